This is an optimization exercise on Yosys and OpenROAD, whose aim is small area, not a production implementation.
At most, simulation tests tie the RTL to the original design; equivalence was not proved.
The runs stand in the order in which they began. Some may have run side by side, so a run need not build on the results above it, and the first need not be the original design.
Not every run is shown, and edits may drop behaviour that the tests do not exercise.
No functional check of the RTL was part of runs 2 to 5, 16 to 20, 22 to 24, 26 and 36 to 38.

**design.v**
```verilog
`timescale 1ns / 1ps
module calc(clk, rst, validIn, dataIn, dataOut);
input clk, rst, validIn;
input  [15:0] dataIn;
output reg [15:0] dataOut;
reg [1:0] state, stateNext;
reg [15:0] num1, num1Next, dataOutNext;
reg [2:0] operator, operatorNext;
always @(posedge clk) begin
    if (rst) begin
        state    <= 0;
        num1     <= 0;
        operator <= 0;
        dataOut  <= 0;
    end else begin
       state         <=  stateNext;
       num1          <=  num1Next;
       operator      <=  operatorNext;
       dataOut       <=  dataOutNext;
    end
end
always @(*) begin
    stateNext    = state;
    num1Next     = num1;
    operatorNext = operator;
    dataOutNext  = dataOut;
    case(state)
        0: begin
            if(validIn) begin
               stateNext   = 1;
               num1Next    = dataIn;
               dataOutNext = dataIn;
            end
        end
        1: begin
            if(validIn) begin
               stateNext = 0;
               case(dataIn)
                 2: dataOutNext = num1 * num1;
                 3: dataOutNext = num1 + 1;        
                 default: begin
                    dataOutNext = dataIn;
                    if(dataIn <2) begin
                       stateNext  = 2;
                       operatorNext = dataIn;
                    end else
                      stateNext  = 1;
                end
               endcase  
            end
        end
        2: begin
            if(validIn) begin
               stateNext = 0;
               case(operator)
                    0: dataOutNext = num1 * dataIn;
                    1: dataOutNext = num1 + dataIn;
               endcase
            end
        end
    endcase
end
endmodule
```
**run.sh**
```bash
#!/bin/bash
# synth_recipe.tcl (not shown) runs the flow's synth.tcl, then flattens the netlist and writes it again
# the make line also repeats each setting of config.mk as NAME=value (left out here)
make -C /OpenROAD-flow-scripts/flow DESIGN_CONFIG=/design/flow/config.mk WORK_HOME=/design/flow/orfs CLKGATE_MAP_FILE= SYNTH_SCRIPT=/design/flow/synth_recipe.tcl finish
```
**config.mk**
```make
export PLATFORM = sky130hd
export DESIGN_NAME = calc
export DESIGN_NICKNAME = calc
export VERILOG_FILES = /design/flow/design.v
export SDC_FILE = /design/flow/constraint.sdc
export NUM_CORES = 4
export LEC_CHECK = 0
export CAP_MARGIN = 20
export CORE_MARGIN = 2
export CORE_UTILIZATION = 40
export SLEW_MARGIN = 20
```
**constraint.sdc**
```tcl
create_clock -name core_clock -period 8.0 [get_ports {clk}]
set_input_delay 1.6000 -clock core_clock [delete_from_list [all_inputs] [get_ports {clk}]]
set_output_delay 1.6000 -clock core_clock [all_outputs]
set_load 0.01 [all_outputs]
```
==> run notes, run 1 <==
PostCTS Resize Cnt=0; synthesized flop and latch total=37; P&R area growth vs syn=8.61%; via count=8388; CP endpoint kind=flip-flop; Port Buffer Count=34; first-pass GRT wire length=~46000 um; mapped cell area=10200 um2; CP Launch Type=primary input; CTS tree=done; slew margin rel.=around a fifth; Fin. Hold Viols=0; drt pass-1 iters=5; die area=~27000 um2; HPWL Detailed=between 20000 and 25000 um; Pins Over Slew Limit=0; initial antenna violation count=0; Avg Vias per Cell=5.27; Mapped Avg Cell Area=8.08 um2; classification of the worst-slack hold path=reg2reg; Total GRT Usage=21.8%; routed wire length=28300 um; DRC=0; fmax=138 MHz; grt total ovfl=0; RSZ-0062 raised after global routing=no; Tightest Pin Transition=1190 ps; setup TNS=0 ps; Worst EP arrival=7370 ps; CP Max Fanout=14; layout cells sized above 1=3.96%; most common cell after layout, fill and taps aside=inv_1; clock latency on the worst-skew pair=280 ps; IO Pins=35; Nets=about 1500; chip width=163 um; root buffer cell=clkbuf_16; total number of yosys warnings=1; reg2reg start=num1[2]; Finished Core Util=44.1%; fin crit share=90.3%; CTS sink cnt=37; fillers=2526; Hold Crit Start=dataOut[3]; r2r setup slk=around 1400 ps; sequential fraction of the synthesis area=7.29%; wire length per cell=17.7 um; EDFF count, synth=0; post-synthesis cell type count=57; Placer Congestion=0.924; Antenna diodes=0; Async S/R FF share, synth=0%; Final setup viols=0; crit path from=dataIn[2]; Starting Density=a little over 40%; initial drt markers=about 500; most frequent cells in the layout=229 x inv_1, 182 x nand2_1, 148 x fa_1, 117 x ha_1, 82 x and2_1; vias in the first global route=8681; cell row count=58; Final Critical Period=7220 ps; TritonCTS buffer count=5; ANT nets after route=0; Post CTS Setup Buffer Count=0; hold-fix buffers at CTS=0; status=finished clean; H-tree depth=2; cell count after synthesis=1258; Crit Path Category=in2reg; Final Skew=approximately 3.7 ps; Post-Syn Nets=1542; largest net degree at the start of global routing=40; max_cap viols=0; Die Span Y=163 um; Req. time, crit path=8150 ps; clk slew on worst S/H paths=60 ps; clock buffer depth=2; Primary FF master, synth=dfxtp_1; core box area=25000 um2
state kept, by name (all words and copies together), names as in the netlist:
register and cells:
state 2, dataOut 16, operator 3, num1 16
per-stage QoR:
step                std cells  setup WS, ps  hold slack (ps)  instance area [um2]
floorplan                1258          1480              472                10200
global placement         1584           586              449                10900
detailed placement       1584           490              447                10900
CTS                      1592           754              455                11000
global route             1592           468              467                11000
finish                   1592           778              449                11000
per-layer routing:
layer	routed length, um	global-route usage [%]	vias up
li1	-	-	3973
met1	12700	28.9	4121
met2	13000	36.2	222
met3	1400	2.74	72
met4	1080	8.57	0
met5	0	0	-
synth_stat cells (3+ instances only):
cell type,number,share of area (%)
inv_1,229,8.5
nand2_1,182,6.7
fa_1,148,29
ha_1,117,14
and2_1,82,5.0
xnor2_1,62,5.3
a21oi_1,54,2.7
clkbuf_1,48,1.8
o21ai_0,41,2.0
dfxtp_1,37,7.3
nor2_1,34,1.3
xor2_1,19,1.6
nor3_1,18,0.89
a211oi_1,15,1.1
a21o_1,11,0.81
buf_2,10,0.49
nand2b_1,10,0.62
nor2b_1,10,0.62
nand3_1,9,0.44
nor4_1,8,0.49
o211ai_1,8,0.59
buf_1,7,0.26
nor3b_1,7,0.52
o21a_1,7,0.52
a31oi_1,6,0.37
nand4_1,6,0.37
or3_1,6,0.37
and3_1,5,0.31
o31ai_1,5,0.37
a22oi_1,4,0.30
mux2i_1,4,0.39
or2_2,4,0.25
a221oi_1,3,0.26
a311oi_1,3,0.26
a31o_2,3,0.26
o21bai_1,3,0.22
o22ai_1,3,0.18
o31a_1,3,0.26
cell type report:
| cell class | count | area (um2) | area share [%] |
|---|---|---|---|
| clock buffers | 7 | 143 | 1.29 |
| clock inverters | 1 | 30.0 | 0.272 |
| inverters | 229 | 860 | 7.79 |
| multi-input cells | 926 | 8300 | 75.2 |
| flip-flops and latches | 37 | 741 | 6.71 |
| well taps | 330 | 413 | 3.74 |
| repair buffers | 62 | 551 | 4.99 |
logic make-up after synthesis:
family | count (synthesis) | synth area share [%]
fa+ha+maj | 265 | 43.6
mux | 6 | 0.616
xor+xnor | 82 | 7.20
buf+inv | 295 | 11.0
flops | 37 | 7.29
simple gates | 384 | 18.1
compound gates | 189 | 12.2
critical path: stages:
cell	delay, ps
clkdlybuf4s50_1	730
and2_1	340
fa_1	510
inv_1	60
fa_1	540
inv_1	60
fa_1	480
fa_1	540
inv_1	50
fa_1	450
fa_1	390
xnor2_1	190
xnor2_1	110
xnor2_1	210
xnor2_1	140
xnor3_1	450
a31o_2	240
a31oi_1	160
a311oi_1	110
path summary, 6_finish.rpt:
kind	to	depth (start not counted)
setup / recovery	dataOut[15]	19
hold / removal	dataOut[3]	2
setup reg to reg	dataOut[15]	21
hold reg to reg	dataOut[3]	2
Power of run 1 is not shown: the default activity estimate is doubtful for this run.
==> run 2: changes to the inputs <==
==> design.v (replaced) <==
`timescale 1ns / 1ps
module calc(clk, rst, validIn, dataIn, dataOut);
input clk, rst, validIn;
input  [15:0] dataIn;
output reg [15:0] dataOut;
reg [1:0] state;
reg [15:0] num1;
wire inA = ~state[1] & ~state[0];
wire inB = state[0];
wire inC = state[1];
wire opAdd = dataOut[0];
wire isOp  = (dataIn[15:2] == 14'd0);
wire selSq  = inB & ~dataIn[0];
wire selMul = inC & ~opAdd;
wire [15:0] mb;
assign mb[0] = (selSq & num1[0]) | (selMul & dataIn[0]) | (inC & opAdd) | (inB & dataIn[0]);
assign mb[15:1] = ({15{selSq}} & num1[15:1]) | ({15{selMul}} & dataIn[15:1]);
wire injHi = inC & opAdd;
wire injLo = inB | (inC & opAdd);
wire [15:0] prod;
    wire pp_0_0 = ~(num1[0] & mb[0]);
    wire pp_1_0 = ~(num1[1] & mb[0]);
    wire pp_2_0 = ~(num1[2] & mb[0]);
    wire pp_3_0 = ~(num1[3] & mb[0]);
    wire pp_4_0 = ~(num1[4] & mb[0]);
    wire pp_5_0 = ~(num1[5] & mb[0]);
    wire pp_6_0 = ~(num1[6] & mb[0]);
    wire pp_7_0 = ~(num1[7] & mb[0]);
    wire pp_8_0 = ~(num1[8] & mb[0]);
    wire pp_9_0 = ~(num1[9] & mb[0]);
    wire pp_10_0 = ~(num1[10] & mb[0]);
    wire pp_11_0 = ~(num1[11] & mb[0]);
    wire pp_12_0 = ~(num1[12] & mb[0]);
    wire pp_13_0 = ~(num1[13] & mb[0]);
    wire pp_14_0 = ~(num1[14] & mb[0]);
    wire pp_15_0 = ~(num1[15] & mb[0]);
    wire pp_0_1 = ~((num1[0] & mb[1]) | (dataIn[1] & injHi));
    wire pp_1_1 = ~((num1[1] & mb[1]) | (dataIn[2] & injHi));
    wire pp_2_1 = ~((num1[2] & mb[1]) | (dataIn[3] & injHi));
    wire pp_3_1 = ~((num1[3] & mb[1]) | (dataIn[4] & injHi));
    wire pp_4_1 = ~((num1[4] & mb[1]) | (dataIn[5] & injHi));
    wire pp_5_1 = ~((num1[5] & mb[1]) | (dataIn[6] & injHi));
    wire pp_6_1 = ~((num1[6] & mb[1]) | (dataIn[7] & injHi));
    wire pp_7_1 = ~((num1[7] & mb[1]) | (dataIn[8] & injHi));
    wire pp_8_1 = ~((num1[8] & mb[1]) | (dataIn[9] & injHi));
    wire pp_9_1 = ~((num1[9] & mb[1]) | (dataIn[10] & injHi));
    wire pp_10_1 = ~((num1[10] & mb[1]) | (dataIn[11] & injHi));
    wire pp_11_1 = ~((num1[11] & mb[1]) | (dataIn[12] & injHi));
    wire pp_12_1 = ~((num1[12] & mb[1]) | (dataIn[13] & injHi));
    wire pp_13_1 = ~((num1[13] & mb[1]) | (dataIn[14] & injHi));
    wire pp_14_1 = ~((num1[14] & mb[1]) | (dataIn[15] & injHi));
    wire pp_0_2 = ~(num1[0] & mb[2]);
    wire pp_1_2 = ~(num1[1] & mb[2]);
    wire pp_2_2 = ~(num1[2] & mb[2]);
    wire pp_3_2 = ~(num1[3] & mb[2]);
    wire pp_4_2 = ~(num1[4] & mb[2]);
    wire pp_5_2 = ~(num1[5] & mb[2]);
    wire pp_6_2 = ~(num1[6] & mb[2]);
    wire pp_7_2 = ~(num1[7] & mb[2]);
    wire pp_8_2 = ~(num1[8] & mb[2]);
    wire pp_9_2 = ~(num1[9] & mb[2]);
    wire pp_10_2 = ~(num1[10] & mb[2]);
    wire pp_11_2 = ~(num1[11] & mb[2]);
    wire pp_12_2 = ~(num1[12] & mb[2]);
    wire pp_13_2 = ~(num1[13] & mb[2]);
    wire pp_0_3 = ~(num1[0] & mb[3]);
    wire pp_1_3 = ~(num1[1] & mb[3]);
    wire pp_2_3 = ~(num1[2] & mb[3]);
    wire pp_3_3 = ~(num1[3] & mb[3]);
    wire pp_4_3 = ~(num1[4] & mb[3]);
    wire pp_5_3 = ~(num1[5] & mb[3]);
    wire pp_6_3 = ~(num1[6] & mb[3]);
    wire pp_7_3 = ~(num1[7] & mb[3]);
    wire pp_8_3 = ~(num1[8] & mb[3]);
    wire pp_9_3 = ~(num1[9] & mb[3]);
    wire pp_10_3 = ~(num1[10] & mb[3]);
    wire pp_11_3 = ~(num1[11] & mb[3]);
    wire pp_12_3 = ~(num1[12] & mb[3]);
    wire pp_0_4 = ~(num1[0] & mb[4]);
    wire pp_1_4 = ~(num1[1] & mb[4]);
    wire pp_2_4 = ~(num1[2] & mb[4]);
    wire pp_3_4 = ~(num1[3] & mb[4]);
    wire pp_4_4 = ~(num1[4] & mb[4]);
    wire pp_5_4 = ~(num1[5] & mb[4]);
    wire pp_6_4 = ~(num1[6] & mb[4]);
    wire pp_7_4 = ~(num1[7] & mb[4]);
    wire pp_8_4 = ~(num1[8] & mb[4]);
    wire pp_9_4 = ~(num1[9] & mb[4]);
    wire pp_10_4 = ~(num1[10] & mb[4]);
    wire pp_11_4 = ~(num1[11] & mb[4]);
    wire pp_0_5 = ~(num1[0] & mb[5]);
    wire pp_1_5 = ~(num1[1] & mb[5]);
    wire pp_2_5 = ~(num1[2] & mb[5]);
    wire pp_3_5 = ~(num1[3] & mb[5]);
    wire pp_4_5 = ~(num1[4] & mb[5]);
    wire pp_5_5 = ~(num1[5] & mb[5]);
    wire pp_6_5 = ~(num1[6] & mb[5]);
    wire pp_7_5 = ~(num1[7] & mb[5]);
    wire pp_8_5 = ~(num1[8] & mb[5]);
    wire pp_9_5 = ~(num1[9] & mb[5]);
    wire pp_10_5 = ~(num1[10] & mb[5]);
    wire pp_0_6 = ~(num1[0] & mb[6]);
    wire pp_1_6 = ~(num1[1] & mb[6]);
    wire pp_2_6 = ~(num1[2] & mb[6]);
    wire pp_3_6 = ~(num1[3] & mb[6]);
    wire pp_4_6 = ~(num1[4] & mb[6]);
    wire pp_5_6 = ~(num1[5] & mb[6]);
    wire pp_6_6 = ~(num1[6] & mb[6]);
    wire pp_7_6 = ~(num1[7] & mb[6]);
    wire pp_8_6 = ~(num1[8] & mb[6]);
    wire pp_9_6 = ~(num1[9] & mb[6]);
    wire pp_0_7 = ~(num1[0] & mb[7]);
    wire pp_1_7 = ~(num1[1] & mb[7]);
    wire pp_2_7 = ~(num1[2] & mb[7]);
    wire pp_3_7 = ~(num1[3] & mb[7]);
    wire pp_4_7 = ~(num1[4] & mb[7]);
    wire pp_5_7 = ~(num1[5] & mb[7]);
    wire pp_6_7 = ~(num1[6] & mb[7]);
    wire pp_7_7 = ~(num1[7] & mb[7]);
    wire pp_8_7 = ~(num1[8] & mb[7]);
    wire pp_0_8 = ~(num1[0] & mb[8]);
    wire pp_1_8 = ~(num1[1] & mb[8]);
    wire pp_2_8 = ~(num1[2] & mb[8]);
    wire pp_3_8 = ~(num1[3] & mb[8]);
    wire pp_4_8 = ~(num1[4] & mb[8]);
    wire pp_5_8 = ~(num1[5] & mb[8]);
    wire pp_6_8 = ~(num1[6] & mb[8]);
    wire pp_7_8 = ~(num1[7] & mb[8]);
    wire pp_0_9 = ~(num1[0] & mb[9]);
    wire pp_1_9 = ~(num1[1] & mb[9]);
    wire pp_2_9 = ~(num1[2] & mb[9]);
    wire pp_3_9 = ~(num1[3] & mb[9]);
    wire pp_4_9 = ~(num1[4] & mb[9]);
    wire pp_5_9 = ~(num1[5] & mb[9]);
    wire pp_6_9 = ~(num1[6] & mb[9]);
    wire pp_0_10 = ~(num1[0] & mb[10]);
    wire pp_1_10 = ~(num1[1] & mb[10]);
    wire pp_2_10 = ~(num1[2] & mb[10]);
    wire pp_3_10 = ~(num1[3] & mb[10]);
    wire pp_4_10 = ~(num1[4] & mb[10]);
    wire pp_5_10 = ~(num1[5] & mb[10]);
    wire pp_0_11 = ~(num1[0] & mb[11]);
    wire pp_1_11 = ~(num1[1] & mb[11]);
    wire pp_2_11 = ~(num1[2] & mb[11]);
    wire pp_3_11 = ~(num1[3] & mb[11]);
    wire pp_4_11 = ~(num1[4] & mb[11]);
    wire pp_0_12 = ~(num1[0] & mb[12]);
    wire pp_1_12 = ~(num1[1] & mb[12]);
    wire pp_2_12 = ~(num1[2] & mb[12]);
    wire pp_3_12 = ~(num1[3] & mb[12]);
    wire pp_0_13 = ~(num1[0] & mb[13]);
    wire pp_1_13 = ~(num1[1] & mb[13]);
    wire pp_2_13 = ~(num1[2] & mb[13]);
    wire pp_0_14 = ~(num1[0] & mb[14]);
    wire pp_1_14 = ~(num1[1] & mb[14]);
    wire pp_0_15 = ~(num1[0] & mb[15]);
    wire pp_inj0 = ~(dataIn[0] & injLo);
    wire s1 = ~(pp_2_0 ^ pp_1_1);
    wire c2 = pp_2_0 | pp_1_1;
    wire s3, c4;
    fa u_s3 (.a(pp_3_0), .b(pp_2_1), .c(pp_1_2), .s(s3), .co(c4));
    wire s5 = ~(pp_0_3 ^ c2);
    wire c6 = pp_0_3 | c2;
    wire s7, c8;
    fa u_s7 (.a(pp_4_0), .b(pp_3_1), .c(pp_2_2), .s(s7), .co(c8));
    wire s9, c10;
    fa u_s9 (.a(pp_1_3), .b(pp_0_4), .c(c6), .s(s9), .co(c10));
    wire s11 = ~(c4 ^ s7);
    wire c12 = c4 | s7;
    wire s13, c14;
    fa u_s13 (.a(pp_5_0), .b(pp_4_1), .c(pp_3_2), .s(s13), .co(c14));
    wire s15, c16;
    fa u_s15 (.a(pp_2_3), .b(pp_1_4), .c(pp_0_5), .s(s15), .co(c16));
    wire s17, c18;
    fa u_s17 (.a(c8), .b(s13), .c(s15), .s(s17), .co(c18));
    wire s19 = ~(c12 ^ c10);
    wire c20 = c12 | c10;
    wire s21, c22;
    fa u_s21 (.a(pp_6_0), .b(pp_5_1), .c(pp_4_2), .s(s21), .co(c22));
    wire s23, c24;
    fa u_s23 (.a(pp_3_3), .b(pp_2_4), .c(pp_1_5), .s(s23), .co(c24));
    wire s25, c26;
    fa u_s25 (.a(pp_0_6), .b(c14), .c(c16), .s(s25), .co(c26));
    wire s27, c28;
    fa u_s27 (.a(s21), .b(s23), .c(c18), .s(s27), .co(c28));
    wire s29 = ~(s25 ^ c20);
    wire c30 = s25 | c20;
    wire s31, c32;
    fa u_s31 (.a(pp_7_0), .b(pp_6_1), .c(pp_5_2), .s(s31), .co(c32));
    wire s33, c34;
    fa u_s33 (.a(pp_4_3), .b(pp_3_4), .c(pp_2_5), .s(s33), .co(c34));
    wire s35, c36;
    fa u_s35 (.a(pp_1_6), .b(pp_0_7), .c(c22), .s(s35), .co(c36));
    wire s37, c38;
    fa u_s37 (.a(c24), .b(s31), .c(s33), .s(s37), .co(c38));
    wire s39, c40;
    fa u_s39 (.a(c26), .b(s35), .c(s37), .s(s39), .co(c40));
    wire s41 = ~(c30 ^ c28);
    wire c42 = c30 | c28;
    wire s43, c44;
    fa u_s43 (.a(pp_8_0), .b(pp_7_1), .c(pp_6_2), .s(s43), .co(c44));
    wire s45, c46;
    fa u_s45 (.a(pp_5_3), .b(pp_4_4), .c(pp_3_5), .s(s45), .co(c46));
    wire s47, c48;
    fa u_s47 (.a(pp_2_6), .b(pp_1_7), .c(pp_0_8), .s(s47), .co(c48));
    wire s49, c50;
    fa u_s49 (.a(c32), .b(c34), .c(s43), .s(s49), .co(c50));
    wire s51, c52;
    fa u_s51 (.a(s45), .b(s47), .c(c36), .s(s51), .co(c52));
    wire s53, c54;
    fa u_s53 (.a(c38), .b(s49), .c(s51), .s(s53), .co(c54));
    wire s55 = ~(c40 ^ c42);
    wire c56 = c40 | c42;
    wire s57, c58;
    fa u_s57 (.a(pp_9_0), .b(pp_8_1), .c(pp_7_2), .s(s57), .co(c58));
    wire s59, c60;
    fa u_s59 (.a(pp_6_3), .b(pp_5_4), .c(pp_4_5), .s(s59), .co(c60));
    wire s61, c62;
    fa u_s61 (.a(pp_3_6), .b(pp_2_7), .c(pp_1_8), .s(s61), .co(c62));
    wire s63, c64;
    fa u_s63 (.a(pp_0_9), .b(c44), .c(c46), .s(s63), .co(c64));
    wire s65, c66;
    fa u_s65 (.a(c48), .b(s57), .c(s59), .s(s65), .co(c66));
    wire s67, c68;
    fa u_s67 (.a(s61), .b(c50), .c(s63), .s(s67), .co(c68));
    wire s69, c70;
    fa u_s69 (.a(s65), .b(c52), .c(s67), .s(s69), .co(c70));
    wire s71 = ~(c54 ^ c56);
    wire c72 = c54 | c56;
    wire s73, c74;
    fa u_s73 (.a(pp_10_0), .b(pp_9_1), .c(pp_8_2), .s(s73), .co(c74));
    wire s75, c76;
    fa u_s75 (.a(pp_7_3), .b(pp_6_4), .c(pp_5_5), .s(s75), .co(c76));
    wire s77, c78;
    fa u_s77 (.a(pp_4_6), .b(pp_3_7), .c(pp_2_8), .s(s77), .co(c78));
    wire s79, c80;
    fa u_s79 (.a(pp_1_9), .b(pp_0_10), .c(c58), .s(s79), .co(c80));
    wire s81, c82;
    fa u_s81 (.a(c60), .b(c62), .c(s73), .s(s81), .co(c82));
    wire s83, c84;
    fa u_s83 (.a(s75), .b(s77), .c(c64), .s(s83), .co(c84));
    wire s85, c86;
    fa u_s85 (.a(c66), .b(s79), .c(s81), .s(s85), .co(c86));
    wire s87, c88;
    fa u_s87 (.a(c68), .b(s83), .c(s85), .s(s87), .co(c88));
    wire s89 = ~(c70 ^ c72);
    wire c90 = c70 | c72;
    wire s91, c92;
    fa u_s91 (.a(pp_11_0), .b(pp_10_1), .c(pp_9_2), .s(s91), .co(c92));
    wire s93, c94;
    fa u_s93 (.a(pp_8_3), .b(pp_7_4), .c(pp_6_5), .s(s93), .co(c94));
    wire s95, c96;
    fa u_s95 (.a(pp_5_6), .b(pp_4_7), .c(pp_3_8), .s(s95), .co(c96));
    wire s97, c98;
    fa u_s97 (.a(pp_2_9), .b(pp_1_10), .c(pp_0_11), .s(s97), .co(c98));
    wire s99, c100;
    fa u_s99 (.a(c74), .b(c76), .c(c78), .s(s99), .co(c100));
    wire s101, c102;
    fa u_s101 (.a(s91), .b(s93), .c(s95), .s(s101), .co(c102));
    wire s103, c104;
    fa u_s103 (.a(s97), .b(c80), .c(c82), .s(s103), .co(c104));
    wire s105, c106;
    fa u_s105 (.a(s99), .b(s101), .c(c84), .s(s105), .co(c106));
    wire s107, c108;
    fa u_s107 (.a(c86), .b(s103), .c(s105), .s(s107), .co(c108));
    wire s109 = ~(c88 ^ c90);
    wire c110 = c88 | c90;
    wire s111, c112;
    fa u_s111 (.a(pp_12_0), .b(pp_11_1), .c(pp_10_2), .s(s111), .co(c112));
    wire s113, c114;
    fa u_s113 (.a(pp_9_3), .b(pp_8_4), .c(pp_7_5), .s(s113), .co(c114));
    wire s115, c116;
    fa u_s115 (.a(pp_6_6), .b(pp_5_7), .c(pp_4_8), .s(s115), .co(c116));
    wire s117, c118;
    fa u_s117 (.a(pp_3_9), .b(pp_2_10), .c(pp_1_11), .s(s117), .co(c118));
    wire s119, c120;
    fa u_s119 (.a(pp_0_12), .b(c92), .c(c94), .s(s119), .co(c120));
    wire s121, c122;
    fa u_s121 (.a(c96), .b(c98), .c(s111), .s(s121), .co(c122));
    wire s123, c124;
    fa u_s123 (.a(s113), .b(s115), .c(s117), .s(s123), .co(c124));
    wire s125, c126;
    fa u_s125 (.a(c100), .b(c102), .c(s119), .s(s125), .co(c126));
    wire s127, c128;
    fa u_s127 (.a(s121), .b(s123), .c(c104), .s(s127), .co(c128));
    wire s129, c130;
    fa u_s129 (.a(s125), .b(c106), .c(s127), .s(s129), .co(c130));
    wire s131 = ~(c108 ^ s129);
    wire c132 = c108 | s129;
    wire s133, c134;
    fa u_s133 (.a(pp_13_0), .b(pp_12_1), .c(pp_11_2), .s(s133), .co(c134));
    wire s135, c136;
    fa u_s135 (.a(pp_10_3), .b(pp_9_4), .c(pp_8_5), .s(s135), .co(c136));
    wire s137, c138;
    fa u_s137 (.a(pp_7_6), .b(pp_6_7), .c(pp_5_8), .s(s137), .co(c138));
    wire s139, c140;
    fa u_s139 (.a(pp_4_9), .b(pp_3_10), .c(pp_2_11), .s(s139), .co(c140));
    wire s141, c142;
    fa u_s141 (.a(pp_1_12), .b(pp_0_13), .c(c112), .s(s141), .co(c142));
    wire s143, c144;
    fa u_s143 (.a(c114), .b(c116), .c(c118), .s(s143), .co(c144));
    wire s145, c146;
    fa u_s145 (.a(s133), .b(s135), .c(s137), .s(s145), .co(c146));
    wire s147, c148;
    fa u_s147 (.a(s139), .b(c120), .c(c122), .s(s147), .co(c148));
    wire s149, c150;
    fa u_s149 (.a(c124), .b(s141), .c(s143), .s(s149), .co(c150));
    wire s151, c152;
    fa u_s151 (.a(s145), .b(c126), .c(s147), .s(s151), .co(c152));
    wire s153, c154;
    fa u_s153 (.a(s149), .b(c128), .c(s151), .s(s153), .co(c154));
    wire s155 = ~(c130 ^ s153);
    wire c156 = c130 | s153;
    wire s157, c158;
    fa u_s157 (.a(pp_14_0), .b(pp_13_1), .c(pp_12_2), .s(s157), .co(c158));
    wire s159, c160;
    fa u_s159 (.a(pp_11_3), .b(pp_10_4), .c(pp_9_5), .s(s159), .co(c160));
    wire s161, c162;
    fa u_s161 (.a(pp_8_6), .b(pp_7_7), .c(pp_6_8), .s(s161), .co(c162));
    wire s163, c164;
    fa u_s163 (.a(pp_5_9), .b(pp_4_10), .c(pp_3_11), .s(s163), .co(c164));
    wire s165, c166;
    fa u_s165 (.a(pp_2_12), .b(pp_1_13), .c(pp_0_14), .s(s165), .co(c166));
    wire s167, c168;
    fa u_s167 (.a(c134), .b(c136), .c(c138), .s(s167), .co(c168));
    wire s169, c170;
    fa u_s169 (.a(c140), .b(s157), .c(s159), .s(s169), .co(c170));
    wire s171, c172;
    fa u_s171 (.a(s161), .b(s163), .c(s165), .s(s171), .co(c172));
    wire s173, c174;
    fa u_s173 (.a(c142), .b(c144), .c(c146), .s(s173), .co(c174));
    wire s175, c176;
    fa u_s175 (.a(s167), .b(s169), .c(s171), .s(s175), .co(c176));
    wire s177, c178;
    fa u_s177 (.a(c148), .b(c150), .c(s173), .s(s177), .co(c178));
    wire s179, c180;
    fa u_s179 (.a(s175), .b(c152), .c(s177), .s(s179), .co(c180));
    wire s181 = ~(c154 ^ s179);
    wire c182 = c154 | s179;
    wire t183;
    xn2 u_t183 (.a(pp_15_0), .b(pp_14_1), .y(t183));
    wire s184;
    xn2 u_s184 (.a(t183), .b(pp_13_2), .y(s184));
    wire t185;
    xn2 u_t185 (.a(pp_12_3), .b(pp_11_4), .y(t185));
    wire s186;
    xn2 u_s186 (.a(t185), .b(pp_10_5), .y(s186));
    wire t187;
    xn2 u_t187 (.a(pp_9_6), .b(pp_8_7), .y(t187));
    wire s188;
    xn2 u_s188 (.a(t187), .b(pp_7_8), .y(s188));
    wire t189;
    xn2 u_t189 (.a(pp_6_9), .b(pp_5_10), .y(t189));
    wire s190;
    xn2 u_s190 (.a(t189), .b(pp_4_11), .y(s190));
    wire t191;
    xn2 u_t191 (.a(pp_3_12), .b(pp_2_13), .y(t191));
    wire s192;
    xn2 u_s192 (.a(t191), .b(pp_1_14), .y(s192));
    wire t193;
    xn2 u_t193 (.a(pp_0_15), .b(s184), .y(t193));
    wire s194;
    xn2 u_s194 (.a(t193), .b(s186), .y(s194));
    wire t195;
    xn2 u_t195 (.a(s188), .b(s190), .y(t195));
    wire s196;
    xn2 u_s196 (.a(t195), .b(s192), .y(s196));
    wire t197;
    xn2 u_t197 (.a(c158), .b(c160), .y(t197));
    wire s198;
    xn2 u_s198 (.a(t197), .b(c162), .y(s198));
    wire t199;
    xn2 u_t199 (.a(c164), .b(c166), .y(t199));
    wire s200;
    xn2 u_s200 (.a(t199), .b(s194), .y(s200));
    wire t201;
    xn2 u_t201 (.a(s196), .b(s198), .y(t201));
    wire s202;
    xn2 u_s202 (.a(t201), .b(c168), .y(s202));
    wire t203;
    xn2 u_t203 (.a(c170), .b(c172), .y(t203));
    wire s204;
    xn2 u_s204 (.a(t203), .b(s200), .y(s204));
    wire t205;
    xn2 u_t205 (.a(s202), .b(c174), .y(t205));
    wire s206;
    xn2 u_s206 (.a(t205), .b(s204), .y(s206));
    wire t207;
    xn2 u_t207 (.a(c176), .b(s206), .y(t207));
    wire s208;
    xn2 u_s208 (.a(t207), .b(c178), .y(s208));
    wire t209;
    xn2 u_t209 (.a(s208), .b(c180), .y(t209));
    wire s210;
    xn2 u_s210 (.a(t209), .b(c182), .y(s210));
    wire s211 = ~(pp_0_0 ^ pp_inj0);
    wire c212 = pp_0_0 | pp_inj0;
    wire s213, c214;
    fa u_s213 (.a(pp_1_0), .b(pp_0_1), .c(c212), .s(s213), .co(c214));
    wire s215, c216;
    fa u_s215 (.a(pp_0_2), .b(s1), .c(c214), .s(s215), .co(c216));
    wire s217, c218;
    fa u_s217 (.a(s5), .b(s3), .c(c216), .s(s217), .co(c218));
    wire s219, c220;
    fa u_s219 (.a(s11), .b(s9), .c(c218), .s(s219), .co(c220));
    wire s221, c222;
    fa u_s221 (.a(s19), .b(s17), .c(c220), .s(s221), .co(c222));
    wire s223, c224;
    fa u_s223 (.a(s29), .b(s27), .c(c222), .s(s223), .co(c224));
    wire s225, c226;
    fa u_s225 (.a(s41), .b(s39), .c(c224), .s(s225), .co(c226));
    wire s227, c228;
    fa u_s227 (.a(s55), .b(s53), .c(c226), .s(s227), .co(c228));
    wire s229, c230;
    fa u_s229 (.a(s71), .b(s69), .c(c228), .s(s229), .co(c230));
    wire s231, c232;
    fa u_s231 (.a(s87), .b(s89), .c(c230), .s(s231), .co(c232));
    wire s233, c234;
    fa u_s233 (.a(s107), .b(s109), .c(c232), .s(s233), .co(c234));
    wire s235, c236;
    fa u_s235 (.a(c110), .b(s131), .c(c234), .s(s235), .co(c236));
    wire s237, c238;
    fa u_s237 (.a(c132), .b(s155), .c(c236), .s(s237), .co(c238));
    wire s239, c240;
    fa u_s239 (.a(c156), .b(s181), .c(c238), .s(s239), .co(c240));
    wire s241;
    xn2 u_s241 (.a(s210), .b(c240), .y(s241));
    assign prod = ~{s241, s239, s237, s235, s233, s231, s229, s227, s225, s223, s221, s219, s217, s215, s213, s211};
reg [15:0] res;
reg [1:0] stn;
always @(*) begin
    res = dataIn;
    stn = 2'b00;
    if (inB) begin
        if (isOp & dataIn[1]) res = prod;
        stn = isOp ? (dataIn[1] ? 2'b00 : 2'b10) : 2'b01;
    end else if (inC) begin
        res = prod;
        stn = 2'b00;
    end else begin
        stn = 2'b01;
    end
end
always @(posedge clk) begin
    if (inA) num1 <= dataIn;
    if (rst) begin
        state   <= 2'b00;
        dataOut <= 16'd0;
    end else if (validIn) begin
        state   <= stn;
        dataOut <= res;
    end
end
endmodule
module fa(input a, input b, input c, output s, output co);
assign s = a ^ b ^ c;
assign co = (a & b) | (a & c) | (b & c);
endmodule
module xn2(input a, input b, output y);
assign y = ~(a ^ b);
endmodule
--- a/config.mk
+++ b/config.mk
@@ -9,3 +9,4 @@
 export CORE_MARGIN = 2
 export CORE_UTILIZATION = 40
 export SLEW_MARGIN = 20
+export SYNTH_HIERARCHICAL = 1
==> run 2 against run 1 <==
  * Critical path type unchanged
  * Die area is 53% lower
  * Cell area is 50% lower
  * Register-to-register slack worse by 290 ps
  * Via count is 58% lower
  * Clock skew is 7.6 ps higher
  * Wire length is 58% lower
  * First-iteration DRC count is 54% lower
  * Critical endpoint unchanged
  * Global-route usage is 1.3 points lower
  * Still clean
==> run notes, run 2 <==
post-synthesis cell type count=37 (-35%); grt total ovfl=0 (unchanged); first-pass GRT wire length=20300 um (-55%); leading area contributor after synthesis=fa_1; synthesized flop and latch total=34 (-8.1%); Die Span Y=113 um (-31%); Fin. Hold Viols=0 (unchanged); vias in the first global route=3814 (-56%); Port Buffer Count=34 (unchanged); clock buffer depth=2 (unchanged); total number of yosys warnings=7 (+6); reg2reg end=dataOut[15]; via count=3554 (-58%); final std cells w/o fill=658 (-59%); slew margin rel.=35.3% (+15 points); cell count after synthesis=482 (-62%); DRC=0 (unchanged); fillers=1077 (-57%); clock latency on the worst-skew pair=290 ps (about the same); root buffer cell=clkbuf_16; largest registers=dataOut: 16 flops, num1: 16 flops, state: 2 flops; most frequent cells in the layout=123 x nand2_1, 79 x fa_1, 35 x inv_1, 32 x clkdlybuf4s50_1, 29 x xnor2_1; EDFF count, synth=16 (+16); CP endpoint kind=flip-flop; TritonCTS buffer count=5 (unchanged); Async S/R FF share, synth=0% (unchanged); IO Pins=35 (unchanged); worst setup slack after placement=-746 ps (-1240 ps); ANT nets after route=0 (unchanged); largest cells by area after synthesis=fa_1 39%, edfxtp_1 10%, nand2_1 9.8%; fmax=129 MHz (-7.1%); core box area=11500 um2 (-54%); Pins Over Slew Limit=0 (unchanged); Primary FF master, synth=dfxtp_1; HPWL Detailed=9420 um (-57%); P&R area growth vs syn=17.0%; Final setup viols=0 (unchanged); CTS tree=done; H-tree depth=2 (unchanged); status=finished clean; sequential fraction of the synthesis area=17.8% (+11 points); Req. time, crit path=8180 ps (+30 ps); routed wire length=12000 um (-58%); wire length per cell=18.2 um (+2.5%); post-layout instance area=5520 um2 (-50%); Worst EP arrival=7960 ps (+590 ps); initial antenna violation count=0 (unchanged); Starting Density=41.1% (+0.51 points); die area=12700 um2 (-53%); Tightest Pin Transition=969 ps (-220 ps); mapped cell area=4710 um2 (-54%); Total GRT Usage=20.5% (-1.3 points); Reg2Reg Depth=22 (+4.8%); largest net degree at the start of global routing=20 (-50%); hold-fix buffers at CTS=0 (unchanged); max_cap viols=0 (unchanged); Crit Path Category=in2reg; Mapped Avg Cell Area=9.78 um2 (+21%); classification of the worst-slack hold path=reg2reg; drt pass-1 iters=4 (-1); Synth top area share=39.1% (+9.9 points); Antenna diodes=0 (unchanged); clk slew on worst S/H paths=60 ps (about the same); CTS sink cnt=34 (-8.1%); CP Launch Type=primary input; layout cells sized above 1=11.3% (+7.3 points); dpl cell area=5290 um2 (-51%); Placer Congestion=0.837 (-9.4%); reg2reg start=state[1]; placed cells=650 (-59%); most common cell after layout, fill and taps aside=nand2_1; Avg Vias per Cell=5.40 (+2.5%); final setup margin=227 ps (-551 ps); Nets=639 (-59%); fin crit share=97.2% (+6.9 points); Synth top cells by count=123 x nand2_1, 92 x fa_1, 35 x inv_1, 29 x xnor2_1, 25 x clkbuf_1; most frequent cell after synthesis=nand2_1; r2r setup slk=1140 ps (-290 ps); crit path from=dataIn[0]; RSZ-0062 raised after global routing=no; chip width=113 um (-31%); Final Skew=11.3 ps (+7.61 ps); Post-Syn Nets=607 (-61%); critical path endpoint=dataOut[15]; CP Max Fanout=6 (-8); cell row count=39 (-33%); initial drt markers=230 (-54%); Final Critical Period=7770 ps (+551 ps)
## run 2: area by class of cell
class	count	area [um2]	area share (%)
Clock buffer	5	125	2.27
Multi-Input combinational cell	377	3620	65.7
Timing Repair Buffer	61	546	9.89
Tap cell	143	179	3.24
Inverter	35	131	2.38
Clock inverter	3	68.8	1.25
Sequential cell	34	841	15.2
## run 2: repair_timing
action,in CTS,in global routing
setup endpoints to repair,3,2
gates resized for setup,8,5
setup buffers,0,0
pin swaps,2,2
## run 2: routing by layer
layer  routed length [um]  vias to the layer above  global-route usage, %
li1                     -                     1622                      -
met1                 5420                     1792                   29.0
met2                 5630                      124                   33.1
met3                  713                       16                   3.19
met4                  198                        0                   5.28
met5                    0                        -                      0
## run 2: worst min-delay path by stage
| stage | startpoint | endpoint | slack [ps] | cells past startpoint |
|---|---|---|---|---|
| after floorplan | dataOut[0] | dataOut[0] | 460 | 2 |
| after global routing | dataOut[1] | dataOut[1] | 490 | 1 |
| after detailed placement | dataOut[1] | dataOut[1] | 460 | 1 |
| after global placement | dataOut[1] | dataOut[1] | 460 | 1 |
| after CTS | dataOut[1] | dataOut[1] | 470 | 1 |
| final | dataOut[1] | dataOut[1] | 470 | 1 |
## run 2: critical path: stages
cell and delay [ps]:
clkdlybuf4s15_1 250, nor2b_1 90, a22o_4 260, a22o_1 230, ha_1 280, inv_1 50, fa_2 360, fa_2 410
fa_2 360, fa_2 350, fa_2 350, fa_2 350, fa_2 350, fa_2 340, fa_1 380, fa_2 350
fa_2 350, fa_2 350, fa_2 340, xnor2_1 130, o21bai_1 160, a211oi_1 250
## run 2: cell families (layout without fill, tap and decap cells)
logic type | count (synthesis) | in the layout | synth area share [%]
mux | 1 | 1 | 0.239
simple gates | 158 | 158 | 14.7
flops | 34 | 34 | 17.8
buf+inv | 71 | 104 | 6.32
compound gates | 83 | 83 | 12.7
fa+ha+maj | 106 | 106 | 42.8
xor+xnor | 29 | 29 | 5.39
## run 2: per-stage QoR
stage	TNS, ps	hold slack, ps	util (%)
final	0	474	48.1
after detailed placement	-1730	459	46.1
after floorplan	0	465	-
after CTS	0	469	47.9
after global routing	0	494	48.1
after global placement	-1450	457	46.1
## run 2: Yosys stat by module (local to each module, per instance)
module,cells,times used,area (um2),flops+latches
calc,361,1,2620,34
fa,1,92,20.0,0
xn2,1,29,8.76,0
Power of run 2 is not shown: the default activity estimate is doubtful for this run.
==> run 3: changes to the inputs <==
--- a/design.v
+++ b/design.v
@@ -409,8 +409,8 @@
     fa u_s223 (.a(s29), .b(s27), .c(c222), .s(s223), .co(c224));
     wire s225, c226;
     fa u_s225 (.a(s41), .b(s39), .c(c224), .s(s225), .co(c226));
-    wire s227, c228;
-    fa u_s227 (.a(s55), .b(s53), .c(c226), .s(s227), .co(c228));
+    wire s227 = ~(s55 ^ s53);
+    wire c228 = s55 | s53;
     wire s229, c230;
     fa u_s229 (.a(s71), .b(s69), .c(c228), .s(s229), .co(c230));
     wire s231, c232;
@@ -425,7 +425,31 @@
     fa u_s239 (.a(c156), .b(s181), .c(c238), .s(s239), .co(c240));
     wire s241;
     xn2 u_s241 (.a(s210), .b(c240), .y(s241));
-    assign prod = ~{s241, s239, s237, s235, s233, s231, s229, s227, s225, s223, s221, s219, s217, s215, s213, s211};
+    wire s242 = s55 ^ s53;
+    wire c243 = s55 & s53;
+    wire s244, c245;
+    fa u_s244 (.a(s71), .b(s69), .c(c243), .s(s244), .co(c245));
+    wire s246, c247;
+    fa u_s246 (.a(s87), .b(s89), .c(c245), .s(s246), .co(c247));
+    wire s248, c249;
+    fa u_s248 (.a(s107), .b(s109), .c(c247), .s(s248), .co(c249));
+    wire s250, c251;
+    fa u_s250 (.a(c110), .b(s131), .c(c249), .s(s250), .co(c251));
+    wire s252, c253;
+    fa u_s252 (.a(c132), .b(s155), .c(c251), .s(s252), .co(c253));
+    wire s254, c255;
+    fa u_s254 (.a(c156), .b(s181), .c(c253), .s(s254), .co(c255));
+    wire s256;
+    xn2 u_s256 (.a(s210), .b(c255), .y(s256));
+    wire m257 = c226 ? s227 : s242;
+    wire m258 = c226 ? s229 : s244;
+    wire m259 = c226 ? s231 : s246;
+    wire m260 = c226 ? s233 : s248;
+    wire m261 = c226 ? s235 : s250;
+    wire m262 = c226 ? s237 : s252;
+    wire m263 = c226 ? s239 : s254;
+    wire m264 = c226 ? s241 : s256;
+    assign prod = ~{m264, m263, m262, m261, m260, m259, m258, m257, s225, s223, s221, s219, s217, s215, s213, s211};
 reg [15:0] res;
 reg [1:0] stn;
 always @(*) begin
==> run 3 against run 2 <==
  * Still clean on timing, DRC and antenna
  * Non-clock buffer count fell by 5
  * Global-route usage increased by 0.35 points
  * Register-to-register slack improved by 280 ps
  * Synthesized cell count increased by 5.0%
  * First-iteration DRC count up 24%
==> run notes, run 3 <==
Post-Syn Nets=638 (+5.1%); vias in the first global route=3970 (+4.1%); Final Critical Period=7640 ps (-132 ps); drt pass-1 iters=5 (+1); routed wire length=12800 um (+7.1%); die area=13200 um2 (+4.2%); Hold Crit Start=dataOut[9]; total number of yosys warnings=7 (unchanged); status=finished clean; CP Max Fanout=8 (+2); fmax=131 MHz (+1.7%); clk slew on worst S/H paths=50 ps (about the same); setup TNS=0 ps (unchanged); DRC=0 (unchanged); Nets=665 (+4.1%); root buffer cell=clkbuf_16; grt total ovfl=0 (unchanged); Synth top area share=39.5% (+0.39 points); CP Launch Type=primary input; Antenna diodes=0 (unchanged); reg2reg start=num1[0]; Avg Vias per Cell=5.50 (+1.8%); max_cap viols=0 (unchanged); PostCTS Resize Cnt=0 (-8); IO Pins=35 (unchanged); Pins Over Slew Limit=0 (unchanged); largest cells by area after synthesis=fa_1 39%, nand2_1 10%, edfxtp_1 9.8%; Worst EP arrival=7820 ps (-140 ps); CTS tree=done; CTS sink cnt=34 (unchanged); core box area=12000 um2 (+4.7%); Final Skew=3.27 ps (-8.02 ps); Mapped Avg Cell Area=9.72 um2 (-0.57%); initial antenna violation count=0 (unchanged); Synth top cells by count=134 x nand2_1, 97 x fa_1, 37 x inv_1, 31 x xnor2_1, 25 x clkbuf_1; Total GRT Usage=20.8% (+0.35 points); FF+latch area=841 um2 (unchanged); fillers=1144 (+6.2%); Starting Density=41.0% (-0.14 points); crit path from=dataIn[0]; most frequent cell after synthesis=nand2_1; CP endpoint kind=flip-flop; H-tree depth=2 (unchanged); Async S/R FF share, synth=0% (unchanged); hold-fix buffers at CTS=0 (unchanged); post-synthesis cell type count=36 (-2.7%); wire length per cell=18.8 um (+3.5%); cell row count=40 (+2.6%); sequential fraction of the synthesis area=17.1% (-0.75 points); chip width=115 um (+2.1%); layout cells sized above 1=6.55% (-4.7 points); Die Span Y=115 um (+2.1%); most common cell after layout, fill and taps aside=nand2_1; first-pass GRT wire length=20900 um (+3.0%); clock buffer depth=2 (unchanged); EDFF count, synth=16 (unchanged); Final setup viols=0 (unchanged); cell count after synthesis=506 (+5.0%); Port Buffer Count=34 (unchanged); initial drt markers=285 (+24%); slew margin rel.=29.7% (-5.6 points); Crit Path Category=in2reg; Fin. Hold Viols=0 (unchanged); largest registers=dataOut: 16 flops, num1: 16 flops, state: 2 flops; Primary FF master, synth=dfxtp_1; mapped cell area=4920 um2 (+4.4%); Multi-input gate area=3780 um2 (+4.3%); largest net degree at the start of global routing=31 (+55%); via count=3743 (+5.3%); fin crit share=95.5% (-1.7 points); synthesized flop and latch total=34 (unchanged); most frequent cells in the layout=134 x nand2_1, 97 x fa_1, 37 x inv_1, 34 x clkdlybuf4s50_1, 31 x xnor2_1; P&R area growth vs syn=13.8%; Placer Congestion=0.861 (+3.0%); RSZ-0062 raised after global routing=no; Tightest Pin Transition=1050 ps (+83.7 ps); leading area contributor after synthesis=fa_1; TritonCTS buffer count=5 (unchanged); classification of the worst-slack hold path=reg2reg; HPWL Detailed=10100 um (+6.9%); ANT nets after route=0 (unchanged); clock latency on the worst-skew pair=280 ps (about the same); Req. time, crit path=8180 ps (about the same); Post CTS Setup Buffer Count=0 (unchanged)
run 3: cell types whose count changed after synthesis, moves of 9 or more:
cell,before,now
o21bai_1,14,0
a211oi_1,14,1
a21oi_1,16,3
nand2_1,123,134
o21ai_1,0,10
a311oi_1,0,9
run 3: kinds of logic (layout without fill, tap and decap cells):
logic type	after synthesis	in the layout	share of synthesized area [%]
AOI/OAI and AO/OA	63	63	9.59
and+or+nand+nor	184	184	16.8
buffers and inverters	74	102	6.08
xor gates and xnor gates	31	31	5.52
DFF	34	34	17.1
muxes	7	7	1.42
adders and majority gates	113	113	43.5
run 3: layout make-up:
| cell class | count | share of cell area (%) |
|---|---|---|
| Sequential cell | 34 | 15.0 |
| Timing Repair Buffer | 56 | 9.03 |
| Clock buffer | 7 | 2.55 |
| Tap cell | 147 | 3.28 |
| Clock inverter | 1 | 0.0894 |
| Inverter | 38 | 2.55 |
| Multi-Input combinational cell | 398 | 67.5 |
run 3: per-module statistics from Yosys, one instance, submodules excluded:
module	flip-flops and latches	copies in the design	cells	area [um2]
calc	34	1	379	2720
fa	0	97	1	20.0
xn2	0	30	1	8.76
run 3: metrics by stage:
| stage | util, % | hold slack, ps | worst slack, ps | cells | cell area, um2 |
|---|---|---|---|---|---|
| floorplan | - | 491 | 714 | 506 | 4920 |
| global placement | 45.4 | 480 | 231 | 673 | 5450 |
| detailed placement | 45.4 | 482 | 114 | 673 | 5450 |
| CTS | 46.6 | 489 | 401 | 681 | 5600 |
| global route | 46.6 | 517 | 90.9 | 681 | 5600 |
| finish | 46.6 | 483 | 359 | 681 | 5600 |
run 3: routing by layer:
layer  global-route usage (%)  share of wire [%]
met4                     5.78                1.6
met5                        0                  0
met2                     34.0                 48
met1                     28.6                 43
met3                     3.95                7.3
run 3: path summary, 6_finish.rpt:
kind                               endpoint  slack (ps)  cells past startpoint
worst max-delay path            dataOut[15]         360                     22
worst min-delay path             dataOut[9]         480                      2
worst max register to register  dataOut[15]        1420                     20
worst min register to register   dataOut[9]         480                      2
run 3: critical path: stages:
cell,delay (ps)
clkdlybuf4s50_1,420
nor2b_1,170
buf_4,180
a22o_1,330
nand2_1,120
fa_1,410
fa_1,400
fa_1,520
fa_1,440
inv_1,80
ha_1,140
inv_1,50
fa_1,370
fa_1,380
fa_1,390
fa_1,390
fa_1,390
fa_1,390
xnor2_1,130
mux2i_1,160
o21ai_1,90
a311oi_1,280
Power of run 3 is not shown: the default activity estimate is doubtful for this run.
==> run 4: changes to the inputs <==
--- a/design.v
+++ b/design.v
@@ -155,17 +155,20 @@
     wire pp_1_14 = ~(num1[1] & mb[14]);
     wire pp_0_15 = ~(num1[0] & mb[15]);
     wire pp_inj0 = ~(dataIn[0] & injLo);
-    wire s1 = ~(pp_2_0 ^ pp_1_1);
+    wire s1;
+    xn2 u_s1 (.a(pp_2_0), .b(pp_1_1), .y(s1));
     wire c2 = pp_2_0 | pp_1_1;
     wire s3, c4;
     fa u_s3 (.a(pp_3_0), .b(pp_2_1), .c(pp_1_2), .s(s3), .co(c4));
-    wire s5 = ~(pp_0_3 ^ c2);
+    wire s5;
+    xn2 u_s5 (.a(pp_0_3), .b(c2), .y(s5));
     wire c6 = pp_0_3 | c2;
     wire s7, c8;
     fa u_s7 (.a(pp_4_0), .b(pp_3_1), .c(pp_2_2), .s(s7), .co(c8));
     wire s9, c10;
     fa u_s9 (.a(pp_1_3), .b(pp_0_4), .c(c6), .s(s9), .co(c10));
-    wire s11 = ~(c4 ^ s7);
+    wire s11;
+    xn2 u_s11 (.a(c4), .b(s7), .y(s11));
     wire c12 = c4 | s7;
     wire s13, c14;
     fa u_s13 (.a(pp_5_0), .b(pp_4_1), .c(pp_3_2), .s(s13), .co(c14));
@@ -173,7 +176,8 @@
     fa u_s15 (.a(pp_2_3), .b(pp_1_4), .c(pp_0_5), .s(s15), .co(c16));
     wire s17, c18;
     fa u_s17 (.a(c8), .b(s13), .c(s15), .s(s17), .co(c18));
-    wire s19 = ~(c12 ^ c10);
+    wire s19;
+    xn2 u_s19 (.a(c12), .b(c10), .y(s19));
     wire c20 = c12 | c10;
     wire s21, c22;
     fa u_s21 (.a(pp_6_0), .b(pp_5_1), .c(pp_4_2), .s(s21), .co(c22));
@@ -183,7 +187,8 @@
     fa u_s25 (.a(pp_0_6), .b(c14), .c(c16), .s(s25), .co(c26));
     wire s27, c28;
     fa u_s27 (.a(s21), .b(s23), .c(c18), .s(s27), .co(c28));
-    wire s29 = ~(s25 ^ c20);
+    wire s29;
+    xn2 u_s29 (.a(s25), .b(c20), .y(s29));
     wire c30 = s25 | c20;
     wire s31, c32;
     fa u_s31 (.a(pp_7_0), .b(pp_6_1), .c(pp_5_2), .s(s31), .co(c32));
@@ -195,7 +200,8 @@
     fa u_s37 (.a(c24), .b(s31), .c(s33), .s(s37), .co(c38));
     wire s39, c40;
     fa u_s39 (.a(c26), .b(s35), .c(s37), .s(s39), .co(c40));
-    wire s41 = ~(c30 ^ c28);
+    wire s41;
+    xn2 u_s41 (.a(c30), .b(c28), .y(s41));
     wire c42 = c30 | c28;
     wire s43, c44;
     fa u_s43 (.a(pp_8_0), .b(pp_7_1), .c(pp_6_2), .s(s43), .co(c44));
@@ -209,7 +215,8 @@
     fa u_s51 (.a(s45), .b(s47), .c(c36), .s(s51), .co(c52));
     wire s53, c54;
     fa u_s53 (.a(c38), .b(s49), .c(s51), .s(s53), .co(c54));
-    wire s55 = ~(c40 ^ c42);
+    wire s55;
+    xn2 u_s55 (.a(c40), .b(c42), .y(s55));
     wire c56 = c40 | c42;
     wire s57, c58;
     fa u_s57 (.a(pp_9_0), .b(pp_8_1), .c(pp_7_2), .s(s57), .co(c58));
@@ -225,7 +232,8 @@
     fa u_s67 (.a(s61), .b(c50), .c(s63), .s(s67), .co(c68));
     wire s69, c70;
     fa u_s69 (.a(s65), .b(c52), .c(s67), .s(s69), .co(c70));
-    wire s71 = ~(c54 ^ c56);
+    wire s71;
+    xn2 u_s71 (.a(c54), .b(c56), .y(s71));
     wire c72 = c54 | c56;
     wire s73, c74;
     fa u_s73 (.a(pp_10_0), .b(pp_9_1), .c(pp_8_2), .s(s73), .co(c74));
@@ -243,7 +251,8 @@
     fa u_s85 (.a(c66), .b(s79), .c(s81), .s(s85), .co(c86));
     wire s87, c88;
     fa u_s87 (.a(c68), .b(s83), .c(s85), .s(s87), .co(c88));
-    wire s89 = ~(c70 ^ c72);
+    wire s89;
+    xn2 u_s89 (.a(c70), .b(c72), .y(s89));
     wire c90 = c70 | c72;
     wire s91, c92;
     fa u_s91 (.a(pp_11_0), .b(pp_10_1), .c(pp_9_2), .s(s91), .co(c92));
@@ -263,7 +272,8 @@
     fa u_s105 (.a(s99), .b(s101), .c(c84), .s(s105), .co(c106));
     wire s107, c108;
     fa u_s107 (.a(c86), .b(s103), .c(s105), .s(s107), .co(c108));
-    wire s109 = ~(c88 ^ c90);
+    wire s109;
+    xn2 u_s109 (.a(c88), .b(c90), .y(s109));
     wire c110 = c88 | c90;
     wire s111, c112;
     fa u_s111 (.a(pp_12_0), .b(pp_11_1), .c(pp_10_2), .s(s111), .co(c112));
@@ -285,7 +295,8 @@
     fa u_s127 (.a(s121), .b(s123), .c(c104), .s(s127), .co(c128));
     wire s129, c130;
     fa u_s129 (.a(s125), .b(c106), .c(s127), .s(s129), .co(c130));
-    wire s131 = ~(c108 ^ s129);
+    wire s131;
+    xn2 u_s131 (.a(c108), .b(s129), .y(s131));
     wire c132 = c108 | s129;
     wire s133, c134;
     fa u_s133 (.a(pp_13_0), .b(pp_12_1), .c(pp_11_2), .s(s133), .co(c134));
@@ -309,7 +320,8 @@
     fa u_s151 (.a(s145), .b(c126), .c(s147), .s(s151), .co(c152));
     wire s153, c154;
     fa u_s153 (.a(s149), .b(c128), .c(s151), .s(s153), .co(c154));
-    wire s155 = ~(c130 ^ s153);
+    wire s155;
+    xn2 u_s155 (.a(c130), .b(s153), .y(s155));
     wire c156 = c130 | s153;
     wire s157, c158;
     fa u_s157 (.a(pp_14_0), .b(pp_13_1), .c(pp_12_2), .s(s157), .co(c158));
@@ -335,7 +347,8 @@
     fa u_s177 (.a(c148), .b(c150), .c(s173), .s(s177), .co(c178));
     wire s179, c180;
     fa u_s179 (.a(s175), .b(c152), .c(s177), .s(s179), .co(c180));
-    wire s181 = ~(c154 ^ s179);
+    wire s181;
+    xn2 u_s181 (.a(c154), .b(s179), .y(s181));
     wire c182 = c154 | s179;
     wire t183;
     xn2 u_t183 (.a(pp_15_0), .b(pp_14_1), .y(t183));
@@ -393,7 +406,8 @@
     xn2 u_t209 (.a(s208), .b(c180), .y(t209));
     wire s210;
     xn2 u_s210 (.a(t209), .b(c182), .y(s210));
-    wire s211 = ~(pp_0_0 ^ pp_inj0);
+    wire s211;
+    xn2 u_s211 (.a(pp_0_0), .b(pp_inj0), .y(s211));
     wire c212 = pp_0_0 | pp_inj0;
     wire s213, c214;
     fa u_s213 (.a(pp_1_0), .b(pp_0_1), .c(c212), .s(s213), .co(c214));
@@ -409,8 +423,8 @@
     fa u_s223 (.a(s29), .b(s27), .c(c222), .s(s223), .co(c224));
     wire s225, c226;
     fa u_s225 (.a(s41), .b(s39), .c(c224), .s(s225), .co(c226));
-    wire s227 = ~(s55 ^ s53);
-    wire c228 = s55 | s53;
+    wire s227, c228;
+    fa u_s227 (.a(s55), .b(s53), .c(c226), .s(s227), .co(c228));
     wire s229, c230;
     fa u_s229 (.a(s71), .b(s69), .c(c228), .s(s229), .co(c230));
     wire s231, c232;
@@ -425,31 +439,7 @@
     fa u_s239 (.a(c156), .b(s181), .c(c238), .s(s239), .co(c240));
     wire s241;
     xn2 u_s241 (.a(s210), .b(c240), .y(s241));
-    wire s242 = s55 ^ s53;
-    wire c243 = s55 & s53;
-    wire s244, c245;
-    fa u_s244 (.a(s71), .b(s69), .c(c243), .s(s244), .co(c245));
-    wire s246, c247;
-    fa u_s246 (.a(s87), .b(s89), .c(c245), .s(s246), .co(c247));
-    wire s248, c249;
-    fa u_s248 (.a(s107), .b(s109), .c(c247), .s(s248), .co(c249));
-    wire s250, c251;
-    fa u_s250 (.a(c110), .b(s131), .c(c249), .s(s250), .co(c251));
-    wire s252, c253;
-    fa u_s252 (.a(c132), .b(s155), .c(c251), .s(s252), .co(c253));
-    wire s254, c255;
-    fa u_s254 (.a(c156), .b(s181), .c(c253), .s(s254), .co(c255));
-    wire s256;
-    xn2 u_s256 (.a(s210), .b(c255), .y(s256));
-    wire m257 = c226 ? s227 : s242;
-    wire m258 = c226 ? s229 : s244;
-    wire m259 = c226 ? s231 : s246;
-    wire m260 = c226 ? s233 : s248;
-    wire m261 = c226 ? s235 : s250;
-    wire m262 = c226 ? s237 : s252;
-    wire m263 = c226 ? s239 : s254;
-    wire m264 = c226 ? s241 : s256;
-    assign prod = ~{m264, m263, m262, m261, m260, m259, m258, m257, s225, s223, s221, s219, s217, s215, s213, s211};
+    assign prod = ~{s241, s239, s237, s235, s233, s231, s229, s227, s225, s223, s221, s219, s217, s215, s213, s211};
 reg [15:0] res;
 reg [1:0] stn;
 always @(*) begin
--- a/config.mk
+++ b/config.mk
@@ -8,5 +8,6 @@
 export CAP_MARGIN = 20
 export CORE_MARGIN = 2
 export CORE_UTILIZATION = 40
+export CTS_BUF_LIST = sky130_fd_sc_hd__clkbuf_4
 export SLEW_MARGIN = 20
 export SYNTH_HIERARCHICAL = 1
==> run 4 against run 3 <==
  * Sequential share of layout area grew 0.78 points
  * Cell area shrank 4.9%
  * Clock skew grew 17 ps
  * Global-route usage grew 0.57 points
  * Final cell count shrank 5.0%
  * Area after synthesis shrank 7.5%
  * Critical path depth is the same
  * Non-clock buffer count grew 13
  * Largest cell class unchanged
==> run notes, run 4 <==
status=finished clean; clk slew on worst S/H paths=120 ps (+70 ps); most frequent cell after synthesis=nand2_1; Final Skew=20.6 ps (+17.3 ps); Crit Path Category=in2reg; total number of yosys warnings=7 (unchanged); Synth top area share=40.5% (+1.0 points); CP Max Fanout=5 (-3); Tightest Pin Transition=1010 ps (-46.0 ps); post-synthesis cell type count=36 (unchanged); Pins Over Slew Limit=0 (unchanged); Hold Path Cell Cnt=2 (unchanged); grt total ovfl=0 (unchanged); fin crit share=96.9% (+1.3 points); wire length per cell=19.6 um (+4.2%); fillers=1059 (-7.4%); clock latency on the worst-skew pair=340 ps (+60 ps); CTS sink cnt=34 (unchanged); WHS Endpoint=dataOut[1]; Mapped Avg Cell Area=9.79 um2 (+0.65%); cell count after synthesis=465 (-8.1%); most common cell after layout, fill and taps aside=nand2_1; CP endpoint kind=flip-flop; Antenna diodes=0 (unchanged); largest cells by area after synthesis=fa_1 40%, edfxtp_1 11%, nand2_1 10%; Nets=617 (-7.2%); Primary FF master, synth=dfxtp_1; reg2reg start=state[1]; Reg2Reg Depth=21 (+5.0%); Post CTS Setup Buffer Count=0 (unchanged); largest registers=dataOut: 16 flops, num1: 16 flops, state: 2 flops; clock buffer depth=2 (unchanged); Worst EP arrival=8010 ps (+190 ps); max_cap viols=0 (unchanged); PostCTS Resize Cnt=7 (+7); TritonCTS buffer count=5 (unchanged); worst setup slack after placement=-775 ps (-888 ps); Post-Syn Nets=576 (-9.7%); EDFF count, synth=16 (unchanged); reg2reg end=dataOut[15]; HPWL Detailed=10000 um (-0.45%); first-pass GRT wire length=20700 um (-0.89%); hold-fix buffers at CTS=0 (unchanged); core box area=11000 um2 (-8.6%); via count=3631 (-3.0%); DRC=0 (unchanged); CP Launch Type=primary input; most frequent cells in the layout=125 x nand2_1, 82 x fa_1, 43 x xnor2_1, 35 x buf_4, 32 x clkdlybuf4s50_1; initial antenna violation count=0 (unchanged); Req. time, crit path=8260 ps (+80 ps); fmax=129 MHz (-1.4%); Synth top cells by count=125 x nand2_1, 92 x fa_1, 43 x xnor2_1, 31 x clkbuf_1, 21 x nor2_1; initial drt markers=267 (-6.3%); root buffer cell=clkbuf_4; Avg Vias per Cell=5.61 (+2.1%); classification of the worst-slack hold path=reg2reg; Final Critical Period=7750 ps (+108 ps); leading area contributor after synthesis=fa_1; vias in the first global route=3862 (-2.7%); cell row count=38 (-5.0%); Starting Density=41.4% (+0.47 points); mapped cell area=4550 um2 (-7.5%); synthesized flop and latch total=34 (unchanged); die area=12200 um2 (-7.2%); Fin. Hold Viols=0 (unchanged); largest net degree at the start of global routing=31 (unchanged); crit path from=dataIn[0]; Async S/R FF share, synth=0% (unchanged); Total GRT Usage=21.4% (+0.57 points); slew margin rel.=32.9% (+3.2 points); ANT nets after route=0 (unchanged); routed wire length=12700 um (-0.98%); Port Buffer Count=34 (unchanged); sequential fraction of the synthesis area=18.5% (+1.4 points); Die Span Y=111 um (-3.7%); RSZ-0062 raised after global routing=no; chip width=111 um (-3.7%); H-tree depth=2 (unchanged); final setup margin=251 ps (-108 ps); IO Pins=35 (unchanged); Hold Crit Start=dataOut[1]; CTS tree=done; layout cells sized above 1=13.8% (+7.3 points); Final setup viols=0 (unchanged); drt pass-1 iters=5 (unchanged); Placer Congestion=0.809 (-6.1%); r2r setup slk=930 ps (-490 ps); P&R area growth vs syn=17.0%
==> run 4: cell count changes in the layout (fill, tap and decap cells not counted), moves of 13 or more <==
cell     before  now
inv_1        37    1
ha_1         16    0
fa_1         97   82
a211o_1       0   14
a21oi_1       3   17
a31oi_1       0   14
buf_4        22   35
==> run 4: per-layer routing <==
| layer | share of wire [%] | GRT usage (%) | vias up |
|---|---|---|---|
| met5 | 0 | 0 | - |
| li1 | - | - | 1629 |
| met1 | 42 | 29.0 | 1850 |
| met3 | 6.9 | 3.34 | 10 |
| met4 | 1.7 | 5.42 | 0 |
| met2 | 49 | 36.2 | 142 |
==> run 4: stage by stage <==
step | instance area, um2 | utilization [%] | instances | hold slack [ps] | TNS (ps)
5_1_grt | 5320 | 48.5 | 647 | 521 | 0
2_1_floorplan | 4590 | - | 465 | 504 | 0
4_1_cts | 5310 | 48.4 | 647 | 507 | 0
3_3_place_gp | 5220 | 47.5 | 639 | 469 | -1500
6_report | 5320 | 48.5 | 647 | 500 | 0
3_5_place_dp | 5220 | 47.5 | 639 | 479 | -1840
==> run 4: cells by family (layout without fill, tap and decap cells) <==
| logic type | after synthesis | after routing | synth area share (%) |
|---|---|---|---|
| xor+xnor | 43 | 43 | 8.28 |
| simple gates | 177 | 177 | 16.8 |
| fa+ha+maj | 92 | 92 | 40.5 |
| flops | 34 | 34 | 18.5 |
| buf+inv | 37 | 79 | 3.16 |
| compound gates | 82 | 82 | 12.8 |
==> run 4: how the worst max path moves through the flow <==
stage | to | depth (start not counted) | slack, ps
5_1_grt | dataOut[15] | 22 | 40
4_1_cts | dataOut[15] | 22 | 30
2_1_floorplan | dataOut[15] | 21 | 30
6_report | dataOut[15] | 22 | 250
3_3_place_gp | dataOut[15] | 22 | -660
3_5_place_dp | dataOut[15] | 22 | -770
==> run 4: cell type report <==
| cell class | instances | area [um2] | area share, % |
|---|---|---|---|
| clock inverters | 2 | 33.8 | 0.635 |
| clock buffers | 6 | 45.0 | 0.846 |
| inverters | 2 | 7.51 | 0.141 |
| repair buffers | 69 | 603 | 11.3 |
| multi-input cells | 394 | 3620 | 68.0 |
| flip-flops and latches | 34 | 841 | 15.8 |
| well taps | 140 | 175 | 3.29 |
==> run 4: per-module statistics from Yosys, one instance, submodules excluded <==
| module | cells inside | times used | flops+latches |
|---|---|---|---|
| fa | 1 | 92 | 0 |
| xn2 | 1 | 43 | 0 |
| calc | 330 | 1 | 34 |
==> run 4: worst max-delay path: stages <==
cell	delay, ps
clkdlybuf4s15_2	220
o21ai_0	90
nand2_1	110
nand2_1	80
or2_2	300
fa_1	390
fa_2	370
fa_2	360
fa_2	350
fa_2	350
fa_2	350
fa_1	390
fa_2	350
fa_2	340
fa_1	390
fa_2	350
fa_2	350
fa_2	350
fa_1	380
xnor2_1	140
a211o_1	260
a31oi_1	130
Power of run 4 is not shown: the default activity estimate is doubtful for this run.
==> run 5: changes to the inputs <==
--- a/config.mk
+++ b/config.mk
@@ -8,6 +8,5 @@
 export CAP_MARGIN = 20
 export CORE_MARGIN = 2
 export CORE_UTILIZATION = 40
-export CTS_BUF_LIST = sky130_fd_sc_hd__clkbuf_4
 export SLEW_MARGIN = 20
 export SYNTH_HIERARCHICAL = 1
==> run 5 against run 4 <==
  * Clock skew down 9.9 ps
  * Final cell count up 0.15%
  * Sequential share of layout area down 0.29 points
  * Fmax down 0.54%
  * Global-route usage about the same
  * Worst setup slack worse by 42 ps
  * Highest routed layer unchanged
  * Critical endpoint unchanged
==> run notes, run 5 <==
largest registers=dataOut: 16 flops, num1: 16 flops, state: 2 flops; grt total ovfl=0 (unchanged); status=finished clean; initial drt markers=236 (-12%); hold-fix buffers at CTS=0 (unchanged); Die Span Y=111 um (unchanged); HPWL Detailed=10000 um (unchanged); post-layout instance area=5420 um2 (+1.9%); layout cells sized above 1=14.0% (+0.17 points); CP Max Fanout=14 (+9); setup TNS=0 ps (unchanged); dpl cell area=5220 um2 (unchanged); root buffer cell=clkbuf_16; clock latency on the worst-skew pair=280 ps (-60 ps); most frequent cell after synthesis=nand2_1; routed wire length=12700 um (+0.17%); most common cell after layout, fill and taps aside=nand2_1; Synth top area share=40.5% (unchanged); leading area contributor after synthesis=fa_1; clock buffer depth=2 (unchanged); classification of the worst-slack hold path=reg2reg; IO Pins=35 (unchanged); Synth top cells by count=125 x nand2_1, 92 x fa_1, 43 x xnor2_1, 31 x clkbuf_1, 21 x nor2_1; Post-Syn Nets=576 (unchanged); cell row count=38 (unchanged); CP Launch Type=primary input; ANT nets after route=0 (unchanged); H-tree depth=2 (unchanged); FF+latch area=841 um2 (unchanged); drt pass-1 iters=5 (unchanged); Worst EP arrival=7990 ps (-20 ps); Final setup viols=0 (unchanged); mapped cell area=4550 um2 (unchanged); clk slew on worst S/H paths=60 ps (-60 ps); sequential fraction of the synthesis area=18.5% (unchanged); Antenna diodes=0 (unchanged); P&R area growth vs syn=19.2%; Placer Congestion=0.809 (unchanged); first-pass GRT wire length=20700 um (unchanged); Pins Over Slew Limit=0 (unchanged); wire length per cell=19.6 um (about the same); largest cells by area after synthesis=fa_1 40%, edfxtp_1 11%, nand2_1 10%; total number of yosys warnings=7 (unchanged); Tightest Pin Transition=1020 ps (+11.0 ps); most frequent cells in the layout=125 x nand2_1, 81 x fa_1, 43 x xnor2_1, 36 x buf_4, 32 x clkdlybuf4s50_1; Final Skew=10.7 ps (-9.87 ps); fmax=128 MHz (-0.54%); fillers=1046 (-1.2%); fin crit share=97.4% (+0.53 points); CTS sink cnt=34 (unchanged); Avg Vias per Cell=5.60 (-0.21%); Total GRT Usage=21.4% (+0.033 points); core box area=11000 um2 (unchanged); EDFF count, synth=16 (unchanged); Mapped Avg Cell Area=9.79 um2 (unchanged); via count=3629 (-0.055%); Primary FF master, synth=dfxtp_1; Fin. Hold Viols=0 (unchanged); Final Critical Period=7790 ps (+42.1 ps); RSZ-0062 raised after global routing=no; largest net degree at the start of global routing=31 (unchanged); Nets=618 (+0.16%); Multi-input gate area=3620 um2 (about the same); post-synthesis cell type count=36 (unchanged); CP endpoint kind=flip-flop; DRC=0 (unchanged); slew margin rel.=32.2% (-0.73 points); chip width=111 um (unchanged); r2r setup slk=1010 ps (+80 ps); synthesized flop and latch total=34 (unchanged); Crit Path Category=in2reg; cell count after synthesis=465 (unchanged); Port Buffer Count=34 (unchanged); Starting Density=41.4% (unchanged); Async S/R FF share, synth=0% (unchanged); max_cap viols=0 (unchanged); vias in the first global route=3879 (+0.44%); Req. time, crit path=8200 ps (-60 ps); initial antenna violation count=0 (unchanged); die area=12200 um2 (unchanged); CTS tree=done; TritonCTS buffer count=5 (unchanged)
-- run 5: modules after synthesis (local to each module, per instance) --
module	area, um2	cells	flip-flops and latches
calc	2330	330	34
fa	20.0	1	0
xn2	8.76	1	0
-- run 5: area by class of cell --
class | count | share of cell area [%]
Clock buffer | 8 | 3.09
Inverter | 2 | 0.138
Multi-Input combinational cell | 394 | 66.8
Sequential cell | 34 | 15.5
Tap cell | 140 | 3.23
Timing Repair Buffer | 70 | 11.3
-- run 5: logic make-up after synthesis --
| group | share of synthesized area [%] |
|---|---|
| and+or+nand+nor | 16.8 |
| adders and majority gates | 40.5 |
| AOI/OAI and AO/OA | 12.8 |
| DFF | 18.5 |
| buffers and inverters | 3.16 |
| xor gates and xnor gates | 8.28 |
-- run 5: repair_timing --
action	in CTS	in global routing
resized for setup	8	6
pin swaps	0	1
endpoints found under the setup margin	3	2
buffers inserted	0	1
-- run 5: worst max-delay path, cell delays in order --
cell and delay [ps]:
clkdlybuf4s15_2 210, o21ai_0 160, nand2_1 90, buf_4 140
buf_4 120, buf_4 180, nand2_1 110, xnor2_1 110
fa_2 390, fa_2 360, fa_2 350, fa_2 350
fa_2 350, fa_1 390, fa_2 350, fa_2 340
fa_1 390, fa_2 350, fa_2 350, fa_2 350
fa_1 380, xnor2_1 150, a211o_1 260, a31oi_1 130
-- run 5: path summary, 6_finish.rpt --
check	depth (start not counted)	endpoint	from
hold reg to reg	2	dataOut[1]	dataOut[1]
setup / recovery	24	dataOut[15]	dataIn[0]
hold / removal	2	dataOut[1]	dataOut[1]
setup reg to reg	21	dataOut[15]	state[1]
-- run 5: through the flow --
stage          std cells  worst slack [ps]  util (%)  hold WS [ps]
2_1_floorplan        465              31.0         -           504
3_3_place_gp         639              -658      47.5           469
3_5_place_dp         639              -775      47.5           479
4_1_cts              647              8.41      49.2           497
5_1_grt              648              2.31      49.4           512
6_report             648               209      49.4           490
-- run 5: layer usage --
layer / up-vias / global-route usage [%] / wire (um)
met4: 0 / 5.75 / 235
li1: 1630 / - / -
met2: 130 / 36.4 / 6240
met3: 12 / 3.23 / 731
met1: 1857 / 28.8 / 5500
met5: - / 0 / 0
Power of run 5 is not shown: the default activity estimate is doubtful for this run.
==> run 6: changes to the inputs <==
--- a/design.v
+++ b/design.v
@@ -2,9 +2,11 @@
 module calc(clk, rst, validIn, dataIn, dataOut);
 input clk, rst, validIn;
 input  [15:0] dataIn;
-output reg [15:0] dataOut;
+output [15:0] dataOut;
 reg [1:0] state;
 reg [15:0] num1;
+reg [15:0] dataOutN;
+assign dataOut = ~dataOutN;
 wire inA = ~state[1] & ~state[0];
 wire inB = state[0];
 wire inC = state[1];
@@ -440,30 +442,19 @@
     wire s241;
     xn2 u_s241 (.a(s210), .b(c240), .y(s241));
     assign prod = ~{s241, s239, s237, s235, s233, s231, s229, s227, s225, s223, s221, s219, s217, s215, s213, s211};
-reg [15:0] res;
-reg [1:0] stn;
-always @(*) begin
-    res = dataIn;
-    stn = 2'b00;
-    if (inB) begin
-        if (isOp & dataIn[1]) res = prod;
-        stn = isOp ? (dataIn[1] ? 2'b00 : 2'b10) : 2'b01;
-    end else if (inC) begin
-        res = prod;
-        stn = 2'b00;
-    end else begin
-        stn = 2'b01;
-    end
-end
+wire selRes = inC | (inB & isOp & dataIn[1]);
+wire [1:0] stn = inB ? (isOp ? (dataIn[1] ? 2'b00 : 2'b10) : 2'b01) : (inC ? 2'b00 : 2'b01);
+wire ld   = validIn & ~rst;
+wire sRes = ld & selRes;
+wire sIn  = ld & ~selRes;
+wire sOld = ~validIn & ~rst;
 always @(posedge clk) begin
     if (inA) num1 <= dataIn;
-    if (rst) begin
-        state   <= 2'b00;
-        dataOut <= 16'd0;
-    end else if (validIn) begin
-        state   <= stn;
-        dataOut <= res;
-    end
+    if (rst)
+        state <= 2'b00;
+    else if (validIn)
+        state <= stn;
+    dataOutN <= ~(({16{sRes}} & prod) | ({16{sIn}} & dataIn) | ({16{sOld}} & dataOut));
 end
 endmodule
 module fa(input a, input b, input c, output s, output co);
==> flow/run.sh (new file) <==
#!/bin/bash
# Layout flow: the standard layout (standard.sh), with the port buffers
# that global placement inserts on every input and output port made from the
# smallest buffer cell instead of the cell the resizer picks by default.
# The resizer still upsizes any of them that needs more drive.
export BUFFER_PORTS_ARGS="-buffer_cell sky130_fd_sc_hd__buf_1"
bash standard.sh finish > standard.log 2>&1
==> standard.sh (new file) <==
#!/bin/bash
# synth_recipe.tcl (not shown) runs the flow's synth.tcl, then flattens the netlist and writes it again
# the make line also repeats each setting of config.mk as NAME=value (left out here)
make -C /OpenROAD-flow-scripts/flow DESIGN_CONFIG=/design/flow/config.mk WORK_HOME=/design/flow/orfs CLKGATE_MAP_FILE= SYNTH_SCRIPT=/design/flow/synth_recipe.tcl "${@:-finish}"
--- a/config.mk
+++ b/config.mk
@@ -8,5 +8,6 @@
 export CAP_MARGIN = 20
 export CORE_MARGIN = 2
 export CORE_UTILIZATION = 40
+export CTS_BUF_LIST = sky130_fd_sc_hd__clkbuf_8
 export SLEW_MARGIN = 20
 export SYNTH_HIERARCHICAL = 1
removed: run.sh
==> run 6 against run 5 <==
  * Still clean on timing, DRC and antenna
  * Sequential share of layout area up 1.1 points
  * First-iteration DRC count up 19%
  * Worst setup slack improved by 33 ps
  * Non-clock buffer count decreased by 8
  * Wire length is 3.0% lower
  * Hold slack gained 2.7 ps
  * Cell area down 6.6%
  * Count of clock-buffer cells in the layout decreased by 3
  * Fmax rose by 0.43%
  * Largest cell class unchanged
==> run notes, run 6 <==
status=finished clean; fillers=1041 (-0.48%); synthesized flop and latch total=34 (unchanged); largest registers=dataOutN: 16 flops, num1: 16 flops, state: 2 flops; largest family of logic cells by synthesized area=adder cells; Post-Synth XOR/XNOR Area=8.38% (+0.10 points); met3 wire length=1000 um (+37%); ANT nets after route=0 (unchanged); Final Critical Period=7760 ps (-33.3 ps); worst setup slack after placement=-331 ps (+444 ps); EDFF count, synth=16 (unchanged); CP Max Fanout=5 (-9); Req. time, crit path=8140 ps (-60 ps); Nets=608 (-1.6%); clock buffer depth=2 (unchanged); cell count after synthesis=461 (-0.86%); leading area contributor after synthesis=fa_1; Synth top area share=41.0% (+0.50 points); layout cells sized above 1=11.2% (-2.7 points); highest metal used=met4; Post-Syn Nets=572 (-0.69%); buffers plus inverters on the worst setup path=1 (-3); core box area=10900 um2 (-0.87%); reg2reg start=state[1]; grt total ovfl=0 (unchanged); Hold Path Cell Cnt=2 (unchanged); max_cap viols=0 (unchanged); fmax=129 MHz (+0.43%); HPWL Detailed=9670 um (-3.5%); drt pass-1 iters=5 (unchanged); Post-Synth Adder-Cell Area=41.0% (+0.50 points); most common cell after layout, fill and taps aside=nand2_1; Final setup viols=0 (unchanged); Avg Vias per Cell=5.60 (about the same); slowest CP cell=fa_1; CTS sink cnt=34 (unchanged); Antenna diodes=0 (unchanged); wire length per cell=19.3 um (-1.5%); P&R area growth vs syn=12.6%; Fin. Hold Viols=0 (unchanged); Most Frequent Cell on Critical Path=fa_1; first-pass GRT wire length=20000 um (-3.4%); fin crit share=97.0% (-0.42 points); Tightest Pin Transition=897 ps (-120 ps); Reg2Reg Depth=19 (-9.5%); most frequent cell after synthesis=nand2_1; Worst EP arrival=7900 ps (-90 ps); final setup margin=243 ps (+33.3 ps); hold-fix buffers at CTS=0 (unchanged); area fraction in and, or, nand and nor cells after synthesis=17.5% (+0.62 points); root buffer cell=clkbuf_8; Total GRT Usage=22.2% (+0.74 points); met2 WL=5720 um (-8.4%); Synth top cells by count=124 x nand2_1, 92 x fa_1, 43 x xnor2_1, 30 x clkbuf_1, 20 x inv_1; dpl cell area=4920 um2 (-5.8%); post-synthesis mux area share=0% (unchanged); DRC=0 (unchanged); total number of yosys warnings=7 (unchanged); routed wire length=12300 um (-3.0%); via count=3571 (-1.6%); WHS Endpoint=dataOutN[4]; Mapped Avg Cell Area=9.75 um2 (-0.35%); CP Launch Type=primary input; chip width=110 um (-0.58%); Synth Area in Compound Gates=9.94% (-2.8 points); cell family with most CP delay=adder cells; Starting Density=41.3% (-0.14 points); Die Span Y=110 um (-0.58%); Pins Over Slew Limit=0 (unchanged); vias in the first global route=3723 (-4.0%); post-layout instance area=5060 um2 (-6.6%); initial drt markers=280 (+19%); sequential fraction of the synthesis area=18.7% (+0.23 points); worst-path cell chain=buf_2 -> nor2b_4 -> a22o_4 -> a22oi_1 -> fa_2 -> fa_1 -> fa_2 -> fa_1 -> fa_1 -> fa_2 -> fa_1 -> fa_1 -> fa_2 -> fa_2 -> fa_1 -> fa_1 -> fa_1 -> fa_1 -> xnor2_1 -> nor3_1 -> a311oi_1; post-synthesis cell type count=33 (-8.3%); most frequent cells in the layout=123 x nand2_1, 87 x fa_1, 43 x xnor2_1, 33 x buf_1, 28 x buf_4; largest net degree at the start of global routing=32 (+3.2%); WL met1=5260 um (-4.3%); setup TNS=0 ps (unchanged); H-tree depth=2 (unchanged); clk slew on worst S/H paths=80 ps (+20 ps); initial antenna violation count=0 (unchanged); slew margin rel.=40.0% (+7.8 points); Primary FF master, synth=dfxtp_1; die area=12100 um2 (-1.2%); classification of the worst-slack hold path=reg2reg; Final Skew=10.9 ps (+0.188 ps); cell row count=38 (unchanged); Hold Crit Start=dataOutN[4]; largest cells by area after synthesis=fa_1 41%, edfxtp_1 11%, nand2_1 10%; TritonCTS buffer count=5 (unchanged); mapped cell area=4500 um2 (-1.2%); RSZ-0062 raised after global routing=no; reg2reg end=dataOutN[15]; CP peak stage delay=410 ps (+20 ps); Placer Congestion=0.861 (+6.4%); CTS tree=done; CP endpoint kind=flip-flop; Finished Core Util=46.5% (-2.9 points); clock latency on the worst-skew pair=290 ps (about the same); Crit Path Category=in2reg; Port Buffer Count=34 (unchanged); r2r setup slk=730 ps (-280 ps); Async S/R FF share, synth=0% (unchanged); IO Pins=35 (unchanged)
==> run 6: layout make-up <==
class                           instances  area [um2]  share of cell area [%]
Clock buffer                            5        68.8                    1.36
Clock inverter                          3        63.8                    1.26
Inverter                               20        75.1                    1.48
Multi-Input combinational cell        374        3500                    69.1
Sequential cell                        34         841                    16.6
Tap cell                              140         175                    3.46
Timing Repair Buffer                   62         339                    6.70
==> run 6: how the worst max path moves through the flow <==
| stage | start | to | cells past startpoint |
|---|---|---|---|
| final | dataIn[0] | dataOutN[15] | 21 |
| after global routing | dataIn[0] | dataOutN[15] | 21 |
| after CTS | dataIn[0] | dataOutN[15] | 21 |
| after detailed placement | dataIn[0] | dataOutN[15] | 21 |
| after global placement | dataIn[0] | dataOutN[15] | 21 |
| after floorplan | dataIn[0] | dataOutN[15] | 21 |
==> run 6: what timing repair did <==
action                                  in CTS  in global routing
endpoints found under the setup margin       1                  2
pin swaps                                    0                  2
gates resized for setup                      1                  4
buffers inserted                             0                  0
==> run 6: modules after synthesis (local to each module, per instance) <==
module	area (um2)	times used	cells	flops+latches
fa	20.0	92	1	0
xn2	8.76	43	1	0
calc	2280	1	326	34
==> run 6: worst min-delay path, cell delays in order (launching register included) <==
cell	delay [ps]
dfxtp_1	320
nor2_1	90
a311oi_1	40
==> run 6: cells by family after synthesis <==
kind of cell,after synthesis
xor gates and xnor gates,43
AOI/OAI and AO/OA,57
buffers and inverters,53
DFF,34
adders and majority gates,92
and+or+nand+nor,182
==> run 6: per-layer routing <==
| layer | up-vias | global-route usage (%) |
|---|---|---|
| met3 | 21 | 5.00 |
| li1 | 1579 | - |
| met2 | 166 | 34.8 |
| met1 | 1805 | 30.4 |
| met4 | 0 | 7.41 |
| met5 | - | 0 |
==> run 6: stage by stage <==
stage                     std cells  hold WS [ps]
final                           638           492
after global routing            638           514
after CTS                       638           497
after detailed placement        630           479
after global placement          630           462
after floorplan                 461           436
Power of run 6 is not shown: the default activity estimate is doubtful for this run.
==> run 7: changes to the inputs <==
==> run.sh (new file) <==
#!/bin/bash
# synth_recipe.tcl (not shown) runs the flow's synth.tcl, then flattens the netlist and writes it again
# the make line also repeats each setting of config.mk as NAME=value (left out here)
make -C /OpenROAD-flow-scripts/flow DESIGN_CONFIG=/design/flow/config.mk WORK_HOME=/design/flow/orfs CLKGATE_MAP_FILE= SYNTH_SCRIPT=/design/flow/synth_recipe.tcl finish
removed: flow/run.sh
removed: standard.sh
==> run 7 against run 6 <==
  * Critical path type unchanged
  * Count of clock-buffer cells in the layout did not move
  * Cell area rose by 5.7%
  * Sequential share of layout area fell by 0.90 points
  * Final cell count rose by 1.4%
==> run notes, run 7 <==
status=finished clean; root buffer cell=clkbuf_8; P&R area growth vs syn=19.1%; H-tree depth=2 (unchanged); r2r setup slk=960 ps (+230 ps); synthesized flop and latch total=34 (unchanged); TritonCTS buffer count=5 (unchanged); WL met1=5170 um (-1.7%); Synth top area share=41.0% (unchanged); HPWL Detailed=9600 um (-0.76%); largest registers=dataOutN: 16 flops, num1: 16 flops, state: 2 flops; largest net degree at the start of global routing=32 (unchanged); final std cells w/o fill=647 (+1.4%); routed wire length=12400 um (+0.44%); sequential fraction of the synthesis area=18.7% (unchanged); Req. time, crit path=8140 ps (about the same); Reg2Reg Depth=21 (+2); most frequent cells in the layout=123 x nand2_1, 86 x fa_1, 43 x xnor2_1, 36 x buf_4, 32 x clkdlybuf4s50_1; CP Max Fanout=4 (-1); mapped cell area=4500 um2 (unchanged); reg2reg start=state[1]; classification of the worst-slack hold path=reg2reg; Primary FF master, synth=dfxtp_1; Async S/R FF share, synth=0% (unchanged); slew margin rel.=36.5% (-3.5 points); ANT nets after route=0 (unchanged); Pins Over Slew Limit=0 (unchanged); Final Skew=8.01 ps (-2.87 ps); DRC=0 (unchanged); Placer Congestion=0.854 (-0.79%); Port Buffer Count=34 (unchanged); clk slew on worst S/H paths=80 ps (about the same); Starting Density=41.3% (unchanged); total number of yosys warnings=7 (unchanged); Post-Syn Nets=572 (unchanged); EDFF count, synth=16 (unchanged); die area=12100 um2 (unchanged); Synth top cells by count=124 x nand2_1, 92 x fa_1, 43 x xnor2_1, 30 x clkbuf_1, 20 x inv_1; Final Critical Period=7730 ps (-25.0 ps); initial drt markers=255 (-8.9%); highest metal used=met4; RSZ-0062 raised after global routing=no; max_cap viols=0 (unchanged); first-pass GRT wire length=20100 um (+0.45%); Avg Vias per Cell=5.47 (-2.3%); cell row count=38 (unchanged); Mapped Avg Cell Area=9.75 um2 (unchanged); reg2reg end=dataOutN[15]; via count=3538 (-0.92%); Nets=617 (+1.5%); leading area contributor after synthesis=fa_1; fin crit share=96.7% (-0.31 points); fmax=129 MHz (+0.32%); Worst EP arrival=7870 ps (-30 ps); Hold WS=483 ps (-9.85 ps); largest cells by area after synthesis=fa_1 41%, edfxtp_1 11%, nand2_1 10%; clock buffer depth=2 (unchanged); vias in the first global route=3758 (+0.94%); grt total ovfl=0 (unchanged); Fin. Hold Viols=0 (unchanged); crit path from=dataIn[2]; CP endpoint kind=flip-flop; Final setup viols=0 (unchanged); CTS tree=done; wire length per cell=19.1 um (-0.96%); chip width=110 um (unchanged); critical path endpoint=dataOutN[15]; met3 wire length=935 um (-6.9%); Total GRT Usage=22.4% (+0.26 points); cell count after synthesis=461 (unchanged); initial antenna violation count=0 (unchanged); Crit Path Category=in2reg; CTS sink cnt=34 (unchanged); post-synthesis cell type count=33 (unchanged); core box area=10900 um2 (unchanged); Antenna diodes=0 (unchanged); layout cells sized above 1=13.4% (+2.2 points); Tightest Pin Transition=949 ps (+51.9 ps); IO Pins=35 (unchanged); clock latency on the worst-skew pair=300 ps (about the same); fillers=1064 (+2.2%); met2 WL=5970 um (+4.3%); most frequent cell after synthesis=nand2_1; CP Launch Type=primary input; most common cell after layout, fill and taps aside=nand2_1; drt pass-1 iters=5 (unchanged); Die Span Y=110 um (unchanged); placed cells=638 (+1.3%)
[run 7: layer usage]
metal / track usage, % / vias to the layer above
met4: 5.70 / 0
met3: 3.94 / 27
met1: 30.5 / 1769
met2: 37.3 / 147
met5: 0 / -
li1: - / 1595
[run 7: Yosys stat by module, one instance, submodules excluded]
module  copies in the design  cells  flip-flops and latches  cell area, um2
calc                       1    326                      34            2280
fa                        92      1                       0            20.0
xn2                       43      1                       0            8.76
[run 7: worst max-delay path, stage by stage]
cell             delay [ps]
clkdlybuf4s50_1         510
a22o_1                  240
nand2_1                 100
fa_1                    480
fa_2                    400
fa_1                    400
fa_2                    360
fa_2                    350
fa_1                    400
fa_2                    360
fa_2                    350
fa_1                    390
fa_1                    380
fa_1                    380
fa_1                    400
fa_1                    390
xnor2_1                 140
nor3_1                  190
a311oi_1                 60
[run 7: layout make-up]
cell class / instances / area, um2 / share of cell area (%)
Clock buffer: 5 / 68.8 / 1.29
Clock inverter: 3 / 68.8 / 1.29
Inverter: 20 / 75.1 / 1.40
Multi-Input combinational cell: 374 / 3510 / 65.5
Sequential cell: 34 / 841 / 15.7
Tap cell: 140 / 175 / 3.27
Timing Repair Buffer: 71 / 616 / 11.5
[run 7: worst min path at each step]
stage | start | end | slack (ps) | cells after the start
2_1_floorplan | dataOutN[1] | dataOutN[1] | 440 | 2
3_3_place_gp | dataOutN[1] | dataOutN[1] | 460 | 2
3_5_place_dp | dataOutN[1] | dataOutN[1] | 470 | 2
4_1_cts | dataOutN[1] | dataOutN[1] | 490 | 2
5_1_grt | dataOutN[5] | dataOutN[5] | 500 | 2
6_report | dataOutN[1] | dataOutN[1] | 480 | 2
[run 7: kinds of logic (layout without fill, tap and decap cells)]
logic type	Yosys count	after routing	share of synthesized area [%]
and+or+nand+nor	182	182	17.5
buffers and inverters	53	99	4.56
adders and majority gates	92	92	41.0
AOI/OAI and AO/OA	57	57	9.94
DFF	34	34	18.7
xor gates and xnor gates	43	43	8.38
[run 7: metrics by stage]
step | TNS, ps | setup slack, ps | utilization [%] | area (um2)
5_1_grt | 0 | 9.67 | 49.2 | 5350
3_5_place_dp | -1520 | -653 | 47.7 | 5190
2_1_floorplan | 0 | 38.5 | - | 4540
6_report | 0 | 268 | 49.2 | 5350
4_1_cts | 0 | 15.9 | 49.0 | 5330
3_3_place_gp | -1450 | -643 | 47.6 | 5180
[run 7: timing repair]
action	CTS	global route
pin swaps	0	3
hold buffers	0	0
gates resized for setup	4	7
setup endpoints to repair	2	2
buffers inserted	0	1
Power of run 7 is not shown: the default activity estimate is doubtful for this run.
==> run 8: changes to the inputs <==
==> flow/run.sh (new file) <==
#!/bin/bash
# Layout flow: the standard layout (standard.sh) with two changes:
# - the port buffers that global placement puts on every input and output
#   port are made from the smallest buffer cell (the resizer still upsizes
#   any that needs more drive);
# - clock tree synthesis adds no dummy loads (they only balance the leaf
#   buffers' loads and take area).
# Every tool's output goes to standard.log here, and ORFS's own logs.
export BUFFER_PORTS_ARGS="-buffer_cell sky130_fd_sc_hd__buf_1"
export CTS_ARGS="-sink_clustering_enable -repair_clock_nets -buf_list sky130_fd_sc_hd__clkbuf_8 -dont_use_dummy_load"
bash standard.sh finish > standard.log 2>&1
==> standard.sh (new file) <==
#!/bin/bash
# synth_recipe.tcl (not shown) runs the flow's synth.tcl, then flattens the netlist and writes it again
# the make line also repeats each setting of config.mk as NAME=value (left out here)
make -C /OpenROAD-flow-scripts/flow DESIGN_CONFIG=/design/flow/config.mk WORK_HOME=/design/flow/orfs CLKGATE_MAP_FILE= SYNTH_SCRIPT=/design/flow/synth_recipe.tcl "${@:-finish}"
--- a/config.mk
+++ b/config.mk
@@ -5,9 +5,9 @@
 export SDC_FILE = /design/flow/constraint.sdc
 export NUM_CORES = 4
 export LEC_CHECK = 0
-export CAP_MARGIN = 20
+export CAP_MARGIN = 0
 export CORE_MARGIN = 2
 export CORE_UTILIZATION = 40
 export CTS_BUF_LIST = sky130_fd_sc_hd__clkbuf_8
-export SLEW_MARGIN = 20
+export SLEW_MARGIN = 0
 export SYNTH_HIERARCHICAL = 1
removed: run.sh
==> run 8 against run 7 <==
  * Final cell count down 1.9%
  * Cell area down 6.8%
  * Register-to-register slack worse by 200 ps
  * Via count up 0.42%
  * Fmax down 0.40%
  * Utilization down 3.3 points
  * Count of clock-buffer cells in the layout unchanged
  * Sequential cell count unchanged
  * First-iteration DRC count up 5.1%
  * Die area unchanged
  * Highest routed layer unchanged
  * Wire length down 1.2%
  * Worst setup slack worse by 31 ps
==> run notes, run 8 <==
largest net degree at the start of global routing=32 (unchanged); Worst EP arrival=7870 ps (about the same); dpl cell area=4910 um2 (-5.5%); CP Max Fanout=5 (+1); classification of the worst-slack hold path=reg2reg; synthesized flop and latch total=34 (unchanged); cell count after synthesis=461 (unchanged); initial drt markers=268 (+5.1%); Post CTS Setup Buffer Count=0 (unchanged); Final Skew=12.3 ps (+4.31 ps); reg2reg end=dataOutN[15]; Hold Crit Start=dataOutN[1]; slew margin rel.=16.4% (-20 points); DRC=0 (unchanged); vias in the first global route=3705 (-1.4%); clock latency on the worst-skew pair=290 ps (about the same); via count=3553 (+0.42%); most frequent cells in the layout=123 x nand2_1, 86 x fa_1, 43 x xnor2_1, 33 x buf_1, 28 x buf_4; CTS tree=done; Port Buffer Count=34 (unchanged); leading area contributor after synthesis=fa_1; largest registers=dataOutN: 16 flops, num1: 16 flops, state: 2 flops; root buffer cell=clkbuf_8; Final setup viols=0 (unchanged); chip width=110 um (unchanged); Hold Path Cell Cnt=2 (unchanged); max_cap viols=0 (unchanged); Synth top area share=41.0% (unchanged); Post-Syn Nets=572 (unchanged); first-pass GRT wire length=19800 um (-1.4%); Final Critical Period=7760 ps (+31.0 ps); Placer Congestion=0.861 (+0.80%); die area=12100 um2 (unchanged); core box area=10900 um2 (unchanged); Total GRT Usage=22.0% (-0.45 points); drt pass-1 iters=5 (unchanged); Nets=608 (-1.5%); ANT nets after route=0 (unchanged); grt total ovfl=0 (unchanged); EDFF count, synth=16 (unchanged); cell row count=38 (unchanged); final std cells w/o fill=635 (-1.9%); reg2reg start=state[1]; H-tree depth=2 (unchanged); Primary FF master, synth=dfxtp_1; fin crit share=97.0% (+0.39 points); WHS Endpoint=dataOutN[1]; post-synthesis cell type count=33 (unchanged); most common cell after layout, fill and taps aside=nand2_1; Async S/R FF share, synth=0% (unchanged); r2r setup slk=760 ps (-200 ps); Avg Vias per Cell=5.60 (+2.3%); sequential fraction of the synthesis area=18.7% (unchanged); Crit Path Category=in2reg; RSZ-0062 raised after global routing=no; placed cells=630 (-1.3%); Mapped Avg Cell Area=9.75 um2 (unchanged); Pins Over Slew Limit=0 (unchanged); status=finished clean; post-layout instance area=4990 um2 (-6.8%); initial antenna violation count=0 (unchanged); Fin. Hold Viols=0 (unchanged); fmax=129 MHz (-0.40%); CTS sink cnt=34 (unchanged); routed wire length=12200 um (-1.2%); Antenna diodes=0 (unchanged); Req. time, crit path=8110 ps (-30 ps); Synth top cells by count=124 x nand2_1, 92 x fa_1, 43 x xnor2_1, 30 x clkbuf_1, 20 x inv_1; fillers=1061 (-0.28%); IO Pins=35 (unchanged); most frequent cell after synthesis=nand2_1; Tightest Pin Transition=1250 ps (+304 ps); clock buffer depth=2 (unchanged); HPWL Detailed=9650 um (+0.56%); Die Span Y=110 um (unchanged); Hold WS=481 ps (-1.41 ps); CP Launch Type=primary input; Starting Density=41.3% (unchanged); mapped cell area=4500 um2 (unchanged); layout cells sized above 1=11.1% (-2.3 points); Reg2Reg Depth=19 (-9.5%); clk slew on worst S/H paths=80 ps (about the same); CP endpoint kind=flip-flop; wire length per cell=19.3 um (+0.66%); P&R area growth vs syn=11.0%; largest cells by area after synthesis=fa_1 41%, edfxtp_1 11%, nand2_1 10%; TritonCTS buffer count=5 (unchanged); total number of yosys warnings=7 (unchanged)
## run 8: final cells by class
class / instances / area, um2 / share of cell area [%]
multi-input combinational: 374 / 3490 / 70.0
sequential: 34 / 841 / 16.9
timing repair buffer: 62 / 339 / 6.80
tap: 140 / 175 / 3.51
inverter: 20 / 75.1 / 1.50
clock buffer: 5 / 68.8 / 1.38
## run 8: worst max-delay path: stages
cell and delay [ps]:
buf_2 130, nor2b_4 120, a22o_4 160, a22oi_1 100, fa_2 420, fa_1 400
fa_2 370, fa_2 360, fa_1 400, fa_2 360, fa_1 390, fa_1 410
fa_2 360, fa_2 350, fa_1 380, fa_1 390, fa_1 390, fa_1 380
xnor2_1 140, nor3_1 210, a311oi_1 70
## run 8: layer usage
metal	vias up	GRT usage [%]	routed length, um
met1	1804	30.5	5350
met5	-	0	0
li1	1574	-	-
met2	152	35.5	5660
met3	23	3.53	916
met4	0	6.78	302
## run 8: worst max-delay path by stage
stage	from	endpoint	slack (ps)	depth (start not counted)
6_report	dataIn[0]	dataOutN[15]	240	21
5_1_grt	dataIn[0]	dataOutN[15]	7	21
4_1_cts	dataIn[0]	dataOutN[15]	10	21
3_5_place_dp	dataIn[0]	dataOutN[15]	-340	21
3_3_place_gp	dataIn[0]	dataOutN[15]	-290	21
2_1_floorplan	dataIn[0]	dataOutN[15]	40	21
## run 8: per-module statistics from Yosys, one instance, submodules excluded
module / cells / flops+latches
calc: 326 / 34
fa: 1 / 0
xn2: 1 / 0
## run 8: cell families after synthesis
group / share of synthesized area (%)
compound gates: 9.94
flops: 18.7
xor+xnor: 8.38
buf+inv: 4.56
simple gates: 17.5
fa+ha+maj: 41.0
## run 8: what timing repair did
action	CTS	global route
gates resized for setup	1	5
hold buffers	0	0
pin swaps	0	3
endpoints found under the setup margin	1	2
## run 8: per-stage QoR
step	worst slack (ps)	setup TNS (ps)	util, %
floorplan	38.5	0	-
global placement	-292	-495	45.1
detailed placement	-345	-602	45.1
CTS	10.3	0	45.7
global route	7.48	0	45.8
finish	237	0	45.8
Power of run 8 is not shown: the default activity estimate is doubtful for this run.
==> run 9: changes to the inputs <==
--- a/design.v
+++ b/design.v
@@ -5,8 +5,7 @@
 output [15:0] dataOut;
 reg [1:0] state;
 reg [15:0] num1;
-reg [15:0] dataOutN;
-assign dataOut = ~dataOutN;
+reg [15:0] dataOut;
 wire inA = ~state[1] & ~state[0];
 wire inB = state[0];
 wire inC = state[1];
@@ -19,7 +18,7 @@
 assign mb[15:1] = ({15{selSq}} & num1[15:1]) | ({15{selMul}} & dataIn[15:1]);
 wire injHi = inC & opAdd;
 wire injLo = inB | (inC & opAdd);
-wire [15:0] prod;
+wire [15:0] prodN;
     wire pp_0_0 = ~(num1[0] & mb[0]);
     wire pp_1_0 = ~(num1[1] & mb[0]);
     wire pp_2_0 = ~(num1[2] & mb[0]);
@@ -441,20 +440,26 @@
     fa u_s239 (.a(c156), .b(s181), .c(c238), .s(s239), .co(c240));
     wire s241;
     xn2 u_s241 (.a(s210), .b(c240), .y(s241));
-    assign prod = ~{s241, s239, s237, s235, s233, s231, s229, s227, s225, s223, s221, s219, s217, s215, s213, s211};
+    assign prodN = {s241, s239, s237, s235, s233, s231, s229, s227, s225, s223, s221, s219, s217, s215, s213, s211};
 wire selRes = inC | (inB & isOp & dataIn[1]);
 wire [1:0] stn = inB ? (isOp ? (dataIn[1] ? 2'b00 : 2'b10) : 2'b01) : (inC ? 2'b00 : 2'b01);
-wire ld   = validIn & ~rst;
-wire sRes = ld & selRes;
-wire sIn  = ld & ~selRes;
-wire sOld = ~validIn & ~rst;
+wire ld    = validIn & ~rst;
+wire sResN = ~(ld & selRes);
+wire sIn   = ld & ~selRes;
+wire sOld  = ~validIn & ~rst;
+wire [15:0] dNext;
+genvar gi;
+generate for (gi = 0; gi < 16; gi = gi + 1) begin : g_out
+    omux u_omux (.pn(prodN[gi]), .x(dataIn[gi]), .q(dataOut[gi]),
+                 .s1n(sResN), .s2(sIn), .s3(sOld), .d(dNext[gi]));
+end endgenerate
 always @(posedge clk) begin
     if (inA) num1 <= dataIn;
     if (rst)
         state <= 2'b00;
     else if (validIn)
         state <= stn;
-    dataOutN <= ~(({16{sRes}} & prod) | ({16{sIn}} & dataIn) | ({16{sOld}} & dataOut));
+    dataOut <= dNext;
 end
 endmodule
 module fa(input a, input b, input c, output s, output co);
@@ -464,3 +469,6 @@
 module xn2(input a, input b, output y);
 assign y = ~(a ^ b);
 endmodule
+module omux(input pn, input x, input q, input s1n, input s2, input s3, output d);
+assign d = ~((s1n | pn) & ~((x & s2) | (q & s3)));
+endmodule
--- a/config.mk
+++ b/config.mk
@@ -7,7 +7,7 @@
 export LEC_CHECK = 0
 export CAP_MARGIN = 0
 export CORE_MARGIN = 2
-export CORE_UTILIZATION = 40
+export CORE_UTILIZATION = 65
 export CTS_BUF_LIST = sky130_fd_sc_hd__clkbuf_8
 export SLEW_MARGIN = 0
 export SYNTH_HIERARCHICAL = 1
==> run 9 against run 8 <==
  * Count of clock-buffer cells in the layout unchanged
  * First-iteration DRC count increased by 7.8%
  * Utilization increased by 28 points
  * Wire length decreased by 6.0%
  * Critical endpoint is now dataOut[15]
  * Critical path depth unchanged
  * Global-route usage increased by 12 points
  * Clock skew increased by 5.1 ps
  * Hold slack improved by 21 ps
  * Fmax decreased by 0.20%
  * Cell area decreased by 4.6%
  * Synthesized cell count decreased by 8.0%
  * Sequential share of layout area increased by 0.81 points
==> run notes, run 9 <==
most common cell after layout, fill and taps aside=nand2_1; layout cells sized above 1=10.6% (-0.51 points); HPWL Detailed=8870 um (-8.1%); Starting Density=67.7% (+26 points); Async S/R FF share, synth=0% (unchanged); final std cells w/o fill=539 (-15%); total number of yosys warnings=7 (unchanged); Mapped Avg Cell Area=10.2 um2 (+5.1%); chip width=85.8 um (-22%); largest net degree at the start of global routing=18 (-44%); via count=3485 (-1.9%); cell row count=29 (-24%); clock buffer depth=2 (unchanged); post-synthesis cell type count=37 (+12%); worst setup slack after placement=-166 ps (+178 ps); largest cells by area after synthesis=fa_1 42%, edfxtp_1 11%, nand2_1 10%; IO Pins=35 (unchanged); worst-path cell chain=clkbuf_2 -> nor2b_2 -> a22o_1 -> buf_4 -> buf_4 -> a22oi_1 -> fa_1 -> xnor2_1 -> fa_1 -> fa_1 -> fa_1 -> fa_1 -> fa_1 -> fa_1 -> fa_1 -> fa_1 -> fa_1 -> fa_1 -> fa_1 -> xnor2_1 -> o21ai_1; classification of the worst-slack hold path=reg2reg; fin crit share=97.2% (+0.20 points); Most Frequent Cell on Critical Path=fa_1; Worst EP arrival=7950 ps (+80 ps); Final Critical Period=7780 ps (+15.9 ps); mapped cell area=4350 um2 (-3.3%); highest metal used=met4; fillers=489 (-54%); routed wire length=11500 um (-6.0%); largest registers=dataOut: 16 flops, num1: 16 flops, state: 2 flops; Die Span Y=85.8 um (-22%); Port Buffer Count=34 (unchanged); max_cap viols=0 (unchanged); Final Skew=17.5 ps (+5.14 ps); slowest CP cell=fa_1; setup TNS=0 ps (unchanged); Post-Syn Nets=535 (-6.5%); initial antenna violation count=0 (unchanged); reg2reg end=dataOut[15]; TritonCTS buffer count=5 (unchanged); clock latency on the worst-skew pair=300 ps (about the same); Hold Crit Start=dataOut[2]; drt pass-1 iters=18 (+13); CTS tree=done; RSZ-0062 raised after global routing=no; Nets=575 (-5.4%); most frequent cell after synthesis=nand2_1; CTS sink cnt=34 (unchanged); sequential fraction of the synthesis area=19.3% (+0.65 points); CP endpoint kind=flip-flop; Placer Congestion=0.885 (+2.8%); CP Max Fanout=8 (+3); final setup margin=221 ps (-15.9 ps); reg2reg start=dataOut[0]; r2r setup slk=930 ps (+170 ps); wire length per cell=21.3 um (+11%); Fin. Hold Viols=0 (unchanged); Req. time, crit path=8170 ps (+60 ps); slew margin rel.=49.8% (+33 points); DRC=0 (unchanged); most frequent cells in the layout=121 x nand2_1, 90 x fa_1, 43 x xnor2_1, 33 x buf_1, 29 x a22oi_1; Synth top cells by count=121 x nand2_1, 92 x fa_1, 43 x xnor2_1, 30 x a22oi_1, 22 x clkbuf_1; leading area contributor after synthesis=fa_1; cell count after synthesis=424 (-8.0%); clk slew on worst S/H paths=80 ps (about the same); core box area=6420 um2 (-41%); ANT nets after route=0 (unchanged); synthesized flop and latch total=34 (unchanged); Antenna diodes=0 (unchanged); Avg Vias per Cell=6.47 (+16%); H-tree depth=2 (unchanged); Hold Path Cell Cnt=2 (unchanged); met2 WL=5800 um (+2.5%); Pins Over Slew Limit=0 (unchanged); placed cells=534 (-15%); Final setup viols=0 (unchanged); initial drt markers=289 (+7.8%); Primary FF master, synth=dfxtp_1; Synth top area share=42.4% (+1.4 points); die area=7360 um2 (-39%); Reg2Reg Depth=21 (+2); Tightest Pin Transition=753 ps (-501 ps); WHS Endpoint=dataOut[2]; first-pass GRT wire length=18600 um (-6.0%); status=finished clean; grt total ovfl=0 (unchanged); fmax=129 MHz (-0.20%); CP Launch Type=primary input; vias in the first global route=3575 (-3.5%); CP peak stage delay=510 ps (+90 ps); met3 wire length=965 um (+5.3%); P&R area growth vs syn=9.59%; WL met1=4400 um (-18%); EDFF count, synth=16 (unchanged); Crit Path Category=in2reg; Total GRT Usage=34.0% (+12 points); root buffer cell=clkbuf_8
## run 9: changes by cell type in the layout (fill, tap and decap cells not counted), moves of 2 or more
cell / change
o21ai_0: -3
buf_4: -2
inv_1: -16
a22oi_1: +15
fa_2: -4
nand2_1: -2
a21oi_1: -2
a311oi_1: -14
nor3_1: -11
nor2_1: -14
o21ai_1: +16
fa_1: +4
nand4_1: -2
o21a_1: +2
## run 9: how the worst max path moves through the flow
stage | cells past startpoint | end | slack [ps] | start
after floorplan | 21 | dataOut[15] | 20 | dataIn[0]
after global placement | 20 | dataOut[15] | -50 | dataIn[0]
after detailed placement | 21 | dataOut[15] | -170 | dataIn[0]
after CTS | 21 | dataOut[15] | 130 | dataIn[0]
after global routing | 20 | dataOut[15] | 40 | dataIn[0]
final | 21 | dataOut[15] | 220 | dataIn[0]
## run 9: cells by family (layout without fill, tap and decap cells)
family	after synthesis	after routing	share of synthesized area (%)
buf+inv	32	70	2.91
xor+xnor	43	43	8.67
compound gates	73	73	11.9
fa+ha+maj	92	92	42.4
flops	34	34	19.3
simple gates	150	150	14.7
## run 9: cell type report
cell class	instances	area, um2	area share (%)
tap	77	96.3	2.02
sequential	34	841	17.7
multi-input combinational	358	3410	71.5
inverter	4	15.0	0.315
timing repair buffer	61	335	7.04
clock buffer	5	68.8	1.45
## run 9: worst max-delay path, delay by kind of cell
kind            cells  cell delay (ps)
simple gates        1               60
compound gates      3              500
buf+inv             3              460
fa+ha+maj          12             4960
xor+xnor            2              340
## run 9: timing repair
action	CTS	global route
endpoints found under the setup margin	0	2
resized for setup	0	6
hold buffers	0	0
buffers inserted	0	0
## run 9: per-module statistics from Yosys (local to each module, per instance)
module	flops+latches	cells inside
calc	34	257
fa	0	1
xn2	0	1
omux	0	2
## run 9: through the flow
| step | instance area (um2) | hold slack, ps | utilization (%) |
|---|---|---|---|
| finish | 4760 | 502 | 74.1 |
| global route | 4760 | 534 | 74.1 |
| CTS | 4740 | 510 | 73.8 |
| detailed placement | 4670 | 494 | 72.7 |
| global placement | 4670 | 479 | 72.7 |
| floorplan | 4360 | 533 | - |
## run 9: per-layer routing
layer | track usage, % | vias up
met5 | 0 | -
met4 | 12.7 | 0
met3 | 6.26 | 29
met2 | 55.3 | 206
met1 | 46.2 | 1758
li1 | - | 1492
Power of run 9 is not shown: the default activity estimate is doubtful for this run.
==> run 10: changes to the inputs <==
--- a/config.mk
+++ b/config.mk
@@ -7,7 +7,8 @@
 export LEC_CHECK = 0
 export CAP_MARGIN = 0
 export CORE_MARGIN = 2
-export CORE_UTILIZATION = 65
+export CORE_UTILIZATION = 40
 export CTS_BUF_LIST = sky130_fd_sc_hd__clkbuf_8
+export GPL_TIMING_DRIVEN = 0
 export SLEW_MARGIN = 0
 export SYNTH_HIERARCHICAL = 1
==> run 10 against run 9 <==
  * Count of clock-buffer cells in the layout stayed put
  * Sequential cell count unchanged
  * Global-route usage decreased by 13 points
  * Critical path type unchanged
  * Final cell count grew 12%
  * Largest cell class unchanged
  * Via count decreased by 3.0%
  * Cell area increased by 1.3%
  * Hold slack gained 3.4 ps
  * Non-clock buffer count rose by 1
  * Critical path depth is 1 higher
  * First-iteration DRC count shrank 17%
==> run notes, run 10 <==
Fin. Hold Viols=0 (unchanged); most common cell after layout, fill and taps aside=nand2_1; Total GRT Usage=21.4% (-13 points); Antenna diodes=0 (unchanged); most frequent cell after synthesis=nand2_1; total number of yosys warnings=7 (unchanged); Hold Path Cell Cnt=2 (unchanged); Hold Crit Start=dataOut[1]; clock latency on the worst-skew pair=290 ps (about the same); via count=3380 (-3.0%); initial antenna violation count=0 (unchanged); post-synthesis cell type count=37 (unchanged); ANT nets after route=0 (unchanged); FF+latch area=841 um2 (unchanged); largest cells by area after synthesis=fa_1 42%, edfxtp_1 11%, nand2_1 10%; Final setup viols=0 (unchanged); fillers=1044 (+110%); crit path from=dataIn[0]; Reg2Reg Depth=20 (-4.8%); Synth top area share=42.4% (unchanged); initial drt markers=240 (-17%); cell count after synthesis=424 (unchanged); max_cap viols=0 (unchanged); chip width=108 um (+26%); clk slew on worst S/H paths=90 ps (about the same); H-tree depth=2 (unchanged); Nets=576 (+0.17%); DRC=0 (unchanged); Pins Over Slew Limit=0 (unchanged); die area=11700 um2 (+59%); classification of the worst-slack hold path=reg2reg; wire length per cell=19.6 um (-8.2%); Most Frequent Cell on Critical Path=fa_2; HPWL Detailed=9340 um (+5.3%); Final Critical Period=7840 ps (+64.2 ps); CP peak stage delay=440 ps (-70 ps); setup TNS=0 ps (unchanged); core box area=10700 um2 (+67%); Synth top cells by count=121 x nand2_1, 92 x fa_1, 43 x xnor2_1, 30 x a22oi_1, 22 x clkbuf_1; reg2reg end=dataOut[15]; reg2reg start=state[1]; largest registers=dataOut: 16 flops, num1: 16 flops, state: 2 flops; sequential fraction of the synthesis area=19.3% (unchanged); leading area contributor after synthesis=fa_1; Port Buffer Count=34 (unchanged); worst-path cell chain=buf_2 -> o21a_1 -> nand2b_1 -> buf_6 -> clkbuf_8 -> nand2_1 -> fa_2 -> fa_1 -> fa_2 -> fa_2 -> fa_1 -> fa_1 -> fa_2 -> fa_2 -> fa_2 -> fa_2 -> fa_1 -> fa_1 -> fa_2 -> fa_2 -> xnor2_4 -> o21ai_1; CTS sink cnt=34 (unchanged); Async S/R FF share, synth=0% (unchanged); first-pass GRT wire length=19000 um (+2.1%); Post-Syn Nets=535 (unchanged); r2r setup slk=790 ps (-140 ps); buffers plus inverters on the worst setup path=3 (unchanged); EDFF count, synth=16 (unchanged); Mapped Avg Cell Area=10.2 um2 (unchanged); WP depth=22 (+4.8%); slowest CP cell=fa_2; fmax=127 MHz (-0.82%); slew margin rel.=18.9% (-31 points); synthesized flop and latch total=34 (unchanged); Tightest Pin Transition=1210 ps (+459 ps); worst setup slack after placement=-891 ps (-725 ps); GR Util met2=36.2% (-19 points); hold-fix buffers at CTS=0 (unchanged); Final Skew=22.1 ps (+4.63 ps); cell row count=38 (+31%); drt pass-1 iters=8 (-10); Multi-input gate area=3440 um2 (+1.1%); root buffer cell=clkbuf_8; Worst EP arrival=8000 ps (+50 ps); Die Span Y=108 um (+26%); fin crit share=98.0% (+0.80 points); clock buffer depth=2 (unchanged); Starting Density=40.6% (-27 points); grt total ovfl=0 (unchanged); most frequent cells in the layout=121 x nand2_1, 83 x fa_1, 42 x xnor2_1, 35 x buf_1, 30 x a22oi_1; GRT met3 Usage=3.07% (-3.2 points); Avg Vias per Cell=5.61 (-13%); busiest grt layer=met2; Req. time, crit path=8160 ps (about the same); status=finished clean; Primary FF master, synth=dfxtp_1; routed wire length=11800 um (+2.7%); P&R area growth vs syn=11.0%; met1 Use GR=29.5% (-17 points); CP endpoint kind=flip-flop; CTS tree=done; largest net degree at the start of global routing=17 (-1); vias in the first global route=3537 (-1.1%); CP Launch Type=primary input; Placer Congestion=0.847 (-4.3%); mapped cell area=4350 um2 (unchanged); final setup margin=156 ps (-64.2 ps); critical path endpoint=dataOut[15]; layout cells sized above 1=9.07% (-1.5 points); TritonCTS buffer count=5 (unchanged); CP Max Fanout=10 (+2); IO Pins=35 (unchanged); cell family with most CP delay=adder cells; Crit Path Category=in2reg
-- run 10: layer usage --
layer / share of wire (%) / routed length [um] / up-vias
li1: - / - / 1491
met1: 42 / 4920 / 1742
met2: 50 / 5920 / 131
met3: 6.1 / 722 / 16
met4: 2.0 / 241 / 0
met5: 0 / 0 / -
-- run 10: through the flow --
| stage | std cells | hold slack [ps] | utilization, % | area (um2) |
|---|---|---|---|---|
| floorplan | 424 | 533 | - | 4360 |
| global placement | 598 | 480 | 43.6 | 4670 |
| detailed placement | 599 | 498 | 43.8 | 4690 |
| CTS | 603 | 514 | 45.0 | 4810 |
| global route | 603 | 535 | 45.1 | 4820 |
| finish | 603 | 506 | 45.1 | 4820 |
-- run 10: worst min path at each step --
stage / endpoint / slack (ps)
2_1_floorplan: state[0] / 530
3_3_place_gp: dataOut[6] / 480
3_5_place_dp: dataOut[7] / 500
4_1_cts: dataOut[3] / 510
5_1_grt: dataOut[7] / 530
6_report: dataOut[1] / 510
-- run 10: area by class of cell --
class	count	area share, %
Buffer	27	2.93
Clock buffer	5	1.43
Inverter	4	0.311
Multi-Input combinational cell	358	71.4
Sequential cell	34	17.4
Tap cell	140	3.63
Timing Repair Buffer	35	2.85
-- run 10: cell families (layout without fill, tap and decap cells) --
family,count (synthesis),in the layout,synth area share (%)
xor+xnor,43,43,8.67
simple gates,150,150,14.7
compound gates,73,73,11.9
fa+ha+maj,92,92,42.4
buf+inv,32,71,2.91
flops,34,34,19.3
-- run 10: worst register-to-register path: stages, from the launching register on --
cell	delay [ps]
dfxtp_1	450
and2_1	160
clkbuf_1	250
clkbuf_1	480
a22oi_1	220
fa_2	400
fa_1	400
fa_2	360
fa_2	360
fa_1	390
fa_1	410
fa_2	360
fa_2	350
fa_2	350
fa_2	350
fa_1	380
fa_1	390
fa_2	350
fa_2	390
xnor2_4	180
o21ai_1	90
-- run 10: modules after synthesis (local to each module, per instance) --
module,cells inside,copies in the design,flops+latches,cell area [um2]
xn2,1,43,0,8.76
omux,2,16,0,12.5
calc,257,1,34,1930
fa,1,92,0,20.0
-- run 10: timing repair --
action / CTS / global route
pin swaps: 3 / 2
buffers inserted: 0 / 0
gates cloned: 0 / 0
setup endpoints to repair: 2 / 2
gates resized for setup: 16 / 7
Power of run 10 is not shown: the default activity estimate is doubtful for this run.
==> run 11: changes to the inputs <==
--- a/config.mk
+++ b/config.mk
@@ -9,6 +9,5 @@
 export CORE_MARGIN = 2
 export CORE_UTILIZATION = 40
 export CTS_BUF_LIST = sky130_fd_sc_hd__clkbuf_8
-export GPL_TIMING_DRIVEN = 0
 export SLEW_MARGIN = 0
 export SYNTH_HIERARCHICAL = 1
==> run 11 against run 10 <==
  * Worst setup slack improved by 110 ps
  * First-iteration DRC count increased by 28%
  * Highest routed layer unchanged
  * Final cell count decreased by 0.33%
  * Critical path type unchanged
  * Utilization decreased by 0.13 points
  * Critical path depth decreased by 2
  * Non-clock buffer count decreased by 2
==> run notes, run 11 <==
status=finished clean; CTS tree=done; IO Pins=35 (unchanged); Total GRT Usage=21.8% (+0.40 points); clk slew on worst S/H paths=60 ps (-30 ps); Pins Over Slew Limit=0 (unchanged); grt total ovfl=0 (unchanged); layout cells sized above 1=9.33% (+0.26 points); Die Span Y=108 um (unchanged); slowest CP cell=fa_1; Final setup viols=0 (unchanged); DRC=0 (unchanged); Placer Congestion=0.840 (-0.84%); fmax=129 MHz (+1.4%); fin crit share=96.7% (-1.3 points); clock buffer depth=2 (unchanged); synthesized flop and latch total=34 (unchanged); CP Max Fanout=6 (-4); Starting Density=40.6% (unchanged); post-synthesis cell type count=37 (unchanged); worst setup slack after placement=-75.5 ps (+815 ps); total number of yosys warnings=7 (unchanged); Nets=574 (-0.35%); CTS sink cnt=34 (unchanged); cell family with most CP delay=adder cells; clock latency on the worst-skew pair=300 ps (about the same); core box area=10700 um2 (unchanged); CP Launch Type=primary input; classification of the worst-slack hold path=reg2reg; ANT nets after route=0 (unchanged); P&R area growth vs syn=10.7%; slew margin rel.=47.7% (+29 points); Fin. Hold Viols=0 (unchanged); RSZ-0062 raised after global routing=no; hold-fix buffers at CTS=0 (unchanged); drt pass-1 iters=5 (-3); Req. time, crit path=8140 ps (-20 ps); Async S/R FF share, synth=0% (unchanged); largest net degree at the start of global routing=18 (+1); max_cap viols=0 (unchanged); Worst EP arrival=7880 ps (-120 ps); worst-path cell chain=buf_1 -> nor2b_1 -> a22o_1 -> buf_4 -> a22oi_1 -> fa_1 -> fa_1 -> fa_1 -> fa_1 -> fa_1 -> fa_1 -> fa_1 -> fa_1 -> fa_1 -> fa_1 -> fa_1 -> fa_1 -> fa_1 -> xnor2_1 -> o21ai_1; Tightest Pin Transition=785 ps (-426 ps); wire length per cell=19.5 um (-0.48%); Finished Core Util=45.0% (-0.13 points); initial antenna violation count=0 (unchanged); vias in the first global route=3617 (+2.3%); root buffer cell=clkbuf_8; Synth top area share=42.4% (unchanged); routed wire length=11700 um (-0.81%); Port Buffer Count=34 (unchanged); first-pass GRT wire length=19300 um (+1.4%); cell count after synthesis=424 (unchanged); Avg Vias per Cell=5.58 (-0.47%); Mapped Avg Cell Area=10.2 um2 (unchanged); mapped cell area=4350 um2 (unchanged); HPWL Detailed=9160 um (-2.0%); Post CTS Setup Buffer Count=0 (unchanged); chip width=108 um (unchanged); most common cell after layout, fill and taps aside=nand2_1; leading area contributor after synthesis=fa_1; setup TNS=0 ps (unchanged); Antenna diodes=0 (unchanged); EDFF count, synth=16 (unchanged); initial drt markers=308 (+28%); Crit Path Category=in2reg; Final Skew=25.9 ps (+3.80 ps); sequential fraction of the synthesis area=19.3% (unchanged); largest cells by area after synthesis=fa_1 42%, edfxtp_1 11%, nand2_1 10%; most frequent cells in the layout=121 x nand2_1, 91 x fa_1, 43 x xnor2_1, 34 x buf_1, 30 x a22oi_1; largest registers=dataOut: 16 flops, num1: 16 flops, state: 2 flops; H-tree depth=2 (unchanged); PostCTS Resize Cnt=0 (-16); most frequent cell after synthesis=nand2_1; Synth top cells by count=121 x nand2_1, 92 x fa_1, 43 x xnor2_1, 30 x a22oi_1, 22 x clkbuf_1; die area=11700 um2 (unchanged); CP endpoint kind=flip-flop; buffers plus inverters on the worst setup path=2 (-1); cell row count=38 (unchanged); TritonCTS buffer count=5 (unchanged); Primary FF master, synth=dfxtp_1; Post-Syn Nets=535 (unchanged); final setup margin=262 ps (+106 ps); Most Frequent Cell on Critical Path=fa_1; via count=3353 (-0.80%); Final Critical Period=7740 ps (-106 ps); CP peak stage delay=480 ps (+40 ps)
## run 11: cell counts after synthesis
Identical to the previous run, type by type.
## run 11: cell type report
type	instances	area (um2)
fill	1045	5890
multi-input combinational	358	3390
sequential	34	841
timing repair buffer	60	323
inverter	4	15.0
tap	140	175
clock buffer	5	68.8
## run 11: modules after synthesis, one instance, submodules excluded
module	cell area, um2	times used
omux	12.5	16
xn2	8.76	43
calc	1930	1
fa	20.0	92
## run 11: logic make-up after synthesis
group / share of synthesized area (%)
simple gates: 14.7
fa+ha+maj: 42.4
compound gates: 11.9
xor+xnor: 8.67
flops: 19.3
buf+inv: 2.91
## run 11: routing by layer
layer  share of wire, %  GRT usage (%)  vias up
li1                   -              -     1481
met1                 43           29.9     1703
met2                 49           35.9      143
met3                5.7           3.50       26
met4                2.5           6.41        0
met5                  0              0        -
## run 11: worst register-to-register path: cells and delay by family, from the launching register on
family,cells,cell delay [ps]
xor+xnor,1,160
simple gates,2,470
buf+inv,1,230
fa+ha+maj,14,5420
flops,1,450
compound gates,2,210
## run 11: path summary, 6_finish.rpt
kind | from | end | slack, ps | depth (start not counted)
setup / recovery | dataIn[0] | dataOut[15] | 260 | 20
hold reg to reg | dataOut[4] | dataOut[4] | 500 | 2
setup reg to reg | state[1] | dataOut[15] | 900 | 20
hold / removal | dataOut[4] | dataOut[4] | 500 | 2
## run 11: per-stage QoR
stage,area [um2],hold WS [ps],cells
floorplan,4360,533,424
global placement,4740,483,596
detailed placement,4740,491,596
CTS,4810,504,601
global route,4810,532,601
finish,4810,495,601
Power of run 11 is not shown: the default activity estimate is doubtful for this run.
==> run 12: changes to the inputs <==
==> flow/run.sh (replaced) <==
#!/bin/bash
# Layout flow: the standard layout (standard.sh) with these changes:
# - the port buffers that global placement puts on every input and output
#   port are made from the smallest buffer cell (the resizer still upsizes
#   any that needs more drive);
# - clock tree synthesis adds no dummy loads (they only balance the leaf
#   buffers' loads and take area);
# - the resizer may not use the large plain buffers (buf_4 and up) when it
#   splits high-fanout nets, so it uses the smaller ones.
# Every tool's output goes to standard.log here, and ORFS's own logs.
export BUFFER_PORTS_ARGS="-buffer_cell sky130_fd_sc_hd__buf_1"
export CTS_ARGS="-sink_clustering_enable -repair_clock_nets -buf_list sky130_fd_sc_hd__clkbuf_8 -dont_use_dummy_load"
export DONT_USE_CELLS="sky130_fd_sc_hd__buf_4 sky130_fd_sc_hd__buf_6 sky130_fd_sc_hd__buf_8 sky130_fd_sc_hd__buf_12 sky130_fd_sc_hd__buf_16"
bash standard.sh finish > standard.log 2>&1
==> run 12 against run 11 <==
  * Still clean on timing, DRC and antenna
  * Cell area unchanged
  * Area after synthesis unchanged
  * Synthesized cell count unchanged
  * Via count unchanged
  * Final cell count unchanged
  * Register-to-register slack about the same
  * Clock skew unchanged
  * Worst setup slack unchanged
  * Fmax unchanged
==> run notes, run 12 <==
status=finished clean; Placer Congestion=0.840 (unchanged); EDFF count, synth=16 (unchanged); reg2reg end=dataOut[15]; Mapped Avg Cell Area=10.2 um2 (unchanged); Most Frequent Cell on Critical Path=fa_1; clock latency on the worst-skew pair=300 ps (about the same); synthesized flop and latch total=34 (unchanged); initial drt markers=308 (unchanged); Final Skew=25.9 ps (unchanged); post-layout instance area=4810 um2 (unchanged); Reg2Reg Depth=20 (unchanged); chip width=108 um (unchanged); highest metal used=met4; met3 wire length=669 um (unchanged); Final setup viols=0 (unchanged); Worst EP arrival=7880 ps (about the same); Req. time, crit path=8140 ps (about the same); dpl cell area=4740 um2 (unchanged); fin crit share=96.7% (unchanged); Antenna diodes=0 (unchanged); sequential fraction of the synthesis area=19.3% (unchanged); post-synthesis cell type count=37 (unchanged); Synth top cells by count=121 x nand2_1, 92 x fa_1, 43 x xnor2_1, 30 x a22oi_1, 22 x clkbuf_1; Avg Vias per Cell=5.58 (unchanged); Primary FF master, synth=dfxtp_1; TritonCTS buffer count=5 (unchanged); worst-path cell chain=buf_1 -> nor2b_1 -> a22o_1 -> buf_4 -> a22oi_1 -> fa_1 -> fa_1 -> fa_1 -> fa_1 -> fa_1 -> fa_1 -> fa_1 -> fa_1 -> fa_1 -> fa_1 -> fa_1 -> fa_1 -> fa_1 -> xnor2_1 -> o21ai_1; via count=3353 (unchanged); CP Max Fanout=6 (unchanged); H-tree depth=2 (unchanged); mapped cell area=4350 um2 (unchanged); Pins Over Slew Limit=0 (unchanged); CTS tree=done; cell family with most CP delay=adder cells; largest registers=dataOut: 16 flops, num1: 16 flops, state: 2 flops; RSZ-0062 raised after global routing=no; Async S/R FF share, synth=0% (unchanged); classification of the worst-slack hold path=reg2reg; Synth top area share=42.4% (unchanged); first-pass GRT wire length=19300 um (unchanged); drt pass-1 iters=5 (unchanged); initial antenna violation count=0 (unchanged); Total GRT Usage=21.8% (unchanged); clk slew on worst S/H paths=60 ps (about the same); r2r setup slk=900 ps (about the same); CP peak stage delay=480 ps (about the same); Post-Syn Nets=535 (unchanged); CP endpoint kind=flip-flop; most common cell after layout, fill and taps aside=nand2_1; clock buffer depth=2 (unchanged); wire length per cell=19.5 um (unchanged); routed wire length=11700 um (unchanged); largest cells by area after synthesis=fa_1 42%, edfxtp_1 11%, nand2_1 10%; layout cells sized above 1=9.33% (unchanged); met2 WL=5690 um (unchanged); HPWL Detailed=9160 um (unchanged); hold-fix buffers at CTS=0 (unchanged); final std cells w/o fill=601 (unchanged); P&R area growth vs syn=10.7% (unchanged); Starting Density=40.6% (unchanged); most frequent cells in the layout=121 x nand2_1, 91 x fa_1, 43 x xnor2_1, 34 x buf_1, 30 x a22oi_1; Nets=574 (unchanged); max_cap viols=0 (unchanged); Die Span Y=108 um (unchanged); die area=11700 um2 (unchanged); cell count after synthesis=424 (unchanged); core box area=10700 um2 (unchanged); vias in the first global route=3617 (unchanged); reg2reg start=state[1]; Tightest Pin Transition=785 ps (unchanged); Post CTS Setup Buffer Count=0 (unchanged); WL met1=5050 um (unchanged); Final Critical Period=7740 ps (unchanged); most frequent cell after synthesis=nand2_1; fmax=129 MHz (unchanged); buffers plus inverters on the worst setup path=2 (unchanged); DRC=0 (unchanged); cell row count=38 (unchanged); largest net degree at the start of global routing=18 (unchanged); Hold Path Cell Cnt=2 (unchanged); leading area contributor after synthesis=fa_1; CP Launch Type=primary input; grt total ovfl=0 (unchanged); ANT nets after route=0 (unchanged); IO Pins=35 (unchanged); Fin. Hold Viols=0 (unchanged); WHS Endpoint=dataOut[4]; slowest CP cell=fa_1; total number of yosys warnings=7 (unchanged); root buffer cell=clkbuf_8; CTS sink cnt=34 (unchanged); placed cells=596 (unchanged); slew margin rel.=47.7% (unchanged); Port Buffer Count=34 (unchanged); crit path from=dataIn[0]; Hold Crit Start=dataOut[4]; Crit Path Category=in2reg; PostCTS Resize Cnt=0 (unchanged)
run 12: through the flow:
step                hold slack (ps)  TNS, ps  setup slack (ps)  util (%)
floorplan                       533        0              20.1         -
detailed placement              491    -75.5             -75.5      44.3
global route                    532        0              19.3      45.0
CTS                             504        0               225      45.0
finish                          495        0               262      45.0
global placement                483        0              3.75      44.3
run 12: per-layer routing:
layer | vias to the layer above | GRT usage (%)
li1 | 1481 | -
met1 | 1703 | 29.9
met2 | 143 | 35.9
met3 | 26 | 3.50
met4 | 0 | 6.41
met5 | - | 0
run 12: cell families after synthesis:
logic type	after synthesis	share of synthesized area, %
AOI/OAI and AO/OA	73	11.9
xor gates and xnor gates	43	8.67
adders and majority gates	92	42.4
buffers and inverters	32	2.91
DFF	34	19.3
and+or+nand+nor	150	14.7
run 12: layout make-up:
type	instances	area [um2]
Clock buffer	5	68.8
Tap cell	140	175
Multi-Input combinational cell	358	3390
Sequential cell	34	841
Inverter	4	15.0
Fill cell	1045	5890
Timing Repair Buffer	60	323
run 12: Yosys stat by module, one instance, submodules excluded:
module | cells inside | cell area [um2]
calc | 257 | 1930
fa | 1 | 20.0
omux | 2 | 12.5
xn2 | 1 | 8.76
run 12: worst max-delay path by stage:
stage / end / slack (ps) / depth (start not counted)
2_1_floorplan: dataOut[15] / 20 / 21
3_3_place_gp: dataOut[15] / 4 / 20
3_5_place_dp: dataOut[15] / -80 / 20
4_1_cts: dataOut[15] / 230 / 20
5_1_grt: dataOut[15] / 20 / 20
6_report: dataOut[15] / 260 / 20
run 12: worst min-delay path: cells and delay by family (launching register included):
family	cells	cell delay, ps
flip-flops	1	320
AO/OA/AOI/OAI	2	140
Power of run 12 is not shown: the default activity estimate is doubtful for this run.
==> run 13: changes to the inputs <==
==> flow/run.sh (replaced) <==
#!/bin/bash
# Layout flow: the standard layout (standard.sh) with these changes:
# - the port buffers that global placement puts on every input and output
#   port are made from the smallest buffer cell (the resizer still upsizes
#   any that needs more drive);
# - clock tree synthesis adds no dummy loads (they only balance the leaf
#   buffers' loads and take area);
# - the resizer may not use the large plain buffers (buf_4 and up) when it
#   splits high-fanout nets, so it uses the smaller ones. DONT_USE_CELLS is
#   the platform's list with those buffers added.
# Every tool's output goes to standard.log here, and ORFS's own logs.
export BUFFER_PORTS_ARGS="-buffer_cell sky130_fd_sc_hd__buf_1"
export CTS_ARGS="-sink_clustering_enable -repair_clock_nets -buf_list sky130_fd_sc_hd__clkbuf_8 -dont_use_dummy_load"
DU="sky130_fd_sc_hd__probe_p_8 sky130_fd_sc_hd__probec_p_8 sky130_fd_sc_hd__lpflow_bleeder_1 sky130_fd_sc_hd__lpflow_clkbufkapwr_1 sky130_fd_sc_hd__lpflow_clkbufkapwr_16 sky130_fd_sc_hd__lpflow_clkbufkapwr_2 sky130_fd_sc_hd__lpflow_clkbufkapwr_4 sky130_fd_sc_hd__lpflow_clkbufkapwr_8 sky130_fd_sc_hd__lpflow_clkinvkapwr_1 sky130_fd_sc_hd__lpflow_clkinvkapwr_16 sky130_fd_sc_hd__lpflow_clkinvkapwr_2 sky130_fd_sc_hd__lpflow_clkinvkapwr_4 sky130_fd_sc_hd__lpflow_clkinvkapwr_8 sky130_fd_sc_hd__lpflow_decapkapwr_12 sky130_fd_sc_hd__lpflow_decapkapwr_3 sky130_fd_sc_hd__lpflow_decapkapwr_4 sky130_fd_sc_hd__lpflow_decapkapwr_6 sky130_fd_sc_hd__lpflow_decapkapwr_8 sky130_fd_sc_hd__lpflow_inputiso0n_1 sky130_fd_sc_hd__lpflow_inputiso0p_1 sky130_fd_sc_hd__lpflow_inputiso1n_1 sky130_fd_sc_hd__lpflow_inputiso1p_1 sky130_fd_sc_hd__lpflow_inputisolatch_1 sky130_fd_sc_hd__lpflow_isobufsrc_1 sky130_fd_sc_hd__lpflow_isobufsrc_16 sky130_fd_sc_hd__lpflow_isobufsrc_2 sky130_fd_sc_hd__lpflow_isobufsrc_4 sky130_fd_sc_hd__lpflow_isobufsrc_8 sky130_fd_sc_hd__lpflow_isobufsrckapwr_16 sky130_fd_sc_hd__lpflow_lsbuf_lh_hl_isowell_tap_1 sky130_fd_sc_hd__lpflow_lsbuf_lh_hl_isowell_tap_2 sky130_fd_sc_hd__lpflow_lsbuf_lh_hl_isowell_tap_4 sky130_fd_sc_hd__lpflow_lsbuf_lh_isowell_4 sky130_fd_sc_hd__lpflow_lsbuf_lh_isowell_tap_1 sky130_fd_sc_hd__lpflow_lsbuf_lh_isowell_tap_2 sky130_fd_sc_hd__lpflow_lsbuf_lh_isowell_tap_4  sky130_fd_sc_hd__buf_4 sky130_fd_sc_hd__buf_6 sky130_fd_sc_hd__buf_8 sky130_fd_sc_hd__buf_12 sky130_fd_sc_hd__buf_16"
bash standard.sh "DONT_USE_CELLS=$DU" finish > standard.log 2>&1
==> run 13 against run 12 <==
  * The run now fails in 1_2_yosys
==> run notes, run 13 <==
Err=ERROR: TCL interpreter returned an error: The step that buffers pass-through wires placed cells that are on DONT_USE_CELLS: 1 sky130_fd_sc_hd__buf_4 (a module's cells ...; status=aborted with a tool error; total number of yosys warnings=1 (-6); Fail Step=1_2_yosys
==> run 14: changes to the inputs <==
==> flow/run.sh (replaced) <==
#!/bin/bash
# Layout flow: the standard layout (standard.sh) with these changes:
# - the port buffers that global placement puts on every input and output
#   port are made from the smallest buffer cell (the resizer still upsizes
#   any that needs more drive);
# - clock tree synthesis uses clkbuf_4 below a clkbuf_8 root and adds no
#   dummy loads (they only balance the leaf buffers' loads and take area).
# Every tool's output goes to standard.log here, and ORFS's own logs.
export BUFFER_PORTS_ARGS="-buffer_cell sky130_fd_sc_hd__buf_1"
export CTS_ARGS="-sink_clustering_enable -repair_clock_nets -buf_list sky130_fd_sc_hd__clkbuf_4 -root_buf sky130_fd_sc_hd__clkbuf_8 -dont_use_dummy_load"
bash standard.sh finish > standard.log 2>&1
--- a/config.mk
+++ b/config.mk
@@ -8,6 +8,6 @@
 export CAP_MARGIN = 0
 export CORE_MARGIN = 2
 export CORE_UTILIZATION = 40
-export CTS_BUF_LIST = sky130_fd_sc_hd__clkbuf_8
+export CTS_BUF_LIST = sky130_fd_sc_hd__clkbuf_4
 export SLEW_MARGIN = 0
 export SYNTH_HIERARCHICAL = 1
==> run 14 against run 13 <==
  * The run now finishes clean
==> run notes, run 14 <==
ANT nets after route=0; synthesized flop and latch total=34; fin crit share=96.7%; CTS tree=done; sequential fraction of the synthesis area=19.3%; layout cells sized above 1=9.33%; fmax=129 MHz; Final setup viols=0; Starting Density=40.6%; clk slew on worst S/H paths=60 ps; max_cap viols=0; Final Critical Period=7740 ps; IO Pins=35; Primary FF master, synth=dfxtp_1; routed wire length=~12000 um; slew margin rel.=47.7%; initial drt markers=308; Mapped Avg Cell Area=10.2 um2; final setup margin=262 ps; Total GRT Usage=21.8%; Multi-input gate area=3390 um2; Async S/R FF share, synth=0%; leading area contributor after synthesis=fa_1; largest registers=dataOut: 16 flops, num1: 16 flops, state: 2 flops; CP Max Fanout=6; initial antenna violation count=0; Post CTS Setup Buffer Count=0; Crit Path Category=in2reg; Fin. Hold Viols=0; grt total ovfl=0; largest net degree at the start of global routing=18; worst setup slack after placement=-75.5 ps; Synth top area share=42.4%; chip width=108 um; Tightest Pin Transition=a little under 800 ps; vias in the first global route=between 3000 and 4000; Post-Syn Nets=about 540; total number of yosys warnings=7 (+6); final std cells w/o fill=between 600 and 700; wire length per cell=19.5 um; post-synthesis cell type count=37; clock buffer depth=2; CTS sink cnt=34; Final Skew=25.9 ps; Worst EP arrival=7880 ps; Placer Congestion=about 0.84; Antenna diodes=0; core box area=10700 um2; Hold WS=495 ps; EDFF count, synth=16; P&R area growth vs syn=10.7%; classification of the worst-slack hold path=reg2reg; Port Buffer Count=34; H-tree depth=2; TritonCTS buffer count=5; cell count after synthesis=424; placed cells=596; Avg Vias per Cell=5.58; Pins Over Slew Limit=0; DRC=0; mapped cell area=around 4300 um2; Synth top cells by count=121 x nand2_1, 92 x fa_1, 43 x xnor2_1, 30 x a22oi_1, 22 x clkbuf_1; cell row count=38; root buffer cell=clkbuf_8; clock latency on the worst-skew pair=300 ps; die area=11700 um2; PostCTS Resize Cnt=0; fillers=1045; HPWL Detailed=roughly 9000 um; drt pass-1 iters=5; via count=3353; CP endpoint kind=flip-flop; RSZ-0062 raised after global routing=no; Nets=574; most frequent cell after synthesis=nand2_1; Die Span Y=about 110 um; hold-fix buffers at CTS=0; most common cell after layout, fill and taps aside=nand2_1; most frequent cells in the layout=121 x nand2_1, 91 x fa_1, 43 x xnor2_1, 34 x buf_1, 30 x a22oi_1; FF+latch area=roughly 840 um2; first-pass GRT wire length=slightly below 20000 um; largest cells by area after synthesis=fa_1 42%, edfxtp_1 11%, nand2_1 10%; CP Launch Type=primary input; Req. time, crit path=8140 ps; status=finished clean; r2r setup slk=about 900 ps
[run 14: logic make-up (layout without fill, tap and decap cells)]
kind of cell	after synthesis	count (layout)	synth area share (%)
adder cells (fa/ha/maj)	92	92	42.4
AO/OA/AOI/OAI	73	73	11.9
AND/OR/NAND/NOR	150	150	14.7
XOR/XNOR	43	43	8.67
flip-flops	34	34	19.3
buffers and inverters	32	69	2.91
[run 14: worst paths after layout]
path | startpoint | depth (start not counted) | to
max | dataIn[0] | 20 | dataOut[15]
min | dataOut[4] | 2 | dataOut[4]
max reg2reg | state[1] | 20 | dataOut[15]
min reg2reg | dataOut[4] | 2 | dataOut[4]
[run 14: metal layers]
metal  up-vias  GRT usage [%]  part of all wire [%]
met1      1703           29.9                    43
met4         0           6.41                   2.5
met5         -              0                     0
met3        26           3.50                   5.7
met2       143           35.9                    49
li1       1481              -                     -
[run 14: cell type report]
type,count,area share [%]
timing repair buffer,60,6.71
sequential,34,17.5
clock buffer,5,1.43
multi-input combinational,358,70.4
inverter,4,0.312
tap,140,3.64
[run 14: critical path, cell delays in order]
cell and delay (ps):
buf_1 180, nor2b_1 90, a22o_1 230, buf_4 150, a22oi_1 190, fa_1 480
fa_1 430, fa_1 390, fa_1 400, fa_1 400, fa_1 390, fa_1 390
fa_1 380, fa_1 380, fa_1 380, fa_1 380, fa_1 400, fa_1 390
xnor2_1 160, o21ai_1 80
[run 14: per-module statistics from Yosys (local to each module, per instance)]
| module | cells | times used | area (um2) | flops+latches |
|---|---|---|---|---|
| xn2 | 1 | 43 | 8.76 | 0 |
| calc | 257 | 1 | 1930 | 34 |
| fa | 1 | 92 | 20.0 | 0 |
| omux | 2 | 16 | 12.5 | 0 |
[run 14: per-stage QoR]
step                      setup TNS, ps  util (%)  cell area (um2)
after global placement                0      44.3             4740
final                                 0      45.0             4810
after CTS                             0      45.0             4810
after floorplan                       0         -             4360
after detailed placement          -75.5      44.3             4740
after global routing                  0      45.0             4810
Power of run 14 is not shown: the default activity estimate is doubtful for this run.
==> run 15: changes to the inputs <==
==> flow/run.sh (replaced) <==
#!/bin/bash
# Layout flow: the standard layout (standard.sh) with these changes:
# - the port buffers that global placement puts on every input and output
#   port are made from the smallest buffer cell (the resizer still upsizes
#   any that needs more drive);
# - clock tree synthesis adds no dummy loads (they only balance the leaf
#   buffers' loads and take area);
# - the resizer may not use the large plain buffers (buf_4 and up) when it
#   splits high-fanout nets, so it uses the smaller ones. DONT_USE_CELLS is
#   the platform's list with those buffers added, after synthesis (which
#   runs unchanged).
# Every tool's output goes to standard.log here, and ORFS's own logs.
export BUFFER_PORTS_ARGS="-buffer_cell sky130_fd_sc_hd__buf_1"
export CTS_ARGS="-sink_clustering_enable -repair_clock_nets -buf_list sky130_fd_sc_hd__clkbuf_8 -dont_use_dummy_load"
DU="sky130_fd_sc_hd__probe_p_8 sky130_fd_sc_hd__probec_p_8 sky130_fd_sc_hd__lpflow_bleeder_1 sky130_fd_sc_hd__lpflow_clkbufkapwr_1 sky130_fd_sc_hd__lpflow_clkbufkapwr_16 sky130_fd_sc_hd__lpflow_clkbufkapwr_2 sky130_fd_sc_hd__lpflow_clkbufkapwr_4 sky130_fd_sc_hd__lpflow_clkbufkapwr_8 sky130_fd_sc_hd__lpflow_clkinvkapwr_1 sky130_fd_sc_hd__lpflow_clkinvkapwr_16 sky130_fd_sc_hd__lpflow_clkinvkapwr_2 sky130_fd_sc_hd__lpflow_clkinvkapwr_4 sky130_fd_sc_hd__lpflow_clkinvkapwr_8 sky130_fd_sc_hd__lpflow_decapkapwr_12 sky130_fd_sc_hd__lpflow_decapkapwr_3 sky130_fd_sc_hd__lpflow_decapkapwr_4 sky130_fd_sc_hd__lpflow_decapkapwr_6 sky130_fd_sc_hd__lpflow_decapkapwr_8 sky130_fd_sc_hd__lpflow_inputiso0n_1 sky130_fd_sc_hd__lpflow_inputiso0p_1 sky130_fd_sc_hd__lpflow_inputiso1n_1 sky130_fd_sc_hd__lpflow_inputiso1p_1 sky130_fd_sc_hd__lpflow_inputisolatch_1 sky130_fd_sc_hd__lpflow_isobufsrc_1 sky130_fd_sc_hd__lpflow_isobufsrc_16 sky130_fd_sc_hd__lpflow_isobufsrc_2 sky130_fd_sc_hd__lpflow_isobufsrc_4 sky130_fd_sc_hd__lpflow_isobufsrc_8 sky130_fd_sc_hd__lpflow_isobufsrckapwr_16 sky130_fd_sc_hd__lpflow_lsbuf_lh_hl_isowell_tap_1 sky130_fd_sc_hd__lpflow_lsbuf_lh_hl_isowell_tap_2 sky130_fd_sc_hd__lpflow_lsbuf_lh_hl_isowell_tap_4 sky130_fd_sc_hd__lpflow_lsbuf_lh_isowell_4 sky130_fd_sc_hd__lpflow_lsbuf_lh_isowell_tap_1 sky130_fd_sc_hd__lpflow_lsbuf_lh_isowell_tap_2 sky130_fd_sc_hd__lpflow_lsbuf_lh_isowell_tap_4  sky130_fd_sc_hd__buf_4 sky130_fd_sc_hd__buf_6 sky130_fd_sc_hd__buf_8 sky130_fd_sc_hd__buf_12 sky130_fd_sc_hd__buf_16"
bash standard.sh synth > standard_synth.log 2>&1
bash standard.sh "DONT_USE_CELLS=$DU" finish > standard.log 2>&1
--- a/config.mk
+++ b/config.mk
@@ -8,6 +8,6 @@
 export CAP_MARGIN = 0
 export CORE_MARGIN = 2
 export CORE_UTILIZATION = 40
-export CTS_BUF_LIST = sky130_fd_sc_hd__clkbuf_4
+export CTS_BUF_LIST = sky130_fd_sc_hd__clkbuf_8
 export SLEW_MARGIN = 0
 export SYNTH_HIERARCHICAL = 1
==> run 15 against run 14 <==
  * Cell area grew 4.0%
  * Synthesized cell count is the same
  * Wire length shrank 0.93%
  * Die area is the same
  * Critical path depth is the same
==> run notes, run 15 <==
layout cells sized above 1=5.49% (-3.8 points); Mapped Avg Cell Area=10.2 um2 (unchanged); sequential fraction of the synthesis area=19.3% (unchanged); CP Max Fanout=5 (-1); Tightest Pin Transition=816 ps (+30.5 ps); leading area contributor after synthesis=fa_1; Starting Density=40.6% (unchanged); Worst EP arrival=7920 ps (+40 ps); mapped cell area=4350 um2 (unchanged); fmax=129 MHz (-0.44%); vias in the first global route=3603 (-0.39%); max_cap viols=0 (unchanged); core box area=10700 um2 (unchanged); Final setup viols=0 (unchanged); Avg Vias per Cell=5.66 (+1.5%); most frequent cells in the layout=121 x nand2_1, 91 x fa_1, 43 x xnor2_1, 33 x buf_1, 30 x a22oi_1; clock latency on the worst-skew pair=300 ps (about the same); Finished Core Util=46.7% (+1.8 points); clk slew on worst S/H paths=70 ps (about the same); Hold WS=503 ps (+7.75 ps); H-tree depth=2 (unchanged); Nets=587 (+2.3%); Final Skew=29.5 ps (+3.60 ps); initial antenna violation count=0 (unchanged); Final Critical Period=7770 ps (+34.6 ps); largest cells by area after synthesis=fa_1 42%, edfxtp_1 11%, nand2_1 10%; chip width=108 um (unchanged); Req. time, crit path=8150 ps (about the same); HPWL Detailed=9180 um (+0.18%); Total GRT Usage=21.5% (-0.33 points); post-synthesis cell type count=37 (unchanged); EDFF count, synth=16 (unchanged); cell row count=38 (unchanged); Placer Congestion=0.864 (+2.8%); Synth top area share=42.4% (unchanged); fillers=1035 (-0.96%); P&R area growth vs syn=15.1%; largest registers=dataOut: 16 flops, num1: 16 flops, state: 2 flops; CP endpoint kind=flip-flop; Pins Over Slew Limit=0 (unchanged); first-pass GRT wire length=18900 um (-1.8%); Hold Crit Start=dataOut[6]; via count=3478 (+3.7%); ANT nets after route=0 (unchanged); CTS tree=done; RSZ-0062 raised after global routing=no; Antenna diodes=0 (unchanged); Port Buffer Count=34 (unchanged); grt total ovfl=0 (unchanged); fin crit share=97.2% (+0.43 points); reg2reg end=dataOut[15]; Crit Path Category=in2reg; reg2reg start=num1[1]; root buffer cell=clkbuf_8; cell count after synthesis=424 (unchanged); WHS Endpoint=dataOut[6]; Die Span Y=108 um (unchanged); IO Pins=35 (unchanged); classification of the worst-slack hold path=reg2reg; Reg2Reg Depth=19 (-5.0%); synthesized flop and latch total=34 (unchanged); r2r setup slk=860 ps (-40 ps); wire length per cell=18.9 um (-3.0%); total number of yosys warnings=7 (unchanged); status=finished clean; Hold Path Cell Cnt=2 (unchanged); largest net degree at the start of global routing=17 (-1); DRC=0 (unchanged); CP Launch Type=primary input; slew margin rel.=45.6% (-2.0 points); most frequent cell after synthesis=nand2_1; drt pass-1 iters=4 (-1); initial drt markers=245 (-20%); setup TNS=0 ps (unchanged); Primary FF master, synth=dfxtp_1; Async S/R FF share, synth=0% (unchanged); Synth top cells by count=121 x nand2_1, 92 x fa_1, 43 x xnor2_1, 30 x a22oi_1, 22 x clkbuf_1; TritonCTS buffer count=5 (unchanged); Fin. Hold Viols=0 (unchanged); clock buffer depth=2 (unchanged); most common cell after layout, fill and taps aside=nand2_1; routed wire length=11600 um (-0.93%); CTS sink cnt=34 (unchanged); Post-Syn Nets=535 (unchanged); die area=11700 um2 (unchanged)
==> run 15: changes by cell type in the layout (fill, tap and decap cells not counted) <==
cell	before	now
buf_1	34	33
buf_4	26	0
bufbuf_8	0	3
clkbuf_2	0	2
clkdlybuf4s15_1	0	3
clkdlybuf4s15_2	0	1
clkdlybuf4s18_2	0	2
dlygate4sd1_1	0	29
nand2b_1	2	1
nand2b_4	0	1
o21ai_0	2	1
o21ai_1	16	17
==> run 15: cell families (layout without fill, tap and decap cells) <==
group | after synthesis | count (layout) | share of synthesized area, %
xor gates and xnor gates | 43 | 43 | 8.67
AOI/OAI and AO/OA | 73 | 73 | 11.9
DFF | 34 | 34 | 19.3
adders and majority gates | 92 | 92 | 42.4
and+or+nand+nor | 150 | 150 | 14.7
buffers and inverters | 32 | 82 | 2.91
==> run 15: critical path, cell delays in order <==
cell      delay [ps]
clkbuf_2         110
nor2b_1          150
a22o_1           200
a22oi_1          100
fa_2             390
fa_1             410
fa_1             400
fa_1             400
fa_1             400
fa_1             400
fa_1             400
fa_1             390
fa_1             390
fa_1             400
fa_1             390
fa_1             390
fa_1             390
fa_1             390
xnor2_1          160
o21ai_1           80
==> run 15: metal layers <==
layer | part of all wire, % | GRT usage, % | vias to the layer above
met1 | 40 | 29.0 | 1776
li1 | - | - | 1506
met4 | 3.5 | 8.61 | 0
met3 | 7.9 | 2.89 | 22
met5 | 0 | 0 | -
met2 | 48 | 35.1 | 174
==> run 15: per-stage QoR <==
step           setup slack, ps  instance area [um2]  instances
3_5_place_dp              -186                 4910        607
2_1_floorplan             20.1                 4360        424
3_3_place_gp             -64.7                 4910        607
5_1_grt                   16.3                 5000        614
6_report                   227                 5000        614
4_1_cts                    127                 4980        612
==> run 15: repair_timing <==
item	in CTS	in global routing
hold buffers	0	0
resized for setup	0	4
buffers inserted	0	2
setup endpoints to repair	0	1
==> run 15: how the worst max path moves through the flow <==
stage | startpoint | endpoint | slack, ps | cells after the start
finish | dataIn[0] | dataOut[15] | 230 | 20
global route | dataIn[0] | dataOut[15] | 20 | 20
CTS | dataIn[0] | dataOut[15] | 130 | 21
detailed placement | dataIn[0] | dataOut[15] | -190 | 21
global placement | dataIn[0] | dataOut[15] | -60 | 20
floorplan | dataIn[0] | dataOut[15] | 20 | 21
==> run 15: layout make-up <==
class                      instances  area, um2  area share (%)
inverter                           4       15.0           0.300
timing repair buffer              73        505            10.1
multi-input combinational        358       3390            67.9
sequential                        34        841            16.8
tap                              140        175            3.50
clock buffer                       5       68.8            1.38
==> run 15: modules after synthesis, one instance, submodules excluded <==
| module | flops+latches | cells inside |
|---|---|---|
| omux | 0 | 2 |
| fa | 0 | 1 |
| xn2 | 0 | 1 |
| calc | 34 | 257 |
Power of run 15 is not shown: the default activity estimate is doubtful for this run.
==> run 16: changes to the inputs <==
--- a/design.v
+++ b/design.v
@@ -432,15 +432,28 @@
     fa u_s231 (.a(s87), .b(s89), .c(c230), .s(s231), .co(c232));
     wire s233, c234;
     fa u_s233 (.a(s107), .b(s109), .c(c232), .s(s233), .co(c234));
-    wire s235, c236;
-    fa u_s235 (.a(c110), .b(s131), .c(c234), .s(s235), .co(c236));
+    wire s235;
+    xn2 u_s235 (.a(c110), .b(s131), .y(s235));
+    wire c236 = c110 | s131;
     wire s237, c238;
     fa u_s237 (.a(c132), .b(s155), .c(c236), .s(s237), .co(c238));
     wire s239, c240;
     fa u_s239 (.a(c156), .b(s181), .c(c238), .s(s239), .co(c240));
     wire s241;
     xn2 u_s241 (.a(s210), .b(c240), .y(s241));
-    assign prodN = {s241, s239, s237, s235, s233, s231, s229, s227, s225, s223, s221, s219, s217, s215, s213, s211};
+    wire s242 = c110 ^ s131;
+    wire c243 = c110 & s131;
+    wire s244, c245;
+    fa u_s244 (.a(c132), .b(s155), .c(c243), .s(s244), .co(c245));
+    wire s246, c247;
+    fa u_s246 (.a(c156), .b(s181), .c(c245), .s(s246), .co(c247));
+    wire s248;
+    xn2 u_s248 (.a(s210), .b(c247), .y(s248));
+    wire m249 = c234 ? s235 : s242;
+    wire m250 = c234 ? s237 : s244;
+    wire m251 = c234 ? s239 : s246;
+    wire m252 = c234 ? s241 : s248;
+    assign prodN = {m252, m251, m250, m249, s233, s231, s229, s227, s225, s223, s221, s219, s217, s215, s213, s211};
 wire selRes = inC | (inB & isOp & dataIn[1]);
 wire [1:0] stn = inB ? (isOp ? (dataIn[1] ? 2'b00 : 2'b10) : 2'b01) : (inC ? 2'b00 : 2'b01);
 wire ld    = validIn & ~rst;
==> flow/run.sh (replaced) <==
#!/bin/bash
# Layout flow: the standard layout (standard.sh) with two changes:
# - the port buffers that global placement puts on every input and output
#   port are made from the smallest buffer cell (the resizer still upsizes
#   any that needs more drive);
# - clock tree synthesis adds no dummy loads (they only balance the leaf
#   buffers' loads and take area).
# Every tool's output goes to standard.log here, and ORFS's own logs.
export BUFFER_PORTS_ARGS="-buffer_cell sky130_fd_sc_hd__buf_1"
export CTS_ARGS="-sink_clustering_enable -repair_clock_nets -buf_list sky130_fd_sc_hd__clkbuf_8 -dont_use_dummy_load"
bash standard.sh finish > standard.log 2>&1
==> run 16 against run 15 <==
  * Via count shrank 2.2%
  * Cell area shrank 3.7%
  * Count of clock-buffer cells in the layout is the same
  * First-iteration DRC count grew 36%
  * Non-clock buffer count shrank 28
  * Hold slack lost 4.8 ps
  * Worst setup slack gained 850 ps
  * Wire length grew 0.77%
  * Sequential share of layout area grew 0.64 points
  * Die area grew 2.7%
  * Fmax grew 12%
==> run notes, run 16 <==
status=finished clean; core box area=10900 um2 (+1.8%); sequential fraction of the synthesis area=18.8% (-0.53 points); DRC=0 (unchanged); final std cells w/o fill=598 (-2.6%); post-synthesis cell type count=39 (+5.4%); largest registers=dataOut: 16 flops, num1: 16 flops, state: 2 flops; CP endpoint kind=flip-flop; clock latency on the worst-skew pair=300 ps (about the same); Starting Density=41.0% (+0.41 points); clk slew on worst S/H paths=90 ps (+20 ps); Primary FF master, synth=dfxtp_1; Final setup viols=0 (unchanged); initial antenna violation count=0 (unchanged); CP Max Fanout=8 (+3); EDFF count, synth=16 (unchanged); placed cells=593 (-2.3%); die area=12000 um2 (+2.7%); Most Frequent Cell on Critical Path=fa_1; Placer Congestion=0.835 (-3.3%); worst-path cell chain=buf_1 -> a22o_1 -> a22oi_1 -> fa_1 -> fa_1 -> fa_1 -> fa_1 -> fa_1 -> fa_1 -> fa_1 -> fa_1 -> fa_1 -> fa_1 -> fa_1 -> mux2_2 -> o21ai_1; Hold WS=498 ps (-4.81 ps); CTS sink cnt=34 (unchanged); Finished Core Util=44.2% (-2.5 points); most common cell after layout, fill and taps aside=nand2_1; root buffer cell=clkbuf_8; CP peak stage delay=500 ps (+90 ps); Final Critical Period=6930 ps (-847 ps); chip width=110 um (+1.3%); Worst EP arrival=7160 ps (-760 ps); mapped cell area=4470 um2 (+2.8%); cell count after synthesis=436 (+2.8%); most frequent cell after synthesis=nand2_1; slew margin rel.=18.2% (-27 points); HPWL Detailed=8950 um (-2.5%); Port Buffer Count=34 (unchanged); CP Launch Type=primary input; Final Skew=27.6 ps (-1.92 ps); Synth top area share=41.7% (-0.70 points); Avg Vias per Cell=5.69 (+0.40%); Total GRT Usage=21.1% (-0.39 points); max_cap viols=0 (unchanged); drt pass-1 iters=5 (+1); via count=3401 (-2.2%); Pins Over Slew Limit=0 (unchanged); IO Pins=35 (unchanged); largest cells by area after synthesis=fa_1 42%, edfxtp_1 11%, nand2_1 10%; slowest CP cell=fa_1; Crit Path Category=in2reg; Antenna diodes=0 (unchanged); synthesized flop and latch total=34 (unchanged); routed wire length=11700 um (+0.77%); PostCTS Resize Cnt=0 (unchanged); setup TNS=0 ps (unchanged); RSZ-0062 raised after global routing=no; first-pass GRT wire length=19100 um (+0.73%); total number of yosys warnings=7 (unchanged); most frequent cells in the layout=121 x nand2_1, 93 x fa_1, 45 x xnor2_1, 34 x buf_1, 30 x a22oi_1; Async S/R FF share, synth=0% (unchanged); leading area contributor after synthesis=fa_1; Die Span Y=110 um (+1.3%); Post-Syn Nets=550 (+2.8%); fin crit share=86.6% (-11 points); Fin. Hold Viols=0 (unchanged); ANT nets after route=0 (unchanged); Req. time, crit path=8230 ps (+80 ps); CTS tree=done; fmax=144 MHz (+12%); hold-fix buffers at CTS=0 (unchanged); grt total ovfl=0 (unchanged); Post CTS Setup Buffer Count=0 (unchanged); clock buffer depth=2 (unchanged); Nets=574 (-2.2%); cell row count=38 (unchanged); Tightest Pin Transition=1220 ps (+407 ps); classification of the worst-slack hold path=reg2reg; TritonCTS buffer count=5 (unchanged); Synth top cells by count=121 x nand2_1, 93 x fa_1, 45 x xnor2_1, 30 x a22oi_1, 22 x clkbuf_1; largest net degree at the start of global routing=18 (+1); initial drt markers=332 (+36%); vias in the first global route=3595 (-0.22%); wire length per cell=19.6 um (+3.5%); H-tree depth=2 (unchanged); P&R area growth vs syn=7.82%; layout cells sized above 1=6.77% (+1.3 points); Mapped Avg Cell Area=10.2 um2 (about the same)
run 16: cells by family (layout without fill, tap and decap cells):
logic type	count (synthesis)	in the layout	share of synthesized area, %
adder cells (fa/ha/maj)	95	95	42.2
multiplexers	4	4	1.01
flip-flops	34	34	18.8
AND/OR/NAND/NOR	151	151	14.5
buffers and inverters	34	56	3.00
AO/OA/AOI/OAI	73	73	11.6
XOR/XNOR	45	45	8.82
run 16: per-module statistics from Yosys, one instance, submodules excluded:
module / copies in the design / cells inside
fa: 93 / 1
calc: 1 / 266
omux: 16 / 2
xn2: 45 / 1
run 16: layer usage:
metal  GRT usage (%)  wire, um
met1            29.2      4960
met2            35.1      5760
met3            2.90       777
met4            4.97       195
met5               0         0
run 16: final timing paths:
| check | start | end | slack [ps] | cells after the start |
|---|---|---|---|---|
| worst max register to register | state[1] | dataOut[15] | 1630 | 16 |
| worst min-delay path | dataOut[6] | dataOut[6] | 500 | 2 |
| worst max-delay path | dataIn[1] | dataOut[15] | 1070 | 16 |
| worst min register to register | dataOut[6] | dataOut[6] | 500 | 2 |
run 16: through the flow:
stage | area [um2] | setup WS, ps
6_report | 4820 | 1070
5_1_grt | 4820 | 866
4_1_cts | 4820 | 1060
3_5_place_dp | 4750 | 735
3_3_place_gp | 4750 | 834
2_1_floorplan | 4470 | 738
run 16: cell type report:
type                            instances  area [um2]
Multi-Input combinational cell        368        3500
Inverter                                6        22.5
Clock buffer                            5        68.8
Fill cell                            1049        6070
Tap cell                              140         175
Sequential cell                        34         841
Timing Repair Buffer                   45         210
run 16: critical path: cells and delay by family:
family,cells,cell delay [ps]
muxes,1,320
buffers and inverters,1,310
adders and majority gates,11,4450
AOI/OAI and AO/OA,3,460
Power of run 16 is not shown: the default activity estimate is doubtful for this run.
==> run 17: changes to the inputs <==
--- a/config.mk
+++ b/config.mk
@@ -9,5 +9,6 @@
 export CORE_MARGIN = 2
 export CORE_UTILIZATION = 40
 export CTS_BUF_LIST = sky130_fd_sc_hd__clkbuf_8
+export GPL_TIMING_DRIVEN = 0
 export SLEW_MARGIN = 0
 export SYNTH_HIERARCHICAL = 1
==> run 17 against run 16 <==
  * Area after synthesis did not move
  * Largest cell class unchanged
  * Fmax fell by 11%
  * Synthesized cell count did not move
  * Count of clock-buffer cells in the layout did not move
  * Utilization rose by 0.43 points
  * Still clean on timing, DRC and antenna
  * Final cell count rose by 3.0%
  * Hold slack got worse by 4.9 ps
  * Clock skew fell by 8.9 ps
==> run notes, run 17 <==
classification of the worst-slack hold path=reg2reg; largest net degree at the start of global routing=17 (-1); most common cell after layout, fill and taps aside=nand2_1; most frequent cell after synthesis=nand2_1; mapped cell area=4470 um2 (unchanged); Mapped Avg Cell Area=10.2 um2 (unchanged); Synth top area share=41.7% (unchanged); largest registers=dataOut: 16 flops, num1: 16 flops, state: 2 flops; reg2reg start=num1[0]; reg2reg end=dataOut[12]; Worst EP arrival=8010 ps (+850 ps); drt pass-1 iters=4 (-1); Post CTS Setup Buffer Count=0 (unchanged); clock buffer depth=2 (unchanged); chip width=110 um (unchanged); P&R area growth vs syn=8.85%; slowest CP cell=fa_1; ANT nets after route=0 (unchanged); sequential fraction of the synthesis area=18.8% (unchanged); vias in the first global route=3555 (-1.1%); Hold Path Cell Cnt=2 (unchanged); first-pass GRT wire length=18500 um (-3.1%); Port Buffer Count=34 (unchanged); CP Launch Type=primary input; leading area contributor after synthesis=fa_1; CP endpoint kind=flip-flop; CP Max Fanout=10 (+2); clock latency on the worst-skew pair=290 ps (about the same); Final Critical Period=7790 ps (+865 ps); TritonCTS buffer count=5 (unchanged); IO Pins=35 (unchanged); cell count after synthesis=436 (unchanged); Nets=592 (+3.1%); H-tree depth=2 (unchanged); slew margin rel.=21.5% (+3.3 points); Hold Crit Start=dataOut[5]; r2r setup slk=1170 ps (-460 ps); fin crit share=97.4% (+11 points); buffers plus inverters on the worst setup path=3 (+2); Primary FF master, synth=dfxtp_1; Final setup viols=0 (unchanged); CTS sink cnt=34 (unchanged); Starting Density=41.0% (unchanged); synthesized flop and latch total=34 (unchanged); Reg2Reg Depth=19 (+3); final std cells w/o fill=616 (+3.0%); Async S/R FF share, synth=0% (unchanged); routed wire length=11400 um (-2.4%); CP peak stage delay=480 ps (-20 ps); largest cells by area after synthesis=fa_1 42%, edfxtp_1 11%, nand2_1 10%; cell row count=38 (unchanged); cell family with most CP delay=adder cells; DRC=0 (unchanged); clk slew on worst S/H paths=80 ps (about the same); grt total ovfl=0 (unchanged); hold-fix buffers at CTS=0 (unchanged); core box area=10900 um2 (unchanged); Post-Syn Nets=550 (unchanged); CTS tree=done; Fin. Hold Viols=0 (unchanged); Final Skew=18.7 ps (-8.91 ps); Tightest Pin Transition=1170 ps (-50.0 ps); PostCTS Resize Cnt=0 (unchanged); EDFF count, synth=16 (unchanged); Crit Path Category=in2reg; RSZ-0062 raised after global routing=no; most frequent cells in the layout=121 x nand2_1, 93 x fa_1, 45 x xnor2_1, 37 x buf_1, 30 x a22oi_1; max_cap viols=0 (unchanged); Synth top cells by count=121 x nand2_1, 93 x fa_1, 45 x xnor2_1, 30 x a22oi_1, 22 x clkbuf_1; layout cells sized above 1=5.67% (-1.1 points); via count=3393 (-0.24%); Placer Congestion=0.880 (+5.3%); Avg Vias per Cell=5.51 (-3.2%); Most Frequent Cell on Critical Path=fa_1; final setup margin=209 ps (-865 ps); Die Span Y=110 um (unchanged); worst setup slack after placement=-147 ps (-881 ps); initial drt markers=247 (-26%); post-synthesis cell type count=39 (unchanged); WHS Endpoint=dataOut[5]; Req. time, crit path=8220 ps (about the same); placed cells=611 (+3.0%); Total GRT Usage=20.3% (-0.77 points); Pins Over Slew Limit=0 (unchanged); initial antenna violation count=0 (unchanged); wire length per cell=18.5 um (-5.2%); HPWL Detailed=9170 um (+2.5%); status=finished clean; fillers=1064 (+1.4%); Antenna diodes=0 (unchanged); root buffer cell=clkbuf_8; worst-path cell chain=buf_1 -> o21a_1 -> nand2b_1 -> clkbuf_1 -> clkbuf_1 -> nand2_1 -> fa_1 -> fa_1 -> fa_1 -> fa_1 -> fa_1 -> fa_1 -> fa_1 -> fa_1 -> fa_1 -> fa_1 -> fa_1 -> mux2_2 -> o21ai_1; die area=12000 um2 (unchanged); total number of yosys warnings=7 (unchanged); fmax=128 MHz (-11%)
-- run 17: kinds of logic (layout without fill, tap and decap cells) --
family          Yosys count  count (layout)  share of synthesized area [%]
simple gates            151             151                           14.5
fa+ha+maj                95              95                           42.2
compound gates           73              73                           11.6
xor+xnor                 45              45                           8.82
flops                    34              34                           18.8
buf+inv                  34              74                           3.00
mux                       4               4                           1.01
-- run 17: layer usage --
metal	wire (um)	part of all wire (%)	GRT usage (%)	vias to the layer above
met1	5020	44	29.3	1731
met2	5590	49	33.2	116
met3	637	5.6	1.96	14
li1	-	-	-	1532
met5	0	0	0	-
met4	170	1.5	4.79	0
-- run 17: worst reg2reg max path: stages (launching register included) --
cell      delay, ps
edfxtp_1        330
clkbuf_1        290
o21ai_0         120
nand2b_1         80
clkbuf_1        310
clkbuf_1        450
nand2_1         170
fa_1            480
fa_1            400
fa_1            400
fa_1            400
fa_1            410
fa_1            400
fa_1            390
fa_1            390
fa_1            390
fa_1            400
fa_1            460
mux2_2          350
o21ai_1         140
-- run 17: worst max path at each step --
stage | cells past startpoint | start | slack [ps] | endpoint
final | 19 | dataIn[0] | 210 | dataOut[12]
after global routing | 19 | dataIn[0] | 20 | dataOut[13]
after CTS | 19 | dataIn[0] | 160 | dataOut[12]
after detailed placement | 19 | dataIn[0] | -150 | dataOut[12]
after global placement | 19 | dataIn[0] | -30 | dataOut[15]
after floorplan | 18 | dataIn[0] | 740 | dataOut[12]
-- run 17: area by class of cell --
type | count | area [um2] | area share [%]
repair buffers | 35 | 135 | 2.78
inverters | 6 | 22.5 | 0.463
multi-input cells | 368 | 3510 | 72.1
clock buffers | 5 | 68.8 | 1.42
flip-flops and latches | 34 | 841 | 17.3
well taps | 140 | 175 | 3.60
plain buffers | 28 | 113 | 2.32
-- run 17: Yosys stat by module, one instance, submodules excluded --
| module | cells inside | copies in the design |
|---|---|---|
| calc | 266 | 1 |
| fa | 1 | 93 |
| omux | 2 | 16 |
| xn2 | 1 | 45 |
-- run 17: per-stage QoR --
step | hold slack [ps] | setup TNS (ps) | instance area, um2 | utilization (%)
floorplan | 533 | 0 | 4470 | -
global placement | 481 | -131 | 4770 | 43.8
detailed placement | 487 | -550 | 4790 | 44.0
CTS | 502 | 0 | 4860 | 44.6
global route | 534 | 0 | 4860 | 44.7
finish | 493 | 0 | 4860 | 44.7
Power of run 17 is not shown: the default activity estimate is doubtful for this run.
==> run 18: changes to the inputs <==
--- a/design.v
+++ b/design.v
@@ -432,28 +432,25 @@
     fa u_s231 (.a(s87), .b(s89), .c(c230), .s(s231), .co(c232));
     wire s233, c234;
     fa u_s233 (.a(s107), .b(s109), .c(c232), .s(s233), .co(c234));
-    wire s235;
-    xn2 u_s235 (.a(c110), .b(s131), .y(s235));
-    wire c236 = c110 | s131;
-    wire s237, c238;
-    fa u_s237 (.a(c132), .b(s155), .c(c236), .s(s237), .co(c238));
+    wire s235, c236;
+    fa u_s235 (.a(c110), .b(s131), .c(c234), .s(s235), .co(c236));
+    wire s237;
+    xn2 u_s237 (.a(c132), .b(s155), .y(s237));
+    wire c238 = c132 | s155;
     wire s239, c240;
     fa u_s239 (.a(c156), .b(s181), .c(c238), .s(s239), .co(c240));
     wire s241;
     xn2 u_s241 (.a(s210), .b(c240), .y(s241));
-    wire s242 = c110 ^ s131;
-    wire c243 = c110 & s131;
+    wire s242 = c132 ^ s155;
+    wire c243 = c132 & s155;
     wire s244, c245;
-    fa u_s244 (.a(c132), .b(s155), .c(c243), .s(s244), .co(c245));
-    wire s246, c247;
-    fa u_s246 (.a(c156), .b(s181), .c(c245), .s(s246), .co(c247));
-    wire s248;
-    xn2 u_s248 (.a(s210), .b(c247), .y(s248));
-    wire m249 = c234 ? s235 : s242;
-    wire m250 = c234 ? s237 : s244;
-    wire m251 = c234 ? s239 : s246;
-    wire m252 = c234 ? s241 : s248;
-    assign prodN = {m252, m251, m250, m249, s233, s231, s229, s227, s225, s223, s221, s219, s217, s215, s213, s211};
+    fa u_s244 (.a(c156), .b(s181), .c(c243), .s(s244), .co(c245));
+    wire s246;
+    xn2 u_s246 (.a(s210), .b(c245), .y(s246));
+    wire m247 = c236 ? s237 : s242;
+    wire m248 = c236 ? s239 : s244;
+    wire m249 = c236 ? s241 : s246;
+    assign prodN = {m249, m248, m247, s235, s233, s231, s229, s227, s225, s223, s221, s219, s217, s215, s213, s211};
 wire selRes = inC | (inB & isOp & dataIn[1]);
 wire [1:0] stn = inB ? (isOp ? (dataIn[1] ? 2'b00 : 2'b10) : 2'b01) : (inC ? 2'b00 : 2'b01);
 wire ld    = validIn & ~rst;
--- a/config.mk
+++ b/config.mk
@@ -9,6 +9,5 @@
 export CORE_MARGIN = 2
 export CORE_UTILIZATION = 40
 export CTS_BUF_LIST = sky130_fd_sc_hd__clkbuf_8
-export GPL_TIMING_DRIVEN = 0
 export SLEW_MARGIN = 0
 export SYNTH_HIERARCHICAL = 1
==> run 18 against run 17 <==
  * Critical endpoint is now dataOut[14]
  * Critical path type unchanged
  * Via count grew 0.35%
  * Still clean
  * Non-clock buffer count fell by 16
  * Wire length grew 4.0%
  * Final cell count fell by 2.9%
  * Sequential cell count is the same
  * Clock skew grew 0.89 ps
  * Register-to-register slack improved by 110 ps
  * Fmax rose by 6.6%
==> run notes, run 18 <==
status=finished clean; grt total ovfl=0 (unchanged); Final Skew=19.5 ps (+0.890 ps); root buffer cell=clkbuf_8; Pins Over Slew Limit=0 (unchanged); CP peak stage delay=470 ps (about the same); hold-fix buffers at CTS=0 (unchanged); clock latency on the worst-skew pair=290 ps (about the same); routed wire length=11900 um (+4.0%); mapped cell area=4430 um2 (-0.76%); ANT nets after route=0 (unchanged); cell row count=38 (unchanged); most frequent cells in the layout=121 x nand2_1, 92 x fa_1, 45 x xnor2_1, 34 x buf_1, 30 x a22oi_1; r2r setup slk=1280 ps (+110 ps); most frequent cell after synthesis=nand2_1; HPWL Detailed=8990 um (-1.9%); Synth top area share=41.5% (-0.13 points); PostCTS Resize Cnt=0 (unchanged); fillers=1072 (+0.75%); fmax=137 MHz (+6.6%); clk slew on worst S/H paths=70 ps (about the same); clock buffer depth=2 (unchanged); IO Pins=35 (unchanged); wire length per cell=19.9 um (+7.1%); Worst EP arrival=7540 ps (-470 ps); leading area contributor after synthesis=fa_1; CP endpoint kind=flip-flop; cell family with most CP delay=adder cells; largest registers=dataOut: 16 flops, num1: 16 flops, state: 2 flops; die area=11900 um2 (-0.73%); first-pass GRT wire length=19300 um (+4.3%); Antenna diodes=0 (unchanged); chip width=109 um (-0.36%); Primary FF master, synth=dfxtp_1; Final setup viols=0 (unchanged); Synth top cells by count=121 x nand2_1, 92 x fa_1, 45 x xnor2_1, 30 x a22oi_1, 22 x clkbuf_1; setup TNS=0 ps (unchanged); Most Frequent Cell on Critical Path=fa_1; initial antenna violation count=0 (unchanged); FF+latch area=841 um2 (unchanged); Req. time, crit path=8220 ps (about the same); RSZ-0062 raised after global routing=no; Post-Syn Nets=547 (-0.55%); slew margin rel.=19.7% (-1.9 points); H-tree depth=2 (unchanged); buffers plus inverters on the worst setup path=2 (-1); Avg Vias per Cell=5.69 (+3.4%); initial drt markers=370 (+50%); post-synthesis cell type count=39 (unchanged); Multi-input gate area=3460 um2 (-1.3%); total number of yosys warnings=7 (unchanged); Tightest Pin Transition=1200 ps (+28.2 ps); cell count after synthesis=434 (-0.46%); Total GRT Usage=21.7% (+1.4 points); Fin. Hold Viols=0 (unchanged); Nets=573 (-3.2%); vias in the first global route=3443 (-3.2%); classification of the worst-slack hold path=reg2reg; sequential fraction of the synthesis area=19.0% (+0.14 points); worst-path cell chain=buf_1 -> nor2b_1 -> buf_4 -> a22o_1 -> nand2_1 -> fa_1 -> fa_1 -> fa_1 -> fa_1 -> fa_1 -> fa_1 -> fa_1 -> fa_1 -> fa_1 -> fa_1 -> fa_1 -> mux2_2 -> o21ai_1; core box area=10800 um2 (-0.44%); most common cell after layout, fill and taps aside=nand2_1; via count=3405 (+0.35%); Crit Path Category=in2reg; drt pass-1 iters=5 (+1); Starting Density=40.9% (-0.13 points); CP Max Fanout=15 (+5); P&R area growth vs syn=8.21%; CTS tree=done; Hold WS=498 ps (+5.28 ps); max_cap viols=0 (unchanged); Post CTS Setup Buffer Count=0 (unchanged); Async S/R FF share, synth=0% (unchanged); CTS sink cnt=34 (unchanged); TritonCTS buffer count=5 (unchanged); CP Launch Type=primary input; largest cells by area after synthesis=fa_1 42%, edfxtp_1 11%, nand2_1 10%; layout cells sized above 1=6.99% (+1.3 points); slowest CP cell=fa_1; DRC=0 (unchanged); Die Span Y=109 um (-0.36%); fin crit share=91.4% (-6.0 points); Port Buffer Count=34 (unchanged); Placer Congestion=0.847 (-3.7%); Mapped Avg Cell Area=10.2 um2 (-0.30%); synthesized flop and latch total=34 (unchanged); EDFF count, synth=16 (unchanged); largest net degree at the start of global routing=18 (+1); Final Critical Period=7310 ps (-480 ps)
## run 18: cell types whose count changed after synthesis, sizes merged
cell,change
fa,-1
inv,+1
mux2,-1
nor4,-1
## run 18: cells by family after synthesis
group | Yosys count | synth area share (%)
flip-flops | 34 | 19.0
adder cells (fa/ha/maj) | 94 | 42.1
AO/OA/AOI/OAI | 73 | 11.7
multiplexers | 3 | 0.762
XOR/XNOR | 45 | 8.89
buffers and inverters | 35 | 3.10
AND/OR/NAND/NOR | 150 | 14.5
## run 18: area by class of cell
cell class                      count  share of cell area, %
Inverter                            7                  0.548
Sequential cell                    34                   17.5
Multi-Input combinational cell    365                   72.1
Clock buffer                        5                   1.43
Tap cell                          140                   3.65
Timing Repair Buffer               47                   4.69
## run 18: tightest hold or removal path, delay by kind of cell (launching register included)
kind | cells | cell delay [ps]
flops | 1 | 320
compound gates | 2 | 140
## run 18: final timing paths
path	depth (start not counted)	startpoint	to
worst max-delay path	18	dataIn[0]	dataOut[14]
worst min-delay path	2	dataOut[7]	dataOut[7]
worst min register to register	2	dataOut[7]	dataOut[7]
worst max register to register	17	dataOut[0]	dataOut[14]
## run 18: Yosys stat by module, one instance, submodules excluded
| module | cells | flip-flops and latches |
|---|---|---|
| calc | 265 | 34 |
| fa | 1 | 0 |
| xn2 | 1 | 0 |
| omux | 2 | 0 |
## run 18: routing by layer
metal  global-route usage (%)  wire length [um]  vias to the layer above
li1                         -                 -                     1491
met1                     30.0              5030                     1763
met2                     36.6              5830                      138
met3                     2.39               793                       13
met4                     5.52               214                        0
met5                        0                 0                        -
## run 18: stage by stage
stage               instance area (um2)  cells  util [%]  worst slack (ps)
finish                             4800    598      44.3               689
global route                       4800    598      44.3               482
CTS                                4800    598      44.3               693
detailed placement                 4730    593      43.6               386
global placement                   4730    593      43.6               475
floorplan                          4430    434         -               377
Power of run 18 is not shown: the default activity estimate is doubtful for this run.
==> run 19: changes to the inputs <==
--- a/design.v
+++ b/design.v
@@ -434,23 +434,20 @@
     fa u_s233 (.a(s107), .b(s109), .c(c232), .s(s233), .co(c234));
     wire s235, c236;
     fa u_s235 (.a(c110), .b(s131), .c(c234), .s(s235), .co(c236));
-    wire s237;
-    xn2 u_s237 (.a(c132), .b(s155), .y(s237));
-    wire c238 = c132 | s155;
-    wire s239, c240;
-    fa u_s239 (.a(c156), .b(s181), .c(c238), .s(s239), .co(c240));
+    wire s237, c238;
+    fa u_s237 (.a(c132), .b(s155), .c(c236), .s(s237), .co(c238));
+    wire s239;
+    xn2 u_s239 (.a(c156), .b(s181), .y(s239));
+    wire c240 = c156 | s181;
     wire s241;
     xn2 u_s241 (.a(s210), .b(c240), .y(s241));
-    wire s242 = c132 ^ s155;
-    wire c243 = c132 & s155;
-    wire s244, c245;
-    fa u_s244 (.a(c156), .b(s181), .c(c243), .s(s244), .co(c245));
-    wire s246;
-    xn2 u_s246 (.a(s210), .b(c245), .y(s246));
-    wire m247 = c236 ? s237 : s242;
-    wire m248 = c236 ? s239 : s244;
-    wire m249 = c236 ? s241 : s246;
-    assign prodN = {m249, m248, m247, s235, s233, s231, s229, s227, s225, s223, s221, s219, s217, s215, s213, s211};
+    wire s242 = c156 ^ s181;
+    wire c243 = c156 & s181;
+    wire s244;
+    xn2 u_s244 (.a(s210), .b(c243), .y(s244));
+    wire m245 = c238 ? s239 : s242;
+    wire m246 = c238 ? s241 : s244;
+    assign prodN = {m246, m245, s237, s235, s233, s231, s229, s227, s225, s223, s221, s219, s217, s215, s213, s211};
 wire selRes = inC | (inB & isOp & dataIn[1]);
 wire [1:0] stn = inB ? (isOp ? (dataIn[1] ? 2'b00 : 2'b10) : 2'b01) : (inC ? 2'b00 : 2'b01);
 wire ld    = validIn & ~rst;
==> run 19 against run 18 <==
  * Hold slack improved by 4.3 ps
  * Register-to-register slack got worse by 230 ps
  * Non-clock buffer count rose by 4
  * First-iteration DRC count fell by 24%
  * Global-route usage barely moved
  * Via count fell by 2.6%
  * Fmax fell by 5.5%
  * Area after synthesis fell by 0.71%
  * Critical path type unchanged
  * Highest routed layer unchanged
==> run notes, run 19 <==
status=finished clean; CTS sink cnt=34 (unchanged); H-tree depth=2 (unchanged); synthesized flop and latch total=34 (unchanged); Post CTS Setup Buffer Count=0 (unchanged); chip width=109 um (-0.34%); max_cap viols=0 (unchanged); PostCTS Resize Cnt=0 (unchanged); Post-Syn Nets=544 (-0.55%); fmax=129 MHz (-5.5%); Tightest Pin Transition=1200 ps (-1.12 ps); Final setup viols=0 (unchanged); clock buffer depth=2 (unchanged); Antenna diodes=0 (unchanged); Synth top area share=41.4% (-0.16 points); Post-Synth XOR/XNOR Area=8.95% (+0.063 points); CP peak stage delay=460 ps (about the same); clk slew on worst S/H paths=80 ps (about the same); Req. time, crit path=8220 ps (about the same); Placer Congestion=0.907 (+7.2%); layout cells sized above 1=7.61% (+0.62 points); Crit Path Category=in2reg; CP endpoint kind=flip-flop; mapped cell area=4400 um2 (-0.71%); Starting Density=40.8% (-0.11 points); classification of the worst-slack hold path=reg2reg; routed wire length=11600 um (-1.9%); core box area=10800 um2 (-0.44%); cell row count=38 (unchanged); Die Span Y=109 um (-0.34%); final std cells w/o fill=600 (+0.33%); Worst EP arrival=7960 ps (+420 ps); HPWL Detailed=9180 um (+2.1%); slowest CP cell=fa_1; post-synthesis cell type count=39 (unchanged); Post-Synth Adder-Cell Area=42.0% (-0.16 points); CTS tree=done; RSZ-0062 raised after global routing=no; Primary FF master, synth=dfxtp_1; worst-path cell chain=buf_1 -> o21a_1 -> nand2b_1 -> nand2_1 -> fa_1 -> fa_1 -> fa_1 -> fa_1 -> fa_1 -> fa_1 -> fa_1 -> fa_1 -> fa_1 -> fa_1 -> fa_1 -> fa_1 -> fa_1 -> mux2_2 -> o21ai_1; wire length per cell=19.4 um (-2.2%); largest family of logic cells by synthesized area=adder cells; Nets=574 (+0.17%); total number of yosys warnings=7 (unchanged); Mapped Avg Cell Area=10.2 um2 (-0.25%); die area=11900 um2 (-0.69%); IO Pins=35 (unchanged); via count=3317 (-2.6%); first-pass GRT wire length=19200 um (about the same); Most Frequent Cell on Critical Path=fa_1; dpl cell area=4730 um2 (about the same); Final Critical Period=7740 ps (+429 ps); Pins Over Slew Limit=0 (unchanged); Final Skew=17.5 ps (-2.05 ps); post-layout instance area=4800 um2 (about the same); Synth top cells by count=121 x nand2_1, 91 x fa_1, 45 x xnor2_1, 30 x a22oi_1, 22 x clkbuf_1; CP Max Fanout=6 (-9); Synth Area in Compound Gates=11.8% (+0.083 points); fin crit share=96.8% (+5.4 points); TritonCTS buffer count=5 (unchanged); hold-fix buffers at CTS=0 (unchanged); grt total ovfl=0 (unchanged); most frequent cell after synthesis=nand2_1; placed cells=595 (+0.34%); DRC=0 (unchanged); most common cell after layout, fill and taps aside=nand2_1; largest net degree at the start of global routing=18 (unchanged); most frequent cells in the layout=121 x nand2_1, 91 x fa_1, 45 x xnor2_1, 34 x buf_1, 30 x a22oi_1; CP Launch Type=primary input; Fin. Hold Viols=0 (unchanged); cell count after synthesis=432 (-0.46%); clock latency on the worst-skew pair=290 ps (about the same); slew margin rel.=19.7% (+0.075 points); Port Buffer Count=34 (unchanged); initial drt markers=281 (-24%); sequential fraction of the synthesis area=19.1% (+0.13 points); drt pass-1 iters=4 (-1); Avg Vias per Cell=5.53 (-2.9%); initial antenna violation count=0 (unchanged); largest cells by area after synthesis=fa_1 41%, edfxtp_1 11%, nand2_1 10%; Total GRT Usage=21.7% (-0.044 points); root buffer cell=clkbuf_8; Async S/R FF share, synth=0% (unchanged); vias in the first global route=3607 (+4.8%); P&R area growth vs syn=8.95%; EDFF count, synth=16 (unchanged); post-synthesis mux area share=0.512% (-0.25 points); ANT nets after route=0 (unchanged); area fraction in and, or, nand and nor cells after synthesis=14.6% (+0.10 points); leading area contributor after synthesis=fa_1; largest registers=dataOut: 16 flops, num1: 16 flops, state: 2 flops
## run 19: changes by cell type after synthesis
cell,before,now
fa_1,92,91
mux2_2,3,2
## run 19: metal layers
| metal | part of all wire, % | global-route usage [%] |
|---|---|---|
| met5 | 0 | 0 |
| met4 | 2.8 | 7.42 |
| met3 | 6.2 | 2.99 |
| met2 | 49 | 35.1 |
| met1 | 42 | 29.9 |
## run 19: final cells by class
class	instances	area (um2)
multi-input combinational	363	3430
timing repair buffer	51	255
fill	1027	6000
clock buffer	5	68.8
inverter	7	26.3
sequential	34	841
tap	140	175
## run 19: per-module statistics from Yosys, one instance, submodules excluded
module	flops+latches	cell area, um2	cells inside	copies in the design
fa	0	20.0	1	91
omux	0	12.5	2	16
xn2	0	8.76	1	45
calc	34	1990	264	1
## run 19: cell families after synthesis
| group | Yosys count |
|---|---|
| flops | 34 |
| simple gates | 150 |
| buf+inv | 35 |
| compound gates | 73 |
| mux | 2 |
| xor+xnor | 45 |
| fa+ha+maj | 93 |
## run 19: worst max-delay path, delay by kind of cell
| family | cells | cell delay, ps |
|---|---|---|
| buffers and inverters | 1 | 200 |
| adder cells (fa/ha/maj) | 13 | 5290 |
| multiplexers | 1 | 300 |
| AND/OR/NAND/NOR | 2 | 230 |
| AO/OA/AOI/OAI | 2 | 350 |
## run 19: path summary, 6_finish.rpt
path,from,depth (start not counted),to,slack [ps]
worst max-delay path,dataIn[0],19,dataOut[14],260
worst min-delay path,dataOut[2],2,dataOut[2],500
worst max register to register,state[1],18,dataOut[14],1050
worst min register to register,dataOut[2],2,dataOut[2],500
## run 19: stage by stage
| step | hold WS (ps) | setup slack [ps] | setup TNS (ps) | utilization (%) |
|---|---|---|---|---|
| global route | 532 | 95.7 | 0 | 44.4 |
| global placement | 480 | 127 | 0 | 43.8 |
| detailed placement | 492 | -69.0 | -101 | 43.8 |
| CTS | 507 | 244 | 0 | 44.4 |
| finish | 503 | 260 | 0 | 44.4 |
| floorplan | 533 | 27.5 | 0 | - |
Power of run 19 is not shown: the default activity estimate is doubtful for this run.
==> run 20: changes to the inputs <==
--- a/design.v
+++ b/design.v
@@ -11,150 +11,291 @@
 wire inC = state[1];
 wire opAdd = dataOut[0];
 wire isOp  = (dataIn[15:2] == 14'd0);
-wire selSq  = inB & ~dataIn[0];
-wire selMul = inC & ~opAdd;
+wire isInc  = isOp & dataIn[1] & dataIn[0];
+wire selN   = (inB & ~(validIn & isInc)) | (inC & ~validIn);
+wire selX   = inA | (inC & validIn & ~opAdd);
+wire selOne = validIn & ((inC & opAdd) | (inB & isInc));
 wire [15:0] mb;
-assign mb[0] = (selSq & num1[0]) | (selMul & dataIn[0]) | (inC & opAdd) | (inB & dataIn[0]);
-assign mb[15:1] = ({15{selSq}} & num1[15:1]) | ({15{selMul}} & dataIn[15:1]);
+assign mb[0] = (selN & num1[0]) | (selX & dataIn[0]) | selOne;
+genvar gj;
+generate for (gj = 1; gj < 16; gj = gj + 1) begin : g_mb
+    ao22 u_mb (.a(selN), .b(num1[gj]), .c(selX), .d(dataIn[gj]), .y(mb[gj]));
+end endgenerate
 wire injHi = inC & opAdd;
 wire injLo = inB | (inC & opAdd);
 wire [15:0] prodN;
-    wire pp_0_0 = ~(num1[0] & mb[0]);
-    wire pp_1_0 = ~(num1[1] & mb[0]);
-    wire pp_2_0 = ~(num1[2] & mb[0]);
-    wire pp_3_0 = ~(num1[3] & mb[0]);
-    wire pp_4_0 = ~(num1[4] & mb[0]);
-    wire pp_5_0 = ~(num1[5] & mb[0]);
-    wire pp_6_0 = ~(num1[6] & mb[0]);
-    wire pp_7_0 = ~(num1[7] & mb[0]);
-    wire pp_8_0 = ~(num1[8] & mb[0]);
-    wire pp_9_0 = ~(num1[9] & mb[0]);
-    wire pp_10_0 = ~(num1[10] & mb[0]);
-    wire pp_11_0 = ~(num1[11] & mb[0]);
-    wire pp_12_0 = ~(num1[12] & mb[0]);
-    wire pp_13_0 = ~(num1[13] & mb[0]);
-    wire pp_14_0 = ~(num1[14] & mb[0]);
-    wire pp_15_0 = ~(num1[15] & mb[0]);
-    wire pp_0_1 = ~((num1[0] & mb[1]) | (dataIn[1] & injHi));
-    wire pp_1_1 = ~((num1[1] & mb[1]) | (dataIn[2] & injHi));
-    wire pp_2_1 = ~((num1[2] & mb[1]) | (dataIn[3] & injHi));
-    wire pp_3_1 = ~((num1[3] & mb[1]) | (dataIn[4] & injHi));
-    wire pp_4_1 = ~((num1[4] & mb[1]) | (dataIn[5] & injHi));
-    wire pp_5_1 = ~((num1[5] & mb[1]) | (dataIn[6] & injHi));
-    wire pp_6_1 = ~((num1[6] & mb[1]) | (dataIn[7] & injHi));
-    wire pp_7_1 = ~((num1[7] & mb[1]) | (dataIn[8] & injHi));
-    wire pp_8_1 = ~((num1[8] & mb[1]) | (dataIn[9] & injHi));
-    wire pp_9_1 = ~((num1[9] & mb[1]) | (dataIn[10] & injHi));
-    wire pp_10_1 = ~((num1[10] & mb[1]) | (dataIn[11] & injHi));
-    wire pp_11_1 = ~((num1[11] & mb[1]) | (dataIn[12] & injHi));
-    wire pp_12_1 = ~((num1[12] & mb[1]) | (dataIn[13] & injHi));
-    wire pp_13_1 = ~((num1[13] & mb[1]) | (dataIn[14] & injHi));
-    wire pp_14_1 = ~((num1[14] & mb[1]) | (dataIn[15] & injHi));
-    wire pp_0_2 = ~(num1[0] & mb[2]);
-    wire pp_1_2 = ~(num1[1] & mb[2]);
-    wire pp_2_2 = ~(num1[2] & mb[2]);
-    wire pp_3_2 = ~(num1[3] & mb[2]);
-    wire pp_4_2 = ~(num1[4] & mb[2]);
-    wire pp_5_2 = ~(num1[5] & mb[2]);
-    wire pp_6_2 = ~(num1[6] & mb[2]);
-    wire pp_7_2 = ~(num1[7] & mb[2]);
-    wire pp_8_2 = ~(num1[8] & mb[2]);
-    wire pp_9_2 = ~(num1[9] & mb[2]);
-    wire pp_10_2 = ~(num1[10] & mb[2]);
-    wire pp_11_2 = ~(num1[11] & mb[2]);
-    wire pp_12_2 = ~(num1[12] & mb[2]);
-    wire pp_13_2 = ~(num1[13] & mb[2]);
-    wire pp_0_3 = ~(num1[0] & mb[3]);
-    wire pp_1_3 = ~(num1[1] & mb[3]);
-    wire pp_2_3 = ~(num1[2] & mb[3]);
-    wire pp_3_3 = ~(num1[3] & mb[3]);
-    wire pp_4_3 = ~(num1[4] & mb[3]);
-    wire pp_5_3 = ~(num1[5] & mb[3]);
-    wire pp_6_3 = ~(num1[6] & mb[3]);
-    wire pp_7_3 = ~(num1[7] & mb[3]);
-    wire pp_8_3 = ~(num1[8] & mb[3]);
-    wire pp_9_3 = ~(num1[9] & mb[3]);
-    wire pp_10_3 = ~(num1[10] & mb[3]);
-    wire pp_11_3 = ~(num1[11] & mb[3]);
-    wire pp_12_3 = ~(num1[12] & mb[3]);
-    wire pp_0_4 = ~(num1[0] & mb[4]);
-    wire pp_1_4 = ~(num1[1] & mb[4]);
-    wire pp_2_4 = ~(num1[2] & mb[4]);
-    wire pp_3_4 = ~(num1[3] & mb[4]);
-    wire pp_4_4 = ~(num1[4] & mb[4]);
-    wire pp_5_4 = ~(num1[5] & mb[4]);
-    wire pp_6_4 = ~(num1[6] & mb[4]);
-    wire pp_7_4 = ~(num1[7] & mb[4]);
-    wire pp_8_4 = ~(num1[8] & mb[4]);
-    wire pp_9_4 = ~(num1[9] & mb[4]);
-    wire pp_10_4 = ~(num1[10] & mb[4]);
-    wire pp_11_4 = ~(num1[11] & mb[4]);
-    wire pp_0_5 = ~(num1[0] & mb[5]);
-    wire pp_1_5 = ~(num1[1] & mb[5]);
-    wire pp_2_5 = ~(num1[2] & mb[5]);
-    wire pp_3_5 = ~(num1[3] & mb[5]);
-    wire pp_4_5 = ~(num1[4] & mb[5]);
-    wire pp_5_5 = ~(num1[5] & mb[5]);
-    wire pp_6_5 = ~(num1[6] & mb[5]);
-    wire pp_7_5 = ~(num1[7] & mb[5]);
-    wire pp_8_5 = ~(num1[8] & mb[5]);
-    wire pp_9_5 = ~(num1[9] & mb[5]);
-    wire pp_10_5 = ~(num1[10] & mb[5]);
-    wire pp_0_6 = ~(num1[0] & mb[6]);
-    wire pp_1_6 = ~(num1[1] & mb[6]);
-    wire pp_2_6 = ~(num1[2] & mb[6]);
-    wire pp_3_6 = ~(num1[3] & mb[6]);
-    wire pp_4_6 = ~(num1[4] & mb[6]);
-    wire pp_5_6 = ~(num1[5] & mb[6]);
-    wire pp_6_6 = ~(num1[6] & mb[6]);
-    wire pp_7_6 = ~(num1[7] & mb[6]);
-    wire pp_8_6 = ~(num1[8] & mb[6]);
-    wire pp_9_6 = ~(num1[9] & mb[6]);
-    wire pp_0_7 = ~(num1[0] & mb[7]);
-    wire pp_1_7 = ~(num1[1] & mb[7]);
-    wire pp_2_7 = ~(num1[2] & mb[7]);
-    wire pp_3_7 = ~(num1[3] & mb[7]);
-    wire pp_4_7 = ~(num1[4] & mb[7]);
-    wire pp_5_7 = ~(num1[5] & mb[7]);
-    wire pp_6_7 = ~(num1[6] & mb[7]);
-    wire pp_7_7 = ~(num1[7] & mb[7]);
-    wire pp_8_7 = ~(num1[8] & mb[7]);
-    wire pp_0_8 = ~(num1[0] & mb[8]);
-    wire pp_1_8 = ~(num1[1] & mb[8]);
-    wire pp_2_8 = ~(num1[2] & mb[8]);
-    wire pp_3_8 = ~(num1[3] & mb[8]);
-    wire pp_4_8 = ~(num1[4] & mb[8]);
-    wire pp_5_8 = ~(num1[5] & mb[8]);
-    wire pp_6_8 = ~(num1[6] & mb[8]);
-    wire pp_7_8 = ~(num1[7] & mb[8]);
-    wire pp_0_9 = ~(num1[0] & mb[9]);
-    wire pp_1_9 = ~(num1[1] & mb[9]);
-    wire pp_2_9 = ~(num1[2] & mb[9]);
-    wire pp_3_9 = ~(num1[3] & mb[9]);
-    wire pp_4_9 = ~(num1[4] & mb[9]);
-    wire pp_5_9 = ~(num1[5] & mb[9]);
-    wire pp_6_9 = ~(num1[6] & mb[9]);
-    wire pp_0_10 = ~(num1[0] & mb[10]);
-    wire pp_1_10 = ~(num1[1] & mb[10]);
-    wire pp_2_10 = ~(num1[2] & mb[10]);
-    wire pp_3_10 = ~(num1[3] & mb[10]);
-    wire pp_4_10 = ~(num1[4] & mb[10]);
-    wire pp_5_10 = ~(num1[5] & mb[10]);
-    wire pp_0_11 = ~(num1[0] & mb[11]);
-    wire pp_1_11 = ~(num1[1] & mb[11]);
-    wire pp_2_11 = ~(num1[2] & mb[11]);
-    wire pp_3_11 = ~(num1[3] & mb[11]);
-    wire pp_4_11 = ~(num1[4] & mb[11]);
-    wire pp_0_12 = ~(num1[0] & mb[12]);
-    wire pp_1_12 = ~(num1[1] & mb[12]);
-    wire pp_2_12 = ~(num1[2] & mb[12]);
-    wire pp_3_12 = ~(num1[3] & mb[12]);
-    wire pp_0_13 = ~(num1[0] & mb[13]);
-    wire pp_1_13 = ~(num1[1] & mb[13]);
-    wire pp_2_13 = ~(num1[2] & mb[13]);
-    wire pp_0_14 = ~(num1[0] & mb[14]);
-    wire pp_1_14 = ~(num1[1] & mb[14]);
-    wire pp_0_15 = ~(num1[0] & mb[15]);
+    wire pp_0_0;
+    nd2 u_pp_0_0 (.a(num1[0]), .b(mb[0]), .y(pp_0_0));
+    wire pp_1_0;
+    nd2 u_pp_1_0 (.a(num1[1]), .b(mb[0]), .y(pp_1_0));
+    wire pp_2_0;
+    nd2 u_pp_2_0 (.a(num1[2]), .b(mb[0]), .y(pp_2_0));
+    wire pp_3_0;
+    nd2 u_pp_3_0 (.a(num1[3]), .b(mb[0]), .y(pp_3_0));
+    wire pp_4_0;
+    nd2 u_pp_4_0 (.a(num1[4]), .b(mb[0]), .y(pp_4_0));
+    wire pp_5_0;
+    nd2 u_pp_5_0 (.a(num1[5]), .b(mb[0]), .y(pp_5_0));
+    wire pp_6_0;
+    nd2 u_pp_6_0 (.a(num1[6]), .b(mb[0]), .y(pp_6_0));
+    wire pp_7_0;
+    nd2 u_pp_7_0 (.a(num1[7]), .b(mb[0]), .y(pp_7_0));
+    wire pp_8_0;
+    nd2 u_pp_8_0 (.a(num1[8]), .b(mb[0]), .y(pp_8_0));
+    wire pp_9_0;
+    nd2 u_pp_9_0 (.a(num1[9]), .b(mb[0]), .y(pp_9_0));
+    wire pp_10_0;
+    nd2 u_pp_10_0 (.a(num1[10]), .b(mb[0]), .y(pp_10_0));
+    wire pp_11_0;
+    nd2 u_pp_11_0 (.a(num1[11]), .b(mb[0]), .y(pp_11_0));
+    wire pp_12_0;
+    nd2 u_pp_12_0 (.a(num1[12]), .b(mb[0]), .y(pp_12_0));
+    wire pp_13_0;
+    nd2 u_pp_13_0 (.a(num1[13]), .b(mb[0]), .y(pp_13_0));
+    wire pp_14_0;
+    nd2 u_pp_14_0 (.a(num1[14]), .b(mb[0]), .y(pp_14_0));
+    wire pp_15_0;
+    nd2 u_pp_15_0 (.a(num1[15]), .b(mb[0]), .y(pp_15_0));
+    wire pp_0_1;
+    ao22n u_pp_0_1 (.a(num1[0]), .b(mb[1]), .c(dataIn[1]), .d(injHi), .y(pp_0_1));
+    wire pp_1_1;
+    ao22n u_pp_1_1 (.a(num1[1]), .b(mb[1]), .c(dataIn[2]), .d(injHi), .y(pp_1_1));
+    wire pp_2_1;
+    ao22n u_pp_2_1 (.a(num1[2]), .b(mb[1]), .c(dataIn[3]), .d(injHi), .y(pp_2_1));
+    wire pp_3_1;
+    ao22n u_pp_3_1 (.a(num1[3]), .b(mb[1]), .c(dataIn[4]), .d(injHi), .y(pp_3_1));
+    wire pp_4_1;
+    ao22n u_pp_4_1 (.a(num1[4]), .b(mb[1]), .c(dataIn[5]), .d(injHi), .y(pp_4_1));
+    wire pp_5_1;
+    ao22n u_pp_5_1 (.a(num1[5]), .b(mb[1]), .c(dataIn[6]), .d(injHi), .y(pp_5_1));
+    wire pp_6_1;
+    ao22n u_pp_6_1 (.a(num1[6]), .b(mb[1]), .c(dataIn[7]), .d(injHi), .y(pp_6_1));
+    wire pp_7_1;
+    ao22n u_pp_7_1 (.a(num1[7]), .b(mb[1]), .c(dataIn[8]), .d(injHi), .y(pp_7_1));
+    wire pp_8_1;
+    ao22n u_pp_8_1 (.a(num1[8]), .b(mb[1]), .c(dataIn[9]), .d(injHi), .y(pp_8_1));
+    wire pp_9_1;
+    ao22n u_pp_9_1 (.a(num1[9]), .b(mb[1]), .c(dataIn[10]), .d(injHi), .y(pp_9_1));
+    wire pp_10_1;
+    ao22n u_pp_10_1 (.a(num1[10]), .b(mb[1]), .c(dataIn[11]), .d(injHi), .y(pp_10_1));
+    wire pp_11_1;
+    ao22n u_pp_11_1 (.a(num1[11]), .b(mb[1]), .c(dataIn[12]), .d(injHi), .y(pp_11_1));
+    wire pp_12_1;
+    ao22n u_pp_12_1 (.a(num1[12]), .b(mb[1]), .c(dataIn[13]), .d(injHi), .y(pp_12_1));
+    wire pp_13_1;
+    ao22n u_pp_13_1 (.a(num1[13]), .b(mb[1]), .c(dataIn[14]), .d(injHi), .y(pp_13_1));
+    wire pp_14_1;
+    ao22n u_pp_14_1 (.a(num1[14]), .b(mb[1]), .c(dataIn[15]), .d(injHi), .y(pp_14_1));
+    wire pp_0_2;
+    nd2 u_pp_0_2 (.a(num1[0]), .b(mb[2]), .y(pp_0_2));
+    wire pp_1_2;
+    nd2 u_pp_1_2 (.a(num1[1]), .b(mb[2]), .y(pp_1_2));
+    wire pp_2_2;
+    nd2 u_pp_2_2 (.a(num1[2]), .b(mb[2]), .y(pp_2_2));
+    wire pp_3_2;
+    nd2 u_pp_3_2 (.a(num1[3]), .b(mb[2]), .y(pp_3_2));
+    wire pp_4_2;
+    nd2 u_pp_4_2 (.a(num1[4]), .b(mb[2]), .y(pp_4_2));
+    wire pp_5_2;
+    nd2 u_pp_5_2 (.a(num1[5]), .b(mb[2]), .y(pp_5_2));
+    wire pp_6_2;
+    nd2 u_pp_6_2 (.a(num1[6]), .b(mb[2]), .y(pp_6_2));
+    wire pp_7_2;
+    nd2 u_pp_7_2 (.a(num1[7]), .b(mb[2]), .y(pp_7_2));
+    wire pp_8_2;
+    nd2 u_pp_8_2 (.a(num1[8]), .b(mb[2]), .y(pp_8_2));
+    wire pp_9_2;
+    nd2 u_pp_9_2 (.a(num1[9]), .b(mb[2]), .y(pp_9_2));
+    wire pp_10_2;
+    nd2 u_pp_10_2 (.a(num1[10]), .b(mb[2]), .y(pp_10_2));
+    wire pp_11_2;
+    nd2 u_pp_11_2 (.a(num1[11]), .b(mb[2]), .y(pp_11_2));
+    wire pp_12_2;
+    nd2 u_pp_12_2 (.a(num1[12]), .b(mb[2]), .y(pp_12_2));
+    wire pp_13_2;
+    nd2 u_pp_13_2 (.a(num1[13]), .b(mb[2]), .y(pp_13_2));
+    wire pp_0_3;
+    nd2 u_pp_0_3 (.a(num1[0]), .b(mb[3]), .y(pp_0_3));
+    wire pp_1_3;
+    nd2 u_pp_1_3 (.a(num1[1]), .b(mb[3]), .y(pp_1_3));
+    wire pp_2_3;
+    nd2 u_pp_2_3 (.a(num1[2]), .b(mb[3]), .y(pp_2_3));
+    wire pp_3_3;
+    nd2 u_pp_3_3 (.a(num1[3]), .b(mb[3]), .y(pp_3_3));
+    wire pp_4_3;
+    nd2 u_pp_4_3 (.a(num1[4]), .b(mb[3]), .y(pp_4_3));
+    wire pp_5_3;
+    nd2 u_pp_5_3 (.a(num1[5]), .b(mb[3]), .y(pp_5_3));
+    wire pp_6_3;
+    nd2 u_pp_6_3 (.a(num1[6]), .b(mb[3]), .y(pp_6_3));
+    wire pp_7_3;
+    nd2 u_pp_7_3 (.a(num1[7]), .b(mb[3]), .y(pp_7_3));
+    wire pp_8_3;
+    nd2 u_pp_8_3 (.a(num1[8]), .b(mb[3]), .y(pp_8_3));
+    wire pp_9_3;
+    nd2 u_pp_9_3 (.a(num1[9]), .b(mb[3]), .y(pp_9_3));
+    wire pp_10_3;
+    nd2 u_pp_10_3 (.a(num1[10]), .b(mb[3]), .y(pp_10_3));
+    wire pp_11_3;
+    nd2 u_pp_11_3 (.a(num1[11]), .b(mb[3]), .y(pp_11_3));
+    wire pp_12_3;
+    nd2 u_pp_12_3 (.a(num1[12]), .b(mb[3]), .y(pp_12_3));
+    wire pp_0_4;
+    nd2 u_pp_0_4 (.a(num1[0]), .b(mb[4]), .y(pp_0_4));
+    wire pp_1_4;
+    nd2 u_pp_1_4 (.a(num1[1]), .b(mb[4]), .y(pp_1_4));
+    wire pp_2_4;
+    nd2 u_pp_2_4 (.a(num1[2]), .b(mb[4]), .y(pp_2_4));
+    wire pp_3_4;
+    nd2 u_pp_3_4 (.a(num1[3]), .b(mb[4]), .y(pp_3_4));
+    wire pp_4_4;
+    nd2 u_pp_4_4 (.a(num1[4]), .b(mb[4]), .y(pp_4_4));
+    wire pp_5_4;
+    nd2 u_pp_5_4 (.a(num1[5]), .b(mb[4]), .y(pp_5_4));
+    wire pp_6_4;
+    nd2 u_pp_6_4 (.a(num1[6]), .b(mb[4]), .y(pp_6_4));
+    wire pp_7_4;
+    nd2 u_pp_7_4 (.a(num1[7]), .b(mb[4]), .y(pp_7_4));
+    wire pp_8_4;
+    nd2 u_pp_8_4 (.a(num1[8]), .b(mb[4]), .y(pp_8_4));
+    wire pp_9_4;
+    nd2 u_pp_9_4 (.a(num1[9]), .b(mb[4]), .y(pp_9_4));
+    wire pp_10_4;
+    nd2 u_pp_10_4 (.a(num1[10]), .b(mb[4]), .y(pp_10_4));
+    wire pp_11_4;
+    nd2 u_pp_11_4 (.a(num1[11]), .b(mb[4]), .y(pp_11_4));
+    wire pp_0_5;
+    nd2 u_pp_0_5 (.a(num1[0]), .b(mb[5]), .y(pp_0_5));
+    wire pp_1_5;
+    nd2 u_pp_1_5 (.a(num1[1]), .b(mb[5]), .y(pp_1_5));
+    wire pp_2_5;
+    nd2 u_pp_2_5 (.a(num1[2]), .b(mb[5]), .y(pp_2_5));
+    wire pp_3_5;
+    nd2 u_pp_3_5 (.a(num1[3]), .b(mb[5]), .y(pp_3_5));
+    wire pp_4_5;
+    nd2 u_pp_4_5 (.a(num1[4]), .b(mb[5]), .y(pp_4_5));
+    wire pp_5_5;
+    nd2 u_pp_5_5 (.a(num1[5]), .b(mb[5]), .y(pp_5_5));
+    wire pp_6_5;
+    nd2 u_pp_6_5 (.a(num1[6]), .b(mb[5]), .y(pp_6_5));
+    wire pp_7_5;
+    nd2 u_pp_7_5 (.a(num1[7]), .b(mb[5]), .y(pp_7_5));
+    wire pp_8_5;
+    nd2 u_pp_8_5 (.a(num1[8]), .b(mb[5]), .y(pp_8_5));
+    wire pp_9_5;
+    nd2 u_pp_9_5 (.a(num1[9]), .b(mb[5]), .y(pp_9_5));
+    wire pp_10_5;
+    nd2 u_pp_10_5 (.a(num1[10]), .b(mb[5]), .y(pp_10_5));
+    wire pp_0_6;
+    nd2 u_pp_0_6 (.a(num1[0]), .b(mb[6]), .y(pp_0_6));
+    wire pp_1_6;
+    nd2 u_pp_1_6 (.a(num1[1]), .b(mb[6]), .y(pp_1_6));
+    wire pp_2_6;
+    nd2 u_pp_2_6 (.a(num1[2]), .b(mb[6]), .y(pp_2_6));
+    wire pp_3_6;
+    nd2 u_pp_3_6 (.a(num1[3]), .b(mb[6]), .y(pp_3_6));
+    wire pp_4_6;
+    nd2 u_pp_4_6 (.a(num1[4]), .b(mb[6]), .y(pp_4_6));
+    wire pp_5_6;
+    nd2 u_pp_5_6 (.a(num1[5]), .b(mb[6]), .y(pp_5_6));
+    wire pp_6_6;
+    nd2 u_pp_6_6 (.a(num1[6]), .b(mb[6]), .y(pp_6_6));
+    wire pp_7_6;
+    nd2 u_pp_7_6 (.a(num1[7]), .b(mb[6]), .y(pp_7_6));
+    wire pp_8_6;
+    nd2 u_pp_8_6 (.a(num1[8]), .b(mb[6]), .y(pp_8_6));
+    wire pp_9_6;
+    nd2 u_pp_9_6 (.a(num1[9]), .b(mb[6]), .y(pp_9_6));
+    wire pp_0_7;
+    nd2 u_pp_0_7 (.a(num1[0]), .b(mb[7]), .y(pp_0_7));
+    wire pp_1_7;
+    nd2 u_pp_1_7 (.a(num1[1]), .b(mb[7]), .y(pp_1_7));
+    wire pp_2_7;
+    nd2 u_pp_2_7 (.a(num1[2]), .b(mb[7]), .y(pp_2_7));
+    wire pp_3_7;
+    nd2 u_pp_3_7 (.a(num1[3]), .b(mb[7]), .y(pp_3_7));
+    wire pp_4_7;
+    nd2 u_pp_4_7 (.a(num1[4]), .b(mb[7]), .y(pp_4_7));
+    wire pp_5_7;
+    nd2 u_pp_5_7 (.a(num1[5]), .b(mb[7]), .y(pp_5_7));
+    wire pp_6_7;
+    nd2 u_pp_6_7 (.a(num1[6]), .b(mb[7]), .y(pp_6_7));
+    wire pp_7_7;
+    nd2 u_pp_7_7 (.a(num1[7]), .b(mb[7]), .y(pp_7_7));
+    wire pp_8_7;
+    nd2 u_pp_8_7 (.a(num1[8]), .b(mb[7]), .y(pp_8_7));
+    wire pp_0_8;
+    nd2 u_pp_0_8 (.a(num1[0]), .b(mb[8]), .y(pp_0_8));
+    wire pp_1_8;
+    nd2 u_pp_1_8 (.a(num1[1]), .b(mb[8]), .y(pp_1_8));
+    wire pp_2_8;
+    nd2 u_pp_2_8 (.a(num1[2]), .b(mb[8]), .y(pp_2_8));
+    wire pp_3_8;
+    nd2 u_pp_3_8 (.a(num1[3]), .b(mb[8]), .y(pp_3_8));
+    wire pp_4_8;
+    nd2 u_pp_4_8 (.a(num1[4]), .b(mb[8]), .y(pp_4_8));
+    wire pp_5_8;
+    nd2 u_pp_5_8 (.a(num1[5]), .b(mb[8]), .y(pp_5_8));
+    wire pp_6_8;
+    nd2 u_pp_6_8 (.a(num1[6]), .b(mb[8]), .y(pp_6_8));
+    wire pp_7_8;
+    nd2 u_pp_7_8 (.a(num1[7]), .b(mb[8]), .y(pp_7_8));
+    wire pp_0_9;
+    nd2 u_pp_0_9 (.a(num1[0]), .b(mb[9]), .y(pp_0_9));
+    wire pp_1_9;
+    nd2 u_pp_1_9 (.a(num1[1]), .b(mb[9]), .y(pp_1_9));
+    wire pp_2_9;
+    nd2 u_pp_2_9 (.a(num1[2]), .b(mb[9]), .y(pp_2_9));
+    wire pp_3_9;
+    nd2 u_pp_3_9 (.a(num1[3]), .b(mb[9]), .y(pp_3_9));
+    wire pp_4_9;
+    nd2 u_pp_4_9 (.a(num1[4]), .b(mb[9]), .y(pp_4_9));
+    wire pp_5_9;
+    nd2 u_pp_5_9 (.a(num1[5]), .b(mb[9]), .y(pp_5_9));
+    wire pp_6_9;
+    nd2 u_pp_6_9 (.a(num1[6]), .b(mb[9]), .y(pp_6_9));
+    wire pp_0_10;
+    nd2 u_pp_0_10 (.a(num1[0]), .b(mb[10]), .y(pp_0_10));
+    wire pp_1_10;
+    nd2 u_pp_1_10 (.a(num1[1]), .b(mb[10]), .y(pp_1_10));
+    wire pp_2_10;
+    nd2 u_pp_2_10 (.a(num1[2]), .b(mb[10]), .y(pp_2_10));
+    wire pp_3_10;
+    nd2 u_pp_3_10 (.a(num1[3]), .b(mb[10]), .y(pp_3_10));
+    wire pp_4_10;
+    nd2 u_pp_4_10 (.a(num1[4]), .b(mb[10]), .y(pp_4_10));
+    wire pp_5_10;
+    nd2 u_pp_5_10 (.a(num1[5]), .b(mb[10]), .y(pp_5_10));
+    wire pp_0_11;
+    nd2 u_pp_0_11 (.a(num1[0]), .b(mb[11]), .y(pp_0_11));
+    wire pp_1_11;
+    nd2 u_pp_1_11 (.a(num1[1]), .b(mb[11]), .y(pp_1_11));
+    wire pp_2_11;
+    nd2 u_pp_2_11 (.a(num1[2]), .b(mb[11]), .y(pp_2_11));
+    wire pp_3_11;
+    nd2 u_pp_3_11 (.a(num1[3]), .b(mb[11]), .y(pp_3_11));
+    wire pp_4_11;
+    nd2 u_pp_4_11 (.a(num1[4]), .b(mb[11]), .y(pp_4_11));
+    wire pp_0_12;
+    nd2 u_pp_0_12 (.a(num1[0]), .b(mb[12]), .y(pp_0_12));
+    wire pp_1_12;
+    nd2 u_pp_1_12 (.a(num1[1]), .b(mb[12]), .y(pp_1_12));
+    wire pp_2_12;
+    nd2 u_pp_2_12 (.a(num1[2]), .b(mb[12]), .y(pp_2_12));
+    wire pp_3_12;
+    nd2 u_pp_3_12 (.a(num1[3]), .b(mb[12]), .y(pp_3_12));
+    wire pp_0_13;
+    nd2 u_pp_0_13 (.a(num1[0]), .b(mb[13]), .y(pp_0_13));
+    wire pp_1_13;
+    nd2 u_pp_1_13 (.a(num1[1]), .b(mb[13]), .y(pp_1_13));
+    wire pp_2_13;
+    nd2 u_pp_2_13 (.a(num1[2]), .b(mb[13]), .y(pp_2_13));
+    wire pp_0_14;
+    nd2 u_pp_0_14 (.a(num1[0]), .b(mb[14]), .y(pp_0_14));
+    wire pp_1_14;
+    nd2 u_pp_1_14 (.a(num1[1]), .b(mb[14]), .y(pp_1_14));
+    wire pp_0_15;
+    nd2 u_pp_0_15 (.a(num1[0]), .b(mb[15]), .y(pp_0_15));
     wire pp_inj0 = ~(dataIn[0] & injLo);
     wire s1;
     xn2 u_s1 (.a(pp_2_0), .b(pp_1_1), .y(s1));
@@ -432,22 +573,28 @@
     fa u_s231 (.a(s87), .b(s89), .c(c230), .s(s231), .co(c232));
     wire s233, c234;
     fa u_s233 (.a(s107), .b(s109), .c(c232), .s(s233), .co(c234));
-    wire s235, c236;
-    fa u_s235 (.a(c110), .b(s131), .c(c234), .s(s235), .co(c236));
+    wire s235;
+    xn2 u_s235 (.a(c110), .b(s131), .y(s235));
+    wire c236 = c110 | s131;
     wire s237, c238;
     fa u_s237 (.a(c132), .b(s155), .c(c236), .s(s237), .co(c238));
-    wire s239;
-    xn2 u_s239 (.a(c156), .b(s181), .y(s239));
-    wire c240 = c156 | s181;
+    wire s239, c240;
+    fa u_s239 (.a(c156), .b(s181), .c(c238), .s(s239), .co(c240));
     wire s241;
     xn2 u_s241 (.a(s210), .b(c240), .y(s241));
-    wire s242 = c156 ^ s181;
-    wire c243 = c156 & s181;
-    wire s244;
-    xn2 u_s244 (.a(s210), .b(c243), .y(s244));
-    wire m245 = c238 ? s239 : s242;
-    wire m246 = c238 ? s241 : s244;
-    assign prodN = {m246, m245, s237, s235, s233, s231, s229, s227, s225, s223, s221, s219, s217, s215, s213, s211};
+    wire s242 = c110 ^ s131;
+    wire c243 = c110 & s131;
+    wire s244, c245;
+    fa u_s244 (.a(c132), .b(s155), .c(c243), .s(s244), .co(c245));
+    wire s246, c247;
+    fa u_s246 (.a(c156), .b(s181), .c(c245), .s(s246), .co(c247));
+    wire s248;
+    xn2 u_s248 (.a(s210), .b(c247), .y(s248));
+    wire m249 = c234 ? s235 : s242;
+    wire m250 = c234 ? s237 : s244;
+    wire m251 = c234 ? s239 : s246;
+    wire m252 = c234 ? s241 : s248;
+    assign prodN = {m252, m251, m250, m249, s233, s231, s229, s227, s225, s223, s221, s219, s217, s215, s213, s211};
 wire selRes = inC | (inB & isOp & dataIn[1]);
 wire [1:0] stn = inB ? (isOp ? (dataIn[1] ? 2'b00 : 2'b10) : 2'b01) : (inC ? 2'b00 : 2'b01);
 wire ld    = validIn & ~rst;
@@ -461,7 +608,7 @@
                  .s1n(sResN), .s2(sIn), .s3(sOld), .d(dNext[gi]));
 end endgenerate
 always @(posedge clk) begin
-    if (inA) num1 <= dataIn;
+    num1 <= mb;
     if (rst)
         state <= 2'b00;
     else if (validIn)
@@ -479,3 +626,12 @@
 module omux(input pn, input x, input q, input s1n, input s2, input s3, output d);
 assign d = ~((s1n | pn) & ~((x & s2) | (q & s3)));
 endmodule
+module nd2(input a, input b, output y);
+assign y = ~(a & b);
+endmodule
+module ao22n(input a, input b, input c, input d, output y);
+assign y = ~((a & b) | (c & d));
+endmodule
+module ao22(input a, input b, input c, input d, output y);
+assign y = (a & b) | (c & d);
+endmodule
==> run 20 against run 19 <==
  * Cell area rose by 2.2%
  * Hold slack barely moved
  * Register-to-register slack improved by 250 ps
  * Fmax rose by 0.39%
  * Die area fell by 2.2%
  * Worst setup slack improved by 30 ps
  * Non-clock buffer count rose by 16
  * First-iteration DRC count fell by 39%
  * Area after synthesis fell by 2.3%
==> run notes, run 20 <==
layout cells sized above 1=14.7% (+7.1 points); H-tree depth=2 (unchanged); initial drt markers=171 (-39%); most frequent cells in the layout=124 x nand2_1, 93 x fa_1, 45 x xnor2_1, 34 x dfxtp_1, 34 x buf_1; Async S/R FF share, synth=0% (unchanged); Antenna diodes=0 (unchanged); largest net degree at the start of global routing=17 (-1); CP peak stage delay=460 ps (about the same); CTS tree=done; HPWL Detailed=9350 um (+1.9%); highest metal used=met4; CTS sink cnt=34 (unchanged); met2 WL=6020 um (+6.2%); final setup margin=290 ps (+30.4 ps); Worst EP arrival=7910 ps (-50 ps); worst setup slack after placement=6.77 ps (+75.7 ps); final std cells w/o fill=618 (+3.0%); Avg Vias per Cell=5.52 (-0.22%); Post-Syn Nets=528 (-2.9%); setup TNS=0 ps (unchanged); core box area=10400 um2 (-3.9%); status=finished clean; Hold WS=502 ps (-0.309 ps); reg2reg end=dataOut[14]; ANT nets after route=0 (unchanged); Nets=598 (+4.2%); slew margin rel.=20.5% (+0.75 points); routed wire length=12000 um (+3.0%); reg2reg start=state[1]; cell row count=37 (-2.6%); PostCTS Resize Cnt=0 (unchanged); Synth top area share=43.3% (+1.9 points); chip width=108 um (-1.1%); clock buffer depth=2 (unchanged); Total GRT Usage=22.3% (+0.68 points); synthesized flop and latch total=34 (unchanged); Starting Density=41.5% (+0.70 points); wire length per cell=19.4 um (about the same); Fin. Hold Viols=0 (unchanged); Placer Congestion=0.871 (-4.1%); classification of the worst-slack hold path=reg2reg; most frequent cell after synthesis=nand2_1; cell count after synthesis=414 (-4.2%); CP Max Fanout=16 (+10); total number of yosys warnings=7 (unchanged); Hold Crit Start=dataOut[5]; Crit Path Category=in2reg; mapped cell area=4300 um2 (-2.3%); Req. time, crit path=8200 ps (-20 ps); DRC=0 (unchanged); CP endpoint kind=flip-flop; worst-path cell chain=buf_1 -> nor4_1 -> buf_4 -> and4_1 -> and2_1 -> a221o_1 -> buf_4 -> nand2_1 -> fa_1 -> fa_1 -> fa_1 -> fa_1 -> fa_1 -> fa_1 -> fa_1 -> fa_1 -> fa_1 -> fa_1 -> fa_1 -> mux2_2 -> o21ai_1; slowest CP cell=fa_1; WHS Endpoint=dataOut[5]; hold-fix buffers at CTS=0 (unchanged); fin crit share=96.4% (-0.38 points); initial antenna violation count=0 (unchanged); fillers=1014 (-1.3%); CP Launch Type=primary input; Primary FF master, synth=dfxtp_1; Post CTS Setup Buffer Count=0 (unchanged); grt total ovfl=0 (unchanged); Final Critical Period=7710 ps (-30.4 ps); placed cells=613 (+3.0%); Synth top cells by count=124 x nand2_1, 93 x fa_1, 45 x xnor2_1, 34 x dfxtp_1; Most Frequent Cell on Critical Path=fa_1; clock latency on the worst-skew pair=290 ps (about the same); Pins Over Slew Limit=0 (unchanged); Post-Synth XOR/XNOR Area=9.16% (+0.21 points); Die Span Y=108 um (-1.1%); Tightest Pin Transition=1190 ps (-11.3 ps); Synth Area in Compound Gates=13.7% (+1.9 points); post-synthesis cell type count=35 (-10%); WL met1=5040 um (+2.5%); first-pass GRT wire length=19500 um (+1.3%); Final Skew=20.1 ps (+2.55 ps); via count=3409 (+2.8%); largest family of logic cells by synthesized area=adder cells; Port Buffer Count=34 (unchanged); post-synthesis mux area share=1.05% (+0.54 points); Reg2Reg Depth=20 (+2); Final setup viols=0 (unchanged); max_cap viols=0 (unchanged); met3 wire length=635 um (-13%); root buffer cell=clkbuf_8; most common cell after layout, fill and taps aside=nand2_1; leading area contributor after synthesis=fa_1; die area=11600 um2 (-2.2%); largest registers=dataOut: 16 flops, num1: 16 flops, state: 2 flops; EDFF count, synth=0 (-16); TritonCTS buffer count=5 (unchanged); crit path from=dataIn[6]; Mapped Avg Cell Area=10.4 um2 (+2.0%); RSZ-0062 raised after global routing=no; P&R area growth vs syn=14.0%; area fraction in and, or, nand and nor cells after synthesis=15.6% (+1.1 points); Hold Path Cell Cnt=2 (unchanged); IO Pins=35 (unchanged); sequential fraction of the synthesis area=15.8% (-3.3 points); fmax=130 MHz (+0.39%); r2r setup slk=1300 ps (+250 ps); Post-Synth Adder-Cell Area=43.9% (+1.9 points); largest cells by area after synthesis=fa_1 43%, dfxtp_1 16%, nand2_1 11%; clk slew on worst S/H paths=80 ps (about the same); drt pass-1 iters=4 (unchanged); vias in the first global route=3746 (+3.9%)
==> run 20: Yosys stat by module (local to each module, per instance) <==
| module | cell area (um2) | flops+latches |
|---|---|---|
| calc | 1070 | 34 |
| xn2 | 8.76 | 0 |
| ao22n | 12.5 | 0 |
| omux | 12.5 | 0 |
| ao22 | 8.76 | 0 |
| fa | 20.0 | 0 |
| nd2 | 3.75 | 0 |
==> run 20: area by class of cell <==
| class | count | area, um2 | area share (%) |
|---|---|---|---|
| Multi-Input combinational cell | 372 | 3590 | 73.3 |
| Sequential cell | 34 | 681 | 13.9 |
| Timing Repair Buffer | 67 | 375 | 7.66 |
| Tap cell | 136 | 170 | 3.47 |
| Clock buffer | 5 | 68.8 | 1.40 |
| Inverter | 4 | 15.0 | 0.306 |
==> run 20: how the worst max path moves through the flow <==
stage                              to  slack [ps]  depth (start not counted)
after floorplan           dataOut[12]         110                         18
after global placement    dataOut[14]          90                         21
after detailed placement  dataOut[14]           7                         21
after CTS                 dataOut[14]         270                         21
after global routing      dataOut[13]          10                         22
final                     dataOut[14]         290                         21
==> run 20: metrics by stage <==
step           instance area, um2  util (%)
2_1_floorplan                4300         -
3_3_place_gp                 4830      46.6
5_1_grt                      4900      47.3
3_5_place_dp                 4830      46.6
4_1_cts                      4900      47.3
6_report                     4900      47.3
==> run 20: critical path: cells and delay by family <==
family                     cells  cell delay (ps)
AOI/OAI and AO/OA              2              290
adders and majority gates     11             4430
and+or+nand+nor                4              760
buffers and inverters          3              500
muxes                          1              300
==> run 20: kinds of logic after synthesis <==
group,Yosys count
AND/OR/NAND/NOR,156
multiplexers,4
AO/OA/AOI/OAI,72
adder cells (fa/ha/maj),95
XOR/XNOR,45
buffers and inverters,8
flip-flops,34
==> run 20: metal layers <==
layer,vias up,track usage [%]
li1,1533,-
met1,1758,28.8
met2,100,38.7
met3,18,3.09
met4,0,7.23
met5,-,0
Power of run 20 is not shown: the default activity estimate is doubtful for this run.
==> run 21: changes to the inputs <==
--- a/design.v
+++ b/design.v
@@ -573,28 +573,25 @@
     fa u_s231 (.a(s87), .b(s89), .c(c230), .s(s231), .co(c232));
     wire s233, c234;
     fa u_s233 (.a(s107), .b(s109), .c(c232), .s(s233), .co(c234));
-    wire s235;
-    xn2 u_s235 (.a(c110), .b(s131), .y(s235));
-    wire c236 = c110 | s131;
-    wire s237, c238;
-    fa u_s237 (.a(c132), .b(s155), .c(c236), .s(s237), .co(c238));
+    wire s235, c236;
+    fa u_s235 (.a(c110), .b(s131), .c(c234), .s(s235), .co(c236));
+    wire s237;
+    xn2 u_s237 (.a(c132), .b(s155), .y(s237));
+    wire c238 = c132 | s155;
     wire s239, c240;
     fa u_s239 (.a(c156), .b(s181), .c(c238), .s(s239), .co(c240));
     wire s241;
     xn2 u_s241 (.a(s210), .b(c240), .y(s241));
-    wire s242 = c110 ^ s131;
-    wire c243 = c110 & s131;
+    wire s242 = c132 ^ s155;
+    wire c243 = c132 & s155;
     wire s244, c245;
-    fa u_s244 (.a(c132), .b(s155), .c(c243), .s(s244), .co(c245));
-    wire s246, c247;
-    fa u_s246 (.a(c156), .b(s181), .c(c245), .s(s246), .co(c247));
-    wire s248;
-    xn2 u_s248 (.a(s210), .b(c247), .y(s248));
-    wire m249 = c234 ? s235 : s242;
-    wire m250 = c234 ? s237 : s244;
-    wire m251 = c234 ? s239 : s246;
-    wire m252 = c234 ? s241 : s248;
-    assign prodN = {m252, m251, m250, m249, s233, s231, s229, s227, s225, s223, s221, s219, s217, s215, s213, s211};
+    fa u_s244 (.a(c156), .b(s181), .c(c243), .s(s244), .co(c245));
+    wire s246;
+    xn2 u_s246 (.a(s210), .b(c245), .y(s246));
+    wire m247 = c236 ? s237 : s242;
+    wire m248 = c236 ? s239 : s244;
+    wire m249 = c236 ? s241 : s246;
+    assign prodN = {m249, m248, m247, s235, s233, s231, s229, s227, s225, s223, s221, s219, s217, s215, s213, s211};
 wire selRes = inC | (inB & isOp & dataIn[1]);
 wire [1:0] stn = inB ? (isOp ? (dataIn[1] ? 2'b00 : 2'b10) : 2'b01) : (inC ? 2'b00 : 2'b01);
 wire ld    = validIn & ~rst;
==> run 21 against run 20 <==
  * Synthesized cell count fell by 0.48%
  * Area after synthesis shrank 0.73%
  * Cell area increased by 0.61%
  * Wire length is 5.1% lower
  * First-iteration DRC count grew 18%
==> run notes, run 21 <==
status=finished clean; CP endpoint kind=flip-flop; Synth top cells by count=124 x nand2_1, 92 x fa_1, 45 x xnor2_1, 34 x dfxtp_1; cell row count=37 (unchanged); drt pass-1 iters=4 (unchanged); RSZ-0062 raised after global routing=no; Final Critical Period=7760 ps (+45.3 ps); max_cap viols=0 (unchanged); Antenna diodes=0 (unchanged); HPWL Detailed=8860 um (-5.3%); die area=11500 um2 (-0.69%); Nets=599 (+0.17%); grt total ovfl=0 (unchanged); IO Pins=35 (unchanged); Final Skew=25.8 ps (+5.74 ps); fillers=993 (-2.1%); layout cells sized above 1=17.4% (+2.6 points); H-tree depth=2 (unchanged); Hold WS=504 ps (+1.63 ps); EDFF count, synth=0 (unchanged); Pins Over Slew Limit=0 (unchanged); vias in the first global route=3680 (-1.8%); most frequent cells in the layout=124 x nand2_1, 86 x fa_1, 45 x xnor2_1, 37 x buf_4; most common cell after layout, fill and taps aside=nand2_1; CP Launch Type=primary input; via count=3348 (-1.8%); initial antenna violation count=0 (unchanged); largest net degree at the start of global routing=17 (unchanged); Worst EP arrival=7960 ps (+50 ps); cell count after synthesis=412 (-0.48%); classification of the worst-slack hold path=reg2reg; Avg Vias per Cell=5.40 (-2.1%); P&R area growth vs syn=15.5%; setup TNS=0 ps (unchanged); CTS tree=done; CTS sink cnt=34 (unchanged); synthesized flop and latch total=34 (unchanged); total number of yosys warnings=7 (unchanged); Reg2Reg Depth=21 (+5.0%); wire length per cell=18.3 um (-5.4%); ANT nets after route=0 (unchanged); DRC=0 (unchanged); Port Buffer Count=34 (unchanged); chip width=107 um (-0.35%); Multi-input gate area=3590 um2 (-0.10%); r2r setup slk=1270 ps (-30 ps); Tightest Pin Transition=1220 ps (+30.9 ps); largest registers=dataOut: 16 flops, num1: 16 flops, state: 2 flops; clock latency on the worst-skew pair=300 ps (about the same); sequential fraction of the synthesis area=15.9% (+0.12 points); crit path from=dataIn[10]; initial drt markers=201 (+18%); Total GRT Usage=21.7% (-0.66 points); first-pass GRT wire length=18900 um (-2.9%); reg2reg start=state[1]; core box area=10300 um2 (-0.45%); Die Span Y=107 um (-0.35%); Crit Path Category=in2reg; largest cells by area after synthesis=fa_1 43%, dfxtp_1 16%, nand2_1 11%; FF+latch area=681 um2 (unchanged); fin crit share=96.9% (+0.57 points); CP Max Fanout=4 (-12); Mapped Avg Cell Area=10.4 um2 (-0.25%); leading area contributor after synthesis=fa_1; Final setup viols=0 (unchanged); mapped cell area=4270 um2 (-0.73%); Starting Density=41.4% (-0.12 points); Primary FF master, synth=dfxtp_1; Post-Syn Nets=525 (-0.57%); clock buffer depth=2 (unchanged); critical path endpoint=dataOut[15]; post-synthesis cell type count=35 (unchanged); clk slew on worst S/H paths=70 ps (about the same); slew margin rel.=18.4% (-2.1 points); reg2reg end=dataOut[15]; fmax=129 MHz (-0.58%); Synth top area share=43.1% (-0.15 points); TritonCTS buffer count=5 (unchanged); Placer Congestion=0.833 (-4.4%); Req. time, crit path=8210 ps (about the same); Async S/R FF share, synth=0% (unchanged); Fin. Hold Viols=0 (unchanged); Hold Path Cell Cnt=2 (unchanged); root buffer cell=clkbuf_8; most frequent cell after synthesis=nand2_1; routed wire length=11400 um (-5.1%)
run 21: repair_timing:
action,4_1_cts,5_1_grt
hold buffers,0,0
setup buffers,0,0
gates cloned,0,0
pin swaps,1,2
resized for setup,1,7
setup endpoints to repair,3,4
run 21: cell families (layout without fill, tap and decap cells):
logic type	Yosys count	after routing	synth area share (%)
xor gates and xnor gates	45	45	9.23
adders and majority gates	94	94	43.7
DFF	34	34	15.9
muxes	3	3	0.791
buffers and inverters	9	81	0.879
AOI/OAI and AO/OA	72	72	13.8
and+or+nand+nor	155	155	15.6
run 21: per-stage QoR:
| step | std cells | utilization [%] | cell area [um2] | worst slack, ps |
|---|---|---|---|---|
| after floorplan | 412 | - | 4280 | 37.6 |
| after global placement | 615 | 46.9 | 4840 | -192 |
| after detailed placement | 615 | 46.9 | 4840 | -305 |
| after CTS | 620 | 47.6 | 4920 | 25.0 |
| after global routing | 620 | 47.8 | 4930 | 3.99 |
| final | 620 | 47.8 | 4930 | 245 |
run 21: how the worst min path moves through the flow:
| stage | start | endpoint | slack, ps |
|---|---|---|---|
| floorplan | num1[15] | num1[15] | 470 |
| global placement | dataOut[5] | dataOut[5] | 480 |
| detailed placement | dataOut[4] | dataOut[4] | 490 |
| CTS | dataOut[13] | dataOut[13] | 510 |
| global route | dataOut[5] | dataOut[5] | 540 |
| finish | dataOut[5] | dataOut[5] | 500 |
run 21: area by class of cell:
| class | instances | share of cell area (%) |
|---|---|---|
| Timing Repair Buffer | 71 | 8.22 |
| Multi-Input combinational cell | 369 | 72.8 |
| Clock buffer | 5 | 1.39 |
| Tap cell | 136 | 3.45 |
| Sequential cell | 34 | 13.8 |
| Inverter | 5 | 0.380 |
run 21: worst max-delay path, stage by stage:
cell and delay [ps]:
buf_1 90, nor4_1 280, buf_4 160, and4_4 230, and2_1 120, a221o_2 150, nand2_1 60, or2_2 310
fa_1 390, fa_2 350, fa_1 390, fa_2 360, fa_2 350, fa_2 350, fa_1 390, fa_1 390
fa_1 390, fa_1 390, fa_2 360, fa_2 440, mux2_2 290, o21ai_1 120
run 21: per-layer routing:
metal / up-vias / GRT usage [%] / wire (um)
li1: 1532 / - / -
met1: 1703 / 29.2 / 5010
met2: 92 / 35.3 / 5560
met3: 21 / 3.03 / 523
met4: 0 / 8.91 / 280
met5: - / 0 / 0
run 21: Yosys stat by module, one instance, submodules excluded:
module / copies in the design / cells inside
calc: 1 / 92
ao22: 15 / 1
fa: 92 / 1
xn2: 45 / 1
ao22n: 15 / 1
omux: 16 / 2
nd2: 121 / 1
Power of run 21 is not shown: the default activity estimate is doubtful for this run.
==> run 22: changes to the inputs <==
--- a/design.v
+++ b/design.v
@@ -573,25 +573,28 @@
     fa u_s231 (.a(s87), .b(s89), .c(c230), .s(s231), .co(c232));
     wire s233, c234;
     fa u_s233 (.a(s107), .b(s109), .c(c232), .s(s233), .co(c234));
-    wire s235, c236;
-    fa u_s235 (.a(c110), .b(s131), .c(c234), .s(s235), .co(c236));
-    wire s237;
-    xn2 u_s237 (.a(c132), .b(s155), .y(s237));
-    wire c238 = c132 | s155;
+    wire s235;
+    xn2 u_s235 (.a(c110), .b(s131), .y(s235));
+    wire c236 = c110 | s131;
+    wire s237, c238;
+    fa u_s237 (.a(c132), .b(s155), .c(c236), .s(s237), .co(c238));
     wire s239, c240;
     fa u_s239 (.a(c156), .b(s181), .c(c238), .s(s239), .co(c240));
     wire s241;
     xn2 u_s241 (.a(s210), .b(c240), .y(s241));
-    wire s242 = c132 ^ s155;
-    wire c243 = c132 & s155;
+    wire s242 = c110 ^ s131;
+    wire c243 = c110 & s131;
     wire s244, c245;
-    fa u_s244 (.a(c156), .b(s181), .c(c243), .s(s244), .co(c245));
-    wire s246;
-    xn2 u_s246 (.a(s210), .b(c245), .y(s246));
-    wire m247 = c236 ? s237 : s242;
-    wire m248 = c236 ? s239 : s244;
-    wire m249 = c236 ? s241 : s246;
-    assign prodN = {m249, m248, m247, s235, s233, s231, s229, s227, s225, s223, s221, s219, s217, s215, s213, s211};
+    fa u_s244 (.a(c132), .b(s155), .c(c243), .s(s244), .co(c245));
+    wire s246, c247;
+    fa u_s246 (.a(c156), .b(s181), .c(c245), .s(s246), .co(c247));
+    wire s248;
+    xn2 u_s248 (.a(s210), .b(c247), .y(s248));
+    wire m249 = c234 ? s235 : s242;
+    wire m250 = c234 ? s237 : s244;
+    wire m251 = c234 ? s239 : s246;
+    wire m252 = c234 ? s241 : s248;
+    assign prodN = {m252, m251, m250, m249, s233, s231, s229, s227, s225, s223, s221, s219, s217, s215, s213, s211};
 wire selRes = inC | (inB & isOp & dataIn[1]);
 wire [1:0] stn = inB ? (isOp ? (dataIn[1] ? 2'b00 : 2'b10) : 2'b01) : (inC ? 2'b00 : 2'b01);
 wire ld    = validIn & ~rst;
--- a/config.mk
+++ b/config.mk
@@ -9,5 +9,6 @@
 export CORE_MARGIN = 2
 export CORE_UTILIZATION = 40
 export CTS_BUF_LIST = sky130_fd_sc_hd__clkbuf_8
+export GPL_TIMING_DRIVEN = 0
 export SLEW_MARGIN = 0
 export SYNTH_HIERARCHICAL = 1
==> run 22 against run 21 <==
  * Sequential cell count is the same
  * Clock skew is 6.3 ps higher
  * Area after synthesis grew 0.73%
  * Final cell count decreased by 4.5%
  * Non-clock buffer count fell by 30
  * Count of clock-buffer cells in the layout stayed put
  * Register-to-register slack got worse by 610 ps
  * Die area up 0.70%
  * Worst setup slack improved by 0.83 ps
  * Fmax about the same
  * Utilization fell by 2.0 points
  * Wire length shrank 1.0%
==> run notes, run 22 <==
vias in the first global route=3602 (-2.1%); largest net degree at the start of global routing=18 (+1); routed wire length=11300 um (-1.0%); FF+latch area=681 um2 (unchanged); Finished Core Util=45.8% (-2.0 points); Synth top cells by count=124 x nand2_1, 93 x fa_1, 45 x xnor2_1, 34 x dfxtp_1; cell count after synthesis=414 (+0.49%); Hold Path Cell Cnt=2 (unchanged); die area=11600 um2 (+0.70%); classification of the worst-slack hold path=reg2reg; fmax=129 MHz (about the same); Req. time, crit path=8200 ps (about the same); Pins Over Slew Limit=0 (unchanged); clk slew on worst S/H paths=60 ps (about the same); Post-Syn Nets=528 (+0.57%); slew margin rel.=21.3% (+2.9 points); root buffer cell=clkbuf_8; Synth top area share=43.3% (+0.15 points); Tightest Pin Transition=1180 ps (-43.4 ps); CP Launch Type=primary input; most common cell after layout, fill and taps aside=nand2_1; grt total ovfl=0 (unchanged); initial antenna violation count=0 (unchanged); post-synthesis cell type count=35 (unchanged); Primary FF master, synth=dfxtp_1; synthesized flop and latch total=34 (unchanged); largest registers=dataOut: 16 flops, num1: 16 flops, state: 2 flops; Final Critical Period=7750 ps (-0.826 ps); Crit Path Category=in2reg; Fin. Hold Viols=0 (unchanged); total number of yosys warnings=7 (unchanged); crit path from=dataIn[6]; Total GRT Usage=20.9% (-0.80 points); Port Buffer Count=33 (-2.9%); sequential fraction of the synthesis area=15.8% (-0.12 points); CTS tree=done; largest cells by area after synthesis=fa_1 43%, dfxtp_1 16%, nand2_1 11%; Final Skew=32.1 ps (+6.27 ps); Starting Density=41.5% (+0.12 points); RSZ-0062 raised after global routing=no; fillers=1019 (+2.6%); TritonCTS buffer count=5 (unchanged); area fraction in and, or, nand and nor cells after synthesis=15.6% (-0.027 points); via count=3363 (+0.45%); Avg Vias per Cell=5.68 (+5.2%); largest family of logic cells by synthesized area=adder cells; ANT nets after route=0 (unchanged); CP endpoint kind=flip-flop; layout cells sized above 1=11.6% (-5.7 points); most frequent cell after synthesis=nand2_1; most frequent cells in the layout=124 x nand2_1, 92 x fa_1, 45 x xnor2_1, 34 x dfxtp_1, 33 x buf_1; Reg2Reg Depth=19 (-9.5%); IO Pins=35 (unchanged); Post-Synth Adder-Cell Area=43.9% (+0.15 points); worst setup slack after placement=-787 ps (-482 ps); drt pass-1 iters=4 (unchanged); Die Span Y=108 um (+0.35%); cell row count=37 (unchanged); Post-Synth XOR/XNOR Area=9.16% (-0.067 points); Hold Crit Start=dataOut[7]; reg2reg start=state[1]; wire length per cell=19.0 um (+3.6%); HPWL Detailed=8330 um (-5.9%); Async S/R FF share, synth=0% (unchanged); post-synthesis mux area share=1.05% (+0.26 points); Nets=572 (-4.5%); mapped cell area=4300 um2 (+0.73%); CP Max Fanout=6 (+2); chip width=108 um (+0.35%); clock latency on the worst-skew pair=310 ps (about the same); core box area=10400 um2 (+0.45%); first-pass GRT wire length=18400 um (-3.0%); fin crit share=96.9% (about the same); CTS sink cnt=34 (unchanged); max_cap viols=0 (unchanged); Final setup viols=0 (unchanged); final setup margin=245 ps (+0.826 ps); H-tree depth=2 (unchanged); Mapped Avg Cell Area=10.4 um2 (+0.25%); Synth Area in Compound Gates=13.7% (-0.10 points); P&R area growth vs syn=10.4%; DRC=0 (unchanged); EDFF count, synth=0 (unchanged); initial drt markers=207 (+3.0%); Multi-input gate area=3640 um2 (+1.3%); status=finished clean; Antenna diodes=0 (unchanged); clock buffer depth=2 (unchanged); Placer Congestion=0.822 (-1.3%); Worst EP arrival=7960 ps (about the same); leading area contributor after synthesis=fa_1
==> run 22: cell count changes in the layout (fill, tap and decap cells not counted), sizes merged <==
cell / before / now
buf: 71 / 39
mux2: 3 / 4
fa: 92 / 93
inv: 5 / 4
clkbuf: 5 / 7
nor2: 6 / 7
==> run 22: cells by family after synthesis <==
| group | Yosys count |
|---|---|
| simple gates | 156 |
| buf+inv | 8 |
| compound gates | 72 |
| xor+xnor | 45 |
| fa+ha+maj | 95 |
| flops | 34 |
| mux | 4 |
==> run 22: worst max-delay path, stage by stage <==
cell and delay (ps):
buf_1 150, nor4_2 310, and4_4 300, and2_1 140, a221o_2 170, nand2_1 70
or2_2 340, fa_1 400, fa_1 410, fa_1 400, fa_1 390, fa_1 400
fa_1 400, fa_1 400, fa_1 390, fa_1 390, fa_1 440, fa_2 410
mux2_2 310, o21ai_1 140
==> run 22: area by class of cell <==
class | instances | area share, %
Multi-Input combinational cell | 372 | 76.5
Sequential cell | 34 | 14.3
Tap cell | 136 | 3.58
Timing Repair Buffer | 38 | 3.48
Clock buffer | 5 | 1.45
Buffer | 3 | 0.316
Inverter | 4 | 0.316
==> run 22: per-module statistics from Yosys, one instance, submodules excluded, a selection <==
module,area [um2],flops+latches,cells,copies in the design
calc,1070,34,93,1
fa,20.0,0,1,93
omux,12.5,0,2,16
ao22n,12.5,0,1,15
ao22,8.76,0,1,15
nd2,3.75,0,1,121
==> run 22: final timing paths <==
path,endpoint,slack [ps]
setup / recovery,dataOut[14],250
hold / removal,dataOut[7],500
setup reg to reg,dataOut[14],660
hold reg to reg,dataOut[7],500
==> run 22: repair_timing <==
action | CTS | global route
pin swaps | 1 | 0
setup endpoints to repair | 5 | 5
buffers inserted | 4 | 0
hold buffers | 0 | 0
gates resized for setup | 7 | 5
==> run 22: through the flow <==
| stage | hold WS (ps) | TNS (ps) | area [um2] | cells |
|---|---|---|---|---|
| 6_report | 497 | 0 | 4750 | 592 |
| 5_1_grt | 535 | 0 | 4750 | 592 |
| 3_3_place_gp | 479 | -3480 | 4600 | 583 |
| 4_1_cts | 503 | 0 | 4740 | 593 |
| 3_5_place_dp | 487 | -3610 | 4610 | 584 |
| 2_1_floorplan | 473 | 0 | 4300 | 414 |
==> run 22: layer usage <==
metal / share of wire, % / track usage, % / vias to the layer above
li1: - / - / 1478
met1: 43 / 27.1 / 1752
met2: 49 / 36.2 / 105
met3: 5.4 / 2.97 / 28
met4: 2.4 / 6.23 / 0
met5: 0 / 0 / -
Power of run 22 is not shown: the default activity estimate is doubtful for this run.
==> run 23: changes to the inputs <==
==> flow/run.sh (replaced) <==
#!/bin/bash
# Layout flow: the standard layout (standard.sh) with two changes:
# - the port buffers that global placement puts on every input and output
#   port are made from a small buffer cell (buf_2) (the resizer still upsizes
#   any that needs more drive);
# - clock tree synthesis adds no dummy loads (they only balance the leaf
#   buffers' loads and take area).
# Every tool's output goes to standard.log here, and ORFS's own logs.
export BUFFER_PORTS_ARGS="-buffer_cell sky130_fd_sc_hd__buf_2"
export CTS_ARGS="-sink_clustering_enable -repair_clock_nets -buf_list sky130_fd_sc_hd__clkbuf_8 -dont_use_dummy_load"
bash standard.sh finish > standard.log 2>&1
--- a/config.mk
+++ b/config.mk
@@ -9,6 +9,5 @@
 export CORE_MARGIN = 2
 export CORE_UTILIZATION = 40
 export CTS_BUF_LIST = sky130_fd_sc_hd__clkbuf_8
-export GPL_TIMING_DRIVEN = 0
 export SLEW_MARGIN = 0
 export SYNTH_HIERARCHICAL = 1
==> run 23 against run 22 <==
  * Area after synthesis stayed put
  * Clock skew is 27 ps lower
  * Synthesized cell count unchanged
  * Non-clock buffer count is 21 higher
  * Wire length rose by 4.1%
  * Worst setup slack better by 86 ps
  * Utilization grew 1.7 points
  * Critical path depth rose by 1
  * Sequential share of layout area fell by 0.50 points
  * Largest cell class unchanged
  * Die area unchanged
  * Still clean
  * Cell area rose by 3.6%
==> run notes, run 23 <==
Pins Over Slew Limit=0 (unchanged); Total GRT Usage=22.1% (+1.3 points); drt pass-1 iters=4 (unchanged); IO Pins=35 (unchanged); clock latency on the worst-skew pair=290 ps (-20 ps); Tightest Pin Transition=1240 ps (+63.9 ps); largest net degree at the start of global routing=18 (unchanged); ANT nets after route=0 (unchanged); Fin. Hold Viols=0 (unchanged); cell row count=37 (unchanged); Mapped Avg Cell Area=10.4 um2 (unchanged); RSZ-0062 raised after global routing=no; HPWL Detailed=9170 um (+10%); fmax=130 MHz (+1.1%); Post-Syn Nets=528 (unchanged); most frequent cells in the layout=124 x nand2_1, 92 x fa_1, 45 x xnor2_1, 34 x dfxtp_1, 34 x buf_2; largest cells by area after synthesis=fa_1 43%, dfxtp_1 16%, nand2_1 11%; fin crit share=95.9% (-1.1 points); leading area contributor after synthesis=fa_1; final setup margin=331 ps (+85.6 ps); vias in the first global route=3728 (+3.5%); P&R area growth vs syn=14.5%; Async S/R FF share, synth=0% (unchanged); chip width=108 um (unchanged); most frequent cell after synthesis=nand2_1; cell count after synthesis=414 (unchanged); first-pass GRT wire length=19400 um (+5.6%); clk slew on worst S/H paths=70 ps (about the same); initial antenna violation count=0 (unchanged); Avg Vias per Cell=5.54 (-2.4%); status=finished clean; Port Buffer Count=34 (+3.0%); clock buffer depth=2 (unchanged); classification of the worst-slack hold path=reg2reg; root buffer cell=clkbuf_8; CP Max Fanout=5 (-1); die area=11600 um2 (unchanged); Placer Congestion=0.860 (+4.6%); grt total ovfl=0 (unchanged); EDFF count, synth=0 (unchanged); DRC=0 (unchanged); setup TNS=0 ps (unchanged); routed wire length=11700 um (+4.1%); Synth top cells by count=124 x nand2_1, 93 x fa_1, 45 x xnor2_1, 34 x dfxtp_1; layout cells sized above 1=21.6% (+10 points); total number of yosys warnings=7 (unchanged); Worst EP arrival=7890 ps (-70 ps); Antenna diodes=0 (unchanged); max_cap viols=0 (unchanged); final std cells w/o fill=613 (+3.5%); TritonCTS buffer count=5 (unchanged); worst setup slack after placement=-103 ps (+684 ps); CTS tree=done; Nets=593 (+3.7%); CTS sink cnt=34 (unchanged); initial drt markers=214 (+3.4%); placed cells=608 (+4.1%); Primary FF master, synth=dfxtp_1; Synth top area share=43.3% (unchanged); Crit Path Category=in2reg; fillers=1006 (-1.3%); H-tree depth=2 (unchanged); synthesized flop and latch total=34 (unchanged); most common cell after layout, fill and taps aside=nand2_1; Final Skew=5.32 ps (-26.7 ps); Starting Density=41.5% (unchanged); largest registers=dataOut: 16 flops, num1: 16 flops, state: 2 flops; sequential fraction of the synthesis area=15.8% (unchanged); post-synthesis cell type count=35 (unchanged); wire length per cell=19.1 um (+0.55%); Die Span Y=108 um (unchanged); CP Launch Type=primary input; Final setup viols=0 (unchanged); Final Critical Period=7670 ps (-85.6 ps); Req. time, crit path=8220 ps (+20 ps); Finished Core Util=47.5% (+1.7 points); via count=3399 (+1.1%); slew margin rel.=17.0% (-4.3 points); core box area=10400 um2 (unchanged); mapped cell area=4300 um2 (unchanged); CP endpoint kind=flip-flop
-- run 23: final timing paths --
kind                                  from          end  slack (ps)  cells after the start
worst min-delay path            dataOut[6]   dataOut[6]         500                      2
worst max register to register    state[1]  dataOut[14]        1430                     20
worst max-delay path            dataIn[13]  dataOut[14]         330                     21
worst min register to register  dataOut[6]   dataOut[6]         500                      2
-- run 23: worst max-delay path: stages --
cell and delay [ps]:
buf_2 140, nor4_2 380, and4_1 310, buf_4 140, nand3_1 70, a21o_1 190
a22o_2 310, a22oi_2 230, xnor2_1 130, fa_1 420, fa_1 410, fa_1 390
fa_1 400, fa_1 390, fa_1 390, fa_1 380, fa_1 390, fa_1 390
fa_2 390, mux2_2 290, o21ai_1 130
-- run 23: per-module statistics from Yosys (local to each module, per instance) --
module / area, um2 / flops+latches / copies in the design
omux: 12.5 / 0 / 16
ao22n: 12.5 / 0 / 15
ao22: 8.76 / 0 / 15
xn2: 8.76 / 0 / 45
nd2: 3.75 / 0 / 121
calc: 1070 / 34 / 1
fa: 20.0 / 0 / 93
-- run 23: final cells by class --
type / count / area [um2] / share of cell area, %
Multi-Input combinational cell: 372 / 3610 / 73.3
Sequential cell: 34 / 681 / 13.8
Timing Repair Buffer: 62 / 380 / 7.73
Tap cell: 136 / 170 / 3.46
Clock buffer: 5 / 68.8 / 1.40
Inverter: 4 / 15.0 / 0.305
-- run 23: through the flow --
stage | hold WS, ps | cell area, um2
2_1_floorplan | 473 | 4300
3_3_place_gp | 478 | 4840
3_5_place_dp | 485 | 4840
4_1_cts | 503 | 4910
5_1_grt | 525 | 4920
6_report | 498 | 4920
-- run 23: timing repair --
action / CTS / global route
resized for setup: 0 / 3
buffers inserted: 0 / 0
setup endpoints to repair: 0 / 4
endpoints found under the hold margin: 0 / 0
hold buffers: 0 / 0
-- run 23: cells by family (layout without fill, tap and decap cells) --
logic type | Yosys count | count (layout) | share of synthesized area [%]
fa+ha+maj | 95 | 95 | 43.9
flops | 34 | 34 | 15.8
compound gates | 72 | 72 | 13.7
buf+inv | 8 | 71 | 0.785
simple gates | 156 | 156 | 15.6
mux | 4 | 4 | 1.05
xor+xnor | 45 | 45 | 9.16
-- run 23: metal layers --
metal	wire length [um]	GRT usage [%]
met1	4880	29.0
met2	5880	37.6
met3	684	2.60
met4	277	8.06
met5	0	0
Power of run 23 is not shown: the default activity estimate is doubtful for this run.
==> run 24: changes to the inputs <==
--- a/design.v
+++ b/design.v
@@ -573,28 +573,15 @@
     fa u_s231 (.a(s87), .b(s89), .c(c230), .s(s231), .co(c232));
     wire s233, c234;
     fa u_s233 (.a(s107), .b(s109), .c(c232), .s(s233), .co(c234));
-    wire s235;
-    xn2 u_s235 (.a(c110), .b(s131), .y(s235));
-    wire c236 = c110 | s131;
+    wire s235, c236;
+    fa u_s235 (.a(c110), .b(s131), .c(c234), .s(s235), .co(c236));
     wire s237, c238;
     fa u_s237 (.a(c132), .b(s155), .c(c236), .s(s237), .co(c238));
     wire s239, c240;
     fa u_s239 (.a(c156), .b(s181), .c(c238), .s(s239), .co(c240));
     wire s241;
     xn2 u_s241 (.a(s210), .b(c240), .y(s241));
-    wire s242 = c110 ^ s131;
-    wire c243 = c110 & s131;
-    wire s244, c245;
-    fa u_s244 (.a(c132), .b(s155), .c(c243), .s(s244), .co(c245));
-    wire s246, c247;
-    fa u_s246 (.a(c156), .b(s181), .c(c245), .s(s246), .co(c247));
-    wire s248;
-    xn2 u_s248 (.a(s210), .b(c247), .y(s248));
-    wire m249 = c234 ? s235 : s242;
-    wire m250 = c234 ? s237 : s244;
-    wire m251 = c234 ? s239 : s246;
-    wire m252 = c234 ? s241 : s248;
-    assign prodN = {m252, m251, m250, m249, s233, s231, s229, s227, s225, s223, s221, s219, s217, s215, s213, s211};
+    assign prodN = {s241, s239, s237, s235, s233, s231, s229, s227, s225, s223, s221, s219, s217, s215, s213, s211};
 wire selRes = inC | (inB & isOp & dataIn[1]);
 wire [1:0] stn = inB ? (isOp ? (dataIn[1] ? 2'b00 : 2'b10) : 2'b01) : (inC ? 2'b00 : 2'b01);
 wire ld    = validIn & ~rst;
==> flow/run.sh (replaced) <==
#!/bin/bash
# Layout flow: the standard layout (standard.sh) with two changes:
# - the port buffers that global placement puts on every input and output
#   port are made from the smallest buffer cell (the resizer still upsizes
#   any that needs more drive);
# - clock tree synthesis adds no dummy loads (they only balance the leaf
#   buffers' loads and take area).
# Every tool's output goes to standard.log here, and ORFS's own logs.
export BUFFER_PORTS_ARGS="-buffer_cell sky130_fd_sc_hd__buf_1"
export CTS_ARGS="-sink_clustering_enable -repair_clock_nets -buf_list sky130_fd_sc_hd__clkbuf_8 -dont_use_dummy_load"
bash standard.sh finish > standard.log 2>&1
--- a/config.mk
+++ b/config.mk
@@ -9,5 +9,6 @@
 export CORE_MARGIN = 2
 export CORE_UTILIZATION = 40
 export CTS_BUF_LIST = sky130_fd_sc_hd__clkbuf_8
+export GPL_TIMING_DRIVEN = 0
 export SLEW_MARGIN = 0
 export SYNTH_HIERARCHICAL = 1
==> run 24 against run 23 <==
  * Now fails the layout checks on setup timing
  * First-iteration DRC count decreased by 11%
  * Die area decreased by 2.7%
  * Sequential cell count is the same
  * Sequential share of layout area grew 0.14 points
  * Cell area down 0.99%
  * Highest routed layer unchanged
==> run notes, run 24 <==
status=complete, but fails checks; SO Viols=setup timing; Primary FF master, synth=dfxtp_1; clock latency on the worst-skew pair=290 ps (about the same); most frequent cell after synthesis=nand2_1; P&R area growth vs syn=16.5%; Synth top cells by count=124 x nand2_1, 92 x fa_1, 43 x xnor2_1, 34 x dfxtp_1; CTS sink cnt=34 (unchanged); Starting Density=40.9% (-0.60 points); clk slew on worst S/H paths=70 ps (about the same); largest registers=dataOut: 16 flops, num1: 16 flops, state: 2 flops; CP Launch Type=primary input; cell row count=37 (unchanged); post-synthesis cell type count=33 (-5.7%); IO Pins=35 (unchanged); H-tree depth=2 (unchanged); DRC=0 (unchanged); synthesized flop and latch total=34 (unchanged); leading area contributor after synthesis=fa_1; wire length per cell=19.4 um (+1.6%); Worst EP arrival=8190 ps (+300 ps); drt pass-1 iters=5 (+1); classification of the worst-slack hold path=reg2reg; Final Skew=8.18 ps (+2.85 ps); max_cap viols=0 (unchanged); CP Max Fanout=7 (+2); clock buffer depth=2 (unchanged); layout cells sized above 1=18.8% (-2.8 points); Crit Path Category=in2reg; CTS tree=done; Pins Over Slew Limit=0 (unchanged); mapped cell area=4180 um2 (-2.8%); Total GRT Usage=21.7% (-0.38 points); Req. time, crit path=8170 ps (-50 ps); fillers=978 (-2.8%); core box area=10200 um2 (-1.3%); Tightest Pin Transition=1170 ps (-66.0 ps); TritonCTS buffer count=5 (unchanged); Final setup viols=2 (+2); Async S/R FF share, synth=0% (unchanged); chip width=106 um (-1.3%); slowest CP cell=fa_2; RSZ-0062 raised after global routing=yes; root buffer cell=clkbuf_8; die area=11300 um2 (-2.7%); initial drt markers=191 (-11%); most frequent cells in the layout=123 x nand2_1, 78 x fa_1, 41 x xnor2_1, 34 x dfxtp_1, 24 x buf_1; sequential fraction of the synthesis area=16.3% (+0.45 points); hold-fix buffers at CTS=0 (unchanged); fin crit share=100% (+4.4 points); Die Span Y=106 um (-1.3%); slew margin rel.=21.5% (+4.4 points); EDFF count, synth=0 (unchanged); via count=3268 (-3.9%); placed cells=572 (-5.9%); first-pass GRT wire length=18600 um (-3.9%); FF+latch area=681 um2 (unchanged); Placer Congestion=0.886 (+3.1%); Final Critical Period=8020 ps (+354 ps); largest cells by area after synthesis=fa_1 44%, dfxtp_1 16%, nand2_1 11%; Synth top area share=44.0% (+0.75 points); Post-Syn Nets=513 (-2.8%); HPWL Detailed=8490 um (-7.3%); vias in the first global route=3586 (-3.8%); Antenna diodes=0 (unchanged); routed wire length=11400 um (-2.3%); fmax=125 MHz (-4.4%); Multi-input gate area=3640 um2 (+0.90%); initial antenna violation count=0 (unchanged); final std cells w/o fill=589 (-3.9%); Nets=566 (-4.6%); final setup margin=-22.5 ps (-354 ps); CP endpoint kind=flip-flop; total number of yosys warnings=7 (unchanged); grt total ovfl=0 (unchanged); Most Frequent Cell on Critical Path=fa_2; largest net degree at the start of global routing=18 (unchanged); Avg Vias per Cell=5.55 (about the same); most common cell after layout, fill and taps aside=nand2_1; CP peak stage delay=570 ps (+150 ps); worst-path cell chain=buf_1 -> nor4_4 -> and4_1 -> clkbuf_8 -> nand3_4 -> a21o_4 -> a22o_4 -> buf_4 -> a22oi_2 -> fa_2 -> fa_2 -> fa_2 -> fa_2 -> fa_2 -> fa_2 -> fa_2 -> fa_2 -> fa_2 -> fa_2 -> fa_2 -> fa_2 -> fa_2 -> fa_2 -> o21ai_2; Fin. Hold Viols=0 (unchanged); Port Buffer Count=33 (-2.9%); ANT nets after route=0 (unchanged); Mapped Avg Cell Area=10.4 um2 (+0.14%); cell count after synthesis=402 (-2.9%)
[run 24: what timing repair did]
item	4_1_cts	5_1_grt
gates resized for setup	38	2
endpoints found under the hold margin	0	0
pin swaps	5	1
setup endpoints to repair	3	2
cloned	0	0
setup buffers	11	1
[run 24: worst max-delay path, delay by kind of cell]
family	cells	cell delay [ps]
fa+ha+maj	14	5220
buf+inv	3	560
compound gates	4	490
simple gates	3	320
[run 24: cell type report]
class | count | area share [%]
multi-input cells | 362 | 74.7
flip-flops and latches | 34 | 14.0
repair buffers | 46 | 5.70
well taps | 136 | 3.49
clock buffers | 5 | 1.41
plain buffers | 4 | 0.590
inverters | 2 | 0.154
[run 24: routing by layer]
layer	GRT usage, %	part of all wire (%)	routed length [um]
met5	0	0	0
met4	5.45	1.4	165
met3	2.70	5.3	610
met2	37.7	50	5770
met1	29.0	43	4900
[run 24: cells by family (layout without fill, tap and decap cells)]
kind of cell / Yosys count / in the layout / share of synthesized area, %
AND/OR/NAND/NOR: 155 / 155 / 16.0
adder cells (fa/ha/maj): 92 / 92 / 44.0
AO/OA/AOI/OAI: 72 / 72 / 14.1
XOR/XNOR: 43 / 43 / 9.00
flip-flops: 34 / 34 / 16.3
buffers and inverters: 6 / 57 / 0.628
[run 24: through the flow]
step                TNS, ps  worst slack, ps  instance area [um2]  hold WS (ps)  util (%)
floorplan             -9.92            -9.92                 4240           473         -
global placement      -1800             -757                 4540           483      44.3
detailed placement    -2010             -823                 4550           494      44.5
CTS                   -5.60            -5.60                 4860           511      47.5
global route           -449             -228                 4870           532      47.6
finish                -31.2            -22.5                 4870           505      47.6
[run 24: per-module statistics from Yosys (local to each module, per instance)]
module  cell area, um2  cells
calc               991     84
nd2               3.75      1
ao22              8.76      1
fa                20.0      1
omux              12.5      2
ao22n             12.5      1
xn2               8.76      1
[run 24: final timing paths]
path                from           to  slack [ps]  depth (start not counted)
min reg2reg  dataOut[10]  dataOut[10]         500                          2
max           dataIn[10]  dataOut[14]         -20                         24
min          dataOut[10]  dataOut[10]         500                          2
max reg2reg     state[1]  dataOut[14]         360                         21
Power of run 24 is not shown: the default activity estimate is doubtful for this run.
==> run 25: changes to the inputs <==
--- a/design.v
+++ b/design.v
@@ -575,13 +575,23 @@
     fa u_s233 (.a(s107), .b(s109), .c(c232), .s(s233), .co(c234));
     wire s235, c236;
     fa u_s235 (.a(c110), .b(s131), .c(c234), .s(s235), .co(c236));
-    wire s237, c238;
-    fa u_s237 (.a(c132), .b(s155), .c(c236), .s(s237), .co(c238));
+    wire s237;
+    xn2 u_s237 (.a(c132), .b(s155), .y(s237));
+    wire c238 = c132 | s155;
     wire s239, c240;
     fa u_s239 (.a(c156), .b(s181), .c(c238), .s(s239), .co(c240));
     wire s241;
     xn2 u_s241 (.a(s210), .b(c240), .y(s241));
-    assign prodN = {s241, s239, s237, s235, s233, s231, s229, s227, s225, s223, s221, s219, s217, s215, s213, s211};
+    wire s242 = c132 ^ s155;
+    wire c243 = c132 & s155;
+    wire s244, c245;
+    fa u_s244 (.a(c156), .b(s181), .c(c243), .s(s244), .co(c245));
+    wire s246;
+    xn2 u_s246 (.a(s210), .b(c245), .y(s246));
+    wire m247 = c236 ? s237 : s242;
+    wire m248 = c236 ? s239 : s244;
+    wire m249 = c236 ? s241 : s246;
+    assign prodN = {m249, m248, m247, s235, s233, s231, s229, s227, s225, s223, s221, s219, s217, s215, s213, s211};
 wire selRes = inC | (inB & isOp & dataIn[1]);
 wire [1:0] stn = inB ? (isOp ? (dataIn[1] ? 2'b00 : 2'b10) : 2'b01) : (inC ? 2'b00 : 2'b01);
 wire ld    = validIn & ~rst;
==> run 25 against run 24 <==
  * The run now finishes clean
  * Sequential cell count unchanged
  * Largest cell class unchanged
  * Worst setup slack better by 280 ps
  * Critical path type unchanged
  * Synthesized cell count up 2.5%
  * Non-clock buffer count down 8
  * Sequential share of layout area up 0.39 points
==> run notes, run 25 <==
Pins Over Slew Limit=0 (unchanged); Most Frequent Cell on Critical Path=fa_2; worst-path cell chain=buf_2 -> nor4_2 -> and4_1 -> clkbuf_2 -> and2_1 -> a221o_2 -> nand2_1 -> or2_2 -> fa_1 -> fa_1 -> fa_2 -> fa_2 -> fa_2 -> fa_2 -> fa_2 -> fa_2 -> fa_1 -> fa_2 -> fa_2 -> fa_2 -> mux2_2 -> o21ai_1; clock latency on the worst-skew pair=300 ps (about the same); buffers plus inverters on the worst setup path=2 (-1); drt pass-1 iters=5 (unchanged); Nets=570 (+0.71%); Worst EP arrival=7940 ps (-250 ps); Synth top cells by count=124 x nand2_1, 92 x fa_1, 45 x xnor2_1, 34 x dfxtp_1; Post-Syn Nets=525 (+2.3%); CP peak stage delay=400 ps (-170 ps); Tightest Pin Transition=1200 ps (+25.6 ps); chip width=107 um (+1.0%); Post-Synth XOR/XNOR Area=9.23% (+0.23 points); core box area=10300 um2 (+0.91%); mapped cell area=4270 um2 (+2.1%); largest registers=dataOut: 16 flops, num1: 16 flops, state: 2 flops; Die Span Y=107 um (+1.0%); sequential fraction of the synthesis area=15.9% (-0.33 points); CTS sink cnt=34 (unchanged); CP Launch Type=primary input; grt total ovfl=0 (unchanged); clock buffer depth=2 (unchanged); total number of yosys warnings=7 (unchanged); initial drt markers=273 (+43%); CTS tree=done; reg2reg end=dataOut[15]; largest cells by area after synthesis=fa_1 43%, dfxtp_1 16%, nand2_1 11%; Mapped Avg Cell Area=10.4 um2 (-0.38%); Post-Synth Adder-Cell Area=43.7% (-0.32 points); Hold Crit Start=dataOut[7]; via count=3327 (+1.8%); Hold Path Cell Cnt=2 (unchanged); H-tree depth=2 (unchanged); die area=11500 um2 (+2.0%); EDFF count, synth=0 (unchanged); DRC=0 (unchanged); r2r setup slk=760 ps (+400 ps); wire length per cell=19.0 um (-2.3%); slowest CP cell=fa_1; clk slew on worst S/H paths=60 ps (about the same); routed wire length=11200 um (-2.0%); Total GRT Usage=21.0% (-0.70 points); most common cell after layout, fill and taps aside=nand2_1; layout cells sized above 1=13.4% (-5.4 points); max_cap viols=0 (unchanged); Final Skew=25.2 ps (+17.0 ps); Final Critical Period=7740 ps (-285 ps); Reg2Reg Depth=20 (-4.8%); area fraction in and, or, nand and nor cells after synthesis=15.6% (-0.33 points); ANT nets after route=0 (unchanged); Placer Congestion=0.879 (-0.82%); cell family with most CP delay=adder cells; Synth Area in Compound Gates=13.8% (-0.29 points); classification of the worst-slack hold path=reg2reg; RSZ-0062 raised after global routing=no; Primary FF master, synth=dfxtp_1; status=finished clean; CP Max Fanout=6 (-1); fillers=975 (-0.31%); Crit Path Category=in2reg; largest net degree at the start of global routing=18 (unchanged); TritonCTS buffer count=5 (unchanged); post-synthesis cell type count=35 (+6.1%); Synth top area share=43.1% (-0.90 points); IO Pins=35 (unchanged); Starting Density=41.4% (+0.48 points); Antenna diodes=0 (unchanged); Port Buffer Count=33 (unchanged); WHS Endpoint=dataOut[7]; Fin. Hold Viols=0 (unchanged); largest family of logic cells by synthesized area=adder cells; first-pass GRT wire length=18400 um (-1.4%); Hold WS=500 ps (-4.71 ps); fin crit share=96.7% (-3.6 points); slew margin rel.=19.8% (-1.7 points); most frequent cells in the layout=124 x nand2_1, 83 x fa_1, 45 x xnor2_1, 34 x dfxtp_1, 31 x buf_1; leading area contributor after synthesis=fa_1; cell row count=37 (unchanged); synthesized flop and latch total=34 (unchanged); initial antenna violation count=0 (unchanged); Req. time, crit path=8200 ps (+30 ps); Final setup viols=0 (-2); reg2reg start=state[1]; root buffer cell=clkbuf_8; hold-fix buffers at CTS=0 (unchanged); Avg Vias per Cell=5.63 (+1.5%); post-synthesis mux area share=0.791% (+0.79 points); most frequent cell after synthesis=nand2_1; CP endpoint kind=flip-flop; cell count after synthesis=412 (+2.5%); Async S/R FF share, synth=0% (unchanged); P&R area growth vs syn=11.1%; vias in the first global route=3500 (-2.4%); HPWL Detailed=8470 um (-0.33%); fmax=129 MHz (+3.7%)
## run 25: worst max path at each step
| stage | startpoint | to | slack (ps) | cells past startpoint |
|---|---|---|---|---|
| 4_1_cts | dataIn[10] | dataOut[15] | 40 | 22 |
| 5_1_grt | dataIn[14] | dataOut[14] | 10 | 22 |
| 6_report | dataIn[10] | dataOut[15] | 260 | 22 |
| 2_1_floorplan | dataIn[3] | dataOut[13] | 40 | 21 |
| 3_5_place_dp | dataIn[9] | dataOut[15] | -920 | 22 |
| 3_3_place_gp | dataIn[9] | dataOut[15] | -870 | 22 |
## run 25: final cells by class
class                           count  area, um2  area share [%]
Inverter                            5       18.8           0.396
Buffer                              4       20.0           0.422
Timing Repair Buffer               38        168            3.53
Clock buffer                        5       68.8            1.45
Sequential cell                    34        681            14.3
Multi-Input combinational cell    369       3620            76.3
Tap cell                          136        170            3.59
## run 25: worst reg2reg max path: cells and delay by family (launching register included)
kind	cells	cell delay (ps)
simple gates	4	1370
flops	1	450
fa+ha+maj	12	4390
mux	1	300
compound gates	3	640
## run 25: stage by stage
stage | setup TNS [ps] | util [%] | instances | setup WS, ps | instance area (um2)
3_5_place_dp | -3870 | 44.5 | 582 | -917 | 4590
5_1_grt | 0 | 45.9 | 591 | 10.9 | 4740
2_1_floorplan | 0 | - | 412 | 37.6 | 4280
4_1_cts | 0 | 45.9 | 591 | 39.7 | 4740
3_3_place_gp | -3650 | 44.3 | 581 | -869 | 4580
6_report | 0 | 45.9 | 591 | 262 | 4740
## run 25: what timing repair did
action | CTS | global route
gates resized for setup | 13 | 3
setup buffers | 4 | 0
pin swaps | 3 | 3
setup endpoints to repair | 5 | 4
## run 25: kinds of logic after synthesis
kind of cell | Yosys count
mux | 3
compound gates | 72
buf+inv | 9
flops | 34
simple gates | 155
fa+ha+maj | 94
xor+xnor | 45
## run 25: metal layers
metal / up-vias / GRT usage (%) / part of all wire (%)
li1: 1471 / - / -
met1: 1715 / 28.9 / 43
met2: 130 / 35.8 / 49
met3: 11 / 2.66 / 6.4
met4: 0 / 4.45 / 1.3
met5: - / 0 / 0
## run 25: modules after synthesis (local to each module, per instance)
module,cells inside,area (um2),copies in the design,flops+latches
nd2,1,3.75,121,0
ao22,1,8.76,15,0
xn2,1,8.76,45,0
fa,1,20.0,92,0
omux,2,12.5,16,0
ao22n,1,12.5,15,0
calc,92,1060,1,34
Power of run 25 is not shown: the default activity estimate is doubtful for this run.
==> run 26: changes to the inputs <==
--- a/design.v
+++ b/design.v
@@ -575,23 +575,20 @@
     fa u_s233 (.a(s107), .b(s109), .c(c232), .s(s233), .co(c234));
     wire s235, c236;
     fa u_s235 (.a(c110), .b(s131), .c(c234), .s(s235), .co(c236));
-    wire s237;
-    xn2 u_s237 (.a(c132), .b(s155), .y(s237));
-    wire c238 = c132 | s155;
-    wire s239, c240;
-    fa u_s239 (.a(c156), .b(s181), .c(c238), .s(s239), .co(c240));
+    wire s237, c238;
+    fa u_s237 (.a(c132), .b(s155), .c(c236), .s(s237), .co(c238));
+    wire s239;
+    xn2 u_s239 (.a(c156), .b(s181), .y(s239));
+    wire c240 = c156 | s181;
     wire s241;
     xn2 u_s241 (.a(s210), .b(c240), .y(s241));
-    wire s242 = c132 ^ s155;
-    wire c243 = c132 & s155;
-    wire s244, c245;
-    fa u_s244 (.a(c156), .b(s181), .c(c243), .s(s244), .co(c245));
-    wire s246;
-    xn2 u_s246 (.a(s210), .b(c245), .y(s246));
-    wire m247 = c236 ? s237 : s242;
-    wire m248 = c236 ? s239 : s244;
-    wire m249 = c236 ? s241 : s246;
-    assign prodN = {m249, m248, m247, s235, s233, s231, s229, s227, s225, s223, s221, s219, s217, s215, s213, s211};
+    wire s242 = c156 ^ s181;
+    wire c243 = c156 & s181;
+    wire s244;
+    xn2 u_s244 (.a(s210), .b(c243), .y(s244));
+    wire m245 = c238 ? s239 : s242;
+    wire m246 = c238 ? s241 : s244;
+    assign prodN = {m246, m245, s237, s235, s233, s231, s229, s227, s225, s223, s221, s219, s217, s215, s213, s211};
 wire selRes = inC | (inB & isOp & dataIn[1]);
 wire [1:0] stn = inB ? (isOp ? (dataIn[1] ? 2'b00 : 2'b10) : 2'b01) : (inC ? 2'b00 : 2'b01);
 wire ld    = validIn & ~rst;
==> run 26 against run 25 <==
  * Cell area rose by 3.0%
  * Area after synthesis fell by 0.73%
  * Non-clock buffer count rose by 6
  * Clock skew fell by 8.6 ps
  * Hold slack got worse by 0.86 ps
  * Still clean on timing, DRC and antenna
  * Critical path type unchanged
  * Global-route usage fell by 0.055 points
  * Sequential share of layout area fell by 0.41 points
==> run notes, run 26 <==
status=finished clean; CTS tree=done; post-layout instance area=4880 um2 (+3.0%); cell family with most CP delay=adder cells; Most Frequent Cell on Critical Path=fa_2; wire length per cell=18.7 um (-1.4%); classification of the worst-slack hold path=reg2reg; Starting Density=41.1% (-0.30 points); Final setup viols=0 (unchanged); initial antenna violation count=0 (unchanged); worst-path cell chain=buf_4 -> nor4_4 -> and4_1 -> clkbuf_8 -> nand3_2 -> a21o_4 -> a22o_4 -> a22oi_2 -> xnor2_2 -> fa_2 -> fa_2 -> fa_2 -> fa_2 -> fa_2 -> fa_2 -> fa_2 -> fa_2 -> fa_2 -> fa_2 -> fa_2 -> fa_2 -> mux2_4 -> o21ai_1; chip width=107 um (-0.35%); P&R area growth vs syn=15.2%; root buffer cell=clkbuf_8; largest registers=dataOut: 16 flops, num1: 16 flops, state: 2 flops; vias in the first global route=3470 (-0.86%); most frequent cells in the layout=123 x nand2_1, 78 x fa_1, 43 x xnor2_1, 34 x dfxtp_1, 25 x buf_1; layout cells sized above 1=17.9% (+4.5 points); CP Launch Type=primary input; Tightest Pin Transition=1250 ps (+54.2 ps); slowest CP cell=fa_2; clk slew on worst S/H paths=80 ps (+20 ps); post-synthesis cell type count=35 (unchanged); first-pass GRT wire length=18300 um (-0.41%); met1 Use GR=29.1% (+0.10 points); largest cells by area after synthesis=fa_1 43%, dfxtp_1 16%, nand2_1 11%; Pins Over Slew Limit=0 (unchanged); Synth top area share=43.0% (-0.15 points); CP Max Fanout=6 (unchanged); CP endpoint kind=flip-flop; GRT met3 Usage=3.22% (+0.56 points); Die Span Y=107 um (-0.35%); total number of yosys warnings=7 (unchanged); Primary FF master, synth=dfxtp_1; Port Buffer Count=33 (unchanged); worst setup slack after placement=-823 ps (+93.9 ps); DRC=0 (unchanged); CTS sink cnt=34 (unchanged); sequential fraction of the synthesis area=16.1% (+0.12 points); mapped cell area=4240 um2 (-0.73%); max_cap viols=0 (unchanged); H-tree depth=2 (unchanged); die area=11400 um2 (-0.71%); hold-fix buffers at CTS=0 (unchanged); Post-Syn Nets=522 (-0.57%); HPWL Detailed=8350 um (-1.3%); busiest grt layer=met2; final setup margin=182 ps (-80.7 ps); buffers plus inverters on the worst setup path=2 (unchanged); largest net degree at the start of global routing=18 (unchanged); clock buffer depth=2 (unchanged); Fin. Hold Viols=0 (unchanged); Placer Congestion=0.845 (-3.9%); Req. time, crit path=8220 ps (+20 ps); Synth top cells by count=124 x nand2_1, 91 x fa_1, 45 x xnor2_1, 34 x dfxtp_1; fmax=128 MHz (-1.0%); core box area=10300 um2 (unchanged); IO Pins=35 (unchanged); grt total ovfl=0 (unchanged); CP peak stage delay=380 ps (-20 ps); Worst EP arrival=8040 ps (+100 ps); Finished Core Util=47.3% (+1.4 points); TritonCTS buffer count=5 (unchanged); drt pass-1 iters=4 (-1); leading area contributor after synthesis=fa_1; Nets=573 (+0.53%); routed wire length=11100 um (-0.74%); cell count after synthesis=410 (-0.49%); EDFF count, synth=0 (unchanged); most common cell after layout, fill and taps aside=nand2_1; cell row count=37 (unchanged); Antenna diodes=0 (unchanged); fin crit share=97.7% (+1.0 points); clock latency on the worst-skew pair=290 ps (about the same); Mapped Avg Cell Area=10.3 um2 (-0.25%); initial drt markers=239 (-12%); GR Util met2=34.8% (-1.0 points); most frequent cell after synthesis=nand2_1; Total GRT Usage=21.0% (-0.055 points); Final Skew=16.6 ps (-8.63 ps); setup TNS=0 ps (unchanged); via count=3310 (-0.51%); synthesized flop and latch total=34 (unchanged); Crit Path Category=in2reg; Final Critical Period=7820 ps (+80.8 ps); Async S/R FF share, synth=0% (unchanged); Avg Vias per Cell=5.56 (-1.2%); ANT nets after route=0 (unchanged); slew margin rel.=16.1% (-3.6 points); dpl cell area=4590 um2 (about the same)
==> run 26: kinds of logic after synthesis <==
family	after synthesis	synth area share (%)
multiplexers	2	0.531
adder cells (fa/ha/maj)	93	43.6
XOR/XNOR	45	9.30
flip-flops	34	16.1
AND/OR/NAND/NOR	155	15.8
AO/OA/AOI/OAI	72	13.9
buffers and inverters	9	0.886
==> run 26: worst reg2reg max path, stage by stage (launching register included) <==
cell	delay [ps]
dfxtp_1	470
and2_1	770
o21ai_0	340
nor2_1	190
a221o_4	200
nand2_2	60
or2_4	280
fa_2	340
fa_2	350
fa_2	350
fa_2	350
fa_2	350
fa_2	360
fa_2	350
fa_2	340
fa_2	350
fa_2	350
fa_2	350
fa_2	380
fa_2	370
mux2_4	300
o21ai_1	120
==> run 26: metal layers <==
layer,part of all wire (%),up-vias
met2,51,116
met1,41,1698
met5,0,-
met3,6.3,17
li1,-,1479
met4,1.9,0
==> run 26: final timing paths <==
check                  start     endpoint  slack, ps  depth (start not counted)
hold / removal    dataOut[2]   dataOut[2]        500                          2
setup / recovery  dataIn[10]  dataOut[14]        180                         23
setup reg to reg    state[1]  dataOut[14]        640                         21
hold reg to reg   dataOut[2]   dataOut[2]        500                          2
==> run 26: final cells by class <==
| cell class | instances | area (um2) |
|---|---|---|
| fill | 980 | 5440 |
| multi-input combinational | 367 | 3670 |
| sequential | 34 | 681 |
| timing repair buffer | 44 | 249 |
| tap | 136 | 170 |
| clock buffer | 5 | 68.8 |
| buffer | 4 | 28.8 |
| inverter | 5 | 18.8 |
==> run 26: through the flow <==
| step | hold WS (ps) | cells |
|---|---|---|
| 2_1_floorplan | 473 | 410 |
| 3_3_place_gp | 480 | 579 |
| 3_5_place_dp | 491 | 580 |
| 4_1_cts | 507 | 592 |
| 5_1_grt | 531 | 595 |
| 6_report | 499 | 595 |
==> run 26: modules after synthesis (local to each module, per instance), excerpt <==
module	times used	area (um2)	cells inside	flip-flops and latches
omux	16	12.5	2	0
ao22	15	8.76	1	0
ao22n	15	12.5	1	0
calc	1	1050	91	34
xn2	45	8.76	1	0
fa	91	20.0	1	0
==> run 26: what timing repair did <==
item / in CTS / in global routing
resized for setup: 13 / 34
pin swaps: 5 / 5
endpoints found under the setup margin: 4 / 3
gates cloned: 0 / 0
buffers inserted: 7 / 3
Power of run 26 is not shown: the default activity estimate is doubtful for this run.
==> run 27: changes to the inputs <==
--- a/design.v
+++ b/design.v
@@ -575,20 +575,23 @@
     fa u_s233 (.a(s107), .b(s109), .c(c232), .s(s233), .co(c234));
     wire s235, c236;
     fa u_s235 (.a(c110), .b(s131), .c(c234), .s(s235), .co(c236));
-    wire s237, c238;
-    fa u_s237 (.a(c132), .b(s155), .c(c236), .s(s237), .co(c238));
-    wire s239;
-    xn2 u_s239 (.a(c156), .b(s181), .y(s239));
-    wire c240 = c156 | s181;
+    wire s237;
+    xn2 u_s237 (.a(c132), .b(s155), .y(s237));
+    wire c238 = c132 | s155;
+    wire s239, c240;
+    fa u_s239 (.a(c156), .b(s181), .c(c238), .s(s239), .co(c240));
     wire s241;
     xn2 u_s241 (.a(s210), .b(c240), .y(s241));
-    wire s242 = c156 ^ s181;
-    wire c243 = c156 & s181;
-    wire s244;
-    xn2 u_s244 (.a(s210), .b(c243), .y(s244));
-    wire m245 = c238 ? s239 : s242;
-    wire m246 = c238 ? s241 : s244;
-    assign prodN = {m246, m245, s237, s235, s233, s231, s229, s227, s225, s223, s221, s219, s217, s215, s213, s211};
+    wire s242 = c132 ^ s155;
+    wire c243 = c132 & s155;
+    wire s244, c245;
+    fa u_s244 (.a(c156), .b(s181), .c(c243), .s(s244), .co(c245));
+    wire s246;
+    xn2 u_s246 (.a(s210), .b(c245), .y(s246));
+    wire m247 = c236 ? s237 : s242;
+    wire m248 = c236 ? s239 : s244;
+    wire m249 = c236 ? s241 : s246;
+    assign prodN = {m249, m248, m247, s235, s233, s231, s229, s227, s225, s223, s221, s219, s217, s215, s213, s211};
 wire selRes = inC | (inB & isOp & dataIn[1]);
 wire [1:0] stn = inB ? (isOp ? (dataIn[1] ? 2'b00 : 2'b10) : 2'b01) : (inC ? 2'b00 : 2'b01);
 wire ld    = validIn & ~rst;
--- a/flow/run.sh
+++ b/flow/run.sh
@@ -7,5 +7,5 @@
 #   buffers' loads and take area).
 # Every tool's output goes to standard.log here, and ORFS's own logs.
 export BUFFER_PORTS_ARGS="-buffer_cell sky130_fd_sc_hd__buf_1"
-export CTS_ARGS="-sink_clustering_enable -repair_clock_nets -buf_list sky130_fd_sc_hd__clkbuf_8 -dont_use_dummy_load"
+export CTS_ARGS="-sink_clustering_enable -repair_clock_nets -buf_list sky130_fd_sc_hd__clkbuf_16 -dont_use_dummy_load"
 bash standard.sh finish > standard.log 2>&1
--- a/config.mk
+++ b/config.mk
@@ -8,7 +8,7 @@
 export CAP_MARGIN = 0
 export CORE_MARGIN = 2
 export CORE_UTILIZATION = 40
-export CTS_BUF_LIST = sky130_fd_sc_hd__clkbuf_8
+export CTS_BUF_LIST = sky130_fd_sc_hd__clkbuf_16
 export GPL_TIMING_DRIVEN = 0
 export SLEW_MARGIN = 0
 export SYNTH_HIERARCHICAL = 1
==> run 27 against run 26 <==
  * Still clean on timing, DRC and antenna
  * Sequential share of layout area is 0.24 points higher
  * Die area grew 0.71%
  * Area after synthesis rose by 0.74%
  * Clock skew fell by 1.5 ps
  * Global-route usage grew 0.15 points
  * Worst setup slack better by 90 ps
  * Cell area down 1.7%
  * Register-to-register slack better by 150 ps
  * Non-clock buffer count is 6 lower
  * Final cell count shrank 0.67%
==> run notes, run 27 <==
Starting Density=41.4% (+0.30 points); buffers plus inverters on the worst setup path=2 (unchanged); Final setup viols=0 (unchanged); final std cells w/o fill=591 (-0.67%); die area=11500 um2 (+0.71%); classification of the worst-slack hold path=reg2reg; largest registers=dataOut: 16 flops, num1: 16 flops, state: 2 flops; vias in the first global route=3492 (+0.63%); Req. time, crit path=8200 ps (-20 ps); fillers=969 (-1.1%); CP Launch Type=primary input; Total GRT Usage=21.1% (+0.15 points); first-pass GRT wire length=18400 um (+0.45%); H-tree depth=2 (unchanged); fin crit share=96.6% (-1.1 points); DRC=0 (unchanged); status=finished clean; Primary FF master, synth=dfxtp_1; Post-Syn Nets=525 (+0.57%); Nets=570 (-0.52%); cell row count=37 (unchanged); TritonCTS buffer count=5 (unchanged); grt total ovfl=0 (unchanged); ANT nets after route=0 (unchanged); Synth top area share=43.1% (+0.15 points); root buffer cell=clkbuf_16; Most Frequent Cell on Critical Path=fa_2; max_cap viols=0 (unchanged); initial antenna violation count=0 (unchanged); via count=3331 (+0.63%); Die Span Y=107 um (+0.36%); drt pass-1 iters=5 (+1); IO Pins=35 (unchanged); slew margin rel.=19.9% (+3.7 points); EDFF count, synth=0 (unchanged); CP peak stage delay=400 ps (+20 ps); clock buffer depth=2 (unchanged); Finished Core Util=46.5% (-0.81 points); Tightest Pin Transition=1200 ps (-55.8 ps); chip width=107 um (+0.36%); post-synthesis cell type count=35 (unchanged); most common cell after layout, fill and taps aside=nand2_1; Async S/R FF share, synth=0% (unchanged); cell count after synthesis=412 (+0.49%); largest net degree at the start of global routing=18 (unchanged); cell family with most CP delay=adder cells; largest cells by area after synthesis=fa_1 43%, dfxtp_1 16%, nand2_1 11%; synthesized flop and latch total=34 (unchanged); HPWL Detailed=8470 um (+1.4%); placed cells=582 (+0.34%); Placer Congestion=0.879 (+4.0%); leading area contributor after synthesis=fa_1; layout cells sized above 1=13.4% (-4.5 points); Avg Vias per Cell=5.64 (+1.3%); Fin. Hold Viols=0 (unchanged); most frequent cells in the layout=124 x nand2_1, 83 x fa_1, 45 x xnor2_1, 34 x dfxtp_1, 31 x buf_1; Mapped Avg Cell Area=10.4 um2 (+0.25%); Antenna diodes=0 (unchanged); Port Buffer Count=33 (unchanged); wire length per cell=19.0 um (+1.5%); sequential fraction of the synthesis area=15.9% (-0.12 points); fmax=129 MHz (+1.2%); clk slew on worst S/H paths=50 ps (-30 ps); CTS tree=done; CP endpoint kind=flip-flop; most frequent cell after synthesis=nand2_1; RSZ-0062 raised after global routing=no; routed wire length=11200 um (+0.85%); Hold WS=497 ps (-2.04 ps); Final Skew=15.0 ps (-1.54 ps); CP Max Fanout=6 (unchanged); Synth top cells by count=124 x nand2_1, 92 x fa_1, 45 x xnor2_1, 34 x dfxtp_1; clock latency on the worst-skew pair=290 ps (about the same); Final Critical Period=7730 ps (-90.0 ps); Crit Path Category=in2reg; CTS sink cnt=34 (unchanged); worst-path cell chain=buf_1 -> nor4_2 -> and4_1 -> clkbuf_2 -> and2_1 -> a221o_2 -> nand2_1 -> or2_2 -> fa_1 -> fa_1 -> fa_2 -> fa_2 -> fa_2 -> fa_2 -> fa_2 -> fa_2 -> fa_1 -> fa_2 -> fa_2 -> fa_2 -> mux2_2 -> o21ai_1; Worst EP arrival=7930 ps (-110 ps); total number of yosys warnings=7 (unchanged); mapped cell area=4270 um2 (+0.74%); core box area=10300 um2 (unchanged); initial drt markers=305 (+28%); Pins Over Slew Limit=0 (unchanged); slowest CP cell=fa_1; P&R area growth vs syn=12.4%
-- run 27: changes by cell type in the layout (fill, tap and decap cells not counted), sizes merged --
cell    previous run  this run
buf               43        39
fa                91        92
mux2               2         3
clkbuf            10         8
-- run 27: modules after synthesis, one instance, submodules excluded, excerpt --
module  times used  cells inside
calc             1            92
xn2             45             1
omux            16             2
ao22            15             1
fa              92             1
ao22n           15             1
-- run 27: final timing paths --
check	from	to	slack, ps	cells past startpoint
min reg2reg	dataOut[7]	dataOut[7]	500	2
max	dataIn[14]	dataOut[15]	270	22
max reg2reg	state[1]	dataOut[15]	790	20
min	dataOut[7]	dataOut[7]	500	2
-- run 27: per-layer routing --
metal / GRT usage (%) / part of all wire [%] / up-vias
met4: 5.29 / 1.4 / 0
met5: 0 / 0 / -
met1: 28.9 / 44 / 1736
li1: - / - / 1476
met2: 35.8 / 50 / 109
met3: 2.66 / 4.7 / 10
-- run 27: cells by family after synthesis --
kind of cell,Yosys count,synth area share (%)
compound gates,72,13.8
xor+xnor,45,9.23
fa+ha+maj,94,43.7
buf+inv,9,0.879
flops,34,15.9
mux,3,0.791
simple gates,155,15.6
-- run 27: per-stage QoR --
stage | setup WS (ps) | cell area, um2 | TNS [ps]
6_report | 272 | 4800 | 0
5_1_grt | 5.91 | 4800 | 0
3_5_place_dp | -917 | 4590 | -3870
2_1_floorplan | 37.6 | 4280 | 0
4_1_cts | 30.8 | 4790 | 0
3_3_place_gp | -869 | 4580 | -3650
-- run 27: timing repair --
item / 4_1_cts / 5_1_grt
pin swaps: 3 / 3
resized for setup: 13 / 3
buffers inserted: 4 / 0
hold buffers: 0 / 0
endpoints found under the setup margin: 5 / 4
-- run 27: final cells by class --
type | count | area, um2 | area share, %
buffer | 4 | 20.0 | 0.417
clock buffer | 5 | 125 | 2.61
inverter | 5 | 18.8 | 0.391
multi-input combinational | 369 | 3620 | 75.4
sequential | 34 | 681 | 14.2
tap | 136 | 170 | 3.55
timing repair buffer | 38 | 168 | 3.49
-- run 27: worst reg2reg max path, delay by kind of cell, from the launching register on --
kind                       cells  cell delay, ps
muxes                          1             300
AOI/OAI and AO/OA              3             640
and+or+nand+nor                4            1360
DFF                            1             440
adders and majority gates     12            4390
Power of run 27 is not shown: the default activity estimate is doubtful for this run.
==> run 28: changes to the inputs <==
--- a/flow/run.sh
+++ b/flow/run.sh
@@ -7,5 +7,5 @@
 #   buffers' loads and take area).
 # Every tool's output goes to standard.log here, and ORFS's own logs.
 export BUFFER_PORTS_ARGS="-buffer_cell sky130_fd_sc_hd__buf_1"
-export CTS_ARGS="-sink_clustering_enable -repair_clock_nets -buf_list sky130_fd_sc_hd__clkbuf_16 -dont_use_dummy_load"
+export CTS_ARGS="-sink_clustering_enable -repair_clock_nets -buf_list sky130_fd_sc_hd__clkbuf_8 -sink_clustering_size 40 -sink_clustering_max_diameter 200 -dont_use_dummy_load"
 bash standard.sh finish > standard.log 2>&1
--- a/config.mk
+++ b/config.mk
@@ -8,7 +8,7 @@
 export CAP_MARGIN = 0
 export CORE_MARGIN = 2
 export CORE_UTILIZATION = 40
-export CTS_BUF_LIST = sky130_fd_sc_hd__clkbuf_16
+export CTS_BUF_LIST = sky130_fd_sc_hd__clkbuf_8
 export GPL_TIMING_DRIVEN = 0
 export SLEW_MARGIN = 0
 export SYNTH_HIERARCHICAL = 1
==> run 28 against run 27 <==
  * Still clean on timing, DRC and antenna
  * Fmax decreased by 0.12%
  * Utilization decreased by 0.55 points
  * Synthesized cell count unchanged
  * Critical path depth unchanged
  * Sequential share of layout area increased by 0.17 points
  * First-iteration DRC count decreased by 10%
  * Cell area decreased by 1.2%
  * Hold slack improved by 2.9 ps
  * Via count decreased by 0.12%
  * Non-clock buffer count unchanged
  * Count of clock-buffer cells in the layout unchanged
  * Register-to-register slack got worse by 30 ps
==> run notes, run 28 <==
total number of yosys warnings=7 (unchanged); post-layout instance area=4740 um2 (-1.2%); fmax=129 MHz (-0.12%); met1 Use GR=28.9% (+0.079 points); IO Pins=35 (unchanged); leading area contributor after synthesis=fa_1; r2r setup slk=760 ps (-30 ps); H-tree depth=2 (unchanged); P&R area growth vs syn=11.1%; Nets=570 (unchanged); Synth top cells by count=124 x nand2_1, 92 x fa_1, 45 x xnor2_1, 34 x dfxtp_1; synthesized flop and latch total=34 (unchanged); initial drt markers=273 (-10%); most frequent cell after synthesis=nand2_1; critical path endpoint=dataOut[15]; routed wire length=11200 um (-0.11%); crit path from=dataIn[10]; Final Skew=25.2 ps (+10.2 ps); first-pass GRT wire length=18400 um (about the same); Die Span Y=107 um (unchanged); hold-fix buffers at CTS=0 (unchanged); ANT nets after route=0 (unchanged); post-synthesis cell type count=35 (unchanged); classification of the worst-slack hold path=reg2reg; fin crit share=96.7% (+0.12 points); Async S/R FF share, synth=0% (unchanged); Synth top area share=43.1% (unchanged); status=finished clean; clock buffer depth=2 (unchanged); most frequent cells in the layout=124 x nand2_1, 83 x fa_1, 45 x xnor2_1, 34 x dfxtp_1, 31 x buf_1; Placer Congestion=0.879 (unchanged); largest cells by area after synthesis=fa_1 43%, dfxtp_1 16%, nand2_1 11%; reg2reg start=state[1]; GR Util met2=35.8% (unchanged); CTS sink cnt=34 (unchanged); fillers=975 (+0.62%); clock latency on the worst-skew pair=300 ps (about the same); clk slew on worst S/H paths=60 ps (about the same); mapped cell area=4270 um2 (unchanged); Antenna diodes=0 (unchanged); max_cap viols=0 (unchanged); largest registers=dataOut: 16 flops, num1: 16 flops, state: 2 flops; initial antenna violation count=0 (unchanged); most common cell after layout, fill and taps aside=nand2_1; CP Launch Type=primary input; Total GRT Usage=21.0% (-0.091 points); largest net degree at the start of global routing=18 (unchanged); TritonCTS buffer count=5 (unchanged); DRC=0 (unchanged); dpl cell area=4590 um2 (unchanged); Port Buffer Count=33 (unchanged); Final setup viols=0 (unchanged); layout cells sized above 1=13.4% (unchanged); CP endpoint kind=flip-flop; vias in the first global route=3500 (+0.23%); EDFF count, synth=0 (unchanged); Post-Syn Nets=525 (unchanged); CP Max Fanout=6 (unchanged); Reg2Reg Depth=20 (unchanged); sequential fraction of the synthesis area=15.9% (unchanged); Worst EP arrival=7940 ps (about the same); core box area=10300 um2 (unchanged); Final Critical Period=7740 ps (+9.26 ps); drt pass-1 iters=5 (unchanged); slew margin rel.=19.8% (-0.11 points); root buffer cell=clkbuf_8; Mapped Avg Cell Area=10.4 um2 (unchanged); Avg Vias per Cell=5.63 (-0.12%); Crit Path Category=in2reg; die area=11500 um2 (unchanged); CTS tree=done; Primary FF master, synth=dfxtp_1; HPWL Detailed=8470 um (unchanged); GRT met3 Usage=2.66% (unchanged); reg2reg end=dataOut[15]; via count=3327 (-0.12%); Tightest Pin Transition=1200 ps (+1.68 ps); busiest grt layer=met2; Starting Density=41.4% (unchanged); Pins Over Slew Limit=0 (unchanged); cell count after synthesis=412 (unchanged); grt total ovfl=0 (unchanged); Fin. Hold Viols=0 (unchanged); RSZ-0062 raised after global routing=no; Req. time, crit path=8200 ps (about the same); cell row count=37 (unchanged); chip width=107 um (unchanged); wire length per cell=19.0 um (-0.11%)
[run 28: cell counts after synthesis]
Identical to the previous run, type by type.
[run 28: kinds of logic (layout without fill, tap and decap cells)]
logic type      after synthesis  in the layout  share of synthesized area [%]
compound gates               72             72                           13.8
buf+inv                       9             52                          0.879
mux                           3              3                          0.791
flops                        34             34                           15.9
xor+xnor                     45             45                           9.23
fa+ha+maj                    94             94                           43.7
simple gates                155            155                           15.6
[run 28: per-layer routing]
| layer | vias up | routed length, um |
|---|---|---|
| li1 | 1471 | - |
| met1 | 1715 | 4800 |
| met2 | 130 | 5550 |
| met4 | 0 | 146 |
| met5 | - | 0 |
| met3 | 11 | 722 |
[run 28: final cells by class]
type	count	area [um2]	share of cell area, %
plain buffers	4	20.0	0.422
repair buffers	38	168	3.53
well taps	136	170	3.59
multi-input cells	369	3620	76.3
inverters	5	18.8	0.396
clock buffers	5	68.8	1.45
flip-flops and latches	34	681	14.3
[run 28: how the worst min path moves through the flow]
stage                       end   startpoint  cells after the start  slack [ps]
finish               dataOut[7]   dataOut[7]                      2         500
global route        dataOut[15]  dataOut[15]                      2         530
CTS                  dataOut[7]   dataOut[7]                      2         510
detailed placement   dataOut[7]   dataOut[7]                      2         490
global placement     dataOut[5]   dataOut[5]                      2         480
floorplan              num1[15]     num1[15]                      1         470
[run 28: per-module statistics from Yosys, one instance, submodules excluded]
module	cells inside	flops+latches	area [um2]	times used
calc	92	34	1060	1
ao22n	1	0	12.5	15
fa	1	0	20.0	92
xn2	1	0	8.76	45
ao22	1	0	8.76	15
omux	2	0	12.5	16
nd2	1	0	3.75	121
[run 28: critical path: stages]
cell	delay, ps
buf_2	150
nor4_2	300
and4_1	220
clkbuf_2	150
and2_1	140
a221o_2	160
nand2_1	70
or2_2	340
fa_1	390
fa_1	400
fa_2	360
fa_2	350
fa_2	350
fa_2	350
fa_2	350
fa_2	350
fa_1	380
fa_2	360
fa_2	350
fa_2	400
mux2_2	300
o21ai_1	120
[run 28: what timing repair did]
action	4_1_cts	5_1_grt
pin swaps	3	3
gates cloned	0	0
gates resized for setup	13	3
endpoints found under the setup margin	5	4
setup buffers	4	0
[run 28: per-stage QoR]
stage                     util (%)  setup slack [ps]  hold slack [ps]  std cells  setup TNS (ps)
after floorplan                  -              37.6              473        412               0
after global placement        44.3              -869              481        581           -3650
after detailed placement      44.5              -917              490        582           -3870
after CTS                     45.9              39.7              505        591               0
after global routing          45.9              10.9              532        591               0
final                         45.9               262              500        591               0
Power of run 28 is not shown: the default activity estimate is doubtful for this run.
==> run 29: changes to the inputs <==
==> run.sh (new file) <==
#!/bin/bash
# synth_recipe.tcl (not shown) runs the flow's synth.tcl, then flattens the netlist and writes it again
# the make line also repeats each setting of config.mk as NAME=value (left out here)
make -C /OpenROAD-flow-scripts/flow DESIGN_CONFIG=/design/flow/config.mk WORK_HOME=/design/flow/orfs CLKGATE_MAP_FILE= SYNTH_SCRIPT=/design/flow/synth_recipe.tcl finish
removed: flow/run.sh
removed: standard.sh
==> run 29 against run 28 <==
  * Still clean on timing, DRC and antenna
  * Via count is 1.0% lower
  * Wire length is 1.9% lower
  * Sequential share of layout area decreased by 0.75 points
  * Die area stayed put
  * Area after synthesis unchanged
  * Non-clock buffer count is 2 higher
  * Sequential cell count did not move
  * Critical path depth shrank 1
  * Cell area increased by 5.5%
  * Register-to-register slack improved by 120 ps
  * Hold slack worse by 1.7 ps
  * Critical endpoint unchanged
  * Highest routed layer unchanged
==> run notes, run 29 <==
Post-Syn Nets=525 (unchanged); HPWL Detailed=8440 um (-0.29%); Die Span Y=107 um (unchanged); most frequent cell after synthesis=nand2_1; Synth top cells by count=124 x nand2_1, 92 x fa_1, 45 x xnor2_1, 34 x dfxtp_1; CP Launch Type=primary input; Multi-input gate area=3620 um2 (+0.17%); cell count after synthesis=412 (unchanged); Antenna diodes=0 (unchanged); Pins Over Slew Limit=0 (unchanged); Avg Vias per Cell=5.53 (-1.9%); cell row count=37 (unchanged); chip width=107 um (unchanged); total number of yosys warnings=7 (unchanged); CP endpoint kind=flip-flop; most frequent cells in the layout=124 x nand2_1, 82 x fa_1, 45 x xnor2_1, 34 x dfxtp_1, 19 x clkdlybuf4s50_1; mapped cell area=4270 um2 (unchanged); P&R area growth vs syn=17.2%; Final setup viols=0 (unchanged); sequential fraction of the synthesis area=15.9% (unchanged); initial drt markers=135 (-51%); setup TNS=0 ps (unchanged); largest registers=dataOut: 16 flops, num1: 16 flops, state: 2 flops; Starting Density=41.4% (unchanged); layout cells sized above 1=14.8% (+1.4 points); Req. time, crit path=8220 ps (+20 ps); slew margin rel.=19.6% (-0.14 points); clk slew on worst S/H paths=70 ps (about the same); Synth top area share=43.1% (unchanged); drt pass-1 iters=5 (unchanged); CTS sink cnt=34 (unchanged); fillers=949 (-2.7%); via count=3293 (-1.0%); FF+latch area=681 um2 (unchanged); Worst EP arrival=8010 ps (+70 ps); Mapped Avg Cell Area=10.4 um2 (unchanged); largest cells by area after synthesis=fa_1 43%, dfxtp_1 16%, nand2_1 11%; RSZ-0062 raised after global routing=no; status=finished clean; Tightest Pin Transition=1200 ps (+2.12 ps); Fin. Hold Viols=0 (unchanged); DRC=0 (unchanged); root buffer cell=clkbuf_8; TritonCTS buffer count=5 (unchanged); Async S/R FF share, synth=0% (unchanged); Port Buffer Count=33 (unchanged); Total GRT Usage=20.3% (-0.72 points); Nets=572 (+0.35%); hold-fix buffers at CTS=0 (unchanged); synthesized flop and latch total=34 (unchanged); ANT nets after route=0 (unchanged); post-synthesis cell type count=35 (unchanged); Crit Path Category=in2reg; largest net degree at the start of global routing=18 (unchanged); first-pass GRT wire length=17800 um (-3.0%); fin crit share=97.4% (+0.64 points); core box area=10300 um2 (unchanged); leading area contributor after synthesis=fa_1; max_cap viols=0 (unchanged); clock buffer depth=2 (unchanged); H-tree depth=2 (unchanged); die area=11500 um2 (unchanged); Primary FF master, synth=dfxtp_1; CP Max Fanout=13 (+7); Placer Congestion=0.863 (-1.8%); clock latency on the worst-skew pair=290 ps (about the same); initial antenna violation count=0 (unchanged); wire length per cell=18.5 um (-2.8%); Final Skew=7.41 ps (-17.8 ps); vias in the first global route=3448 (-1.5%); CTS tree=done; IO Pins=35 (unchanged); EDFF count, synth=0 (unchanged); routed wire length=11000 um (-1.9%); Final Critical Period=7790 ps (+51.0 ps); fmax=128 MHz (-0.66%); most common cell after layout, fill and taps aside=nand2_1; grt total ovfl=0 (unchanged); classification of the worst-slack hold path=reg2reg
-- run 29: critical path, cell delays in order --
cell and delay, ps:
dlygate4sd2_1 300, nor4_1 290, and4_1 230, clkbuf_8 140, nand3_1 90, a21o_4 250
buf_12 140, a22o_1 460, nand2_1 180, fa_1 440, fa_1 410, fa_1 480
fa_2 380, fa_2 350, fa_2 340, fa_1 380, fa_2 360, fa_2 350
fa_2 410, mux2_2 300, o21ai_1 120
-- run 29: cells by family (layout without fill, tap and decap cells) --
family / after synthesis / after routing / synth area share, %
simple gates: 155 / 155 / 15.6
fa+ha+maj: 94 / 94 / 43.7
compound gates: 72 / 72 / 13.8
xor+xnor: 45 / 45 / 9.23
flops: 34 / 34 / 15.9
buf+inv: 9 / 57 / 0.879
mux: 3 / 3 / 0.791
-- run 29: modules after synthesis, one instance, submodules excluded --
module	cell area [um2]	flops+latches	times used
ao22	8.76	0	15
ao22n	12.5	0	15
calc	1060	34	1
fa	20.0	0	92
nd2	3.75	0	121
omux	12.5	0	16
xn2	8.76	0	45
-- run 29: cell type report --
class | count | share of cell area [%]
multi-input combinational | 369 | 72.4
sequential | 34 | 13.6
timing repair buffer | 40 | 7.73
tap | 136 | 3.40
clock buffer | 6 | 1.65
buffer | 4 | 0.575
inverter | 5 | 0.375
clock inverter | 2 | 0.250
-- run 29: stage by stage --
| stage | std cells | hold slack, ps | util (%) | area [um2] | setup WS, ps |
|---|---|---|---|---|---|
| after global routing | 596 | 519 | 48.5 | 5000 | 5.77 |
| after global placement | 581 | 483 | 46.3 | 4780 | -1230 |
| final | 596 | 498 | 48.5 | 5000 | 211 |
| after detailed placement | 582 | 487 | 46.5 | 4800 | -1280 |
| after CTS | 594 | 507 | 48.1 | 4970 | 16.8 |
| after floorplan | 412 | 473 | - | 4280 | 37.6 |
-- run 29: final timing paths --
| kind | startpoint | end | slack (ps) | cells after the start |
|---|---|---|---|---|
| hold reg to reg | dataOut[5] | dataOut[5] | 500 | 2 |
| setup / recovery | dataIn[2] | dataOut[15] | 210 | 21 |
| hold / removal | dataOut[5] | dataOut[5] | 500 | 2 |
| setup reg to reg | state[1] | dataOut[15] | 880 | 20 |
-- run 29: repair_timing --
item | 4_1_cts | 5_1_grt
resized for setup | 33 | 3
pin swaps | 7 | 3
buffers inserted | 4 | 2
endpoints found under the setup margin | 5 | 4
-- run 29: layer usage --
layer	wire length, um	vias up	track usage [%]
met3	751	14	3.63
met4	242	0	6.31
met5	0	-	0
li1	-	1481	-
met1	4630	1684	26.8
met2	5370	114	34.2
Power of run 29 is not shown: the default activity estimate is doubtful for this run.
==> run 30: changes to the inputs <==
==> flow/run.sh (new file) <==
#!/bin/bash
# Layout flow: the standard layout (standard.sh) with two changes:
# - the port buffers that global placement puts on every input and output
#   port are made from the smallest buffer cell (the resizer still upsizes
#   any that needs more drive);
# - clock tree synthesis adds no dummy loads (they only balance the leaf
#   buffers' loads and take area).
# Every tool's output goes to standard.log here, and ORFS's own logs.
export BUFFER_PORTS_ARGS="-buffer_cell sky130_fd_sc_hd__buf_1"
export CTS_ARGS="-sink_clustering_enable -repair_clock_nets -buf_list sky130_fd_sc_hd__clkbuf_8 -dont_use_dummy_load"
bash standard.sh finish > standard.log 2>&1
==> standard.sh (new file) <==
#!/bin/bash
# synth_recipe.tcl (not shown) runs the flow's synth.tcl, then flattens the netlist and writes it again
# the make line also repeats each setting of config.mk as NAME=value (left out here)
make -C /OpenROAD-flow-scripts/flow DESIGN_CONFIG=/design/flow/config.mk WORK_HOME=/design/flow/orfs CLKGATE_MAP_FILE= SYNTH_SCRIPT=/design/flow/synth_recipe.tcl "${@:-finish}"
--- a/config.mk
+++ b/config.mk
@@ -7,7 +7,7 @@
 export LEC_CHECK = 0
 export CAP_MARGIN = 0
 export CORE_MARGIN = 2
-export CORE_UTILIZATION = 40
+export CORE_UTILIZATION = 55
 export CTS_BUF_LIST = sky130_fd_sc_hd__clkbuf_8
 export GPL_TIMING_DRIVEN = 0
 export SLEW_MARGIN = 0
removed: run.sh
==> run 30 against run 29 <==
  * Still clean on timing, DRC and antenna
  * Utilization increased by 14 points
  * Sequential share of layout area increased by 0.81 points
  * First-iteration DRC count decreased by 2.2%
  * Fmax increased by 0.33%
  * Clock skew increased by 8.4 ps
  * Sequential cell count unchanged
==> run notes, run 30 <==
status=finished clean; clock latency on the worst-skew pair=280 ps (about the same); root buffer cell=clkbuf_8; CP Max Fanout=12 (-1); mapped cell area=4270 um2 (unchanged); Hold WS=511 ps (+12.8 ps); wire length per cell=19.6 um (+6.5%); Mapped Avg Cell Area=10.4 um2 (unchanged); Reg2Reg Depth=20 (unchanged); hold-fix buffers at CTS=0 (unchanged); reg2reg start=state[1]; Req. time, crit path=8210 ps (about the same); routed wire length=11000 um (-0.13%); Worst EP arrival=7970 ps (-40 ps); Total GRT Usage=28.2% (+7.9 points); Synth top area share=43.1% (unchanged); initial drt markers=132 (-2.2%); synthesized flop and latch total=34 (unchanged); fmax=129 MHz (+0.33%); IO Pins=35 (unchanged); cell family with most CP delay=adder cells; slew margin rel.=20.9% (+1.3 points); most frequent cell after synthesis=nand2_1; cell count after synthesis=412 (unchanged); CTS tree=done; total number of yosys warnings=7 (unchanged); grt total ovfl=0 (unchanged); DRC=0 (unchanged); P&R area growth vs syn=10.5%; largest registers=dataOut: 16 flops, num1: 16 flops, state: 2 flops; chip width=92.1 um (-14%); CTS sink cnt=34 (unchanged); Final Skew=15.8 ps (+8.40 ps); CP peak stage delay=470 ps (about the same); Die Span Y=92.1 um (-14%); fin crit share=97.0% (-0.32 points); HPWL Detailed=8210 um (-2.7%); Primary FF master, synth=dfxtp_1; fillers=681 (-28%); worst-path cell chain=buf_1 -> nor4_2 -> and4_1 -> clkbuf_4 -> nand3_1 -> a21o_4 -> buf_4 -> a22o_1 -> nand2_1 -> fa_1 -> fa_1 -> fa_1 -> fa_2 -> fa_2 -> fa_1 -> fa_1 -> fa_2 -> fa_2 -> fa_2 -> mux2_2 -> o21ai_1; TritonCTS buffer count=5 (unchanged); Starting Density=56.1% (+15 points); post-synthesis cell type count=35 (unchanged); ANT nets after route=0 (unchanged); crit path from=dataIn[13]; critical path endpoint=dataOut[13]; layout cells sized above 1=13.8% (-1.0 points); drt pass-1 iters=5 (unchanged); Final setup viols=0 (unchanged); most common cell after layout, fill and taps aside=nand2_1; sequential fraction of the synthesis area=15.9% (unchanged); Pins Over Slew Limit=0 (unchanged); most frequent cells in the layout=124 x nand2_1, 83 x fa_1, 45 x xnor2_1, 34 x dfxtp_1, 32 x buf_1; cell row count=32 (-14%); largest cells by area after synthesis=fa_1 43%, dfxtp_1 16%, nand2_1 11%; Placer Congestion=0.885 (+2.5%); reg2reg end=dataOut[13]; EDFF count, synth=0 (unchanged); max_cap viols=0 (unchanged); clock buffer depth=2 (unchanged); leading area contributor after synthesis=fa_1; buffers plus inverters on the worst setup path=3 (unchanged); H-tree depth=2 (unchanged); Crit Path Category=in2reg; Avg Vias per Cell=5.93 (+7.4%); core box area=7610 um2 (-26%); via count=3316 (+0.70%); WP depth=21 (unchanged); Async S/R FF share, synth=0% (unchanged); r2r setup slk=780 ps (-100 ps); CP Launch Type=primary input; largest net degree at the start of global routing=18 (unchanged); first-pass GRT wire length=18200 um (+2.1%); Post-Syn Nets=525 (unchanged); Antenna diodes=0 (unchanged); Tightest Pin Transition=1180 ps (-19.0 ps); vias in the first global route=3501 (+1.5%); Port Buffer Count=33 (unchanged); CP endpoint kind=flip-flop; Fin. Hold Viols=0 (unchanged); clk slew on worst S/H paths=70 ps (about the same); RSZ-0062 raised after global routing=no; slowest CP cell=fa_1; Synth top cells by count=124 x nand2_1, 92 x fa_1, 45 x xnor2_1, 34 x dfxtp_1; Nets=572 (unchanged); initial antenna violation count=0 (unchanged); Final Critical Period=7760 ps (-26.0 ps); die area=8490 um2 (-26%); classification of the worst-slack hold path=reg2reg
-- run 30: changes by cell type in the layout (fill, tap and decap cells not counted), moves of 2 or more --
cell	delta
buf_1	+32
clkbuf_8	-2
clkdlybuf4s15_2	-2
clkdlybuf4s50_1	-19
dlygate4sd2_1	-12
-- run 30: Yosys stat by module (local to each module, per instance) --
module / copies in the design / area, um2 / cells / flip-flops and latches
calc: 1 / 1060 / 92 / 34
nd2: 121 / 3.75 / 1 / 0
fa: 92 / 20.0 / 1 / 0
xn2: 45 / 8.76 / 1 / 0
ao22: 15 / 8.76 / 1 / 0
ao22n: 15 / 12.5 / 1 / 0
omux: 16 / 12.5 / 2 / 0
-- run 30: cell families after synthesis --
| family | Yosys count | share of synthesized area (%) |
|---|---|---|
| AOI/OAI and AO/OA | 72 | 13.8 |
| and+or+nand+nor | 155 | 15.6 |
| adders and majority gates | 94 | 43.7 |
| buffers and inverters | 9 | 0.879 |
| xor gates and xnor gates | 45 | 9.23 |
| muxes | 3 | 0.791 |
| DFF | 34 | 15.9 |
-- run 30: layout make-up --
class	instances	area (um2)	area share, %
buffer	4	22.5	0.477
inverter	5	18.8	0.398
tap	102	128	2.70
multi-input combinational	369	3620	76.7
clock buffer	5	68.8	1.46
sequential	34	681	14.4
timing repair buffer	40	181	3.84
-- run 30: through the flow --
stage	cell area (um2)	util, %	TNS, ps	setup WS, ps	instances
final	4720	62.1	0	237	559
after global routing	4720	62.1	0	2.28	559
after CTS	4710	61.9	0	31.2	559
after detailed placement	4550	59.8	-3930	-926	548
after global placement	4530	59.6	-3530	-854	547
after floorplan	4280	-	0	37.6	412
-- run 30: how the worst min path moves through the flow --
stage | slack, ps | startpoint | to | depth (start not counted)
detailed placement | 490 | num1[15] | num1[15] | 1
floorplan | 470 | num1[15] | num1[15] | 1
finish | 510 | dataOut[1] | dataOut[1] | 2
global placement | 480 | dataOut[4] | dataOut[4] | 2
global route | 540 | dataOut[14] | dataOut[14] | 2
CTS | 510 | dataOut[10] | dataOut[10] | 2
-- run 30: worst reg2reg max path: stages (launching register included) --
cell     delay (ps)
dfxtp_1         480
and2_1          780
o21ai_0         340
nor2_1          160
a221o_2         180
nand2_1          90
or2_4           300
fa_1            390
fa_2            360
fa_2            350
fa_2            360
fa_2            360
fa_2            360
fa_2            350
fa_1            380
fa_1            390
fa_2            370
fa_2            350
fa_2            410
mux2_2          310
o21ai_1         120
-- run 30: routing by layer --
metal  vias to the layer above  track usage [%]  share of wire, %
li1                       1476                -                 -
met1                      1716             38.6                42
met2                       114             47.2                49
met3                        10             3.20               6.4
met4                         0             9.08               2.8
met5                         -                0                 0
-- run 30: what timing repair did --
action	in CTS	in global routing
setup buffers	6	0
gates resized for setup	13	5
pin swaps	6	2
setup endpoints to repair	5	4
Power of run 30 is not shown: the default activity estimate is doubtful for this run.
==> run 31: changes to the inputs <==
--- a/flow/run.sh
+++ b/flow/run.sh
@@ -7,5 +7,5 @@
 #   buffers' loads and take area).
 # Every tool's output goes to standard.log here, and ORFS's own logs.
 export BUFFER_PORTS_ARGS="-buffer_cell sky130_fd_sc_hd__buf_1"
-export CTS_ARGS="-sink_clustering_enable -repair_clock_nets -buf_list sky130_fd_sc_hd__clkbuf_8 -dont_use_dummy_load"
+export CTS_ARGS="-sink_clustering_enable -repair_clock_nets -buf_list sky130_fd_sc_hd__clkbuf_4 -dont_use_dummy_load"
 bash standard.sh finish > standard.log 2>&1
--- a/config.mk
+++ b/config.mk
@@ -8,7 +8,7 @@
 export CAP_MARGIN = 0
 export CORE_MARGIN = 2
 export CORE_UTILIZATION = 55
-export CTS_BUF_LIST = sky130_fd_sc_hd__clkbuf_8
+export CTS_BUF_LIST = sky130_fd_sc_hd__clkbuf_4
 export GPL_TIMING_DRIVEN = 0
 export SLEW_MARGIN = 0
 export SYNTH_HIERARCHICAL = 1
==> run 31 against run 30 <==
  * Critical path depth grew 1
  * Wire length grew 0.44%
  * Synthesized cell count is the same
  * Final cell count is the same
  * Via count shrank 0.21%
  * Hold slack gained 7.5 ps
  * Critical path type unchanged
==> run notes, run 31 <==
core box area=7610 um2 (unchanged); initial drt markers=169 (+28%); DRC=0 (unchanged); routed wire length=11000 um (+0.44%); Req. time, crit path=8280 ps (+70 ps); Fin. Hold Viols=0 (unchanged); Starting Density=56.1% (unchanged); cell count after synthesis=412 (unchanged); Post-Syn Nets=525 (unchanged); die area=8490 um2 (unchanged); Die Span Y=92.1 um (unchanged); CP endpoint kind=flip-flop; CTS tree=done; CP Launch Type=primary input; Most Frequent Cell on Critical Path=fa_2; CP Max Fanout=6 (-6); reg2reg end=dataOut[14]; max_cap viols=0 (unchanged); cell row count=32 (unchanged); clock latency on the worst-skew pair=350 ps (+70 ps); Placer Congestion=0.885 (unchanged); grt total ovfl=0 (unchanged); WHS Endpoint=dataOut[1]; Pins Over Slew Limit=0 (unchanged); Hold Crit Start=dataOut[1]; root buffer cell=clkbuf_4; most common cell after layout, fill and taps aside=nand2_1; Reg2Reg Depth=20 (unchanged); fin crit share=97.3% (+0.28 points); RSZ-0062 raised after global routing=no; Total GRT Usage=28.3% (+0.076 points); hold-fix buffers at CTS=0 (unchanged); H-tree depth=2 (unchanged); Mapped Avg Cell Area=10.4 um2 (unchanged); leading area contributor after synthesis=fa_1; layout cells sized above 1=13.3% (-0.44 points); clk slew on worst S/H paths=130 ps (+60 ps); CP peak stage delay=410 ps (-60 ps); Antenna diodes=0 (unchanged); chip width=92.1 um (unchanged); Worst EP arrival=8070 ps (+100 ps); synthesized flop and latch total=34 (unchanged); clock buffer depth=2 (unchanged); reg2reg start=state[1]; Crit Path Category=in2reg; placed cells=548 (unchanged); CTS sink cnt=34 (unchanged); Primary FF master, synth=dfxtp_1; Tightest Pin Transition=1130 ps (-50.6 ps); Hold WS=519 ps (+7.49 ps); most frequent cell after synthesis=nand2_1; Nets=572 (unchanged); largest registers=dataOut: 16 flops, num1: 16 flops, state: 2 flops; Async S/R FF share, synth=0% (unchanged); total number of yosys warnings=7 (unchanged); Final Critical Period=7790 ps (+22.7 ps); status=finished clean; HPWL Detailed=8210 um (unchanged); P&R area growth vs syn=9.67%; classification of the worst-slack hold path=reg2reg; initial antenna violation count=0 (unchanged); EDFF count, synth=0 (unchanged); Synth top area share=43.1% (unchanged); Synth top cells by count=124 x nand2_1, 92 x fa_1, 45 x xnor2_1, 34 x dfxtp_1; most frequent cells in the layout=124 x nand2_1, 84 x fa_1, 45 x xnor2_1, 34 x dfxtp_1, 32 x buf_1; r2r setup slk=720 ps (-60 ps); worst-path cell chain=buf_1 -> nor4_2 -> and4_1 -> clkbuf_4 -> and2_1 -> a221o_2 -> nand2_1 -> or2_2 -> fa_1 -> fa_1 -> fa_2 -> fa_2 -> fa_2 -> fa_2 -> fa_2 -> fa_1 -> fa_1 -> fa_2 -> fa_2 -> fa_2 -> mux2_2 -> o21ai_1; drt pass-1 iters=4 (-1); wire length per cell=19.7 um (+0.44%); Port Buffer Count=33 (unchanged); slowest CP cell=fa_1; final setup margin=215 ps (-22.7 ps); vias in the first global route=3477 (-0.69%); mapped cell area=4270 um2 (unchanged); slew margin rel.=24.3% (+3.4 points); largest cells by area after synthesis=fa_1 43%, dfxtp_1 16%, nand2_1 11%; Hold Path Cell Cnt=2 (unchanged); Final setup viols=0 (unchanged); IO Pins=35 (unchanged); via count=3309 (-0.21%); Final Skew=34.9 ps (+19.1 ps); worst setup slack after placement=-926 ps (unchanged); post-synthesis cell type count=35 (unchanged); largest net degree at the start of global routing=18 (unchanged); Avg Vias per Cell=5.92 (-0.21%); final std cells w/o fill=559 (unchanged); sequential fraction of the synthesis area=15.9% (unchanged); TritonCTS buffer count=5 (unchanged); fmax=128 MHz (-0.29%); first-pass GRT wire length=18200 um (+0.26%); ANT nets after route=0 (unchanged)
## run 31: cell types whose count changed in the layout (fill, tap and decap cells not counted)
cell      previous run  this run
fa_1                83        84
fa_2                 9         8
or2_2                7         8
clkbuf_4             1         6
or2_4                1         0
a22o_2               2         1
clkbuf_8             5         0
a22o_1              12        13
## run 31: critical path, delay by kind of cell
kind                     cells  cell delay (ps)
adder cells (fa/ha/maj)     12             4470
AND/OR/NAND/NOR              5             1120
buffers and inverters        2              310
multiplexers                 1              300
AO/OA/AOI/OAI                2              290
## run 31: cell families (layout without fill, tap and decap cells)
| logic type | after synthesis | in the layout | synth area share (%) |
|---|---|---|---|
| and+or+nand+nor | 155 | 155 | 15.6 |
| adders and majority gates | 94 | 94 | 43.7 |
| AOI/OAI and AO/OA | 72 | 72 | 13.8 |
| xor gates and xnor gates | 45 | 45 | 9.23 |
| DFF | 34 | 34 | 15.9 |
| buffers and inverters | 9 | 54 | 0.879 |
| muxes | 3 | 3 | 0.791 |
## run 31: through the flow
stage	instance area, um2	utilization (%)	TNS [ps]
6_report	4680	61.6	0
5_1_grt	4680	61.6	0
4_1_cts	4670	61.4	0
3_5_place_dp	4550	59.8	-3930
3_3_place_gp	4530	59.6	-3530
2_1_floorplan	4280	-	0
## run 31: cell type report
type | instances | area (um2)
Sequential cell | 34 | 681
Multi-Input combinational cell | 369 | 3610
Inverter | 5 | 18.8
Timing Repair Buffer | 40 | 181
Buffer | 4 | 22.5
Tap cell | 102 | 128
Fill cell | 687 | 2920
Clock buffer | 5 | 37.5
## run 31: modules after synthesis, one instance, submodules excluded
module,cells,flip-flops and latches,times used,area (um2)
ao22n,1,0,15,12.5
ao22,1,0,15,8.76
calc,92,34,1,1060
fa,1,0,92,20.0
nd2,1,0,121,3.75
omux,2,0,16,12.5
xn2,1,0,45,8.76
## run 31: worst max path at each step
stage                     from     endpoint  slack (ps)  cells after the start
finish              dataIn[13]  dataOut[14]         210                     22
global route        dataIn[13]  dataOut[13]          10                     22
CTS                 dataIn[14]  dataOut[14]           7                     22
detailed placement   dataIn[9]  dataOut[14]        -930                     22
global placement     dataIn[9]  dataOut[15]        -850                     22
floorplan            dataIn[3]  dataOut[13]          40                     21
## run 31: repair_timing
item,CTS,global route
pin swaps,6,2
endpoints found under the setup margin,5,4
resized for setup,11,4
setup buffers,6,0
## run 31: per-layer routing
metal  GRT usage [%]  wire, um  vias to the layer above
met3            2.88       506                       16
met2            48.5      5520                      105
li1                -         -                     1481
met1            38.5      4710                     1707
met4            7.71       291                        0
met5               0         0                        -
Power of run 31 is not shown: the default activity estimate is doubtful for this run.
==> run 32: changes to the inputs <==
==> flow/run.sh (replaced) <==
#!/bin/bash
# Layout flow: the standard layout (standard.sh) with these changes:
# - the port buffers that global placement puts on every input and output
#   port are made from the smallest buffer cell (the resizer still upsizes
#   any that needs more drive);
# - clock tree synthesis adds no dummy loads (they only balance the leaf
#   buffers' loads and take area);
# - after global routing, ORFS's power recovery (repair_timing
#   -recover_power) downsizes gates on paths that have slack to spare.
# Every tool's output goes to standard.log here, and ORFS's own logs.
export BUFFER_PORTS_ARGS="-buffer_cell sky130_fd_sc_hd__buf_1"
export CTS_ARGS="-sink_clustering_enable -repair_clock_nets -buf_list sky130_fd_sc_hd__clkbuf_8 -dont_use_dummy_load"
export RECOVER_POWER=100
bash standard.sh finish > standard.log 2>&1
--- a/config.mk
+++ b/config.mk
@@ -7,8 +7,7 @@
 export LEC_CHECK = 0
 export CAP_MARGIN = 0
 export CORE_MARGIN = 2
-export CORE_UTILIZATION = 55
-export CTS_BUF_LIST = sky130_fd_sc_hd__clkbuf_4
-export GPL_TIMING_DRIVEN = 0
+export CORE_UTILIZATION = 40
+export CTS_BUF_LIST = sky130_fd_sc_hd__clkbuf_8
 export SLEW_MARGIN = 0
 export SYNTH_HIERARCHICAL = 1
==> run 32 against run 31 <==
  * The layout now fails its checks (capacitance limit, slew limit)
  * Register-to-register slack improved by 550 ps
  * Non-clock buffer count increased by 27
  * Final cell count is 11% higher
  * Cell area grew 4.8%
  * Die area increased by 36%
  * Critical path depth did not move
  * Area after synthesis is the same
  * Utilization is 14 points lower
  * Critical endpoint is now dataOut[15]
==> run notes, run 32 <==
status=complete, but fails checks; SO Viols=capacitance limit, slew limit; buffers plus inverters on the worst setup path=2 (unchanged); Final setup viols=0 (unchanged); r2r setup slk=1270 ps (+550 ps); cell count after synthesis=412 (unchanged); vias in the first global route=3680 (+5.8%); Pins Over Slew Limit=17 (+17); grt total ovfl=0 (unchanged); Starting Density=41.4% (-15 points); most frequent cells in the layout=124 x nand2_1, 86 x fa_1, 45 x xnor2_1, 34 x dfxtp_1, 34 x buf_1; chip width=107 um (+17%); Final Critical Period=7760 ps (-28.2 ps); Crit Path Category=in2reg; CP endpoint kind=flip-flop; Antenna diodes=0 (unchanged); sequential fraction of the synthesis area=15.9% (unchanged); layout cells sized above 1=15.9% (+2.6 points); P&R area growth vs syn=14.9%; via count=3358 (+1.5%); Synth top area share=43.1% (unchanged); CP Max Fanout=4 (-2); largest cells by area after synthesis=fa_1 43%, dfxtp_1 16%, nand2_1 11%; Total GRT Usage=21.7% (-6.6 points); mapped cell area=4270 um2 (unchanged); Async S/R FF share, synth=0% (unchanged); cell family with most CP delay=adder cells; Die Span Y=107 um (+17%); initial antenna violation count=0 (unchanged); CP Launch Type=primary input; leading area contributor after synthesis=fa_1; Mapped Avg Cell Area=10.4 um2 (unchanged); largest registers=dataOut: 16 flops, num1: 16 flops, state: 2 flops; Fin. Hold Viols=0 (unchanged); Port Buffer Count=34 (+3.0%); slew margin rel.=-37.7% (-62 points); post-synthesis cell type count=35 (unchanged); ANT nets after route=0 (unchanged); final setup margin=243 ps (+28.2 ps); HPWL Detailed=8860 um (+7.9%); clk slew on worst S/H paths=70 ps (-60 ps); Placer Congestion=0.833 (-6.0%); slowest CP cell=fa_2; core box area=10300 um2 (+36%); TritonCTS buffer count=5 (unchanged); routed wire length=11400 um (+3.5%); max_cap viols=1 (+1); Hold WS=504 ps (-14.8 ps); root buffer cell=clkbuf_8; Final Skew=26.2 ps (-8.72 ps); H-tree depth=2 (unchanged); Post-Syn Nets=525 (unchanged); drt pass-1 iters=4 (unchanged); Synth top cells by count=124 x nand2_1, 92 x fa_1, 45 x xnor2_1, 34 x dfxtp_1; Worst EP arrival=7960 ps (-110 ps); wire length per cell=18.4 um (-6.7%); synthesized flop and latch total=34 (unchanged); DRC=0 (unchanged); clock latency on the worst-skew pair=300 ps (-50 ps); most frequent cell after synthesis=nand2_1; classification of the worst-slack hold path=reg2reg; CP peak stage delay=440 ps (+30 ps); CTS sink cnt=34 (unchanged); die area=11500 um2 (+36%); Avg Vias per Cell=5.42 (-8.5%); worst-path cell chain=buf_1 -> nor4_1 -> buf_4 -> and4_4 -> and2_1 -> a221o_2 -> nand2_1 -> or2_2 -> fa_1 -> fa_2 -> fa_1 -> fa_2 -> fa_2 -> fa_2 -> fa_1 -> fa_1 -> fa_1 -> fa_1 -> fa_2 -> fa_2 -> mux2_2 -> o21ai_1; fin crit share=97.0% (-0.35 points); placed cells=615 (+12%); final std cells w/o fill=620 (+11%); Post CTS Setup Buffer Count=0 (-6); worst setup slack after placement=-305 ps (+620 ps); fmax=129 MHz (+0.36%); cell row count=37 (+16%); total number of yosys warnings=7 (unchanged); Primary FF master, synth=dfxtp_1; IO Pins=35 (unchanged); hold-fix buffers at CTS=0 (unchanged); clock buffer depth=2 (unchanged); most common cell after layout, fill and taps aside=nand2_1; first-pass GRT wire length=18900 um (+3.7%); CTS tree=done; initial drt markers=183 (+8.3%); Nets=599 (+4.7%); Tightest Pin Transition=2060 ps (+929 ps); largest net degree at the start of global routing=17 (-1); EDFF count, synth=0 (unchanged); RSZ-0062 raised after global routing=no; Req. time, crit path=8210 ps (-70 ps)
-- run 32: cells by family (layout without fill, tap and decap cells) --
logic type,Yosys count,count (layout),synth area share [%]
AOI/OAI and AO/OA,72,72,13.8
xor gates and xnor gates,45,45,9.23
adders and majority gates,94,94,43.7
muxes,3,3,0.791
buffers and inverters,9,81,0.879
DFF,34,34,15.9
and+or+nand+nor,155,155,15.6
-- run 32: worst paths after layout --
path | start | end | depth (start not counted)
max | dataIn[10] | dataOut[15] | 22
min | dataOut[5] | dataOut[5] | 2
max reg2reg | state[1] | dataOut[15] | 21
min reg2reg | dataOut[5] | dataOut[5] | 2
-- run 32: metal layers --
metal / track usage (%) / wire length (um) / share of wire, % / vias up
met4: 8.91 / 281 / 2.5 / 0
li1: - / - / - / 1534
met3: 3.03 / 441 / 3.9 / 19
met5: 0 / 0 / 0 / -
met1: 29.2 / 5120 / 45 / 1711
met2: 35.3 / 5580 / 49 / 94
-- run 32: worst reg2reg max path, cell delays in order (launching register included) --
cell     delay, ps
dfxtp_1        450
and2_1         160
buf_4          270
o21ai_0        150
nor2_1         110
a221o_2        160
nand2_1         60
or2_2          310
fa_1           390
fa_2           350
fa_1           390
fa_2           360
fa_2           350
fa_2           350
fa_1           390
fa_1           390
fa_1           390
fa_1           390
fa_2           360
fa_2           440
mux2_2         290
o21ai_1        120
-- run 32: layout make-up --
cell class,instances,area [um2]
Timing Repair Buffer,71,383
Fill cell,1002,5420
Tap cell,136,170
Multi-Input combinational cell,369,3580
Clock buffer,5,68.8
Inverter,5,18.8
Sequential cell,34,681
-- run 32: per-module statistics from Yosys (local to each module, per instance) --
module  flops+latches  cells inside  copies in the design
ao22                0             1                    15
ao22n               0             1                    15
calc               34            92                     1
fa                  0             1                    92
nd2                 0             1                   121
omux                0             2                    16
xn2                 0             1                    45
-- run 32: per-stage QoR --
stage,TNS [ps],cell area (um2),util (%)
6_report,0,4910,47.5
3_5_place_dp,-1090,4840,46.9
2_1_floorplan,0,4280,-
5_1_grt,0,4910,47.5
4_1_cts,0,4920,47.6
3_3_place_gp,-651,4840,46.9
-- run 32: timing repair --
action                                  CTS  global route
pin swaps                                 1             2
endpoints found under the hold margin     0             0
endpoints found under the setup margin    3             4
resized for setup                         1             7
Power of run 32 is not shown: the default activity estimate is doubtful for this run.
==> run 33: changes to the inputs <==
--- a/config.mk
+++ b/config.mk
@@ -9,5 +9,6 @@
 export CORE_MARGIN = 2
 export CORE_UTILIZATION = 40
 export CTS_BUF_LIST = sky130_fd_sc_hd__clkbuf_8
+export GPL_TIMING_DRIVEN = 0
 export SLEW_MARGIN = 0
 export SYNTH_HIERARCHICAL = 1
==> run 33 against run 32 <==
  * Now clean on timing, DRC and antenna
  * Sequential share of layout area up 0.52 points
  * Count of clock-buffer cells in the layout unchanged
  * Register-to-register slack worse by 500 ps
  * Cell area down 3.6%
  * Die area unchanged
  * Fmax up 0.38%
  * Global-route usage down 0.63 points
==> run notes, run 33 <==
Nets=570 (-4.8%); Worst EP arrival=7930 ps (-30 ps); Starting Density=41.4% (unchanged); drt pass-1 iters=5 (+1); clock buffer depth=2 (unchanged); root buffer cell=clkbuf_8; Hold Path Cell Cnt=2 (unchanged); IO Pins=35 (unchanged); CP endpoint kind=flip-flop; post-synthesis cell type count=35 (unchanged); CP Max Fanout=6 (+2); largest cells by area after synthesis=fa_1 43%, dfxtp_1 16%, nand2_1 11%; grt total ovfl=0 (unchanged); vias in the first global route=3500 (-4.9%); layout cells sized above 1=12.7% (-3.2 points); first-pass GRT wire length=18400 um (-2.9%); Tightest Pin Transition=1190 ps (-872 ps); max_cap viols=0 (-1); most frequent cells in the layout=124 x nand2_1, 83 x fa_1, 45 x xnor2_1, 34 x dfxtp_1, 31 x buf_1; CP peak stage delay=410 ps (-30 ps); RSZ-0062 raised after global routing=no; DRC=0 (unchanged); Req. time, crit path=8200 ps (about the same); CTS sink cnt=34 (unchanged); Reg2Reg Depth=20 (-4.8%); largest registers=dataOut: 16 flops, num1: 16 flops, state: 2 flops; core box area=10300 um2 (unchanged); synthesized flop and latch total=34 (unchanged); Placer Congestion=0.879 (+5.6%); worst setup slack after placement=-917 ps (-612 ps); total number of yosys warnings=7 (unchanged); clock latency on the worst-skew pair=300 ps (about the same); Synth top area share=43.1% (unchanged); Primary FF master, synth=dfxtp_1; leading area contributor after synthesis=fa_1; TritonCTS buffer count=5 (unchanged); H-tree depth=2 (unchanged); cell family with most CP delay=adder cells; Crit Path Category=in2reg; r2r setup slk=770 ps (-500 ps); P&R area growth vs syn=10.8%; routed wire length=11200 um (-1.8%); Pins Over Slew Limit=0 (-17); setup TNS=0 ps (unchanged); Most Frequent Cell on Critical Path=fa_2; mapped cell area=4270 um2 (unchanged); Final Critical Period=7730 ps (-29.3 ps); ANT nets after route=0 (unchanged); post-layout instance area=4730 um2 (-3.6%); wire length per cell=19.0 um (+3.0%); EDFF count, synth=0 (unchanged); CTS tree=done; worst-path cell chain=buf_2 -> nor4_2 -> and4_1 -> clkbuf_2 -> and2_1 -> a221o_2 -> nand2_1 -> or2_2 -> fa_1 -> fa_1 -> fa_2 -> fa_2 -> fa_2 -> fa_2 -> fa_2 -> fa_2 -> fa_1 -> fa_2 -> fa_2 -> fa_2 -> mux2_2 -> o21ai_1; slowest CP cell=fa_2; Synth top cells by count=124 x nand2_1, 92 x fa_1, 45 x xnor2_1, 34 x dfxtp_1; WP depth=22 (unchanged); Avg Vias per Cell=5.62 (+3.8%); Final setup viols=0 (unchanged); CP Launch Type=primary input; cell row count=37 (unchanged); Async S/R FF share, synth=0% (unchanged); Post-Syn Nets=525 (unchanged); Final Skew=25.0 ps (-1.18 ps); chip width=107 um (unchanged); fmax=129 MHz (+0.38%); fin crit share=96.6% (-0.37 points); classification of the worst-slack hold path=reg2reg; via count=3323 (-1.0%); Die Span Y=107 um (unchanged); HPWL Detailed=8470 um (-4.4%); sequential fraction of the synthesis area=15.9% (unchanged); most common cell after layout, fill and taps aside=nand2_1; cell count after synthesis=412 (unchanged); die area=11500 um2 (unchanged); hold-fix buffers at CTS=0 (unchanged); Total GRT Usage=21.0% (-0.63 points); Fin. Hold Viols=0 (unchanged); Antenna diodes=0 (unchanged); initial antenna violation count=0 (unchanged); Port Buffer Count=33 (-2.9%); dpl cell area=4590 um2 (-5.2%); buffers plus inverters on the worst setup path=2 (unchanged); largest net degree at the start of global routing=18 (+1); most frequent cell after synthesis=nand2_1; slew margin rel.=20.4% (+58 points); clk slew on worst S/H paths=60 ps (about the same); status=finished clean; final setup margin=272 ps (+29.3 ps); Mapped Avg Cell Area=10.4 um2 (unchanged); initial drt markers=274 (+50%)
==> run 33: changes by cell type in the layout (fill, tap and decap cells not counted), moves of 3 or more <==
| cell | change |
|---|---|
| clkbuf_1 | -3 |
| fa_1 | -3 |
| o21ai_0 | -4 |
| buf_4 | -28 |
| buf_1 | -3 |
| fa_2 | +3 |
| o21ai_1 | +4 |
==> run 33: layer usage <==
layer / track usage, % / share of wire, %
met4: 4.45 / 1.2
met1: 28.9 / 44
met5: 0 / 0
met2: 35.8 / 49
met3: 2.66 / 5.4
==> run 33: worst paths after layout <==
kind / from / to
max: dataIn[10] / dataOut[15]
min: dataOut[7] / dataOut[7]
max reg2reg: state[1] / dataOut[15]
min reg2reg: dataOut[7] / dataOut[7]
==> run 33: Yosys stat by module (local to each module, per instance), a selection <==
module / area, um2 / cells inside / times used / flip-flops and latches
nd2: 3.75 / 1 / 121 / 0
fa: 20.0 / 1 / 92 / 0
omux: 12.5 / 2 / 16 / 0
calc: 1060 / 92 / 1 / 34
xn2: 8.76 / 1 / 45 / 0
ao22n: 12.5 / 1 / 15 / 0
==> run 33: logic make-up after synthesis <==
group / synth area share, %
flops: 15.9
xor+xnor: 9.23
buf+inv: 0.879
compound gates: 13.8
simple gates: 15.6
fa+ha+maj: 43.7
mux: 0.791
==> run 33: final cells by class <==
cell class,count,area (um2)
Clock buffer,5,68.8
Timing Repair Buffer,38,164
Buffer,4,20.0
Tap cell,136,170
Fill cell,977,5590
Sequential cell,34,681
Inverter,5,18.8
Multi-Input combinational cell,369,3610
==> run 33: worst min-delay path, stage by stage, from the launching register on <==
cell     delay [ps]
dfxtp_1         320
a22oi_1          80
o21ai_1          70
==> run 33: per-stage QoR <==
| step | hold WS [ps] | utilization [%] | std cells |
|---|---|---|---|
| after global placement | 481 | 44.3 | 581 |
| after CTS | 505 | 45.9 | 591 |
| after global routing | 532 | 45.8 | 591 |
| final | 500 | 45.8 | 591 |
| after detailed placement | 490 | 44.5 | 582 |
| after floorplan | 473 | - | 412 |
==> run 33: what timing repair did <==
action | in CTS | in global routing
endpoints found under the hold margin | 0 | 0
pin swaps | 3 | 3
buffers inserted | 4 | 0
resized for setup | 13 | 3
gates cloned | 0 | 0
endpoints found under the setup margin | 5 | 4
Power of run 33 is not shown: the default activity estimate is doubtful for this run.
==> run 34: changes to the inputs <==
--- a/design.v
+++ b/design.v
@@ -57,35 +57,35 @@
     wire pp_15_0;
     nd2 u_pp_15_0 (.a(num1[15]), .b(mb[0]), .y(pp_15_0));
     wire pp_0_1;
-    ao22n u_pp_0_1 (.a(num1[0]), .b(mb[1]), .c(dataIn[1]), .d(injHi), .y(pp_0_1));
+    assign pp_0_1 = ~((num1[0] & mb[1]) | (dataIn[1] & injHi));
     wire pp_1_1;
-    ao22n u_pp_1_1 (.a(num1[1]), .b(mb[1]), .c(dataIn[2]), .d(injHi), .y(pp_1_1));
+    assign pp_1_1 = ~((num1[1] & mb[1]) | (dataIn[2] & injHi));
     wire pp_2_1;
-    ao22n u_pp_2_1 (.a(num1[2]), .b(mb[1]), .c(dataIn[3]), .d(injHi), .y(pp_2_1));
+    assign pp_2_1 = ~((num1[2] & mb[1]) | (dataIn[3] & injHi));
     wire pp_3_1;
-    ao22n u_pp_3_1 (.a(num1[3]), .b(mb[1]), .c(dataIn[4]), .d(injHi), .y(pp_3_1));
+    assign pp_3_1 = ~((num1[3] & mb[1]) | (dataIn[4] & injHi));
     wire pp_4_1;
-    ao22n u_pp_4_1 (.a(num1[4]), .b(mb[1]), .c(dataIn[5]), .d(injHi), .y(pp_4_1));
+    assign pp_4_1 = ~((num1[4] & mb[1]) | (dataIn[5] & injHi));
     wire pp_5_1;
-    ao22n u_pp_5_1 (.a(num1[5]), .b(mb[1]), .c(dataIn[6]), .d(injHi), .y(pp_5_1));
+    assign pp_5_1 = ~((num1[5] & mb[1]) | (dataIn[6] & injHi));
     wire pp_6_1;
-    ao22n u_pp_6_1 (.a(num1[6]), .b(mb[1]), .c(dataIn[7]), .d(injHi), .y(pp_6_1));
+    assign pp_6_1 = ~((num1[6] & mb[1]) | (dataIn[7] & injHi));
     wire pp_7_1;
-    ao22n u_pp_7_1 (.a(num1[7]), .b(mb[1]), .c(dataIn[8]), .d(injHi), .y(pp_7_1));
+    assign pp_7_1 = ~((num1[7] & mb[1]) | (dataIn[8] & injHi));
     wire pp_8_1;
-    ao22n u_pp_8_1 (.a(num1[8]), .b(mb[1]), .c(dataIn[9]), .d(injHi), .y(pp_8_1));
+    assign pp_8_1 = ~((num1[8] & mb[1]) | (dataIn[9] & injHi));
     wire pp_9_1;
-    ao22n u_pp_9_1 (.a(num1[9]), .b(mb[1]), .c(dataIn[10]), .d(injHi), .y(pp_9_1));
+    assign pp_9_1 = ~((num1[9] & mb[1]) | (dataIn[10] & injHi));
     wire pp_10_1;
-    ao22n u_pp_10_1 (.a(num1[10]), .b(mb[1]), .c(dataIn[11]), .d(injHi), .y(pp_10_1));
+    assign pp_10_1 = ~((num1[10] & mb[1]) | (dataIn[11] & injHi));
     wire pp_11_1;
-    ao22n u_pp_11_1 (.a(num1[11]), .b(mb[1]), .c(dataIn[12]), .d(injHi), .y(pp_11_1));
+    assign pp_11_1 = ~((num1[11] & mb[1]) | (dataIn[12] & injHi));
     wire pp_12_1;
-    ao22n u_pp_12_1 (.a(num1[12]), .b(mb[1]), .c(dataIn[13]), .d(injHi), .y(pp_12_1));
+    assign pp_12_1 = ~((num1[12] & mb[1]) | (dataIn[13] & injHi));
     wire pp_13_1;
-    ao22n u_pp_13_1 (.a(num1[13]), .b(mb[1]), .c(dataIn[14]), .d(injHi), .y(pp_13_1));
+    assign pp_13_1 = ~((num1[13] & mb[1]) | (dataIn[14] & injHi));
     wire pp_14_1;
-    ao22n u_pp_14_1 (.a(num1[14]), .b(mb[1]), .c(dataIn[15]), .d(injHi), .y(pp_14_1));
+    assign pp_14_1 = ~((num1[14] & mb[1]) | (dataIn[15] & injHi));
     wire pp_0_2;
     nd2 u_pp_0_2 (.a(num1[0]), .b(mb[2]), .y(pp_0_2));
     wire pp_1_2;
==> flow/run.sh (replaced) <==
#!/bin/bash
# Layout flow: the standard layout (standard.sh) with two changes:
# - the port buffers that global placement puts on every input and output
#   port are made from the smallest buffer cell (the resizer still upsizes
#   any that needs more drive);
# - clock tree synthesis adds no dummy loads (they only balance the leaf
#   buffers' loads and take area).
# Every tool's output goes to standard.log here, and ORFS's own logs.
export BUFFER_PORTS_ARGS="-buffer_cell sky130_fd_sc_hd__buf_1"
export CTS_ARGS="-sink_clustering_enable -repair_clock_nets -buf_list sky130_fd_sc_hd__clkbuf_8 -dont_use_dummy_load"
bash standard.sh finish > standard.log 2>&1
==> run 34 against run 33 <==
  * Global-route usage increased by 0.24 points
  * Sequential cell count unchanged
  * Wire length is essentially flat
  * Non-clock buffer count increased by 2
  * Still clean on timing, DRC and antenna
  * First-iteration DRC count decreased by 7.7%
  * Critical path depth stayed put
  * Final cell count increased by 0.34%
  * Via count fell by 0.66%
==> run notes, run 34 <==
largest net degree at the start of global routing=18 (unchanged); Nets=572 (+0.35%); vias in the first global route=3491 (-0.26%); Worst EP arrival=8010 ps (+80 ps); GR Util met2=35.8% (about the same); FF+latch area=681 um2 (unchanged); Tightest Pin Transition=1210 ps (+18.9 ps); Post-Syn Nets=528 (+0.57%); Multi-input gate area=3560 um2 (-1.3%); most frequent cells in the layout=124 x nand2_1, 83 x fa_1, 45 x xnor2_1, 34 x dfxtp_1, 33 x buf_1; Req. time, crit path=8200 ps (about the same); status=finished clean; first-pass GRT wire length=18300 um (-0.18%); chip width=107 um (-0.72%); Crit Path Category=in2reg; Final setup viols=0 (unchanged); fillers=1015 (+3.9%); cell count after synthesis=415 (+0.73%); synthesized flop and latch total=34 (unchanged); met1 Use GR=29.4% (+0.47 points); Async S/R FF share, synth=0% (unchanged); ANT nets after route=0 (unchanged); CP Launch Type=primary input; Antenna diodes=0 (unchanged); GRT met3 Usage=2.45% (-0.21 points); die area=11400 um2 (-1.4%); hold-fix buffers at CTS=0 (unchanged); sequential fraction of the synthesis area=16.2% (+0.24 points); Avg Vias per Cell=5.57 (-1.0%); largest registers=dataOut: 16 flops, num1: 16 flops, state: 2 flops; Placer Congestion=0.868 (-1.3%); Final Skew=21.1 ps (-3.87 ps); cell row count=37 (unchanged); clk slew on worst S/H paths=60 ps (about the same); total number of yosys warnings=7 (unchanged); HPWL Detailed=8520 um (+0.59%); initial antenna violation count=0 (unchanged); CP Max Fanout=10 (+4); classification of the worst-slack hold path=reg2reg; root buffer cell=clkbuf_8; Die Span Y=107 um (-0.72%); busiest grt layer=met2; grt total ovfl=0 (unchanged); leading area contributor after synthesis=fa_1; fin crit share=97.6% (+1.0 points); setup TNS=0 ps (unchanged); CTS tree=done; TritonCTS buffer count=5 (unchanged); routed wire length=11200 um (about the same); via count=3301 (-0.66%); Synth top cells by count=124 x nand2_1, 92 x fa_1, 45 x xnor2_1, 34 x dfxtp_1, 31 x a22oi_1; DRC=0 (unchanged); wire length per cell=18.9 um (-0.39%); drt pass-1 iters=4 (-1); Primary FF master, synth=dfxtp_1; IO Pins=35 (unchanged); P&R area growth vs syn=11.7%; H-tree depth=2 (unchanged); post-synthesis cell type count=34 (-2.9%); max_cap viols=0 (unchanged); CTS sink cnt=34 (unchanged); fmax=128 MHz (-1.1%); RSZ-0062 raised after global routing=no; clock buffer depth=2 (unchanged); Fin. Hold Viols=0 (unchanged); most frequent cell after synthesis=nand2_1; layout cells sized above 1=10.3% (-2.5 points); largest cells by area after synthesis=fa_1 44%, dfxtp_1 16%, nand2_1 11%; mapped cell area=4210 um2 (-1.5%); Starting Density=40.9% (-0.43 points); clock latency on the worst-skew pair=290 ps (about the same); Pins Over Slew Limit=0 (unchanged); Port Buffer Count=33 (unchanged); EDFF count, synth=0 (unchanged); most common cell after layout, fill and taps aside=nand2_1; Synth top area share=43.8% (+0.65 points); initial drt markers=253 (-7.7%); CP endpoint kind=flip-flop; slew margin rel.=19.2% (-1.3 points); Final Critical Period=7810 ps (+82.4 ps); Mapped Avg Cell Area=10.1 um2 (-2.2%); Total GRT Usage=21.3% (+0.24 points); core box area=10300 um2 (-0.45%)
==> run 34: logic make-up (layout without fill, tap and decap cells) <==
group | Yosys count | in the layout | share of synthesized area [%]
xor gates and xnor gates | 45 | 45 | 9.37
muxes | 3 | 3 | 0.803
buffers and inverters | 12 | 54 | 1.16
DFF | 34 | 34 | 16.2
and+or+nand+nor | 155 | 155 | 15.9
adders and majority gates | 94 | 94 | 44.4
AOI/OAI and AO/OA | 72 | 72 | 12.2
==> run 34: Yosys stat by module, one instance, submodules excluded <==
module  cell area [um2]  copies in the design  cells inside  flops+latches
fa                 20.0                    92             1              0
nd2                3.75                   121             1              0
xn2                8.76                    45             1              0
ao22               8.76                    15             1              0
calc               1180                     1           110             34
omux               12.5                    16             2              0
==> run 34: cell type report <==
cell class | count | share of cell area, %
plain buffers | 7 | 0.932
flip-flops and latches | 34 | 14.5
repair buffers | 37 | 3.35
clock buffers | 5 | 1.46
multi-input cells | 369 | 75.8
well taps | 136 | 3.62
inverters | 5 | 0.399
==> run 34: metrics by stage <==
| stage | hold slack [ps] | util [%] | worst slack (ps) | cell area (um2) | instances |
|---|---|---|---|---|---|
| 5_1_grt | 532 | 45.7 | 19.1 | 4700 | 593 |
| 3_3_place_gp | 481 | 44.0 | -741 | 4520 | 584 |
| 6_report | 504 | 45.7 | 190 | 4700 | 593 |
| 2_1_floorplan | 473 | - | 38.5 | 4230 | 415 |
| 3_5_place_dp | 492 | 44.1 | -774 | 4540 | 585 |
| 4_1_cts | 513 | 45.6 | 40.0 | 4690 | 593 |
==> run 34: per-layer routing <==
layer | wire length (um) | up-vias
li1 | - | 1478
met1 | 4800 | 1699
met2 | 5500 | 111
met3 | 720 | 13
met4 | 182 | 0
met5 | 0 | -
==> run 34: repair_timing <==
action / 4_1_cts / 5_1_grt
gates resized for setup: 14 / 7
setup endpoints to repair: 4 / 4
setup buffers: 3 / 0
pin swaps: 6 / 4
==> run 34: path summary, 6_finish.rpt <==
kind / startpoint / endpoint / slack (ps) / cells past startpoint
worst min register to register: dataOut[12] / dataOut[12] / 500 / 2
worst max-delay path: dataIn[2] / dataOut[14] / 190 / 22
worst min-delay path: dataOut[12] / dataOut[12] / 500 / 2
worst max register to register: state[1] / dataOut[14] / 1200 / 21
==> run 34: worst max-delay path, cell delays in order <==
cell and delay [ps]:
buf_1 160, nor4_1 290, and4_1 230, buf_4 140, nand3_1 90, a21o_4 240
a22o_4 290, clkbuf_8 170, a22oi_2 210, fa_1 470, fa_2 390, fa_2 350
fa_2 350, fa_2 350, fa_2 350, fa_1 380, fa_1 390, fa_2 370
fa_2 350, fa_2 410, mux2_2 290, o21ai_1 130
Power of run 34 is not shown: the default activity estimate is doubtful for this run.
==> run 35: changes to the inputs <==
==> flow/run.sh (replaced) <==
#!/bin/bash
# Layout flow: the standard layout (standard.sh) with these changes:
# - the port buffers that global placement puts on every input and output
#   port are made from the smallest buffer cell (the resizer still upsizes
#   any that needs more drive);
# - clock tree synthesis adds no dummy loads (they only balance the leaf
#   buffers' loads and take area);
# - after global routing, ORFS's power recovery (repair_timing
#   -recover_power) downsizes gates on paths that have slack to spare.
# Every tool's output goes to standard.log here, and ORFS's own logs.
export BUFFER_PORTS_ARGS="-buffer_cell sky130_fd_sc_hd__buf_1"
export CTS_ARGS="-sink_clustering_enable -repair_clock_nets -buf_list sky130_fd_sc_hd__clkbuf_8 -dont_use_dummy_load"
export RECOVER_POWER=100
bash standard.sh finish > standard.log 2>&1
==> run 35 against run 34 <==
  * Non-clock buffer count unchanged
  * Clock skew increased by 0.72 ps
  * Hold slack got worse by 0.56 ps
  * Worst setup slack improved by 37 ps
  * Synthesized cell count unchanged
==> run notes, run 35 <==
Hold Crit Start=dataOut[12]; largest family of logic cells by synthesized area=adder cells; CTS tree=done; via count=3314 (+0.39%); classification of the worst-slack hold path=reg2reg; IO Pins=35 (unchanged); CP peak stage delay=460 ps (about the same); mapped cell area=4210 um2 (unchanged); most frequent cells in the layout=124 x nand2_1, 83 x fa_1, 45 x xnor2_1, 34 x dfxtp_1, 33 x buf_1; cell row count=37 (unchanged); Starting Density=40.9% (unchanged); first-pass GRT wire length=18300 um (unchanged); initial antenna violation count=0 (unchanged); largest cells by area after synthesis=fa_1 44%, dfxtp_1 16%, nand2_1 11%; slew margin rel.=17.3% (-1.9 points); Synth top cells by count=124 x nand2_1, 92 x fa_1, 45 x xnor2_1, 34 x dfxtp_1, 31 x a22oi_1; fmax=129 MHz (+0.48%); Post-Synth XOR/XNOR Area=9.37% (unchanged); Nets=572 (unchanged); Tightest Pin Transition=1240 ps (+27.8 ps); wire length per cell=18.9 um (unchanged); chip width=107 um (unchanged); WHS Endpoint=dataOut[12]; total number of yosys warnings=7 (unchanged); Antenna diodes=0 (unchanged); slowest CP cell=fa_1; die area=11400 um2 (unchanged); RSZ-0062 raised after global routing=no; Hold Path Cell Cnt=2 (unchanged); HPWL Detailed=8520 um (unchanged); Async S/R FF share, synth=0% (unchanged); buffers plus inverters on the worst setup path=3 (unchanged); TritonCTS buffer count=5 (unchanged); Synth top area share=43.8% (unchanged); CP Max Fanout=10 (unchanged); post-synthesis cell type count=34 (unchanged); CP endpoint kind=flip-flop; Total GRT Usage=21.3% (unchanged); DRC=0 (unchanged); clk slew on worst S/H paths=60 ps (about the same); Die Span Y=107 um (unchanged); Reg2Reg Depth=21 (unchanged); Post-Synth Adder-Cell Area=44.4% (unchanged); Crit Path Category=in2reg; vias in the first global route=3491 (unchanged); most common cell after layout, fill and taps aside=nand2_1; Post-Syn Nets=528 (unchanged); Fin. Hold Viols=0 (unchanged); drt pass-1 iters=4 (unchanged); CTS sink cnt=34 (unchanged); Req. time, crit path=8200 ps (about the same); clock buffer depth=2 (unchanged); Mapped Avg Cell Area=10.1 um2 (unchanged); final setup margin=227 ps (+36.9 ps); CP Launch Type=primary input; largest registers=dataOut: 16 flops, num1: 16 flops, state: 2 flops; worst-path cell chain=buf_1 -> nor4_2 -> and4_1 -> buf_4 -> nand3_1 -> a21o_4 -> a22o_4 -> clkbuf_8 -> a22oi_2 -> fa_1 -> fa_2 -> fa_2 -> fa_2 -> fa_2 -> fa_2 -> fa_1 -> fa_1 -> fa_2 -> fa_2 -> fa_2 -> mux2_2 -> o21ai_1; Final setup viols=0 (unchanged); largest net degree at the start of global routing=18 (unchanged); sequential fraction of the synthesis area=16.2% (unchanged); max_cap viols=0 (unchanged); H-tree depth=2 (unchanged); Synth Area in Compound Gates=12.2% (unchanged); root buffer cell=clkbuf_8; leading area contributor after synthesis=fa_1; reg2reg end=dataOut[14]; synthesized flop and latch total=34 (unchanged); grt total ovfl=0 (unchanged); Final Critical Period=7770 ps (-36.9 ps); Placer Congestion=0.868 (unchanged); initial drt markers=274 (+8.3%); status=finished clean; clock latency on the worst-skew pair=290 ps (about the same); Port Buffer Count=33 (unchanged); most frequent cell after synthesis=nand2_1; Most Frequent Cell on Critical Path=fa_2; r2r setup slk=1190 ps (about the same); fin crit share=97.2% (-0.46 points); worst setup slack after placement=-774 ps (unchanged); ANT nets after route=0 (unchanged); EDFF count, synth=0 (unchanged); cell count after synthesis=415 (unchanged); Worst EP arrival=7970 ps (-40 ps); layout cells sized above 1=10.1% (-0.22 points); post-synthesis mux area share=0.803% (unchanged); Final Skew=21.8 ps (+0.717 ps); core box area=10300 um2 (unchanged); routed wire length=11200 um (unchanged); Primary FF master, synth=dfxtp_1; cell family with most CP delay=adder cells; Avg Vias per Cell=5.59 (+0.39%); area fraction in and, or, nand and nor cells after synthesis=15.9% (unchanged); reg2reg start=state[1]; P&R area growth vs syn=11.7% (about the same); Pins Over Slew Limit=0 (unchanged)
## run 35: cell counts after synthesis
No cell type changed its count.
## run 35: modules after synthesis (local to each module, per instance)
module	times used	cells inside	area [um2]	flops+latches
xn2	45	1	8.76	0
fa	92	1	20.0	0
omux	16	2	12.5	0
calc	1	110	1180	34
nd2	121	1	3.75	0
ao22	15	1	8.76	0
## run 35: worst reg2reg max path: stages, from the launching register on
cell	delay (ps)
dfxtp_1	500
and2_1	180
clkbuf_1	280
o21ai_0	210
nor2_1	140
a221o_2	180
nand2_1	80
or2_2	340
fa_2	350
fa_1	390
fa_2	360
fa_2	350
fa_2	350
fa_2	350
fa_2	350
fa_1	380
fa_1	390
fa_2	370
fa_2	350
fa_2	410
mux2_2	290
o21ai_1	130
## run 35: how the worst max path moves through the flow
stage	cells past startpoint	from	slack, ps	endpoint
2_1_floorplan	21	dataIn[3]	40	dataOut[13]
3_3_place_gp	22	dataIn[13]	-740	dataOut[15]
3_5_place_dp	23	dataIn[8]	-770	dataOut[14]
4_1_cts	22	dataIn[14]	40	dataOut[14]
5_1_grt	22	dataIn[13]	20	dataOut[14]
6_report	22	dataIn[13]	230	dataOut[14]
## run 35: per-stage QoR
| stage | util [%] | cell area, um2 | std cells | hold WS, ps | TNS [ps] |
|---|---|---|---|---|---|
| after global placement | 44.0 | 4520 | 584 | 481 | -3010 |
| after floorplan | - | 4230 | 415 | 473 | 0 |
| after CTS | 45.6 | 4690 | 593 | 513 | 0 |
| after detailed placement | 44.1 | 4540 | 585 | 492 | -3130 |
| after global routing | 45.7 | 4700 | 593 | 533 | 0 |
| final | 45.7 | 4700 | 593 | 504 | 0 |
## run 35: timing repair
item	4_1_cts	5_1_grt
setup buffers	3	0
gates resized for setup	14	7
pin swaps	6	4
hold buffers	0	0
setup endpoints to repair	4	4
## run 35: metal layers
metal  track usage (%)  part of all wire [%]  up-vias
met5                 0                     0        -
met4              5.66                   1.6        0
met3              2.45                   4.8       13
met2              35.8                    50      102
met1              29.4                    44     1722
li1                  -                     -     1477
## run 35: layout make-up
class / count / area, um2
well taps: 136 / 170
flip-flops and latches: 34 / 681
multi-input cells: 369 / 3560
inverters: 5 / 18.8
clock buffers: 5 / 68.8
plain buffers: 7 / 43.8
fillers: 1015 / 5580
repair buffers: 37 / 154
## run 35: kinds of logic after synthesis
logic type                 Yosys count
and+or+nand+nor                    155
adders and majority gates           94
AOI/OAI and AO/OA                   72
xor gates and xnor gates            45
DFF                                 34
buffers and inverters               12
muxes                                3
Power of run 35 is not shown: the default activity estimate is doubtful for this run.
==> run 36: changes to the inputs <==
--- a/design.v
+++ b/design.v
@@ -573,25 +573,28 @@
     fa u_s231 (.a(s87), .b(s89), .c(c230), .s(s231), .co(c232));
     wire s233, c234;
     fa u_s233 (.a(s107), .b(s109), .c(c232), .s(s233), .co(c234));
-    wire s235, c236;
-    fa u_s235 (.a(c110), .b(s131), .c(c234), .s(s235), .co(c236));
-    wire s237;
-    xn2 u_s237 (.a(c132), .b(s155), .y(s237));
-    wire c238 = c132 | s155;
+    wire s235;
+    xn2 u_s235 (.a(c110), .b(s131), .y(s235));
+    wire c236 = c110 | s131;
+    wire s237, c238;
+    fa u_s237 (.a(c132), .b(s155), .c(c236), .s(s237), .co(c238));
     wire s239, c240;
     fa u_s239 (.a(c156), .b(s181), .c(c238), .s(s239), .co(c240));
     wire s241;
     xn2 u_s241 (.a(s210), .b(c240), .y(s241));
-    wire s242 = c132 ^ s155;
-    wire c243 = c132 & s155;
+    wire s242 = c110 ^ s131;
+    wire c243 = c110 & s131;
     wire s244, c245;
-    fa u_s244 (.a(c156), .b(s181), .c(c243), .s(s244), .co(c245));
-    wire s246;
-    xn2 u_s246 (.a(s210), .b(c245), .y(s246));
-    wire m247 = c236 ? s237 : s242;
-    wire m248 = c236 ? s239 : s244;
-    wire m249 = c236 ? s241 : s246;
-    assign prodN = {m249, m248, m247, s235, s233, s231, s229, s227, s225, s223, s221, s219, s217, s215, s213, s211};
+    fa u_s244 (.a(c132), .b(s155), .c(c243), .s(s244), .co(c245));
+    wire s246, c247;
+    fa u_s246 (.a(c156), .b(s181), .c(c245), .s(s246), .co(c247));
+    wire s248;
+    xn2 u_s248 (.a(s210), .b(c247), .y(s248));
+    wire m249 = c234 ? s235 : s242;
+    wire m250 = c234 ? s237 : s244;
+    wire m251 = c234 ? s239 : s246;
+    wire m252 = c234 ? s241 : s248;
+    assign prodN = {m252, m251, m250, m249, s233, s231, s229, s227, s225, s223, s221, s219, s217, s215, s213, s211};
 wire selRes = inC | (inB & isOp & dataIn[1]);
 wire [1:0] stn = inB ? (isOp ? (dataIn[1] ? 2'b00 : 2'b10) : 2'b01) : (inC ? 2'b00 : 2'b01);
 wire ld    = validIn & ~rst;
==> run 36 against run 35 <==
  * Still clean
  * Global-route usage shrank 0.56 points
  * Final cell count grew 0.67%
  * Worst setup slack lost 6.0 ps
  * Sequential share of layout area is essentially flat
  * Critical path depth shrank 2
  * Largest cell class unchanged
==> run notes, run 36 <==
slew margin rel.=16.0% (-1.3 points); Final Critical Period=7780 ps (+6.01 ps); most frequent cell after synthesis=nand2_1; Synth Area in Compound Gates=12.1% (-0.090 points); largest cells by area after synthesis=fa_1 44%, dfxtp_1 16%, nand2_1 11%; CP Max Fanout=5 (-5); fin crit share=97.2% (about the same); final setup margin=221 ps (-6.01 ps); most frequent cells in the layout=124 x nand2_1, 91 x fa_1, 45 x xnor2_1, 34 x dfxtp_1, 33 x buf_1; worst setup slack after placement=-956 ps (-182 ps); CP endpoint kind=flip-flop; core box area=10300 um2 (+0.45%); chip width=107 um (+0.36%); classification of the worst-slack hold path=reg2reg; CP peak stage delay=440 ps (-20 ps); routed wire length=11000 um (-1.8%); Req. time, crit path=8210 ps (about the same); Nets=577 (+0.87%); post-layout instance area=4710 um2 (+0.27%); worst-path cell chain=buf_1 -> nor4_2 -> and4_4 -> and2_0 -> a221o_2 -> nand2_1 -> or2_2 -> fa_1 -> fa_1 -> fa_1 -> fa_1 -> fa_1 -> fa_1 -> fa_1 -> fa_1 -> fa_1 -> fa_2 -> fa_2 -> mux2_2 -> o21ai_1; DRC=0 (unchanged); final std cells w/o fill=597 (+0.67%); IO Pins=35 (unchanged); Worst EP arrival=7990 ps (+20 ps); synthesized flop and latch total=34 (unchanged); reg2reg start=state[1]; EDFF count, synth=0 (unchanged); CTS sink cnt=34 (unchanged); Synth top cells by count=124 x nand2_1, 93 x fa_1, 45 x xnor2_1, 34 x dfxtp_1, 31 x a22oi_1; largest family of logic cells by synthesized area=adder cells; wire length per cell=18.4 um (-2.5%); Final setup viols=0 (unchanged); leading area contributor after synthesis=fa_1; initial antenna violation count=0 (unchanged); cell row count=37 (unchanged); Post-Syn Nets=531 (+0.57%); RSZ-0062 raised after global routing=no; clock latency on the worst-skew pair=300 ps (about the same); P&R area growth vs syn=11.1%; Antenna diodes=0 (unchanged); area fraction in and, or, nand and nor cells after synthesis=15.9% (-0.029 points); vias in the first global route=3604 (+3.2%); slowest CP cell=fa_2; ANT nets after route=0 (unchanged); r2r setup slk=1100 ps (-90 ps); post-synthesis mux area share=1.06% (+0.26 points); Final Skew=28.1 ps (+6.22 ps); via count=3333 (+0.57%); critical path endpoint=dataOut[15]; Starting Density=41.0% (+0.12 points); dpl cell area=4550 um2 (+0.41%); most common cell after layout, fill and taps aside=nand2_1; layout cells sized above 1=8.68% (-1.4 points); post-synthesis cell type count=34 (unchanged); Primary FF master, synth=dfxtp_1; fmax=129 MHz (about the same); clk slew on worst S/H paths=60 ps (about the same); fillers=964 (-5.0%); Most Frequent Cell on Critical Path=fa_1; initial drt markers=207 (-24%); largest net degree at the start of global routing=18 (unchanged); sequential fraction of the synthesis area=16.1% (-0.12 points); Mapped Avg Cell Area=10.2 um2 (+0.26%); cell count after synthesis=417 (+0.48%); Tightest Pin Transition=1260 ps (+19.8 ps); Total GRT Usage=20.7% (-0.56 points); grt total ovfl=0 (unchanged); Post-Synth Adder-Cell Area=44.5% (+0.14 points); placed cells=587 (+0.34%); Fin. Hold Viols=0 (unchanged); die area=11400 um2 (+0.71%); Hold Crit Start=dataOut[10]; total number of yosys warnings=7 (unchanged); first-pass GRT wire length=18200 um (-0.57%); Async S/R FF share, synth=0% (unchanged); max_cap viols=0 (unchanged); largest registers=dataOut: 16 flops, num1: 16 flops, state: 2 flops; hold-fix buffers at CTS=0 (unchanged); Crit Path Category=in2reg; H-tree depth=2 (unchanged); Placer Congestion=0.839 (-3.3%); reg2reg end=dataOut[15]; Synth top area share=43.9% (+0.15 points); root buffer cell=clkbuf_8; mapped cell area=4240 um2 (+0.74%); CP Launch Type=primary input; Pins Over Slew Limit=0 (unchanged); crit path from=dataIn[14]; HPWL Detailed=8320 um (-2.3%); status=finished clean; clock buffer depth=2 (unchanged); Post-Synth XOR/XNOR Area=9.30% (-0.069 points); drt pass-1 iters=4 (unchanged); Avg Vias per Cell=5.58 (-0.10%); Reg2Reg Depth=20 (-4.8%); CTS tree=done; Die Span Y=107 um (+0.36%); Port Buffer Count=33 (unchanged); TritonCTS buffer count=5 (unchanged)
==> run 36: final cells by class <==
class,count,area [um2],share of cell area [%]
timing repair buffer,40,173,3.67
clock buffer,5,68.8,1.46
tap,136,170,3.61
multi-input combinational,372,3570,75.9
buffer,6,30.0,0.638
sequential,34,681,14.5
inverter,4,15.0,0.319
==> run 36: per-module statistics from Yosys, one instance, submodules excluded <==
module  area, um2  flops+latches
omux         12.5              0
calc         1200             34
fa           20.0              0
xn2          8.76              0
nd2          3.75              0
ao22         8.76              0
==> run 36: per-layer routing <==
layer	up-vias	routed length (um)	track usage (%)
met4	0	230	6.77
met3	22	679	3.71
li1	1489	-	-
met5	-	0	0
met2	122	5340	35.1
met1	1700	4750	27.0
==> run 36: kinds of logic (layout without fill, tap and decap cells) <==
| group | after synthesis | count (layout) |
|---|---|---|
| simple gates | 156 | 156 |
| fa+ha+maj | 95 | 95 |
| compound gates | 72 | 72 |
| xor+xnor | 45 | 45 |
| flops | 34 | 34 |
| buf+inv | 11 | 55 |
| mux | 4 | 4 |
==> run 36: worst min-delay path by stage <==
stage / slack [ps] / endpoint / depth (start not counted)
after CTS: 510 / dataOut[10] / 2
after detailed placement: 490 / dataOut[10] / 2
after global placement: 480 / dataOut[5] / 2
after global routing: 530 / dataOut[7] / 2
after floorplan: 470 / num1[15] / 1
final: 500 / dataOut[10] / 2
==> run 36: stage by stage <==
step           util (%)  TNS [ps]  hold slack [ps]
2_1_floorplan         -         0              473
3_3_place_gp       44.0     -4120              479
3_5_place_dp       44.1     -4490              492
4_1_cts            45.2         0              508
5_1_grt            45.6         0              527
6_report           45.6         0              496
==> run 36: critical path, delay by kind of cell <==
kind	cells	cell delay, ps
adder cells (fa/ha/maj)	11	4410
AO/OA/AOI/OAI	2	310
buffers and inverters	1	130
multiplexers	1	310
AND/OR/NAND/NOR	5	1210
==> run 36: repair_timing <==
item	in CTS	in global routing
buffers inserted	1	5
pin swaps	2	6
resized for setup	12	5
setup endpoints to repair	5	5
Power of run 36 is not shown: the default activity estimate is doubtful for this run.
==> run 37: changes to the inputs <==
--- a/design.v
+++ b/design.v
@@ -573,28 +573,22 @@
     fa u_s231 (.a(s87), .b(s89), .c(c230), .s(s231), .co(c232));
     wire s233, c234;
     fa u_s233 (.a(s107), .b(s109), .c(c232), .s(s233), .co(c234));
-    wire s235;
-    xn2 u_s235 (.a(c110), .b(s131), .y(s235));
-    wire c236 = c110 | s131;
+    wire s235, c236;
+    fa u_s235 (.a(c110), .b(s131), .c(c234), .s(s235), .co(c236));
     wire s237, c238;
     fa u_s237 (.a(c132), .b(s155), .c(c236), .s(s237), .co(c238));
-    wire s239, c240;
-    fa u_s239 (.a(c156), .b(s181), .c(c238), .s(s239), .co(c240));
+    wire s239;
+    xn2 u_s239 (.a(c156), .b(s181), .y(s239));
+    wire c240 = c156 | s181;
     wire s241;
     xn2 u_s241 (.a(s210), .b(c240), .y(s241));
-    wire s242 = c110 ^ s131;
-    wire c243 = c110 & s131;
-    wire s244, c245;
-    fa u_s244 (.a(c132), .b(s155), .c(c243), .s(s244), .co(c245));
-    wire s246, c247;
-    fa u_s246 (.a(c156), .b(s181), .c(c245), .s(s246), .co(c247));
-    wire s248;
-    xn2 u_s248 (.a(s210), .b(c247), .y(s248));
-    wire m249 = c234 ? s235 : s242;
-    wire m250 = c234 ? s237 : s244;
-    wire m251 = c234 ? s239 : s246;
-    wire m252 = c234 ? s241 : s248;
-    assign prodN = {m252, m251, m250, m249, s233, s231, s229, s227, s225, s223, s221, s219, s217, s215, s213, s211};
+    wire s242 = c156 ^ s181;
+    wire c243 = c156 & s181;
+    wire s244;
+    xn2 u_s244 (.a(s210), .b(c243), .y(s244));
+    wire m245 = c238 ? s239 : s242;
+    wire m246 = c238 ? s241 : s244;
+    assign prodN = {m246, m245, s237, s235, s233, s231, s229, s227, s225, s223, s221, s219, s217, s215, s213, s211};
 wire selRes = inC | (inB & isOp & dataIn[1]);
 wire [1:0] stn = inB ? (isOp ? (dataIn[1] ? 2'b00 : 2'b10) : 2'b01) : (inC ? 2'b00 : 2'b01);
 wire ld    = validIn & ~rst;
==> flow/run.sh (replaced) <==
#!/bin/bash
# Layout flow: the standard layout (standard.sh) with two changes:
# - the port buffers that global placement puts on every input and output
#   port are made from the smallest buffer cell (the resizer still upsizes
#   any that needs more drive);
# - clock tree synthesis adds no dummy loads (they only balance the leaf
#   buffers' loads and take area).
# Every tool's output goes to standard.log here, and ORFS's own logs.
export BUFFER_PORTS_ARGS="-buffer_cell sky130_fd_sc_hd__buf_1"
export CTS_ARGS="-sink_clustering_enable -repair_clock_nets -buf_list sky130_fd_sc_hd__clkbuf_8 -dont_use_dummy_load"
bash standard.sh finish > standard.log 2>&1
==> run 37 against run 36 <==
  * Final cell count up 0.34%
  * Sequential cell count stayed put
  * Register-to-register slack lost 60 ps
  * Global-route usage up 0.30 points
  * Clock skew down 5.9 ps
  * Critical endpoint is now dataOut[14]
  * Highest routed layer unchanged
  * Non-clock buffer count up 7
==> run notes, run 37 <==
initial drt markers=264 (+28%); Crit Path Category=in2reg; P&R area growth vs syn=17.0%; r2r setup slk=1040 ps (-60 ps); clock latency on the worst-skew pair=290 ps (about the same); leading area contributor after synthesis=fa_1; hold-fix buffers at CTS=0 (unchanged); CP Launch Type=primary input; Port Buffer Count=34 (+3.0%); Fin. Hold Viols=0 (unchanged); status=finished clean; Mapped Avg Cell Area=10.1 um2 (-0.22%); RSZ-0062 raised after global routing=yes; DRC=0 (unchanged); setup TNS=0 ps (unchanged); Starting Density=40.8% (-0.22 points); ANT nets after route=0 (unchanged); largest cells by area after synthesis=fa_1 44%, dfxtp_1 16%, nand2_1 11%; HPWL Detailed=8310 um (-0.15%); final std cells w/o fill=599 (+0.34%); Pins Over Slew Limit=0 (unchanged); most frequent cells in the layout=122 x nand2_1, 78 x fa_1, 45 x xnor2_1, 34 x dfxtp_1, 29 x a22oi_1; classification of the worst-slack hold path=reg2reg; Post-Syn Nets=524 (-1.3%); IO Pins=35 (unchanged); Placer Congestion=0.841 (+0.23%); drt pass-1 iters=5 (+1); Req. time, crit path=8230 ps (+20 ps); fmax=127 MHz (-0.99%); Synth top area share=43.6% (-0.33 points); Final setup viols=0 (unchanged); Tightest Pin Transition=1290 ps (+35.2 ps); EDFF count, synth=0 (unchanged); Total GRT Usage=21.0% (+0.30 points); layout cells sized above 1=15.6% (+6.9 points); CTS sink cnt=34 (unchanged); first-pass GRT wire length=18300 um (+0.19%); cell count after synthesis=412 (-1.2%); CTS tree=done; wire length per cell=19.1 um (+3.5%); fin crit share=98.2% (+0.98 points); crit path from=dataIn[12]; mapped cell area=4180 um2 (-1.4%); TritonCTS buffer count=5 (unchanged); synthesized flop and latch total=34 (unchanged); post-synthesis cell type count=37 (+8.8%); CP endpoint kind=flip-flop; placed cells=582 (-0.85%); die area=11300 um2 (-1.4%); Worst EP arrival=8090 ps (+100 ps); clk slew on worst S/H paths=80 ps (+20 ps); most frequent cell after synthesis=nand2_1; Antenna diodes=0 (unchanged); routed wire length=11400 um (+3.8%); vias in the first global route=3499 (-2.9%); Async S/R FF share, synth=0% (unchanged); root buffer cell=clkbuf_8; initial antenna violation count=0 (unchanged); sequential fraction of the synthesis area=16.3% (+0.23 points); clock buffer depth=2 (unchanged); Hold Crit Start=dataOut[8]; Avg Vias per Cell=5.63 (+0.80%); chip width=106 um (-0.69%); reg2reg end=dataOut[14]; Primary FF master, synth=dfxtp_1; total number of yosys warnings=7 (unchanged); reg2reg start=state[0]; CP Max Fanout=5 (unchanged); Final Critical Period=7860 ps (+78.1 ps); critical path endpoint=dataOut[14]; largest registers=dataOut: 16 flops, num1: 16 flops, state: 2 flops; Reg2Reg Depth=22 (+10%); H-tree depth=2 (unchanged); max_cap viols=0 (unchanged); Nets=577 (unchanged); cell row count=37 (unchanged); largest net degree at the start of global routing=18 (unchanged); via count=3371 (+1.1%); grt total ovfl=0 (unchanged); Synth top cells by count=124 x nand2_1, 91 x fa_1, 45 x xnor2_1, 34 x dfxtp_1, 31 x a22oi_1; fillers=948 (-1.7%); core box area=10200 um2 (-0.90%); slew margin rel.=13.6% (-2.4 points); most common cell after layout, fill and taps aside=nand2_1; Final Skew=22.1 ps (-5.91 ps); Die Span Y=106 um (-0.69%)
-- run 37: repair_timing --
item	CTS	global route
setup buffers	9	3
resized for setup	25	28
gates cloned	0	0
pin swaps	8	6
endpoints found under the setup margin	4	3
-- run 37: how the worst min path moves through the flow --
stage	endpoint	cells after the start
floorplan	num1[15]	1
global placement	dataOut[5]	2
detailed placement	dataOut[6]	2
CTS	dataOut[6]	2
global route	dataOut[6]	2
finish	dataOut[8]	2
-- run 37: logic make-up after synthesis --
family          Yosys count  share of synthesized area, %
simple gates            154                          16.0
fa+ha+maj                93                          44.2
compound gates           73                          12.4
xor+xnor                 45                          9.43
flops                    34                          16.3
buf+inv                  11                          1.08
mux                       2                         0.539
-- run 37: per-stage QoR --
step	setup slack (ps)	utilization (%)	instance area, um2	hold WS (ps)
after detailed placement	-924	44.3	4540	488
after global routing	-10.8	47.8	4890	521
final	142	47.8	4890	501
after global placement	-844	44.3	4540	479
after CTS	10.8	46.6	4770	501
after floorplan	32.8	-	4240	473
-- run 37: metal layers --
layer | vias to the layer above | global-route usage [%] | part of all wire [%]
li1 | 1490 | - | -
met1 | 1733 | 29.7 | 43
met2 | 134 | 34.3 | 49
met3 | 14 | 2.51 | 5.9
met4 | 0 | 5.73 | 1.5
met5 | - | 0 | 0
-- run 37: area by class of cell --
type                    count  area [um2]  area share (%)
multi-input cells         367        3640            74.5
repair buffers             46         249            5.09
flip-flops and latches     34         681            13.9
plain buffers               7        61.3            1.25
inverters                   4        15.0           0.307
well taps                 136         170            3.48
clock buffers               5        68.8            1.41
-- run 37: per-module statistics from Yosys, one instance, submodules excluded --
module	copies in the design	cells	flip-flops and latches
ao22	15	1	0
calc	1	108	34
fa	91	1	0
nd2	121	1	0
omux	16	2	0
xn2	45	1	0
-- run 37: worst max-delay path, stage by stage --
cell and delay, ps:
buf_2 130, nor4_4 250, and4_1 250, clkbuf_8 160, nand3_4 80, a21o_4 230
a22o_4 270, clkbuf_16 150, a22oi_2 170, fa_1 470, fa_2 360, fa_2 350
fa_2 350, fa_2 360, fa_2 340, fa_2 350, fa_2 350, fa_2 350
fa_2 340, fa_2 380, fa_2 370, mux2_4 300, o21ai_1 100
Power of run 37 is not shown: the default activity estimate is doubtful for this run.
==> run 38: changes to the inputs <==
--- a/design.v
+++ b/design.v
@@ -577,18 +577,11 @@
     fa u_s235 (.a(c110), .b(s131), .c(c234), .s(s235), .co(c236));
     wire s237, c238;
     fa u_s237 (.a(c132), .b(s155), .c(c236), .s(s237), .co(c238));
-    wire s239;
-    xn2 u_s239 (.a(c156), .b(s181), .y(s239));
-    wire c240 = c156 | s181;
+    wire s239, c240;
+    fa u_s239 (.a(c156), .b(s181), .c(c238), .s(s239), .co(c240));
     wire s241;
     xn2 u_s241 (.a(s210), .b(c240), .y(s241));
-    wire s242 = c156 ^ s181;
-    wire c243 = c156 & s181;
-    wire s244;
-    xn2 u_s244 (.a(s210), .b(c243), .y(s244));
-    wire m245 = c238 ? s239 : s242;
-    wire m246 = c238 ? s241 : s244;
-    assign prodN = {m246, m245, s237, s235, s233, s231, s229, s227, s225, s223, s221, s219, s217, s215, s213, s211};
+    assign prodN = {s241, s239, s237, s235, s233, s231, s229, s227, s225, s223, s221, s219, s217, s215, s213, s211};
 wire selRes = inC | (inB & isOp & dataIn[1]);
 wire [1:0] stn = inB ? (isOp ? (dataIn[1] ? 2'b00 : 2'b10) : 2'b01) : (inC ? 2'b00 : 2'b01);
 wire ld    = validIn & ~rst;
--- a/config.mk
+++ b/config.mk
@@ -9,6 +9,5 @@
 export CORE_MARGIN = 2
 export CORE_UTILIZATION = 40
 export CTS_BUF_LIST = sky130_fd_sc_hd__clkbuf_8
-export GPL_TIMING_DRIVEN = 0
 export SLEW_MARGIN = 0
 export SYNTH_HIERARCHICAL = 1
==> run 38 against run 37 <==
  * Still clean on timing, DRC and antenna
  * First-iteration DRC count shrank 4.5%
  * Register-to-register slack gained 100 ps
  * Sequential cell count is the same
  * Critical path depth shrank 1
  * Die area shrank 1.3%
  * Critical endpoint unchanged
==> run notes, run 38 <==
status=finished clean; Avg Vias per Cell=5.56 (-1.3%); EDFF count, synth=0 (unchanged); DRC=0 (unchanged); H-tree depth=2 (unchanged); ANT nets after route=0 (unchanged); WHS Endpoint=dataOut[9]; hold-fix buffers at CTS=0 (unchanged); CP peak stage delay=520 ps (+50 ps); reg2reg start=state[0]; chip width=106 um (-0.65%); root buffer cell=clkbuf_8; buffers plus inverters on the worst setup path=3 (unchanged); P&R area growth vs syn=21.6%; die area=11100 um2 (-1.3%); clock buffer depth=2 (unchanged); Reg2Reg Depth=21 (-4.5%); clock latency on the worst-skew pair=290 ps (about the same); classification of the worst-slack hold path=reg2reg; met3 wire length=687 um (+1.9%); post-synthesis cell type count=35 (-5.4%); Worst EP arrival=8070 ps (-20 ps); dpl cell area=4830 um2 (+6.5%); synthesized flop and latch total=34 (unchanged); Synth top area share=44.7% (+1.1 points); most frequent cells in the layout=122 x nand2_1, 77 x fa_1, 45 x buf_4, 41 x xnor2_1, 34 x dfxtp_1; clk slew on worst S/H paths=80 ps (about the same); TritonCTS buffer count=5 (unchanged); Final Skew=22.6 ps (+0.490 ps); max_cap viols=0 (unchanged); fmax=127 MHz (-0.58%); Total GRT Usage=22.2% (+1.2 points); Placer Congestion=0.874 (+3.9%); Crit Path Category=in2reg; drt pass-1 iters=5 (unchanged); HPWL Detailed=9250 um (+11%); grt total ovfl=0 (unchanged); Nets=595 (+3.1%); Pins Over Slew Limit=0 (unchanged); Port Buffer Count=34 (unchanged); initial antenna violation count=0 (unchanged); CP Max Fanout=7 (+2); Fin. Hold Viols=0 (unchanged); fillers=977 (+3.1%); sequential fraction of the synthesis area=16.5% (+0.22 points); WL met1=4730 um (-4.6%); Final Critical Period=7900 ps (+45.9 ps); layout cells sized above 1=21.0% (+5.4 points); FF+latch area=681 um2 (unchanged); largest cells by area after synthesis=fa_1 45%, dfxtp_1 17%, nand2_1 11%; core box area=10200 um2 (-0.45%); met2 WL=6030 um (+7.4%); most common cell after layout, fill and taps aside=nand2_1; cell family with most CP delay=adder cells; CTS tree=done; cell count after synthesis=404 (-1.9%); Primary FF master, synth=dfxtp_1; IO Pins=35 (unchanged); Hold Crit Start=dataOut[9]; CP Launch Type=primary input; Antenna diodes=0 (unchanged); RSZ-0062 raised after global routing=yes; Hold Path Cell Cnt=2 (unchanged); vias in the first global route=3615 (+3.3%); via count=3434 (+1.9%); fin crit share=98.8% (+0.57 points); Most Frequent Cell on Critical Path=fa_2; largest registers=dataOut: 16 flops, num1: 16 flops, state: 2 flops; Mapped Avg Cell Area=10.2 um2 (+0.61%); cell row count=37 (unchanged); post-layout instance area=5010 um2 (+2.6%); leading area contributor after synthesis=fa_1; most frequent cell after synthesis=nand2_1; initial drt markers=252 (-4.5%); r2r setup slk=1140 ps (+100 ps); highest metal used=met4; Synth top cells by count=124 x nand2_1, 92 x fa_1, 43 x xnor2_1, 34 x dfxtp_1, 31 x a22oi_1; Multi-input gate area=3580 um2 (-1.8%); Post-Syn Nets=515 (-1.7%); Tightest Pin Transition=1240 ps (-52.5 ps); slew margin rel.=17.1% (+3.5 points); Async S/R FF share, synth=0% (unchanged); Req. time, crit path=8170 ps (-60 ps); CP endpoint kind=flip-flop; CTS sink cnt=34 (unchanged); routed wire length=11800 um (+3.1%); Final setup viols=0 (unchanged); largest net degree at the start of global routing=18 (unchanged); worst-path cell chain=buf_8 -> nor4_4 -> buf_4 -> and4_4 -> nand3_2 -> a21o_4 -> a22o_4 -> buf_4 -> a22oi_2 -> fa_1 -> fa_1 -> fa_1 -> fa_2 -> fa_2 -> fa_2 -> fa_2 -> fa_2 -> fa_2 -> fa_2 -> fa_2 -> fa_2 -> o21ai_1; wire length per cell=19.1 um (about the same); Die Span Y=106 um (-0.65%); reg2reg end=dataOut[14]; total number of yosys warnings=7 (unchanged); first-pass GRT wire length=18900 um (+3.4%); mapped cell area=4120 um2 (-1.3%); Starting Density=40.5% (-0.37 points); slowest CP cell=fa_2
## run 38: cell types whose count changed in the layout (fill, tap and decap cells not counted), moves of 3 or more
cell / before / now
clkbuf_1: 4 / 0
a22o_1: 10 / 14
a22o_4: 4 / 1
buf_1: 26 / 29
inv_1: 4 / 1
buf_4: 14 / 45
xnor2_1: 45 / 41
buf_2: 3 / 0
## run 38: kinds of logic (layout without fill, tap and decap cells)
family	Yosys count	after routing	synth area share, %
compound gates	73	73	12.6
xor+xnor	43	43	9.14
fa+ha+maj	92	92	44.7
buf+inv	8	86	0.820
flops	34	34	16.5
simple gates	154	154	16.2
## run 38: per-module statistics from Yosys (local to each module, per instance)
module  cells  area, um2
calc      101       1120
nd2         1       3.75
fa          1       20.0
omux        2       12.5
xn2         1       8.76
ao22        1       8.76
## run 38: worst max-delay path by stage
stage                     slack (ps)  depth (start not counted)     endpoint       start
after floorplan                  -40                         22  dataOut[14]   dataIn[3]
after global placement          -290                         23  dataOut[14]   dataIn[6]
after detailed placement        -410                         22  dataOut[14]   dataIn[6]
after CTS                         10                         24  dataOut[14]  dataIn[10]
after global routing             -50                         24  dataOut[15]   dataIn[6]
final                            100                         22  dataOut[14]   dataIn[3]
## run 38: repair_timing
item / 4_1_cts / 5_1_grt
setup endpoints to repair: 2 / 2
buffers inserted: 0 / 0
pin swaps: 2 / 4
gates resized for setup: 8 / 25
## run 38: area by class of cell
cell class / instances / share of cell area, %
clock buffer: 5 / 1.37
tap: 136 / 3.39
timing repair buffer: 80 / 10.2
sequential: 34 / 13.6
inverter: 1 / 0.0749
multi-input combinational: 362 / 71.4
## run 38: stage by stage
step	hold slack (ps)	utilization [%]	setup slack (ps)	std cells	TNS [ps]
global route	526	49.2	-46.7	618	-72.9
global placement	481	47.4	-288	613	-551
floorplan	472	-	-35.0	404	-35.0
CTS	504	48.5	10.7	618	0
finish	503	49.2	96.5	618	0
detailed placement	492	47.4	-409	613	-889
## run 38: worst reg2reg max path, cell delays in order, from the launching register on
cell      delay [ps]
dfxtp_1          560
nor2_1           130
nor2_1           190
and4b_1          250
o221ai_4         180
buf_4            180
nand2_1           80
fa_2             430
fa_2             350
fa_2             350
fa_2             350
fa_2             350
fa_2             350
fa_2             340
fa_2             350
fa_2             350
fa_2             350
fa_2             340
fa_2             350
fa_2             340
fa_2             520
o21ai_1           60
## run 38: layer usage
layer | vias to the layer above | global-route usage [%]
li1 | 1530 | -
met1 | 1744 | 28.8
met2 | 138 | 38.7
met3 | 22 | 2.78
met4 | 0 | 7.42
met5 | - | 0
Power of run 38 is not shown: the default activity estimate is doubtful for this run.

[what the ideal ports hide]
The results above use ideal ports. As a check the final layouts listed here were re-extracted and re-timed, cells and wires unchanged. Step 1: set_driving_cell puts a clkbuf_16 on clk and a buf_2 on each other input, an assumption about the parent block. Step 2 moves the port delays by t, midway between the first and last clock arrival at a register: inputs arrive t later, outputs are due t later. That takes back most of the time a late clock gives input paths. Slacks: no drivers / after step 1 / after step 2; pairs: no drivers / after step 1.
run | t, ns | slack for setup (ns) | worst data-port slew with drivers (ns)
run 1 | 0.324 | 0.778 / 0.792 / 0.468 | 0.04
run 2 | 0.318 | 0.227 / 0.242 / -0.075 | 0.04
run 3 | 0.317 | 0.359 / 0.373 / 0.056 | 0.04
run 4 | 0.362 | 0.251 / 0.259 / -0.103 | 0.03
run 5 | 0.311 | 0.209 / 0.225 / -0.086 | 0.03
run 6 | 0.318 | 0.243 / 0.254 / -0.063 | 0.03
run 7 | 0.323 | 0.268 / 0.270 / -0.053 | 0.03
run 8 | 0.320 | 0.237 / 0.249 / -0.071 | 0.03
run 9 | 0.317 | 0.221 / 0.224 / -0.092 | 0.03
run 10 | 0.309 | 0.156 / 0.159 / -0.150 | 0.04
run 11 | 0.313 | 0.262 / 0.267 / -0.046 | 0.03
run 12 | 0.313 | 0.262 / 0.267 / -0.046 | 0.03
run 14 | 0.313 | 0.262 / 0.267 / -0.046 | 0.03
run 15 | 0.312 | 0.227 / 0.235 / -0.078 | 0.04
run 16 | 0.308 | 1.074 / 1.078 / 0.770 | 0.03
run 17 | 0.304 | 0.209 / 0.212 / -0.092 | 0.03
run 18 | 0.311 | 0.689 / 0.698 / 0.386 | 0.04
run 19 | 0.312 | 0.260 / 0.268 / -0.044 | 0.03
run 20 | 0.317 | 0.290 / 0.305 / -0.012 | 0.04
run 21 | 0.325 | 0.245 / 0.258 / -0.067 | 0.04
run 22 | 0.326 | 0.245 / 0.260 / -0.066 | 0.04
run 23 | 0.326 | 0.331 / 0.345 / 0.019 | 0.03
run 24 | 0.317 | -0.022 / -0.017 / -0.334 | 0.06
run 25 | 0.314 | 0.262 / 0.271 / -0.043 | 0.03
run 26 | 0.309 | 0.182 / 0.185 / -0.124 | 0.04
run 27 | 0.315 | 0.272 / 0.287 / -0.027 | 0.03
run 28 | 0.314 | 0.262 / 0.271 / -0.043 | 0.03
run 29 | 0.322 | 0.211 / 0.223 / -0.099 | 0.03
run 30 | 0.305 | 0.237 / 0.241 / -0.064 | 0.03
run 31 | 0.356 | 0.215 / 0.222 / -0.134 | 0.03
run 32 | 0.325 | 0.243 / 0.256 / -0.069 | 0.04
run 33 | 0.314 | 0.272 / 0.281 / -0.033 | 0.03
run 34 | 0.314 | 0.190 / 0.198 / -0.116 | 0.04
run 35 | 0.315 | 0.227 / 0.235 / -0.080 | 0.05
run 36 | 0.320 | 0.221 / 0.232 / -0.088 | 0.03
run 37 | 0.311 | 0.142 / 0.147 / -0.164 | 0.05
run 38 | 0.312 | 0.096 / 0.090 / -0.223 | 0.05
For run 4, which loses most, drivers alone change the setup slack by +0.008 ns; drivers and shift together by -0.354 ns.
